From an optimization exercise on the open Yosys and OpenROAD flow, aimed at small area, a short achievable clock period and few clock cycles per item; shortcuts taken in it are not production practice.
RTL that was checked went through simulation tests only; none was proved equivalent to the original.
Runs are listed by start time; runs that overlapped did not see each other's results, and the first one shown may already differ from the original design.
Not every run is shown, and edits may drop behaviour that the tests do not exercise.
Function not checked in runs 1, 5 to 10, 12, 16, 19, 21, 23, 24, 29, 30 and 37 to 39: the RTL went through the layout flow alone.
Power figures rest on the tool's default switching activity, not on a simulated workload.

===== design/flow/design.v =====
module fpadd (
    clk, reset, start,
    a, b,
    sum, 
    done,
    nan
);
    reg [23+2:0] mant_ar, mant_br;
    reg [23+2:0] mant_ar_next, mant_br_next;
    reg [8:0] exp_ar, exp_br;
    reg [8:0] exp_ar_next, exp_br_next;
    reg sign_ar, sign_br;
    reg sign_ar_next, sign_br_next;
    reg [23+2:0] mant_sum_temp;
    reg [23+2:0] mant_sum_temp_next;
    reg [23+1:0] mant_sum;
    reg [23+1:0] mant_sum_next;
    reg [8-1:0] exp_sum;
    reg [8-1:0] exp_sum_next;
    reg [31:0] sum_reg;
    reg [31:0] sum_reg_next;
    reg sign_sum_next;
    reg sign_sum;
    reg done_reg;
    reg done_reg_next;
    reg temp;
    reg temp_next;
    wire [23+2:0] mant_a, mant_b;
    wire [8-1:0] exp_a, exp_b;
    wire sign_a, sign_b;
    input clk, reset, start;
    input [31:0] a, b;
    output [31:0] sum;
    output done;
    output reg nan;
    reg nan_q;
    assign sum = sum_reg;
    assign done = done_reg;
    assign {sign_a, sign_b} = {a[32-1], b[32-1]};
    assign {exp_a, exp_b} = {a[32-2:32-9], b[32-2:32-9]};
    assign {mant_a, mant_b} = {1'b0,1'b0,1'b1,a[32-10:0],1'b0,1'b0,1'b1,b[32-10:0]};
localparam State_Initial = 4'd0,
            State_1 = 4'd1,
            State_2 = 4'd2,
            State_3 = 4'd3,
            State_4 = 4'd4,
            State_5 = 4'd5,
            State_6 = 4'd6,
            State_7 = 4'd7,
            State_8 = 4'd8,
            State_9 = 4'd9,
            State_10 = 4'd10;
    reg [3:0] current_state;
    reg [3:0] next_state;
    always @ (posedge clk) begin
        if (reset == 1 || start == 1) begin
            current_state <= State_Initial;
        end
        else begin
            current_state <= next_state;
            mant_ar_next <= mant_ar;
            mant_br_next <= mant_br;
            exp_ar_next <= exp_ar;
            exp_br_next <= exp_br;
            sign_ar_next <= sign_ar;
            sign_br_next <= sign_br;
            mant_sum_temp_next <= mant_sum_temp;
            mant_sum_next <= mant_sum;
            exp_sum_next <= exp_sum;
            sum_reg_next <= sum_reg;
            sign_sum_next <= sign_sum;
            done_reg_next <= done_reg;
            temp_next <= temp;
            nan_q <= nan;
        end
    end
    always @ (*) begin
        next_state = current_state;
        mant_ar = mant_ar_next;
        mant_br = mant_br_next;
        exp_ar = exp_ar_next;
        exp_br = exp_br_next;
        sign_ar = sign_ar_next;
        sign_br = sign_br_next;
        mant_sum_temp = mant_sum_temp_next;
        mant_sum = mant_sum_next;
        exp_sum = exp_sum_next;
        sum_reg = sum_reg_next;
        sign_sum = sign_sum_next;
        done_reg = done_reg_next;
        temp = temp_next;
        nan = nan_q;
        case(current_state)
            State_Initial: begin
                sum_reg = 0;    
                done_reg = 0;
                mant_ar = 0;
                mant_br = 0;
                exp_ar = 0;
                exp_br = 0;
                sign_ar = 0;
                sign_br = 0;
                mant_sum_temp = 0;
                mant_sum = 0;
                exp_sum = 0;
                sign_sum = 0;
                nan = 0;
                temp = 0;
                if (start != 1) begin
                    next_state = State_1;
                end
            end
            State_1: begin
                if (sign_a == 1 && sign_b == 0) begin
                    mant_ar = ~(mant_a) + 1;
                    mant_br = mant_b;
                end
                else if (sign_a == 0 && sign_b == 1) begin
                    mant_ar = mant_a;
                    mant_br = ~(mant_b) + 1;
                end
                else if (sign_a == 0 && sign_b == 0) begin
                    mant_ar = mant_a;
                    mant_br = mant_b;
                end
                else begin
                    mant_ar = ~(mant_a) + 1;
                    mant_br = ~(mant_b) + 1;
                end
                next_state = State_2;
            end
            State_2: begin
                if (exp_a > exp_b) begin
                    exp_ar = {1'b0, exp_a};
                    exp_br = ~{1'b0, exp_b} + 1;
                    {temp,exp_sum} = exp_ar + exp_br;
                        if (mant_br[23+2] == 1) begin
                            mant_br = ~(mant_br) + 1;
                            mant_br = mant_br >> exp_sum;
                            mant_br = ~(mant_br) + 1;
                        end
                        else begin
                            mant_br = mant_br >> exp_sum;
                        end
                    exp_sum = exp_a;
                end
                else if (exp_a < exp_b) begin
                    exp_br = {1'b0, exp_b};
                    exp_ar = ~{1'b0, exp_a} + 1;
                    {temp,exp_sum} = exp_ar + exp_br;
                        if (mant_ar[23+2] == 1) begin
                            mant_ar = ~(mant_ar) + 1;
                            mant_ar = mant_ar >> exp_sum;
                            mant_ar = ~(mant_ar) + 1;
                        end
                        else begin
                            mant_ar = mant_ar >> exp_sum;
                        end
                    exp_sum = exp_b;
                end
                else begin
                    exp_sum = exp_a;
                end
                next_state = State_3;
            end
            State_3: begin
                mant_sum_temp = mant_ar + mant_br;
                if (mant_sum_temp[23+2] == 1) begin
                    sign_sum = 1;
                    mant_sum_temp = ~(mant_sum_temp) + 1;
                    {temp, mant_sum} = mant_sum_temp;
                end
                else begin
                    sign_sum = 0;
                    {temp, mant_sum} = mant_sum_temp;
                end
                if (exp_a == 0 && mant_a[22:0] == 0) begin
                    next_state = State_4;                   
                end
                else if (exp_b == 0 && mant_b[22:0] == 0) begin
                    next_state = State_4;
                end
                else if (exp_a == 8'hff && mant_a[22:0] == 0) begin
                    next_state = State_4;              
                end
                else if (exp_b == 8'hff && mant_b[22:0] == 0) begin
                    next_state = State_4;
                end
                else if (exp_a == 8'hff && mant_a[22:0] != 0) begin
                    next_state = State_4;
                end
                else if (exp_b == 8'hff && mant_b[22:0] != 0) begin
                    next_state = State_4;
                end
                else if (mant_sum == 0) begin
                    next_state = State_4;
                end
                else if (mant_sum[23+1] == 0 && mant_sum[23] == 1) begin
                    next_state = State_5;
                end
                else if (mant_sum[23+1] == 1) begin
                    next_state = State_6;
                end
                else begin
                    next_state = State_7;
                end
            end
            State_4: begin
                if (exp_a == 8'hff && mant_a[22:0] != 0 && done_reg != 1) begin
                    sum_reg = 0;
                    nan = 1;
                    done_reg = 1;
                end
                else if (exp_b == 8'hff && mant_b[22:0] != 0 && done_reg != 1) begin
                    sum_reg = 0;
                    nan = 1;
                    done_reg = 1;
                end
                else if (exp_a == 0 && mant_a[22:0] == 0 && done_reg != 1) begin
                    sum_reg = b;
                    done_reg = 1;
                end
                else if (exp_b == 0 && mant_b[22:0] == 0 && done_reg != 1) begin
                    sum_reg = a;
                    done_reg = 1;
                end
                else if (exp_a == 8'hff && mant_a[22:0] == 0 && done_reg != 1) begin
                    sum_reg = a;
                    done_reg = 1;
                end
                else if (exp_b == 8'hff && mant_b[22:0] == 0 && done_reg != 1) begin
                    sum_reg = b;
                    done_reg = 1;
                end
                else if (mant_sum == 0 && done_reg != 1) begin
                    exp_sum = 0;
                    sum_reg = 0;
                    done_reg = 1;
                end
                if (start == 1) begin
                    next_state = State_Initial;
                end
            end
            State_5: begin                
                if (done_reg != 1) begin
                    exp_sum = exp_sum;
                    mant_sum = mant_sum;
                    sum_reg = {sign_sum, exp_sum, mant_sum[23-1:0]};
                    done_reg = 1;
                end
                if (start == 1) begin
                    next_state = State_Initial;
                end
            end
            State_6: begin
                if (done_reg != 1) begin
                    mant_sum = mant_sum >> 1;
                    exp_sum = exp_sum + 1;
                    sum_reg = {sign_sum, exp_sum, mant_sum[23-1:0]};
                    done_reg = 1;
                end
                if (start == 1) begin
                    next_state = State_Initial;
                end
            end
            State_7: begin
                if(mant_sum[23] == 1 && done_reg != 1) begin
                    sum_reg = {sign_sum, exp_sum, mant_sum[23-1:0]};
                    done_reg = 1;
                end
                else if (done_reg != 1) begin
                    mant_sum = mant_sum << 1;
                    exp_sum = exp_sum - 1;
                    next_state = State_8;               
                end
                if (start == 1) begin
                    next_state = State_Initial;
                end
            end
            State_8: begin
                next_state = State_7;
            end
        endcase
    end 
endmodule

===== design/flow/run.sh =====
#!/bin/bash
# synth_recipe.tcl (not shown) runs the flow's synth.tcl, then flattens the netlist and writes it again
# the make line also repeats each setting of config.mk as NAME=value (left out here)
make -C /OpenROAD-flow-scripts/flow DESIGN_CONFIG=/design/flow/config.mk WORK_HOME=/design/flow/orfs CLKGATE_MAP_FILE= SYNTH_SCRIPT=/design/flow/synth_recipe.tcl finish

===== design/flow/config.mk =====
export PLATFORM = sky130hd
export DESIGN_NAME = fpadd
export DESIGN_NICKNAME = fpadd
export VERILOG_FILES = /design/flow/design.v
export SDC_FILE = /design/flow/constraint.sdc
export NUM_CORES = 4
export LEC_CHECK = 0
export CAP_MARGIN = 20
export CORE_MARGIN = 2
export CORE_UTILIZATION = 40
export SLEW_MARGIN = 20

===== design/flow/constraint.sdc =====
create_clock -name core_clock -period 13.0 [get_ports {clk}]
set_input_delay 2.6000 -clock core_clock [delete_from_list [all_inputs] [get_ports {clk}]]
set_output_delay 2.6000 -clock core_clock [all_outputs]
set_load 0.01 [all_outputs]

==> run_results.csv, run 1 <==
group,metric,value,unit
clocking,post_cts.repair.setup_buffers,0,
route,drc,0,
yosys,yosys_warnings,1,
worst_setup_path,crit_fanout,33,
power,leakage,7.80,nW
route,drt_iter0_drc,3887,
global_routing,grt_start_max_net_pins,59,
clocking,cts_num_sinks,124,
floorplanning,dieArea,0.0547,mm2
clocking,hold_buffers,0,
finish,nets,3004,
power,p_per_area,100,mW/mm2
worst_setup_path,timing.rr.end,"mant_ar_next[24]",
route,vias,25429,
yosys,syn_inst,2948,
route,vias_per_cell,7.09,
finish,antenna_cells,0,
sta,rsz0062_at_grt,"false",
sta,finalCritPeriodShare,78.4,%
yosys,yosys.area_share.simple,27.1,%
worst_setup_path,cp.required,10400,ps
yosys,synth_fa_ha_area_share,3.18,%
worst_hold_path,holdPathEnd,"mant_sum_next[23]",
clocking,clock_latency,460,ps
global_routing,grt_first_pass_wirelength,146,mm
power,ir_worst_vdd,0.0000986,V
yosys,postSynth.asyncResetShare,0,%
finish,syn_to_final_growth,9.74,%
yosys,synthFlopType,"edfxtp_1",
clocking,cts_buffers,17,
floorplanning,num_rows,84,
floorplanning,die_w,234,um
global_routing,track_usage,34.9,%
yosys,syn-mean-instance-area,7.17,um2
place,gp_congestion,0.997,
outcome,status,"complete, no violations",
worst_setup_path,worst_setup_path_end_kind,"output port",
finish,fin_util,44.3,%
worst_setup_path,start_kind,"primary input",
yosys,yosysTopAreaCell,"edfxtp_1",
yosys,yosysTopAreaCellShare,17.0,%
sta,period_needed,10200,ps
yosys,yosysUniqueCellTypes,102,
sta,fmax,0.0981,GHz
yosys,synth_common_cells,"nand2_1 (330), nor2_1 (257), o21ai_0 (234)",
sta,finalSetupViolations,0,
global_routing,antenna_found_initial,2,
floorplanning,core,0.0524,mm2
worst_setup_path,rr_worst_depth,15,
worst_setup_path,critPathTopFamily,"simple AND/OR/NAND/NOR gates",
yosys,synth_area_leaders,"edfxtp_1 (17%), nand2_1 (5.9%), o21ai_0 (5.5%)",
route,firstDrtPassIters,9,
worst_setup_path,max_stage_delay,680,ps
sta,holdWs,597,ps
worst_setup_path,criticalPathCategory,"in2out",
yosys,synth_most_common_cell,"nand2_1",
clocking,cts_htree_levels,4,
place,portBuffers,100,
sta,skew,10.2,ps
sta,fin_setup_tns,0,ps
floorplanning,die_h,234,um
global_routing,grt.overflow.total,0,
clocking,cts_root_buf,"clkbuf_16",
route,final_antenna_net_count,0,
finish,fillCellCount,5364,
sta,drv_slew,0,
worst_setup_path,r2r_start,"mant_ar_next[9]",
finish,drive_gt1_share,7.63,%
route,wire_per_inst,27.4,um
worst_setup_path,arrival,7600,ps
yosys,yosys.area_share.xor_xnor,6.34,%
run,cap_violations,0,
worst_setup_path,crit_slowest_cell,"clkdlybuf4s50_1",
floorplanning,ios,101,
floorplanning,initial_utilization,40.3,%
clocking,cts.path.max_buffers,2,
yosys,synthesis.area,0.0212,mm2
yosys,syn-num-nets,3067,
global_routing,grt_pass1_vias,23246,
clocking,cts_resized,0,
clocking,tritoncts,"yes",
worst_hold_path,hold_depth,2,
yosys,ys_seq_area_share,17.4,%
yosys,synth_top_family_by_area,"compound AO/OA/AOI/OAI gates",
sta,slew_headroom,15.8,%
clocking,cts.reportedPaths.clkPinSlew,60,ps
worst_setup_path,path_buf_inv,4,
yosys,synth_compound_area_share,34.6,%
power,total_power,2.33,mW
route,postRouteWirelength,98.4,mm
yosys,synth_seq_cells,124,
sta,hold_viol,0,
worst_hold_path,hold_class,"reg2reg",
sta,worstMarginPinSlew,1250,ps
worst_hold_path,min_from,"mant_sum_next[24]",
worst_setup_path,crit_chain,"clkdlybuf4s50_1 > or4_1 > nor3_1 > nand4_1 > nand3b_1 > nor2_2 > buf_4 > a21o_1 > buf_4 > nand2_1 > o21ai_0 > nand2_1 > a21oi_1 > nor2_1 > a41oi_1 > clkdlybuf4s50_1",
worst_setup_path,reg2reg_slack,6980,ps
yosys,synthMuxAreaShare,5.59,%
worst_setup_path,cp_num_cells,16,
place,hpwl,74.0,mm
yosys,synth_edf_count,120,
## cells by family (layout without fill, tap and decap cells)
group / count (synthesis) / in the layout
and+or+nand+nor: 1131 / 1131
AOI/OAI and AO/OA: 1080 / 1080
buffers and inverters: 312 / 262
xor gates and xnor gates: 153 / 153
DFF: 124 / 124
muxes: 96 / 96
adders and majority gates: 52 / 52
## layout make-up
class                           count  area, um2  share of cell area, %
Tap cell                          688        861                   3.71
Timing Repair Buffer              159       1440                   6.22
Sequential cell                   124       3680                   15.9
Clock buffer                       17        425                   1.83
Clock inverter                     15        163                  0.701
Inverter                           71        267                   1.15
Multi-Input combinational cell   2512      16400                   70.5
## power breakdown
part / switching, mW / internal (mW) / leakage, nW
Combinational: 0.876 / 0.441 / 6.34
Sequential: 0.0515 / 0.465 / 1.18
Clock: 0.213 / 0.285 / 0.281
Total: 1.14 / 1.19 / 7.80
## cells in the final DEF, fill, tap and decap left out, types with 32 or more instances in the layout
cell type        count
mux2i_1             63
xnor2_1             85
inv_1               69
a22oi_1             95
clkdlybuf4s50_1    100
ha_1                48
a21oi_1            227
nor4_1              48
o211ai_1            38
edfxtp_1           120
o31ai_1             45
nand3_1             94
o22ai_1             39
o221ai_1            37
nand4_1             45
buf_4               59
xor2_1              64
nor2_1             251
nor3_1             101
nand2_1            330
a21o_1              32
a211oi_1            52
o21ai_0            233
## stage by stage
| stage | area [um2] | setup WS, ps | cells |
|---|---|---|---|
| floorplan | 21200 | 4960 | 2948 |
| global placement | 22600 | 2940 | 3554 |
| detailed placement | 22600 | 2910 | 3554 |
| CTS | 23200 | 2890 | 3586 |
| global route | 23200 | 2560 | 3586 |
| finish | 23200 | 2800 | 3586 |
## sequential cells by signal (all words and copies together) (netlist names)
register	count
sum_reg_next	32
done_reg_next	1
mant_br_next	26
exp_sum_next	8
mant_ar_next	26
mant_sum_next	25
sign_sum_next	1
nan_q	1
current_state	4
## layer usage
layer / up-vias / share of wire (%) / global-route usage (%)
met5: - / 0.011 / 0
met4: 2 / 4.9 / 15.1
met3: 303 / 12 / 6.34
met2: 1878 / 43 / 53.2
met1: 11998 / 40 / 48.2
li1: 11248 / - / -
## worst max path at each step
stage	slack (ps)	from	to
after floorplan	4960	b[0]	sum[10]
after global placement	2940	a[3]	sum[20]
after detailed placement	2910	a[3]	sum[20]
after CTS	2890	a[3]	sum[20]
after global routing	2560	b[0]	sum[19]
final	2800	a[3]	sum[9]
## tightest hold or removal path, stage by stage (launching register included)
cell	delay, ps
edfxtp_1	350
a22oi_1	70
o21ai_0	70
==> inputs of run 2 (changes only) <==
==> design/flow/design.v (replaced) <==
module fpadd (
    clk, reset, start,
    a, b,
    sum,
    done,
    nan
);
    input clk, reset, start;
    input [31:0] a, b;
    output [31:0] sum;
    output done;
    output nan;
    wire       sa = a[31], sb = b[31];
    wire [7:0] ea = a[30:23], eb = b[30:23];
    wire [22:0] fa = a[22:0], fb = b[22:0];
    wire fa_z = (fa == 23'd0);
    wire fb_z = (fb == 23'd0);
    wire ea_0 = (ea == 8'd0), eb_0 = (eb == 8'd0);
    wire ea_1 = (ea == 8'hff), eb_1 = (eb == 8'hff);
    wire za = ea_0 & fa_z, zb = eb_0 & fb_z;    
    wire ia = ea_1 & fa_z, ib = eb_1 & fb_z;    
    wire na = ea_1 & ~fa_z, nb = eb_1 & ~fb_z;  
    wire is_nan = na | nb;
    wire special = za | zb | ia | ib;
    wire pick_b = za | (~zb & ~ia);
    wire a_lt_b = (a[30:0] < b[30:0]);
    wire swap = special ? pick_b : a_lt_b;
    wire [7:0] dab = ea - eb;
    wire [7:0] dba = eb - ea;
    wire [7:0] d = a_lt_b ? dba : dab;
    wire [23:0] mx = swap ? {1'b1, fb} : {1'b1, fa};
    wire [23:0] my = swap ? {1'b1, fa} : {1'b1, fb};
    wire [7:0]  ex = swap ? eb : ea;
    wire        sx = swap ? sb : sa;
    wire        sub = sa ^ sb;
    wire kill = special | (d[7:5] != 3'd0);
    wire [23:0] ys = kill ? 24'd0 : (my >> d[4:0]);
    wire [24:0] r = sub ? ({1'b0, mx} - {1'b0, ys}) : ({1'b0, mx} + {1'b0, ys});
    reg [24:0] r_q;
    reg [7:0]  e_q;      
    reg        s_q;
    reg        nan_q;
    reg        done_q;
    always @(posedge clk) begin
        if (start) begin
            r_q   <= r;
            e_q   <= ex + 8'd1;
            s_q   <= sx;
            nan_q <= is_nan;
        end
        if (reset)
            done_q <= 1'b0;
        else if (start)
            done_q <= 1'b1;
    end
    reg [4:0] k;
    integer i;
    always @(*) begin
        k = 5'd25;
        for (i = 0; i < 25; i = i + 1)
            if (r_q[i]) k = 5'd24 - i;
    end
    wire        zero = (r_q == 25'd0) | nan_q;
    wire [24:0] rn = r_q << k;
    wire [7:0]  en = e_q - {3'd0, k};
    assign sum  = zero ? 32'd0 : {s_q, en, rn[23:1]};
    assign nan  = nan_q;
    assign done = done_q;
endmodule
==> run 2 against run 1 <==
Net effect: critical endpoint is now r_q[24]; clock skew is 10 ps lower; critical path type is now in2reg; largest cell class unchanged; critical path depth is 16 higher; flip-flop and latch count is 88 lower; power is 18% lower; final area is 58% lower.
==> run_results.csv, run 2 <==
group,metric,value,unit
outcome,status,"complete, no violations",
yosys,synth_most_common_cell,"mux2i_1",
place,placed_area,0.00963,mm2
yosys,synth_edf_count,35,
route,wl_met3,1.92,mm
floorplanning,core,0.0209,mm2
floorplanning,initial_utilization,40.5,%
yosys,yosysUniqueCellTypes,81,
finish,stdcell_area,0.00977,mm2
clocking,post_cts.repair.setup_buffers,0,
route,top_layer_used,"met4",
floorplanning,ios,101,
yosys,syn_inst,1127,
worst_hold_path,hold_class,"reg2reg",
yosys,syn-mean-instance-area,7.50,um2
yosys,yosysTopAreaCell,"mux2i_1",
sta,slew_headroom,32.2,%
clocking,hold_buffers,0,
yosys,synthFlopType,"edfxtp_1",
finish,largest-register,"r_q",
yosys,yosysTopAreaCellShare,12.8,%
worst_setup_path,worst_setup_path_end_kind,"flip-flop",
floorplanning,die_w,149,um
route,firstDrtPassIters,8,
global_routing,grt_start_max_net_pins,39,
global_routing,grt_first_pass_wirelength,47.0,mm
power,comb_power_share,79.8,%
yosys,synth_common_cells,"mux2i_1 (108), nand2_1 (102), nor2_1 (102)",
floorplanning,dieArea,0.0223,mm2
finish,largest_reg_flops,25,
global_routing,antenna_found_initial,0,
sta,fmax,0.0873,GHz
finish,layout_common_cells,"mux2i_1 (108), nand2_1 (102), nor2_1 (102)",
finish,drive_gt1_share,5.97,%
worst_setup_path,start_kind,"primary input",
global_routing,track_usage,26.8,%
route,final_antenna_net_count,0,
place,hpwl,24.9,mm
sta,drv_slew,0,
yosys,yosys_warnings,1,
worst_setup_path,crit_slowest_cell,"a21o_1",
power,p_per_area,195,mW/mm2
sta,skew,0,ps
worst_setup_path,critical_path.most_common_cell,"a21o_1",
route,drc,0,
global_routing,grt.overflow.total,0,
route,dr_wl_met2,13.6,mm
sta,worstMarginPinSlew,1020,ps
yosys,syn-num-nets,1266,
power,leakage,4.10,nW
sta,period_needed,11460,ps
route,wire_per_inst,20.4,um
route,drt_iter0_drc,849,
clocking,tritoncts,"yes",
route,postRouteWirelength,29.9,mm
sta,hold_viol,0,
yosys,synthesis.area,0.00845,mm2
clocking,clock_latency,280,ps
floorplanning,die_h,149,um
sta,finalCritPeriodShare,88.1,%
yosys,synth_seq_cells,36,
clocking,cts_num_sinks,36,
clocking,cts.reportedPaths.clkPinSlew,60,ps
clocking,cts_resized,0,
worst_setup_path,criticalPathCategory,"in2reg",
worst_setup_path,max_stage_delay,770,ps
route,vias_per_cell,6.10,
power,p_int,0.930,mW
route,wl_met1,13.5,mm
yosys,synth_area_leaders,"mux2i_1 (13%), edfxtp_1 (12%), ha_1 (10%)",
power,p_clk_share,5.9,%
clocking,cts.path.max_buffers,2,
worst_setup_path,path_buf_inv,2,
run,cap_violations,0,
sta,fin_setup_tns,0,ps
clocking,cts_htree_levels,2,
route,vias,8931,
place,gp_congestion,0.949,
clocking,cts_root_buf,"clkbuf_16",
finish,antenna_cells,0,
worst_setup_path,reg2reg_slack,12450,ps
floorplanning,num_rows,53,
worst_setup_path,crit_fanout,25,
finish,layout_commonest_cell,"mux2i_1",
worst_setup_path,critPathTopFamily,"compound AO/OA/AOI/OAI gates",
power,switchingPower,0.975,mW
sta,rsz0062_at_grt,"false",
worst_setup_path,arrival,11570,ps
place,portBuffers,100,
power,p_sw_share,51.2,%
finish,syn_to_final_growth,15.6,%
yosys,ys_seq_area_share,12.7,%
global_routing,grt_pass1_vias,8249,
clocking,cts_buffers,5,
finish,largestRegisters,"r_q x25, e_q x8",
finish,nets,1328,
power,ir_worst_vdd,0.0000622,V
worst_setup_path,cp.required,13110,ps
sta,finalSetupViolations,0,
yosys,postSynth.asyncResetShare,0,%
finish,fillCellCount,2148,
power,seq_power_share,14.4,%
[run 2: cell count changes after synthesis, sizes merged, moves of 36 or more]
cell / previous run / this run
nand2: 331 / 104
a21oi: 230 / 92
nor2: 259 / 105
xor2: 66 / 24
xnor2: 87 / 30
nor3: 108 / 33
mux2i: 63 / 108
o221ai: 37 / 1
nor4: 60 / 21
o21ai: 239 / 65
clkbuf: 185 / 31
edfxtp: 120 / 35
a22oi: 95 / 7
nand3: 97 / 21
[run 2: final timing paths]
check / cells after the start / startpoint / to
worst max-delay path: 32 / a[29] / r_q[24]
worst min-delay path: 2 / done_q / done_q
worst max register to register: 2 / done_q / done_q
worst min register to register: 2 / done_q / done_q
[run 2: through the flow]
| stage | hold slack [ps] | worst slack, ps | std cells | power, mW | util [%] |
|---|---|---|---|---|---|
| floorplan | 503 | 3630 | 1127 | 1.32 | - |
| global placement | 451 | 1540 | 1457 | 1.77 | 46.1 |
| detailed placement | 468 | 1400 | 1457 | 1.77 | 46.1 |
| CTS | 486 | 1690 | 1465 | 1.89 | 46.8 |
| global route | 569 | 863 | 1465 | 2.07 | 46.8 |
| finish | 482 | 1540 | 1465 | 1.90 | 46.8 |
[run 2: kinds of logic after synthesis]
| kind of cell | Yosys count | synth area share, % |
|---|---|---|
| xor+xnor | 54 | 5.68 |
| fa+ha+maj | 72 | 11.0 |
| compound gates | 350 | 27.6 |
| buf+inv | 129 | 6.72 |
| flops | 36 | 12.7 |
| simple gates | 364 | 20.9 |
| mux | 122 | 15.5 |
[run 2: layer usage]
metal  GRT usage (%)  vias to the layer above
met4            8.76                        0
li1                -                     4341
met2            43.7                      352
met1            37.6                     4190
met3            1.99                       48
met5               0                        -
[run 2: power groups by stage]
stage          Clock, mW  Combinational, mW  Sequential [mW]
3_5_place_dp           0               1.50            0.274
3_3_place_gp           0               1.50            0.272
5_1_grt            0.121               1.67            0.281
2_1_floorplan          0               1.08            0.240
6_report           0.112               1.52            0.274
4_1_cts            0.116               1.51            0.272
[run 2: layout make-up]
class,instances,area [um2],share of cell area [%]
clock inverter,2,11.3,0.115
inverter,69,259,2.65
sequential,36,1070,11.0
clock buffer,6,129,1.32
multi-input combinational,962,6850,70.0
timing repair buffer,115,1110,11.4
tap,275,344,3.52
[run 2: tightest hold or removal path: stages, from the launching register on]
cell,delay [ps]
dfxtp_1,330
nor2_1,50
nor2_1,60
Testbench counts for the RTL of run 2, summed over its fixed seeds: cycles 48,000, items 24,000.
==> inputs of run 3 (changes only) <==
--- a/design/flow/config.mk
+++ b/design/flow/config.mk
@@ -7,5 +7,7 @@
 export LEC_CHECK = 0
+export ABC_AREA = 1
 export CAP_MARGIN = 20
 export CORE_MARGIN = 2
-export CORE_UTILIZATION = 40
+export CORE_UTILIZATION = 60
+export SETUP_SLACK_MARGIN = 4
 export SLEW_MARGIN = 20
==> run 3 against run 2 <==
Net effect: final cell count grew 14%; critical path depth is 14 higher; global-route usage increased by 8.8 points; largest cell class unchanged.
==> run_results.csv, run 3 <==
group,metric,value,unit
yosys,syn-mean-instance-area,5.80,um2
yosys,synthFlopType,"edfxtp_1",
worst_setup_path,crit_slowest_cell,"nor2_1",
worst_setup_path,crit_fanout,7,
route,wire_per_inst,16.1,um
yosys,synth_area_leaders,"nand2_1 (18%), nand3_1 (18%), edfxtp_1 (13%)",
place,gp_congestion,0.964,
worst_setup_path,reg2reg_slack,12450,ps
floorplanning,die_w,121,um
yosys,ys_seq_area_share,13.0,%
clocking,cts.path.max_buffers,2,
floorplanning,initial_utilization,61.7,%
yosys,yosysUniqueCellTypes,51,
route,vias_per_cell,5.96,
worst_hold_path,holdPathEnd,"done_q",
floorplanning,core,0.0133,mm2
place,dp.cells,1650,
sta,finalCritPeriodShare,66.6,%
clocking,cts_num_sinks,36,
worst_setup_path,start_kind,"primary input",
sta,fmax,0.115,GHz
sta,holdWs,478,ps
finish,largestRegisters,"r_q x25, e_q x8",
run,cap_violations,0,
global_routing,track_usage,35.6,%
finish,stdcell_area,0.00965,mm2
worst_setup_path,rr_worst_depth,2,
worst_setup_path,arrival,8700,ps
yosys,synth_common_cells,"nand2_1 (389), nand3_1 (288), inv_1 (166)",
global_routing,grt_pass1_vias,8892,
sta,worstMarginPinSlew,839,ps
place,hpwl,20.9,mm
place,portBuffers,100,
worst_setup_path,max_stage_delay,650,ps
power,leakage,4.80,nW
yosys,postSynth.asyncResetShare,0,%
clocking,clock_latency,290,ps
place,place_ws,3490,ps
worst_setup_path,criticalPathCategory,"in2reg",
floorplanning,dieArea,0.0147,mm2
finish,fin_util,72.3,%
route,vias,9967,
floorplanning,die_h,121,um
place,placed_area,0.00922,mm2
clocking,cts.reportedPaths.clkPinSlew,60,ps
sta,hold_viol,0,
route,postRouteWirelength,27.0,mm
sta,fin_setup_tns,0,ps
finish,largest-register,"r_q",
outcome,status,"complete, no violations",
yosys,synth_most_common_cell,"nand2_1",
yosys,yosysTopAreaCellShare,17.7,%
sta,period_needed,8660,ps
finish,final_cells,1671,
power,ir_worst_vdd,0.000116,V
worst_setup_path,worst_setup_path_end_kind,"flip-flop",
clocking,tritoncts,"yes",
clocking,cts_buffers,5,
sta,slew_headroom,43.8,%
worst_setup_path,timing.rr.end,"done_q",
clocking,cts_root_buf,"clkbuf_16",
yosys,syn-num-nets,1560,
power,p_per_area,207,mW/mm2
yosys,synth_seq_cells,36,
floorplanning,num_rows,42,
yosys,synthesis.area,0.00824,mm2
sta,finalSetupViolations,0,
route,drc,0,
finish,antenna_cells,0,
clocking,cts_htree_levels,2,
global_routing,antenna_found_initial,0,
yosys,yosysTopAreaCell,"nand2_1",
global_routing,grt_start_max_net_pins,45,
sta,drv_slew,0,
sta,rsz0062_at_grt,"false",
finish,syn_to_final_growth,17.2,%
global_routing,grt.overflow.total,0,
finish,layout_common_cells,"nand2_1 (386), nand3_1 (288), inv_1 (164)",
sta,skew,0,ps
route,firstDrtPassIters,6,
clocking,hold_buffers,0,
route,final_antenna_net_count,0,
finish,nets,1634,
finish,largest_reg_flops,25,
sta,setup_ws,4340,ps
yosys,synth_edf_count,35,
finish,layout_commonest_cell,"nand2_1",
route,drt_iter0_drc,1293,
yosys,yosys_warnings,1,
worst_hold_path,hold_depth,2,
worst_setup_path,cp.required,13040,ps
global_routing,grt_first_pass_wirelength,42.4,mm
worst_setup_path,r2r_start,"done_q",
yosys,syn_inst,1421,
worst_hold_path,hold_class,"reg2reg",
power,total_power,2.00,mW
floorplanning,ios,101,
worst_hold_path,min_from,"done_q",
finish,drive_gt1_share,6.96,%
[run 3: cell count changes in the layout (fill, tap and decap cells not counted), sizes merged, moves of 19 or more]
cell	previous run	this run
nand3	21	292
a211oi	57	2
nand2b	19	0
a21o	27	3
nor3	33	11
a21oi	92	62
mux2i	108	0
xor2	24	43
nand2	104	424
inv	67	175
[run 3: worst max-delay path by stage]
stage	cells past startpoint	from	end	slack (ps)
detailed placement	49	a[27]	r_q[23]	3490
floorplan	53	a[28]	r_q[23]	5340
CTS	46	a[27]	r_q[23]	4050
finish	46	a[16]	r_q[23]	4340
global placement	39	a[23]	r_q[24]	3800
global route	49	a[23]	r_q[23]	3960
[run 3: power by group]
part           internal [mW]  switching [mW]  leakage [nW]
Clock                 0.0687          0.0487        0.0648
Sequential             0.217          0.0305         0.350
Combinational          0.620            1.01          4.39
Total                  0.905            1.09          4.80
[run 3: cells by family after synthesis]
family	after synthesis	share of synthesized area, %
AND/OR/NAND/NOR	851	46.3
AO/OA/AOI/OAI	172	11.6
adder cells (fa/ha/maj)	72	11.3
buffers and inverters	232	11.6
flip-flops	36	13.0
XOR/XNOR	58	6.17
[run 3: timing repair]
action	CTS	global route
endpoints found under the setup margin	4	7
endpoints found under the hold margin	0	0
gates resized for setup	6	37
cloned	4	4
pin swaps	1	10
setup buffers	0	6
[run 3: metal layers]
metal	track usage (%)	routed length (um)
met2	59.3	12600
met1	46.0	10900
met5	0	0
met4	14.4	1160
met3	5.55	2290
[run 3: final cells by class]
type	count	area, um2
clock buffers	5	125
clock inverters	2	7.51
fillers	1247	3700
inverters	179	691
multi-input cells	1160	6400
flip-flops and latches	36	1070
well taps	176	220
repair buffers	112	1120
repair inverters	1	5.00
[run 3: worst max-delay path: cells and delay by family]
| family | cells | cell delay, ps |
|---|---|---|
| simple gates | 33 | 3920 |
| buf+inv | 5 | 890 |
| xor+xnor | 1 | 160 |
| compound gates | 5 | 630 |
| fa+ha+maj | 2 | 480 |
==> inputs of run 4 (changes only) <==
--- a/design/flow/config.mk
+++ b/design/flow/config.mk
@@ -11,3 +11,2 @@
 export CORE_UTILIZATION = 60
-export SETUP_SLACK_MARGIN = 4
 export SLEW_MARGIN = 20
==> run 4 against run 3 <==
Net effect: still clean on timing, DRC and antenna; sequential power about the same; critical path depth increased by 3; power is 2.6% lower; synthesized cell count is the same; routed wire length shrank 4.4%; first-iteration DRC count down 9.0%.
==> run_results.csv, run 4 <==
group,metric,value,unit
floorplanning,ios,101,
yosys,synth_seq_cells,36,
place,placed_area,0.00922,mm2
worst_setup_path,crit_fanout,89,
place,portBuffers,100,
yosys,yosys.area_share.xor_xnor,6.17,%
yosys,syn_inst,1421,
yosys,yosys.area_share.simple,46.3,%
finish,drive_gt1_share,4.79,%
finish,seqCellArea,0.00107,mm2
yosys,yosysTopAreaCellShare,17.7,%
sta,drv_slew,0,
clocking,hold_buffers,0,
worst_setup_path,crit_slowest_cell,"clkdlybuf4s50_1",
yosys,synth_most_common_cell,"nand2_1",
worst_setup_path,start_kind,"primary input",
worst_setup_path,r2r_start,"done_q",
yosys,ys_seq_area_share,13.0,%
route,drt_iter0_drc,1177,
finish,layout_common_cells,"nand2_1 (389), nand3_1 (288), inv_1 (166)",
global_routing,grt_start_max_net_pins,90,
clocking,clock_latency,280,ps
sta,fin_setup_tns,0,ps
global_routing,grt_first_pass_wirelength,41.9,mm
yosys,synthesis.area,0.00824,mm2
power,leakage,4.70,nW
global_routing,grt.overflow.total,0,
yosys,yosys_warnings,1,
global_routing,grt_pass1_vias,8782,
sta,finalSetupViolations,0,
finish,largest-register,"r_q",
route,final_antenna_net_count,0,
finish,multi_input_area,0.00621,mm2
sta,worstMarginPinSlew,818,ps
finish,fin_util,70.1,%
yosys,postSynth.asyncResetShare,0,%
yosys,synth_area_leaders,"nand2_1 (18%), nand3_1 (18%), edfxtp_1 (13%)",
finish,antenna_cells,0,
route,vias,9769,
worst_hold_path,hold_class,"reg2reg",
power,ir_worst_vdd,0.000123,V
worst_setup_path,critical_path.most_common_cell,"nand2_1",
clocking,post_cts.repair.setup_buffers,0,
clocking,cts.reportedPaths.clkPinSlew,60,ps
clocking,tritoncts,"yes",
yosys,yosysUniqueCellTypes,51,
route,drc,0,
floorplanning,initial_utilization,61.7,%
power,p_per_area,208,mW/mm2
sta,hold_viol,0,
sta,period_needed,9390,ps
yosys,synth_edf_count,35,
yosys,synthMuxAreaShare,0,%
yosys,syn-num-nets,1560,
yosys,synth_top_family_by_area,"simple AND/OR/NAND/NOR gates",
yosys,synth_compound_area_share,11.6,%
worst_setup_path,cp.required,13040,ps
sta,fmax,0.106,GHz
worst_setup_path,startpoint,"a[27]",
floorplanning,dieArea,0.0147,mm2
finish,layout_commonest_cell,"nand2_1",
finish,largestRegisters,"r_q x25, e_q x8",
clocking,cts_buffers,5,
worst_setup_path,reg2reg_slack,12450,ps
route,firstDrtPassIters,9,
route,wire_per_inst,15.6,um
worst_setup_path,max_stage_delay,560,ps
finish,stdcell_area,0.00935,mm2
floorplanning,num_rows,42,
worst_setup_path,criticalPathCategory,"in2reg",
clocking,cts_root_buf,"clkbuf_16",
place,hpwl,20.9,mm
sta,rsz0062_at_grt,"false",
outcome,status,"complete, no violations",
finish,fillCellCount,1292,
worst_setup_path,worst_setup_path_end_kind,"flip-flop",
sta,finalCritPeriodShare,72.2,%
yosys,synthFlopType,"edfxtp_1",
global_routing,antenna_found_initial,0,
clocking,cts.path.max_buffers,2,
clocking,cts_num_sinks,36,
floorplanning,die_h,121,um
worst_hold_path,min_from,"done_q",
run,cap_violations,0,
finish,largest_reg_flops,25,
yosys,syn-mean-instance-area,5.80,um2
sta,slew_headroom,45.3,%
finish,syn_to_final_growth,13.6,%
floorplanning,die_w,121,um
yosys,yosysTopAreaCell,"nand2_1",
yosys,synth_fa_ha_area_share,11.3,%
place,gp_congestion,0.964,
route,vias_per_cell,5.90,
clocking,cts_htree_levels,2,
floorplanning,core,0.0133,mm2
global_routing,track_usage,35.0,%
route,postRouteWirelength,25.8,mm
finish,nets,1620,
clocking,cts_resized,0,
yosys,synth_common_cells,"nand2_1 (389), nand3_1 (288), inv_1 (166)",
worst_setup_path,arrival,9430,ps
sta,skew,0,ps
==> run 4: path summary, 6_finish.rpt <==
check | end | depth (start not counted)
worst min register to register | done_q | 2
worst max-delay path | r_q[23] | 49
worst min-delay path | done_q | 2
worst max register to register | done_q | 2
==> run 4: layout make-up <==
class,count,share of cell area [%]
multi-input cells,1153,66.4
flip-flops and latches,36,11.5
repair buffers,106,11.2
inverters,179,7.18
well taps,176,2.35
clock buffers,5,1.34
clock inverters,2,0.0803
==> run 4: where the power goes <==
group | internal (mW) | switching [mW]
logic | 0.595 | 0.985
registers | 0.217 | 0.0304
clock network | 0.0687 | 0.0481
total | 0.881 | 1.06
==> run 4: metrics by stage <==
| step | setup WS (ps) | std cells | hold WS [ps] | power (mW) |
|---|---|---|---|---|
| 2_1_floorplan | 5340 | 1421 | 503 | 1.36 |
| 3_3_place_gp | 3800 | 1650 | 448 | 1.77 |
| 3_5_place_dp | 3490 | 1650 | 471 | 1.80 |
| 4_1_cts | 3740 | 1657 | 480 | 1.92 |
| 5_1_grt | 3040 | 1657 | 536 | 2.13 |
| 6_report | 3610 | 1657 | 477 | 1.94 |
==> run 4: logic make-up (layout without fill, tap and decap cells) <==
group                      Yosys count  count (layout)
DFF                                 36              36
adders and majority gates           72              72
buffers and inverters              232             292
xor gates and xnor gates            58              58
and+or+nand+nor                    851             851
AOI/OAI and AO/OA                  172             172
==> run 4: metal layers <==
metal  track usage [%]  vias to the layer above  part of all wire, %
met2              59.5                      398                   48
li1                  -                     4837                    -
met5                 0                        -                    0
met4              11.2                        0                  3.0
met3              4.32                       59                  6.8
met1              46.2                     4475                   43
==> run 4: critical path: cells and delay by family <==
| kind | cells | cell delay, ps |
|---|---|---|
| fa+ha+maj | 3 | 950 |
| compound gates | 4 | 690 |
| xor+xnor | 1 | 160 |
| buf+inv | 5 | 840 |
| simple gates | 36 | 4140 |
==> inputs of run 5 (changes only) <==
==> design/flow/design.v (replaced) <==
module fpadd (
    clk, reset, start,
    a, b,
    sum,
    done,
    nan
);
    input clk, reset, start;
    input [31:0] a, b;
    output [31:0] sum;
    output done;
    output nan;
    wire        sa = a[31], sb = b[31];
    wire [7:0]  ea = a[30:23], eb = b[30:23];
    wire [22:0] fa = a[22:0], fb = b[22:0];
    wire fa_z = (fa == 23'd0);
    wire fb_z = (fb == 23'd0);
    wire ea_0 = (ea == 8'd0), eb_0 = (eb == 8'd0);
    wire ea_1 = (ea == 8'hff), eb_1 = (eb == 8'hff);
    wire za = ea_0 & fa_z, zb = eb_0 & fb_z;    
    wire ia = ea_1 & fa_z, ib = eb_1 & fb_z;    
    wire na = ea_1 & ~fa_z, nb = eb_1 & ~fb_z;  
    wire is_nan = na | nb;
    wire special = za | zb | ia | ib;
    wire pick_b = za | (~zb & ~ia);
    wire [8:0] dab = {1'b0, ea} - {1'b0, eb};
    wire [7:0] dba = eb - ea;
    wire       e_lt = dab[8];
    wire       e_eq = (ea == eb);
    wire       swap = special ? pick_b : e_lt;
    wire [7:0] d = e_lt ? dba : dab[7:0];
    wire [23:0] mx = swap ? {1'b1, fb} : {1'b1, fa};
    wire [23:0] my = swap ? {1'b1, fa} : {1'b1, fb};
    wire [7:0]  ex = swap ? eb : ea;
    wire        sub = (sa ^ sb) & ~special;
    wire        neg = sub & e_eq & (fa < fb);
    wire        sx = (swap ? sb : sa) ^ neg;
    wire kill = special | (d[7:5] != 3'd0);
    wire [23:0] ys = kill ? 24'd0 : (my >> d[4:0]);
    wire [23:0] yo = ys ^ {24{sub}};
    wire [23:0] p = mx ^ yo;
    wire [23:0] g = mx & yo;
    wire        cin = sub & ~neg;
    wire pg1_g = g[0] | (p[0] & cin);
    wire pg2_g = g[2] | (p[2] & g[1]);
    wire pg2_p = p[2] & p[1];
    wire pg3_g = g[4] | (p[4] & g[3]);
    wire pg3_p = p[4] & p[3];
    wire pg4_g = g[6] | (p[6] & g[5]);
    wire pg4_p = p[6] & p[5];
    wire pg5_g = g[8] | (p[8] & g[7]);
    wire pg5_p = p[8] & p[7];
    wire pg6_g = g[10] | (p[10] & g[9]);
    wire pg6_p = p[10] & p[9];
    wire pg7_g = g[12] | (p[12] & g[11]);
    wire pg7_p = p[12] & p[11];
    wire pg8_g = g[14] | (p[14] & g[13]);
    wire pg8_p = p[14] & p[13];
    wire pg9_g = g[16] | (p[16] & g[15]);
    wire pg9_p = p[16] & p[15];
    wire pg10_g = g[18] | (p[18] & g[17]);
    wire pg10_p = p[18] & p[17];
    wire pg11_g = g[20] | (p[20] & g[19]);
    wire pg11_p = p[20] & p[19];
    wire pg12_g = g[22] | (p[22] & g[21]);
    wire pg12_p = p[22] & p[21];
    wire pg13_g = g[1] | (p[1] & pg1_g);
    wire pg14_g = pg2_g | (pg2_p & pg1_g);
    wire pg15_g = g[5] | (p[5] & pg3_g);
    wire pg15_p = p[5] & pg3_p;
    wire pg16_g = pg4_g | (pg4_p & pg3_g);
    wire pg16_p = pg4_p & pg3_p;
    wire pg17_g = g[9] | (p[9] & pg5_g);
    wire pg17_p = p[9] & pg5_p;
    wire pg18_g = pg6_g | (pg6_p & pg5_g);
    wire pg18_p = pg6_p & pg5_p;
    wire pg19_g = g[13] | (p[13] & pg7_g);
    wire pg19_p = p[13] & pg7_p;
    wire pg20_g = pg8_g | (pg8_p & pg7_g);
    wire pg20_p = pg8_p & pg7_p;
    wire pg21_g = g[17] | (p[17] & pg9_g);
    wire pg21_p = p[17] & pg9_p;
    wire pg22_g = pg10_g | (pg10_p & pg9_g);
    wire pg22_p = pg10_p & pg9_p;
    wire pg23_g = g[21] | (p[21] & pg11_g);
    wire pg23_p = p[21] & pg11_p;
    wire pg24_g = pg12_g | (pg12_p & pg11_g);
    wire pg24_p = pg12_p & pg11_p;
    wire pg25_g = g[3] | (p[3] & pg14_g);
    wire pg26_g = pg3_g | (pg3_p & pg14_g);
    wire pg27_g = pg15_g | (pg15_p & pg14_g);
    wire pg28_g = pg16_g | (pg16_p & pg14_g);
    wire pg29_g = g[11] | (p[11] & pg18_g);
    wire pg29_p = p[11] & pg18_p;
    wire pg30_g = pg7_g | (pg7_p & pg18_g);
    wire pg30_p = pg7_p & pg18_p;
    wire pg31_g = pg19_g | (pg19_p & pg18_g);
    wire pg31_p = pg19_p & pg18_p;
    wire pg32_g = pg20_g | (pg20_p & pg18_g);
    wire pg32_p = pg20_p & pg18_p;
    wire pg33_g = g[19] | (p[19] & pg22_g);
    wire pg33_p = p[19] & pg22_p;
    wire pg34_g = pg11_g | (pg11_p & pg22_g);
    wire pg34_p = pg11_p & pg22_p;
    wire pg35_g = pg23_g | (pg23_p & pg22_g);
    wire pg35_p = pg23_p & pg22_p;
    wire pg36_g = pg24_g | (pg24_p & pg22_g);
    wire pg36_p = pg24_p & pg22_p;
    wire pg37_g = g[7] | (p[7] & pg28_g);
    wire pg38_g = pg5_g | (pg5_p & pg28_g);
    wire pg39_g = pg17_g | (pg17_p & pg28_g);
    wire pg40_g = pg18_g | (pg18_p & pg28_g);
    wire pg41_g = pg29_g | (pg29_p & pg28_g);
    wire pg42_g = pg30_g | (pg30_p & pg28_g);
    wire pg43_g = pg31_g | (pg31_p & pg28_g);
    wire pg44_g = pg32_g | (pg32_p & pg28_g);
    wire pg45_g = g[23] | (p[23] & pg36_g);
    wire pg45_p = p[23] & pg36_p;
    wire pg46_g = g[15] | (p[15] & pg44_g);
    wire pg47_g = pg9_g | (pg9_p & pg44_g);
    wire pg48_g = pg21_g | (pg21_p & pg44_g);
    wire pg49_g = pg22_g | (pg22_p & pg44_g);
    wire pg50_g = pg33_g | (pg33_p & pg44_g);
    wire pg51_g = pg34_g | (pg34_p & pg44_g);
    wire pg52_g = pg35_g | (pg35_p & pg44_g);
    wire pg53_g = pg36_g | (pg36_p & pg44_g);
    wire pg54_g = pg45_g | (pg45_p & pg44_g);
    wire [24:0] c;
    assign c[0] = cin;
    assign c[1] = pg1_g;
    assign c[2] = pg13_g;
    assign c[3] = pg14_g;
    assign c[4] = pg25_g;
    assign c[5] = pg26_g;
    assign c[6] = pg27_g;
    assign c[7] = pg28_g;
    assign c[8] = pg37_g;
    assign c[9] = pg38_g;
    assign c[10] = pg39_g;
    assign c[11] = pg40_g;
    assign c[12] = pg41_g;
    assign c[13] = pg42_g;
    assign c[14] = pg43_g;
    assign c[15] = pg44_g;
    assign c[16] = pg46_g;
    assign c[17] = pg47_g;
    assign c[18] = pg48_g;
    assign c[19] = pg49_g;
    assign c[20] = pg50_g;
    assign c[21] = pg51_g;
    assign c[22] = pg52_g;
    assign c[23] = pg53_g;
    assign c[24] = pg54_g;
    wire [24:0] r = {c[24] & ~sub, p ^ c[23:0] ^ {24{neg}}};
    reg [24:0] r_q;
    reg [7:0]  e_q;      
    reg        s_q;
    reg        nan_q;
    reg        done_q;
    always @(posedge clk) begin
        if (start) begin
            r_q   <= r;
            e_q   <= ex + 8'd1;
            s_q   <= sx;
            nan_q <= is_nan;
        end
        if (reset)
            done_q <= 1'b0;
        else if (start)
            done_q <= 1'b1;
    end
    wire        k4 = (r_q[24:9] == 16'd0) | nan_q;
    wire [24:0] n4 = k4 ? {r_q[8:0], 16'd0} : r_q;
    wire        k3 = (n4[24:17] == 8'd0) | nan_q;
    wire [24:0] n3 = k3 ? {n4[16:0], 8'd0} : n4;
    wire        k2 = (n3[24:21] == 4'd0);
    wire [24:0] n2 = k2 ? {n3[20:0], 4'd0} : n3;
    wire        k1 = (n2[24:23] == 2'd0);
    wire [24:0] n1 = k1 ? {n2[22:0], 2'd0} : n2;
    wire        k0 = ~n1[24];
    wire [24:0] rn = k0 ? {n1[23:0], 1'b0} : n1;
    wire        zero = ~rn[24] | nan_q;
    wire [7:0]  en = e_q - {3'd0, k4, k3, k2, k1, k0};
    assign sum  = {{9{~zero}} & {s_q, en}, rn[23:1]};
    assign nan  = nan_q;
    assign done = done_q;
endmodule
--- a/design/flow/config.mk
+++ b/design/flow/config.mk
@@ -7,3 +7,3 @@
 export LEC_CHECK = 0
-export ABC_AREA = 1
+export ABC_AREA = 0
 export CAP_MARGIN = 20
@@ -11,2 +11,3 @@
 export CORE_UTILIZATION = 60
+export SETUP_SLACK_MARGIN = 5
 export SLEW_MARGIN = 20
==> run 5 against run 4 <==
Net effect: global-route usage is 2.1 points higher; register-to-register slack is essentially flat; clock power is essentially flat; final cell count decreased by 27%; hold slack got worse by 3.9 ps; clock skew unchanged; utilization up 11 points; flip-flop and latch count did not move; critical path depth is 26 lower; first-iteration DRC count shrank 24%; largest cell class unchanged.
==> run_results.csv, run 5 <==
group,metric,value,unit
outcome,status,"complete, no violations",
finish,largest-register,"r_q",
route,drt_iter0_drc,890,
yosys,postSynth.asyncResetShare,0,%
yosys,yosysUniqueCellTypes,92,
worst_setup_path,crit_fanout,5,
floorplanning,ios,101,
sta,drv_slew,0,
sta,slew_headroom,50.9,%
floorplanning,die_w,117,um
yosys,synth_edf_count,35,
route,vias_per_cell,6.70,
sta,fin_setup_tns,0,ps
yosys,synth_seq_cells,36,
finish,layout_commonest_cell,"buf_4",
sta,fmax,0.124,GHz
route,drc,0,
finish,largestRegisters,"r_q x25, e_q x8",
yosys,yosys_warnings,1,
global_routing,track_usage,37.1,%
finish,drive_gt1_share,27.7,%
worst_setup_path,start_kind,"primary input",
yosys,syn-num-nets,1021,
route,vias,8102,
clocking,cts_htree_levels,2,
floorplanning,initial_utilization,61.0,%
run,cap_violations,0,
place,gp_congestion,0.956,
route,postRouteWirelength,27.3,mm
global_routing,grt_start_max_net_pins,37,
worst_setup_path,criticalPathCategory,"in2reg",
yosys,yosysTopAreaCell,"edfxtp_1",
finish,nets,1178,
clocking,cts_buffers,5,
clocking,cts_num_sinks,36,
clocking,cts.path.max_buffers,2,
place,portBuffers,100,
route,final_antenna_net_count,0,
power,leakage,4.53,nW
worst_setup_path,timing.rr.end,"done_q",
floorplanning,dieArea,0.0137,mm2
sta,rsz0062_at_grt,"true",
sta,period_needed,8080,ps
power,p_per_area,140,mW/mm2
finish,fin_util,81.3,%
worst_hold_path,min_from,"done_q",
worst_setup_path,reg2reg_slack,12450,ps
worst_setup_path,cp.required,13020,ps
floorplanning,num_rows,41,
route,firstDrtPassIters,6,
finish,syn_to_final_growth,33.2,%
place,dp.cells,1118,
clocking,cts_root_buf,"clkbuf_16",
clocking,clock_latency,280,ps
finish,largest_reg_flops,25,
route,wire_per_inst,22.6,um
global_routing,grt_first_pass_wirelength,39.1,mm
yosys,syn_inst,881,
clocking,tritoncts,"yes",
yosys,synthesis.area,0.00767,mm2
power,total_power,1.43,mW
yosys,synth_area_leaders,"edfxtp_1 (14%), ha_1 (11%), mux2i_1 (8.7%)",
worst_hold_path,holdPathEnd,"done_q",
global_routing,antenna_found_initial,0,
clocking,hold_buffers,0,
yosys,ys_seq_area_share,14.0,%
yosys,yosysTopAreaCellShare,13.7,%
sta,hold_viol,0,
place,hpwl,18.7,mm
worst_hold_path,hold_depth,2,
yosys,synthFlopType,"edfxtp_1",
power,ir_worst_vdd,0.0000794,V
finish,antenna_cells,0,
sta,worstMarginPinSlew,736,ps
worst_setup_path,worst_setup_path_end_kind,"flip-flop",
worst_setup_path,arrival,8100,ps
finish,final_cells,1210,
sta,skew,0,ps
global_routing,grt_pass1_vias,7530,
worst_setup_path,r2r_start,"done_q",
worst_setup_path,rr_worst_depth,2,
yosys,synth_common_cells,"nand2_1 (68), mux2i_1 (67), ha_1 (65)",
floorplanning,die_h,117,um
worst_hold_path,hold_class,"reg2reg",
floorplanning,core,0.0126,mm2
sta,finalSetupViolations,0,
yosys,syn-mean-instance-area,8.70,um2
finish,layout_common_cells,"buf_4 (79), nand2_1 (68), mux2i_1 (61)",
global_routing,grt.overflow.total,0,
yosys,synth_most_common_cell,"nand2_1",
clocking,cts.reportedPaths.clkPinSlew,60,ps
sta,finalCritPeriodShare,62.1,%
run 5: repair_timing:
item | 4_1_cts | 5_1_grt
endpoints found under the setup margin | 32 | 17
gates cloned | 3 | 2
pin swaps | 33 | 64
buffers inserted | 43 | 37
gates resized for setup | 115 | 141
run 5: layout make-up:
type,instances,area (um2)
inverter,60,233
fill,770,2350
clock inverter,2,12.5
timing repair buffer,194,1840
clock buffer,5,125
multi-input combinational,741,6720
sequential,36,1070
tap,172,215
run 5: report_power, final:
group          internal, mW  switching, mW
registers             0.181         0.0466
clock network        0.0694         0.0449
logic                 0.531          0.558
run 5: cells by family after synthesis:
kind of cell,Yosys count,share of synthesized area (%)
and+or+nand+nor,247,16.4
AOI/OAI and AO/OA,208,19.3
muxes,127,21.5
buffers and inverters,104,5.97
xor gates and xnor gates,86,10.2
adders and majority gates,73,12.7
DFF,36,14.0
run 5: worst max path at each step:
stage,startpoint,endpoint,slack [ps],cells past startpoint
floorplan,a[23],r_q[24],5000,25
global placement,a[23],r_q[24],3220,26
detailed placement,a[23],r_q[24],3020,26
CTS,a[16],r_q[24],4980,23
global route,a[10],r_q[16],4820,24
finish,a[10],r_q[23],4920,23
run 5: metal layers:
| layer | vias up | global-route usage, % | wire length [um] |
|---|---|---|---|
| met5 | - | 0 | 0 |
| met1 | 3826 | 45.9 | 10200 |
| li1 | 3600 | - | - |
| met2 | 548 | 63.0 | 13300 |
| met3 | 128 | 6.44 | 2410 |
| met4 | 0 | 17.5 | 1470 |
run 5: worst max-delay path, stage by stage:
cell and delay, ps:
clkdlybuf4s50_1 520, nor4_2 230, nand2_1 150, or3_4 410
a31oi_4 320, buf_6 190, buf_16 130, mux4_2 550
mux4_2 510, a32oi_1 160, nand2_1 110, xor2_1 170
ha_2 210, a21oi_2 150, o21ai_2 100, or3_4 360
o21ai_2 140, o211ai_1 130, a31o_2 250, a31o_4 240
a21oi_4 200, o21bai_4 110, xnor2_1 150
run 5: metrics by stage:
stage | hold slack [ps] | instance area, um2 | setup slack (ps)
after global routing | 523 | 10200 | 4820
after CTS | 480 | 9630 | 4980
after floorplan | 503 | 7670 | 5000
after detailed placement | 467 | 8740 | 3020
final | 473 | 10200 | 4920
after global placement | 452 | 8740 | 3220
==> inputs of run 6 (changes only) <==
--- a/design/flow/config.mk
+++ b/design/flow/config.mk
@@ -7,3 +7,3 @@
 export LEC_CHECK = 0
-export ABC_AREA = 0
+export ABC_AREA = 1
 export CAP_MARGIN = 20
==> run 6 against run 5 <==
Net effect: still clean; area after synthesis is 2.9% higher; clock-buffer cell count is 1 higher; sequential share of layout area is 0.86 points higher; final cell count is 32% higher; die area is 2.8% higher; sequential power is 12% lower; critical path type unchanged; largest cell class unchanged; largest power group unchanged.
==> run_results.csv, run 6 <==
group,metric,value,unit
sta,worstMarginPinSlew,821,ps
finish,largest-register,"r_q",
clocking,cts_num_sinks,36,
worst_setup_path,timing.rr.end,"done_q",
yosys,synth_compound_area_share,10.4,%
finish,syn_to_final_growth,19.7,%
yosys,synth_most_common_cell,"nand2_1",
worst_setup_path,r2r_start,"done_q",
sta,rsz0062_at_grt,"true",
yosys,yosys_warnings,1,
yosys,synth_area_leaders,"nand2_1 (21%), nand3_1 (14%), edfxtp_1 (13%)",
finish,drive_gt1_share,6.66,%
yosys,synth_edf_count,35,
place,hpwl,19.4,mm
worst_setup_path,path_buf_inv,5,
yosys,ys_seq_area_share,13.6,%
global_routing,grt_first_pass_wirelength,39.2,mm
place,placed_area,0.00887,mm2
yosys,syn-mean-instance-area,5.87,um2
clocking,cts_buffers,5,
finish,seqCellArea,0.00107,mm2
clocking,cts_htree_levels,2,
worst_setup_path,worst_setup_path_end_kind,"flip-flop",
global_routing,grtUsageMet2,59.3,%
route,vias,9140,
global_routing,antenna_found_initial,0,
global_routing,track_usage,34.1,%
worst_hold_path,holdPathEnd,"done_q",
yosys,yosysTopAreaCell,"nand2_1",
finish,multi_input_area,0.00620,mm2
yosys,yosysTopAreaCellShare,20.7,%
sta,holdWs,474,ps
clocking,cts.path.max_buffers,2,
route,vias_per_cell,5.72,
route,postRouteWirelength,24.9,mm
global_routing,grt.overflow.total,0,
sta,fmax,0.128,GHz
floorplanning,ios,101,
power,total_power,1.20,mW
worst_hold_path,hold_depth,2,
yosys,synthFlopType,"edfxtp_1",
power,p_clk_share,11.4,%
route,firstDrtPassIters,6,
worst_setup_path,max_stage_delay,550,ps
power,leakage,4.68,nW
clocking,tritoncts,"yes",
yosys,syn_inst,1345,
route,wire_per_inst,15.6,um
route,drt_iter0_drc,861,
yosys,yosys.area_share.simple,44.7,%
floorplanning,core,0.0127,mm2
sta,hold_viol,0,
sta,period_needed,7810,ps
floorplanning,dieArea,0.0141,mm2
finish,nets,1565,
yosys,yosys.area_share.xor_xnor,8.55,%
finish,largestRegisters,"r_q x25, e_q x8",
power,ir_worst_vdd,0.0000724,V
floorplanning,num_rows,41,
floorplanning,die_h,119,um
finish,fillCellCount,1130,
finish,largest_reg_flops,25,
power,p_sw_share,49.2,%
sta,fin_setup_tns,0,ps
sta,skew,0,ps
finish,antenna_cells,0,
global_routing,grtUsageMet3,4.25,%
outcome,status,"complete, no violations",
route,drc,0,
worst_setup_path,cp.required,13020,ps
route,final_antenna_net_count,0,
global_routing,grt_pass1_vias,8331,
yosys,synthesis.area,0.00789,mm2
sta,finalSetupViolations,0,
worst_setup_path,arrival,7830,ps
global_routing,grt_start_max_net_pins,62,
clocking,cts.reportedPaths.clkPinSlew,60,ps
yosys,syn-num-nets,1485,
power,comb_power_share,71.9,%
worst_setup_path,critical_path.most_common_cell,"nand2_1",
finish,layout_commonest_cell,"nand2_1",
finish,layout_common_cells,"nand2_1 (432), nand3_1 (212), inv_1 (131)",
worst_setup_path,crit_slowest_cell,"clkdlybuf4s50_1",
finish,stdcell_area,0.00944,mm2
worst_setup_path,cp_num_cells,30,
global_routing,gr-usage-met1,39.0,%
yosys,yosysUniqueCellTypes,47,
yosys,synth_common_cells,"nand2_1 (436), nand3_1 (215), inv_1 (136)",
power,switchingPower,0.589,mW
yosys,postSynth.asyncResetShare,0,%
yosys,synthMuxAreaShare,0,%
power,seq_power_share,16.7,%
worst_setup_path,rr_worst_depth,2,
worst_setup_path,critPathTopFamily,"simple AND/OR/NAND/NOR gates",
floorplanning,die_w,119,um
yosys,synth_seq_cells,36,
worst_setup_path,startpoint,"a[26]",
global_routing,gr-max-usage-layer,"met2",
sta,slew_headroom,44.7,%
power,p_per_area,127,mW/mm2
worst_hold_path,hold_class,"reg2reg",
floorplanning,initial_utilization,62.0,%
finish,fin_util,74.2,%
yosys,synth_top_family_by_area,"simple AND/OR/NAND/NOR gates",
sta,drv_slew,0,
worst_setup_path,start_kind,"primary input",
place,gp_congestion,0.969,
sta,finalCritPeriodShare,60.0,%
clocking,clock_latency,280,ps
run,cap_violations,0,
worst_setup_path,crit_fanout,10,
worst_setup_path,criticalPathCategory,"in2reg",
power,p_int,0.608,mW
place,portBuffers,100,
clocking,cts_root_buf,"clkbuf_16",
yosys,synth_fa_ha_area_share,12.3,%
worst_setup_path,reg2reg_slack,12450,ps
worst_hold_path,min_from,"done_q",
==> run 6: cell types whose count changed in the layout (fill, tap and decap cells not counted), sizes merged, moves of 35 or more <==
cell           delta
mux2i            -69
nand2           +380
clkdlybuf4s50    +60
nor2             +49
xor2             +40
buf              -73
mux2             -35
xnor2            -49
nand3           +195
inv              +77
==> run 6: cells by family (layout without fill, tap and decap cells) <==
family                   after synthesis  after routing
buffers and inverters                199            275
adder cells (fa/ha/maj)               73             73
XOR/XNOR                              77             77
AND/OR/NAND/NOR                      812            816
flip-flops                            36             36
AO/OA/AOI/OAI                        148            149
==> run 6: worst max path at each step <==
stage	end
2_1_floorplan	r_q[15]
3_3_place_gp	r_q[15]
3_5_place_dp	r_q[15]
4_1_cts	r_q[16]
5_1_grt	r_q[16]
6_report	r_q[15]
==> run 6: area by class of cell <==
cell class	instances	area share (%)
Clock inverter	2	0.371
Inverter	143	5.94
Timing Repair Buffer	122	12.9
Clock buffer	6	1.36
Timing Repair inverter	2	0.106
Multi-Input combinational cell	1115	65.7
Sequential cell	36	11.3
Tap cell	172	2.28
==> run 6: metal layers <==
metal	wire [um]	vias up
met4	1750	0
met5	0	-
met3	1600	104
met2	11800	426
met1	9810	4034
li1	-	4576
==> run 6: metrics by stage <==
stage / instances / setup WS, ps
final: 1598 / 5190
after global routing: 1598 / 4850
after CTS: 1588 / 5000
after detailed placement: 1567 / 3730
after global placement: 1567 / 3970
after floorplan: 1345 / 5920
==> run 6: worst register-to-register path, cell delays in order (launching register included) <==
cell     delay, ps
dfxtp_1        300
nor2_1          90
nor2_1          50
==> run 6: repair_timing <==
item	in CTS	in global routing
pin swaps	3	3
buffers inserted	8	7
gates cloned	5	3
endpoints found under the setup margin	21	21
hold buffers	0	0
resized for setup	18	35
==> run 6: power groups by stage <==
stage / clock network, mW / logic, mW / registers, mW
2_1_floorplan: 0 / 0.578 / 0.190
3_3_place_gp: 0 / 0.792 / 0.199
3_5_place_dp: 0 / 0.805 / 0.201
4_1_cts: 0.137 / 0.825 / 0.199
5_1_grt: 0.142 / 0.954 / 0.203
6_report: 0.136 / 0.861 / 0.200
==> inputs of run 7 (changes only) <==
==> design/flow/flow/run.sh (new file) <==
#!/bin/bash
# Standard layout, with port buffers of type buf_1 instead of the default choice.
set -euo pipefail
bash standard.sh BUFFER_PORTS_ARGS="-buffer_cell sky130_fd_sc_hd__buf_1" finish > standard_flow.log 2>&1
==> design/flow/standard.sh (new file) <==
#!/bin/bash
# synth_recipe.tcl (not shown) runs the flow's synth.tcl, then flattens the netlist and writes it again
# the make line also repeats each setting of config.mk as NAME=value (left out here)
make -C /OpenROAD-flow-scripts/flow DESIGN_CONFIG=/design/flow/config.mk WORK_HOME=/design/flow/orfs CLKGATE_MAP_FILE= SYNTH_SCRIPT=/design/flow/synth_recipe.tcl "${@:-finish}"
removed: design/flow/run.sh
==> run 7 against run 6 <==
Net effect: sequential share of layout area up 1.1 points; critical endpoint unchanged; flip-flop and latch count did not move; largest cell class unchanged; setup slack better by 190 ps; die area is the same; critical path type unchanged; highest routed layer unchanged; clock power shrank 15%; final cell count shrank 0.81%.
==> run_results.csv, run 7 <==
group,metric,value,unit
sta,worstMarginPinSlew,922,ps
clocking,cts_root_buf,"clkbuf_16",
power,ir_worst_vdd,0.0000872,V
sta,skew,0,ps
yosys,yosysUniqueCellTypes,47,
worst_setup_path,start_kind,"primary input",
finish,antenna_cells,0,
worst_setup_path,cp.required,13020,ps
worst_setup_path,criticalPathCategory,"in2reg",
yosys,syn-num-nets,1485,
sta,rsz0062_at_grt,"false",
yosys,syn_inst,1345,
clocking,clock_latency,280,ps
place,portBuffers,100,
worst_setup_path,crit_slowest_cell,"fa_1",
global_routing,gr-usage-met1,37.7,%
route,vias,9056,
worst_setup_path,arrival,7640,ps
worst_setup_path,critical_path.most_common_cell,"nand2_1",
power,leakage,4.33,nW
finish,multi_input_area,0.00609,mm2
floorplanning,num_rows,41,
clocking,hold_buffers,0,
worst_hold_path,hold_class,"reg2reg",
finish,layout_common_cells,"nand2_1 (434), nand3_1 (215), inv_1 (133)",
floorplanning,die_w,119,um
worst_setup_path,critPathTopFamily,"simple AND/OR/NAND/NOR gates",
floorplanning,dieArea,0.0141,mm2
route,wire_per_inst,15.0,um
global_routing,grt_pass1_vias,8102,
floorplanning,die_h,119,um
power,p_per_area,126,mW/mm2
yosys,synth_top_family_by_area,"simple AND/OR/NAND/NOR gates",
place,gp_congestion,1.00,
global_routing,grt.overflow.total,0,
sta,slew_headroom,38.5,%
global_routing,grtUsageMet2,58.8,%
finish,fillCellCount,1257,
yosys,synthMuxAreaShare,0,%
finish,largest-register,"r_q",
global_routing,grtUsageMet3,3.81,%
yosys,synth_edf_count,35,
sta,fin_setup_tns,0,ps
sta,fmax,0.131,GHz
clocking,tritoncts,"yes",
sta,holdWs,474,ps
yosys,yosys.area_share.xor_xnor,8.55,%
worst_setup_path,crit_fanout,29,
worst_setup_path,max_stage_delay,430,ps
yosys,yosys.area_share.simple,44.7,%
floorplanning,ios,101,
clocking,cts.reportedPaths.clkPinSlew,50,ps
worst_setup_path,path_buf_inv,6,
finish,drive_gt1_share,5.17,%
clocking,cts.path.max_buffers,2,
clocking,cts_htree_levels,2,
route,final_antenna_net_count,0,
finish,layout_commonest_cell,"nand2_1",
global_routing,grt_start_max_net_pins,89,
yosys,synth_most_common_cell,"nand2_1",
yosys,synth_seq_cells,36,
global_routing,track_usage,32.7,%
finish,largestRegisters,"r_q x25, e_q x8",
global_routing,gr-max-usage-layer,"met2",
yosys,synth_area_leaders,"nand2_1 (21%), nand3_1 (14%), edfxtp_1 (13%)",
clocking,cts_buffers,5,
global_routing,antenna_found_initial,0,
yosys,syn-mean-instance-area,5.87,um2
sta,period_needed,7620,ps
finish,nets,1552,
outcome,status,"complete, no violations",
floorplanning,core,0.0127,mm2
route,postRouteWirelength,23.7,mm
yosys,synthesis.area,0.00789,mm2
yosys,ys_seq_area_share,13.6,%
sta,hold_viol,0,
yosys,yosysTopAreaCellShare,20.7,%
yosys,synth_compound_area_share,10.4,%
finish,syn_to_final_growth,8.77,%
place,hpwl,18.9,mm
route,drt_iter0_drc,779,
route,vias_per_cell,5.71,
sta,finalSetupViolations,0,
route,firstDrtPassIters,8,
sta,drv_slew,0,
sta,finalCritPeriodShare,58.6,%
yosys,yosys_warnings,1,
yosys,synthFlopType,"edfxtp_1",
clocking,cts_num_sinks,36,
finish,largest_reg_flops,25,
yosys,postSynth.asyncResetShare,0,%
global_routing,grt_first_pass_wirelength,37.8,mm
worst_setup_path,worst_setup_path_end_kind,"flip-flop",
yosys,synth_fa_ha_area_share,12.3,%
floorplanning,initial_utilization,62.0,%
run,cap_violations,0,
yosys,synth_common_cells,"nand2_1 (436), nand3_1 (215), inv_1 (136)",
route,drc,0,
yosys,yosysTopAreaCell,"nand2_1",
finish,seqCellArea,0.00107,mm2
-- run 7: layout make-up --
cell class                      count  area share [%]
Timing Repair inverter              1          0.0583
Tap cell                          172            2.51
Sequential cell                    36            12.5
Timing Repair Buffer              113            5.91
Clock buffer                        6            1.50
Multi-Input combinational cell   1112            71.0
Clock inverter                      2           0.131
Inverter                          143            6.43
-- run 7: kinds of logic after synthesis --
logic type               count (synthesis)
buffers and inverters                  199
adder cells (fa/ha/maj)                 73
flip-flops                              36
AND/OR/NAND/NOR                        812
XOR/XNOR                                77
AO/OA/AOI/OAI                          148
-- run 7: path summary, 6_finish.rpt --
check | start | endpoint | slack (ps) | depth (start not counted)
min | done_q | done_q | 470 | 2
max | a[28] | r_q[15] | 5380 | 31
max reg2reg | done_q | done_q | 12440 | 2
min reg2reg | done_q | done_q | 470 | 2
-- run 7: worst register-to-register path, stage by stage (launching register included) --
cell     delay, ps
dfxtp_1        300
nor2_1          90
nor2_1          60
-- run 7: routing by layer --
| metal | wire length [um] | vias to the layer above |
|---|---|---|
| li1 | - | 4550 |
| met1 | 9490 | 4021 |
| met2 | 11400 | 399 |
| met3 | 1520 | 86 |
| met4 | 1340 | 0 |
| met5 | 0 | - |
-- run 7: per-stage QoR --
stage | cells | setup slack, ps | util [%] | instance area, um2 | power [mW]
final | 1585 | 5380 | 67.4 | 8580 | 1.08
after floorplan | 1345 | 5920 | - | 7890 | 0.768
after CTS | 1575 | 5010 | 66.1 | 8410 | 1.06
after global routing | 1585 | 5010 | 67.4 | 8580 | 1.19
after global placement | 1567 | 4480 | 64.8 | 8250 | 0.923
after detailed placement | 1567 | 4280 | 64.8 | 8250 | 0.935
-- run 7: power breakdown --
| part | internal, mW | total [mW] | switching [mW] |
|---|---|---|---|
| clock network | 0.0703 | 0.115 | 0.0448 |
| logic | 0.262 | 0.767 | 0.505 |
| registers | 0.179 | 0.201 | 0.0220 |
| total | 0.511 | 1.08 | 0.572 |
-- run 7: timing repair --
| item | in CTS | in global routing |
|---|---|---|
| gates cloned | 0 | 4 |
| buffers inserted | 0 | 6 |
| resized for setup | 5 | 24 |
| pin swaps | 0 | 3 |
| endpoints found under the setup margin | 15 | 18 |
==> inputs of run 8 (changes only) <==
==> design/flow/flow/run.sh (replaced) <==
#!/bin/bash
# Standard layout, with port buffers of type buf_2 instead of the default choice.
set -euo pipefail
bash standard.sh BUFFER_PORTS_ARGS="-buffer_cell sky130_fd_sc_hd__buf_2" finish > standard_flow.log 2>&1
==> run 8 against run 7 <==
Net effect: still clean on timing, DRC and antenna; clock-buffer cell count unchanged; utilization is 0.60 points higher; global-route usage barely moved; clock power hardly changed; register-to-register slack is essentially flat; critical path type unchanged.
==> run_results.csv, run 8 <==
group,metric,value,unit
sta,setup_ws,5320,ps
global_routing,grt.overflow.total,0,
worst_hold_path,hold_class,"reg2reg",
yosys,yosys.area_share.xor_xnor,8.55,%
route,postRouteWirelength,23.7,mm
worst_setup_path,cp.required,13010,ps
route,vias,8958,
place,placed_area,0.00837,mm2
yosys,synthFlopType,"edfxtp_1",
clocking,hold_buffers,0,
run,cap_violations,0,
clocking,cts.reportedPaths.clkPinSlew,50,ps
worst_setup_path,crit_slowest_cell,"fa_1",
route,firstDrtPassIters,5,
yosys,yosys_warnings,1,
finish,layout_commonest_cell,"nand2_1",
sta,finalCritPeriodShare,59.1,%
route,final_antenna_net_count,0,
worst_setup_path,path_buf_inv,4,
route,drt_iter0_drc,776,
worst_setup_path,crit_fanout,60,
floorplanning,num_rows,41,
clocking,cts.path.max_buffers,2,
clocking,tritoncts,"yes",
floorplanning,ios,101,
yosys,synth_edf_count,35,
route,drc,0,
worst_setup_path,worst_setup_path_end_kind,"flip-flop",
yosys,syn-num-nets,1485,
worst_setup_path,start_kind,"primary input",
sta,hold_viol,0,
power,ir_worst_vdd,0.0000749,V
yosys,syn_inst,1345,
yosys,synth_area_leaders,"nand2_1 (21%), nand3_1 (14%), edfxtp_1 (13%)",
yosys,synthesis.area,0.00789,mm2
sta,fmax,0.130,GHz
clocking,cts_num_sinks,36,
sta,slew_headroom,40.2,%
worst_setup_path,rr_worst_depth,2,
yosys,postSynth.asyncResetShare,0,%
power,p_per_area,125,mW/mm2
finish,nets,1549,
outcome,status,"complete, no violations",
yosys,ys_seq_area_share,13.6,%
yosys,synth_most_common_cell,"nand2_1",
worst_setup_path,max_stage_delay,430,ps
finish,layout_common_cells,"nand2_1 (434), nand3_1 (215), inv_1 (134)",
global_routing,track_usage,32.7,%
finish,fin_util,68.0,%
global_routing,antenna_found_initial,0,
yosys,yosys.area_share.simple,44.7,%
finish,largest-register,"r_q",
power,leakage,4.60,nW
finish,drive_gt1_share,11.4,%
sta,fin_setup_tns,0,ps
yosys,syn-mean-instance-area,5.87,um2
place,dp.cells,1567,
sta,worstMarginPinSlew,889,ps
clocking,cts_root_buf,"clkbuf_16",
worst_setup_path,criticalPathCategory,"in2reg",
sta,drv_slew,0,
worst_hold_path,holdPathEnd,"done_q",
floorplanning,die_w,119,um
yosys,synthMuxAreaShare,0,%
yosys,yosysTopAreaCellShare,20.7,%
floorplanning,dieArea,0.0141,mm2
finish,antenna_cells,0,
sta,rsz0062_at_grt,"false",
global_routing,grt_start_max_net_pins,61,
worst_setup_path,arrival,7690,ps
clocking,cts_buffers,5,
place,place_ws,4210,ps
yosys,synth_top_family_by_area,"simple AND/OR/NAND/NOR gates",
worst_setup_path,critPathTopFamily,"simple AND/OR/NAND/NOR gates",
route,wire_per_inst,15.0,um
global_routing,grt_pass1_vias,8092,
finish,largest_reg_flops,25,
place,hpwl,18.9,mm
power,total_power,1.08,mW
floorplanning,die_h,119,um
yosys,synth_common_cells,"nand2_1 (436), nand3_1 (215), inv_1 (136)",
yosys,yosysTopAreaCell,"nand2_1",
worst_hold_path,min_from,"done_q",
global_routing,grt_first_pass_wirelength,38.0,mm
yosys,synth_fa_ha_area_share,12.3,%
floorplanning,core,0.0127,mm2
route,vias_per_cell,5.66,
place,portBuffers,100,
worst_setup_path,timing.rr.end,"done_q",
sta,skew,0,ps
sta,holdWs,480,ps
finish,largestRegisters,"r_q x25, e_q x8",
yosys,synth_seq_cells,36,
worst_setup_path,reg2reg_slack,12440,ps
clocking,cts_htree_levels,2,
finish,final_cells,1582,
sta,period_needed,7680,ps
clocking,clock_latency,280,ps
yosys,synth_compound_area_share,10.4,%
worst_hold_path,hold_depth,2,
floorplanning,initial_utilization,62.0,%
finish,syn_to_final_growth,9.74,%
worst_setup_path,r2r_start,"done_q",
worst_setup_path,critical_path.most_common_cell,"nand2_1",
yosys,yosysUniqueCellTypes,47,
sta,finalSetupViolations,0,
finish,stdcell_area,0.00866,mm2
place,gp_congestion,0.983,
run 8: power by group:
| part | switching (mW) | internal (mW) |
|---|---|---|
| clock network | 0.0429 | 0.0703 |
| logic | 0.499 | 0.270 |
| registers | 0.0212 | 0.179 |
run 8: metal layers:
| layer | GRT usage [%] | part of all wire (%) |
|---|---|---|
| met1 | 38.4 | 41 |
| met2 | 58.0 | 48 |
| met3 | 3.81 | 5.7 |
| met4 | 17.5 | 5.2 |
| met5 | 0 | 0 |
run 8: repair_timing:
item,CTS,global route
endpoints found under the setup margin,18,18
gates cloned,1,4
buffers inserted,0,2
gates resized for setup,5,19
pin swaps,1,1
run 8: how the worst max path moves through the flow:
stage | end | depth (start not counted) | slack [ps] | from
4_1_cts | r_q[16] | 35 | 5040 | a[23]
6_report | r_q[15] | 34 | 5320 | a[23]
2_1_floorplan | r_q[15] | 33 | 5920 | a[23]
3_5_place_dp | r_q[16] | 35 | 4210 | a[23]
3_3_place_gp | r_q[16] | 35 | 4350 | a[23]
5_1_grt | r_q[23] | 39 | 4950 | a[23]
run 8: layout make-up:
| class | count | area [um2] |
|---|---|---|
| Clock buffer | 6 | 129 |
| Clock inverter | 2 | 11.3 |
| Fill cell | 1269 | 4070 |
| Inverter | 143 | 548 |
| Multi-Input combinational cell | 1113 | 6090 |
| Sequential cell | 36 | 1070 |
| Tap cell | 172 | 215 |
| Timing Repair Buffer | 108 | 584 |
| Timing Repair inverter | 2 | 10.0 |
run 8: cell families after synthesis:
| group | count (synthesis) |
|---|---|
| DFF | 36 |
| AOI/OAI and AO/OA | 148 |
| xor gates and xnor gates | 77 |
| and+or+nand+nor | 812 |
| buffers and inverters | 199 |
| adders and majority gates | 73 |
run 8: worst reg2reg max path, stage by stage (launching register included):
cell	delay, ps
dfxtp_1	300
nor2_1	90
nor2_1	60
==> inputs of run 9 (changes only) <==
==> design/flow/flow/run.sh (replaced) <==
#!/bin/bash
# Standard layout, with buf_1 port buffers and a larger setup repair margin.
set -euo pipefail
bash standard.sh BUFFER_PORTS_ARGS="-buffer_cell sky130_fd_sc_hd__buf_1" SETUP_SLACK_MARGIN=8 finish > standard_flow.log 2>&1
==> run 9 against run 8 <==
Net effect: the run now fails in global routing; synthesized cell count is the same; area after synthesis did not move.
==> run_results.csv, run 9 <==
group,metric,value,unit
outcome,status,"stopped before the end",
outcome,failing_step,"global routing",
outcome,stop_error,"[ERROR DPL-0038] Utilization greater than 100%, impossible to legalize",
yosys,yosysUniqueCellTypes,47,
clocking,cts_htree_levels,2,
yosys,synth_edf_count,35,
place,gp_congestion,0.987,
floorplanning,ios,101,
place,portBuffers,100,
floorplanning,die_h,119,um
yosys,yosys_warnings,1,
yosys,postSynth.asyncResetShare,0,%
clocking,cts_num_sinks,36,
clocking,cts.path.max_buffers,2,
yosys,syn-num-nets,1485,
yosys,synthMuxAreaShare,0,%
clocking,cts_buffers,5,
sta,worstEndpointType,"sequential cell input",
yosys,yosysTopAreaCell,"nand2_1",
global_routing,grt_start_max_net_pins,45,
yosys,syn_inst,1345,
floorplanning,die_w,119,um
yosys,yosys.area_share.xor_xnor,8.55,%
yosys,synth_area_leaders,"nand2_1 (21%), nand3_1 (14%), edfxtp_1 (13%)",
yosys,synth_seq_cells,36,
yosys,ys_seq_area_share,13.6,%
yosys,yosys.area_share.simple,44.7,%
yosys,syn-mean-instance-area,5.87,um2
yosys,synth_fa_ha_area_share,12.3,%
yosys,synth_common_cells,"nand2_1 (436), nand3_1 (215), inv_1 (136)",
place,place_ws,4530,ps
sta,crit_endpoint,"r_q[23]$_DFFE_PP_/D",
floorplanning,initial_utilization,62.0,%
yosys,synthFlopType,"edfxtp_1",
clocking,cts_root_buf,"clkbuf_16",
yosys,yosysTopAreaCellShare,20.7,%
yosys,synth_compound_area_share,10.4,%
floorplanning,num_rows,41,
place,hpwl,19.0,mm
yosys,synth_most_common_cell,"nand2_1",
yosys,synthesis.area,0.00789,mm2
yosys,synth_top_family_by_area,"simple AND/OR/NAND/NOR gates",
-- run 9: cell counts after synthesis --
Identical to the previous run, type by type.
-- run 9: what timing repair did --
item                                    CTS
gates resized for setup                 302
pin swaps                               118
setup buffers                            94
endpoints found under the setup margin   66
cloned                                   26
hold buffers                              0
endpoints found under the hold margin     0
-- run 9: logic make-up after synthesis --
family / count (synthesis)
and+or+nand+nor: 812
buffers and inverters: 199
AOI/OAI and AO/OA: 148
xor gates and xnor gates: 77
adders and majority gates: 73
DFF: 36
-- run 9: how the worst min path moves through the flow --
stage	startpoint	to	cells past startpoint
after floorplan	done_q	done_q	2
after global placement	done_q	done_q	2
after detailed placement	done_q	done_q	2
after CTS	done_q	done_q	2
-- run 9: per-stage QoR --
stage               hold slack (ps)  power, mW  area (um2)  std cells
CTS                             504       1.42       11000       1691
floorplan                       503      0.842        8390       1345
detailed placement              497       1.00        8640       1563
global placement                456      0.985        8640       1563
-- run 9: power by group through the flow --
| stage | Combinational [mW] | Sequential [mW] | Clock (mW) |
|---|---|---|---|
| after floorplan | 0.651 | 0.190 | 0 |
| after global placement | 0.783 | 0.202 | 0 |
| after detailed placement | 0.798 | 0.203 | 0 |
| after CTS | 1.10 | 0.200 | 0.119 |
==> inputs of run 10 (changes only) <==
==> design/flow/design.v (replaced) <==
module fpadd (
    clk, reset, start,
    a, b,
    sum,
    done,
    nan
);
    input clk, reset, start;
    input [31:0] a, b;
    output [31:0] sum;
    output done;
    output nan;
    wire        sa = a[31], sb = b[31];
    wire [7:0]  ea = a[30:23], eb = b[30:23];
    wire [22:0] fa = a[22:0], fb = b[22:0];
    wire fa_z = (fa == 23'd0);
    wire fb_z = (fb == 23'd0);
    wire ea_0 = (ea == 8'd0), eb_0 = (eb == 8'd0);
    wire ea_1 = (ea == 8'hff), eb_1 = (eb == 8'hff);
    wire za = ea_0 & fa_z, zb = eb_0 & fb_z;    
    wire ia = ea_1 & fa_z, ib = eb_1 & fb_z;    
    wire na = ea_1 & ~fa_z, nb = eb_1 & ~fb_z;  
    wire is_nan = na | nb;
    wire special = za | zb | ia | ib;
    wire pick_b = za | (~zb & ~ia);
    wire [8:0] dab = {1'b0, ea} - {1'b0, eb};
    wire [7:0] dba = eb - ea;
    wire       e_lt = dab[8];
    wire       e_eq = (ea == eb);
    wire       swap = special ? pick_b : e_lt;
    wire [7:0] d = e_lt ? dba : dab[7:0];
    wire [23:0] mx = swap ? {1'b1, fb} : {1'b1, fa};
    wire [23:0] my = swap ? {1'b1, fa} : {1'b1, fb};
    wire [7:0]  ex = swap ? eb : ea;
    wire        sub = (sa ^ sb) & ~special;
    wire        sx0 = swap ? sb : sa;
    wire kill = special | (d[7:5] != 3'd0);
    wire [23:0] ys = kill ? 24'd0 : (my >> d[4:0]);
    wire [23:0] yo = ys ^ {24{sub}};
    wire [23:0] p = mx ^ yo;
    wire [23:0] g = mx & yo;
    wire pg1_g = g[1] | (p[1] & g[0]);
    wire pg1_p = p[1] & p[0];
    wire pg2_g = g[3] | (p[3] & g[2]);
    wire pg2_p = p[3] & p[2];
    wire pg3_g = g[5] | (p[5] & g[4]);
    wire pg3_p = p[5] & p[4];
    wire pg4_g = g[7] | (p[7] & g[6]);
    wire pg4_p = p[7] & p[6];
    wire pg5_g = g[9] | (p[9] & g[8]);
    wire pg5_p = p[9] & p[8];
    wire pg6_g = g[11] | (p[11] & g[10]);
    wire pg6_p = p[11] & p[10];
    wire pg7_g = g[13] | (p[13] & g[12]);
    wire pg7_p = p[13] & p[12];
    wire pg8_g = g[15] | (p[15] & g[14]);
    wire pg8_p = p[15] & p[14];
    wire pg9_g = g[17] | (p[17] & g[16]);
    wire pg9_p = p[17] & p[16];
    wire pg10_g = g[19] | (p[19] & g[18]);
    wire pg10_p = p[19] & p[18];
    wire pg11_g = g[21] | (p[21] & g[20]);
    wire pg11_p = p[21] & p[20];
    wire pg12_g = g[23] | (p[23] & g[22]);
    wire pg12_p = p[23] & p[22];
    wire pg13_g = g[2] | (p[2] & pg1_g);
    wire pg13_p = p[2] & pg1_p;
    wire pg14_g = pg2_g | (pg2_p & pg1_g);
    wire pg14_p = pg2_p & pg1_p;
    wire pg15_g = g[6] | (p[6] & pg3_g);
    wire pg15_p = p[6] & pg3_p;
    wire pg16_g = pg4_g | (pg4_p & pg3_g);
    wire pg16_p = pg4_p & pg3_p;
    wire pg17_g = g[10] | (p[10] & pg5_g);
    wire pg17_p = p[10] & pg5_p;
    wire pg18_g = pg6_g | (pg6_p & pg5_g);
    wire pg18_p = pg6_p & pg5_p;
    wire pg19_g = g[14] | (p[14] & pg7_g);
    wire pg19_p = p[14] & pg7_p;
    wire pg20_g = pg8_g | (pg8_p & pg7_g);
    wire pg20_p = pg8_p & pg7_p;
    wire pg21_g = g[18] | (p[18] & pg9_g);
    wire pg21_p = p[18] & pg9_p;
    wire pg22_g = pg10_g | (pg10_p & pg9_g);
    wire pg22_p = pg10_p & pg9_p;
    wire pg23_g = g[22] | (p[22] & pg11_g);
    wire pg23_p = p[22] & pg11_p;
    wire pg24_g = pg12_g | (pg12_p & pg11_g);
    wire pg24_p = pg12_p & pg11_p;
    wire pg25_g = g[4] | (p[4] & pg14_g);
    wire pg25_p = p[4] & pg14_p;
    wire pg26_g = pg3_g | (pg3_p & pg14_g);
    wire pg26_p = pg3_p & pg14_p;
    wire pg27_g = pg15_g | (pg15_p & pg14_g);
    wire pg27_p = pg15_p & pg14_p;
    wire pg28_g = pg16_g | (pg16_p & pg14_g);
    wire pg28_p = pg16_p & pg14_p;
    wire pg29_g = g[12] | (p[12] & pg18_g);
    wire pg29_p = p[12] & pg18_p;
    wire pg30_g = pg7_g | (pg7_p & pg18_g);
    wire pg30_p = pg7_p & pg18_p;
    wire pg31_g = pg19_g | (pg19_p & pg18_g);
    wire pg31_p = pg19_p & pg18_p;
    wire pg32_g = pg20_g | (pg20_p & pg18_g);
    wire pg32_p = pg20_p & pg18_p;
    wire pg33_g = g[20] | (p[20] & pg22_g);
    wire pg33_p = p[20] & pg22_p;
    wire pg34_g = pg11_g | (pg11_p & pg22_g);
    wire pg34_p = pg11_p & pg22_p;
    wire pg35_g = pg23_g | (pg23_p & pg22_g);
    wire pg35_p = pg23_p & pg22_p;
    wire pg36_g = pg24_g | (pg24_p & pg22_g);
    wire pg36_p = pg24_p & pg22_p;
    wire pg37_g = g[8] | (p[8] & pg28_g);
    wire pg37_p = p[8] & pg28_p;
    wire pg38_g = pg5_g | (pg5_p & pg28_g);
    wire pg38_p = pg5_p & pg28_p;
    wire pg39_g = pg17_g | (pg17_p & pg28_g);
    wire pg39_p = pg17_p & pg28_p;
    wire pg40_g = pg18_g | (pg18_p & pg28_g);
    wire pg40_p = pg18_p & pg28_p;
    wire pg41_g = pg29_g | (pg29_p & pg28_g);
    wire pg41_p = pg29_p & pg28_p;
    wire pg42_g = pg30_g | (pg30_p & pg28_g);
    wire pg42_p = pg30_p & pg28_p;
    wire pg43_g = pg31_g | (pg31_p & pg28_g);
    wire pg43_p = pg31_p & pg28_p;
    wire pg44_g = pg32_g | (pg32_p & pg28_g);
    wire pg44_p = pg32_p & pg28_p;
    wire pg45_g = g[16] | (p[16] & pg44_g);
    wire pg45_p = p[16] & pg44_p;
    wire pg46_g = pg9_g | (pg9_p & pg44_g);
    wire pg46_p = pg9_p & pg44_p;
    wire pg47_g = pg21_g | (pg21_p & pg44_g);
    wire pg47_p = pg21_p & pg44_p;
    wire pg48_g = pg22_g | (pg22_p & pg44_g);
    wire pg48_p = pg22_p & pg44_p;
    wire pg49_g = pg33_g | (pg33_p & pg44_g);
    wire pg49_p = pg33_p & pg44_p;
    wire pg50_g = pg34_g | (pg34_p & pg44_g);
    wire pg50_p = pg34_p & pg44_p;
    wire pg51_g = pg35_g | (pg35_p & pg44_g);
    wire pg51_p = pg35_p & pg44_p;
    wire pg52_g = pg36_g | (pg36_p & pg44_g);
    wire pg52_p = pg36_p & pg44_p;
    wire [23:0] gg, gp;
    assign gg[0] = g[0];
    assign gp[0] = p[0];
    assign gg[1] = pg1_g;
    assign gp[1] = pg1_p;
    assign gg[2] = pg13_g;
    assign gp[2] = pg13_p;
    assign gg[3] = pg14_g;
    assign gp[3] = pg14_p;
    assign gg[4] = pg25_g;
    assign gp[4] = pg25_p;
    assign gg[5] = pg26_g;
    assign gp[5] = pg26_p;
    assign gg[6] = pg27_g;
    assign gp[6] = pg27_p;
    assign gg[7] = pg28_g;
    assign gp[7] = pg28_p;
    assign gg[8] = pg37_g;
    assign gp[8] = pg37_p;
    assign gg[9] = pg38_g;
    assign gp[9] = pg38_p;
    assign gg[10] = pg39_g;
    assign gp[10] = pg39_p;
    assign gg[11] = pg40_g;
    assign gp[11] = pg40_p;
    assign gg[12] = pg41_g;
    assign gp[12] = pg41_p;
    assign gg[13] = pg42_g;
    assign gp[13] = pg42_p;
    assign gg[14] = pg43_g;
    assign gp[14] = pg43_p;
    assign gg[15] = pg44_g;
    assign gp[15] = pg44_p;
    assign gg[16] = pg45_g;
    assign gp[16] = pg45_p;
    assign gg[17] = pg46_g;
    assign gp[17] = pg46_p;
    assign gg[18] = pg47_g;
    assign gp[18] = pg47_p;
    assign gg[19] = pg48_g;
    assign gp[19] = pg48_p;
    assign gg[20] = pg49_g;
    assign gp[20] = pg49_p;
    assign gg[21] = pg50_g;
    assign gp[21] = pg50_p;
    assign gg[22] = pg51_g;
    assign gp[22] = pg51_p;
    assign gg[23] = pg52_g;
    assign gp[23] = pg52_p;
    wire        co = gg[23];
    wire        eac = sub & co;
    wire        inv = sub & ~co;
    wire [23:0] cc = {gg[22:0] | (gp[22:0] & {23{eac}}), eac};
    wire [24:0] r = {co & ~sub, (p ^ cc) ^ {24{inv}}};
    wire        sx = sx0 ^ inv;
    reg [24:0] r_q;
    reg [7:0]  e_q;      
    reg        s_q;
    reg        nan_q;
    reg        done_q;
    always @(posedge clk) begin
        if (start) begin
            r_q   <= r;
            e_q   <= ex + 8'd1;
            s_q   <= sx;
            nan_q <= is_nan;
        end
        if (reset)
            done_q <= 1'b0;
        else if (start)
            done_q <= 1'b1;
    end
    wire        k4 = (r_q[24:9] == 16'd0) | nan_q;
    wire [24:0] n4 = k4 ? {r_q[8:0], 16'd0} : r_q;
    wire        k3 = (n4[24:17] == 8'd0) | nan_q;
    wire [24:0] n3 = k3 ? {n4[16:0], 8'd0} : n4;
    wire        k2 = (n3[24:21] == 4'd0);
    wire [24:0] n2 = k2 ? {n3[20:0], 4'd0} : n3;
    wire        k1 = (n2[24:23] == 2'd0);
    wire [24:0] n1 = k1 ? {n2[22:0], 2'd0} : n2;
    wire        k0 = ~n1[24];
    wire [24:0] rn = k0 ? {n1[23:0], 1'b0} : n1;
    wire        zero = ~rn[24] | nan_q;
    wire [7:0]  en = e_q - {3'd0, k4, k3, k2, k1, k0};
    assign sum  = {{9{~zero}} & {s_q, en}, rn[23:1]};
    assign nan  = nan_q;
    assign done = done_q;
endmodule
==> design/flow/flow/run.sh (replaced) <==
#!/bin/bash
# Standard layout with extra ORFS settings: BUFFER_PORTS_ARGS="-buffer_cell sky130_fd_sc_hd__buf_1"
set -euo pipefail
bash standard.sh BUFFER_PORTS_ARGS="-buffer_cell sky130_fd_sc_hd__buf_1" finish > standard_flow.log 2>&1
==> run 10 against run 9 <==
Net effect: now clean on timing, DRC and antenna; synthesized cell count rose by 5.2%; area after synthesis fell by 0.54%.
==> run_results.csv, run 10 <==
group,metric,value,unit
yosys,synth_edf_count,35,
finish,layout_common_cells,"nand2_1 (524), nand3_1 (218), inv_1 (132)",
outcome,status,"complete, no violations",
run,cap_violations,0,
global_routing,grtUsageMet2,57.9,%
global_routing,antenna_found_initial,0,
yosys,synth_seq_cells,36,
power,leakage,4.48,nW
clocking,cts.reportedPaths.clkPinSlew,60,ps
clocking,tritoncts,"yes",
yosys,synth_most_common_cell,"nand2_1",
route,postRouteWirelength,24.6,mm
finish,largestRegisters,"r_q x25, e_q x8",
yosys,synth_area_leaders,"nand2_1 (25%), nand3_1 (14%), edfxtp_1 (13%)",
worst_setup_path,critical_path.most_common_cell,"nand2_1",
sta,hold_viol,0,
finish,syn_to_final_growth,12.1,%
worst_setup_path,r2r_start,"done_q",
finish,nets,1614,
yosys,syn-mean-instance-area,5.55,um2
route,wire_per_inst,14.7,um
clocking,clock_latency,280,ps
clocking,cts_root_buf,"clkbuf_16",
floorplanning,die_w,118,um
floorplanning,ios,101,
floorplanning,num_rows,41,
sta,finalSetupViolations,0,
worst_setup_path,cp.required,13040,ps
floorplanning,initial_utilization,61.9,%
floorplanning,dieArea,0.0140,mm2
finish,final_cells,1673,
worst_setup_path,crit_slowest_cell,"fa_2",
sta,period_needed,7630,ps
worst_hold_path,holdPathEnd,"done_q",
route,vias_per_cell,5.66,
yosys,syn_inst,1415,
finish,layout_commonest_cell,"nand2_1",
worst_setup_path,crit_fanout,28,
global_routing,grt_start_max_net_pins,37,
worst_hold_path,hold_depth,2,
route,firstDrtPassIters,6,
global_routing,gr-usage-met1,43.4,%
yosys,synth_common_cells,"nand2_1 (529), nand3_1 (221), inv_1 (134)",
yosys,yosys_warnings,1,
worst_setup_path,criticalPathCategory,"in2reg",
yosys,ys_seq_area_share,13.7,%
worst_hold_path,min_from,"done_q",
worst_setup_path,startpoint,"a[23]",
worst_hold_path,hold_class,"reg2reg",
route,drc,0,
route,vias,9476,
global_routing,track_usage,33.9,%
route,final_antenna_net_count,0,
clocking,cts_buffers,5,
global_routing,grtUsageMet3,4.49,%
yosys,synthFlopType,"edfxtp_1",
sta,slew_headroom,39.5,%
place,dp.cells,1635,
worst_setup_path,max_stage_delay,370,ps
route,drt_iter0_drc,1164,
sta,rsz0062_at_grt,"false",
clocking,cts.path.max_buffers,2,
worst_setup_path,worst_setup_path_end_kind,"flip-flop",
worst_setup_path,rr_worst_depth,2,
sta,finalCritPeriodShare,58.7,%
worst_setup_path,start_kind,"primary input",
finish,largest-register,"r_q",
yosys,yosysTopAreaCellShare,25.3,%
global_routing,grt_pass1_vias,8558,
place,gp_congestion,1.00,
floorplanning,die_h,118,um
global_routing,grt_first_pass_wirelength,39.6,mm
finish,drive_gt1_share,8.19,%
floorplanning,core,0.0127,mm2
finish,multi_input_area,0.00609,mm2
worst_setup_path,arrival,7680,ps
finish,antenna_cells,0,
power,ir_worst_vdd,0.0000711,V
sta,drv_slew,0,
worst_setup_path,timing.rr.end,"done_q",
global_routing,gr-max-usage-layer,"met2",
place,hpwl,18.7,mm
finish,fillCellCount,1265,
clocking,cts_num_sinks,36,
yosys,postSynth.asyncResetShare,0,%
place,portBuffers,100,
sta,fin_setup_tns,0,ps
yosys,syn-num-nets,1529,
sta,fmax,0.131,GHz
sta,worstMarginPinSlew,907,ps
clocking,cts_htree_levels,2,
power,p_per_area,131,mW/mm2
sta,holdWs,477,ps
yosys,yosysUniqueCellTypes,49,
yosys,yosysTopAreaCell,"nand2_1",
finish,largest_reg_flops,25,
sta,skew,0,ps
finish,seqCellArea,0.00107,mm2
worst_setup_path,reg2reg_slack,12440,ps
yosys,synthesis.area,0.00785,mm2
global_routing,grt.overflow.total,0,
[run 10: final cells by class]
class | instances | area share, %
clock buffer | 5 | 1.42
clock inverter | 3 | 0.199
timing repair buffer | 128 | 7.53
sequential | 36 | 12.2
timing repair inverter | 3 | 0.256
tap | 172 | 2.45
multi-input combinational | 1174 | 69.3
inverter | 152 | 6.72
[run 10: cells by family after synthesis]
| kind of cell | after synthesis | synth area share, % |
|---|---|---|
| AOI/OAI and AO/OA | 135 | 9.70 |
| DFF | 36 | 13.7 |
| buffers and inverters | 209 | 11.2 |
| adders and majority gates | 47 | 7.78 |
| xor gates and xnor gates | 46 | 5.13 |
| muxes | 3 | 0.415 |
| and+or+nand+nor | 939 | 52.2 |
[run 10: per-stage QoR]
stage          total power, mW  setup slack (ps)  util [%]  cell area [um2]
2_1_floorplan            0.794              5520         -             7850
3_3_place_gp             0.953              3350      64.5             8170
3_5_place_dp             0.960              3100      64.5             8170
4_1_cts                   1.11              5010      67.5             8550
5_1_grt                   1.26              4950      69.4             8790
6_report                  1.15              5370      69.4             8790
[run 10: worst max-delay path: cells and delay by family]
| family | cells | cell delay (ps) |
|---|---|---|
| AND/OR/NAND/NOR | 19 | 2210 |
| buffers and inverters | 8 | 1010 |
| adder cells (fa/ha/maj) | 3 | 970 |
| AO/OA/AOI/OAI | 6 | 850 |
[run 10: metal layers]
metal	up-vias	share of wire, %
met2	439	46
met4	0	3.7
met1	4195	43
met3	80	7.3
met5	-	0
li1	4762	-
[run 10: repair_timing]
item | 4_1_cts | 5_1_grt
setup endpoints to repair | 25 | 30
cloned | 5 | 3
hold endpoints to repair | 0 | 0
buffers inserted | 9 | 13
gates resized for setup | 21 | 31
hold buffers | 0 | 0
pin swaps | 5 | 8
[run 10: report_power, final]
part           switching (mW)  internal [mW]  total [mW]
registers              0.0159          0.173       0.189
clock network          0.0474         0.0706       0.118
logic                   0.557          0.285       0.842
[run 10: worst max-delay path by stage]
stage	endpoint	slack, ps	cells after the start
floorplan	r_q[7]	5520	38
global placement	r_q[8]	3350	37
detailed placement	r_q[4]	3100	35
CTS	r_q[9]	5010	37
global route	r_q[9]	4950	36
finish	r_q[13]	5370	36
==> inputs of run 11 (changes only) <==
==> design/flow/design.v (replaced) <==
module fpadd (
    clk, reset, start,
    a, b,
    sum,
    done,
    nan
);
    input clk, reset, start;
    input [31:0] a, b;
    output [31:0] sum;
    output done;
    output nan;
    wire        sa = a[31], sb = b[31];
    wire [7:0]  ea = a[30:23], eb = b[30:23];
    wire [22:0] fa = a[22:0], fb = b[22:0];
    wire fa_z = (fa == 23'd0);
    wire fb_z = (fb == 23'd0);
    wire ea_0 = (ea == 8'd0), eb_0 = (eb == 8'd0);
    wire ea_1 = (ea == 8'hff), eb_1 = (eb == 8'hff);
    wire za = ea_0 & fa_z, zb = eb_0 & fb_z;    
    wire ia = ea_1 & fa_z, ib = eb_1 & fb_z;    
    wire na = ea_1 & ~fa_z, nb = eb_1 & ~fb_z;  
    wire is_nan = na | nb;
    wire special = za | zb | ia | ib;
    wire pick_b = za | (~zb & ~ia);
    wire [8:0] dab = {1'b0, ea} - {1'b0, eb};
    wire [7:0] dba = eb - ea;
    wire       e_lt = dab[8];
    wire       e_eq = (ea == eb);
    wire [7:0] d = e_lt ? dba : dab[7:0];
    wire        swap = special ? pick_b : e_lt;
    wire [23:0] mx = swap ? {1'b1, fb} : {1'b1, fa};
    wire [23:0] my = swap ? {1'b1, fa} : {1'b1, fb};
    wire [7:0]  ex = swap ? eb : ea;
    wire        sub = (sa ^ sb) & ~special;
    wire        sx0 = swap ? sb : sa;
    wire kill = special | (d[7:5] != 3'd0);
    wire [23:0] ys = kill ? 24'd0 : (my >> d[4:0]);
    wire [23:0] yo = ys ^ {24{sub}};
    wire [23:0] p = mx ^ yo;
    wire [23:0] g = mx & yo;
    wire        neg = sub & e_eq & (fa < fb);
    wire        sx = sx0 ^ neg;
    wire        cin = sub & ~neg;
    wire [23:0] pn = p ^ {24{neg}};
    wire pg1_g = g[0] | (p[0] & cin);
    wire pg2_g = g[2] | (p[2] & g[1]);
    wire pg2_p = p[2] & p[1];
    wire pg3_g = g[4] | (p[4] & g[3]);
    wire pg3_p = p[4] & p[3];
    wire pg4_g = g[6] | (p[6] & g[5]);
    wire pg4_p = p[6] & p[5];
    wire pg5_g = g[8] | (p[8] & g[7]);
    wire pg5_p = p[8] & p[7];
    wire pg6_g = g[10] | (p[10] & g[9]);
    wire pg6_p = p[10] & p[9];
    wire pg7_g = g[12] | (p[12] & g[11]);
    wire pg7_p = p[12] & p[11];
    wire pg8_g = g[14] | (p[14] & g[13]);
    wire pg8_p = p[14] & p[13];
    wire pg9_g = g[16] | (p[16] & g[15]);
    wire pg9_p = p[16] & p[15];
    wire pg10_g = g[18] | (p[18] & g[17]);
    wire pg10_p = p[18] & p[17];
    wire pg11_g = g[20] | (p[20] & g[19]);
    wire pg11_p = p[20] & p[19];
    wire pg12_g = g[22] | (p[22] & g[21]);
    wire pg12_p = p[22] & p[21];
    wire pg13_g = g[1] | (p[1] & pg1_g);
    wire pg14_g = pg2_g | (pg2_p & pg1_g);
    wire pg15_g = g[5] | (p[5] & pg3_g);
    wire pg15_p = p[5] & pg3_p;
    wire pg16_g = pg4_g | (pg4_p & pg3_g);
    wire pg16_p = pg4_p & pg3_p;
    wire pg17_g = g[9] | (p[9] & pg5_g);
    wire pg17_p = p[9] & pg5_p;
    wire pg18_g = pg6_g | (pg6_p & pg5_g);
    wire pg18_p = pg6_p & pg5_p;
    wire pg19_g = g[13] | (p[13] & pg7_g);
    wire pg19_p = p[13] & pg7_p;
    wire pg20_g = pg8_g | (pg8_p & pg7_g);
    wire pg20_p = pg8_p & pg7_p;
    wire pg21_g = g[17] | (p[17] & pg9_g);
    wire pg21_p = p[17] & pg9_p;
    wire pg22_g = pg10_g | (pg10_p & pg9_g);
    wire pg22_p = pg10_p & pg9_p;
    wire pg23_g = g[21] | (p[21] & pg11_g);
    wire pg23_p = p[21] & pg11_p;
    wire pg24_g = pg12_g | (pg12_p & pg11_g);
    wire pg24_p = pg12_p & pg11_p;
    wire pg25_g = g[3] | (p[3] & pg14_g);
    wire pg26_g = pg3_g | (pg3_p & pg14_g);
    wire pg27_g = pg15_g | (pg15_p & pg14_g);
    wire pg28_g = pg16_g | (pg16_p & pg14_g);
    wire pg29_g = g[11] | (p[11] & pg18_g);
    wire pg29_p = p[11] & pg18_p;
    wire pg30_g = pg7_g | (pg7_p & pg18_g);
    wire pg30_p = pg7_p & pg18_p;
    wire pg31_g = pg19_g | (pg19_p & pg18_g);
    wire pg31_p = pg19_p & pg18_p;
    wire pg32_g = pg20_g | (pg20_p & pg18_g);
    wire pg32_p = pg20_p & pg18_p;
    wire pg33_g = g[19] | (p[19] & pg22_g);
    wire pg33_p = p[19] & pg22_p;
    wire pg34_g = pg11_g | (pg11_p & pg22_g);
    wire pg34_p = pg11_p & pg22_p;
    wire pg35_g = pg23_g | (pg23_p & pg22_g);
    wire pg35_p = pg23_p & pg22_p;
    wire pg36_g = pg24_g | (pg24_p & pg22_g);
    wire pg36_p = pg24_p & pg22_p;
    wire pg37_g = g[7] | (p[7] & pg28_g);
    wire pg38_g = pg5_g | (pg5_p & pg28_g);
    wire pg39_g = pg17_g | (pg17_p & pg28_g);
    wire pg40_g = pg18_g | (pg18_p & pg28_g);
    wire pg41_g = pg29_g | (pg29_p & pg28_g);
    wire pg42_g = pg30_g | (pg30_p & pg28_g);
    wire pg43_g = pg31_g | (pg31_p & pg28_g);
    wire pg44_g = pg32_g | (pg32_p & pg28_g);
    wire pg45_g = g[23] | (p[23] & pg36_g);
    wire pg45_p = p[23] & pg36_p;
    wire pg46_g = g[15] | (p[15] & pg44_g);
    wire pg47_g = pg9_g | (pg9_p & pg44_g);
    wire pg48_g = pg21_g | (pg21_p & pg44_g);
    wire pg49_g = pg22_g | (pg22_p & pg44_g);
    wire pg50_g = pg33_g | (pg33_p & pg44_g);
    wire pg51_g = pg34_g | (pg34_p & pg44_g);
    wire pg52_g = pg35_g | (pg35_p & pg44_g);
    wire pg53_g = pg36_g | (pg36_p & pg44_g);
    wire pg54_g = pg45_g | (pg45_p & pg44_g);
    wire [24:0] c = {pg54_g, pg53_g, pg52_g, pg51_g, pg50_g, pg49_g, pg48_g, pg47_g, pg46_g, pg44_g, pg43_g, pg42_g, pg41_g, pg40_g, pg39_g, pg38_g, pg37_g, pg28_g, pg27_g, pg26_g, pg25_g, pg14_g, pg13_g, pg1_g, cin};
    wire [24:0] r = {c[24] & ~sub, pn ^ c[23:0]};
    reg [24:0] r_q;
    reg [7:0]  e_q;      
    reg        s_q;
    reg        nan_q;
    reg        done_q;
    always @(posedge clk) begin
        if (start) begin
            r_q   <= r;
            e_q   <= ex + 8'd1;
            s_q   <= sx;
            nan_q <= is_nan;
        end
        if (reset)
            done_q <= 1'b0;
        else if (start)
            done_q <= 1'b1;
    end
    reg [4:0] lz;
    integer i;
    always @(*) begin
        lz = 5'd25;
        for (i = 0; i < 25; i = i + 1)
            if (r_q[i]) lz = 5'd24 - i;
    end
    wire [4:0]  k = nan_q ? 5'd24 : lz;
    wire [24:0] rn = r_q << k;
    wire        zero = ~rn[24] | nan_q;
    wire [7:0]  en = e_q - {3'd0, k};
    assign sum  = {{9{~zero}} & {s_q, en}, rn[23:1]};
    assign nan  = nan_q;
    assign done = done_q;
endmodule
==> run 11 against run 10 <==
Net effect: still clean; clock skew unchanged; via count fell by 14%; register-to-register slack hardly changed; power decreased by 8.7%; area after synthesis is 2.3% lower; clock power about the same; critical endpoint is now r_q[24]; highest routed layer unchanged.
==> run_results.csv, run 11 <==
group,metric,value,unit
route,wire_per_inst,13.8,um
place,portBuffers,100,
route,firstDrtPassIters,5,
sta,period_needed,7270,ps
worst_hold_path,min_from,"done_q",
yosys,synthFlopType,"edfxtp_1",
clocking,cts_buffers,5,
worst_setup_path,r2r_start,"done_q",
worst_setup_path,criticalPathCategory,"in2reg",
worst_setup_path,crit_fanout,14,
route,drc,0,
yosys,synth_most_common_cell,"nand2_1",
yosys,yosysUniqueCellTypes,52,
sta,fmax,0.138,GHz
route,vias_per_cell,5.48,
global_routing,antenna_found_initial,1,
yosys,synth_area_leaders,"nand2_1 (17%), edfxtp_1 (14%), ha_1 (11%)",
yosys,postSynth.asyncResetShare,0,%
place,placed_area,0.00808,mm2
yosys,synth_common_cells,"nand2_1 (345), inv_1 (144), nand3_1 (121)",
yosys,synthesis.area,0.00767,mm2
floorplanning,die_w,117,um
clocking,cts.reportedPaths.clkPinSlew,50,ps
finish,largest_reg_flops,25,
place,place_ws,4870,ps
finish,layout_commonest_cell,"nand2_1",
global_routing,grt_start_max_net_pins,93,
finish,fin_util,65.7,%
route,postRouteWirelength,20.6,mm
route,final_antenna_net_count,0,
yosys,syn-num-nets,1391,
worst_setup_path,cp.required,13020,ps
finish,largest-register,"r_q",
worst_setup_path,start_kind,"primary input",
worst_hold_path,holdPathEnd,"done_q",
finish,drive_gt1_share,5.68,%
floorplanning,initial_utilization,61.0,%
clocking,hold_buffers,0,
clocking,clock_latency,280,ps
power,leakage,3.85,nW
global_routing,grt_pass1_vias,7067,
finish,nets,1457,
finish,fillCellCount,1249,
worst_hold_path,hold_class,"reg2reg",
yosys,yosys_warnings,1,
worst_setup_path,rr_worst_depth,2,
worst_setup_path,worst_setup_path_end_kind,"flip-flop",
route,drt_iter0_drc,609,
place,gp_congestion,0.975,
power,ir_worst_vdd,0.0000508,V
yosys,syn-mean-instance-area,6.11,um2
worst_setup_path,reg2reg_slack,12430,ps
yosys,syn_inst,1254,
clocking,cts_num_sinks,36,
clocking,tritoncts,"yes",
yosys,yosysTopAreaCell,"nand2_1",
floorplanning,num_rows,41,
sta,finalCritPeriodShare,55.9,%
clocking,cts.path.max_buffers,2,
clocking,cts_htree_levels,2,
clocking,cts_root_buf,"clkbuf_16",
sta,drv_slew,0,
sta,finalSetupViolations,0,
yosys,ys_seq_area_share,14.0,%
sta,worstMarginPinSlew,891,ps
finish,layout_common_cells,"nand2_1 (345), inv_1 (144), nand3_1 (121)",
yosys,yosysTopAreaCellShare,16.9,%
outcome,status,"complete, no violations",
floorplanning,dieArea,0.0137,mm2
finish,stdcell_area,0.00826,mm2
finish,largestRegisters,"r_q x25, e_q x8",
yosys,synth_seq_cells,36,
worst_setup_path,timing.rr.end,"done_q",
route,vias,8189,
finish,syn_to_final_growth,7.73,%
sta,rsz0062_at_grt,"false",
worst_setup_path,arrival,7290,ps
sta,holdWs,493,ps
floorplanning,die_h,117,um
sta,slew_headroom,40.5,%
global_routing,grt_first_pass_wirelength,33.7,mm
sta,fin_setup_tns,0,ps
floorplanning,ios,101,
run,cap_violations,0,
yosys,synth_edf_count,35,
power,p_per_area,127,mW/mm2
sta,hold_viol,0,
global_routing,track_usage,30.5,%
worst_hold_path,hold_depth,2,
place,hpwl,16.9,mm
sta,skew,0,ps
global_routing,grt.overflow.total,0,
sta,setup_ws,5730,ps
floorplanning,core,0.0126,mm2
-- run 11: worst max-delay path by stage --
| stage | startpoint | end | slack, ps | depth (start not counted) |
|---|---|---|---|---|
| floorplan | a[23] | r_q[24] | 6410 | 34 |
| global placement | a[23] | r_q[24] | 4980 | 32 |
| detailed placement | a[23] | r_q[24] | 4870 | 32 |
| CTS | a[23] | r_q[24] | 5150 | 32 |
| global route | a[23] | r_q[24] | 5160 | 32 |
| finish | a[23] | r_q[24] | 5730 | 23 |
-- run 11: power by group --
part           internal, mW  leakage, nW  switching [mW]
clock network        0.0760       0.0691          0.0439
registers             0.180        0.350          0.0264
logic                 0.250         3.43           0.472
total                 0.506         3.85           0.543
-- run 11: cell type report --
class / count / area [um2] / area share [%]
clock buffer: 6 / 139 / 1.68
tap: 172 / 215 / 2.61
inverter: 155 / 582 / 7.04
antenna: 1 / 2.50 / 0.0303
multi-input combinational: 1014 / 5790 / 70.1
clock inverter: 2 / 15.0 / 0.182
timing repair buffer: 108 / 449 / 5.44
sequential: 36 / 1070 / 13.0
-- run 11: cell families after synthesis --
family                   Yosys count  share of synthesized area, %
XOR/XNOR                          77                          8.89
flip-flops                        36                          14.0
AO/OA/AOI/OAI                    221                          17.2
multiplexers                       6                         0.783
buffers and inverters            204                          10.8
adder cells (fa/ha/maj)           70                          11.7
AND/OR/NAND/NOR                  640                          36.6
-- run 11: routing by layer --
metal / global-route usage (%) / vias up / routed length (um)
met4: 9.80 / 0 / 541
met2: 49.8 / 249 / 9340
met5: 0 / - / 0
met1: 42.8 / 3596 / 9790
li1: - / 4314 / -
met3: 2.94 / 30 / 885
-- run 11: per-stage QoR --
step                std cells  power, mW
finish                   1494       1.05
global route             1493       1.17
CTS                      1492       1.04
detailed placement       1484      0.917
global placement         1484      0.911
floorplan                1254      0.763
-- run 11: critical path, cell delays in order --
cell and delay (ps):
buf_1 160, inv_1 80, ha_1 230, fa_1 420, o21ai_2 190, nand2_2 80, nand2_4 130, mux2i_1 310
xor2_1 730, nand2_2 370, a21oi_1 270, xor2_1 160, ha_1 290, a21oi_1 230, nor2_1 60, nor2_1 140
nor2_1 60, nor3_1 210, nand2_2 180, nand3b_1 150, nand2_1 80, nor2_1 90, nor2_1 40
-- run 11: repair_timing --
item / CTS / global route
setup buffers: 0 / 1
gates resized for setup: 0 / 4
endpoints found under the setup margin: 0 / 20
Testbench counts for the RTL of run 11, summed over its fixed seeds: cycles 48,000, items 24,000.
==> inputs of run 12 (changes only) <==
==> design/flow/design.v (replaced) <==
module fpadd (
    clk, reset, start,
    a, b,
    sum,
    done,
    nan
);
    input clk, reset, start;
    input [31:0] a, b;
    output [31:0] sum;
    output done;
    output nan;
    wire        sa = a[31], sb = b[31];
    wire [7:0]  ea = a[30:23], eb = b[30:23];
    wire [22:0] fa = a[22:0], fb = b[22:0];
    wire fa_z = (fa == 23'd0);
    wire fb_z = (fb == 23'd0);
    wire ea_0 = (ea == 8'd0), eb_0 = (eb == 8'd0);
    wire ea_1 = (ea == 8'hff), eb_1 = (eb == 8'hff);
    wire za = ea_0 & fa_z, zb = eb_0 & fb_z;    
    wire ia = ea_1 & fa_z, ib = eb_1 & fb_z;    
    wire na = ea_1 & ~fa_z, nb = eb_1 & ~fb_z;  
    wire is_nan = na | nb;
    wire special = za | zb | ia | ib;
    wire pick_b = za | (~zb & ~ia);
    wire [8:0] dab = {1'b0, ea} - {1'b0, eb};
    wire [7:0] dba = eb - ea;
    wire       e_lt = dab[8];
    wire       e_eq = (ea == eb);
    wire [7:0] d = e_lt ? dba : dab[7:0];
    wire        swap = special ? pick_b : e_lt;
    wire [23:0] mx = swap ? {1'b1, fb} : {1'b1, fa};
    wire [23:0] my = swap ? {1'b1, fa} : {1'b1, fb};
    wire [7:0]  ex = swap ? eb : ea;
    wire        sub = (sa ^ sb) & ~special;
    wire        sx0 = swap ? sb : sa;
    wire kill = special | (d[7:5] != 3'd0);
    wire [23:0] ys = kill ? 24'd0 : (my >> d[4:0]);
    wire [23:0] yo = ys ^ {24{sub}};
    wire [23:0] p = mx ^ yo;
    wire [23:0] g = mx & yo;
    wire pg1_g = g[1] | (p[1] & g[0]);
    wire pg1_p = p[1] & p[0];
    wire pg2_g = g[3] | (p[3] & g[2]);
    wire pg2_p = p[3] & p[2];
    wire pg3_g = g[5] | (p[5] & g[4]);
    wire pg3_p = p[5] & p[4];
    wire pg4_g = g[7] | (p[7] & g[6]);
    wire pg4_p = p[7] & p[6];
    wire pg5_g = g[9] | (p[9] & g[8]);
    wire pg5_p = p[9] & p[8];
    wire pg6_g = g[11] | (p[11] & g[10]);
    wire pg6_p = p[11] & p[10];
    wire pg7_g = g[13] | (p[13] & g[12]);
    wire pg7_p = p[13] & p[12];
    wire pg8_g = g[15] | (p[15] & g[14]);
    wire pg8_p = p[15] & p[14];
    wire pg9_g = g[17] | (p[17] & g[16]);
    wire pg9_p = p[17] & p[16];
    wire pg10_g = g[19] | (p[19] & g[18]);
    wire pg10_p = p[19] & p[18];
    wire pg11_g = g[21] | (p[21] & g[20]);
    wire pg11_p = p[21] & p[20];
    wire pg12_g = g[23] | (p[23] & g[22]);
    wire pg12_p = p[23] & p[22];
    wire pg13_g = g[2] | (p[2] & pg1_g);
    wire pg13_p = p[2] & pg1_p;
    wire pg14_g = pg2_g | (pg2_p & pg1_g);
    wire pg14_p = pg2_p & pg1_p;
    wire pg15_g = g[6] | (p[6] & pg3_g);
    wire pg15_p = p[6] & pg3_p;
    wire pg16_g = pg4_g | (pg4_p & pg3_g);
    wire pg16_p = pg4_p & pg3_p;
    wire pg17_g = g[10] | (p[10] & pg5_g);
    wire pg17_p = p[10] & pg5_p;
    wire pg18_g = pg6_g | (pg6_p & pg5_g);
    wire pg18_p = pg6_p & pg5_p;
    wire pg19_g = g[14] | (p[14] & pg7_g);
    wire pg19_p = p[14] & pg7_p;
    wire pg20_g = pg8_g | (pg8_p & pg7_g);
    wire pg20_p = pg8_p & pg7_p;
    wire pg21_g = g[18] | (p[18] & pg9_g);
    wire pg21_p = p[18] & pg9_p;
    wire pg22_g = pg10_g | (pg10_p & pg9_g);
    wire pg22_p = pg10_p & pg9_p;
    wire pg23_g = g[22] | (p[22] & pg11_g);
    wire pg23_p = p[22] & pg11_p;
    wire pg24_g = pg12_g | (pg12_p & pg11_g);
    wire pg24_p = pg12_p & pg11_p;
    wire pg25_g = g[4] | (p[4] & pg14_g);
    wire pg25_p = p[4] & pg14_p;
    wire pg26_g = pg3_g | (pg3_p & pg14_g);
    wire pg26_p = pg3_p & pg14_p;
    wire pg27_g = pg15_g | (pg15_p & pg14_g);
    wire pg27_p = pg15_p & pg14_p;
    wire pg28_g = pg16_g | (pg16_p & pg14_g);
    wire pg28_p = pg16_p & pg14_p;
    wire pg29_g = g[12] | (p[12] & pg18_g);
    wire pg29_p = p[12] & pg18_p;
    wire pg30_g = pg7_g | (pg7_p & pg18_g);
    wire pg30_p = pg7_p & pg18_p;
    wire pg31_g = pg19_g | (pg19_p & pg18_g);
    wire pg31_p = pg19_p & pg18_p;
    wire pg32_g = pg20_g | (pg20_p & pg18_g);
    wire pg32_p = pg20_p & pg18_p;
    wire pg33_g = g[20] | (p[20] & pg22_g);
    wire pg33_p = p[20] & pg22_p;
    wire pg34_g = pg11_g | (pg11_p & pg22_g);
    wire pg34_p = pg11_p & pg22_p;
    wire pg35_g = pg23_g | (pg23_p & pg22_g);
    wire pg35_p = pg23_p & pg22_p;
    wire pg36_g = pg24_g | (pg24_p & pg22_g);
    wire pg36_p = pg24_p & pg22_p;
    wire pg37_g = g[8] | (p[8] & pg28_g);
    wire pg37_p = p[8] & pg28_p;
    wire pg38_g = pg5_g | (pg5_p & pg28_g);
    wire pg38_p = pg5_p & pg28_p;
    wire pg39_g = pg17_g | (pg17_p & pg28_g);
    wire pg39_p = pg17_p & pg28_p;
    wire pg40_g = pg18_g | (pg18_p & pg28_g);
    wire pg40_p = pg18_p & pg28_p;
    wire pg41_g = pg29_g | (pg29_p & pg28_g);
    wire pg41_p = pg29_p & pg28_p;
    wire pg42_g = pg30_g | (pg30_p & pg28_g);
    wire pg42_p = pg30_p & pg28_p;
    wire pg43_g = pg31_g | (pg31_p & pg28_g);
    wire pg43_p = pg31_p & pg28_p;
    wire pg44_g = pg32_g | (pg32_p & pg28_g);
    wire pg44_p = pg32_p & pg28_p;
    wire pg45_g = g[16] | (p[16] & pg44_g);
    wire pg45_p = p[16] & pg44_p;
    wire pg46_g = pg9_g | (pg9_p & pg44_g);
    wire pg46_p = pg9_p & pg44_p;
    wire pg47_g = pg21_g | (pg21_p & pg44_g);
    wire pg47_p = pg21_p & pg44_p;
    wire pg48_g = pg22_g | (pg22_p & pg44_g);
    wire pg48_p = pg22_p & pg44_p;
    wire pg49_g = pg33_g | (pg33_p & pg44_g);
    wire pg49_p = pg33_p & pg44_p;
    wire pg50_g = pg34_g | (pg34_p & pg44_g);
    wire pg50_p = pg34_p & pg44_p;
    wire pg51_g = pg35_g | (pg35_p & pg44_g);
    wire pg51_p = pg35_p & pg44_p;
    wire pg52_g = pg36_g | (pg36_p & pg44_g);
    wire pg52_p = pg36_p & pg44_p;
    wire        co = pg52_g;
    wire        eac = sub & co;
    wire        inv = sub & ~co;
    wire [23:0] cc = {pg51_g | (pg51_p & eac), pg50_g | (pg50_p & eac), pg49_g | (pg49_p & eac), pg48_g | (pg48_p & eac), pg47_g | (pg47_p & eac), pg46_g | (pg46_p & eac), pg45_g | (pg45_p & eac), pg44_g | (pg44_p & eac), pg43_g | (pg43_p & eac), pg42_g | (pg42_p & eac), pg41_g | (pg41_p & eac), pg40_g | (pg40_p & eac), pg39_g | (pg39_p & eac), pg38_g | (pg38_p & eac), pg37_g | (pg37_p & eac), pg28_g | (pg28_p & eac), pg27_g | (pg27_p & eac), pg26_g | (pg26_p & eac), pg25_g | (pg25_p & eac), pg14_g | (pg14_p & eac), pg13_g | (pg13_p & eac), pg1_g | (pg1_p & eac), g[0] | (p[0] & eac), eac};
    wire [24:0] r = {co & ~sub, (p ^ cc) ^ {24{inv}}};
    wire        sx = sx0 ^ inv;
    reg [24:0] r_q;
    reg [7:0]  e_q;      
    reg        s_q;
    reg        nan_q;
    reg        done_q;
    always @(posedge clk) begin
        if (start) begin
            r_q   <= r;
            e_q   <= ex + 8'd1;
            s_q   <= sx;
            nan_q <= is_nan;
        end
        if (reset)
            done_q <= 1'b0;
        else if (start)
            done_q <= 1'b1;
    end
    reg [4:0] lz;
    integer i;
    always @(*) begin
        lz = 5'd25;
        for (i = 0; i < 25; i = i + 1)
            if (r_q[i]) lz = 5'd24 - i;
    end
    wire [4:0]  k = nan_q ? 5'd24 : lz;
    wire [24:0] rn = r_q << k;
    wire        zero = ~rn[24] | nan_q;
    wire [7:0]  en = e_q - {3'd0, k};
    assign sum  = {{9{~zero}} & {s_q, en}, rn[23:1]};
    assign nan  = nan_q;
    assign done = done_q;
endmodule
==> run 12 against run 11 <==
Net effect: still clean on timing, DRC and antenna; non-clock buffer count increased by 52; combinational power increased by 21%; global-route usage increased by 3.9 points; setup slack got worse by 620 ps; via count increased by 7.2%; area after synthesis decreased by 7.6%; register-to-register slack about the same; final area increased by 5.2%; critical path type unchanged; highest routed layer unchanged.
==> run_results.csv, run 12 <==
group,metric,value,unit
sta,finalCritPeriodShare,60.7,%
place,gp_congestion,0.989,
worst_hold_path,hold_depth,2,
clocking,tritoncts,"yes",
finish,final_cells,1471,
yosys,synth_area_leaders,"nand2_1 (18%), edfxtp_1 (15%), o21ai_0 (9.3%)",
power,p_per_area,141,mW/mm2
floorplanning,ios,101,
route,final_antenna_net_count,0,
clocking,cts.path.max_buffers,2,
sta,finalSetupViolations,0,
route,wire_per_inst,16.4,um
route,vias_per_cell,5.97,
sta,slew_headroom,42.0,%
clocking,cts_num_sinks,36,
finish,fillCellCount,940,
finish,antenna_cells,0,
finish,drive_gt1_share,13.7,%
outcome,status,"complete, no violations",
floorplanning,dieArea,0.0127,mm2
yosys,ys_seq_area_share,15.1,%
yosys,synthFlopType,"edfxtp_1",
worst_setup_path,worst_setup_path_end_kind,"flip-flop",
yosys,syn_inst,1210,
yosys,syn-num-nets,1324,
route,drt_iter0_drc,880,
yosys,yosys_warnings,1,
clocking,clock_latency,280,ps
finish,syn_to_final_growth,22.7,%
yosys,postSynth.asyncResetShare,0,%
clocking,cts_buffers,5,
sta,drv_slew,0,
global_routing,grt.overflow.total,0,
worst_setup_path,critical_path.most_common_cell,"nand2_1",
finish,largest-register,"r_q",
sta,rsz0062_at_grt,"false",
worst_setup_path,crit_slowest_cell,"ha_2",
floorplanning,die_h,113,um
yosys,syn-mean-instance-area,5.85,um2
finish,nets,1441,
route,firstDrtPassIters,6,
yosys,synth_edf_count,35,
run,cap_violations,0,
clocking,cts.reportedPaths.clkPinSlew,60,ps
power,leakage,3.97,nW
sta,period_needed,7890,ps
worst_setup_path,criticalPathCategory,"in2reg",
route,vias,8777,
global_routing,track_usage,34.4,%
worst_setup_path,rr_worst_depth,2,
yosys,yosysTopAreaCell,"nand2_1",
yosys,synth_most_common_cell,"nand2_1",
worst_setup_path,start_kind,"primary input",
sta,setup_ws,5110,ps
yosys,synthesis.area,0.00708,mm2
place,portBuffers,100,
floorplanning,num_rows,39,
floorplanning,core,0.0115,mm2
yosys,yosysTopAreaCellShare,18.0,%
yosys,yosysUniqueCellTypes,47,
worst_setup_path,arrival,7910,ps
sta,hold_viol,0,
global_routing,grt_first_pass_wirelength,35.6,mm
global_routing,grt_pass1_vias,7480,
sta,skew,0,ps
finish,largest_reg_flops,25,
sta,fmax,0.127,GHz
floorplanning,initial_utilization,61.8,%
place,hpwl,17.5,mm
finish,layout_common_cells,"nand2_1 (329), inv_1 (130), nand3_1 (111)",
clocking,cts_root_buf,"clkbuf_16",
clocking,cts_htree_levels,2,
route,drc,0,
route,postRouteWirelength,24.1,mm
worst_setup_path,cp.required,13020,ps
place,place_ws,3080,ps
power,ir_worst_vdd,0.000108,V
worst_setup_path,crit_fanout,7,
worst_setup_path,max_stage_delay,350,ps
sta,fin_setup_tns,0,ps
yosys,synth_common_cells,"nand2_1 (340), inv_1 (135), o21ai_0 (132)",
finish,multi_input_area,0.00574,mm2
floorplanning,die_w,113,um
finish,layout_commonest_cell,"nand2_1",
worst_hold_path,hold_class,"reg2reg",
finish,seqCellArea,0.00107,mm2
yosys,synth_seq_cells,36,
place,dp.cells,1408,
clocking,hold_buffers,0,
global_routing,grt_start_max_net_pins,44,
sta,worstMarginPinSlew,871,ps
finish,largestRegisters,"r_q x25, e_q x8",
global_routing,antenna_found_initial,0,
run 12: worst paths after layout:
check | startpoint | end | slack [ps]
worst max-delay path | a[28] | r_q[5] | 5110
worst min-delay path | done_q | done_q | 470
worst max register to register | done_q | done_q | 12440
worst min register to register | done_q | done_q | 470
run 12: area by class of cell:
class	instances	area share [%]
well taps	143	2.06
flip-flops and latches	36	12.3
multi-input cells	983	66.0
inverters	141	6.15
clock buffers	5	1.44
clock inverters	3	0.490
repair buffers	160	11.5
run 12: timing repair:
| item | 4_1_cts | 5_1_grt |
|---|---|---|
| setup buffers | 15 | 29 |
| endpoints found under the setup margin | 25 | 25 |
| pin swaps | 9 | 33 |
| cloned | 3 | 8 |
| gates resized for setup | 49 | 117 |
run 12: where the power goes:
group          switching (mW)  total [mW]  internal [mW]
combinational           0.547       0.877          0.330
clock                  0.0468       0.137         0.0900
sequential             0.0308       0.211          0.180
run 12: logic make-up (layout without fill, tap and decap cells):
family	after synthesis	in the layout	synth area share (%)
and+or+nand+nor	604	609	36.0
AOI/OAI and AO/OA	241	241	18.6
buffers and inverters	196	309	10.6
xor gates and xnor gates	83	83	10.6
adders and majority gates	47	47	8.62
DFF	36	36	15.1
muxes	3	3	0.442
run 12: critical path: cells and delay by family:
family / cells / cell delay [ps]
XOR/XNOR: 2 / 240
buffers and inverters: 5 / 620
adder cells (fa/ha/maj): 2 / 680
AO/OA/AOI/OAI: 10 / 1320
AND/OR/NAND/NOR: 21 / 2420
run 12: per-stage QoR:
| step | util [%] | power [mW] | hold slack (ps) | area (um2) |
|---|---|---|---|---|
| after floorplan | - | 0.740 | 503 | 7080 |
| after global placement | 65.5 | 0.919 | 448 | 7520 |
| after detailed placement | 65.5 | 0.923 | 464 | 7520 |
| after CTS | 69.7 | 1.10 | 477 | 8000 |
| after global routing | 75.8 | 1.32 | 521 | 8690 |
| final | 75.8 | 1.22 | 468 | 8690 |
run 12: layer usage:
layer  vias up  track usage [%]  part of all wire (%)
li1       4242                -                     -
met1      3890             44.1                    40
met2       535             56.4                    46
met3       110             2.54                   7.9
met4         0             21.4                   6.7
met5         -                0                     0
==> inputs of run 13 (changes only) <==
==> design/flow/design.v: back to that of run 11 <==
==> design/flow/flow/run.sh (replaced) <==
#!/bin/bash
# Standard layout with extra ORFS settings: BUFFER_PORTS_ARGS="-buffer_cell sky130_fd_sc_hd__buf_1" SETUP_SLACK_MARGIN=5.5
set -euo pipefail
bash standard.sh BUFFER_PORTS_ARGS="-buffer_cell sky130_fd_sc_hd__buf_1" SETUP_SLACK_MARGIN=5.5 finish > standard_flow.log 2>&1
==> run 13 against run 12 <==
Net effect: via count fell by 4.7%; sequential power fell by 2%; power fell by 12%; routed wire length fell by 12%; critical path type unchanged; critical path depth fell by 7; sequential share of layout area rose by 0.38 points; clock-buffer cell count rose by 1; still clean on timing, DRC and antenna; global-route usage fell by 3.9 points; non-clock buffer count fell by 42; hold slack improved by 20 ps; utilization fell by 8.7 points; maximum frequency rose by 11%.
==> run_results.csv, run 13 <==
group,metric,value,unit
finish,largest_reg_flops,25,
sta,rsz0062_at_grt,"false",
place,gp_congestion,0.975,
sta,slew_headroom,40.7,%
run,cap_violations,0,
sta,drv_slew,0,
clocking,cts_buffers,5,
worst_setup_path,r2r_start,"done_q",
yosys,synth_seq_cells,36,
clocking,cts_num_sinks,36,
worst_setup_path,critical_path.most_common_cell,"nand2_1",
finish,fillCellCount,1232,
power,seq_power_share,19.2,%
yosys,synth_area_leaders,"nand2_1 (17%), edfxtp_1 (14%), ha_1 (11%)",
finish,layout_common_cells,"nand2_1 (345), inv_1 (142), nand3_1 (121)",
place,place_ws,4870,ps
place,portBuffers,100,
clocking,clock_latency,280,ps
yosys,syn_inst,1254,
yosys,yosys_warnings,1,
global_routing,antenna_found_initial,1,
sta,hold_viol,0,
worst_setup_path,crit_slowest_cell,"fa_1",
route,vias,8368,
floorplanning,ios,101,
sta,period_needed,7120,ps
global_routing,grt.overflow.total,0,
floorplanning,initial_utilization,61.0,%
finish,drive_gt1_share,7.36,%
floorplanning,die_w,117,um
worst_setup_path,startpoint,"a[23]",
route,wire_per_inst,14.0,um
yosys,postSynth.asyncResetShare,0,%
floorplanning,die_h,117,um
sta,finalCritPeriodShare,54.7,%
floorplanning,core,0.0126,mm2
global_routing,grt_pass1_vias,7070,
finish,stdcell_area,0.00843,mm2
worst_setup_path,arrival,7150,ps
route,vias_per_cell,5.56,
power,p_sw_share,51.5,%
finish,largest-register,"r_q",
clocking,cts.reportedPaths.clkPinSlew,60,ps
finish,layout_commonest_cell,"nand2_1",
worst_hold_path,hold_class,"reg2reg",
worst_setup_path,max_stage_delay,420,ps
route,drc,0,
clocking,hold_buffers,0,
clocking,cts.path.max_buffers,2,
worst_setup_path,cp.required,13040,ps
finish,nets,1468,
worst_setup_path,criticalPathCategory,"in2reg",
power,switchingPower,0.553,mW
sta,fmax,0.141,GHz
worst_setup_path,start_kind,"primary input",
route,final_antenna_net_count,0,
global_routing,grt_first_pass_wirelength,33.7,mm
floorplanning,num_rows,41,
sta,finalSetupViolations,0,
power,p_int,0.520,mW
clocking,cts_root_buf,"clkbuf_16",
global_routing,grt_start_max_net_pins,93,
finish,largestRegisters,"r_q x25, e_q x8",
route,postRouteWirelength,21.1,mm
power,p_clk_share,11.2,%
power,p_per_area,127,mW/mm2
finish,multi_input_area,0.00583,mm2
power,comb_power_share,69.6,%
worst_setup_path,crit_fanout,23,
yosys,synthesis.area,0.00767,mm2
yosys,synth_common_cells,"nand2_1 (345), inv_1 (144), nand3_1 (121)",
power,leakage,3.92,nW
yosys,syn-mean-instance-area,6.11,um2
route,drt_iter0_drc,573,
clocking,tritoncts,"yes",
sta,fin_setup_tns,0,ps
yosys,synth_most_common_cell,"nand2_1",
place,hpwl,16.9,mm
floorplanning,dieArea,0.0137,mm2
global_routing,track_usage,30.6,%
sta,worstMarginPinSlew,889,ps
finish,syn_to_final_growth,9.94,%
outcome,status,"complete, no violations",
sta,skew,0,ps
route,firstDrtPassIters,5,
yosys,yosysTopAreaCell,"nand2_1",
worst_setup_path,worst_setup_path_end_kind,"flip-flop",
clocking,cts_htree_levels,2,
yosys,syn-num-nets,1391,
power,ir_worst_vdd,0.0000513,V
yosys,yosysUniqueCellTypes,52,
worst_hold_path,min_from,"done_q",
yosys,ys_seq_area_share,14.0,%
yosys,yosysTopAreaCellShare,16.9,%
place,placed_area,0.00808,mm2
sta,setup_ws,5880,ps
yosys,synthFlopType,"edfxtp_1",
yosys,synth_edf_count,35,
finish,seqCellArea,0.00107,mm2
run 13: cell types whose count changed after synthesis, sizes merged, moves of 9 or more:
cell    before  now
inv        139  153
ha          44   67
nand3      113  122
buf         13   28
o21ai      141  116
nand2      340  358
clkbuf      42   21
run 13: worst paths after layout:
| check | slack (ps) | depth (start not counted) | to |
|---|---|---|---|
| worst max-delay path | 5880 | 33 | r_q[20] |
| worst min-delay path | 490 | 2 | done_q |
| worst max register to register | 12430 | 2 | done_q |
| worst min register to register | 490 | 2 | done_q |
run 13: kinds of logic (layout without fill, tap and decap cells):
| logic type | count (synthesis) | after routing | share of synthesized area [%] |
|---|---|---|---|
| compound gates | 221 | 221 | 17.2 |
| mux | 6 | 6 | 0.783 |
| flops | 36 | 36 | 14.0 |
| other cells | 0 | 1 | 0 |
| fa+ha+maj | 70 | 70 | 11.7 |
| simple gates | 640 | 640 | 36.6 |
| buf+inv | 204 | 282 | 10.8 |
| xor+xnor | 77 | 77 | 8.89 |
run 13: cell type report:
cell class	count	area share (%)
clock buffers	6	1.65
repair buffers	118	6.71
clock inverters	2	0.178
flip-flops and latches	36	12.7
diodes	1	0.0297
inverters	155	6.99
well taps	172	2.55
repair inverters	1	0.0594
multi-input cells	1014	69.1
run 13: critical path: cells and delay by family:
kind	cells	cell delay (ps)
AOI/OAI and AO/OA	6	1300
adders and majority gates	3	960
buffers and inverters	6	830
and+or+nand+nor	18	1450
run 13: per-stage QoR:
stage / utilization (%) / std cells / hold WS [ps] / total power, mW
after global routing: 67.0 / 1504 / 521 / 1.19
after detailed placement: 64.3 / 1484 / 483 / 0.917
after CTS: 65.6 / 1492 / 496 / 1.04
after global placement: 64.3 / 1484 / 455 / 0.911
final: 67.1 / 1505 / 488 / 1.07
after floorplan: - / 1254 / 503 / 0.763
run 13: repair_timing:
item                       4_1_cts  5_1_grt
buffers inserted                 0        9
gates cloned                     0        3
resized for setup                3       17
pin swaps                        1        2
setup endpoints to repair       18       21
run 13: power by group through the flow:
stage               combinational, mW  sequential, mW  clock, mW
finish                          0.747           0.206      0.120
detailed placement              0.709           0.208          0
CTS                             0.714           0.205      0.122
global route                    0.850           0.212      0.127
global placement                0.704           0.206          0
floorplan                       0.563           0.200          0
run 13: metal layers:
metal,up-vias,global-route usage (%),routed length [um]
li1,4336,-,-
met1,3714,42.9,9770
met2,288,49.8,9640
met3,30,2.94,1180
met4,0,9.80,546
met5,-,0,0
Testbench counts for the RTL of run 13, summed over its fixed seeds: cycles 48,000, items 24,000.
==> inputs of run 14 (changes only) <==
==> design/flow/flow/run.sh (replaced) <==
#!/bin/bash
# Standard layout with extra ORFS settings: BUFFER_PORTS_ARGS="-buffer_cell sky130_fd_sc_hd__buf_1" SETUP_SLACK_MARGIN=6
set -euo pipefail
bash standard.sh BUFFER_PORTS_ARGS="-buffer_cell sky130_fd_sc_hd__buf_1" SETUP_SLACK_MARGIN=6 finish > standard_flow.log 2>&1
==> run 14 against run 13 <==
Net effect: sequential power barely moved; register-to-register slack about the same; area after synthesis did not move; hold slack worse by 1.7 ps; non-clock buffer count increased by 37; via count grew 3.5%; routed wire length up 8.7%; flip-flop and latch count unchanged; combinational power up about 10%; synthesized cell count is the same.
==> run_results.csv, run 14 <==
group,metric,value,unit
outcome,status,"complete, no violations",
worst_setup_path,crit_fanout,6,
route,wire_per_inst,14.9,um
sta,finalCritPeriodShare,52.6,%
route,postRouteWirelength,23.0,mm
sta,period_needed,6840,ps
yosys,postSynth.asyncResetShare,0,%
clocking,cts.path.max_buffers,2,
route,firstDrtPassIters,5,
yosys,synth_common_cells,"nand2_1 (345), inv_1 (144), nand3_1 (121)",
yosys,synthesis.area,0.00767,mm2
worst_setup_path,timing.rr.end,"done_q",
sta,hold_viol,0,
floorplanning,dieArea,0.0137,mm2
finish,nets,1505,
yosys,yosysUniqueCellTypes,52,
route,vias,8657,
sta,fmax,0.146,GHz
power,total_power,1.15,mW
worst_setup_path,critPathTopFamily,"simple AND/OR/NAND/NOR gates",
global_routing,grt.overflow.total,0,
yosys,yosysTopAreaCellShare,16.9,%
place,gp_congestion,0.975,
finish,fillCellCount,1094,
finish,drive_gt1_share,15.3,%
sta,slew_headroom,33.1,%
finish,antenna_cells,0,
floorplanning,core,0.0126,mm2
power,ir_worst_vdd,0.0000526,V
finish,layout_commonest_cell,"nand2_1",
worst_setup_path,criticalPathCategory,"in2reg",
clocking,cts.reportedPaths.clkPinSlew,50,ps
yosys,synthFlopType,"edfxtp_1",
yosys,synth_seq_cells,36,
global_routing,grt_first_pass_wirelength,34.7,mm
worst_setup_path,start_kind,"primary input",
finish,largestRegisters,"r_q x25, e_q x8",
worst_setup_path,cp_num_cells,32,
worst_setup_path,critical_path.most_common_cell,"nand2_1",
sta,finalSetupViolations,0,
global_routing,antenna_found_initial,0,
finish,largest_reg_flops,25,
worst_setup_path,rr_worst_depth,2,
worst_hold_path,hold_depth,2,
route,drc,0,
worst_hold_path,hold_class,"reg2reg",
clocking,tritoncts,"yes",
finish,largest-register,"r_q",
yosys,syn-mean-instance-area,6.11,um2
worst_setup_path,path_buf_inv,6,
global_routing,grt_pass1_vias,7244,
run,cap_violations,0,
yosys,ys_seq_area_share,14.0,%
worst_setup_path,reg2reg_slack,12430,ps
sta,worstMarginPinSlew,1000,ps
clocking,cts_buffers,5,
sta,rsz0062_at_grt,"true",
worst_setup_path,startpoint,"b[17]",
yosys,yosys_warnings,1,
floorplanning,die_w,117,um
route,vias_per_cell,5.62,
floorplanning,num_rows,41,
worst_setup_path,crit_slowest_cell,"nor4_1",
route,final_antenna_net_count,0,
sta,skew,0,ps
worst_setup_path,max_stage_delay,360,ps
yosys,synth_area_leaders,"nand2_1 (17%), edfxtp_1 (14%), ha_1 (11%)",
clocking,cts_num_sinks,36,
worst_setup_path,worst_setup_path_end_kind,"flip-flop",
global_routing,track_usage,31.6,%
yosys,yosysTopAreaCell,"nand2_1",
power,leakage,4.26,nW
global_routing,grt_start_max_net_pins,47,
power,p_per_area,124,mW/mm2
sta,fin_setup_tns,0,ps
worst_setup_path,cp.required,13020,ps
place,portBuffers,100,
place,hpwl,16.9,mm
clocking,clock_latency,280,ps
clocking,cts_htree_levels,2,
route,drt_iter0_drc,732,
floorplanning,initial_utilization,61.0,%
finish,syn_to_final_growth,21.1,%
yosys,syn-num-nets,1391,
finish,layout_common_cells,"nand2_1 (338), inv_1 (129), nand3_1 (120)",
floorplanning,die_h,117,um
worst_setup_path,endpoint,"r_q[18]",
yosys,synth_edf_count,35,
sta,drv_slew,0,
floorplanning,ios,101,
worst_setup_path,r2r_start,"done_q",
clocking,cts_root_buf,"clkbuf_16",
yosys,synth_most_common_cell,"nand2_1",
worst_setup_path,arrival,6860,ps
yosys,syn_inst,1254,
==> run 14: area by class of cell <==
class | instances | area (um2) | share of cell area [%]
inverters | 155 | 617 | 6.64
repair inverters | 1 | 7.51 | 0.0809
clock inverters | 2 | 15.0 | 0.162
multi-input cells | 1014 | 6150 | 66.2
flip-flops and latches | 36 | 1070 | 11.5
repair buffers | 155 | 1070 | 11.5
well taps | 172 | 215 | 2.32
clock buffers | 6 | 139 | 1.50
==> run 14: through the flow <==
step / utilization [%] / setup slack, ps / area [um2] / hold WS (ps) / std cells
5_1_grt: 73.9 / 5850 / 9290 / 521 / 1541
2_1_floorplan: - / 6410 / 7670 / 503 / 1254
4_1_cts: 67.0 / 6020 / 8430 / 496 / 1500
3_5_place_dp: 64.3 / 4870 / 8080 / 483 / 1484
6_report: 73.9 / 6160 / 9290 / 487 / 1541
3_3_place_gp: 64.3 / 4980 / 8080 / 455 / 1484
==> run 14: worst min-delay path by stage <==
stage               slack, ps   start      to
floorplan                 500  done_q  done_q
global placement          450  done_q  done_q
detailed placement        480  done_q  done_q
CTS                       500  done_q  done_q
global route              520  done_q  done_q
finish                    490  done_q  done_q
==> run 14: logic make-up (layout without fill, tap and decap cells) <==
kind of cell | after synthesis | in the layout | share of synthesized area (%)
xor gates and xnor gates | 77 | 77 | 8.89
AOI/OAI and AO/OA | 221 | 221 | 17.2
and+or+nand+nor | 640 | 640 | 36.6
muxes | 6 | 6 | 0.783
buffers and inverters | 204 | 319 | 10.8
adders and majority gates | 70 | 70 | 11.7
DFF | 36 | 36 | 14.0
==> run 14: per-layer routing <==
metal  track usage, %  vias up  wire, um
met2             52.1      327     10700
met1             43.4     3869     10200
met3             3.45       47      1310
li1                 -     4414         -
met4             10.5        0       760
met5                0        -         0
==> run 14: timing repair <==
item / in CTS / in global routing
gates resized for setup: 18 / 158
hold endpoints to repair: 0 / 0
hold buffers: 0 / 0
setup buffers: 4 / 38
pin swaps: 2 / 42
endpoints found under the setup margin: 24 / 23
gates cloned: 4 / 3
==> run 14: power by group <==
part / switching [mW] / internal (mW)
sequential: 0.0263 / 0.180
clock: 0.0442 / 0.0761
combinational: 0.514 / 0.311
==> run 14: worst reg2reg max path, stage by stage (launching register included) <==
cell and delay [ps]:
dfxtp_1 310, nor2_1 100, nor2_1 60
==> inputs of run 15 (changes only) <==
==> design/flow/flow/run.sh (replaced) <==
#!/bin/bash
# The standard layout (standard.sh, unchanged synthesis), except that
# the port buffers are sky130_fd_sc_hd__buf_1 instead of the default choice.
# The full make output goes to standard_flow.log in the work folder.
set -euo pipefail
bash standard.sh BUFFER_PORTS_ARGS="-buffer_cell sky130_fd_sc_hd__buf_1" finish > standard_flow.log 2>&1
==> run 15 against run 14 <==
Net effect: register-to-register slack barely moved; hold slack improved by 6.9 ps; utilization fell by 8.2 points; critical path depth fell by 9; clock power barely moved; clock skew did not move; routed wire length fell by 11%; maximum frequency fell by 5.9%; setup slack got worse by 430 ps.
==> run_results.csv, run 15 <==
group,metric,value,unit
outcome,status,"complete, no violations",
worst_setup_path,critPathTopFamily,"simple AND/OR/NAND/NOR gates",
finish,largestRegisters,"r_q x25, e_q x8",
clocking,cts_num_sinks,36,
yosys,postSynth.asyncResetShare,0,%
sta,slew_headroom,40.5,%
clocking,hold_buffers,0,
worst_hold_path,hold_depth,2,
sta,worstMarginPinSlew,891,ps
yosys,syn-mean-instance-area,6.11,um2
yosys,synth_edf_count,35,
yosys,ys_seq_area_share,14.0,%
sta,period_needed,7270,ps
worst_setup_path,cp_num_cells,23,
finish,fin_util,65.7,%
global_routing,grtUsageMet2,49.8,%
sta,finalCritPeriodShare,55.9,%
yosys,synth_area_leaders,"nand2_1 (17%), edfxtp_1 (14%), ha_1 (11%)",
floorplanning,core,0.0126,mm2
sta,fmax,0.138,GHz
clocking,clock_latency,280,ps
finish,drive_gt1_share,5.68,%
worst_setup_path,crit_slowest_cell,"xor2_1",
yosys,synthesis.area,0.00767,mm2
finish,layout_common_cells,"nand2_1 (345), inv_1 (144), nand3_1 (121)",
worst_setup_path,criticalPathCategory,"in2reg",
route,wire_per_inst,13.8,um
global_routing,gr-max-usage-layer,"met2",
global_routing,gr-usage-met1,42.8,%
global_routing,grt_first_pass_wirelength,33.7,mm
power,ir_worst_vdd,0.0000508,V
power,leakage,3.85,nW
finish,syn_to_final_growth,7.73,%
worst_setup_path,path_buf_inv,2,
route,drt_iter0_drc,609,
global_routing,antenna_found_initial,1,
finish,layout_commonest_cell,"nand2_1",
yosys,syn-num-nets,1391,
route,drc,0,
clocking,cts_htree_levels,2,
route,vias_per_cell,5.48,
yosys,synth_seq_cells,36,
worst_setup_path,rr_worst_depth,2,
finish,nets,1457,
clocking,cts.path.max_buffers,2,
place,portBuffers,100,
yosys,yosysTopAreaCell,"nand2_1",
sta,drv_slew,0,
worst_setup_path,max_stage_delay,730,ps
yosys,synth_most_common_cell,"nand2_1",
yosys,yosysTopAreaCellShare,16.9,%
place,gp_congestion,0.975,
floorplanning,die_h,117,um
finish,fillCellCount,1249,
floorplanning,ios,101,
floorplanning,die_w,117,um
yosys,synthFlopType,"edfxtp_1",
place,hpwl,16.9,mm
floorplanning,num_rows,41,
finish,stdcell_area,0.00826,mm2
finish,largest_reg_flops,25,
route,firstDrtPassIters,5,
clocking,cts_root_buf,"clkbuf_16",
finish,largest-register,"r_q",
global_routing,grt_start_max_net_pins,93,
global_routing,track_usage,30.5,%
global_routing,grt.overflow.total,0,
sta,rsz0062_at_grt,"false",
worst_setup_path,worst_setup_path_end_kind,"flip-flop",
worst_setup_path,critical_path.most_common_cell,"nor2_1",
global_routing,grt_pass1_vias,7067,
floorplanning,dieArea,0.0137,mm2
clocking,cts_buffers,5,
power,p_per_area,127,mW/mm2
yosys,syn_inst,1254,
sta,holdWs,493,ps
finish,multi_input_area,0.00579,mm2
clocking,cts.reportedPaths.clkPinSlew,50,ps
place,place_ws,4870,ps
worst_setup_path,crit_fanout,14,
clocking,tritoncts,"yes",
finish,seqCellArea,0.00107,mm2
run,cap_violations,0,
worst_setup_path,start_kind,"primary input",
worst_hold_path,hold_class,"reg2reg",
route,vias,8189,
worst_setup_path,crit_chain,"buf_1 > inv_1 > ha_1 > fa_1 > o21ai_2 > nand2_2 > nand2_4 > mux2i_1 > xor2_1 > nand2_2 > a21oi_1 > xor2_1 > ha_1 > a21oi_1 > nor2_1 > nor2_1 > nor2_1 > nor3_1 > nand2_2 > nand3b_1 > nand2_1 > nor2_1 > nor2_1",
route,postRouteWirelength,20.6,mm
yosys,synth_common_cells,"nand2_1 (345), inv_1 (144), nand3_1 (121)",
worst_setup_path,arrival,7290,ps
place,placed_area,0.00808,mm2
sta,finalSetupViolations,0,
sta,setup_ws,5730,ps
yosys,yosysUniqueCellTypes,52,
route,final_antenna_net_count,0,
sta,hold_viol,0,
global_routing,grtUsageMet3,2.94,%
floorplanning,initial_utilization,61.0,%
yosys,yosys_warnings,1,
sta,fin_setup_tns,0,ps
worst_setup_path,cp.required,13020,ps
sta,skew,0,ps
-- run 15: cell count changes in the layout (fill, tap and decap cells not counted), moves of 6 or more --
cell,delta
ha_1,+11
clkbuf_2,-6
inv_1,+15
nand2_1,+7
buf_1,+20
o21ai_0,+6
o21ai_2,-9
ha_4,-9
a21oi_2,-8
buf_4,-37
buf_6,-12
a21oi_1,+9
-- run 15: kinds of logic after synthesis --
| family | Yosys count | synth area share [%] |
|---|---|---|
| adder cells (fa/ha/maj) | 70 | 11.7 |
| AO/OA/AOI/OAI | 221 | 17.2 |
| AND/OR/NAND/NOR | 640 | 36.6 |
| flip-flops | 36 | 14.0 |
| multiplexers | 6 | 0.783 |
| buffers and inverters | 204 | 10.8 |
| XOR/XNOR | 77 | 8.89 |
-- run 15: cell type report --
| cell class | count | share of cell area (%) |
|---|---|---|
| Multi-Input combinational cell | 1014 | 70.1 |
| Sequential cell | 36 | 13.0 |
| Inverter | 155 | 7.04 |
| Timing Repair Buffer | 108 | 5.44 |
| Tap cell | 172 | 2.61 |
| Clock buffer | 6 | 1.68 |
| Clock inverter | 2 | 0.182 |
| Antenna cell | 1 | 0.0303 |
-- run 15: tightest hold or removal path, delay by kind of cell, from the launching register on --
family,cells,cell delay [ps]
DFF,1,330
and+or+nand+nor,2,130
-- run 15: path summary, 6_finish.rpt --
kind          start  endpoint  slack (ps)
min reg2reg  done_q    done_q         490
min          done_q    done_q         490
max           a[23]   r_q[24]        5730
max reg2reg  done_q    done_q       12430
-- run 15: power breakdown --
part           internal (mW)  total (mW)  switching (mW)  leakage [nW]
combinational          0.250       0.722           0.472          3.43
sequential             0.180       0.206          0.0264         0.350
clock                 0.0760       0.120          0.0439        0.0691
total                  0.506        1.05           0.543          3.85
-- run 15: repair_timing --
item                                    in CTS  in global routing
gates resized for setup                      0                  4
endpoints found under the setup margin       0                 20
setup buffers                                0                  1
-- run 15: through the flow --
step / power [mW] / std cells
after floorplan: 0.763 / 1254
after global placement: 0.911 / 1484
after detailed placement: 0.917 / 1484
after CTS: 1.04 / 1492
after global routing: 1.17 / 1493
final: 1.05 / 1494
-- run 15: metal layers --
metal	vias up	part of all wire [%]
met2	249	45
li1	4314	-
met5	-	0
met3	30	4.3
met1	3596	48
met4	0	2.6
==> inputs of run 16 (changes only) <==
--- a/design/flow/design.v
+++ b/design/flow/design.v
@@ -38,10 +38,10 @@
     wire [23:0] ys = kill ? 24'd0 : (my >> d[4:0]);
-    wire [23:0] yo = ys ^ {24{sub}};
-    wire [23:0] p = mx ^ yo;
-    wire [23:0] g = mx & yo;
     wire        neg = sub & e_eq & (fa < fb);
     wire        sx = sx0 ^ neg;
-    wire        cin = sub & ~neg;
-    wire [23:0] pn = p ^ {24{neg}};
-    wire pg1_g = g[0] | (p[0] & cin);
+    wire        cpl = sub & ~neg;
+    wire [23:0] xi = mx ^ {24{sub}};
+    wire [23:0] p = xi ^ ys;
+    wire [23:0] g = xi & ys;
+    wire [23:0] pn = p ^ {24{cpl}};
+    wire pg1_g = g[0] | (p[0] & neg);
     wire pg2_g = g[2] | (p[2] & g[1]);
@@ -129,3 +129,3 @@
     wire pg54_g = pg45_g | (pg45_p & pg44_g);
-    wire [24:0] c = {pg54_g, pg53_g, pg52_g, pg51_g, pg50_g, pg49_g, pg48_g, pg47_g, pg46_g, pg44_g, pg43_g, pg42_g, pg41_g, pg40_g, pg39_g, pg38_g, pg37_g, pg28_g, pg27_g, pg26_g, pg25_g, pg14_g, pg13_g, pg1_g, cin};
+    wire [24:0] c = {pg54_g, pg53_g, pg52_g, pg51_g, pg50_g, pg49_g, pg48_g, pg47_g, pg46_g, pg44_g, pg43_g, pg42_g, pg41_g, pg40_g, pg39_g, pg38_g, pg37_g, pg28_g, pg27_g, pg26_g, pg25_g, pg14_g, pg13_g, pg1_g, neg};
     wire [24:0] r = {c[24] & ~sub, pn ^ c[23:0]};
==> design/flow/flow/run.sh (replaced) <==
#!/bin/bash
# Standard layout with extra ORFS settings: BUFFER_PORTS_ARGS="-buffer_cell sky130_fd_sc_hd__buf_1"
set -euo pipefail
bash standard.sh BUFFER_PORTS_ARGS="-buffer_cell sky130_fd_sc_hd__buf_1" finish > standard_flow.log 2>&1
==> run 16 against run 15 <==
Net effect: die area grew 2.3%; register-to-register slack hardly changed; area after synthesis is 2.4% higher; via count up 1.1%; critical endpoint is now r_q[18]; final area increased by 1.5%; hold slack got worse by 27 ps; still clean; critical path type unchanged.
==> run_results.csv, run 16 <==
group,metric,value,unit
clocking,tritoncts,"yes",
sta,finalCritPeriodShare,56.7,%
clocking,cts_root_buf,"clkbuf_16",
sta,period_needed,7370,ps
yosys,yosys_warnings,1,
clocking,clock_latency,280,ps
finish,seqCellArea,0.00107,mm2
finish,multi_input_area,0.00587,mm2
power,leakage,4.17,nW
floorplanning,core,0.0127,mm2
global_routing,grt_pass1_vias,7302,
clocking,cts_num_sinks,36,
yosys,synthesis.area,0.00785,mm2
route,wl_met3,1.17,mm
sta,fmax,0.136,GHz
yosys,yosysTopAreaCell,"nand2_1",
yosys,syn_inst,1278,
run,cap_violations,0,
power,p_per_area,118,mW/mm2
yosys,synth_area_leaders,"nand2_1 (16%), edfxtp_1 (13%), ha_1 (11%)",
finish,stdcell_area,0.00839,mm2
worst_setup_path,crit_slowest_cell,"nor3_1",
yosys,yosysUniqueCellTypes,60,
power,ir_worst_vdd,0.0000594,V
yosys,synthFlopType,"edfxtp_1",
route,final_antenna_net_count,0,
route,wl_met1,9.83,mm
worst_setup_path,worst_setup_path_end_kind,"flip-flop",
worst_setup_path,max_stage_delay,480,ps
place,placed_area,0.00822,mm2
finish,drive_gt1_share,6.61,%
floorplanning,die_h,118,um
finish,fillCellCount,1292,
finish,largestRegisters,"r_q x25, e_q x8",
worst_setup_path,arrival,7410,ps
place,hpwl,17.5,mm
finish,syn_to_final_growth,6.80,%
finish,layout_common_cells,"nand2_1 (345), inv_1 (150), nor2_1 (107)",
worst_setup_path,cp.required,13040,ps
yosys,synth_most_common_cell,"nand2_1",
clocking,hold_buffers,0,
sta,finalSetupViolations,0,
place,portBuffers,100,
worst_setup_path,start_kind,"primary input",
route,drt_iter0_drc,696,
sta,fin_setup_tns,0,ps
sta,skew,0,ps
route,drc,0,
sta,hold_viol,0,
route,firstDrtPassIters,6,
yosys,syn-num-nets,1416,
finish,largest-register,"r_q",
worst_hold_path,hold_class,"reg2reg",
sta,slew_headroom,40.4,%
worst_setup_path,criticalPathCategory,"in2reg",
place,dp.cells,1508,
route,vias,8278,
route,dr_wl_met2,9.72,mm
sta,drv_slew,0,
finish,fin_util,65.9,%
yosys,yosysTopAreaCellShare,16.5,%
global_routing,grt_start_max_net_pins,109,
yosys,synth_common_cells,"nand2_1 (345), inv_1 (150), nor2_1 (107)",
yosys,synth_edf_count,35,
yosys,synth_seq_cells,36,
global_routing,track_usage,29.9,%
floorplanning,initial_utilization,61.7,%
sta,rsz0062_at_grt,"false",
floorplanning,dieArea,0.0140,mm2
power,total_power,0.990,mW
yosys,syn-mean-instance-area,6.14,um2
yosys,ys_seq_area_share,13.6,%
finish,antenna_cells,0,
sta,worstMarginPinSlew,890,ps
clocking,cts_buffers,5,
place,gp_congestion,0.965,
finish,nets,1484,
finish,layout_commonest_cell,"nand2_1",
finish,largest_reg_flops,25,
floorplanning,num_rows,41,
route,wire_per_inst,14.0,um
global_routing,antenna_found_initial,0,
global_routing,grt_first_pass_wirelength,34.7,mm
route,vias_per_cell,5.45,
finish,final_cells,1518,
yosys,postSynth.asyncResetShare,0,%
floorplanning,ios,101,
clocking,cts.reportedPaths.clkPinSlew,50,ps
floorplanning,die_w,118,um
global_routing,grt.overflow.total,0,
clocking,cts_htree_levels,2,
outcome,status,"complete, no violations",
route,postRouteWirelength,21.2,mm
route,top_layer_used,"met4",
clocking,cts.path.max_buffers,2,
worst_setup_path,crit_fanout,108,
-- run 16: cell count changes after synthesis, moves of 11 or more --
cell      delta
nand3_1     -17
nor2_1      +18
o211ai_1    -14
o21ai_0     +12
o21ai_1     +16
o21ai_2     -11
-- run 16: critical path, delay by kind of cell --
family	cells	cell delay (ps)
simple gates	16	2400
buf+inv	2	250
fa+ha+maj	2	740
compound gates	7	1400
-- run 16: final cells by class --
class	instances	area share, %
multi-input cells	1022	70.0
flip-flops and latches	36	12.8
well taps	172	2.57
repair buffers	110	5.39
inverters	171	7.65
clock buffers	5	1.49
clock inverters	2	0.149
-- run 16: timing repair --
| item | in CTS | in global routing |
|---|---|---|
| setup buffers | 0 | 3 |
| setup endpoints to repair | 0 | 12 |
| gates resized for setup | 0 | 1 |
-- run 16: report_power, final --
| part | switching [mW] | internal [mW] |
|---|---|---|
| Clock | 0.0456 | 0.0694 |
| Sequential | 0.0292 | 0.174 |
| Combinational | 0.442 | 0.231 |
| Total | 0.516 | 0.474 |
-- run 16: final timing paths --
check / from / to / slack, ps / depth (start not counted)
setup / recovery: a[26] / r_q[18] / 5630 / 27
hold / removal: done_q / done_q / 470 / 2
setup reg to reg: done_q / done_q / 12440 / 2
hold reg to reg: done_q / done_q / 470 / 2
-- run 16: metrics by stage --
| stage | setup WS (ps) | hold slack (ps) |
|---|---|---|
| 2_1_floorplan | 6300 | 503 |
| 3_3_place_gp | 5210 | 448 |
| 3_5_place_dp | 5080 | 461 |
| 4_1_cts | 5380 | 473 |
| 5_1_grt | 5090 | 535 |
| 6_report | 5630 | 466 |
-- run 16: routing by layer --
metal / global-route usage, % / up-vias
li1: - / 4351
met1: 41.0 / 3663
met2: 49.0 / 224
met3: 3.81 / 40
met4: 9.15 / 0
met5: 0 / -
-- run 16: logic make-up after synthesis --
family / count (synthesis) / synth area share [%]
and+or+nand+nor: 627 / 35.0
buffers and inverters: 220 / 11.9
AOI/OAI and AO/OA: 231 / 17.1
adders and majority gates: 71 / 11.6
muxes: 14 / 1.88
DFF: 36 / 13.6
xor gates and xnor gates: 79 / 8.91
==> inputs of run 17 (changes only) <==
--- a/design/flow/design.v
+++ b/design/flow/design.v
@@ -38,10 +38,10 @@
     wire [23:0] ys = kill ? 24'd0 : (my >> d[4:0]);
+    wire [23:0] yo = ys ^ {24{sub}};
+    wire [23:0] p = mx ^ yo;
+    wire [23:0] g = mx & yo;
     wire        neg = sub & e_eq & (fa < fb);
     wire        sx = sx0 ^ neg;
-    wire        cpl = sub & ~neg;
-    wire [23:0] xi = mx ^ {24{sub}};
-    wire [23:0] p = xi ^ ys;
-    wire [23:0] g = xi & ys;
-    wire [23:0] pn = p ^ {24{cpl}};
-    wire pg1_g = g[0] | (p[0] & neg);
+    wire        cin = sub & ~neg;
+    wire [23:0] pn = p ^ {24{neg}};
+    wire pg1_g = g[0] | (p[0] & cin);
     wire pg2_g = g[2] | (p[2] & g[1]);
@@ -129,3 +129,3 @@
     wire pg54_g = pg45_g | (pg45_p & pg44_g);
-    wire [24:0] c = {pg54_g, pg53_g, pg52_g, pg51_g, pg50_g, pg49_g, pg48_g, pg47_g, pg46_g, pg44_g, pg43_g, pg42_g, pg41_g, pg40_g, pg39_g, pg38_g, pg37_g, pg28_g, pg27_g, pg26_g, pg25_g, pg14_g, pg13_g, pg1_g, neg};
+    wire [24:0] c = {pg54_g, pg53_g, pg52_g, pg51_g, pg50_g, pg49_g, pg48_g, pg47_g, pg46_g, pg44_g, pg43_g, pg42_g, pg41_g, pg40_g, pg39_g, pg38_g, pg37_g, pg28_g, pg27_g, pg26_g, pg25_g, pg14_g, pg13_g, pg1_g, cin};
     wire [24:0] r = {c[24] & ~sub, pn ^ c[23:0]};
--- a/design/flow/config.mk
+++ b/design/flow/config.mk
@@ -11,2 +11,3 @@
 export CORE_UTILIZATION = 60
+export CTS_BUF_LIST = sky130_fd_sc_hd__clkbuf_4 sky130_fd_sc_hd__clkbuf_8
 export SETUP_SLACK_MARGIN = 5
==> run 17 against run 16 <==
Net effect: still clean; sequential power is essentially flat; sequential share of layout area grew 0.28 points; combinational power up 7.4%; die area fell by 2.3%; clock skew did not move; final cell count fell by 1.6%; critical path type unchanged; largest cell class unchanged.
==> run_results.csv, run 17 <==
group,metric,value,unit
yosys,yosys_warnings,1,
sta,slew_headroom,40.7,%
yosys,yosysTopAreaCellShare,16.9,%
yosys,syn_inst,1254,
global_routing,grt_pass1_vias,7055,
floorplanning,die_h,117,um
sta,holdWs,489,ps
yosys,yosysTopAreaCell,"nand2_1",
yosys,postSynth.asyncResetShare,0,%
route,vias_per_cell,5.47,
clocking,cts_num_sinks,36,
power,total_power,1.01,mW
finish,multi_input_area,0.00579,mm2
clocking,cts_root_buf,"clkbuf_8",
yosys,syn-num-nets,1391,
sta,hold_viol,0,
worst_setup_path,reg2reg_slack,12430,ps
route,firstDrtPassIters,6,
sta,drv_slew,0,
floorplanning,num_rows,41,
sta,skew,0,ps
worst_setup_path,arrival,7300,ps
worst_setup_path,cp.required,13040,ps
sta,finalCritPeriodShare,55.8,%
worst_setup_path,crit_slowest_cell,"xor2_1",
worst_hold_path,hold_depth,2,
finish,layout_commonest_cell,"nand2_1",
worst_hold_path,hold_class,"reg2reg",
sta,period_needed,7260,ps
place,placed_area,0.00808,mm2
route,drt_iter0_drc,546,
clocking,cts_htree_levels,2,
yosys,synth_area_leaders,"nand2_1 (17%), edfxtp_1 (14%), ha_1 (11%)",
worst_setup_path,critical_path.most_common_cell,"nor2_1",
worst_setup_path,criticalPathCategory,"in2reg",
worst_setup_path,crit_chain,"buf_1 > inv_1 > ha_1 > fa_1 > o21ai_2 > nand2_2 > nand2_4 > mux2i_1 > xor2_1 > nand2_2 > a21oi_1 > xor2_1 > ha_1 > a21oi_1 > nor2_1 > nor2_1 > nor2_1 > nor3_1 > nand2_2 > nand3b_1 > nand2_1 > nor2_1 > nor2_1",
yosys,syn-mean-instance-area,6.11,um2
global_routing,antenna_found_initial,1,
outcome,status,"complete, no violations",
finish,largestRegisters,"r_q x25, e_q x8",
yosys,synth_edf_count,35,
sta,rsz0062_at_grt,"false",
place,portBuffers,100,
power,p_per_area,123,mW/mm2
route,postRouteWirelength,20.5,mm
global_routing,grt.overflow.total,0,
yosys,yosysUniqueCellTypes,52,
power,ir_worst_vdd,0.0000464,V
worst_hold_path,holdPathEnd,"done_q",
yosys,synth_common_cells,"nand2_1 (345), inv_1 (144), nand3_1 (121)",
place,hpwl,16.9,mm
clocking,cts.path.max_buffers,2,
route,wire_per_inst,13.7,um
floorplanning,die_w,117,um
floorplanning,initial_utilization,61.0,%
finish,largest-register,"r_q",
finish,stdcell_area,0.00820,mm2
clocking,cts_buffers,5,
clocking,clock_latency,290,ps
place,gp_congestion,0.975,
worst_setup_path,crit_fanout,14,
yosys,synthFlopType,"edfxtp_1",
finish,seqCellArea,0.00107,mm2
worst_setup_path,worst_setup_path_end_kind,"flip-flop",
floorplanning,core,0.0126,mm2
worst_hold_path,min_from,"done_q",
worst_setup_path,start_kind,"primary input",
yosys,synthesis.area,0.00767,mm2
finish,final_cells,1494,
finish,fillCellCount,1258,
yosys,synth_seq_cells,36,
yosys,synth_most_common_cell,"nand2_1",
worst_setup_path,r2r_start,"done_q",
finish,syn_to_final_growth,7.00,%
finish,largest_reg_flops,25,
finish,layout_common_cells,"nand2_1 (345), inv_1 (144), nand3_1 (121)",
run,cap_violations,0,
global_routing,grt_start_max_net_pins,93,
worst_setup_path,max_stage_delay,730,ps
sta,worstMarginPinSlew,889,ps
route,drc,0,
worst_setup_path,rr_worst_depth,2,
power,leakage,3.83,nW
global_routing,track_usage,30.5,%
worst_setup_path,timing.rr.end,"done_q",
route,vias,8173,
sta,fin_setup_tns,0,ps
floorplanning,ios,101,
finish,drive_gt1_share,5.68,%
sta,fmax,0.138,GHz
route,final_antenna_net_count,0,
place,dp.cells,1484,
finish,nets,1457,
sta,finalSetupViolations,0,
yosys,ys_seq_area_share,14.0,%
global_routing,grt_first_pass_wirelength,33.6,mm
clocking,cts.reportedPaths.clkPinSlew,70,ps
clocking,tritoncts,"yes",
floorplanning,dieArea,0.0137,mm2
-- run 17: metrics by stage --
stage | setup WS (ps) | util [%]
floorplan | 6410 | -
global route | 5180 | 65.3
detailed placement | 4870 | 64.3
finish | 5740 | 65.3
global placement | 4980 | 64.3
CTS | 5170 | 65.1
-- run 17: where the power goes --
part / switching, mW / internal, mW / total, mW
clock: 0.0392 / 0.0428 / 0.0820
sequential: 0.0262 / 0.179 / 0.206
combinational: 0.472 / 0.250 / 0.722
total: 0.537 / 0.472 / 1.01
-- run 17: cell families after synthesis --
logic type,count (synthesis),synth area share [%]
muxes,6,0.783
xor gates and xnor gates,77,8.89
DFF,36,14.0
adders and majority gates,70,11.7
AOI/OAI and AO/OA,221,17.2
buffers and inverters,204,10.8
and+or+nand+nor,640,36.6
-- run 17: final cells by class --
type,count,area share (%)
multi-input cells,1014,70.5
flip-flops and latches,36,13.1
inverters,155,7.09
repair buffers,108,5.48
well taps,172,2.62
clock buffers,6,1.01
clock inverters,2,0.183
diodes,1,0.0305
-- run 17: worst max-delay path by stage --
| stage | start | to | slack [ps] | depth (start not counted) |
|---|---|---|---|---|
| 6_report | a[23] | r_q[24] | 5740 | 23 |
| 5_1_grt | a[23] | r_q[24] | 5180 | 32 |
| 4_1_cts | a[23] | r_q[24] | 5170 | 32 |
| 3_5_place_dp | a[23] | r_q[24] | 4870 | 32 |
| 3_3_place_gp | a[23] | r_q[24] | 4980 | 32 |
| 2_1_floorplan | a[23] | r_q[24] | 6410 | 34 |
-- run 17: critical path: cells and delay by family --
| kind | cells | cell delay, ps |
|---|---|---|
| compound gates | 3 | 710 |
| xor+xnor | 2 | 890 |
| fa+ha+maj | 3 | 940 |
| buf+inv | 2 | 260 |
| mux | 1 | 310 |
| simple gates | 12 | 1590 |
-- run 17: what timing repair did --
item,CTS,global route
setup buffers,0,1
hold buffers,0,0
resized for setup,0,4
setup endpoints to repair,0,20
-- run 17: metal layers --
metal	GRT usage (%)	vias to the layer above	routed length (um)
met2	49.6	230	9210
met5	0	-	0
met4	10.6	0	654
met3	3.45	35	914
li1	-	4311	-
met1	42.3	3597	9700
Testbench counts for the RTL of run 17, summed over its fixed seeds: cycles 48,000, items 24,000.
==> inputs of run 18 (changes only) <==
--- a/design/flow/config.mk
+++ b/design/flow/config.mk
@@ -10,4 +10,3 @@
 export CORE_MARGIN = 2
-export CORE_UTILIZATION = 60
-export CTS_BUF_LIST = sky130_fd_sc_hd__clkbuf_4 sky130_fd_sc_hd__clkbuf_8
+export CORE_UTILIZATION = 75
 export SETUP_SLACK_MARGIN = 5
==> run 18 against run 17 <==
Net effect: still clean on timing, DRC and antenna; maximum frequency down 2.9%; clock skew stayed put; power grew 4.1%; global-route usage up 8.6 points; combinational power increased by 2.8%; area after synthesis did not move; via count is 7.2% higher; final cell count down 2.6%; clock-buffer cell count shrank 1; critical endpoint unchanged.
==> run_results.csv, run 18 <==
group,metric,value,unit
global_routing,track_usage,39.1,%
finish,largest_reg_flops,25,
finish,drive_gt1_share,5.75,%
global_routing,grt.overflow.total,0,
finish,seqCellArea,0.00107,mm2
sta,finalCritPeriodShare,57.5,%
sta,fmax,0.134,GHz
run,cap_violations,0,
finish,layout_commonest_cell,"nand2_1",
place,place_ws,4820,ps
worst_setup_path,rr_worst_depth,2,
yosys,synth_seq_cells,36,
finish,largestRegisters,"r_q x25, e_q x8",
worst_hold_path,holdPathEnd,"done_q",
worst_hold_path,min_from,"done_q",
route,postRouteWirelength,22.1,mm
yosys,yosysUniqueCellTypes,52,
finish,multi_input_area,0.00580,mm2
finish,antenna_cells,0,
finish,fillCellCount,741,
power,leakage,3.84,nW
yosys,yosysTopAreaCell,"nand2_1",
route,vias_per_cell,6.02,
worst_setup_path,cp.required,13040,ps
yosys,ys_seq_area_share,14.0,%
worst_setup_path,max_stage_delay,480,ps
yosys,yosysTopAreaCellShare,16.9,%
finish,nets,1458,
power,switchingPower,0.564,mW
route,vias,8765,
clocking,cts.path.max_buffers,2,
yosys,synth_edf_count,35,
floorplanning,num_rows,36,
worst_setup_path,criticalPathCategory,"in2reg",
power,p_clk_share,9.5,%
yosys,synth_area_leaders,"nand2_1 (17%), edfxtp_1 (14%), ha_1 (11%)",
sta,setup_ws,5530,ps
yosys,postSynth.asyncResetShare,0,%
sta,finalSetupViolations,0,
clocking,cts.reportedPaths.clkPinSlew,70,ps
clocking,cts_root_buf,"clkbuf_8",
global_routing,grt_first_pass_wirelength,35.9,mm
clocking,tritoncts,"yes",
worst_setup_path,start_kind,"primary input",
global_routing,grt_pass1_vias,7833,
worst_setup_path,crit_fanout,86,
worst_setup_path,timing.rr.end,"done_q",
power,p_per_area,128,mW/mm2
clocking,clock_latency,300,ps
global_routing,antenna_found_initial,0,
floorplanning,core,0.00986,mm2
yosys,synthFlopType,"edfxtp_1",
route,drt_iter0_drc,905,
finish,final_cells,1455,
yosys,synth_common_cells,"nand2_1 (345), inv_1 (144), nand3_1 (121)",
clocking,post_cts.repair.setup_buffers,0,
sta,worstMarginPinSlew,848,ps
sta,hold_viol,0,
route,wire_per_inst,15.2,um
clocking,cts_htree_levels,2,
yosys,syn_inst,1254,
yosys,synth_most_common_cell,"nand2_1",
floorplanning,ios,101,
clocking,cts_buffers,5,
power,p_int,0.487,mW
place,dp.cells,1446,
worst_setup_path,critical_path.most_common_cell,"nand2_1",
place,gp_congestion,1.00,
worst_setup_path,crit_slowest_cell,"fa_1",
outcome,status,"complete, no violations",
worst_setup_path,worst_setup_path_end_kind,"flip-flop",
sta,slew_headroom,43.3,%
yosys,syn-num-nets,1391,
yosys,yosys_warnings,1,
sta,fin_setup_tns,0,ps
sta,rsz0062_at_grt,"false",
power,ir_worst_vdd,0.0000655,V
floorplanning,die_w,105,um
yosys,synthesis.area,0.00767,mm2
yosys,syn-mean-instance-area,6.11,um2
worst_setup_path,arrival,7510,ps
finish,largest-register,"r_q",
route,firstDrtPassIters,6,
power,p_sw_share,53.6,%
worst_setup_path,reg2reg_slack,12440,ps
floorplanning,initial_utilization,77.7,%
worst_hold_path,hold_class,"reg2reg",
finish,layout_common_cells,"nand2_1 (345), inv_1 (144), nand3_1 (121)",
sta,skew,0,ps
sta,period_needed,7470,ps
power,comb_power_share,70.6,%
sta,drv_slew,0,
floorplanning,die_h,105,um
place,hpwl,17.6,mm
route,final_antenna_net_count,0,
global_routing,grt_start_max_net_pins,87,
worst_setup_path,r2r_start,"done_q",
clocking,cts_num_sinks,36,
worst_hold_path,hold_depth,2,
route,drc,0,
finish,syn_to_final_growth,6.66,%
place,portBuffers,100,
floorplanning,dieArea,0.0110,mm2
power,seq_power_share,19.9,%
run 18: worst max-delay path by stage:
stage	start	end	slack (ps)	depth (start not counted)
floorplan	a[23]	r_q[24]	6410	34
global placement	a[23]	r_q[24]	5010	34
detailed placement	a[24]	r_q[24]	4820	31
CTS	a[24]	r_q[24]	5110	31
global route	a[23]	r_q[24]	5040	34
finish	a[24]	r_q[24]	5530	31
run 18: repair_timing:
item	in CTS	in global routing
hold buffers	0	0
gates resized for setup	0	5
setup endpoints to repair	0	19
run 18: area by class of cell:
class                           instances  share of cell area, %
Clock buffer                            5                  0.841
Clock inverter                          3                  0.520
Inverter                              155                   7.11
Multi-Input combinational cell       1015                   70.9
Sequential cell                        36                   13.1
Tap cell                              133                   2.03
Timing Repair Buffer                  108                   5.49
run 18: cells by family (layout without fill, tap and decap cells):
kind of cell             after synthesis  count (layout)  share of synthesized area, %
buffers and inverters                204             271                          10.8
AO/OA/AOI/OAI                        221             222                          17.2
adder cells (fa/ha/maj)               70              70                          11.7
AND/OR/NAND/NOR                      640             640                          36.6
flip-flops                            36              36                          14.0
multiplexers                           6               6                         0.783
XOR/XNOR                              77              77                          8.89
run 18: metrics by stage:
step                utilization, %  power [mW]  cell area [um2]  hold slack (ps)
finish                        82.9        1.05             8180              477
global route                  82.9        1.14             8180              512
CTS                           82.6        1.03             8150              475
detailed placement            81.5       0.923             8040              460
global placement              81.5       0.890             8040              447
floorplan                        -       0.763             7670              503
run 18: metal layers:
layer | track usage (%) | routed length (um)
met2 | 67.2 | 10500
met4 | 17.9 | 891
met3 | 4.18 | 1710
met5 | 0 | 0
met1 | 49.1 | 9020
run 18: worst max-delay path: cells and delay by family:
kind / cells / cell delay, ps
AND/OR/NAND/NOR: 13 / 1350
adder cells (fa/ha/maj): 2 / 790
buffers and inverters: 6 / 980
XOR/XNOR: 1 / 160
AO/OA/AOI/OAI: 9 / 1600
run 18: power groups by stage:
stage / Sequential (mW) / Combinational (mW) / Clock (mW)
after floorplan: 0.200 / 0.563 / 0
after global placement: 0.206 / 0.684 / 0
after detailed placement: 0.210 / 0.713 / 0
after CTS: 0.207 / 0.721 / 0.0989
after global routing: 0.213 / 0.824 / 0.102
final: 0.209 / 0.742 / 0.0995
==> inputs of run 19 (changes only) <==
==> design/flow/design.v (replaced) <==
module fpadd (
    clk, reset, start,
    a, b,
    sum,
    done,
    nan
);
    input clk, reset, start;
    input [31:0] a, b;
    output [31:0] sum;
    output done;
    output nan;
    wire        sa = a[31], sb = b[31];
    wire [7:0]  ea = a[30:23], eb = b[30:23];
    wire [22:0] fa = a[22:0], fb = b[22:0];
    wire fa_z = (fa == 23'd0);
    wire fb_z = (fb == 23'd0);
    wire ea_0 = (ea == 8'd0), eb_0 = (eb == 8'd0);
    wire ea_1 = (ea == 8'hff), eb_1 = (eb == 8'hff);
    wire za = ea_0 & fa_z, zb = eb_0 & fb_z;    
    wire ia = ea_1 & fa_z, ib = eb_1 & fb_z;    
    wire na = ea_1 & ~fa_z, nb = eb_1 & ~fb_z;  
    wire is_nan = na | nb;
    wire special = za | zb | ia | ib;
    wire pick_b = za | (~zb & ~ia);
    wire [7:0] ep = ea ^ ~eb;
    wire [7:0] eg = ea & ~eb;
    wire e1_g = eg[1] | (ep[1] & eg[0]);
    wire e1_p = ep[1] & ep[0];
    wire e2_g = eg[3] | (ep[3] & eg[2]);
    wire e2_p = ep[3] & ep[2];
    wire e3_g = eg[5] | (ep[5] & eg[4]);
    wire e3_p = ep[5] & ep[4];
    wire e4_g = eg[7] | (ep[7] & eg[6]);
    wire e4_p = ep[7] & ep[6];
    wire e5_g = eg[2] | (ep[2] & e1_g);
    wire e5_p = ep[2] & e1_p;
    wire e6_g = e2_g | (e2_p & e1_g);
    wire e6_p = e2_p & e1_p;
    wire e7_g = eg[6] | (ep[6] & e3_g);
    wire e7_p = ep[6] & e3_p;
    wire e8_g = e4_g | (e4_p & e3_g);
    wire e8_p = e4_p & e3_p;
    wire e9_g = eg[4] | (ep[4] & e6_g);
    wire e9_p = ep[4] & e6_p;
    wire e10_g = e3_g | (e3_p & e6_g);
    wire e10_p = e3_p & e6_p;
    wire e11_g = e7_g | (e7_p & e6_g);
    wire e11_p = e7_p & e6_p;
    wire e12_g = e8_g | (e8_p & e6_g);
    wire e12_p = e8_p & e6_p;
    wire       ec = e12_g;
    wire       e_lt = ~ec;
    wire       e_eq = e12_p;
    wire [7:0] ecc = {e11_g | (e11_p & ec), e10_g | (e10_p & ec), e9_g | (e9_p & ec), e6_g | (e6_p & ec), e5_g | (e5_p & ec), e1_g | (e1_p & ec), eg[0] | (ep[0] & ec), ec};
    wire [7:0] d = ep ^ ecc ^ {8{e_lt}};
    wire        swap = special ? pick_b : e_lt;
    wire [23:0] mx = swap ? {1'b1, fb} : {1'b1, fa};
    wire [23:0] my = swap ? {1'b1, fa} : {1'b1, fb};
    wire [7:0]  ex = swap ? eb : ea;
    wire        sub = (sa ^ sb) & ~special;
    wire        sx0 = swap ? sb : sa;
    wire kill = special | (d[7:5] != 3'd0);
    wire [23:0] ys = kill ? 24'd0 : (my >> d[4:0]);
    wire [23:0] yo = ys ^ {24{sub}};
    wire [23:0] p = mx ^ yo;
    wire [23:0] g = mx & yo;
    wire        neg = sub & e_eq & (fb < fa);
    wire        sx = sx0 ^ neg;
    wire        cin = sub & ~neg;
    wire [23:0] pn = p ^ {24{neg}};
    wire pg13_g = g[0] | (p[0] & cin);
    wire pg14_g = g[2] | (p[2] & g[1]);
    wire pg14_p = p[2] & p[1];
    wire pg15_g = g[4] | (p[4] & g[3]);
    wire pg15_p = p[4] & p[3];
    wire pg16_g = g[6] | (p[6] & g[5]);
    wire pg16_p = p[6] & p[5];
    wire pg17_g = g[8] | (p[8] & g[7]);
    wire pg17_p = p[8] & p[7];
    wire pg18_g = g[10] | (p[10] & g[9]);
    wire pg18_p = p[10] & p[9];
    wire pg19_g = g[12] | (p[12] & g[11]);
    wire pg19_p = p[12] & p[11];
    wire pg20_g = g[14] | (p[14] & g[13]);
    wire pg20_p = p[14] & p[13];
    wire pg21_g = g[16] | (p[16] & g[15]);
    wire pg21_p = p[16] & p[15];
    wire pg22_g = g[18] | (p[18] & g[17]);
    wire pg22_p = p[18] & p[17];
    wire pg23_g = g[20] | (p[20] & g[19]);
    wire pg23_p = p[20] & p[19];
    wire pg24_g = g[22] | (p[22] & g[21]);
    wire pg24_p = p[22] & p[21];
    wire pg25_g = g[1] | (p[1] & pg13_g);
    wire pg26_g = pg14_g | (pg14_p & pg13_g);
    wire pg27_g = g[5] | (p[5] & pg15_g);
    wire pg27_p = p[5] & pg15_p;
    wire pg28_g = pg16_g | (pg16_p & pg15_g);
    wire pg28_p = pg16_p & pg15_p;
    wire pg29_g = g[9] | (p[9] & pg17_g);
    wire pg29_p = p[9] & pg17_p;
    wire pg30_g = pg18_g | (pg18_p & pg17_g);
    wire pg30_p = pg18_p & pg17_p;
    wire pg31_g = g[13] | (p[13] & pg19_g);
    wire pg31_p = p[13] & pg19_p;
    wire pg32_g = pg20_g | (pg20_p & pg19_g);
    wire pg32_p = pg20_p & pg19_p;
    wire pg33_g = g[17] | (p[17] & pg21_g);
    wire pg33_p = p[17] & pg21_p;
    wire pg34_g = pg22_g | (pg22_p & pg21_g);
    wire pg34_p = pg22_p & pg21_p;
    wire pg35_g = g[21] | (p[21] & pg23_g);
    wire pg35_p = p[21] & pg23_p;
    wire pg36_g = pg24_g | (pg24_p & pg23_g);
    wire pg36_p = pg24_p & pg23_p;
    wire pg37_g = g[3] | (p[3] & pg26_g);
    wire pg38_g = pg15_g | (pg15_p & pg26_g);
    wire pg39_g = pg27_g | (pg27_p & pg26_g);
    wire pg40_g = pg28_g | (pg28_p & pg26_g);
    wire pg41_g = g[11] | (p[11] & pg30_g);
    wire pg41_p = p[11] & pg30_p;
    wire pg42_g = pg19_g | (pg19_p & pg30_g);
    wire pg42_p = pg19_p & pg30_p;
    wire pg43_g = pg31_g | (pg31_p & pg30_g);
    wire pg43_p = pg31_p & pg30_p;
    wire pg44_g = pg32_g | (pg32_p & pg30_g);
    wire pg44_p = pg32_p & pg30_p;
    wire pg45_g = g[19] | (p[19] & pg34_g);
    wire pg45_p = p[19] & pg34_p;
    wire pg46_g = pg23_g | (pg23_p & pg34_g);
    wire pg46_p = pg23_p & pg34_p;
    wire pg47_g = pg35_g | (pg35_p & pg34_g);
    wire pg47_p = pg35_p & pg34_p;
    wire pg48_g = pg36_g | (pg36_p & pg34_g);
    wire pg48_p = pg36_p & pg34_p;
    wire pg49_g = g[7] | (p[7] & pg40_g);
    wire pg50_g = pg17_g | (pg17_p & pg40_g);
    wire pg51_g = pg29_g | (pg29_p & pg40_g);
    wire pg52_g = pg30_g | (pg30_p & pg40_g);
    wire pg53_g = pg41_g | (pg41_p & pg40_g);
    wire pg54_g = pg42_g | (pg42_p & pg40_g);
    wire pg55_g = pg43_g | (pg43_p & pg40_g);
    wire pg56_g = pg44_g | (pg44_p & pg40_g);
    wire pg57_g = g[23] | (p[23] & pg48_g);
    wire pg57_p = p[23] & pg48_p;
    wire pg58_g = g[15] | (p[15] & pg56_g);
    wire pg59_g = pg21_g | (pg21_p & pg56_g);
    wire pg60_g = pg33_g | (pg33_p & pg56_g);
    wire pg61_g = pg34_g | (pg34_p & pg56_g);
    wire pg62_g = pg45_g | (pg45_p & pg56_g);
    wire pg63_g = pg46_g | (pg46_p & pg56_g);
    wire pg64_g = pg47_g | (pg47_p & pg56_g);
    wire pg65_g = pg48_g | (pg48_p & pg56_g);
    wire pg66_g = pg57_g | (pg57_p & pg56_g);
    wire [24:0] c = {pg66_g, pg65_g, pg64_g, pg63_g, pg62_g, pg61_g, pg60_g, pg59_g, pg58_g, pg56_g, pg55_g, pg54_g, pg53_g, pg52_g, pg51_g, pg50_g, pg49_g, pg40_g, pg39_g, pg38_g, pg37_g, pg26_g, pg25_g, pg13_g, cin};
    wire [24:0] r = {c[24] & ~sub, pn ^ c[23:0]};
    reg [24:0] r_q;
    reg [7:0]  e_q;      
    reg        s_q;
    reg        nan_q;
    reg        done_q;
    always @(posedge clk) begin
        if (start) begin
            r_q   <= r;
            e_q   <= ex + 8'd1;
            s_q   <= sx;
            nan_q <= is_nan;
        end
        if (reset)
            done_q <= 1'b0;
        else if (start)
            done_q <= 1'b1;
    end
    reg [4:0] lz;
    integer i;
    always @(*) begin
        lz = 5'd25;
        for (i = 0; i < 25; i = i + 1)
            if (r_q[i]) lz = 5'd24 - i;
    end
    wire [4:0]  k = nan_q ? 5'd24 : lz;
    wire [24:0] rn = r_q << k;
    wire        zero = ~rn[24] | nan_q;
    wire [7:0]  en = e_q - {3'd0, k};
    assign sum  = {{9{~zero}} & {s_q, en}, rn[23:1]};
    assign nan  = nan_q;
    assign done = done_q;
endmodule
--- a/design/flow/config.mk
+++ b/design/flow/config.mk
@@ -10,3 +10,4 @@
 export CORE_MARGIN = 2
-export CORE_UTILIZATION = 75
+export CORE_UTILIZATION = 60
+export CTS_BUF_LIST = sky130_fd_sc_hd__clkbuf_4 sky130_fd_sc_hd__clkbuf_8
 export SETUP_SLACK_MARGIN = 5
==> run 19 against run 18 <==
Net effect: setup slack gained 130 ps; largest power group unchanged; die area grew 22%; final cell count grew 3.1%; still clean on timing, DRC and antenna; register-to-register slack is essentially flat; clock power shrank 2.9%; global-route usage shrank 6.4 points.
==> run_results.csv, run 19 <==
group,metric,value,unit
worst_hold_path,min_from,"done_q",
route,drc,0,
sta,rsz0062_at_grt,"false",
power,total_power,1.09,mW
yosys,syn-num-nets,1395,
yosys,synthesis.area,0.00752,mm2
worst_setup_path,reg2reg_slack,12440,ps
yosys,ys_seq_area_share,14.2,%
clocking,cts_num_sinks,36,
place,dp.cells,1491,
worst_setup_path,criticalPathCategory,"in2reg",
yosys,synth_area_leaders,"nand2_1 (19%), edfxtp_1 (14%), ha_1 (10%)",
clocking,cts_buffers,5,
route,drt_iter0_drc,721,
worst_setup_path,timing.rr.end,"done_q",
floorplanning,core,0.0121,mm2
clocking,cts.reportedPaths.clkPinSlew,80,ps
yosys,synthFlopType,"edfxtp_1",
run,cap_violations,0,
sta,finalSetupViolations,0,
sta,period_needed,7340,ps
route,vias,8453,
worst_hold_path,hold_class,"reg2reg",
global_routing,track_usage,32.7,%
sta,hold_viol,0,
worst_setup_path,crit_slowest_cell,"ha_2",
sta,skew,0,ps
global_routing,grt_first_pass_wirelength,35.2,mm
sta,worstMarginPinSlew,935,ps
finish,largest-register,"r_q",
global_routing,antenna_found_initial,0,
finish,layout_common_cells,"nand2_1 (386), inv_1 (146), nand3_1 (127)",
clocking,tritoncts,"yes",
yosys,synth_most_common_cell,"nand2_1",
route,firstDrtPassIters,5,
worst_setup_path,crit_fanout,22,
sta,fin_setup_tns,0,ps
sta,finalCritPeriodShare,56.5,%
floorplanning,dieArea,0.0135,mm2
place,portBuffers,100,
finish,syn_to_final_growth,6.85,%
worst_hold_path,hold_depth,2,
clocking,hold_buffers,0,
worst_setup_path,r2r_start,"done_q",
route,vias_per_cell,5.64,
worst_setup_path,start_kind,"primary input",
floorplanning,num_rows,40,
worst_setup_path,max_stage_delay,590,ps
floorplanning,die_w,116,um
clocking,cts.path.max_buffers,2,
yosys,synth_edf_count,35,
finish,nets,1459,
finish,drive_gt1_share,4.43,%
floorplanning,ios,101,
clocking,cts_root_buf,"clkbuf_8",
yosys,syn-mean-instance-area,5.94,um2
sta,slew_headroom,37.7,%
finish,largest_reg_flops,25,
finish,final_cells,1500,
floorplanning,initial_utilization,62.1,%
yosys,syn_inst,1267,
yosys,yosysTopAreaCell,"nand2_1",
outcome,status,"complete, no violations",
yosys,yosysUniqueCellTypes,54,
worst_setup_path,cp.required,13050,ps
finish,layout_commonest_cell,"nand2_1",
yosys,yosysTopAreaCellShare,19.3,%
finish,largestRegisters,"r_q x25, e_q x8",
finish,antenna_cells,0,
clocking,clock_latency,290,ps
worst_setup_path,rr_worst_depth,2,
worst_setup_path,critical_path.most_common_cell,"nand2_1",
power,p_per_area,136,mW/mm2
yosys,synth_common_cells,"nand2_1 (386), inv_1 (147), nand3_1 (127)",
worst_setup_path,arrival,7400,ps
global_routing,grt_start_max_net_pins,92,
route,postRouteWirelength,21.8,mm
place,hpwl,17.9,mm
place,gp_congestion,1.04,
route,wire_per_inst,14.5,um
global_routing,grt_pass1_vias,7409,
power,leakage,3.82,nW
clocking,cts_htree_levels,2,
route,final_antenna_net_count,0,
yosys,synth_seq_cells,36,
yosys,yosys_warnings,1,
yosys,postSynth.asyncResetShare,0,%
worst_hold_path,holdPathEnd,"done_q",
sta,drv_slew,0,
floorplanning,die_h,116,um
power,ir_worst_vdd,0.0000985,V
global_routing,grt.overflow.total,0,
worst_setup_path,worst_setup_path_end_kind,"flip-flop",
sta,fmax,0.136,GHz
clocking,post_cts.repair.setup_buffers,0,
==> run 19: changes by cell type after synthesis, moves of 4 or more <==
cell	previous run	this run
nand2_1	345	386
o21ai_0	65	92
a21oi_1	53	36
o21ai_1	35	23
o21ai_2	15	3
buf_2	21	13
ha_1	67	60
nand3_1	121	127
clkbuf_1	21	26
nor2_1	89	85
==> run 19: worst max-delay path: cells and delay by family <==
kind            cells  cell delay (ps)
simple gates       18             2410
fa+ha+maj           2              920
buf+inv             4              580
compound gates      3              570
xor+xnor            2              300
==> run 19: logic make-up after synthesis <==
group / count (synthesis) / synth area share (%)
xor+xnor: 72 / 8.48
simple gates: 678 / 38.8
mux: 5 / 0.665
fa+ha+maj: 61 / 10.2
buf+inv: 206 / 11.1
compound gates: 209 / 16.4
flops: 36 / 14.2
==> run 19: timing repair <==
item,CTS,global route
endpoints found under the setup margin,0,15
resized for setup,0,2
hold endpoints to repair,0,0
==> run 19: worst max-delay path by stage <==
stage,cells past startpoint,from,end
6_report,29,b[23],r_q[20]
5_1_grt,38,b[24],r_q[17]
4_1_cts,30,b[23],r_q[20]
3_5_place_dp,30,b[23],r_q[20]
3_3_place_gp,25,b[23],r_q[21]
2_1_floorplan,38,b[24],r_q[17]
==> run 19: metal layers <==
layer / track usage, % / wire length [um]
met5: 0 / 0
met2: 56.0 / 10200
met3: 1.88 / 1030
met1: 42.4 / 9610
met4: 15.0 / 940
==> run 19: cell type report <==
| type | instances | area (um2) |
|---|---|---|
| multi-input cells | 1025 | 5630 |
| fillers | 1263 | 4070 |
| flip-flops and latches | 36 | 1070 |
| inverters | 156 | 592 |
| repair buffers | 106 | 422 |
| well taps | 168 | 210 |
| clock buffers | 5 | 68.8 |
| clock inverters | 3 | 37.5 |
| repair inverters | 1 | 5.00 |
==> run 19: per-stage QoR <==
step | hold slack, ps | instance area [um2] | utilization (%) | setup slack [ps]
6_report | 473 | 8040 | 66.4 | 5660
3_5_place_dp | 458 | 7920 | 65.4 | 5190
5_1_grt | 505 | 8040 | 66.4 | 5120
2_1_floorplan | 503 | 7520 | - | 6460
4_1_cts | 476 | 8030 | 66.3 | 5500
3_3_place_gp | 453 | 7920 | 65.4 | 5310
==> run 19: power breakdown <==
group / total (mW) / leakage, nW / switching [mW] / internal (mW)
Clock: 0.0966 / 0.0532 / 0.0407 / 0.0559
Sequential: 0.218 / 0.350 / 0.0338 / 0.184
Combinational: 0.780 / 3.42 / 0.513 / 0.267
==> inputs of run 20 (changes only) <==
==> design/flow/design.v: back to that of run 11 <==
--- a/design/flow/config.mk
+++ b/design/flow/config.mk
@@ -10,3 +10,3 @@
 export CORE_MARGIN = 2
-export CORE_UTILIZATION = 60
+export CORE_UTILIZATION = 50
 export CTS_BUF_LIST = sky130_fd_sc_hd__clkbuf_4 sky130_fd_sc_hd__clkbuf_8
==> run 20 against run 19 <==
Net effect: final cell count rose by 0.80%; sequential share of layout area fell by 0.35 points; maximum frequency fell by 1.3%; still clean on timing, DRC and antenna.
==> run_results.csv, run 20 <==
group,metric,value,unit
outcome,status,"complete, no violations",
yosys,synth_edf_count,35,
route,final_antenna_net_count,0,
clocking,cts_num_sinks,36,
clocking,cts_root_buf,"clkbuf_8",
worst_setup_path,cp.required,13020,ps
finish,largestRegisters,"r_q x25, e_q x8",
finish,largest_reg_flops,25,
floorplanning,initial_utilization,50.8,%
yosys,ys_seq_area_share,14.0,%
global_routing,grt_first_pass_wirelength,34.9,mm
finish,layout_common_cells,"nand2_1 (345), inv_1 (144), nand3_1 (121)",
sta,finalSetupViolations,0,
yosys,synthFlopType,"edfxtp_1",
yosys,syn_inst,1254,
floorplanning,dieArea,0.0163,mm2
power,p_per_area,124,mW/mm2
finish,layout_commonest_cell,"nand2_1",
place,place_ws,4590,ps
sta,finalCritPeriodShare,57.3,%
floorplanning,ios,101,
worst_setup_path,worst_setup_path_end_kind,"flip-flop",
finish,nets,1460,
global_routing,grt_start_max_net_pins,68,
yosys,synth_most_common_cell,"nand2_1",
route,firstDrtPassIters,5,
place,portBuffers,100,
worst_setup_path,criticalPathCategory,"in2reg",
floorplanning,die_h,128,um
yosys,synth_common_cells,"nand2_1 (345), inv_1 (144), nand3_1 (121)",
route,drc,0,
clocking,cts.reportedPaths.clkPinSlew,70,ps
yosys,yosysUniqueCellTypes,52,
clocking,clock_latency,280,ps
worst_setup_path,max_stage_delay,420,ps
sta,setup_ws,5560,ps
global_routing,antenna_found_initial,0,
clocking,cts.path.max_buffers,2,
route,postRouteWirelength,21.6,mm
finish,stdcell_area,0.00826,mm2
clocking,tritoncts,"yes",
global_routing,grt.overflow.total,0,
sta,skew,0,ps
sta,drv_slew,0,
finish,largest-register,"r_q",
yosys,postSynth.asyncResetShare,0,%
run,cap_violations,0,
power,leakage,3.85,nW
floorplanning,die_w,128,um
yosys,synthesis.area,0.00767,mm2
sta,worstMarginPinSlew,916,ps
clocking,hold_buffers,0,
yosys,syn-mean-instance-area,6.11,um2
sta,slew_headroom,38.7,%
finish,drive_gt1_share,5.89,%
yosys,synth_seq_cells,36,
worst_setup_path,crit_slowest_cell,"fa_1",
clocking,cts_htree_levels,2,
global_routing,track_usage,26.1,%
finish,antenna_cells,0,
worst_hold_path,hold_class,"reg2reg",
global_routing,grt_pass1_vias,7137,
floorplanning,core,0.0151,mm2
yosys,synth_area_leaders,"nand2_1 (17%), edfxtp_1 (14%), ha_1 (11%)",
worst_setup_path,arrival,7470,ps
route,vias_per_cell,5.36,
clocking,post_cts.repair.setup_buffers,0,
route,drt_iter0_drc,501,
route,vias,8104,
finish,fin_util,54.7,%
sta,hold_viol,0,
worst_setup_path,start_kind,"primary input",
yosys,yosysTopAreaCell,"nand2_1",
sta,rsz0062_at_grt,"false",
finish,syn_to_final_growth,7.67,%
yosys,yosys_warnings,1,
power,ir_worst_vdd,0.0000497,V
sta,fin_setup_tns,0,ps
place,hpwl,18.0,mm
floorplanning,num_rows,45,
yosys,yosysTopAreaCellShare,16.9,%
place,gp_congestion,0.939,
place,placed_area,0.00811,mm2
yosys,syn-num-nets,1391,
worst_setup_path,crit_fanout,67,
worst_setup_path,critical_path.most_common_cell,"nand2_1",
sta,fmax,0.134,GHz
clocking,cts_buffers,5,
sta,period_needed,7440,ps
route,wire_per_inst,14.3,um
[run 20: area by class of cell]
class	instances	area, um2
fill	1632	6830
multi-input combinational	1016	5800
sequential	36	1070
inverter	155	582
timing repair buffer	109	457
tap	188	235
clock buffer	5	68.8
clock inverter	3	42.5
[run 20: cells by family after synthesis]
family / synth area share (%)
xor+xnor: 8.89
fa+ha+maj: 11.7
mux: 0.783
compound gates: 17.2
flops: 14.0
buf+inv: 10.8
simple gates: 36.6
[run 20: layer usage]
layer  vias to the layer above  GRT usage (%)  part of all wire, %
li1                       4318              -                    -
met1                      3606           36.9                   49
met4                         0           5.56                  1.5
met3                        17           1.67                  3.8
met5                         -              0                    0
met2                       163           43.9                   46
[run 20: report_power, final]
| group | switching, mW | total, mW | internal (mW) |
|---|---|---|---|
| Clock | 0.0379 | 0.0945 | 0.0567 |
| Sequential | 0.0272 | 0.207 | 0.179 |
| Combinational | 0.475 | 0.726 | 0.251 |
| Total | 0.540 | 1.03 | 0.487 |
[run 20: worst paths after layout]
| kind | depth (start not counted) | slack [ps] | start | to |
|---|---|---|---|---|
| setup / recovery | 35 | 5560 | a[23] | r_q[24] |
| hold / removal | 2 | 470 | done_q | done_q |
| setup reg to reg | 2 | 12440 | done_q | done_q |
| hold reg to reg | 2 | 470 | done_q | done_q |
[run 20: through the flow]
stage | power, mW | hold WS [ps] | instances
finish | 1.03 | 475 | 1512
global route | 1.14 | 545 | 1512
CTS | 1.03 | 480 | 1511
detailed placement | 0.927 | 462 | 1502
global placement | 0.927 | 450 | 1502
floorplan | 0.763 | 503 | 1254
[run 20: critical path, delay by kind of cell]
family / cells / cell delay, ps
and+or+nand+nor: 20 / 1740
buffers and inverters: 5 / 700
adders and majority gates: 3 / 950
AOI/OAI and AO/OA: 7 / 1430
[run 20: repair_timing]
item,CTS,global route
gates cloned,1,1
setup endpoints to repair,8,18
gates resized for setup,0,4
pin swaps,1,1
Testbench counts for the RTL of run 20, summed over its fixed seeds: cycles 48,000, items 24,000.
==> inputs of run 21 (changes only) <==
==> design/flow/design.v: back to that of run 19 <==
==> design/flow/flow/run.sh (replaced) <==
#!/bin/bash
# The standard layout (standard.sh, unchanged synthesis), with
# sky130_fd_sc_hd__buf_1 port buffers; timing repair aims at a setup margin of
# 6 ns up to clock tree synthesis and 5 ns after global routing.
# Each make run's full output goes to its own log in the work folder.
set -euo pipefail
PB='BUFFER_PORTS_ARGS=-buffer_cell sky130_fd_sc_hd__buf_1'
bash standard.sh "$PB" SETUP_SLACK_MARGIN=6  cts > flow_to_cts.log 2>&1
bash standard.sh "$PB" SETUP_SLACK_MARGIN=5  finish > flow_finish.log 2>&1
--- a/design/flow/config.mk
+++ b/design/flow/config.mk
@@ -10,3 +10,3 @@
 export CORE_MARGIN = 2
-export CORE_UTILIZATION = 50
+export CORE_UTILIZATION = 60
 export CTS_BUF_LIST = sky130_fd_sc_hd__clkbuf_4 sky130_fd_sc_hd__clkbuf_8
==> run 21 against run 20 <==
Net effect: largest power group unchanged; critical path depth down 3; hold slack worse by 1.4 ps; clock-buffer cell count unchanged; power up 8.5%; highest routed layer unchanged; routed wire length up 4.2%; sequential power up 5%; final cell count down 0.26%.
==> run_results.csv, run 21 <==
group,metric,value,unit
clocking,cts_buffers,5,
worst_setup_path,critical_path.most_common_cell,"nand2_1",
yosys,synth_area_leaders,"nand2_1 (19%), edfxtp_1 (14%), ha_1 (10%)",
place,gp_congestion,1.04,
sta,rsz0062_at_grt,"false",
run,cap_violations,0,
finish,antenna_cells,0,
outcome,status,"complete, no violations",
power,ir_worst_vdd,0.0000959,V
clocking,cts.path.max_buffers,2,
power,leakage,3.87,nW
route,wire_per_inst,14.9,um
clocking,cts_num_sinks,36,
yosys,synth_edf_count,35,
sta,fin_setup_tns,0,ps
worst_setup_path,crit_fanout,12,
worst_setup_path,crit_slowest_cell,"ha_1",
sta,period_needed,7120,ps
power,p_sw_share,53.8,%
yosys,syn-mean-instance-area,5.94,um2
worst_setup_path,rr_worst_depth,2,
worst_hold_path,holdPathEnd,"done_q",
floorplanning,die_w,116,um
finish,drive_gt1_share,5.30,%
clocking,tritoncts,"yes",
floorplanning,dieArea,0.0135,mm2
finish,syn_to_final_growth,8.71,%
worst_hold_path,min_from,"done_q",
route,final_antenna_net_count,0,
floorplanning,initial_utilization,62.1,%
floorplanning,core,0.0121,mm2
clocking,cts_htree_levels,2,
yosys,yosys_warnings,1,
route,postRouteWirelength,22.5,mm
power,comb_power_share,71.8,%
power,switchingPower,0.599,mW
floorplanning,die_h,116,um
route,vias_per_cell,5.65,
floorplanning,ios,101,
global_routing,grt_start_max_net_pins,48,
sta,fmax,0.141,GHz
finish,nets,1467,
finish,fin_util,67.5,%
global_routing,grt.overflow.total,0,
worst_setup_path,cp.required,13050,ps
clocking,hold_buffers,0,
worst_setup_path,r2r_start,"done_q",
worst_setup_path,max_stage_delay,340,ps
yosys,yosysTopAreaCell,"nand2_1",
sta,finalCritPeriodShare,54.7,%
worst_setup_path,start_kind,"primary input",
yosys,syn_inst,1267,
yosys,synth_most_common_cell,"nand2_1",
route,firstDrtPassIters,6,
sta,slew_headroom,38.7,%
place,dp.cells,1491,
finish,largest_reg_flops,25,
yosys,ys_seq_area_share,14.2,%
sta,skew,0,ps
power,p_clk_share,8.7,%
power,total_power,1.11,mW
yosys,synth_common_cells,"nand2_1 (386), inv_1 (147), nand3_1 (127)",
global_routing,grt_pass1_vias,7628,
route,vias,8522,
yosys,synthesis.area,0.00752,mm2
place,portBuffers,100,
power,p_int,0.515,mW
power,p_per_area,136,mW/mm2
finish,layout_common_cells,"nand2_1 (385), inv_1 (145), nand3_1 (127)",
global_routing,track_usage,33.8,%
worst_setup_path,criticalPathCategory,"in2reg",
sta,setup_ws,5880,ps
finish,largest-register,"r_q",
place,hpwl,17.9,mm
worst_hold_path,hold_class,"reg2reg",
global_routing,grt_first_pass_wirelength,36.4,mm
finish,final_cells,1508,
finish,largestRegisters,"r_q x25, e_q x8",
finish,fillCellCount,1247,
floorplanning,num_rows,40,
route,drt_iter0_drc,724,
yosys,synthFlopType,"edfxtp_1",
clocking,cts.reportedPaths.clkPinSlew,80,ps
power,seq_power_share,19.5,%
sta,worstMarginPinSlew,919,ps
worst_setup_path,arrival,7170,ps
worst_setup_path,reg2reg_slack,12440,ps
yosys,syn-num-nets,1395,
sta,drv_slew,0,
sta,hold_viol,0,
finish,layout_commonest_cell,"nand2_1",
yosys,synth_seq_cells,36,
yosys,yosysTopAreaCellShare,19.3,%
yosys,yosysUniqueCellTypes,54,
global_routing,antenna_found_initial,0,
clocking,cts_root_buf,"clkbuf_8",
worst_hold_path,hold_depth,2,
sta,finalSetupViolations,0,
place,place_ws,5190,ps
worst_setup_path,timing.rr.end,"done_q",
yosys,postSynth.asyncResetShare,0,%
route,drc,0,
clocking,clock_latency,290,ps
worst_setup_path,worst_setup_path_end_kind,"flip-flop",
-- run 21: worst max-delay path by stage --
stage / start / endpoint / depth (start not counted)
detailed placement: b[23] / r_q[20] / 30
floorplan: b[24] / r_q[17] / 38
CTS: b[24] / r_q[20] / 38
global route: b[28] / r_q[14] / 36
global placement: b[23] / r_q[21] / 25
finish: b[28] / r_q[20] / 32
-- run 21: routing by layer --
metal | track usage [%] | part of all wire, %
met5 | 0 | 0
met4 | 14.6 | 4.1
met3 | 2.67 | 5.9
met2 | 58.0 | 47
met1 | 43.6 | 43
-- run 21: final cells by class --
type	instances	area, um2	share of cell area, %
Inverter	156	596	7.28
Tap cell	168	210	2.57
Multi-Input combinational cell	1028	5730	70.1
Timing Repair Buffer	110	452	5.52
Sequential cell	36	1070	13.1
Timing Repair inverter	2	12.5	0.153
Clock inverter	3	37.5	0.459
Clock buffer	5	68.8	0.841
-- run 21: what timing repair did --
action                                  in CTS  in global routing
gates resized for setup                     14                  0
buffers inserted                             4                  0
endpoints found under the setup margin      21                  0
-- run 21: cell families after synthesis --
kind of cell	share of synthesized area, %
adders and majority gates	10.2
DFF	14.2
xor gates and xnor gates	8.48
buffers and inverters	11.1
AOI/OAI and AO/OA	16.4
and+or+nand+nor	38.8
muxes	0.665
-- run 21: worst max-delay path: cells and delay by family --
| kind | cells | cell delay [ps] |
|---|---|---|
| simple gates | 18 | 1730 |
| mux | 1 | 300 |
| buf+inv | 3 | 300 |
| compound gates | 8 | 1550 |
| fa+ha+maj | 2 | 670 |
-- run 21: power groups by stage --
stage	clock, mW	sequential [mW]	combinational, mW
5_1_grt	0.102	0.222	0.906
6_report	0.0966	0.218	0.800
3_3_place_gp	0	0.218	0.756
3_5_place_dp	0	0.219	0.768
4_1_cts	0.0975	0.216	0.791
2_1_floorplan	0	0.206	0.609
-- run 21: metrics by stage --
| step | instance area (um2) | hold slack (ps) |
|---|---|---|
| 3_5_place_dp | 7920 | 458 |
| 3_3_place_gp | 7920 | 453 |
| 2_1_floorplan | 7520 | 503 |
| 4_1_cts | 8180 | 476 |
| 6_report | 8180 | 473 |
| 5_1_grt | 8180 | 505 |
==> inputs of run 22 (changes only) <==
==> design/flow/design.v: back to that of run 11 <==
==> run 22 against run 21 <==
Net effect: area after synthesis rose by 1.9%; sequential power shrank 6%; clock-buffer cell count rose by 1; critical path depth increased by 4; utilization shrank 0.98 points; flip-flop and latch count is the same; clock skew stayed put; global-route usage fell by 2.2 points; via count shrank 2.8%; die area up 1.8%; final cell count is 0.53% lower; synthesized cell count down 1.0%; critical endpoint is now r_q[24]; largest power group unchanged.
==> run_results.csv, run 22 <==
group,metric,value,unit
floorplanning,initial_utilization,61.0,%
place,gp_congestion,0.975,
finish,syn_to_final_growth,9.09,%
clocking,clock_latency,290,ps
worst_setup_path,critical_path.most_common_cell,"nand2_1",
worst_setup_path,criticalPathCategory,"in2reg",
worst_setup_path,crit_fanout,11,
yosys,yosysTopAreaCell,"nand2_1",
sta,fmax,0.141,GHz
outcome,status,"complete, no violations",
worst_setup_path,worst_setup_path_end_kind,"flip-flop",
yosys,synth_area_leaders,"nand2_1 (17%), edfxtp_1 (14%), ha_1 (11%)",
clocking,tritoncts,"yes",
global_routing,track_usage,31.6,%
sta,period_needed,7080,ps
route,final_antenna_net_count,0,
sta,finalCritPeriodShare,54.5,%
sta,finalSetupViolations,0,
clocking,cts_root_buf,"clkbuf_8",
worst_setup_path,critPathTopFamily,"simple AND/OR/NAND/NOR gates",
clocking,cts.path.max_buffers,2,
yosys,synth_common_cells,"nand2_1 (345), inv_1 (144), nand3_1 (121)",
floorplanning,num_rows,41,
finish,layout_commonest_cell,"nand2_1",
clocking,cts_num_sinks,36,
yosys,syn_inst,1254,
floorplanning,ios,101,
route,firstDrtPassIters,6,
worst_setup_path,crit_slowest_cell,"fa_1",
sta,drv_slew,0,
yosys,ys_seq_area_share,14.0,%
run,cap_violations,0,
place,hpwl,16.9,mm
power,p_per_area,123,mW/mm2
route,postRouteWirelength,21.2,mm
worst_setup_path,max_stage_delay,410,ps
floorplanning,die_w,117,um
floorplanning,die_h,117,um
sta,worstMarginPinSlew,900,ps
yosys,syn-mean-instance-area,6.11,um2
worst_setup_path,cp.required,13040,ps
place,placed_area,0.00808,mm2
finish,antenna_cells,0,
power,p_int,0.483,mW
yosys,synth_edf_count,35,
finish,drive_gt1_share,6.93,%
place,place_ws,4870,ps
global_routing,grt_first_pass_wirelength,34.7,mm
finish,largest_reg_flops,25,
sta,setup_ws,5920,ps
floorplanning,core,0.0126,mm2
global_routing,antenna_found_initial,0,
yosys,synthFlopType,"edfxtp_1",
finish,stdcell_area,0.00836,mm2
yosys,syn-num-nets,1391,
yosys,yosysTopAreaCellShare,16.9,%
place,portBuffers,100,
power,p_clk_share,8.0,%
route,drt_iter0_drc,637,
clocking,cts_buffers,5,
power,p_sw_share,53.1,%
sta,slew_headroom,40.0,%
power,ir_worst_vdd,0.0000449,V
route,vias_per_cell,5.52,
yosys,yosys_warnings,1,
yosys,synth_seq_cells,36,
finish,fin_util,66.6,%
sta,hold_viol,0,
power,switchingPower,0.546,mW
clocking,cts_htree_levels,2,
worst_hold_path,hold_class,"reg2reg",
global_routing,grt_pass1_vias,7232,
sta,skew,0,ps
worst_setup_path,path_buf_inv,5,
finish,nets,1464,
yosys,synthesis.area,0.00767,mm2
power,comb_power_share,72.0,%
global_routing,grt.overflow.total,0,
worst_setup_path,arrival,7120,ps
power,leakage,3.89,nW
yosys,postSynth.asyncResetShare,0,%
floorplanning,dieArea,0.0137,mm2
worst_setup_path,start_kind,"primary input",
power,seq_power_share,20.0,%
route,drc,0,
finish,largestRegisters,"r_q x25, e_q x8",
yosys,yosysUniqueCellTypes,52,
sta,fin_setup_tns,0,ps
clocking,cts.reportedPaths.clkPinSlew,70,ps
global_routing,grt_start_max_net_pins,47,
route,wire_per_inst,14.1,um
finish,layout_common_cells,"nand2_1 (345), inv_1 (143), nand3_1 (121)",
sta,rsz0062_at_grt,"false",
finish,largest-register,"r_q",
route,vias,8280,
yosys,synth_most_common_cell,"nand2_1",
[run 22: changes by cell type in the layout (fill, tap and decap cells not counted), moves of 4 or more]
cell / previous run / this run
nor2_1: 84 / 88
nand3_1: 127 / 121
a21oi_1: 35 / 50
o21ai_1: 23 / 35
o21ai_2: 3 / 15
o21ai_0: 92 / 65
ha_1: 59 / 66
a21oi_2: 4 / 10
nand2_1: 385 / 345
[run 22: power by group through the flow]
stage	clock (mW)	combinational (mW)	sequential, mW
final	0.0820	0.741	0.206
after global routing	0.0883	0.845	0.212
after CTS	0.0842	0.732	0.205
after detailed placement	0	0.709	0.208
after global placement	0	0.704	0.206
after floorplan	0	0.563	0.200
[run 22: what timing repair did]
action / 4_1_cts / 5_1_grt
setup buffers: 4 / 0
hold endpoints to repair: 0 / 0
resized for setup: 16 / 0
hold buffers: 0 / 0
endpoints found under the setup margin: 24 / 0
[run 22: path summary, 6_finish.rpt]
check / slack (ps) / to / start / depth (start not counted)
max: 5920 / r_q[24] / a[23] / 36
min: 500 / done_q / done_q / 2
min reg2reg: 500 / done_q / done_q / 2
max reg2reg: 12430 / done_q / done_q / 2
[run 22: area by class of cell]
cell class / instances / area, um2
well taps: 172 / 215
flip-flops and latches: 36 / 1070
repair buffers: 114 / 561
fillers: 1237 / 4200
clock buffers: 6 / 82.6
clock inverters: 2 / 15.0
repair inverters: 1 / 5.00
inverters: 155 / 586
multi-input cells: 1014 / 5830
[run 22: kinds of logic (layout without fill, tap and decap cells)]
logic type,after synthesis,after routing,share of synthesized area (%)
adders and majority gates,70,70,11.7
AOI/OAI and AO/OA,221,221,17.2
muxes,6,6,0.783
DFF,36,36,14.0
and+or+nand+nor,640,640,36.6
xor gates and xnor gates,77,77,8.89
buffers and inverters,204,278,10.8
[run 22: metrics by stage]
stage          cells  power, mW  hold slack (ps)
6_report        1500       1.03              498
4_1_cts         1500       1.02              500
3_5_place_dp    1484      0.917              483
5_1_grt         1500       1.14              524
2_1_floorplan   1254      0.763              503
3_3_place_gp    1484      0.911              455
[run 22: routing by layer]
layer	vias up	GRT usage, %	wire length (um)
li1	4326	-	-
met3	35	3.96	1190
met5	-	0	0
met1	3663	42.9	9680
met4	0	11.3	684
met2	256	51.8	9620
[run 22: worst reg2reg max path, cell delays in order (launching register included)]
cell and delay (ps):
dfxtp_1 320, nor2_1 100, nor2_1 60
Testbench counts for the RTL of run 22, summed over its fixed seeds: cycles 48,000, items 24,000.
==> inputs of run 23 (changes only) <==
==> design/flow/design.v: back to that of run 19 <==
==> design/flow/flow/run.sh (replaced) <==
#!/bin/bash
# The standard layout (standard.sh, unchanged synthesis), with
# sky130_fd_sc_hd__buf_1 port buffers; timing repair aims at a setup margin of
# 7 ns up to clock tree synthesis and 5 ns after global routing.
# Each make run's full output goes to its own log in the work folder.
set -euo pipefail
PB='BUFFER_PORTS_ARGS=-buffer_cell sky130_fd_sc_hd__buf_1'
bash standard.sh "$PB" SETUP_SLACK_MARGIN=7  cts > flow_to_cts.log 2>&1
bash standard.sh "$PB" SETUP_SLACK_MARGIN=5  finish > flow_finish.log 2>&1
==> run 23 against run 22 <==
Net effect: maximum frequency grew 4.1%; highest routed layer unchanged; flip-flop and latch count unchanged; synthesized cell count is 1.0% higher; via count is 8.8% higher.
==> run_results.csv, run 23 <==
group,metric,value,unit
outcome,status,"complete, no violations",
yosys,synthFlopType,"edfxtp_1",
finish,largest-register,"r_q",
finish,layout_commonest_cell,"nand2_1",
finish,fillCellCount,1082,
floorplanning,die_h,116,um
yosys,synth_common_cells,"nand2_1 (386), inv_1 (147), nand3_1 (127)",
floorplanning,initial_utilization,62.1,%
power,total_power,1.21,mW
power,p_per_area,136,mW/mm2
floorplanning,num_rows,40,
sta,finalCritPeriodShare,52.3,%
yosys,syn-num-nets,1395,
worst_hold_path,holdPathEnd,"done_q",
worst_setup_path,rr_worst_depth,2,
finish,drive_gt1_share,12.5,%
finish,largestRegisters,"r_q x25, e_q x8",
route,drc,0,
route,wire_per_inst,15.6,um
floorplanning,die_w,116,um
finish,antenna_cells,0,
route,drt_iter0_drc,963,
route,vias_per_cell,5.81,
yosys,synth_edf_count,35,
worst_setup_path,worst_setup_path_end_kind,"flip-flop",
yosys,syn_inst,1267,
sta,hold_viol,0,
worst_setup_path,crit_fanout,7,
yosys,ys_seq_area_share,14.2,%
sta,fin_setup_tns,0,ps
power,leakage,4.15,nW
yosys,yosysUniqueCellTypes,54,
yosys,yosys_warnings,1,
finish,layout_common_cells,"nand2_1 (368), inv_1 (142), nand3_1 (125)",
global_routing,track_usage,36.6,%
clocking,cts_buffers,5,
sta,holdWs,478,ps
sta,worstMarginPinSlew,962,ps
power,ir_worst_vdd,0.0000850,V
sta,fmax,0.147,GHz
worst_hold_path,hold_depth,2,
sta,skew,0,ps
worst_setup_path,cp.required,13060,ps
finish,nets,1510,
finish,multi_input_area,0.00609,mm2
worst_setup_path,critical_path.most_common_cell,"nand2_1",
sta,period_needed,6800,ps
yosys,synthesis.area,0.00752,mm2
clocking,hold_buffers,0,
place,portBuffers,100,
worst_hold_path,hold_class,"reg2reg",
worst_setup_path,reg2reg_slack,12430,ps
clocking,cts.reportedPaths.clkPinSlew,80,ps
worst_setup_path,start_kind,"primary input",
floorplanning,ios,101,
yosys,synth_area_leaders,"nand2_1 (19%), edfxtp_1 (14%), ha_1 (10%)",
worst_setup_path,max_stage_delay,290,ps
worst_setup_path,arrival,6860,ps
route,firstDrtPassIters,6,
clocking,clock_latency,290,ps
floorplanning,core,0.0121,mm2
place,gp_congestion,0.981,
global_routing,grt_start_max_net_pins,46,
clocking,cts_num_sinks,36,
yosys,synth_most_common_cell,"nand2_1",
floorplanning,dieArea,0.0135,mm2
finish,syn_to_final_growth,17.9,%
yosys,synth_seq_cells,36,
worst_setup_path,path_buf_inv,3,
global_routing,antenna_found_initial,0,
global_routing,grt_pass1_vias,8297,
worst_setup_path,crit_slowest_cell,"nand4_1",
sta,rsz0062_at_grt,"false",
worst_setup_path,criticalPathCategory,"in2reg",
yosys,syn-mean-instance-area,5.94,um2
clocking,tritoncts,"yes",
route,vias,9006,
global_routing,grt.overflow.total,0,
clocking,cts.path.max_buffers,2,
worst_setup_path,r2r_start,"done_q",
worst_setup_path,startpoint,"b[16]",
worst_setup_path,critPathTopFamily,"simple AND/OR/NAND/NOR gates",
route,final_antenna_net_count,0,
place,place_ws,5220,ps
sta,drv_slew,0,
worst_setup_path,timing.rr.end,"done_q",
finish,largest_reg_flops,25,
sta,finalSetupViolations,0,
sta,setup_ws,6200,ps
clocking,cts_root_buf,"clkbuf_8",
worst_hold_path,min_from,"done_q",
sta,slew_headroom,35.9,%
yosys,postSynth.asyncResetShare,0,%
finish,fin_util,73.2,%
yosys,yosysTopAreaCellShare,19.3,%
place,hpwl,17.6,mm
global_routing,grt_first_pass_wirelength,39.4,mm
route,postRouteWirelength,24.3,mm
clocking,cts_htree_levels,2,
yosys,yosysTopAreaCell,"nand2_1",
run,cap_violations,0,
finish,seqCellArea,0.00107,mm2
[run 23: cell types whose count changed after synthesis, sizes merged, moves of 4 or more]
cell    delta
nand2     +41
a21oi     -20
ha         -7
nand3      +6
clkbuf     +5
nor2       -5
buf        -4
nor4       -4
[run 23: timing repair]
action,CTS,global route
setup endpoints to repair,53,0
resized for setup,110,0
buffers inserted,40,0
[run 23: worst max-delay path by stage]
stage               depth (start not counted)  endpoint  slack [ps]
finish                                     33   r_q[22]        6200
CTS                                        34   r_q[22]        6430
global placement                           25   r_q[21]        5290
floorplan                                  39   r_q[19]        6580
detailed placement                         29   r_q[23]        5220
global route                               34   r_q[22]        5770
[run 23: cell type report]
class                      count  area share [%]
sequential                    36            12.1
clock inverter                 1          0.0564
timing repair buffer         146            8.70
inverter                     156            7.04
tap                          168            2.37
multi-input combinational   1034            68.6
timing repair inverter         3           0.197
clock buffer                   7           0.945
[run 23: metal layers]
metal | wire, um | track usage, % | vias to the layer above
met5 | 0 | 0 | -
met4 | 1450 | 20.4 | 0
met3 | 1900 | 4.86 | 107
met2 | 11200 | 62.1 | 438
met1 | 9740 | 45.0 | 4022
li1 | - | - | 4439
[run 23: kinds of logic (layout without fill, tap and decap cells)]
kind of cell / count (synthesis) / after routing / share of synthesized area, %
AND/OR/NAND/NOR: 678 / 687 / 38.8
AO/OA/AOI/OAI: 209 / 209 / 16.4
buffers and inverters: 206 / 313 / 11.1
XOR/XNOR: 72 / 72 / 8.48
adder cells (fa/ha/maj): 61 / 61 / 10.2
flip-flops: 36 / 36 / 14.2
multiplexers: 5 / 5 / 0.665
[run 23: tightest hold or removal path, delay by kind of cell, from the launching register on]
family | cells | cell delay [ps]
DFF | 1 | 330
and+or+nand+nor | 2 | 120
[run 23: through the flow]
step | cells | area, um2
after floorplan | 1267 | 7600
after global placement | 1491 | 8000
after detailed placement | 1491 | 8000
after CTS | 1551 | 8870
after global routing | 1551 | 8870
final | 1551 | 8870
[run 23: report_power, final]
| group | switching [mW] | internal, mW | leakage (nW) |
|---|---|---|---|
| combinational | 0.574 | 0.330 | 3.75 |
| clock | 0.0422 | 0.0418 | 0.0491 |
| sequential | 0.0350 | 0.184 | 0.350 |
==> inputs of run 24 (changes only) <==
==> design/flow/flow/run.sh (replaced) <==
#!/bin/bash
# The standard layout (standard.sh, unchanged synthesis), with
# sky130_fd_sc_hd__buf_1 port buffers; timing repair aims at a setup margin of
# 6 ns up to clock tree synthesis and 5.7 ns after global routing.
# Each make run's full output goes to its own log in the work folder.
set -euo pipefail
PB='BUFFER_PORTS_ARGS=-buffer_cell sky130_fd_sc_hd__buf_1'
bash standard.sh "$PB" SETUP_SLACK_MARGIN=6  cts > flow_to_cts.log 2>&1
bash standard.sh "$PB" SETUP_SLACK_MARGIN=5.7  finish > flow_finish.log 2>&1
==> run 24 against run 23 <==
Net effect: still clean; utilization down 4.6 points; final cell count down 2.3%; synthesized cell count unchanged; area after synthesis unchanged; sequential share of layout area up 0.81 points; maximum frequency down 2.8%; sequential power about the same; combinational power down 9.7%; hold slack worse by 4.8 ps; global-route usage down 2.9 points; setup slack worse by 200 ps; highest routed layer unchanged.
==> run_results.csv, run 24 <==
group,metric,value,unit
yosys,synth_area_leaders,"nand2_1 (19%), edfxtp_1 (14%), ha_1 (10%)",
floorplanning,core,0.0121,mm2
finish,largest_reg_flops,25,
finish,syn_to_final_growth,10.5,%
worst_setup_path,crit_slowest_cell,"ha_1",
route,vias_per_cell,5.72,
finish,seqCellArea,0.00107,mm2
power,leakage,3.92,nW
finish,drive_gt1_share,6.68,%
floorplanning,die_w,116,um
sta,hold_viol,0,
power,p_per_area,136,mW/mm2
power,total_power,1.13,mW
finish,final_cells,1515,
power,ir_worst_vdd,0.0000955,V
yosys,yosys_warnings,1,
sta,drv_slew,0,
finish,layout_common_cells,"nand2_1 (382), inv_1 (145), nand3_1 (127)",
clocking,cts_num_sinks,36,
yosys,syn-num-nets,1395,
global_routing,grt_pass1_vias,7628,
sta,setup_ws,6000,ps
yosys,synth_most_common_cell,"nand2_1",
yosys,syn_inst,1267,
route,drc,0,
floorplanning,num_rows,40,
finish,largest-register,"r_q",
global_routing,grt_start_max_net_pins,48,
worst_setup_path,cp.required,13060,ps
worst_setup_path,max_stage_delay,340,ps
route,final_antenna_net_count,0,
yosys,yosysUniqueCellTypes,54,
yosys,synthesis.area,0.00752,mm2
place,hpwl,17.9,mm
sta,slew_headroom,38.0,%
sta,fin_setup_tns,0,ps
sta,worstMarginPinSlew,931,ps
worst_hold_path,hold_class,"reg2reg",
clocking,hold_buffers,0,
route,drt_iter0_drc,754,
worst_setup_path,crit_fanout,10,
clocking,cts_root_buf,"clkbuf_8",
route,vias,8668,
sta,finalCritPeriodShare,53.8,%
finish,multi_input_area,0.00582,mm2
worst_setup_path,criticalPathCategory,"in2reg",
floorplanning,ios,101,
global_routing,grt_first_pass_wirelength,36.4,mm
worst_setup_path,worst_setup_path_end_kind,"flip-flop",
route,firstDrtPassIters,6,
clocking,tritoncts,"yes",
clocking,cts_htree_levels,2,
clocking,clock_latency,290,ps
place,place_ws,5190,ps
worst_setup_path,critical_path.most_common_cell,"nand2_1",
yosys,yosysTopAreaCellShare,19.3,%
finish,antenna_cells,0,
yosys,synth_edf_count,35,
sta,finalSetupViolations,0,
yosys,synth_common_cells,"nand2_1 (386), inv_1 (147), nand3_1 (127)",
finish,stdcell_area,0.00831,mm2
sta,holdWs,473,ps
finish,nets,1474,
clocking,cts.reportedPaths.clkPinSlew,80,ps
place,placed_area,0.00792,mm2
sta,skew,0,ps
sta,fmax,0.143,GHz
sta,rsz0062_at_grt,"false",
yosys,synth_seq_cells,36,
sta,period_needed,7000,ps
clocking,cts.path.max_buffers,2,
yosys,ys_seq_area_share,14.2,%
floorplanning,dieArea,0.0135,mm2
run,cap_violations,0,
route,wire_per_inst,15.2,um
finish,fin_util,68.6,%
route,postRouteWirelength,23.0,mm
yosys,syn-mean-instance-area,5.94,um2
worst_setup_path,arrival,7060,ps
finish,fillCellCount,1219,
global_routing,antenna_found_initial,0,
floorplanning,die_h,116,um
place,portBuffers,100,
place,dp.cells,1491,
finish,layout_commonest_cell,"nand2_1",
outcome,status,"complete, no violations",
clocking,cts_buffers,5,
yosys,yosysTopAreaCell,"nand2_1",
finish,largestRegisters,"r_q x25, e_q x8",
global_routing,track_usage,33.8,%
yosys,postSynth.asyncResetShare,0,%
place,gp_congestion,1.04,
worst_setup_path,start_kind,"primary input",
global_routing,grt.overflow.total,0,
yosys,synthFlopType,"edfxtp_1",
floorplanning,initial_utilization,62.1,%
run 24: cell types whose count changed in the layout (fill, tap and decap cells not counted), sizes merged:
cell,change
bufinv,+1
clkbuf,+1
buf,-34
clkinvlp,-2
nand2,-4
clkinv,+1
inv,+1
run 24: what timing repair did:
action                                  4_1_cts  5_1_grt
pin swaps                                     3        4
buffers inserted                              4        5
resized for setup                            14       23
gates cloned                                  5        2
endpoints found under the setup margin       21       18
run 24: worst paths after layout:
kind / startpoint / to / slack, ps / cells after the start
worst max register to register: done_q / done_q / 12440 / 2
worst max-delay path: a[24] / r_q[20] / 6000 / 31
worst min register to register: done_q / done_q / 470 / 2
worst min-delay path: done_q / done_q / 470 / 2
run 24: logic make-up after synthesis:
logic type | Yosys count | share of synthesized area, %
AO/OA/AOI/OAI | 209 | 16.4
XOR/XNOR | 72 | 8.48
adder cells (fa/ha/maj) | 61 | 10.2
buffers and inverters | 206 | 11.1
flip-flops | 36 | 14.2
multiplexers | 5 | 0.665
AND/OR/NAND/NOR | 678 | 38.8
run 24: cell type report:
class,count,share of cell area (%)
clock buffer,5,0.828
tap,168,2.53
multi-input combinational,1030,70.0
inverter,156,7.23
timing repair buffer,115,5.93
clock inverter,3,0.452
timing repair inverter,2,0.151
sequential,36,12.9
run 24: report_power, final:
| group | switching, mW | internal [mW] | total (mW) |
|---|---|---|---|
| logic | 0.533 | 0.282 | 0.815 |
| registers | 0.0328 | 0.184 | 0.217 |
| clock network | 0.0406 | 0.0559 | 0.0965 |
| total | 0.607 | 0.522 | 1.13 |
run 24: critical path, delay by kind of cell:
kind                     cells  cell delay [ps]
AND/OR/NAND/NOR             17             1960
AO/OA/AOI/OAI                7             1100
adder cells (fa/ha/maj)      2              610
buffers and inverters        3              440
XOR/XNOR                     1              170
multiplexers                 1              150
run 24: per-layer routing:
layer	up-vias	track usage, %	wire length [um]
li1	4370	-	-
met1	3869	43.6	9620
met2	364	58.0	10800
met3	65	2.67	1590
met4	0	14.6	989
met5	-	0	0
==> inputs of run 25 (changes only) <==
--- a/design/flow/design.v
+++ b/design/flow/design.v
@@ -64,10 +64,10 @@
     wire [23:0] ys = kill ? 24'd0 : (my >> d[4:0]);
-    wire [23:0] yo = ys ^ {24{sub}};
-    wire [23:0] p = mx ^ yo;
-    wire [23:0] g = mx & yo;
     wire        neg = sub & e_eq & (fb < fa);
     wire        sx = sx0 ^ neg;
-    wire        cin = sub & ~neg;
-    wire [23:0] pn = p ^ {24{neg}};
-    wire pg13_g = g[0] | (p[0] & cin);
+    wire        cpl = sub & ~neg;
+    wire [23:0] xi = mx ^ {24{sub}};
+    wire [23:0] p = xi ^ ys;
+    wire [23:0] g = xi & ys;
+    wire [23:0] pn = p ^ {24{cpl}};
+    wire pg13_g = g[0] | (p[0] & neg);
     wire pg14_g = g[2] | (p[2] & g[1]);
@@ -155,3 +155,3 @@
     wire pg66_g = pg57_g | (pg57_p & pg56_g);
-    wire [24:0] c = {pg66_g, pg65_g, pg64_g, pg63_g, pg62_g, pg61_g, pg60_g, pg59_g, pg58_g, pg56_g, pg55_g, pg54_g, pg53_g, pg52_g, pg51_g, pg50_g, pg49_g, pg40_g, pg39_g, pg38_g, pg37_g, pg26_g, pg25_g, pg13_g, cin};
+    wire [24:0] c = {pg66_g, pg65_g, pg64_g, pg63_g, pg62_g, pg61_g, pg60_g, pg59_g, pg58_g, pg56_g, pg55_g, pg54_g, pg53_g, pg52_g, pg51_g, pg50_g, pg49_g, pg40_g, pg39_g, pg38_g, pg37_g, pg26_g, pg25_g, pg13_g, neg};
     wire [24:0] r = {c[24] & ~sub, pn ^ c[23:0]};
@@ -174,2 +174,4 @@
     end
+    wire [24:0] m = r_q;
+    wire        s_o = s_q;
     reg [4:0] lz;
@@ -179,9 +181,9 @@
         for (i = 0; i < 25; i = i + 1)
-            if (r_q[i]) lz = 5'd24 - i;
+            if (m[i]) lz = 5'd24 - i;
     end
     wire [4:0]  k = nan_q ? 5'd24 : lz;
-    wire [24:0] rn = r_q << k;
+    wire [24:0] rn = m << k;
     wire        zero = ~rn[24] | nan_q;
     wire [7:0]  en = e_q - {3'd0, k};
-    assign sum  = {{9{~zero}} & {s_q, en}, rn[23:1]};
+    assign sum  = {{9{~zero}} & {s_o, en}, rn[23:1]};
     assign nan  = nan_q;
==> design/flow/flow/run.sh (replaced) <==
#!/bin/bash
# The standard layout (standard.sh, unchanged synthesis), with
# sky130_fd_sc_hd__buf_1 port buffers; timing repair aims at a setup margin of
# 6 ns up to clock tree synthesis and 5 ns after global routing.
# Each make run's full output goes to its own log in the work folder.
set -euo pipefail
PB='BUFFER_PORTS_ARGS=-buffer_cell sky130_fd_sc_hd__buf_1'
bash standard.sh "$PB" SETUP_SLACK_MARGIN=6  cts > flow_to_cts.log 2>&1
bash standard.sh "$PB" SETUP_SLACK_MARGIN=5  finish > flow_finish.log 2>&1
==> run 25 against run 24 <==
Net effect: still clean; maximum frequency fell by 1.6%; largest power group unchanged; via count fell by 7.4%; final area fell by 4.0%; critical path type unchanged; flip-flop and latch count did not move; critical path depth did not move; hold slack improved by 11 ps; first-iteration DRC count fell by 8.4%; non-clock buffer count fell by 8; clock power rose by 7%; setup slack got worse by 120 ps.
==> run_results.csv, run 25 <==
group,metric,value,unit
outcome,status,"complete, no violations",
yosys,yosysUniqueCellTypes,56,
sta,drv_slew,0,
yosys,postSynth.asyncResetShare,0,%
sta,skew,0,ps
worst_setup_path,worst_setup_path_end_kind,"flip-flop",
finish,layout_commonest_cell,"nand2_1",
worst_setup_path,max_stage_delay,330,ps
worst_setup_path,start_kind,"primary input",
finish,syn_to_final_growth,7.99,%
clocking,cts.reportedPaths.clkPinSlew,90,ps
sta,holdWs,484,ps
yosys,yosysTopAreaCell,"nand2_1",
route,firstDrtPassIters,5,
clocking,cts_root_buf,"clkbuf_8",
finish,drive_gt1_share,4.89,%
worst_setup_path,path_buf_inv,4,
place,portBuffers,100,
worst_setup_path,endpoint,"r_q[24]",
floorplanning,core,0.0120,mm2
yosys,synth_edf_count,35,
global_routing,grt_first_pass_wirelength,33.4,mm
sta,finalSetupViolations,0,
route,drt_iter0_drc,691,
power,leakage,3.89,nW
sta,fin_setup_tns,0,ps
yosys,synth_most_common_cell,"nand2_1",
worst_setup_path,crit_fanout,41,
yosys,synthesis.area,0.00739,mm2
route,drc,0,
yosys,yosysTopAreaCellShare,18.1,%
route,final_antenna_net_count,0,
global_routing,grt_start_max_net_pins,46,
sta,finalCritPeriodShare,54.7,%
yosys,synth_area_leaders,"nand2_1 (18%), edfxtp_1 (14%), ha_1 (10%)",
global_routing,antenna_found_initial,0,
yosys,yosys_warnings,1,
yosys,syn-num-nets,1354,
route,vias,8028,
worst_hold_path,hold_depth,2,
worst_setup_path,rr_worst_depth,2,
place,placed_area,0.00777,mm2
run,cap_violations,0,
power,p_per_area,131,mW/mm2
finish,layout_common_cells,"nand2_1 (356), inv_1 (123), nand3_1 (106)",
clocking,post_cts.repair.setup_buffers,0,
worst_setup_path,cp_num_cells,31,
yosys,synth_common_cells,"nand2_1 (357), inv_1 (123), nand3_1 (106)",
floorplanning,num_rows,40,
clocking,clock_latency,300,ps
worst_setup_path,r2r_start,"done_q",
sta,period_needed,7120,ps
sta,fmax,0.141,GHz
finish,nets,1417,
worst_setup_path,critPathTopFamily,"simple AND/OR/NAND/NOR gates",
global_routing,track_usage,31.1,%
floorplanning,initial_utilization,61.5,%
finish,multi_input_area,0.00565,mm2
finish,antenna_cells,0,
sta,worstMarginPinSlew,946,ps
place,gp_congestion,0.970,
yosys,synth_seq_cells,36,
place,hpwl,16.0,mm
clocking,tritoncts,"yes",
global_routing,grt.overflow.total,0,
floorplanning,ios,101,
sta,slew_headroom,36.9,%
clocking,cts_num_sinks,36,
floorplanning,die_h,115,um
finish,largest-register,"r_q",
worst_setup_path,reg2reg_slack,12430,ps
worst_setup_path,timing.rr.end,"done_q",
clocking,hold_buffers,0,
clocking,cts_buffers,5,
clocking,cts.path.max_buffers,2,
worst_hold_path,hold_class,"reg2reg",
worst_setup_path,crit_slowest_cell,"ha_1",
power,ir_worst_vdd,0.0000576,V
route,wire_per_inst,13.9,um
worst_setup_path,arrival,7170,ps
sta,rsz0062_at_grt,"false",
worst_setup_path,criticalPathCategory,"in2reg",
clocking,cts_htree_levels,2,
worst_setup_path,cp.required,13060,ps
global_routing,grt_pass1_vias,7196,
sta,hold_viol,0,
finish,largest_reg_flops,25,
floorplanning,die_w,115,um
yosys,syn-mean-instance-area,6.03,um2
yosys,syn_inst,1225,
finish,seqCellArea,0.00107,mm2
yosys,synthFlopType,"edfxtp_1",
floorplanning,dieArea,0.0132,mm2
finish,largestRegisters,"r_q x25, e_q x8",
yosys,ys_seq_area_share,14.5,%
finish,stdcell_area,0.00798,mm2
worst_setup_path,startpoint,"b[28]",
route,postRouteWirelength,19.9,mm
route,vias_per_cell,5.59,
worst_setup_path,critical_path.most_common_cell,"nor2_1",
finish,fillCellCount,1173,
-- run 25: changes by cell type in the layout (fill, tap and decap cells not counted), sizes merged, moves of 6 or more --
cell	previous run	this run
a21oi	40	47
buf	111	105
inv	152	132
nand2	404	372
nand3	128	106
nand4	21	14
nor2	86	103
o211ai	29	17
o21ai	118	128
xnor2	14	6
xor2	58	75
-- run 25: worst min path at each step --
stage,startpoint,slack [ps],to
after floorplan,done_q,500,done_q
after global placement,done_q,460,done_q
after detailed placement,done_q,470,done_q
after CTS,done_q,490,done_q
after global routing,done_q,540,done_q
final,done_q,480,done_q
-- run 25: timing repair --
item,in CTS,in global routing
setup endpoints to repair,22,0
gates resized for setup,15,0
endpoints found under the hold margin,0,0
-- run 25: worst reg2reg max path, stage by stage, from the launching register on --
cell and delay [ps]:
dfxtp_1 320, nor2_1 90, nor2_1 60
-- run 25: area by class of cell --
class                   instances  share of cell area [%]
inverters                     131                    6.19
clock inverters                 3                   0.580
clock buffers                   5                   0.862
multi-input cells            1007                    70.8
repair buffers                107                    5.85
well taps                     147                    2.30
flip-flops and latches         36                    13.4
-- run 25: report_power, final --
| part | total (mW) | internal, mW | switching (mW) |
|---|---|---|---|
| sequential | 0.212 | 0.183 | 0.0291 |
| clock | 0.103 | 0.0578 | 0.0451 |
| combinational | 0.731 | 0.257 | 0.474 |
| total | 1.05 | 0.497 | 0.548 |
-- run 25: routing by layer --
layer / track usage [%] / part of all wire [%] / wire length, um
met2: 54.8 / 48 / 9520
met4: 10.4 / 2.5 / 503
met3: 2.64 / 4.5 / 894
met5: 0 / 0 / 0
met1: 40.0 / 45 / 9020
-- run 25: logic make-up after synthesis --
logic type / after synthesis / share of synthesized area (%)
AND/OR/NAND/NOR: 634 / 36.9
AO/OA/AOI/OAI: 220 / 17.1
buffers and inverters: 182 / 9.78
XOR/XNOR: 81 / 9.70
adder cells (fa/ha/maj): 62 / 10.6
flip-flops: 36 / 14.5
multiplexers: 10 / 1.35
-- run 25: stage by stage --
stage	total power, mW	setup WS, ps	utilization [%]	std cells
after floorplan	0.772	6500	-	1225
after global placement	0.917	5110	64.7	1427
after detailed placement	0.926	5020	64.7	1427
after CTS	1.04	6000	66.4	1436
after global routing	1.16	5320	66.4	1436
final	1.05	5880	66.4	1436
Testbench counts for the RTL of run 25, summed over its fixed seeds: cycles 48,000, items 24,000.
==> inputs of run 26 (changes only) <==
--- a/design/flow/config.mk
+++ b/design/flow/config.mk
@@ -11,3 +11,5 @@
 export CORE_UTILIZATION = 60
-export CTS_BUF_LIST = sky130_fd_sc_hd__clkbuf_4 sky130_fd_sc_hd__clkbuf_8
+export CTS_BUF_LIST = sky130_fd_sc_hd__clkbuf_8
+export CTS_CLUSTER_DIAMETER = 500
+export CTS_CLUSTER_SIZE = 50
 export SETUP_SLACK_MARGIN = 5
==> run 26 against run 25 <==
Net effect: combinational power barely moved; power is the same; flip-flop and latch count unchanged; sequential power is essentially flat; global-route usage unchanged; largest power group unchanged; final area is the same; via count did not move; register-to-register slack is essentially flat; critical path depth unchanged; maximum frequency stayed put; still clean on timing, DRC and antenna.
==> run_results.csv, run 26 <==
group,metric,value,unit
place,placed_area,0.00777,mm2
clocking,cts_buffers,5,
yosys,postSynth.asyncResetShare,0,%
worst_setup_path,arrival,7170,ps
yosys,yosysUniqueCellTypes,56,
yosys,syn-mean-instance-area,6.03,um2
finish,nets,1417,
clocking,hold_buffers,0,
yosys,synth_common_cells,"nand2_1 (357), inv_1 (123), nand3_1 (106)",
sta,skew,0,ps
route,postRouteWirelength,19.9,mm
run,cap_violations,0,
power,leakage,3.89,nW
yosys,synth_edf_count,35,
floorplanning,dieArea,0.0132,mm2
sta,hold_viol,0,
power,seq_power_share,20.3,%
worst_setup_path,max_stage_delay,330,ps
clocking,cts_num_sinks,36,
global_routing,antenna_found_initial,0,
finish,largest_reg_flops,25,
route,vias,8028,
power,p_sw_share,52.4,%
global_routing,grt_first_pass_wirelength,33.4,mm
worst_setup_path,worst_setup_path_end_kind,"flip-flop",
worst_setup_path,crit_fanout,41,
yosys,yosysTopAreaCell,"nand2_1",
sta,drv_slew,0,
yosys,ys_seq_area_share,14.5,%
finish,stdcell_area,0.00798,mm2
power,comb_power_share,69.9,%
finish,antenna_cells,0,
finish,layout_common_cells,"nand2_1 (356), inv_1 (123), nand3_1 (106)",
power,ir_worst_vdd,0.0000576,V
route,firstDrtPassIters,5,
global_routing,grt_start_max_net_pins,46,
global_routing,grtUsageMet3,2.64,%
worst_setup_path,crit_slowest_cell,"ha_1",
place,hpwl,16.0,mm
clocking,cts.path.max_buffers,2,
clocking,post_cts.repair.setup_buffers,0,
global_routing,gr-usage-met1,40.0,%
route,wire_per_inst,13.9,um
clocking,cts_htree_levels,2,
route,final_antenna_net_count,0,
route,vias_per_cell,5.59,
place,portBuffers,100,
worst_hold_path,hold_class,"reg2reg",
global_routing,gr-max-usage-layer,"met2",
global_routing,track_usage,31.1,%
yosys,syn_inst,1225,
finish,drive_gt1_share,4.89,%
finish,largestRegisters,"r_q x25, e_q x8",
worst_setup_path,critical_path.most_common_cell,"nor2_1",
yosys,syn-num-nets,1354,
clocking,cts_root_buf,"clkbuf_8",
floorplanning,ios,101,
floorplanning,die_w,115,um
place,gp_congestion,0.970,
clocking,clock_latency,300,ps
sta,finalSetupViolations,0,
route,drt_iter0_drc,691,
worst_setup_path,start_kind,"primary input",
floorplanning,num_rows,40,
finish,layout_commonest_cell,"nand2_1",
floorplanning,die_h,115,um
sta,worstMarginPinSlew,946,ps
worst_setup_path,cp.required,13060,ps
yosys,synth_area_leaders,"nand2_1 (18%), edfxtp_1 (14%), ha_1 (10%)",
yosys,synthFlopType,"edfxtp_1",
power,switchingPower,0.548,mW
sta,period_needed,7120,ps
sta,fmax,0.141,GHz
route,drc,0,
power,p_int,0.497,mW
outcome,status,"complete, no violations",
clocking,cts.reportedPaths.clkPinSlew,90,ps
power,p_per_area,131,mW/mm2
power,p_clk_share,9.8,%
floorplanning,initial_utilization,61.5,%
global_routing,grtUsageMet2,54.8,%
sta,finalCritPeriodShare,54.7,%
sta,rsz0062_at_grt,"false",
worst_setup_path,criticalPathCategory,"in2reg",
clocking,tritoncts,"yes",
yosys,yosys_warnings,1,
global_routing,grt.overflow.total,0,
global_routing,grt_pass1_vias,7196,
finish,syn_to_final_growth,7.99,%
sta,fin_setup_tns,0,ps
finish,largest-register,"r_q",
yosys,synth_seq_cells,36,
yosys,synth_most_common_cell,"nand2_1",
floorplanning,core,0.0120,mm2
sta,slew_headroom,36.9,%
finish,fin_util,66.4,%
yosys,synthesis.area,0.00739,mm2
finish,final_cells,1436,
place,dp.cells,1427,
yosys,yosysTopAreaCellShare,18.1,%
[run 26: cell type report]
class                   count  area [um2]
clock buffers               5        68.8
clock inverters             3        46.3
multi-input cells        1007        5650
fillers                  1173        4030
repair buffers            107         467
flip-flops and latches     36        1070
inverters                 131         494
well taps                 147         184
[run 26: path summary, 6_finish.rpt]
| kind | startpoint | slack [ps] | end | depth (start not counted) |
|---|---|---|---|---|
| worst max-delay path | b[28] | 5880 | r_q[24] | 31 |
| worst min-delay path | done_q | 480 | done_q | 2 |
| worst max register to register | done_q | 12430 | done_q | 2 |
| worst min register to register | done_q | 480 | done_q | 2 |
[run 26: layer usage]
metal / up-vias / part of all wire, %
li1: 4195 / -
met5: - / 0
met4: 0 / 2.5
met2: 254 / 48
met1: 3545 / 45
met3: 34 / 4.5
[run 26: logic make-up after synthesis]
| group | synth area share [%] |
|---|---|
| mux | 1.35 |
| buf+inv | 9.78 |
| compound gates | 17.1 |
| simple gates | 36.9 |
| flops | 14.5 |
| xor+xnor | 9.70 |
| fa+ha+maj | 10.6 |
[run 26: power groups by stage]
stage	logic, mW	registers (mW)	clock network, mW
detailed placement	0.711	0.214	0
floorplan	0.568	0.204	0
CTS	0.725	0.212	0.104
global placement	0.703	0.213	0
global route	0.835	0.218	0.108
finish	0.731	0.212	0.103
[run 26: through the flow]
step	hold slack (ps)	worst slack [ps]	power [mW]
after CTS	488	6000	1.04
after floorplan	503	6500	0.772
after global placement	456	5110	0.917
after global routing	541	5320	1.16
final	484	5880	1.05
after detailed placement	468	5020	0.926
[run 26: critical path, delay by kind of cell]
family	cells	cell delay [ps]
simple gates	15	1710
compound gates	10	1640
fa+ha+maj	2	630
buf+inv	4	570
[run 26: repair_timing]
action,in CTS,in global routing
setup endpoints to repair,22,0
resized for setup,15,0
endpoints found under the hold margin,0,0
==> inputs of run 27 (changes only) <==
==> design/flow/flow/run.sh (replaced) <==
#!/bin/bash
# The standard layout (standard.sh, unchanged synthesis), with
# sky130_fd_sc_hd__buf_1 port buffers; timing repair aims at a setup margin of
# 6.5 ns up to clock tree synthesis and 5.5 ns after global routing.
# Each make run's full output goes to its own log in the work folder.
set -euo pipefail
PB='BUFFER_PORTS_ARGS=-buffer_cell sky130_fd_sc_hd__buf_1'
bash standard.sh "$PB" SETUP_SLACK_MARGIN=6.5  cts > flow_to_cts.log 2>&1
bash standard.sh "$PB" SETUP_SLACK_MARGIN=5.5  finish > flow_finish.log 2>&1
--- a/design/flow/config.mk
+++ b/design/flow/config.mk
@@ -11,5 +11,3 @@
 export CORE_UTILIZATION = 60
-export CTS_BUF_LIST = sky130_fd_sc_hd__clkbuf_8
-export CTS_CLUSTER_DIAMETER = 500
-export CTS_CLUSTER_SIZE = 50
+export CTS_BUF_LIST = sky130_fd_sc_hd__clkbuf_4 sky130_fd_sc_hd__clkbuf_8
 export SETUP_SLACK_MARGIN = 5
==> run 27 against run 26 <==
Net effect: non-clock buffer count rose by 18; utilization rose by 3.5 points; flip-flop and latch count did not move; power rose by 5.4%; register-to-register slack barely moved.
==> run_results.csv, run 27 <==
group,metric,value,unit
sta,fin_setup_tns,0,ps
finish,largest-register,"r_q",
sta,finalCritPeriodShare,52.0,%
yosys,ys_seq_area_share,14.5,%
place,portBuffers,100,
floorplanning,ios,101,
route,vias_per_cell,5.68,
sta,slew_headroom,35.0,%
worst_setup_path,criticalPathCategory,"in2reg",
finish,nets,1438,
worst_setup_path,crit_slowest_cell,"nor3_4",
worst_setup_path,critical_path.most_common_cell,"nand2_1",
floorplanning,die_h,115,um
yosys,yosysTopAreaCellShare,18.1,%
yosys,synthesis.area,0.00739,mm2
clocking,cts.reportedPaths.clkPinSlew,90,ps
yosys,synthMuxAreaShare,1.35,%
yosys,synth_common_cells,"nand2_1 (357), inv_1 (123), nand3_1 (106)",
yosys,yosys.area_share.simple,36.9,%
global_routing,track_usage,33.1,%
yosys,yosysTopAreaCell,"nand2_1",
worst_setup_path,cp.required,13060,ps
clocking,cts_root_buf,"clkbuf_8",
outcome,status,"complete, no violations",
sta,drv_slew,0,
yosys,synth_top_family_by_area,"simple AND/OR/NAND/NOR gates",
route,drt_iter0_drc,803,
clocking,clock_latency,300,ps
yosys,syn-num-nets,1354,
yosys,synth_most_common_cell,"nand2_1",
sta,setup_ws,6240,ps
worst_setup_path,max_stage_delay,360,ps
yosys,synth_compound_area_share,17.1,%
clocking,cts_num_sinks,36,
sta,period_needed,6760,ps
power,leakage,4.05,nW
worst_hold_path,hold_class,"reg2reg",
yosys,syn-mean-instance-area,6.03,um2
power,ir_worst_vdd,0.0000612,V
clocking,cts_buffers,5,
floorplanning,die_w,115,um
route,vias,8276,
finish,syn_to_final_growth,13.7,%
yosys,synth_edf_count,35,
global_routing,grt_start_max_net_pins,46,
floorplanning,core,0.0120,mm2
finish,layout_commonest_cell,"nand2_1",
yosys,yosysUniqueCellTypes,56,
sta,hold_viol,0,
place,place_ws,5020,ps
sta,fmax,0.148,GHz
sta,worstMarginPinSlew,974,ps
route,firstDrtPassIters,6,
worst_setup_path,start_kind,"primary input",
finish,largestRegisters,"r_q x25, e_q x8",
sta,skew,0,ps
yosys,postSynth.asyncResetShare,0,%
global_routing,grt.overflow.total,0,
floorplanning,initial_utilization,61.5,%
finish,largest_reg_flops,25,
power,p_per_area,131,mW/mm2
global_routing,grt_pass1_vias,7571,
clocking,tritoncts,"yes",
worst_setup_path,crit_fanout,6,
finish,layout_common_cells,"nand2_1 (352), inv_1 (117), nand3_1 (106)",
place,hpwl,16.0,mm
clocking,cts.path.max_buffers,2,
yosys,syn_inst,1225,
floorplanning,dieArea,0.0132,mm2
route,drc,0,
worst_setup_path,arrival,6820,ps
floorplanning,num_rows,40,
yosys,synth_area_leaders,"nand2_1 (18%), edfxtp_1 (14%), ha_1 (10%)",
global_routing,grt_first_pass_wirelength,35.5,mm
yosys,yosys.area_share.xor_xnor,9.70,%
finish,drive_gt1_share,9.47,%
run,cap_violations,0,
place,gp_congestion,0.970,
yosys,synth_fa_ha_area_share,10.6,%
yosys,yosys_warnings,1,
clocking,cts_htree_levels,2,
finish,antenna_cells,0,
route,wire_per_inst,14.6,um
route,postRouteWirelength,21.2,mm
global_routing,antenna_found_initial,0,
worst_setup_path,worst_setup_path_end_kind,"flip-flop",
sta,rsz0062_at_grt,"false",
route,final_antenna_net_count,0,
yosys,synth_seq_cells,36,
worst_setup_path,reg2reg_slack,12430,ps
sta,finalSetupViolations,0,
yosys,synthFlopType,"edfxtp_1",
## run 27: cell families after synthesis
| group | Yosys count |
|---|---|
| AND/OR/NAND/NOR | 634 |
| AO/OA/AOI/OAI | 220 |
| buffers and inverters | 182 |
| XOR/XNOR | 81 |
| adder cells (fa/ha/maj) | 62 |
| flip-flops | 36 |
| multiplexers | 10 |
## run 27: path summary, 6_finish.rpt
| check | startpoint | end | cells past startpoint |
|---|---|---|---|
| max | b[28] | r_q[24] | 30 |
| min | done_q | done_q | 2 |
| max reg2reg | done_q | done_q | 2 |
| min reg2reg | done_q | done_q | 2 |
## run 27: layout make-up
cell class              instances  area [um2]
clock inverters                 3        46.3
repair buffers                125         652
multi-input cells            1009        5870
inverters                     131         503
well taps                     147         184
fillers                      1116        3610
clock buffers                   5        68.8
repair inverters                1        7.51
flip-flops and latches         36        1070
## run 27: metrics by stage
stage / power [mW] / hold WS, ps / utilization, % / area [um2] / std cells
2_1_floorplan: 0.772 / 503 / - / 7390 / 1225
3_3_place_gp: 0.917 / 456 / 64.7 / 7770 / 1427
3_5_place_dp: 0.926 / 468 / 64.7 / 7770 / 1427
4_1_cts: 1.09 / 488 / 70.0 / 8400 / 1457
5_1_grt: 1.21 / 541 / 70.0 / 8400 / 1457
6_report: 1.10 / 484 / 70.0 / 8400 / 1457
## run 27: critical path, delay by kind of cell
kind | cells | cell delay [ps]
buffers and inverters | 2 | 200
and+or+nand+nor | 18 | 2110
xor gates and xnor gates | 1 | 170
AOI/OAI and AO/OA | 7 | 1180
adders and majority gates | 2 | 530
## run 27: power by group
part	switching, mW	internal, mW	total [mW]	leakage [nW]
Combinational	0.502	0.284	0.786	3.64
Clock	0.0454	0.0578	0.103	0.0548
Sequential	0.0294	0.183	0.212	0.350
## run 27: what timing repair did
item | CTS | global route
gates resized for setup | 75 | 0
setup endpoints to repair | 25 | 0
hold buffers | 0 | 0
buffers inserted | 16 | 0
## run 27: layer usage
metal / global-route usage [%] / wire [um]
met4: 11.3 / 631
met1: 42.1 / 9180
met5: 0 / 0
met2: 58.9 / 10200
met3: 2.95 / 1140
==> inputs of run 28 (changes only) <==
==> design/flow/flow/run.sh (replaced) <==
#!/bin/bash
# The standard layout (standard.sh, unchanged synthesis), with
# sky130_fd_sc_hd__buf_1 port buffers; timing repair aims at a setup margin of
# 7 ns up to clock tree synthesis and 5 ns after global routing.
# Each make run's full output goes to its own log in the work folder.
set -euo pipefail
PB='BUFFER_PORTS_ARGS=-buffer_cell sky130_fd_sc_hd__buf_1'
bash standard.sh "$PB" SETUP_SLACK_MARGIN=7  cts > flow_to_cts.log 2>&1
bash standard.sh "$PB" SETUP_SLACK_MARGIN=5  finish > flow_finish.log 2>&1
==> run 28 against run 27 <==
Net effect: setup slack better by 120 ps; clock skew stayed put; flip-flop and latch count stayed put; via count is 3.8% higher; routed wire length is 7.1% higher; synthesized cell count stayed put; die area stayed put; final cell count is 3.4% higher; register-to-register slack hardly changed.
==> run_results.csv, run 28 <==
group,metric,value,unit
power,comb_power_share,73.4,%
place,gp_congestion,0.904,
worst_hold_path,hold_class,"reg2reg",
clocking,cts.path.max_buffers,2,
finish,antenna_cells,0,
finish,layout_commonest_cell,"nand2_1",
yosys,postSynth.asyncResetShare,0,%
sta,fmax,0.151,GHz
route,postRouteWirelength,22.7,mm
floorplanning,ios,101,
worst_setup_path,r2r_start,"done_q",
finish,drive_gt1_share,15.9,%
yosys,syn-mean-instance-area,6.03,um2
route,drc,0,
yosys,synth_seq_cells,36,
power,p_int,0.581,mW
power,p_per_area,131,mW/mm2
floorplanning,initial_utilization,61.5,%
yosys,synth_area_leaders,"nand2_1 (18%), edfxtp_1 (14%), ha_1 (10%)",
global_routing,grt_start_max_net_pins,41,
worst_hold_path,holdPathEnd,"done_q",
worst_setup_path,worst_setup_path_end_kind,"flip-flop",
clocking,cts_htree_levels,2,
worst_setup_path,reg2reg_slack,12430,ps
power,ir_worst_vdd,0.0000740,V
route,vias_per_cell,5.70,
yosys,ys_seq_area_share,14.5,%
yosys,syn-num-nets,1354,
yosys,yosysTopAreaCell,"nand2_1",
finish,layout_common_cells,"nand2_1 (340), inv_1 (112), nand3_1 (103)",
worst_setup_path,criticalPathCategory,"in2reg",
yosys,yosys_warnings,1,
finish,syn_to_final_growth,23.7,%
worst_setup_path,arrival,6710,ps
clocking,hold_buffers,0,
global_routing,grt_first_pass_wirelength,37.5,mm
global_routing,grt_pass1_vias,7847,
worst_setup_path,crit_fanout,7,
worst_hold_path,min_from,"done_q",
power,leakage,4.41,nW
worst_setup_path,crit_slowest_cell,"a211oi_1",
yosys,yosysUniqueCellTypes,56,
route,drt_iter0_drc,676,
clocking,cts_buffers,5,
worst_setup_path,cp.required,13070,ps
place,portBuffers,100,
sta,hold_viol,0,
worst_setup_path,max_stage_delay,320,ps
yosys,synth_edf_count,35,
floorplanning,dieArea,0.0132,mm2
route,firstDrtPassIters,5,
route,final_antenna_net_count,0,
route,wire_per_inst,15.1,um
yosys,syn_inst,1225,
yosys,yosysTopAreaCellShare,18.1,%
sta,drv_slew,0,
global_routing,grt.overflow.total,0,
worst_setup_path,timing.rr.end,"done_q",
sta,rsz0062_at_grt,"false",
place,hpwl,15.9,mm
floorplanning,core,0.0120,mm2
place,dp.cells,1427,
finish,largest_reg_flops,25,
sta,holdWs,485,ps
sta,skew,0,ps
yosys,synth_most_common_cell,"nand2_1",
route,vias,8589,
finish,final_cells,1507,
clocking,cts_num_sinks,36,
clocking,clock_latency,300,ps
finish,nets,1488,
finish,largest-register,"r_q",
clocking,cts.reportedPaths.clkPinSlew,90,ps
sta,fin_setup_tns,0,ps
power,p_clk_share,8.6,%
run,cap_violations,0,
global_routing,track_usage,34.9,%
yosys,synthesis.area,0.00739,mm2
finish,largestRegisters,"r_q x25, e_q x8",
floorplanning,die_h,115,um
floorplanning,die_w,115,um
sta,worstMarginPinSlew,974,ps
yosys,synth_common_cells,"nand2_1 (357), inv_1 (123), nand3_1 (106)",
worst_setup_path,start_kind,"primary input",
clocking,cts_root_buf,"clkbuf_8",
worst_setup_path,rr_worst_depth,2,
sta,period_needed,6640,ps
power,seq_power_share,18.0,%
worst_hold_path,hold_depth,2,
sta,slew_headroom,35.1,%
clocking,tritoncts,"yes",
floorplanning,num_rows,40,
yosys,synthFlopType,"edfxtp_1",
outcome,status,"complete, no violations",
global_routing,antenna_found_initial,0,
power,switchingPower,0.613,mW
sta,finalCritPeriodShare,51.1,%
worst_setup_path,critical_path.most_common_cell,"nand2_1",
power,p_sw_share,51.3,%
sta,finalSetupViolations,0,
[run 28: cell types whose count changed in the layout (fill, tap and decap cells not counted), sizes merged]
| cell | delta |
|---|---|
| buf | +48 |
| clkinvlp | +2 |
| inv | -1 |
| nand2 | +1 |
[run 28: cells by family after synthesis]
kind of cell    after synthesis  synth area share, %
simple gates                634                 36.9
mux                          10                 1.35
compound gates              220                 17.1
fa+ha+maj                    62                 10.6
buf+inv                     182                 9.78
flops                        36                 14.5
xor+xnor                     81                 9.70
[run 28: power groups by stage]
stage | sequential, mW | clock (mW) | combinational (mW)
floorplan | 0.204 | 0 | 0.584
global placement | 0.215 | 0 | 0.716
detailed placement | 0.216 | 0 | 0.722
CTS | 0.214 | 0.104 | 0.853
global route | 0.220 | 0.107 | 0.976
finish | 0.215 | 0.103 | 0.877
[run 28: through the flow]
| stage | total power [mW] | utilization (%) | setup slack, ps | area (um2) |
|---|---|---|---|---|
| 2_1_floorplan | 0.788 | - | 6680 | 7560 |
| 3_3_place_gp | 0.931 | 65.8 | 5130 | 7900 |
| 3_5_place_dp | 0.938 | 65.8 | 5100 | 7900 |
| 4_1_cts | 1.17 | 76.1 | 6620 | 9140 |
| 5_1_grt | 1.30 | 76.1 | 6000 | 9140 |
| 6_report | 1.19 | 76.1 | 6360 | 9140 |
[run 28: worst max path at each step]
stage	from	endpoint	slack, ps	depth (start not counted)
final	a[24]	r_q[23]	6360	32
after global routing	a[23]	r_q[22]	6000	30
after CTS	b[24]	r_q[22]	6620	38
after detailed placement	b[30]	r_q[24]	5100	30
after global placement	b[30]	r_q[24]	5130	30
after floorplan	a[24]	r_q[24]	6680	32
[run 28: critical path: cells and delay by family]
| family | cells | cell delay (ps) |
|---|---|---|
| simple gates | 17 | 1850 |
| compound gates | 8 | 1250 |
| buf+inv | 5 | 550 |
| fa+ha+maj | 2 | 470 |
[run 28: cell type report]
type	instances	area, um2
well taps	147	184
repair buffers	173	1130
flip-flops and latches	36	1070
inverters	131	514
fillers	1000	2870
clock buffers	5	68.8
clock inverters	3	46.3
repair inverters	2	12.5
multi-input cells	1010	6120
[run 28: repair_timing]
action | CTS | global route
setup buffers | 62 | 0
resized for setup | 122 | 0
setup endpoints to repair | 30 | 0
[run 28: routing by layer]
metal  vias to the layer above  global-route usage [%]  share of wire [%]
met2                       346                    62.0                 48
met4                         0                    11.6                3.2
met3                        41                    3.27                5.7
li1                       4350                       -                  -
met1                      3852                    44.6                 43
met5                         -                       0                  0
==> inputs of run 29 (changes only) <==
--- a/design/flow/design.v
+++ b/design/flow/design.v
@@ -94,64 +94,40 @@
     wire pg24_p = p[22] & p[21];
-    wire pg25_g = g[1] | (p[1] & pg13_g);
-    wire pg26_g = pg14_g | (pg14_p & pg13_g);
-    wire pg27_g = g[5] | (p[5] & pg15_g);
-    wire pg27_p = p[5] & pg15_p;
-    wire pg28_g = pg16_g | (pg16_p & pg15_g);
-    wire pg28_p = pg16_p & pg15_p;
-    wire pg29_g = g[9] | (p[9] & pg17_g);
-    wire pg29_p = p[9] & pg17_p;
-    wire pg30_g = pg18_g | (pg18_p & pg17_g);
-    wire pg30_p = pg18_p & pg17_p;
-    wire pg31_g = g[13] | (p[13] & pg19_g);
-    wire pg31_p = p[13] & pg19_p;
-    wire pg32_g = pg20_g | (pg20_p & pg19_g);
-    wire pg32_p = pg20_p & pg19_p;
-    wire pg33_g = g[17] | (p[17] & pg21_g);
-    wire pg33_p = p[17] & pg21_p;
-    wire pg34_g = pg22_g | (pg22_p & pg21_g);
-    wire pg34_p = pg22_p & pg21_p;
-    wire pg35_g = g[21] | (p[21] & pg23_g);
-    wire pg35_p = p[21] & pg23_p;
-    wire pg36_g = pg24_g | (pg24_p & pg23_g);
-    wire pg36_p = pg24_p & pg23_p;
-    wire pg37_g = g[3] | (p[3] & pg26_g);
-    wire pg38_g = pg15_g | (pg15_p & pg26_g);
-    wire pg39_g = pg27_g | (pg27_p & pg26_g);
-    wire pg40_g = pg28_g | (pg28_p & pg26_g);
-    wire pg41_g = g[11] | (p[11] & pg30_g);
-    wire pg41_p = p[11] & pg30_p;
-    wire pg42_g = pg19_g | (pg19_p & pg30_g);
-    wire pg42_p = pg19_p & pg30_p;
-    wire pg43_g = pg31_g | (pg31_p & pg30_g);
-    wire pg43_p = pg31_p & pg30_p;
-    wire pg44_g = pg32_g | (pg32_p & pg30_g);
-    wire pg44_p = pg32_p & pg30_p;
-    wire pg45_g = g[19] | (p[19] & pg34_g);
-    wire pg45_p = p[19] & pg34_p;
-    wire pg46_g = pg23_g | (pg23_p & pg34_g);
-    wire pg46_p = pg23_p & pg34_p;
-    wire pg47_g = pg35_g | (pg35_p & pg34_g);
-    wire pg47_p = pg35_p & pg34_p;
-    wire pg48_g = pg36_g | (pg36_p & pg34_g);
-    wire pg48_p = pg36_p & pg34_p;
-    wire pg49_g = g[7] | (p[7] & pg40_g);
-    wire pg50_g = pg17_g | (pg17_p & pg40_g);
-    wire pg51_g = pg29_g | (pg29_p & pg40_g);
-    wire pg52_g = pg30_g | (pg30_p & pg40_g);
-    wire pg53_g = pg41_g | (pg41_p & pg40_g);
-    wire pg54_g = pg42_g | (pg42_p & pg40_g);
-    wire pg55_g = pg43_g | (pg43_p & pg40_g);
-    wire pg56_g = pg44_g | (pg44_p & pg40_g);
-    wire pg57_g = g[23] | (p[23] & pg48_g);
-    wire pg57_p = p[23] & pg48_p;
-    wire pg58_g = g[15] | (p[15] & pg56_g);
-    wire pg59_g = pg21_g | (pg21_p & pg56_g);
-    wire pg60_g = pg33_g | (pg33_p & pg56_g);
-    wire pg61_g = pg34_g | (pg34_p & pg56_g);
-    wire pg62_g = pg45_g | (pg45_p & pg56_g);
-    wire pg63_g = pg46_g | (pg46_p & pg56_g);
-    wire pg64_g = pg47_g | (pg47_p & pg56_g);
-    wire pg65_g = pg48_g | (pg48_p & pg56_g);
-    wire pg66_g = pg57_g | (pg57_p & pg56_g);
-    wire [24:0] c = {pg66_g, pg65_g, pg64_g, pg63_g, pg62_g, pg61_g, pg60_g, pg59_g, pg58_g, pg56_g, pg55_g, pg54_g, pg53_g, pg52_g, pg51_g, pg50_g, pg49_g, pg40_g, pg39_g, pg38_g, pg37_g, pg26_g, pg25_g, pg13_g, neg};
+    wire pg25_g = pg14_g | (pg14_p & pg13_g);
+    wire pg26_g = pg16_g | (pg16_p & pg15_g);
+    wire pg26_p = pg16_p & pg15_p;
+    wire pg27_g = pg18_g | (pg18_p & pg17_g);
+    wire pg27_p = pg18_p & pg17_p;
+    wire pg28_g = pg20_g | (pg20_p & pg19_g);
+    wire pg28_p = pg20_p & pg19_p;
+    wire pg29_g = pg22_g | (pg22_p & pg21_g);
+    wire pg29_p = pg22_p & pg21_p;
+    wire pg30_g = pg24_g | (pg24_p & pg23_g);
+    wire pg30_p = pg24_p & pg23_p;
+    wire pg31_g = pg26_g | (pg26_p & pg25_g);
+    wire pg32_g = pg28_g | (pg28_p & pg27_g);
+    wire pg32_p = pg28_p & pg27_p;
+    wire pg33_g = pg30_g | (pg30_p & pg29_g);
+    wire pg33_p = pg30_p & pg29_p;
+    wire pg34_g = pg32_g | (pg32_p & pg31_g);
+    wire pg35_g = pg33_g | (pg33_p & pg34_g);
+    wire pg36_g = pg27_g | (pg27_p & pg31_g);
+    wire pg37_g = pg29_g | (pg29_p & pg34_g);
+    wire pg38_g = pg15_g | (pg15_p & pg25_g);
+    wire pg39_g = pg17_g | (pg17_p & pg31_g);
+    wire pg40_g = pg19_g | (pg19_p & pg36_g);
+    wire pg41_g = pg21_g | (pg21_p & pg34_g);
+    wire pg42_g = pg23_g | (pg23_p & pg37_g);
+    wire pg43_g = g[1] | (p[1] & pg13_g);
+    wire pg44_g = g[3] | (p[3] & pg25_g);
+    wire pg45_g = g[5] | (p[5] & pg38_g);
+    wire pg46_g = g[7] | (p[7] & pg31_g);
+    wire pg47_g = g[9] | (p[9] & pg39_g);
+    wire pg48_g = g[11] | (p[11] & pg36_g);
+    wire pg49_g = g[13] | (p[13] & pg40_g);
+    wire pg50_g = g[15] | (p[15] & pg34_g);
+    wire pg51_g = g[17] | (p[17] & pg41_g);
+    wire pg52_g = g[19] | (p[19] & pg37_g);
+    wire pg53_g = g[21] | (p[21] & pg42_g);
+    wire pg54_g = g[23] | (p[23] & pg35_g);
+    wire [24:0] c = {pg54_g, pg35_g, pg53_g, pg42_g, pg52_g, pg37_g, pg51_g, pg41_g, pg50_g, pg34_g, pg49_g, pg40_g, pg48_g, pg36_g, pg47_g, pg39_g, pg46_g, pg31_g, pg45_g, pg38_g, pg44_g, pg25_g, pg43_g, pg13_g, neg};
     wire [24:0] r = {c[24] & ~sub, pn ^ c[23:0]};
==> design/flow/flow/run.sh (replaced) <==
#!/bin/bash
# The standard layout (standard.sh, unchanged synthesis), with
# sky130_fd_sc_hd__buf_1 port buffers; timing repair aims at a setup margin of
# 6.5 ns up to clock tree synthesis and 5 ns after global routing.
# Each make run's full output goes to its own log in the work folder.
set -euo pipefail
PB='BUFFER_PORTS_ARGS=-buffer_cell sky130_fd_sc_hd__buf_1'
bash standard.sh "$PB" SETUP_SLACK_MARGIN=6.5  cts > flow_to_cts.log 2>&1
bash standard.sh "$PB" SETUP_SLACK_MARGIN=5  finish > flow_finish.log 2>&1
==> run 29 against run 28 <==
Net effect: final cell count decreased by 6.6%; area after synthesis decreased by 3.0%; highest routed layer unchanged; largest cell class unchanged; maximum frequency decreased by 2.2%.
==> run_results.csv, run 29 <==
group,metric,value,unit
outcome,status,"complete, no violations",
floorplanning,die_h,113,um
global_routing,antenna_found_initial,0,
floorplanning,num_rows,39,
clocking,cts_htree_levels,2,
floorplanning,initial_utilization,62.3,%
worst_hold_path,min_from,"done_q",
floorplanning,die_w,113,um
sta,fin_setup_tns,0,ps
sta,hold_viol,0,
finish,fillCellCount,1039,
clocking,cts.reportedPaths.clkPinSlew,70,ps
floorplanning,ios,101,
global_routing,grt_start_max_net_pins,48,
yosys,syn-mean-instance-area,6.19,um2
route,drt_iter0_drc,851,
finish,largest_reg_flops,25,
worst_setup_path,r2r_start,"done_q",
finish,seqCellArea,0.00107,mm2
sta,rsz0062_at_grt,"false",
yosys,synth_most_common_cell,"nand2_1",
worst_setup_path,max_stage_delay,310,ps
worst_setup_path,worst_setup_path_end_kind,"flip-flop",
worst_setup_path,crit_fanout,11,
sta,worstMarginPinSlew,935,ps
worst_setup_path,reg2reg_slack,12420,ps
clocking,tritoncts,"yes",
yosys,yosysUniqueCellTypes,50,
finish,antenna_cells,0,
route,firstDrtPassIters,6,
sta,period_needed,6790,ps
yosys,yosys_warnings,1,
yosys,yosysTopAreaCell,"nand2_1",
worst_setup_path,arrival,6850,ps
power,comb_power_share,72.4,%
clocking,cts_buffers,5,
power,p_clk_share,7.6,%
sta,drv_slew,0,
worst_setup_path,start_kind,"primary input",
power,p_sw_share,52.7,%
finish,stdcell_area,0.00845,mm2
yosys,postSynth.asyncResetShare,0,%
route,postRouteWirelength,21.9,mm
yosys,syn_inst,1159,
worst_setup_path,timing.rr.end,"done_q",
power,leakage,3.83,nW
worst_hold_path,hold_class,"reg2reg",
finish,largestRegisters,"r_q x25, e_q x8",
worst_hold_path,hold_depth,2,
sta,skew,0,ps
route,wire_per_inst,15.6,um
yosys,synth_edf_count,35,
worst_setup_path,criticalPathCategory,"in2reg",
power,switchingPower,0.567,mW
global_routing,grt_pass1_vias,7745,
worst_setup_path,crit_slowest_cell,"ha_1",
yosys,ys_seq_area_share,14.9,%
worst_setup_path,endpoint,"r_q[22]",
clocking,cts_root_buf,"clkbuf_8",
place,gp_congestion,0.907,
clocking,hold_buffers,0,
finish,syn_to_final_growth,17.9,%
clocking,cts_num_sinks,36,
finish,layout_commonest_cell,"nand2_1",
yosys,synth_area_leaders,"nand2_1 (16%), edfxtp_1 (15%), ha_1 (11%)",
worst_setup_path,critical_path.most_common_cell,"nand2_1",
place,placed_area,0.00763,mm2
sta,slew_headroom,37.7,%
worst_setup_path,cp.required,13060,ps
power,p_per_area,127,mW/mm2
finish,largest-register,"r_q",
route,vias_per_cell,5.87,
yosys,synthFlopType,"edfxtp_1",
finish,multi_input_area,0.00584,mm2
place,portBuffers,100,
place,hpwl,16.2,mm
floorplanning,core,0.0115,mm2
finish,nets,1393,
route,vias,8266,
power,seq_power_share,19.9,%
route,final_antenna_net_count,0,
global_routing,grt_first_pass_wirelength,37.0,mm
clocking,clock_latency,300,ps
yosys,yosysTopAreaCellShare,16.5,%
run,cap_violations,0,
finish,layout_common_cells,"nand2_1 (307), nand3_1 (105), buf_1 (93)",
finish,drive_gt1_share,13.0,%
route,drc,0,
sta,finalSetupViolations,0,
worst_setup_path,startpoint,"a[24]",
global_routing,grt.overflow.total,0,
sta,finalCritPeriodShare,52.2,%
yosys,syn-num-nets,1288,
yosys,synthesis.area,0.00717,mm2
power,ir_worst_vdd,0.000108,V
yosys,synth_common_cells,"nand2_1 (315), nand3_1 (105), inv_1 (102)",
sta,fmax,0.147,GHz
global_routing,track_usage,35.1,%
yosys,synth_seq_cells,36,
worst_setup_path,rr_worst_depth,2,
clocking,cts.path.max_buffers,2,
floorplanning,dieArea,0.0128,mm2
power,p_int,0.509,mW
[run 29: how the worst min path moves through the flow]
stage and endpoint:
5_1_grt done_q, 6_report done_q, 3_3_place_gp done_q, 4_1_cts done_q, 2_1_floorplan done_q, 3_5_place_dp done_q
[run 29: kinds of logic after synthesis]
logic type	count (synthesis)	synth area share (%)
buffers and inverters	163	9.30
DFF	36	14.9
xor gates and xnor gates	90	11.2
and+or+nand+nor	579	34.6
adders and majority gates	62	10.9
AOI/OAI and AO/OA	220	17.8
muxes	9	1.26
[run 29: power by group through the flow]
stage	sequential (mW)	clock [mW]	combinational, mW
3_3_place_gp	0.214	0	0.661
2_1_floorplan	0.200	0	0.536
5_1_grt	0.218	0.0876	0.871
4_1_cts	0.213	0.0828	0.763
3_5_place_dp	0.216	0	0.669
6_report	0.214	0.0823	0.779
[run 29: area by class of cell]
type,instances,share of cell area (%)
tap,143,2.12
inverter,115,5.48
timing repair inverter,3,0.192
sequential,36,12.7
clock inverter,2,0.133
timing repair buffer,141,9.41
multi-input combinational,962,69.1
clock buffer,6,0.903
[run 29: layer usage]
metal	up-vias	routed length, um	track usage [%]	share of wire (%)
met1	3726	9190	44.7	42
li1	4120	-	-	-
met4	0	1000	16.2	4.6
met3	70	1400	2.84	6.4
met5	-	0	0	0
met2	350	10300	60.4	47
[run 29: stage by stage]
stage / setup slack, ps / power [mW] / util [%] / std cells / hold slack, ps
after floorplan: 6500 / 0.735 / - / 1159 / 503
after global placement: 5230 / 0.875 / 66.2 / 1361 / 458
after detailed placement: 5150 / 0.884 / 66.2 / 1361 / 485
after CTS: 6480 / 1.06 / 73.4 / 1408 / 501
after global routing: 5830 / 1.18 / 73.4 / 1408 / 514
final: 6210 / 1.08 / 73.4 / 1408 / 493
[run 29: timing repair]
| action | in CTS | in global routing |
|---|---|---|
| setup buffers | 30 | 0 |
| setup endpoints to repair | 28 | 0 |
| resized for setup | 106 | 0 |
[run 29: critical path, delay by kind of cell]
kind / cells / cell delay, ps
AO/OA/AOI/OAI: 10 / 1510
AND/OR/NAND/NOR: 19 / 1500
buffers and inverters: 4 / 620
adder cells (fa/ha/maj): 2 / 590
==> inputs of run 30 (changes only) <==
--- a/design/flow/design.v
+++ b/design/flow/design.v
@@ -72,62 +72,166 @@
     wire pg13_g = g[0] | (p[0] & neg);
-    wire pg14_g = g[2] | (p[2] & g[1]);
-    wire pg14_p = p[2] & p[1];
-    wire pg15_g = g[4] | (p[4] & g[3]);
-    wire pg15_p = p[4] & p[3];
-    wire pg16_g = g[6] | (p[6] & g[5]);
-    wire pg16_p = p[6] & p[5];
-    wire pg17_g = g[8] | (p[8] & g[7]);
-    wire pg17_p = p[8] & p[7];
-    wire pg18_g = g[10] | (p[10] & g[9]);
-    wire pg18_p = p[10] & p[9];
-    wire pg19_g = g[12] | (p[12] & g[11]);
-    wire pg19_p = p[12] & p[11];
-    wire pg20_g = g[14] | (p[14] & g[13]);
-    wire pg20_p = p[14] & p[13];
-    wire pg21_g = g[16] | (p[16] & g[15]);
-    wire pg21_p = p[16] & p[15];
-    wire pg22_g = g[18] | (p[18] & g[17]);
-    wire pg22_p = p[18] & p[17];
-    wire pg23_g = g[20] | (p[20] & g[19]);
-    wire pg23_p = p[20] & p[19];
-    wire pg24_g = g[22] | (p[22] & g[21]);
-    wire pg24_p = p[22] & p[21];
-    wire pg25_g = pg14_g | (pg14_p & pg13_g);
-    wire pg26_g = pg16_g | (pg16_p & pg15_g);
-    wire pg26_p = pg16_p & pg15_p;
-    wire pg27_g = pg18_g | (pg18_p & pg17_g);
-    wire pg27_p = pg18_p & pg17_p;
-    wire pg28_g = pg20_g | (pg20_p & pg19_g);
-    wire pg28_p = pg20_p & pg19_p;
-    wire pg29_g = pg22_g | (pg22_p & pg21_g);
-    wire pg29_p = pg22_p & pg21_p;
-    wire pg30_g = pg24_g | (pg24_p & pg23_g);
-    wire pg30_p = pg24_p & pg23_p;
-    wire pg31_g = pg26_g | (pg26_p & pg25_g);
-    wire pg32_g = pg28_g | (pg28_p & pg27_g);
-    wire pg32_p = pg28_p & pg27_p;
-    wire pg33_g = pg30_g | (pg30_p & pg29_g);
-    wire pg33_p = pg30_p & pg29_p;
-    wire pg34_g = pg32_g | (pg32_p & pg31_g);
-    wire pg35_g = pg33_g | (pg33_p & pg34_g);
-    wire pg36_g = pg27_g | (pg27_p & pg31_g);
-    wire pg37_g = pg29_g | (pg29_p & pg34_g);
-    wire pg38_g = pg15_g | (pg15_p & pg25_g);
-    wire pg39_g = pg17_g | (pg17_p & pg31_g);
-    wire pg40_g = pg19_g | (pg19_p & pg36_g);
-    wire pg41_g = pg21_g | (pg21_p & pg34_g);
-    wire pg42_g = pg23_g | (pg23_p & pg37_g);
-    wire pg43_g = g[1] | (p[1] & pg13_g);
-    wire pg44_g = g[3] | (p[3] & pg25_g);
-    wire pg45_g = g[5] | (p[5] & pg38_g);
-    wire pg46_g = g[7] | (p[7] & pg31_g);
-    wire pg47_g = g[9] | (p[9] & pg39_g);
-    wire pg48_g = g[11] | (p[11] & pg36_g);
-    wire pg49_g = g[13] | (p[13] & pg40_g);
-    wire pg50_g = g[15] | (p[15] & pg34_g);
-    wire pg51_g = g[17] | (p[17] & pg41_g);
-    wire pg52_g = g[19] | (p[19] & pg37_g);
-    wire pg53_g = g[21] | (p[21] & pg42_g);
-    wire pg54_g = g[23] | (p[23] & pg35_g);
-    wire [24:0] c = {pg54_g, pg35_g, pg53_g, pg42_g, pg52_g, pg37_g, pg51_g, pg41_g, pg50_g, pg34_g, pg49_g, pg40_g, pg48_g, pg36_g, pg47_g, pg39_g, pg46_g, pg31_g, pg45_g, pg38_g, pg44_g, pg25_g, pg43_g, pg13_g, neg};
+    wire pg14_g = g[1] | (p[1] & g[0]);
+    wire pg14_p = p[1] & p[0];
+    wire pg15_g = g[2] | (p[2] & g[1]);
+    wire pg15_p = p[2] & p[1];
+    wire pg16_g = g[3] | (p[3] & g[2]);
+    wire pg16_p = p[3] & p[2];
+    wire pg17_g = g[4] | (p[4] & g[3]);
+    wire pg17_p = p[4] & p[3];
+    wire pg18_g = g[5] | (p[5] & g[4]);
+    wire pg18_p = p[5] & p[4];
+    wire pg19_g = g[6] | (p[6] & g[5]);
+    wire pg19_p = p[6] & p[5];
+    wire pg20_g = g[7] | (p[7] & g[6]);
+    wire pg20_p = p[7] & p[6];
+    wire pg21_g = g[8] | (p[8] & g[7]);
+    wire pg21_p = p[8] & p[7];
+    wire pg22_g = g[9] | (p[9] & g[8]);
+    wire pg22_p = p[9] & p[8];
+    wire pg23_g = g[10] | (p[10] & g[9]);
+    wire pg23_p = p[10] & p[9];
+    wire pg24_g = g[11] | (p[11] & g[10]);
+    wire pg24_p = p[11] & p[10];
+    wire pg25_g = g[12] | (p[12] & g[11]);
+    wire pg25_p = p[12] & p[11];
+    wire pg26_g = g[13] | (p[13] & g[12]);
+    wire pg26_p = p[13] & p[12];
+    wire pg27_g = g[14] | (p[14] & g[13]);
+    wire pg27_p = p[14] & p[13];
+    wire pg28_g = g[15] | (p[15] & g[14]);
+    wire pg28_p = p[15] & p[14];
+    wire pg29_g = g[16] | (p[16] & g[15]);
+    wire pg29_p = p[16] & p[15];
+    wire pg30_g = g[17] | (p[17] & g[16]);
+    wire pg30_p = p[17] & p[16];
+    wire pg31_g = g[18] | (p[18] & g[17]);
+    wire pg31_p = p[18] & p[17];
+    wire pg32_g = g[19] | (p[19] & g[18]);
+    wire pg32_p = p[19] & p[18];
+    wire pg33_g = g[20] | (p[20] & g[19]);
+    wire pg33_p = p[20] & p[19];
+    wire pg34_g = g[21] | (p[21] & g[20]);
+    wire pg34_p = p[21] & p[20];
+    wire pg35_g = g[22] | (p[22] & g[21]);
+    wire pg35_p = p[22] & p[21];
+    wire pg36_g = g[23] | (p[23] & g[22]);
+    wire pg36_p = p[23] & p[22];
+    wire pg37_g = pg14_g | (pg14_p & neg);
+    wire pg38_g = pg15_g | (pg15_p & pg13_g);
+    wire pg39_g = pg16_g | (pg16_p & pg14_g);
+    wire pg39_p = pg16_p & pg14_p;
+    wire pg40_g = pg17_g | (pg17_p & pg15_g);
+    wire pg40_p = pg17_p & pg15_p;
+    wire pg41_g = pg18_g | (pg18_p & pg16_g);
+    wire pg41_p = pg18_p & pg16_p;
+    wire pg42_g = pg19_g | (pg19_p & pg17_g);
+    wire pg42_p = pg19_p & pg17_p;
+    wire pg43_g = pg20_g | (pg20_p & pg18_g);
+    wire pg43_p = pg20_p & pg18_p;
+    wire pg44_g = pg21_g | (pg21_p & pg19_g);
+    wire pg44_p = pg21_p & pg19_p;
+    wire pg45_g = pg22_g | (pg22_p & pg20_g);
+    wire pg45_p = pg22_p & pg20_p;
+    wire pg46_g = pg23_g | (pg23_p & pg21_g);
+    wire pg46_p = pg23_p & pg21_p;
+    wire pg47_g = pg24_g | (pg24_p & pg22_g);
+    wire pg47_p = pg24_p & pg22_p;
+    wire pg48_g = pg25_g | (pg25_p & pg23_g);
+    wire pg48_p = pg25_p & pg23_p;
+    wire pg49_g = pg26_g | (pg26_p & pg24_g);
+    wire pg49_p = pg26_p & pg24_p;
+    wire pg50_g = pg27_g | (pg27_p & pg25_g);
+    wire pg50_p = pg27_p & pg25_p;
+    wire pg51_g = pg28_g | (pg28_p & pg26_g);
+    wire pg51_p = pg28_p & pg26_p;
+    wire pg52_g = pg29_g | (pg29_p & pg27_g);
+    wire pg52_p = pg29_p & pg27_p;
+    wire pg53_g = pg30_g | (pg30_p & pg28_g);
+    wire pg53_p = pg30_p & pg28_p;
+    wire pg54_g = pg31_g | (pg31_p & pg29_g);
+    wire pg54_p = pg31_p & pg29_p;
+    wire pg55_g = pg32_g | (pg32_p & pg30_g);
+    wire pg55_p = pg32_p & pg30_p;
+    wire pg56_g = pg33_g | (pg33_p & pg31_g);
+    wire pg56_p = pg33_p & pg31_p;
+    wire pg57_g = pg34_g | (pg34_p & pg32_g);
+    wire pg57_p = pg34_p & pg32_p;
+    wire pg58_g = pg35_g | (pg35_p & pg33_g);
+    wire pg58_p = pg35_p & pg33_p;
+    wire pg59_g = pg36_g | (pg36_p & pg34_g);
+    wire pg59_p = pg36_p & pg34_p;
+    wire pg60_g = pg39_g | (pg39_p & neg);
+    wire pg61_g = pg40_g | (pg40_p & pg13_g);
+    wire pg62_g = pg41_g | (pg41_p & pg37_g);
+    wire pg63_g = pg42_g | (pg42_p & pg38_g);
+    wire pg64_g = pg43_g | (pg43_p & pg39_g);
+    wire pg64_p = pg43_p & pg39_p;
+    wire pg65_g = pg44_g | (pg44_p & pg40_g);
+    wire pg65_p = pg44_p & pg40_p;
+    wire pg66_g = pg45_g | (pg45_p & pg41_g);
+    wire pg66_p = pg45_p & pg41_p;
+    wire pg67_g = pg46_g | (pg46_p & pg42_g);
+    wire pg67_p = pg46_p & pg42_p;
+    wire pg68_g = pg47_g | (pg47_p & pg43_g);
+    wire pg68_p = pg47_p & pg43_p;
+    wire pg69_g = pg48_g | (pg48_p & pg44_g);
+    wire pg69_p = pg48_p & pg44_p;
+    wire pg70_g = pg49_g | (pg49_p & pg45_g);
+    wire pg70_p = pg49_p & pg45_p;
+    wire pg71_g = pg50_g | (pg50_p & pg46_g);
+    wire pg71_p = pg50_p & pg46_p;
+    wire pg72_g = pg51_g | (pg51_p & pg47_g);
+    wire pg72_p = pg51_p & pg47_p;
+    wire pg73_g = pg52_g | (pg52_p & pg48_g);
+    wire pg73_p = pg52_p & pg48_p;
+    wire pg74_g = pg53_g | (pg53_p & pg49_g);
+    wire pg74_p = pg53_p & pg49_p;
+    wire pg75_g = pg54_g | (pg54_p & pg50_g);
+    wire pg75_p = pg54_p & pg50_p;
+    wire pg76_g = pg55_g | (pg55_p & pg51_g);
+    wire pg76_p = pg55_p & pg51_p;
+    wire pg77_g = pg56_g | (pg56_p & pg52_g);
+    wire pg77_p = pg56_p & pg52_p;
+    wire pg78_g = pg57_g | (pg57_p & pg53_g);
+    wire pg78_p = pg57_p & pg53_p;
+    wire pg79_g = pg58_g | (pg58_p & pg54_g);
+    wire pg79_p = pg58_p & pg54_p;
+    wire pg80_g = pg59_g | (pg59_p & pg55_g);
+    wire pg80_p = pg59_p & pg55_p;
+    wire pg81_g = pg64_g | (pg64_p & neg);
+    wire pg82_g = pg65_g | (pg65_p & pg13_g);
+    wire pg83_g = pg66_g | (pg66_p & pg37_g);
+    wire pg84_g = pg67_g | (pg67_p & pg38_g);
+    wire pg85_g = pg68_g | (pg68_p & pg60_g);
+    wire pg86_g = pg69_g | (pg69_p & pg61_g);
+    wire pg87_g = pg70_g | (pg70_p & pg62_g);
+    wire pg88_g = pg71_g | (pg71_p & pg63_g);
+    wire pg89_g = pg72_g | (pg72_p & pg64_g);
+    wire pg89_p = pg72_p & pg64_p;
+    wire pg90_g = pg73_g | (pg73_p & pg65_g);
+    wire pg90_p = pg73_p & pg65_p;
+    wire pg91_g = pg74_g | (pg74_p & pg66_g);
+    wire pg91_p = pg74_p & pg66_p;
+    wire pg92_g = pg75_g | (pg75_p & pg67_g);
+    wire pg92_p = pg75_p & pg67_p;
+    wire pg93_g = pg76_g | (pg76_p & pg68_g);
+    wire pg93_p = pg76_p & pg68_p;
+    wire pg94_g = pg77_g | (pg77_p & pg69_g);
+    wire pg94_p = pg77_p & pg69_p;
+    wire pg95_g = pg78_g | (pg78_p & pg70_g);
+    wire pg95_p = pg78_p & pg70_p;
+    wire pg96_g = pg79_g | (pg79_p & pg71_g);
+    wire pg96_p = pg79_p & pg71_p;
+    wire pg97_g = pg80_g | (pg80_p & pg72_g);
+    wire pg97_p = pg80_p & pg72_p;
+    wire pg98_g = pg89_g | (pg89_p & neg);
+    wire pg99_g = pg90_g | (pg90_p & pg13_g);
+    wire pg100_g = pg91_g | (pg91_p & pg37_g);
+    wire pg101_g = pg92_g | (pg92_p & pg38_g);
+    wire pg102_g = pg93_g | (pg93_p & pg60_g);
+    wire pg103_g = pg94_g | (pg94_p & pg61_g);
+    wire pg104_g = pg95_g | (pg95_p & pg62_g);
+    wire pg105_g = pg96_g | (pg96_p & pg63_g);
+    wire pg106_g = pg97_g | (pg97_p & pg81_g);
+    wire [24:0] c = {pg106_g, pg105_g, pg104_g, pg103_g, pg102_g, pg101_g, pg100_g, pg99_g, pg98_g, pg88_g, pg87_g, pg86_g, pg85_g, pg84_g, pg83_g, pg82_g, pg81_g, pg63_g, pg62_g, pg61_g, pg60_g, pg38_g, pg37_g, pg13_g, neg};
     wire [24:0] r = {c[24] & ~sub, pn ^ c[23:0]};
==> run 30 against run 29 <==
Net effect: area after synthesis is 7.3% higher; synthesized cell count is 8.6% higher; power is 11% higher; die area is 7.0% higher; routed wire length is 8.8% higher; clock power is 2.9% lower; setup slack worse by 66 ps.
==> run_results.csv, run 30 <==
group,metric,value,unit
finish,layout_common_cells,"nand2_1 (315), inv_1 (141), nand3_1 (98)",
sta,slew_headroom,38.0,%
route,postRouteWirelength,23.8,mm
route,vias,8813,
yosys,synthesis.area,0.00769,mm2
place,dp.cells,1487,
worst_setup_path,criticalPathCategory,"in2reg",
clocking,cts.path.max_buffers,2,
yosys,syn-mean-instance-area,6.11,um2
worst_setup_path,crit_slowest_cell,"ha_1",
clocking,tritoncts,"yes",
yosys,syn-num-nets,1388,
power,ir_worst_vdd,0.0000762,V
place,gp_congestion,0.959,
floorplanning,die_w,117,um
outcome,status,"complete, no violations",
sta,period_needed,6850,ps
clocking,cts_root_buf,"clkbuf_8",
finish,largest_reg_flops,25,
worst_setup_path,critical_path.most_common_cell,"nand2_1",
finish,largest-register,"r_q",
floorplanning,num_rows,41,
sta,finalSetupViolations,0,
floorplanning,ios,101,
yosys,synth_common_cells,"nand2_1 (324), inv_1 (145), nand3_1 (98)",
power,leakage,4.15,nW
clocking,cts_buffers,5,
clocking,clock_latency,300,ps
yosys,yosys_warnings,1,
yosys,synthFlopType,"edfxtp_1",
worst_hold_path,hold_class,"reg2reg",
worst_setup_path,worst_setup_path_end_kind,"flip-flop",
route,drt_iter0_drc,956,
finish,final_cells,1536,
global_routing,grt_start_max_net_pins,55,
yosys,synth_area_leaders,"nand2_1 (16%), edfxtp_1 (14%), ha_1 (9.9%)",
floorplanning,core,0.0126,mm2
sta,drv_slew,0,
yosys,syn_inst,1259,
place,hpwl,17.5,mm
worst_setup_path,reg2reg_slack,12430,ps
floorplanning,die_h,117,um
clocking,cts_htree_levels,2,
route,final_antenna_net_count,0,
power,p_per_area,134,mW/mm2
yosys,synth_seq_cells,36,
route,firstDrtPassIters,8,
yosys,synth_edf_count,35,
yosys,yosysTopAreaCellShare,15.8,%
yosys,synth_most_common_cell,"nand2_1",
finish,nets,1492,
global_routing,grt_pass1_vias,7841,
global_routing,track_usage,35.0,%
sta,fin_setup_tns,0,ps
finish,layout_commonest_cell,"nand2_1",
sta,hold_viol,0,
route,wire_per_inst,15.5,um
floorplanning,dieArea,0.0137,mm2
sta,skew,0,ps
finish,drive_gt1_share,12.5,%
floorplanning,initial_utilization,61.2,%
clocking,cts.reportedPaths.clkPinSlew,80,ps
global_routing,grt.overflow.total,0,
worst_setup_path,crit_fanout,8,
finish,antenna_cells,0,
global_routing,antenna_found_initial,0,
finish,syn_to_final_growth,16.0,%
yosys,postSynth.asyncResetShare,0,%
route,drc,0,
yosys,ys_seq_area_share,13.9,%
run,cap_violations,0,
sta,worstMarginPinSlew,929,ps
worst_setup_path,arrival,6910,ps
yosys,yosysTopAreaCell,"nand2_1",
route,vias_per_cell,5.74,
yosys,yosysUniqueCellTypes,52,
sta,finalCritPeriodShare,52.7,%
finish,fillCellCount,1170,
sta,rsz0062_at_grt,"false",
finish,largestRegisters,"r_q x25, e_q x8",
place,portBuffers,100,
global_routing,grt_first_pass_wirelength,38.1,mm
worst_setup_path,cp.required,13060,ps
worst_setup_path,start_kind,"primary input",
sta,fmax,0.146,GHz
worst_setup_path,max_stage_delay,320,ps
clocking,cts_num_sinks,36,
run 30: cell type report:
| cell class | instances | area, um2 | area share (%) |
|---|---|---|---|
| Multi-Input combinational cell | 1022 | 6260 | 70.2 |
| Tap cell | 172 | 215 | 2.41 |
| Clock buffer | 5 | 68.8 | 0.771 |
| Timing Repair Buffer | 139 | 677 | 7.59 |
| Clock inverter | 3 | 18.8 | 0.210 |
| Sequential cell | 36 | 1070 | 12.0 |
| Inverter | 159 | 609 | 6.83 |
run 30: kinds of logic (layout without fill, tap and decap cells):
| kind of cell | Yosys count | count (layout) | synth area share [%] |
|---|---|---|---|
| and+or+nand+nor | 589 | 597 | 33.4 |
| AOI/OAI and AO/OA | 267 | 267 | 20.1 |
| buffers and inverters | 209 | 306 | 11.4 |
| xor gates and xnor gates | 88 | 88 | 10.0 |
| adders and majority gates | 62 | 62 | 10.2 |
| DFF | 36 | 36 | 13.9 |
| muxes | 8 | 8 | 1.04 |
run 30: what timing repair did:
| action | in CTS | in global routing |
|---|---|---|
| endpoints found under the setup margin | 28 | 0 |
| buffers inserted | 33 | 0 |
| hold buffers | 0 | 0 |
| gates resized for setup | 84 | 0 |
run 30: layer usage:
layer	track usage (%)	vias up	part of all wire (%)
met5	0	-	0
met4	13.9	0	4.0
met3	2.73	72	6.5
met2	59.4	383	46
met1	46.3	3935	44
li1	-	4423	-
run 30: final timing paths:
check,end,start,depth (start not counted)
setup reg to reg,done_q,done_q,2
hold reg to reg,done_q,done_q,2
hold / removal,done_q,done_q,2
setup / recovery,r_q[21],b[29],36
run 30: report_power, final:
part,total (mW),internal (mW),leakage (nW),switching [mW]
sequential,0.218,0.186,0.351,0.0316
combinational,0.899,0.326,3.75,0.573
clock,0.0799,0.0373,0.0479,0.0425
total,1.20,0.549,4.15,0.647
run 30: critical path: cells and delay by family:
kind	cells	cell delay, ps
AO/OA/AOI/OAI	10	1350
AND/OR/NAND/NOR	16	1320
buffers and inverters	7	860
adder cells (fa/ha/maj)	2	560
XOR/XNOR	1	200
run 30: through the flow:
| stage | cell area [um2] | hold slack (ps) | setup slack, ps | total power, mW | utilization (%) |
|---|---|---|---|---|---|
| final | 8920 | 479 | 6150 | 1.20 | 71.0 |
| after floorplan | 7730 | 503 | 6510 | 0.828 | - |
| after detailed placement | 8110 | 465 | 5280 | 0.996 | 64.5 |
| after global routing | 8920 | 544 | 5830 | 1.31 | 71.0 |
| after CTS | 8920 | 483 | 6490 | 1.17 | 71.0 |
| after global placement | 8110 | 451 | 5350 | 0.993 | 64.5 |
==> inputs of run 31 (changes only) <==
==> design/flow/design.v: back to that of run 25 <==
==> run 31 against run 30 <==
Net effect: still clean on timing, DRC and antenna; clock power is 29% higher; hold slack better by 5.8 ps; clock skew stayed put; area after synthesis fell by 3.9%; critical path depth decreased by 6; utilization is 1.0 points lower; first-iteration DRC count shrank 16%; power fell by 8.0%; die area down 3.8%; combinational power shrank 13%; critical endpoint is now r_q[24]; highest routed layer unchanged.
==> run_results.csv, run 31 <==
group,metric,value,unit
worst_setup_path,criticalPathCategory,"in2reg",
finish,layout_commonest_cell,"nand2_1",
yosys,synth_edf_count,35,
clocking,cts.reportedPaths.clkPinSlew,90,ps
finish,largest_reg_flops,25,
yosys,syn-num-nets,1354,
clocking,hold_buffers,0,
worst_setup_path,timing.rr.end,"done_q",
power,p_sw_share,52.3,%
yosys,synth_seq_cells,36,
yosys,synth_area_leaders,"nand2_1 (18%), edfxtp_1 (14%), ha_1 (10%)",
worst_setup_path,critPathTopFamily,"simple AND/OR/NAND/NOR gates",
global_routing,track_usage,33.1,%
yosys,synth_most_common_cell,"nand2_1",
yosys,yosysUniqueCellTypes,56,
place,gp_congestion,0.970,
yosys,ys_seq_area_share,14.5,%
route,postRouteWirelength,21.2,mm
global_routing,antenna_found_initial,0,
yosys,yosysTopAreaCell,"nand2_1",
worst_hold_path,min_from,"done_q",
floorplanning,ios,101,
sta,skew,0,ps
worst_setup_path,start_kind,"primary input",
power,comb_power_share,71.4,%
route,drt_iter0_drc,803,
yosys,synth_fa_ha_area_share,10.6,%
worst_hold_path,holdPathEnd,"done_q",
yosys,yosysTopAreaCellShare,18.1,%
sta,rsz0062_at_grt,"false",
sta,worstMarginPinSlew,974,ps
worst_setup_path,worst_setup_path_end_kind,"flip-flop",
sta,finalCritPeriodShare,52.0,%
sta,fmax,0.148,GHz
yosys,synthMuxAreaShare,1.35,%
power,leakage,4.05,nW
worst_hold_path,hold_depth,2,
sta,slew_headroom,35.0,%
worst_setup_path,r2r_start,"done_q",
worst_setup_path,max_stage_delay,360,ps
sta,fin_setup_tns,0,ps
yosys,synth_top_family_by_area,"simple AND/OR/NAND/NOR gates",
power,p_int,0.525,mW
global_routing,grt_first_pass_wirelength,35.5,mm
clocking,cts.path.max_buffers,2,
worst_setup_path,cp.required,13060,ps
route,firstDrtPassIters,6,
sta,holdWs,484,ps
yosys,syn-mean-instance-area,6.03,um2
run,cap_violations,0,
global_routing,grt_start_max_net_pins,46,
clocking,cts_buffers,5,
sta,hold_viol,0,
worst_setup_path,path_buf_inv,2,
floorplanning,dieArea,0.0132,mm2
yosys,yosys.area_share.xor_xnor,9.70,%
place,portBuffers,100,
clocking,clock_latency,300,ps
sta,finalSetupViolations,0,
yosys,synthFlopType,"edfxtp_1",
clocking,cts_htree_levels,2,
sta,period_needed,6760,ps
yosys,synthesis.area,0.00739,mm2
floorplanning,num_rows,40,
route,vias_per_cell,5.68,
worst_setup_path,reg2reg_slack,12430,ps
clocking,tritoncts,"yes",
finish,drive_gt1_share,9.47,%
outcome,status,"complete, no violations",
route,wire_per_inst,14.6,um
worst_setup_path,crit_fanout,6,
finish,antenna_cells,0,
worst_setup_path,rr_worst_depth,2,
finish,nets,1438,
worst_setup_path,crit_slowest_cell,"nor3_4",
finish,largestRegisters,"r_q x25, e_q x8",
yosys,synth_common_cells,"nand2_1 (357), inv_1 (123), nand3_1 (106)",
clocking,cts_root_buf,"clkbuf_8",
route,final_antenna_net_count,0,
yosys,postSynth.asyncResetShare,0,%
power,ir_worst_vdd,0.0000612,V
global_routing,grt.overflow.total,0,
route,drc,0,
yosys,synth_compound_area_share,17.1,%
place,hpwl,16.0,mm
floorplanning,core,0.0120,mm2
power,p_clk_share,9.4,%
yosys,yosys.area_share.simple,36.9,%
finish,largest-register,"r_q",
worst_setup_path,arrival,6820,ps
worst_hold_path,hold_class,"reg2reg",
floorplanning,die_w,115,um
power,switchingPower,0.576,mW
yosys,syn_inst,1225,
clocking,cts_num_sinks,36,
power,seq_power_share,19.3,%
route,vias,8276,
power,p_per_area,131,mW/mm2
finish,layout_common_cells,"nand2_1 (352), inv_1 (117), nand3_1 (106)",
yosys,yosys_warnings,1,
floorplanning,initial_utilization,61.5,%
floorplanning,die_h,115,um
global_routing,grt_pass1_vias,7571,
sta,drv_slew,0,
finish,syn_to_final_growth,13.7,%
worst_setup_path,critical_path.most_common_cell,"nand2_1",
-- run 31: per-stage QoR --
step | instances | total power, mW | instance area (um2) | util [%] | setup WS, ps
6_report | 1457 | 1.10 | 8400 | 70.0 | 6240
5_1_grt | 1457 | 1.21 | 8400 | 70.0 | 5880
4_1_cts | 1457 | 1.09 | 8400 | 70.0 | 6510
3_5_place_dp | 1427 | 0.926 | 7770 | 64.7 | 5020
3_3_place_gp | 1427 | 0.917 | 7770 | 64.7 | 5110
2_1_floorplan | 1225 | 0.772 | 7390 | - | 6500
-- run 31: area by class of cell --
cell class,instances,area (um2)
tap,147,184
sequential,36,1070
clock buffer,5,68.8
multi-input combinational,1009,5870
timing repair inverter,1,7.51
timing repair buffer,125,652
clock inverter,3,46.3
fill,1116,3610
inverter,131,503
-- run 31: kinds of logic after synthesis --
group / Yosys count
flip-flops: 36
XOR/XNOR: 81
buffers and inverters: 182
AO/OA/AOI/OAI: 220
AND/OR/NAND/NOR: 634
multiplexers: 10
adder cells (fa/ha/maj): 62
-- run 31: how the worst max path moves through the flow --
| stage | startpoint | endpoint | slack (ps) | cells past startpoint |
|---|---|---|---|---|
| 6_report | b[28] | r_q[24] | 6240 | 30 |
| 5_1_grt | b[28] | r_q[16] | 5880 | 33 |
| 4_1_cts | a[23] | r_q[14] | 6510 | 30 |
| 3_5_place_dp | b[24] | r_q[24] | 5020 | 34 |
| 3_3_place_gp | b[24] | r_q[24] | 5110 | 34 |
| 2_1_floorplan | b[24] | r_q[24] | 6500 | 32 |
-- run 31: worst reg2reg max path, stage by stage (launching register included) --
cell	delay [ps]
dfxtp_1	320
nor2_1	90
nor2_1	60
-- run 31: repair_timing --
action / CTS / global route
resized for setup: 75 / 0
buffers inserted: 16 / 0
setup endpoints to repair: 25 / 0
-- run 31: metal layers --
metal  vias up  global-route usage, %  share of wire [%]
li1       4246                      -                  -
met1      3684                   42.1                 43
met2       300                   58.9                 48
met3        46                   2.95                5.4
met4         0                   11.3                3.0
met5         -                      0                  0
-- run 31: power by group through the flow --
stage               Clock (mW)  Combinational [mW]  Sequential [mW]
finish                   0.103               0.786            0.212
global route             0.108               0.888            0.218
CTS                      0.104               0.772            0.212
detailed placement           0               0.711            0.214
global placement             0               0.703            0.213
floorplan                    0               0.568            0.204
Testbench counts for the RTL of run 31, summed over its fixed seeds: cycles 48,000, items 24,000.
==> inputs of run 32 (changes only) <==
--- a/design/flow/config.mk
+++ b/design/flow/config.mk
@@ -12,2 +12,3 @@
 export CTS_BUF_LIST = sky130_fd_sc_hd__clkbuf_4 sky130_fd_sc_hd__clkbuf_8
+export PLACE_DENSITY = 0.75
 export SETUP_SLACK_MARGIN = 5
==> run 32 against run 31 <==
Net effect: largest power group unchanged; sequential power hardly changed; global-route usage is 0.10 points higher; critical path depth is 1 higher; highest routed layer unchanged.
==> run_results.csv, run 32 <==
group,metric,value,unit
global_routing,antenna_found_initial,0,
floorplanning,die_h,115,um
worst_setup_path,critical_path.most_common_cell,"nand2_1",
route,final_antenna_net_count,0,
sta,worstMarginPinSlew,901,ps
floorplanning,initial_utilization,61.5,%
power,p_int,0.539,mW
yosys,syn-num-nets,1354,
sta,hold_viol,0,
finish,largest-register,"r_q",
worst_hold_path,hold_class,"reg2reg",
sta,drv_slew,0,
worst_setup_path,worst_setup_path_end_kind,"flip-flop",
finish,layout_commonest_cell,"nand2_1",
place,portBuffers,100,
finish,fillCellCount,1120,
route,wire_per_inst,14.7,um
yosys,postSynth.asyncResetShare,0,%
yosys,yosysTopAreaCellShare,18.1,%
power,switchingPower,0.583,mW
sta,fmax,0.148,GHz
yosys,syn_inst,1225,
sta,fin_setup_tns,0,ps
route,firstDrtPassIters,5,
floorplanning,ios,101,
finish,largestRegisters,"r_q x25, e_q x8",
finish,drive_gt1_share,10.5,%
yosys,ys_seq_area_share,14.5,%
worst_setup_path,max_stage_delay,340,ps
global_routing,grt_start_max_net_pins,46,
yosys,yosysUniqueCellTypes,56,
sta,rsz0062_at_grt,"false",
clocking,cts.reportedPaths.clkPinSlew,80,ps
clocking,cts_htree_levels,2,
yosys,syn-mean-instance-area,6.03,um2
global_routing,grt_first_pass_wirelength,35.8,mm
yosys,yosys_warnings,1,
finish,antenna_cells,0,
clocking,cts_root_buf,"clkbuf_8",
floorplanning,core,0.0120,mm2
worst_setup_path,crit_fanout,7,
global_routing,track_usage,33.2,%
sta,finalSetupViolations,0,
worst_setup_path,crit_slowest_cell,"nor3_4",
finish,largest_reg_flops,25,
yosys,synthFlopType,"edfxtp_1",
floorplanning,dieArea,0.0132,mm2
finish,nets,1457,
worst_setup_path,criticalPathCategory,"in2reg",
route,postRouteWirelength,21.7,mm
power,seq_power_share,19.0,%
power,ir_worst_vdd,0.0000739,V
sta,period_needed,6760,ps
yosys,synth_seq_cells,36,
route,vias_per_cell,5.76,
yosys,synth_most_common_cell,"nand2_1",
worst_setup_path,arrival,6840,ps
run,cap_violations,0,
outcome,status,"complete, no violations",
route,drc,0,
yosys,synth_area_leaders,"nand2_1 (18%), edfxtp_1 (14%), ha_1 (10%)",
sta,setup_ws,6240,ps
route,vias,8508,
worst_setup_path,cp.required,13080,ps
yosys,synth_common_cells,"nand2_1 (357), inv_1 (123), nand3_1 (106)",
finish,layout_common_cells,"nand2_1 (355), inv_1 (117), nand3_1 (105)",
clocking,tritoncts,"yes",
sta,finalCritPeriodShare,52.0,%
yosys,yosysTopAreaCell,"nand2_1",
clocking,cts_num_sinks,36,
power,p_per_area,131,mW/mm2
yosys,synthesis.area,0.00739,mm2
floorplanning,num_rows,40,
yosys,synth_edf_count,35,
worst_setup_path,start_kind,"primary input",
global_routing,grt.overflow.total,0,
clocking,clock_latency,310,ps
floorplanning,die_w,115,um
place,gp_congestion,1.01,
power,leakage,4.13,nW
route,drt_iter0_drc,796,
clocking,cts.path.max_buffers,2,
place,place_ws,4780,ps
clocking,cts_buffers,5,
power,p_sw_share,51.9,%
sta,slew_headroom,39.9,%
global_routing,grt_pass1_vias,7700,
sta,skew,0,ps
sta,holdWs,477,ps
finish,syn_to_final_growth,15.7,%
power,comb_power_share,71.8,%
power,p_clk_share,9.2,%
place,hpwl,16.1,mm
run 32: cell counts after synthesis:
Identical to the previous run, type by type.
run 32: per-stage QoR:
stage	util, %	std cells	total power, mW	area (um2)
finish	71.2	1476	1.12	8550
global route	71.2	1476	1.23	8550
detailed placement	64.7	1427	0.926	7770
floorplan	-	1225	0.772	7390
global placement	64.7	1427	0.918	7770
CTS	71.2	1476	1.11	8550
run 32: metal layers:
layer	part of all wire (%)	up-vias	GRT usage, %
met1	44	3842	42.8
met4	3.2	0	12.1
li1	-	4277	-
met2	47	344	57.9
met5	0	-	0
met3	5.9	45	3.11
run 32: logic make-up (layout without fill, tap and decap cells):
kind of cell / after synthesis / after routing / share of synthesized area, %
compound gates: 220 / 220 / 17.1
xor+xnor: 81 / 81 / 9.70
fa+ha+maj: 62 / 62 / 10.6
buf+inv: 182 / 283 / 9.78
flops: 36 / 36 / 14.5
mux: 10 / 10 / 1.35
simple gates: 634 / 637 / 36.9
run 32: repair_timing:
| action | CTS | global route |
|---|---|---|
| resized for setup | 78 | 0 |
| endpoints found under the hold margin | 0 | 0 |
| hold buffers | 0 | 0 |
| buffers inserted | 33 | 0 |
| endpoints found under the setup margin | 27 | 0 |
run 32: area by class of cell:
| class | instances | area [um2] | share of cell area [%] |
|---|---|---|---|
| multi-input combinational | 1010 | 5870 | 68.7 |
| clock inverter | 3 | 42.5 | 0.498 |
| clock buffer | 5 | 68.8 | 0.805 |
| sequential | 36 | 1070 | 12.5 |
| timing repair buffer | 142 | 786 | 9.19 |
| timing repair inverter | 2 | 12.5 | 0.146 |
| tap | 147 | 184 | 2.15 |
| inverter | 131 | 512 | 5.99 |
run 32: path summary, 6_finish.rpt:
path,from,end,slack (ps),depth (start not counted)
worst max-delay path,b[28],r_q[21],6240,31
worst min register to register,done_q,done_q,480,2
worst min-delay path,done_q,done_q,480,2
worst max register to register,done_q,done_q,12440,2
run 32: worst max-delay path: cells and delay by family:
kind,cells,cell delay (ps)
adders and majority gates,2,500
xor gates and xnor gates,1,240
and+or+nand+nor,18,1790
AOI/OAI and AO/OA,6,1180
buffers and inverters,4,480
run 32: power by group through the flow:
stage	Sequential [mW]	Combinational, mW	Clock [mW]
3_5_place_dp	0.215	0.711	0
4_1_cts	0.212	0.790	0.104
6_report	0.213	0.806	0.103
3_3_place_gp	0.214	0.704	0
2_1_floorplan	0.204	0.568	0
5_1_grt	0.217	0.907	0.108
==> inputs of run 33 (changes only) <==
--- a/design/flow/config.mk
+++ b/design/flow/config.mk
@@ -10,5 +10,4 @@
 export CORE_MARGIN = 2
-export CORE_UTILIZATION = 60
+export CORE_UTILIZATION = 55
 export CTS_BUF_LIST = sky130_fd_sc_hd__clkbuf_4 sky130_fd_sc_hd__clkbuf_8
-export PLACE_DENSITY = 0.75
 export SETUP_SLACK_MARGIN = 5
==> run 33 against run 32 <==
Net effect: flip-flop and latch count did not move; critical path depth increased by 2; sequential power is essentially flat; final area fell by 1.8%; combinational power shrank 3.6%; largest cell class unchanged.
==> run_results.csv, run 33 <==
group,metric,value,unit
global_routing,grtUsageMet2,53.8,%
sta,hold_viol,0,
finish,syn_to_final_growth,13.6,%
worst_setup_path,max_stage_delay,310,ps
floorplanning,die_h,120,um
worst_setup_path,critical_path.most_common_cell,"nand2_1",
route,postRouteWirelength,21.2,mm
place,portBuffers,100,
route,vias_per_cell,5.52,
worst_setup_path,worst_setup_path_end_kind,"flip-flop",
yosys,yosys_warnings,1,
worst_setup_path,critPathTopFamily,"simple AND/OR/NAND/NOR gates",
worst_hold_path,hold_depth,2,
finish,final_cells,1489,
finish,nets,1441,
clocking,hold_buffers,0,
route,firstDrtPassIters,5,
yosys,synth_top_family_by_area,"simple AND/OR/NAND/NOR gates",
global_routing,grt_first_pass_wirelength,35.8,mm
place,dp.cells,1456,
yosys,synth_area_leaders,"nand2_1 (18%), edfxtp_1 (14%), ha_1 (10%)",
global_routing,gr-max-usage-layer,"met2",
worst_setup_path,cp.required,13080,ps
worst_setup_path,reg2reg_slack,12440,ps
yosys,synthMuxAreaShare,1.35,%
global_routing,track_usage,30.5,%
finish,fin_util,63.7,%
yosys,ys_seq_area_share,14.5,%
global_routing,grt.overflow.total,0,
clocking,cts_num_sinks,36,
yosys,yosysTopAreaCell,"nand2_1",
yosys,syn-num-nets,1354,
yosys,synth_common_cells,"nand2_1 (357), inv_1 (123), nand3_1 (106)",
worst_setup_path,start_kind,"primary input",
yosys,synthesis.area,0.00739,mm2
finish,largestRegisters,"r_q x25, e_q x8",
place,placed_area,0.00781,mm2
clocking,cts.path.max_buffers,2,
power,ir_worst_vdd,0.0000666,V
floorplanning,dieArea,0.0144,mm2
sta,worstMarginPinSlew,1020,ps
worst_setup_path,rr_worst_depth,2,
yosys,synth_compound_area_share,17.1,%
worst_setup_path,cp_num_cells,33,
floorplanning,initial_utilization,56.0,%
floorplanning,num_rows,42,
clocking,cts_htree_levels,2,
route,vias,8223,
worst_setup_path,path_buf_inv,6,
sta,fmax,0.148,GHz
sta,slew_headroom,32.3,%
yosys,syn_inst,1225,
global_routing,antenna_found_initial,0,
worst_setup_path,arrival,6810,ps
worst_setup_path,startpoint,"b[28]",
worst_setup_path,timing.rr.end,"done_q",
sta,skew,0,ps
worst_setup_path,endpoint,"r_q[23]",
sta,fin_setup_tns,0,ps
yosys,yosys.area_share.xor_xnor,9.70,%
yosys,yosys.area_share.simple,36.9,%
clocking,cts_root_buf,"clkbuf_8",
worst_setup_path,criticalPathCategory,"in2reg",
yosys,yosysTopAreaCellShare,18.1,%
route,final_antenna_net_count,0,
sta,finalCritPeriodShare,51.8,%
route,drt_iter0_drc,695,
yosys,synth_most_common_cell,"nand2_1",
yosys,synth_edf_count,35,
yosys,synthFlopType,"edfxtp_1",
power,leakage,4.05,nW
run,cap_violations,0,
place,gp_congestion,0.924,
yosys,postSynth.asyncResetShare,0,%
power,p_per_area,128,mW/mm2
global_routing,grt_start_max_net_pins,48,
route,wire_per_inst,14.3,um
clocking,tritoncts,"yes",
yosys,synth_seq_cells,36,
floorplanning,die_w,120,um
clocking,clock_latency,310,ps
finish,layout_common_cells,"nand2_1 (354), inv_1 (116), nand3_1 (105)",
route,drc,0,
place,hpwl,16.4,mm
floorplanning,ios,101,
sta,period_needed,6730,ps
finish,layout_commonest_cell,"nand2_1",
outcome,status,"complete, no violations",
worst_setup_path,crit_fanout,8,
global_routing,gr-usage-met1,38.4,%
worst_setup_path,r2r_start,"done_q",
finish,antenna_cells,0,
sta,drv_slew,0,
finish,stdcell_area,0.00840,mm2
floorplanning,core,0.0132,mm2
global_routing,grt_pass1_vias,7640,
yosys,syn-mean-instance-area,6.03,um2
clocking,cts.reportedPaths.clkPinSlew,90,ps
finish,drive_gt1_share,9.22,%
worst_setup_path,crit_slowest_cell,"nor3_4",
global_routing,grtUsageMet3,2.95,%
yosys,yosysUniqueCellTypes,56,
sta,holdWs,479,ps
finish,largest-register,"r_q",
finish,largest_reg_flops,25,
worst_hold_path,hold_class,"reg2reg",
clocking,cts_buffers,5,
yosys,synth_fa_ha_area_share,10.6,%
sta,rsz0062_at_grt,"false",
sta,finalSetupViolations,0,
## run 33: changes by cell type in the layout (fill, tap and decap cells not counted), sizes merged
cell	delta
buf	-16
bufbuf	+1
clkinv	+2
clkinvlp	-1
nand2	-1
bufinv	-1
## run 33: cell type report
type | instances | area (um2)
well taps | 176 | 220
fillers | 1328 | 4790
repair buffers | 127 | 674
repair inverters | 2 | 12.5
inverters | 131 | 507
clock buffers | 5 | 68.8
multi-input cells | 1009 | 5830
clock inverters | 3 | 18.8
flip-flops and latches | 36 | 1070
## run 33: through the flow
step | power, mW | setup WS, ps
floorplan | 0.772 | 6500
global route | 1.19 | 5900
CTS | 1.07 | 6500
detailed placement | 0.927 | 4850
global placement | 0.923 | 4910
finish | 1.07 | 6270
## run 33: per-layer routing
metal	wire [um]	part of all wire, %
met5	0	0
met4	702	3.3
met3	1030	4.8
met2	10100	48
met1	9410	44
## run 33: cell families after synthesis
group | after synthesis
AO/OA/AOI/OAI | 220
XOR/XNOR | 81
adder cells (fa/ha/maj) | 62
buffers and inverters | 182
flip-flops | 36
multiplexers | 10
AND/OR/NAND/NOR | 634
## run 33: how the worst min path moves through the flow
stage | endpoint | slack, ps | start
2_1_floorplan | done_q | 500 | done_q
3_3_place_gp | done_q | 450 | done_q
3_5_place_dp | done_q | 470 | done_q
4_1_cts | done_q | 490 | done_q
5_1_grt | done_q | 510 | done_q
6_report | done_q | 480 | done_q
## run 33: power by group
| group | switching, mW | internal (mW) |
|---|---|---|
| sequential | 0.0310 | 0.183 |
| combinational | 0.493 | 0.284 |
| clock | 0.0449 | 0.0374 |
| total | 0.569 | 0.504 |
## run 33: worst min-delay path, delay by kind of cell, from the launching register on
family / cells / cell delay, ps
flops: 1 / 330
simple gates: 2 / 110
## run 33: timing repair
action | in CTS | in global routing
endpoints found under the hold margin | 0 | 0
setup endpoints to repair | 27 | 0
buffers inserted | 18 | 0
gates resized for setup | 66 | 0
==> inputs of run 34 (changes only) <==
--- a/design/flow/config.mk
+++ b/design/flow/config.mk
@@ -10,3 +10,3 @@
 export CORE_MARGIN = 2
-export CORE_UTILIZATION = 55
+export CORE_UTILIZATION = 70
 export CTS_BUF_LIST = sky130_fd_sc_hd__clkbuf_4 sky130_fd_sc_hd__clkbuf_8
==> run 34 against run 33 <==
Net effect: clock power grew 21%; critical path depth shrank 3; die area down 21%; clock-buffer cell count did not move; combinational power rose by 4.0%; routed wire length is 6.6% higher; highest routed layer unchanged.
==> run_results.csv, run 34 <==
group,metric,value,unit
power,ir_worst_vdd,0.0000767,V
route,drc,0,
yosys,syn-num-nets,1354,
yosys,yosysUniqueCellTypes,56,
finish,largest-register,"r_q",
sta,rsz0062_at_grt,"false",
route,vias,8724,
floorplanning,ios,101,
clocking,cts.reportedPaths.clkPinSlew,80,ps
place,hpwl,15.9,mm
clocking,tritoncts,"yes",
floorplanning,dieArea,0.0114,mm2
floorplanning,initial_utilization,71.9,%
yosys,synth_common_cells,"nand2_1 (357), inv_1 (123), nand3_1 (106)",
floorplanning,die_w,107,um
worst_setup_path,max_stage_delay,330,ps
global_routing,grt.overflow.total,0,
power,total_power,1.12,mW
global_routing,grt_start_max_net_pins,48,
clocking,cts_root_buf,"clkbuf_8",
worst_setup_path,cp.required,13040,ps
worst_setup_path,rr_worst_depth,2,
finish,antenna_cells,0,
yosys,syn_inst,1225,
sta,worstMarginPinSlew,959,ps
sta,finalCritPeriodShare,52.6,%
worst_setup_path,criticalPathCategory,"in2reg",
run,cap_violations,0,
route,postRouteWirelength,22.6,mm
worst_setup_path,reg2reg_slack,12420,ps
place,gp_congestion,0.968,
yosys,synthesis.area,0.00739,mm2
clocking,clock_latency,290,ps
yosys,yosysTopAreaCell,"nand2_1",
outcome,status,"complete, no violations",
global_routing,grt_pass1_vias,8142,
finish,layout_commonest_cell,"nand2_1",
yosys,yosysTopAreaCellShare,18.1,%
global_routing,track_usage,39.9,%
place,portBuffers,100,
power,leakage,4.05,nW
worst_setup_path,arrival,6880,ps
sta,finalSetupViolations,0,
sta,hold_viol,0,
sta,skew,0,ps
floorplanning,num_rows,37,
global_routing,grt_first_pass_wirelength,37.2,mm
yosys,yosys_warnings,1,
sta,fin_setup_tns,0,ps
worst_hold_path,hold_class,"reg2reg",
clocking,cts_htree_levels,2,
sta,drv_slew,0,
yosys,synth_edf_count,35,
floorplanning,core,0.0103,mm2
clocking,hold_buffers,0,
yosys,ys_seq_area_share,14.5,%
sta,fmax,0.146,GHz
worst_setup_path,worst_setup_path_end_kind,"flip-flop",
worst_setup_path,crit_fanout,16,
worst_setup_path,r2r_start,"done_q",
finish,layout_common_cells,"nand2_1 (352), inv_1 (118), nand3_1 (105)",
worst_setup_path,crit_slowest_cell,"a21oi_1",
sta,period_needed,6840,ps
route,wire_per_inst,15.7,um
worst_setup_path,endpoint,"r_q[24]",
power,p_per_area,133,mW/mm2
floorplanning,die_h,107,um
route,drt_iter0_drc,769,
route,firstDrtPassIters,7,
finish,largestRegisters,"r_q x25, e_q x8",
yosys,synth_seq_cells,36,
route,final_antenna_net_count,0,
worst_setup_path,startpoint,"b[28]",
worst_setup_path,critical_path.most_common_cell,"nand2_1",
clocking,cts.path.max_buffers,2,
finish,fillCellCount,781,
sta,slew_headroom,36.1,%
finish,drive_gt1_share,9.79,%
global_routing,antenna_found_initial,0,
yosys,synth_most_common_cell,"nand2_1",
yosys,synthFlopType,"edfxtp_1",
finish,syn_to_final_growth,14.4,%
finish,largest_reg_flops,25,
clocking,cts_buffers,5,
yosys,synth_area_leaders,"nand2_1 (18%), edfxtp_1 (14%), ha_1 (10%)",
clocking,cts_num_sinks,36,
yosys,postSynth.asyncResetShare,0,%
worst_setup_path,start_kind,"primary input",
finish,nets,1436,
yosys,syn-mean-instance-area,6.03,um2
route,vias_per_cell,6.04,
worst_setup_path,timing.rr.end,"done_q",
## run 34: area by class of cell
| type | instances | area [um2] | area share (%) |
|---|---|---|---|
| clock buffer | 5 | 68.8 | 0.814 |
| timing repair inverter | 1 | 7.51 | 0.0888 |
| tap | 136 | 170 | 2.01 |
| sequential | 36 | 1070 | 12.7 |
| multi-input combinational | 1010 | 5950 | 70.3 |
| inverter | 131 | 505 | 5.98 |
| clock inverter | 3 | 42.5 | 0.503 |
| timing repair buffer | 122 | 643 | 7.60 |
## run 34: how the worst min path moves through the flow
stage	start	endpoint	slack [ps]	depth (start not counted)
floorplan	done_q	done_q	500	2
detailed placement	done_q	done_q	490	2
global route	done_q	done_q	540	2
CTS	done_q	done_q	500	2
global placement	done_q	done_q	450	2
finish	done_q	done_q	500	2
## run 34: timing repair
item                       in CTS  in global routing
setup endpoints to repair      25                  0
gates resized for setup        89                  0
setup buffers                  12                  0
## run 34: power breakdown
part | switching, mW | internal [mW]
clock network | 0.0425 | 0.0568
logic | 0.522 | 0.286
registers | 0.0309 | 0.183
total | 0.595 | 0.526
## run 34: cell families after synthesis
group | synth area share (%)
buffers and inverters | 9.78
AND/OR/NAND/NOR | 36.9
flip-flops | 14.5
multiplexers | 1.35
XOR/XNOR | 9.70
AO/OA/AOI/OAI | 17.1
adder cells (fa/ha/maj) | 10.6
## run 34: stage by stage
stage                     worst slack (ps)  hold slack, ps  instances  instance area (um2)  util (%)
after global placement                5060             447       1416                 7760      75.5
after floorplan                       6500             503       1225                 7390         -
after global routing                  5780             542       1444                 8460      82.3
final                                 6160             501       1444                 8460      82.3
after detailed placement              5000             494       1416                 7760      75.5
after CTS                             6500             504       1444                 8460      82.3
## run 34: critical path, delay by kind of cell
kind                       cells  cell delay (ps)
and+or+nand+nor               18             2120
AOI/OAI and AO/OA              7             1230
adders and majority gates      2              520
buffers and inverters          2              240
xor gates and xnor gates       1              160
## run 34: layer usage
metal / track usage [%] / wire length [um] / up-vias
met3: 3.22 / 1530 / 119
met4: 24.8 / 1490 / 0
met5: 0 / 0 / -
met2: 69.6 / 10700 / 468
met1: 47.5 / 8930 / 3881
li1: - / - / 4256
==> inputs of run 35 (changes only) <==
==> design/flow/flow/run.sh (replaced) <==
#!/bin/bash
# The standard layout (standard.sh, unchanged synthesis), with
# sky130_fd_sc_hd__buf_1 port buffers; timing repair aims at a setup margin of
# 6.75 ns up to clock tree synthesis and 5 ns after global routing.
# Each make run's full output goes to its own log in the work folder.
set -euo pipefail
PB='BUFFER_PORTS_ARGS=-buffer_cell sky130_fd_sc_hd__buf_1'
bash standard.sh "$PB" SETUP_SLACK_MARGIN=6.75  cts > flow_to_cts.log 2>&1
bash standard.sh "$PB" SETUP_SLACK_MARGIN=5  finish > flow_finish.log 2>&1
--- a/design/flow/config.mk
+++ b/design/flow/config.mk
@@ -10,3 +10,3 @@
 export CORE_MARGIN = 2
-export CORE_UTILIZATION = 70
+export CORE_UTILIZATION = 65
 export CTS_BUF_LIST = sky130_fd_sc_hd__clkbuf_4 sky130_fd_sc_hd__clkbuf_8
==> run 35 against run 34 <==
Net effect: die area increased by 7.4%; register-to-register slack hardly changed; clock-buffer cell count stayed put; flip-flop and latch count did not move; via count rose by 1.7%; clock skew unchanged; power is 6.0% higher; sequential share of layout area fell by 0.65 points; utilization decreased by 1.1 points; area after synthesis unchanged; routed wire length is 3.0% higher; global-route usage fell by 2.0 points; critical path type unchanged; critical endpoint is now r_q[12]; largest cell class unchanged; highest routed layer unchanged.
==> run_results.csv, run 35 <==
group,metric,value,unit
worst_setup_path,r2r_start,"done_q",
yosys,yosysUniqueCellTypes,56,
sta,hold_viol,0,
global_routing,grt_start_max_net_pins,48,
finish,layout_common_cells,"nand2_1 (344), inv_1 (116), nand3_1 (104)",
sta,rsz0062_at_grt,"false",
finish,largest-register,"r_q",
power,leakage,4.28,nW
floorplanning,die_h,111,um
floorplanning,dieArea,0.0122,mm2
sta,fin_setup_tns,0,ps
floorplanning,initial_utilization,67.3,%
sta,drv_slew,0,
worst_setup_path,startpoint,"a[29]",
clocking,clock_latency,300,ps
worst_setup_path,endpoint,"r_q[12]",
worst_setup_path,crit_slowest_cell,"nor3_4",
global_routing,track_usage,37.9,%
yosys,synth_seq_cells,36,
worst_setup_path,critical_path.most_common_cell,"nand2_1",
clocking,tritoncts,"yes",
route,wire_per_inst,15.7,um
route,firstDrtPassIters,6,
worst_setup_path,cp.required,13050,ps
yosys,synthFlopType,"edfxtp_1",
route,final_antenna_net_count,0,
route,drt_iter0_drc,994,
clocking,cts_root_buf,"clkbuf_8",
clocking,cts_buffers,5,
finish,largest_reg_flops,25,
worst_setup_path,arrival,6760,ps
global_routing,grt_first_pass_wirelength,39.0,mm
sta,worstMarginPinSlew,940,ps
power,ir_worst_vdd,0.0000810,V
floorplanning,die_w,111,um
clocking,hold_buffers,0,
power,p_per_area,133,mW/mm2
route,vias,8869,
finish,syn_to_final_growth,20.7,%
yosys,postSynth.asyncResetShare,0,%
sta,slew_headroom,37.3,%
yosys,yosysTopAreaCellShare,18.1,%
yosys,synth_common_cells,"nand2_1 (357), inv_1 (123), nand3_1 (106)",
yosys,syn_inst,1225,
place,gp_congestion,0.951,
clocking,cts_htree_levels,2,
sta,period_needed,6710,ps
place,hpwl,16.0,mm
clocking,cts.reportedPaths.clkPinSlew,70,ps
route,vias_per_cell,5.97,
global_routing,grt_pass1_vias,8462,
worst_setup_path,crit_fanout,7,
clocking,cts_num_sinks,36,
yosys,synthesis.area,0.00739,mm2
yosys,synth_edf_count,35,
finish,largestRegisters,"r_q x25, e_q x8",
finish,drive_gt1_share,13.8,%
route,postRouteWirelength,23.3,mm
yosys,yosysTopAreaCell,"nand2_1",
global_routing,antenna_found_initial,0,
finish,nets,1474,
yosys,synth_most_common_cell,"nand2_1",
sta,finalSetupViolations,0,
place,portBuffers,100,
finish,layout_commonest_cell,"nand2_1",
worst_setup_path,rr_worst_depth,2,
floorplanning,ios,101,
worst_setup_path,max_stage_delay,320,ps
finish,antenna_cells,0,
worst_setup_path,reg2reg_slack,12420,ps
floorplanning,num_rows,38,
sta,finalCritPeriodShare,51.6,%
yosys,yosys_warnings,1,
clocking,cts.path.max_buffers,2,
worst_hold_path,hold_class,"reg2reg",
sta,skew,0,ps
outcome,status,"complete, no violations",
power,total_power,1.19,mW
worst_setup_path,criticalPathCategory,"in2reg",
yosys,syn-mean-instance-area,6.03,um2
sta,fmax,0.149,GHz
global_routing,grt.overflow.total,0,
yosys,synth_area_leaders,"nand2_1 (18%), edfxtp_1 (14%), ha_1 (10%)",
run,cap_violations,0,
worst_setup_path,worst_setup_path_end_kind,"flip-flop",
yosys,ys_seq_area_share,14.5,%
route,drc,0,
floorplanning,core,0.0110,mm2
yosys,syn-num-nets,1354,
worst_setup_path,start_kind,"primary input",
worst_setup_path,timing.rr.end,"done_q",
run 35: cell count changes in the layout (fill, tap and decap cells not counted), moves of 3 or more:
cell | before | now
buf_4 | 17 | 51
nand2_1 | 352 | 344
nand2_2 | 14 | 18
inv_6 | 1 | 4
run 35: repair_timing:
action / CTS / global route
setup endpoints to repair: 30 / 0
resized for setup: 115 / 0
setup buffers: 50 / 0
run 35: per-layer routing:
| layer | track usage, % | part of all wire (%) |
|---|---|---|
| met1 | 46.1 | 40 |
| met2 | 66.0 | 47 |
| met3 | 3.84 | 6.9 |
| met4 | 19.9 | 5.8 |
| met5 | 0 | 0 |
run 35: cells by family (layout without fill, tap and decap cells):
group           count (synthesis)  after routing  share of synthesized area (%)
flops                          36             36                           14.5
compound gates                220            220                           17.1
mux                            10             10                           1.35
fa+ha+maj                      62             62                           10.6
buf+inv                       182            301                           9.78
simple gates                  634            636                           36.9
xor+xnor                       81             81                           9.70
run 35: worst max-delay path: cells and delay by family:
kind                       cells  cell delay (ps)
buffers and inverters          3              530
and+or+nand+nor               19             1770
xor gates and xnor gates       2              380
adders and majority gates      2              490
AOI/OAI and AO/OA              5              960
run 35: how the worst min path moves through the flow:
stage,startpoint,to,slack (ps),cells past startpoint
after floorplan,done_q,done_q,500,2
after global placement,done_q,done_q,450,2
after detailed placement,done_q,done_q,480,2
after CTS,done_q,done_q,500,2
after global routing,done_q,done_q,540,2
final,done_q,done_q,490,2
run 35: final cells by class:
type | instances | area (um2)
inverter | 131 | 522
fill | 819 | 2060
tap | 140 | 175
timing repair buffer | 160 | 967
clock inverter | 3 | 42.5
multi-input combinational | 1009 | 6060
sequential | 36 | 1070
timing repair inverter | 2 | 12.5
clock buffer | 5 | 68.8
run 35: where the power goes:
group	internal, mW	switching (mW)	total, mW
Sequential	0.183	0.0333	0.216
Combinational	0.329	0.541	0.870
Clock	0.0568	0.0458	0.103
run 35: per-stage QoR:
stage	worst slack, ps	util, %	std cells	hold WS, ps	cell area (um2)
2_1_floorplan	6680	-	1225	503	7480
3_3_place_gp	5180	71.3	1420	450	7830
3_5_place_dp	5020	71.3	1420	485	7830
4_1_cts	6580	81.2	1486	502	8920
5_1_grt	6000	81.2	1486	542	8920
6_report	6290	81.2	1486	493	8920
==> inputs of run 36 (changes only) <==
==> design/flow/flow/run.sh (replaced) <==
#!/bin/bash
# The standard layout (standard.sh, unchanged synthesis), with
# sky130_fd_sc_hd__buf_1 port buffers; timing repair aims at a setup margin of
# 6.5 ns up to clock tree synthesis and 5 ns after global routing.
# Each make run's full output goes to its own log in the work folder.
set -euo pipefail
PB='BUFFER_PORTS_ARGS=-buffer_cell sky130_fd_sc_hd__buf_1'
bash standard.sh "$PB" SETUP_SLACK_MARGIN=6.5  cts > flow_to_cts.log 2>&1
bash standard.sh "$PB" SETUP_SLACK_MARGIN=5  finish > flow_finish.log 2>&1
==> run 36 against run 35 <==
Net effect: still clean; critical path depth grew 3; global-route usage shrank 3.6 points; die area is the same; final cell count shrank 2.5%; maximum frequency grew 0.46%; first-iteration DRC count shrank 15%; synthesized cell count is the same; routed wire length shrank 10%; clock-buffer cell count is the same; register-to-register slack gained 20 ps; clock skew is the same; final area shrank 6.1%; critical path type unchanged; critical endpoint is now r_q[14].
==> run_results.csv, run 36 <==
group,metric,value,unit
outcome,status,"complete, no violations",
global_routing,antenna_found_initial,0,
yosys,postSynth.asyncResetShare,0,%
finish,fillCellCount,956,
worst_setup_path,worst_setup_path_end_kind,"flip-flop",
yosys,synthesis.area,0.00739,mm2
sta,worstMarginPinSlew,948,ps
worst_setup_path,reg2reg_slack,12440,ps
worst_hold_path,min_from,"done_q",
sta,finalSetupViolations,0,
yosys,yosys.area_share.simple,36.9,%
worst_setup_path,max_stage_delay,320,ps
yosys,yosysUniqueCellTypes,56,
yosys,syn_inst,1225,
yosys,synth_area_leaders,"nand2_1 (18%), edfxtp_1 (14%), ha_1 (10%)",
sta,drv_slew,0,
yosys,yosys.area_share.xor_xnor,9.70,%
yosys,synth_top_family_by_area,"simple AND/OR/NAND/NOR gates",
clocking,cts.path.max_buffers,2,
finish,syn_to_final_growth,13.3,%
route,postRouteWirelength,20.9,mm
worst_setup_path,cp.required,13050,ps
finish,largest-register,"r_q",
route,final_antenna_net_count,0,
yosys,synth_compound_area_share,17.1,%
sta,skew,0,ps
floorplanning,core,0.0110,mm2
route,wire_per_inst,14.4,um
finish,layout_commonest_cell,"nand2_1",
clocking,cts_htree_levels,2,
worst_hold_path,hold_class,"reg2reg",
sta,hold_viol,0,
yosys,syn-mean-instance-area,6.03,um2
yosys,synth_most_common_cell,"nand2_1",
sta,period_needed,6680,ps
finish,layout_common_cells,"nand2_1 (353), inv_1 (118), nand3_1 (106)",
worst_setup_path,r2r_start,"done_q",
floorplanning,ios,101,
finish,antenna_cells,0,
clocking,cts_buffers,5,
yosys,synthFlopType,"edfxtp_1",
finish,stdcell_area,0.00838,mm2
route,firstDrtPassIters,5,
place,place_ws,4780,ps
floorplanning,num_rows,38,
worst_hold_path,holdPathEnd,"done_q",
floorplanning,die_h,111,um
finish,largest_reg_flops,25,
place,portBuffers,100,
power,p_clk_share,9.2,%
place,placed_area,0.00776,mm2
yosys,yosysTopAreaCellShare,18.1,%
worst_setup_path,crit_slowest_cell,"ha_1",
worst_setup_path,timing.rr.end,"done_q",
yosys,yosys_warnings,1,
yosys,synth_seq_cells,36,
power,leakage,4.06,nW
floorplanning,die_w,111,um
sta,fin_setup_tns,0,ps
global_routing,grt_pass1_vias,7864,
floorplanning,initial_utilization,67.3,%
run,cap_violations,0,
power,p_per_area,132,mW/mm2
power,ir_worst_vdd,0.0000866,V
sta,setup_ws,6320,ps
power,comb_power_share,71.4,%
yosys,ys_seq_area_share,14.5,%
place,hpwl,15.8,mm
route,vias_per_cell,5.75,
worst_setup_path,rr_worst_depth,2,
worst_setup_path,criticalPathCategory,"in2reg",
clocking,tritoncts,"yes",
place,gp_congestion,0.960,
worst_setup_path,critical_path.most_common_cell,"nand2_1",
clocking,cts_num_sinks,36,
yosys,synthMuxAreaShare,1.35,%
route,drt_iter0_drc,841,
floorplanning,dieArea,0.0122,mm2
sta,fmax,0.150,GHz
clocking,cts.reportedPaths.clkPinSlew,80,ps
clocking,cts_root_buf,"clkbuf_8",
global_routing,grt_start_max_net_pins,46,
power,p_int,0.525,mW
finish,largestRegisters,"r_q x25, e_q x8",
yosys,yosysTopAreaCell,"nand2_1",
sta,slew_headroom,36.8,%
finish,fin_util,76.3,%
sta,finalCritPeriodShare,51.4,%
power,seq_power_share,19.3,%
worst_setup_path,start_kind,"primary input",
sta,holdWs,478,ps
sta,rsz0062_at_grt,"false",
yosys,syn-num-nets,1354,
route,drc,0,
yosys,synth_fa_ha_area_share,10.6,%
global_routing,grt.overflow.total,0,
worst_setup_path,crit_fanout,20,
finish,nets,1437,
worst_hold_path,hold_depth,2,
global_routing,grt_first_pass_wirelength,35.8,mm
route,vias,8338,
global_routing,track_usage,34.3,%
worst_setup_path,arrival,6730,ps
power,p_sw_share,52.4,%
finish,drive_gt1_share,9.24,%
power,switchingPower,0.577,mW
clocking,clock_latency,300,ps
yosys,synth_edf_count,35,
yosys,synth_common_cells,"nand2_1 (357), inv_1 (123), nand3_1 (106)",
[run 36: cell count changes in the layout (fill, tap and decap cells not counted), sizes merged]
cell,previous run,this run
buf,158,120
bufbuf,1,3
clkinvlp,5,3
inv,129,131
clkinv,1,0
[run 36: worst max path at each step]
stage / from / end / slack (ps) / cells after the start
CTS: r_q[1] / sum[30] / 6510 / 22
global placement: b[24] / r_q[24] / 4900 / 34
floorplan: b[24] / r_q[24] / 6500 / 32
detailed placement: b[24] / r_q[24] / 4780 / 34
finish: b[23] / r_q[14] / 6320 / 34
global route: b[23] / r_q[22] / 5910 / 34
[run 36: cell families after synthesis]
kind of cell | Yosys count
simple gates | 634
compound gates | 220
buf+inv | 182
xor+xnor | 81
fa+ha+maj | 62
flops | 36
mux | 10
[run 36: per-stage QoR]
step	power, mW	cells
after floorplan	0.772	1225
after global placement	0.913	1420
after detailed placement	0.925	1420
after CTS	1.09	1449
after global routing	1.21	1449
final	1.10	1449
[run 36: worst max-delay path: cells and delay by family]
kind                     cells  cell delay, ps
AO/OA/AOI/OAI               10            1450
buffers and inverters        5             720
XOR/XNOR                     1             160
adder cells (fa/ha/maj)      2             490
AND/OR/NAND/NOR             16            1300
[run 36: cell type report]
| class | instances | area, um2 | area share (%) |
|---|---|---|---|
| repair inverters | 1 | 7.51 | 0.0896 |
| clock buffers | 5 | 68.8 | 0.822 |
| well taps | 140 | 175 | 2.09 |
| flip-flops and latches | 36 | 1070 | 12.8 |
| clock inverters | 3 | 46.3 | 0.553 |
| repair buffers | 124 | 649 | 7.75 |
| inverters | 131 | 503 | 6.01 |
| multi-input cells | 1009 | 5850 | 69.9 |
[run 36: timing repair]
action                                  in CTS  in global routing
endpoints found under the setup margin      25                  0
hold buffers                                 0                  0
gates resized for setup                     71                  0
setup buffers                               15                  0
[run 36: power by group through the flow]
stage	sequential, mW	combinational (mW)	clock, mW
finish	0.213	0.787	0.102
global route	0.217	0.887	0.108
CTS	0.212	0.769	0.104
detailed placement	0.215	0.710	0
global placement	0.214	0.699	0
floorplan	0.204	0.568	0
[run 36: layer usage]
| metal | part of all wire, % | wire length, um | global-route usage, % | vias up |
|---|---|---|---|---|
| met5 | 0 | 0 | 0 | - |
| met4 | 3.8 | 786 | 14.6 | 0 |
| met3 | 6.7 | 1400 | 2.47 | 50 |
| met2 | 47 | 9860 | 59.2 | 370 |
| met1 | 42 | 8830 | 44.3 | 3685 |
| li1 | - | - | - | 4233 |
==> inputs of run 37 (changes only) <==
--- a/design/flow/design.v
+++ b/design/flow/design.v
@@ -185,3 +185,3 @@
     wire [24:0] rn = m << k;
-    wire        zero = ~rn[24] | nan_q;
+    wire        zero = (m == 25'd0) | nan_q;
     wire [7:0]  en = e_q - {3'd0, k};
==> run 37 against run 36 <==
Net effect: critical path depth rose by 1; flip-flop and latch count unchanged; maximum frequency decreased by 5.4%; area after synthesis increased by 0.63%; clock power shrank about 20%; routed wire length rose by 18%; clock-buffer cell count increased by 2; final area is 7.9% higher; power grew 6.0%; sequential power about the same; hold slack gained 15 ps; register-to-register slack about the same; largest power group unchanged.
==> run_results.csv, run 37 <==
group,metric,value,unit
outcome,status,"complete, no violations",
yosys,synthesis.area,0.00744,mm2
power,ir_worst_vdd,0.0000869,V
worst_setup_path,cp.required,13070,ps
clocking,cts_htree_levels,2,
yosys,yosys_warnings,1,
worst_setup_path,crit_slowest_cell,"ha_1",
finish,largest_reg_flops,25,
floorplanning,core,0.0113,mm2
floorplanning,dieArea,0.0123,mm2
finish,largestRegisters,"r_q x25, e_q x8",
floorplanning,num_rows,39,
clocking,cts_root_buf,"clkbuf_8",
global_routing,antenna_found_initial,0,
floorplanning,die_h,111,um
yosys,ys_seq_area_share,14.4,%
sta,finalSetupViolations,0,
worst_setup_path,max_stage_delay,310,ps
worst_setup_path,criticalPathCategory,"in2reg",
route,vias,9336,
power,p_per_area,129,mW/mm2
place,portBuffers,100,
route,firstDrtPassIters,6,
floorplanning,ios,101,
clocking,cts_buffers,5,
yosys,yosysUniqueCellTypes,51,
finish,antenna_cells,0,
sta,period_needed,7060,ps
sta,worstMarginPinSlew,887,ps
yosys,synth_common_cells,"nand2_1 (384), nand3_1 (154), inv_1 (126)",
run,cap_violations,0,
worst_setup_path,arrival,7130,ps
route,final_antenna_net_count,0,
sta,slew_headroom,40.9,%
finish,layout_common_cells,"nand2_1 (373), nand3_1 (154), inv_1 (122)",
yosys,synth_area_leaders,"nand2_1 (19%), edfxtp_1 (14%), nand3_1 (10%)",
floorplanning,die_w,111,um
finish,nets,1524,
sta,rsz0062_at_grt,"false",
global_routing,track_usage,40.2,%
yosys,syn_inst,1256,
sta,finalCritPeriodShare,54.3,%
place,place_ws,5130,ps
clocking,cts_num_sinks,36,
finish,seqCellArea,0.00107,mm2
sta,hold_viol,0,
global_routing,grt_start_max_net_pins,42,
clocking,cts.path.max_buffers,2,
route,drt_iter0_drc,945,
clocking,clock_latency,290,ps
sta,skew,0,ps
sta,fin_setup_tns,0,ps
global_routing,grt.overflow.total,0,
floorplanning,initial_utilization,66.0,%
finish,layout_commonest_cell,"nand2_1",
yosys,syn-num-nets,1385,
finish,largest-register,"r_q",
yosys,postSynth.asyncResetShare,0,%
route,postRouteWirelength,24.6,mm
route,drc,0,
clocking,cts.reportedPaths.clkPinSlew,80,ps
place,gp_congestion,0.964,
finish,multi_input_area,0.00601,mm2
worst_setup_path,crit_fanout,11,
finish,fillCellCount,831,
sta,fmax,0.142,GHz
power,leakage,4.52,nW
worst_setup_path,worst_setup_path_end_kind,"flip-flop",
worst_hold_path,hold_class,"reg2reg",
worst_setup_path,start_kind,"primary input",
sta,drv_slew,0,
yosys,synthFlopType,"edfxtp_1",
yosys,synth_edf_count,35,
worst_setup_path,critical_path.most_common_cell,"nand2_1",
finish,syn_to_final_growth,21.5,%
route,vias_per_cell,6.07,
yosys,yosysTopAreaCellShare,19.4,%
clocking,tritoncts,"yes",
yosys,synth_most_common_cell,"nand2_1",
yosys,yosysTopAreaCell,"nand2_1",
global_routing,grt_pass1_vias,8950,
yosys,syn-mean-instance-area,5.92,um2
route,wire_per_inst,16.0,um
finish,drive_gt1_share,13.2,%
place,hpwl,16.1,mm
yosys,synth_seq_cells,36,
global_routing,grt_first_pass_wirelength,41.3,mm
sta,setup_ws,5940,ps
## run 37: timing repair
item                                    4_1_cts  5_1_grt
hold buffers                                  0        0
gates resized for setup                     124        0
buffers inserted                             64        0
endpoints found under the setup margin       32        0
## run 37: layout make-up
| type | count | share of cell area [%] |
|---|---|---|
| Clock buffer | 7 | 0.928 |
| Tap cell | 143 | 1.98 |
| Inverter | 133 | 5.83 |
| Sequential cell | 36 | 11.9 |
| Timing Repair Buffer | 179 | 12.7 |
| Multi-Input combinational cell | 1039 | 66.5 |
| Timing Repair inverter | 1 | 0.0831 |
| Clock inverter | 1 | 0.0554 |
## run 37: kinds of logic after synthesis
logic type	after synthesis	share of synthesized area [%]
simple gates	698	40.1
compound gates	190	14.4
buf+inv	184	9.98
xor+xnor	75	9.03
fa+ha+maj	62	10.5
flops	36	14.4
mux	11	1.48
## run 37: worst paths after layout
check | slack [ps] | to | cells past startpoint | start
min reg2reg | 490 | done_q | 2 | done_q
min | 490 | done_q | 2 | done_q
max | 5940 | r_q[20] | 35 | b[26]
max reg2reg | 12430 | done_q | 2 | done_q
## run 37: layer usage
| layer | global-route usage [%] | share of wire, % | vias up | wire (um) |
|---|---|---|---|---|
| li1 | - | - | 4458 | - |
| met1 | 48.5 | 39 | 4162 | 9680 |
| met2 | 68.1 | 46 | 573 | 11300 |
| met3 | 5.69 | 8.5 | 143 | 2090 |
| met4 | 23.6 | 6.3 | 0 | 1540 |
| met5 | 0 | 0 | - | 0 |
## run 37: metrics by stage
stage	hold slack [ps]	utilization, %	area [um2]	total power, mW	instances
floorplan	503	-	7460	0.770	1256
global placement	457	69.5	7840	0.907	1457
detailed placement	471	69.5	7840	0.916	1457
CTS	487	80.2	9040	1.12	1539
global route	539	80.2	9040	1.27	1539
finish	493	80.2	9040	1.17	1539
## run 37: worst max-delay path, delay by kind of cell
family | cells | cell delay, ps
simple gates | 19 | 2010
buf+inv | 6 | 720
compound gates | 8 | 1180
fa+ha+maj | 2 | 590
## run 37: where the power goes
group          total [mW]  switching (mW)  internal, mW
sequential          0.214          0.0321         0.182
combinational       0.874           0.544         0.330
clock              0.0812          0.0395        0.0418
total                1.17           0.616         0.553
==> inputs of run 38 (changes only) <==
--- a/design/flow/design.v
+++ b/design/flow/design.v
@@ -176,13 +176,14 @@
     wire        s_o = s_q;
-    reg [4:0] lz;
-    integer i;
-    always @(*) begin
-        lz = 5'd25;
-        for (i = 0; i < 25; i = i + 1)
-            if (m[i]) lz = 5'd24 - i;
-    end
-    wire [4:0]  k = nan_q ? 5'd24 : lz;
-    wire [24:0] rn = m << k;
-    wire        zero = (m == 25'd0) | nan_q;
-    wire [7:0]  en = e_q - {3'd0, k};
+    wire        k4 = (m[24:9] == 16'd0) | nan_q;
+    wire [24:0] n4 = k4 ? {m[8:0], 16'd0} : m;
+    wire        k3 = (n4[24:17] == 8'd0) | nan_q;
+    wire [24:0] n3 = k3 ? {n4[16:0], 8'd0} : n4;
+    wire        k2 = (n3[24:21] == 4'd0);
+    wire [24:0] n2 = k2 ? {n3[20:0], 4'd0} : n3;
+    wire        k1 = (n2[24:23] == 2'd0);
+    wire [24:0] n1 = k1 ? {n2[22:0], 2'd0} : n2;
+    wire        k0 = ~n1[24];
+    wire [24:0] rn = k0 ? {n1[23:0], 1'b0} : n1;
+    wire        zero = ~rn[24] | nan_q;
+    wire [7:0]  en = e_q - {3'd0, k4, k3, k2, k1, k0};
     assign sum  = {{9{~zero}} & {s_o, en}, rn[23:1]};
==> run 38 against run 37 <==
Net effect: still clean; non-clock buffer count decreased by 17; critical path depth decreased by 5; global-route usage decreased by 0.92 points; die area increased by 1.8%; first-iteration DRC count increased by 20%; final cell count increased by 3.2%; sequential share of layout area increased by 0.076 points; clock skew unchanged; critical path type unchanged.
==> run_results.csv, run 38 <==
group,metric,value,unit
route,vias,9233,
worst_setup_path,r2r_start,"done_q",
worst_setup_path,timing.rr.end,"done_q",
finish,antenna_cells,0,
clocking,hold_buffers,0,
worst_setup_path,arrival,6880,ps
place,hpwl,17.3,mm
route,vias_per_cell,5.81,
worst_setup_path,crit_fanout,10,
yosys,synthFlopType,"edfxtp_1",
route,drc,0,
sta,worstMarginPinSlew,906,ps
worst_setup_path,max_stage_delay,320,ps
sta,slew_headroom,39.6,%
worst_setup_path,worst_setup_path_end_kind,"flip-flop",
global_routing,antenna_found_initial,0,
yosys,synth_area_leaders,"nand2_1 (22%), edfxtp_1 (14%), ha_1 (9.9%)",
clocking,cts.path.max_buffers,2,
sta,fin_setup_tns,0,ps
worst_setup_path,criticalPathCategory,"in2reg",
sta,skew,0,ps
sta,rsz0062_at_grt,"false",
route,final_antenna_net_count,0,
clocking,cts_htree_levels,2,
route,wire_per_inst,15.6,um
sta,hold_viol,0,
power,ir_worst_vdd,0.000110,V
clocking,clock_latency,300,ps
yosys,syn-mean-instance-area,5.75,um2
power,p_sw_share,53.3,%
route,drt_iter0_drc,1133,
clocking,cts_root_buf,"clkbuf_8",
global_routing,grt_pass1_vias,8337,
yosys,yosysUniqueCellTypes,41,
floorplanning,dieArea,0.0125,mm2
finish,syn_to_final_growth,18.5,%
global_routing,grt_start_max_net_pins,52,
worst_hold_path,hold_depth,2,
clocking,cts.reportedPaths.clkPinSlew,80,ps
worst_setup_path,critical_path.most_common_cell,"nor2_1",
outcome,status,"complete, no violations",
power,p_per_area,130,mW/mm2
worst_hold_path,min_from,"done_q",
global_routing,grt_first_pass_wirelength,40.3,mm
place,place_ws,4490,ps
finish,nets,1573,
power,seq_power_share,16.6,%
worst_setup_path,crit_slowest_cell,"o21bai_1",
clocking,cts_num_sinks,36,
yosys,yosys_warnings,1,
yosys,postSynth.asyncResetShare,0,%
clocking,cts_buffers,5,
place,placed_area,0.00795,mm2
floorplanning,ios,101,
floorplanning,core,0.0114,mm2
sta,drv_slew,0,
worst_setup_path,cp.required,13070,ps
worst_setup_path,reg2reg_slack,12430,ps
place,gp_congestion,0.982,
yosys,synth_common_cells,"nand2_1 (448), nand3_1 (148), inv_1 (144)",
yosys,synth_most_common_cell,"nand2_1",
power,p_int,0.546,mW
power,comb_power_share,74.8,%
run,cap_violations,0,
floorplanning,initial_utilization,66.4,%
sta,setup_ws,6190,ps
power,leakage,4.62,nW
worst_hold_path,hold_class,"reg2reg",
global_routing,grt.overflow.total,0,
route,postRouteWirelength,24.8,mm
yosys,syn_inst,1317,
yosys,yosysTopAreaCellShare,22.2,%
sta,finalSetupViolations,0,
place,portBuffers,100,
power,p_clk_share,8.6,%
floorplanning,die_h,112,um
clocking,tritoncts,"yes",
finish,largest-register,"r_q",
yosys,ys_seq_area_share,14.1,%
finish,fillCellCount,929,
sta,holdWs,493,ps
power,switchingPower,0.623,mW
yosys,yosysTopAreaCell,"nand2_1",
worst_setup_path,rr_worst_depth,2,
global_routing,track_usage,39.3,%
sta,period_needed,6810,ps
finish,layout_common_cells,"nand2_1 (435), nand3_1 (145), inv_1 (140)",
route,firstDrtPassIters,6,
yosys,synth_edf_count,35,
yosys,synthesis.area,0.00758,mm2
worst_setup_path,start_kind,"primary input",
finish,stdcell_area,0.00898,mm2
floorplanning,die_w,112,um
worst_hold_path,holdPathEnd,"done_q",
sta,finalCritPeriodShare,52.4,%
yosys,syn-num-nets,1445,
finish,drive_gt1_share,11.8,%
floorplanning,num_rows,39,
finish,largest_reg_flops,25,
yosys,synth_seq_cells,36,
finish,largestRegisters,"r_q x25, e_q x8",
sta,fmax,0.147,GHz
finish,layout_commonest_cell,"nand2_1",
run 38: cell count changes after synthesis, sizes merged, moves of 9 or more:
| cell | previous run | this run |
|---|---|---|
| nand2 | 389 | 465 |
| inv | 131 | 155 |
| nor2 | 99 | 113 |
| nor4 | 15 | 1 |
| o21ai | 111 | 99 |
| mux2i | 11 | 0 |
| a211oi | 11 | 1 |
| nand3b | 3 | 12 |
run 38: layout make-up:
cell class,instances,area [um2],area share (%)
multi-input cells,1083,6020,67.1
flip-flops and latches,36,1070,11.9
repair buffers,162,977,10.9
inverters,155,604,6.73
well taps,143,179,1.99
clock buffers,5,68.8,0.766
clock inverters,3,42.5,0.474
repair inverters,2,13.8,0.153
run 38: repair_timing:
action | 4_1_cts | 5_1_grt
endpoints found under the setup margin | 33 | 0
buffers inserted | 55 | 0
gates resized for setup | 94 | 0
run 38: cell families after synthesis:
group / count (synthesis) / synth area share (%)
AOI/OAI and AO/OA: 162 / 11.2
xor gates and xnor gates: 78 / 9.11
adders and majority gates: 61 / 10.2
buffers and inverters: 205 / 11.3
DFF: 36 / 14.1
and+or+nand+nor: 775 / 44.0
run 38: through the flow:
| step | power, mW | utilization, % | cells |
|---|---|---|---|
| detailed placement | 0.923 | 69.6 | 1514 |
| floorplan | 0.768 | - | 1317 |
| CTS | 1.13 | 78.6 | 1589 |
| global route | 1.26 | 78.6 | 1589 |
| finish | 1.17 | 78.6 | 1589 |
| global placement | 0.918 | 69.6 | 1514 |
run 38: how the worst max path moves through the flow:
| stage | startpoint | to | cells after the start |
|---|---|---|---|
| global route | b[24] | r_q[23] | 36 |
| floorplan | b[24] | r_q[23] | 33 |
| detailed placement | b[23] | r_q[23] | 27 |
| global placement | b[23] | r_q[23] | 27 |
| CTS | r_q[14] | sum[29] | 30 |
| finish | b[24] | r_q[23] | 30 |
run 38: worst max-delay path: cells and delay by family:
family / cells / cell delay, ps
and+or+nand+nor: 15 / 1780
AOI/OAI and AO/OA: 7 / 1110
buffers and inverters: 5 / 650
adders and majority gates: 2 / 520
xor gates and xnor gates: 1 / 230
run 38: layer usage:
layer	vias to the layer above	track usage, %	wire [um]
met5	-	0	0
li1	4527	-	-
met3	100	4.84	1910
met4	0	16.9	1220
met2	503	67.3	11600
met1	4103	49.8	10100
run 38: power by group through the flow:
stage	registers, mW	clock network [mW]	logic, mW
global route	0.197	0.105	0.957
floorplan	0.190	0	0.578
finish	0.194	0.101	0.874
CTS	0.193	0.0991	0.839
global placement	0.201	0	0.718
detailed placement	0.201	0	0.723
==> inputs of run 39 (changes only) <==
==> design/flow/design.v (replaced) <==
module fpadd (
    clk, reset, start,
    a, b,
    sum,
    done,
    nan
);
    input clk, reset, start;
    input [31:0] a, b;
    output [31:0] sum;
    output done;
    output nan;
    wire        sa = a[31], sb = b[31];
    wire [7:0]  ea = a[30:23], eb = b[30:23];
    wire [22:0] fa = a[22:0], fb = b[22:0];
    wire fa_z = (fa == 23'd0);
    wire fb_z = (fb == 23'd0);
    wire ea_0 = (ea == 8'd0), eb_0 = (eb == 8'd0);
    wire ea_1 = (ea == 8'hff), eb_1 = (eb == 8'hff);
    wire za = ea_0 & fa_z, zb = eb_0 & fb_z;    
    wire ia = ea_1 & fa_z, ib = eb_1 & fb_z;    
    wire na = ea_1 & ~fa_z, nb = eb_1 & ~fb_z;  
    wire is_nan = na | nb;
    wire special = za | zb | ia | ib;
    wire pick_b = za | (~zb & ~ia);
    wire [8:0] dab = {1'b0, ea} - {1'b0, eb};
    wire [7:0] dba = eb - ea;
    wire       e_lt = dab[8];
    wire       e_eq = (ea == eb);
    wire [7:0] d = e_lt ? dba : dab[7:0];
    wire        swap = special ? pick_b : e_lt;
    wire [23:0] mx = swap ? {1'b1, fb} : {1'b1, fa};
    wire [23:0] my = swap ? {1'b1, fa} : {1'b1, fb};
    wire [7:0]  ex = swap ? eb : ea;
    wire        sub = (sa ^ sb) & ~special;
    wire        sx0 = swap ? sb : sa;
    wire kill = special | (d[7:5] != 3'd0);
    wire [23:0] ys = kill ? 24'd0 : (my >> d[4:0]);
    wire        neg = sub & e_eq & (fa < fb);
    wire        sx = sx0 ^ neg;
    wire        cpl = sub & ~neg;
    wire [23:0] xi = mx ^ {24{sub}};
    wire [23:0] p = xi ^ ys;
    wire [23:0] g = xi & ys;
    wire [23:0] pn = p ^ {24{cpl}};
    wire pg1_g = g[0] | (p[0] & neg);
    wire pg2_g = g[2] | (p[2] & g[1]);
    wire pg2_p = p[2] & p[1];
    wire pg3_g = g[4] | (p[4] & g[3]);
    wire pg3_p = p[4] & p[3];
    wire pg4_g = g[6] | (p[6] & g[5]);
    wire pg4_p = p[6] & p[5];
    wire pg5_g = g[8] | (p[8] & g[7]);
    wire pg5_p = p[8] & p[7];
    wire pg6_g = g[10] | (p[10] & g[9]);
    wire pg6_p = p[10] & p[9];
    wire pg7_g = g[12] | (p[12] & g[11]);
    wire pg7_p = p[12] & p[11];
    wire pg8_g = g[14] | (p[14] & g[13]);
    wire pg8_p = p[14] & p[13];
    wire pg9_g = g[16] | (p[16] & g[15]);
    wire pg9_p = p[16] & p[15];
    wire pg10_g = g[18] | (p[18] & g[17]);
    wire pg10_p = p[18] & p[17];
    wire pg11_g = g[20] | (p[20] & g[19]);
    wire pg11_p = p[20] & p[19];
    wire pg12_g = g[22] | (p[22] & g[21]);
    wire pg12_p = p[22] & p[21];
    wire pg13_g = g[1] | (p[1] & pg1_g);
    wire pg14_g = pg2_g | (pg2_p & pg1_g);
    wire pg15_g = g[5] | (p[5] & pg3_g);
    wire pg15_p = p[5] & pg3_p;
    wire pg16_g = pg4_g | (pg4_p & pg3_g);
    wire pg16_p = pg4_p & pg3_p;
    wire pg17_g = g[9] | (p[9] & pg5_g);
    wire pg17_p = p[9] & pg5_p;
    wire pg18_g = pg6_g | (pg6_p & pg5_g);
    wire pg18_p = pg6_p & pg5_p;
    wire pg19_g = g[13] | (p[13] & pg7_g);
    wire pg19_p = p[13] & pg7_p;
    wire pg20_g = pg8_g | (pg8_p & pg7_g);
    wire pg20_p = pg8_p & pg7_p;
    wire pg21_g = g[17] | (p[17] & pg9_g);
    wire pg21_p = p[17] & pg9_p;
    wire pg22_g = pg10_g | (pg10_p & pg9_g);
    wire pg22_p = pg10_p & pg9_p;
    wire pg23_g = g[21] | (p[21] & pg11_g);
    wire pg23_p = p[21] & pg11_p;
    wire pg24_g = pg12_g | (pg12_p & pg11_g);
    wire pg24_p = pg12_p & pg11_p;
    wire pg25_g = g[3] | (p[3] & pg14_g);
    wire pg26_g = pg3_g | (pg3_p & pg14_g);
    wire pg27_g = pg15_g | (pg15_p & pg14_g);
    wire pg28_g = pg16_g | (pg16_p & pg14_g);
    wire pg29_g = g[11] | (p[11] & pg18_g);
    wire pg29_p = p[11] & pg18_p;
    wire pg30_g = pg7_g | (pg7_p & pg18_g);
    wire pg30_p = pg7_p & pg18_p;
    wire pg31_g = pg19_g | (pg19_p & pg18_g);
    wire pg31_p = pg19_p & pg18_p;
    wire pg32_g = pg20_g | (pg20_p & pg18_g);
    wire pg32_p = pg20_p & pg18_p;
    wire pg33_g = g[19] | (p[19] & pg22_g);
    wire pg33_p = p[19] & pg22_p;
    wire pg34_g = pg11_g | (pg11_p & pg22_g);
    wire pg34_p = pg11_p & pg22_p;
    wire pg35_g = pg23_g | (pg23_p & pg22_g);
    wire pg35_p = pg23_p & pg22_p;
    wire pg36_g = pg24_g | (pg24_p & pg22_g);
    wire pg36_p = pg24_p & pg22_p;
    wire pg37_g = g[7] | (p[7] & pg28_g);
    wire pg38_g = pg5_g | (pg5_p & pg28_g);
    wire pg39_g = pg17_g | (pg17_p & pg28_g);
    wire pg40_g = pg18_g | (pg18_p & pg28_g);
    wire pg41_g = pg29_g | (pg29_p & pg28_g);
    wire pg42_g = pg30_g | (pg30_p & pg28_g);
    wire pg43_g = pg31_g | (pg31_p & pg28_g);
    wire pg44_g = pg32_g | (pg32_p & pg28_g);
    wire pg45_g = g[23] | (p[23] & pg36_g);
    wire pg45_p = p[23] & pg36_p;
    wire pg46_g = g[15] | (p[15] & pg44_g);
    wire pg47_g = pg9_g | (pg9_p & pg44_g);
    wire pg48_g = pg21_g | (pg21_p & pg44_g);
    wire pg49_g = pg22_g | (pg22_p & pg44_g);
    wire pg50_g = pg33_g | (pg33_p & pg44_g);
    wire pg51_g = pg34_g | (pg34_p & pg44_g);
    wire pg52_g = pg35_g | (pg35_p & pg44_g);
    wire pg53_g = pg36_g | (pg36_p & pg44_g);
    wire pg54_g = pg45_g | (pg45_p & pg44_g);
    wire [24:0] c = {pg54_g, pg53_g, pg52_g, pg51_g, pg50_g, pg49_g, pg48_g, pg47_g, pg46_g, pg44_g, pg43_g, pg42_g, pg41_g, pg40_g, pg39_g, pg38_g, pg37_g, pg28_g, pg27_g, pg26_g, pg25_g, pg14_g, pg13_g, pg1_g, neg};
    wire [24:0] r = {c[24] & ~sub, pn ^ c[23:0]};
    reg [24:0] r_q;
    reg [7:0]  e_q;      
    reg        s_q;
    reg        nan_q;
    reg        done_q;
    always @(posedge clk) begin
        if (start) begin
            r_q   <= r;
            e_q   <= ex + 8'd1;
            s_q   <= sx;
            nan_q <= is_nan;
        end
        if (reset)
            done_q <= 1'b0;
        else if (start)
            done_q <= 1'b1;
    end
    wire [24:0] m = r_q;
    wire        s_o = s_q;
    reg [4:0] lz;
    integer i;
    always @(*) begin
        lz = 5'd25;
        for (i = 0; i < 25; i = i + 1)
            if (m[i]) lz = 5'd24 - i;
    end
    wire [4:0]  k = nan_q ? 5'd24 : lz;
    wire [24:0] rn = m << k;
    wire        zero = ~rn[24] | nan_q;
    wire [7:0]  en = e_q - {3'd0, k};
    assign sum  = {{9{~zero}} & {s_o, en}, rn[23:1]};
    assign nan  = nan_q;
    assign done = done_q;
endmodule
==> run 39 against run 38 <==
Net effect: power fell by 14%; synthesized cell count shrank 3.0%; utilization fell by 4.8 points; sequential power grew 4%.
==> run_results.csv, run 39 <==
group,metric,value,unit
sta,fin_setup_tns,0,ps
clocking,cts_htree_levels,2,
yosys,synth_common_cells,"nand2_1 (345), inv_1 (150), nor2_1 (107)",
global_routing,grt_start_max_net_pins,55,
place,portBuffers,100,
finish,fillCellCount,1065,
place,placed_area,0.00820,mm2
power,p_int,0.473,mW
worst_setup_path,start_kind,"primary input",
clocking,hold_buffers,0,
power,leakage,4.31,nW
finish,largestRegisters,"r_q x25, e_q x8",
route,drc,0,
power,seq_power_share,19.9,%
finish,largest-register,"r_q",
sta,slew_headroom,40.0,%
finish,antenna_cells,0,
finish,drive_gt1_share,11.6,%
yosys,postSynth.asyncResetShare,0,%
clocking,cts.reportedPaths.clkPinSlew,80,ps
worst_hold_path,hold_class,"reg2reg",
power,comb_power_share,72.9,%
global_routing,antenna_found_initial,0,
power,total_power,1.01,mW
worst_setup_path,critical_path.most_common_cell,"nand2_1",
finish,layout_common_cells,"nand2_1 (341), inv_1 (146), nand3_1 (103)",
yosys,synthMuxAreaShare,1.88,%
sta,finalSetupViolations,0,
yosys,synthesis.area,0.00785,mm2
finish,layout_commonest_cell,"nand2_1",
worst_setup_path,crit_fanout,27,
worst_setup_path,arrival,6710,ps
worst_setup_path,max_stage_delay,530,ps
finish,final_cells,1518,
yosys,syn-mean-instance-area,6.14,um2
global_routing,grt_first_pass_wirelength,36.1,mm
worst_setup_path,cp.required,13050,ps
route,vias_per_cell,5.76,
sta,rsz0062_at_grt,"false",
floorplanning,num_rows,40,
yosys,syn_inst,1278,
finish,syn_to_final_growth,12.1,%
place,gp_congestion,0.971,
floorplanning,core,0.0119,mm2
yosys,synth_top_family_by_area,"simple AND/OR/NAND/NOR gates",
yosys,synth_area_leaders,"nand2_1 (16%), edfxtp_1 (13%), ha_1 (11%)",
run,cap_violations,0,
worst_setup_path,crit_slowest_cell,"o311ai_4",
clocking,cts_num_sinks,36,
global_routing,track_usage,34.2,%
sta,skew,0,ps
power,ir_worst_vdd,0.0000509,V
yosys,synth_compound_area_share,17.1,%
finish,multi_input_area,0.00612,mm2
clocking,cts_buffers,5,
power,p_per_area,115,mW/mm2
yosys,yosys.area_share.xor_xnor,8.91,%
finish,stdcell_area,0.00880,mm2
place,dp.cells,1483,
place,hpwl,17.2,mm
clocking,clock_latency,300,ps
outcome,status,"complete, no violations",
yosys,ys_seq_area_share,13.6,%
route,wire_per_inst,14.7,um
yosys,synth_fa_ha_area_share,11.6,%
route,final_antenna_net_count,0,
global_routing,grt_pass1_vias,7617,
yosys,synth_edf_count,35,
sta,worstMarginPinSlew,897,ps
finish,nets,1509,
finish,fin_util,73.9,%
sta,fmax,0.150,GHz
worst_setup_path,worst_setup_path_end_kind,"flip-flop",
yosys,yosysTopAreaCellShare,16.5,%
power,p_clk_share,7.2,%
clocking,cts_root_buf,"clkbuf_8",
sta,setup_ws,6340,ps
floorplanning,die_h,114,um
sta,drv_slew,0,
sta,hold_viol,0,
worst_setup_path,criticalPathCategory,"in2reg",
route,postRouteWirelength,22.3,mm
clocking,cts.path.max_buffers,2,
yosys,syn-num-nets,1416,
power,switchingPower,0.537,mW
sta,period_needed,6660,ps
place,place_ws,5300,ps
floorplanning,initial_utilization,65.9,%
finish,largest_reg_flops,25,
floorplanning,ios,101,
route,drt_iter0_drc,999,
route,vias,8740,
sta,holdWs,475,ps
yosys,yosysUniqueCellTypes,60,
yosys,yosys_warnings,1,
yosys,yosysTopAreaCell,"nand2_1",
yosys,yosys.area_share.simple,35.0,%
yosys,synth_most_common_cell,"nand2_1",
route,firstDrtPassIters,6,
floorplanning,dieArea,0.0130,mm2
finish,seqCellArea,0.00107,mm2
floorplanning,die_w,114,um
sta,finalCritPeriodShare,51.2,%
yosys,synthFlopType,"edfxtp_1",
yosys,synth_seq_cells,36,
power,p_sw_share,53.2,%
clocking,tritoncts,"yes",
global_routing,grt.overflow.total,0,
## run 39: cell types whose count changed in the layout (fill, tap and decap cells not counted), moves of 12 or more
| cell | delta |
|---|---|
| a21oi_1 | +12 |
| nand2_1 | -94 |
| buf_4 | -29 |
| nand3_1 | -42 |
| o21ai_1 | +20 |
## run 39: layer usage
metal | vias to the layer above | wire length (um) | GRT usage (%)
li1 | 4397 | - | -
met1 | 3936 | 9690 | 44.9
met2 | 346 | 10500 | 57.5
met3 | 61 | 1320 | 3.35
met4 | 0 | 882 | 14.9
met5 | - | 0 | 0
## run 39: cell type report
type	instances	area share (%)
Sequential cell	36	12.2
Inverter	171	7.44
Multi-Input combinational cell	1025	69.5
Clock inverter	2	0.0853
Tap cell	147	2.09
Timing Repair Buffer	128	7.64
Timing Repair inverter	4	0.284
Clock buffer	5	0.782
## run 39: logic make-up (layout without fill, tap and decap cells)
logic type,after synthesis,count (layout)
buffers and inverters,220,310
and+or+nand+nor,627,630
AOI/OAI and AO/OA,231,231
xor gates and xnor gates,79,79
DFF,36,36
muxes,14,14
adders and majority gates,71,71
## run 39: what timing repair did
action | 4_1_cts | 5_1_grt
gates resized for setup | 65 | 0
setup endpoints to repair | 28 | 0
setup buffers | 20 | 0
## run 39: path summary, 6_finish.rpt
check | start | endpoint | slack, ps | depth (start not counted)
worst max-delay path | b[27] | r_q[17] | 6340 | 30
worst min-delay path | done_q | done_q | 480 | 2
worst max register to register | done_q | done_q | 12440 | 2
worst min register to register | done_q | done_q | 480 | 2
## run 39: power groups by stage
| stage | clock network, mW | registers [mW] | logic [mW] |
|---|---|---|---|
| global placement | 0 | 0.203 | 0.653 |
| global route | 0.0779 | 0.204 | 0.818 |
| finish | 0.0730 | 0.201 | 0.736 |
| CTS | 0.0739 | 0.201 | 0.721 |
| floorplan | 0 | 0.192 | 0.527 |
| detailed placement | 0 | 0.203 | 0.659 |
## run 39: worst max-delay path: cells and delay by family
kind            cells  cell delay (ps)
simple gates       13             1060
compound gates      9             1680
buf+inv             6              760
fa+ha+maj           2              600

[port drivers added, routing unchanged]
Ports are ideal in the flow. The routed layouts listed here were re-timed in OpenROAD.
Step 1, drivers: a clkbuf_16 drives clk and a buf_2 each remaining input, both assumed.
Step 2 moves the port delays by t, midway between the first and last clock arrival at a register: inputs arrive t later, outputs are due t later. That takes back most of the time a late clock gives input paths.
Slacks: ideal ports / drivers / drivers and shift; pairs: ideal ports / drivers.
| run | t, ns | setup WS [ns] | worst slew at a driven data input, ns |
|---|---|---|---|
| run 1 | 0.502 | 2.804 / 2.783 / 2.783 | 0.08 |
| run 2 | 0.315 | 1.543 / 1.554 / 1.239 | 0.07 |
| run 3 | 0.323 | 4.341 / 4.352 / 4.030 | 0.05 |
| run 4 | 0.324 | 3.609 / 3.624 / 3.300 | 0.05 |
| run 5 | 0.321 | 4.921 / 4.940 / 4.619 | 0.05 |
| run 6 | 0.328 | 5.194 / 5.215 / 4.888 | 0.05 |
| run 7 | 0.324 | 5.380 / 5.398 / 5.074 | 0.03 |
| run 8 | 0.317 | 5.320 / 5.330 / 5.013 | 0.04 |
| run 10 | 0.317 | 5.368 / 5.380 / 5.063 | 0.06 |
| run 11 | 0.312 | 5.730 / 5.740 / 5.428 | 0.07 |
| run 12 | 0.316 | 5.110 / 5.123 / 4.807 | 0.06 |
| run 13 | 0.313 | 5.884 / 5.894 / 5.581 | 0.07 |
| run 14 | 0.314 | 6.158 / 6.150 / 5.837 | 0.08 |
| run 15 | 0.312 | 5.730 / 5.740 / 5.428 | 0.07 |
| run 16 | 0.320 | 5.631 / 5.646 / 5.326 | 0.03 |
| run 17 | 0.315 | 5.742 / 5.745 / 5.431 | 0.07 |
| run 18 | 0.325 | 5.527 / 5.530 / 5.205 | 0.06 |
| run 19 | 0.317 | 5.655 / 5.660 / 5.343 | 0.05 |
| run 20 | 0.311 | 5.556 / 5.566 / 5.254 | 0.07 |
| run 21 | 0.316 | 5.884 / 5.893 / 5.577 | 0.05 |
| run 22 | 0.316 | 5.918 / 5.923 / 5.607 | 0.05 |
| run 23 | 0.326 | 6.199 / 6.184 / 5.858 | 0.06 |
| run 24 | 0.318 | 6.001 / 6.008 / 5.690 | 0.05 |
| run 25 | 0.327 | 5.884 / 5.896 / 5.569 | 0.03 |
| run 26 | 0.327 | 5.884 / 5.896 / 5.569 | 0.03 |
| run 27 | 0.331 | 6.236 / 6.248 / 5.917 | 0.03 |
| run 28 | 0.333 | 6.358 / 6.337 / 6.004 | 0.06 |
| run 29 | 0.330 | 6.211 / 6.221 / 5.892 | 0.03 |
| run 30 | 0.326 | 6.145 / 6.156 / 5.830 | 0.04 |
| run 31 | 0.331 | 6.236 / 6.248 / 5.917 | 0.03 |
| run 32 | 0.349 | 6.244 / 6.264 / 5.915 | 0.04 |
| run 33 | 0.327 | 6.265 / 6.270 / 5.944 | 0.04 |
| run 34 | 0.319 | 6.157 / 6.166 / 5.847 | 0.04 |
| run 35 | 0.333 | 6.289 / 6.277 / 5.945 | 0.05 |
| run 36 | 0.321 | 6.319 / 6.326 / 6.005 | 0.04 |
| run 37 | 0.328 | 5.938 / 5.954 / 5.626 | 0.05 |
| run 38 | 0.330 | 6.186 / 6.192 / 5.862 | 0.05 |
| run 39 | 0.325 | 6.341 / 6.352 / 6.027 | 0.04 |
After both steps every run listed still meets setup and hold. The setup slack of run 28, which loses most, moves by -0.021 ns with the drivers and by -0.354 ns with both steps.
